Source: an optimization exercise on an open RTL-to-GDS flow (aim: small area). Production flows keep margins and buffers that such runs may drop.
Where RTL was checked, it was by simulation tests only, not by an equivalence proof against the original.
Runs are listed by start time; runs that overlapped did not see each other's results, and the first one shown may already differ from the original design.
Not every run is shown, and edits may drop behaviour that the tests do not exercise.
Only the layout flow was run in runs 3 to 8, 11 to 13 and 17; the RTL was not checked for function there.

`config.mk`:
```
export PLATFORM = sky130hd
export DESIGN_NAME = pipelined_fir
export DESIGN_NICKNAME = pipelined_fir
export VERILOG_FILES = /design/flow/design.v
export SDC_FILE = /design/flow/constraint.sdc
export NUM_CORES = 4
export LEC_CHECK = 0
export CAP_MARGIN = 20
export CORE_MARGIN = 2
export CORE_UTILIZATION = 40
export SLEW_MARGIN = 20
```
`constraint.sdc`:
```
create_clock -name core_clock -period 8.0 [get_ports {clk}]
set_input_delay 1.6000 -clock core_clock [delete_from_list [all_inputs] [get_ports {clk}]]
set_output_delay 1.6000 -clock core_clock [all_outputs]
set_load 0.01 [all_outputs]
```
`design.v`:
```
module pipelined_fir(clk,reset,xn,yn);
input clk,reset;
input signed [15:0] xn;
output wire signed [15:0] yn;
parameter signed [15:0] h0=16'b1001100110111011;
parameter signed [15:0] h1=16'b1010111010101110;
parameter signed [15:0] h2=16'b0101001111011011;
parameter signed [15:0] h3=16'b0100100100101000;
reg signed [31:0] mul_reg [0:3];
reg signed [31:0] add_reg [0:2];
reg signed [31:0] yn_reg;
always @(posedge clk or posedge reset)
	if(reset)
		begin
		mul_reg[0]<=0;
		mul_reg[1]<=0;
		mul_reg[2]<=0;
		mul_reg[3]<=0;
		add_reg[0]<=0;
		add_reg[1]<=0;
		add_reg[2]<=0;
		yn_reg<=0;	
		end
	else
		begin
		add_reg[0]<=mul_reg[0];
		add_reg[1]<=mul_reg[1]+add_reg[0];
		add_reg[2]<=mul_reg[2]+add_reg[1];
		yn_reg<=mul_reg[3]+add_reg[2];
		mul_reg[0]<=xn*h3;
		mul_reg[1]<=xn*h2;
		mul_reg[2]<=xn*h1;
		mul_reg[3]<=xn*h0;
		end
	assign yn=yn_reg[31:16];
endmodule 
```
`run.sh`:
```
#!/bin/bash
# synth_recipe.tcl (not shown) runs the flow's synth.tcl, then flattens the netlist and writes it again
# the make line also repeats each setting of config.mk as NAME=value (left out here)
make -C /OpenROAD-flow-scripts/flow DESIGN_CONFIG=/design/flow/config.mk WORK_HOME=/design/flow/orfs CLKGATE_MAP_FILE= SYNTH_SCRIPT=/design/flow/synth_recipe.tcl finish
```
==> results.cfg, run 1 <==
[grt]
grt_max_degree = 146
grt_overflow_total = 0
grtUsageTotal_pct = 21.6
grt_pass1_wl_um = 123000
grt_pass1_vias = 21100
antenna_found_initial = 0

[final_layout]
final_core_util_pct = 45.0
layout.nets = 3925
area_growth_pct = 10.8
largest_reg_flops = 116
final_common_cell = inv_1
final_cell_mix = inv_1, ha_1, fa_1, dfrtp_1, a21oi_1
drive_gt1_share_pct = 5.56
diodes = 0

[setup_path]
rr_startpoint = mul_reg[3][3]
worst-setup-path-type = in2reg
cpMaxStageDelayCell = fa_1
crit_chain = clkdlybuf4s50_1, inv_1, ha_1, inv_1, fa_1, inv_1, fa_1, inv_1, ha_1, fa_1, fa_1, ha_1, nand4_1, nor2_1, o31ai_1, o211ai_1, a31oi_1, o21ai_1, mux2i_1, a2111oi_0
ff2ff_path_depth = 11
cp_slowest_stage_delay_ns = 0.56
start_kind = primary input
critPathArrivalTime_ns = 7.76
r2r_slack_ns = 4.17
reg2reg_to = add_reg[1][31]
path_max_fanout = 6
endpoint_kind = flip-flop
worstPathRequired_ns = 8.45

[clock_network]
cts_tree = built
clk_latency_ns = 0.59
htreeDepth = 1
cts_made_buffers = 28
clock_path_buffers = 3
cts_resized = 0
clk_pin_slew_worst_paths_ns = 0.06
cts-root-buf = clkbuf_16
cts.sinks = 224
cts_hold_buf = 0
post_cts_buffers = 0

[yosys]
ys_seq_elements = 224
synthFlopType = dfrtp_1
async_flop_share_pct = 100
synth_cells = 2905
synth_edf_count = 0
synthesis.area_um2 = 29100
yosys.cell_types.count = 75
yosys_warnings = 3
yosysSeqAreaShare_pct = 19.3
avgSynthCellArea_um2 = 10.0

[timing]
setup_viol = 0
period_share_pct = 91.4
slew_violations = 0
rsz0062_at_grt = false
final.setup.tns_ns = 0
finClkSkew_ns = 0.0118
worstMarginPinSlew_ns = 1.05
relSlewSlack_pct = 29.1
holdWs_ns = 0.343
setup_ws_ns = 0.692
finalHoldViolCount = 0
max_freq_ghz = 0.137
fin_crit_ns = 7.31

[route]
route.detailed.drc = 0
vias = 20700
drtIter0Drc = 1459
ant_nets = 0
wl_per_cell_um = 19.4
wirelength_um = 77600
vias_per_cell = 5.16
first_pass_iters = 5

[min_path]
hold_depth = 0
hold_class = reg2reg
hp-start = mul_reg[0][18]
hold_end = add_reg[0][18]

[status]
status = no timing/DRC/antenna violations

[placed_design]
dp_hpwl_um = 67000
port_buffers = 33
gp_congestion = 0.938
pre_cts_ws_ns = 0.217

[floorplan]
dieHeight_um = 274
rows = 98
die_x_um = 274
ioPinCount = 34
core_area_um2 = 71700
die_area_um2 = 74900
start_util_pct = 40.6

[job]
cap_violations = 0
[how the worst max path moves through the flow]
stage               start        endpoint  slack, ns  depth (start not counted)
global placement    xn[4]  mul_reg[1][28]       0.23                         21
global route        xn[8]  mul_reg[3][28]       0.45                         20
detailed placement  xn[6]  mul_reg[3][28]       0.22                         18
floorplan           reset  add_reg[0][10]       0.27                          1
CTS                 xn[6]  mul_reg[3][28]       0.80                         18
finish              xn[8]  mul_reg[3][28]       0.69                         20
[stage by stage]
stage	instances	area, µm²
2_1_floorplan	2905	29100
3_3_place_gp	3955	31300
3_5_place_dp	3955	31300
4_1_cts	4007	32200
5_1_grt	4007	32200
6_report	4007	32200
[kinds of logic after synthesis]
group,after synthesis,synth area share (%)
compound gates,518,11.7
xor+xnor,186,5.60
fa+ha+maj,872,47.4
buf+inv,708,9.17
flops,224,19.3
mux,11,0.383
simple gates,386,6.49
[synthesized netlist by cell type, drive strengths merged, types with 6 or more instances]
library cell | count | area share, %
a311oi | 6 | 0.18
inv | 678 | 8.7
a21o | 91 | 2.4
nor3 | 29 | 0.50
o21a | 21 | 0.54
a41oi | 6 | 0.18
mux2i | 10 | 0.34
a21oi | 157 | 2.7
clkbuf | 27 | 0.35
ha | 487 | 21
and3 | 14 | 0.31
a2111oi | 7 | 0.23
nor2b | 13 | 0.28
xor2 | 52 | 1.6
nand3 | 34 | 0.58
o21ai | 83 | 1.4
nor2 | 114 | 1.5
a211oi | 19 | 0.51
fa | 385 | 26
o31ai | 9 | 0.23
o311ai | 7 | 0.21
xnor2 | 134 | 4.0
a31oi | 26 | 0.56
nand2b | 20 | 0.43
o211ai | 11 | 0.28
nand4 | 24 | 0.52
nor3b | 6 | 0.15
nand2 | 85 | 1.1
nand4b | 6 | 0.18
and2 | 17 | 0.37
dfrtp | 224 | 19
o21bai | 24 | 0.62
[critical path: cells and delay by family]
kind,cells,cell delay (ns)
compound gates,5,1.36
simple gates,2,0.51
mux,1,0.11
fa+ha+maj,7,3.14
buf+inv,5,1.03
[area by class of cell]
class	instances	area (µm²)
clock buffer	35	777
clock inverter	17	209
inverter	678	2550
tap	950	1190
sequential	224	5610
fill	6883	39500
multi-input combinational	1973	20800
timing repair buffer	130	1090
[per-layer routing]
metal  vias up  global-route usage (%)  part of all wire (%)
met4         0                    4.96                   2.7
met3        81                    2.99                   5.9
met1     10400                    31.3                    47
li1       9712                       -                     -
met2       464                    34.0                    45
met5         -                       0                     0
Power of run 1 is not shown: default switching activity piles up to over one toggle a cycle in this logic, so the estimate is an artifact.
==> run 2, diff against run 1 <==
==> design.v (replaced) <==
module pipelined_fir(clk,reset,xn,yn);
input clk,reset;
input signed [15:0] xn;
output wire signed [15:0] yn;
reg [15:0] a, b, c, d;
reg [15:0] yr;
wire [15:0] ysum;
always @(posedge clk or posedge reset)
  if (reset) begin
    a <= 16'd0; b <= 16'd0; c <= 16'd0; d <= 16'd0; yr <= 16'd0;
  end else begin
    a <= xn; b <= a; c <= b; d <= c; yr <= ysum;
  end
assign yn = yr;
wire s1 = a[1] ^ b[0];
wire c2 = ~(a[1] | b[0]);
wire s3, c4;
fir_fa u_s3 (.a(1'b0), .b(a[0]), .c(a[2]), .s(s3), .co(c4));
wire s5, c6;
fir_fa u_s5 (.a(b[1]), .b(c[0]), .c(c[2]), .s(s5), .co(c6));
wire s7 = c2 ^ s3;
wire c8 = c2 & ~s3;
wire s9, c10;
fir_fa u_s9 (.a(1'b0), .b(a[1]), .c(a[3]), .s(s9), .co(c10));
wire s11, c12;
fir_fa u_s11 (.a(b[2]), .b(c[1]), .c(c[3]), .s(s11), .co(c12));
wire s13, c14;
fir_fa u_s13 (.a(c4), .b(c6), .c(s11), .s(s13), .co(c14));
wire i15 = ~s9;
wire s16, c17;
fir_fa u_s16 (.a(d[0]), .b(i15), .c(c8), .s(s16), .co(c17));
wire s18, c19;
fir_fa u_s18 (.a(1'b0), .b(a[2]), .c(a[4]), .s(s18), .co(c19));
wire s20, c21;
fir_fa u_s20 (.a(b[0]), .b(b[3]), .c(c[2]), .s(s20), .co(c21));
wire s22, c23;
fir_fa u_s22 (.a(c[4]), .b(c10), .c(c12), .s(s22), .co(c23));
wire i24 = ~d[1];
wire s25, c26;
fir_fa u_s25 (.a(i24), .b(s18), .c(s20), .s(s25), .co(c26));
wire s27, c28;
fir_fa u_s27 (.a(c14), .b(s22), .c(s25), .s(s27), .co(c28));
wire s29, c30;
fir_fa u_s29 (.a(1'b0), .b(a[3]), .c(a[5]), .s(s29), .co(c30));
wire s31, c32;
fir_fa u_s31 (.a(b[1]), .b(b[4]), .c(c[0]), .s(s31), .co(c32));
wire i33 = ~d[0];
wire s34, c35;
fir_fa u_s34 (.a(c[3]), .b(c[5]), .c(i33), .s(s34), .co(c35));
wire s36, c37;
fir_fa u_s36 (.a(c19), .b(c21), .c(s29), .s(s36), .co(c37));
wire i38 = ~d[2];
wire s39, c40;
fir_fa u_s39 (.a(i38), .b(s31), .c(s34), .s(s39), .co(c40));
wire s41, c42;
fir_fa u_s41 (.a(c23), .b(c26), .c(s36), .s(s41), .co(c42));
wire s43 = s39 ^ c28;
wire c44 = ~(s39 | c28);
wire s45, c46;
fir_fa u_s45 (.a(a[0]), .b(a[4]), .c(a[6]), .s(s45), .co(c46));
wire s47, c48;
fir_fa u_s47 (.a(b[0]), .b(b[2]), .c(b[5]), .s(s47), .co(c48));
wire s49, c50;
fir_fa u_s49 (.a(c[1]), .b(c[4]), .c(c[6]), .s(s49), .co(c50));
wire s51, c52;
fir_fa u_s51 (.a(c30), .b(c32), .c(c35), .s(s51), .co(c52));
wire s53, c54;
fir_fa u_s53 (.a(s45), .b(s47), .c(s49), .s(s53), .co(c54));
wire s55, c56;
fir_fa u_s55 (.a(c37), .b(c40), .c(s51), .s(s55), .co(c56));
wire i57 = ~s53;
wire s58, c59;
fir_fa u_s58 (.a(d[1]), .b(d[3]), .c(i57), .s(s58), .co(c59));
wire i60 = ~s58;
wire s61, c62;
fir_fa u_s61 (.a(c42), .b(s55), .c(i60), .s(s61), .co(c62));
wire s63, c64;
fir_fa u_s63 (.a(1'b0), .b(a[1]), .c(a[5]), .s(s63), .co(c64));
wire s65, c66;
fir_fa u_s65 (.a(a[7]), .b(b[1]), .c(b[3]), .s(s65), .co(c66));
wire s67, c68;
fir_fa u_s67 (.a(b[6]), .b(c[2]), .c(c[5]), .s(s67), .co(c68));
wire i69 = ~c[7];
wire s70, c71;
fir_fa u_s70 (.a(i69), .b(d[2]), .c(d[4]), .s(s70), .co(c71));
wire s72, c73;
fir_fa u_s72 (.a(c46), .b(c48), .c(c50), .s(s72), .co(c73));
wire s74, c75;
fir_fa u_s74 (.a(s63), .b(s65), .c(s67), .s(s74), .co(c75));
wire s76, c77;
fir_fa u_s76 (.a(c52), .b(c54), .c(s72), .s(s76), .co(c77));
wire s78, c79;
fir_fa u_s78 (.a(s74), .b(c56), .c(s76), .s(s78), .co(c79));
wire i80 = ~s78;
wire s81, c82;
fir_fa u_s81 (.a(s70), .b(c59), .c(i80), .s(s81), .co(c82));
wire s83, c84;
fir_fa u_s83 (.a(d[0]), .b(d[3]), .c(d[5]), .s(s83), .co(c84));
wire s85, c86;
fir_fa u_s85 (.a(1'b0), .b(a[2]), .c(a[6]), .s(s85), .co(c86));
wire s87, c88;
fir_fa u_s87 (.a(a[8]), .b(b[0]), .c(b[2]), .s(s87), .co(c88));
wire s89, c90;
fir_fa u_s89 (.a(b[4]), .b(b[7]), .c(c[3]), .s(s89), .co(c90));
wire s91, c92;
fir_fa u_s91 (.a(c[6]), .b(c[8]), .c(c64), .s(s91), .co(c92));
wire s93, c94;
fir_fa u_s93 (.a(c66), .b(c68), .c(s85), .s(s93), .co(c94));
wire i95 = ~s87;
wire s96, c97;
fir_fa u_s96 (.a(c71), .b(s83), .c(i95), .s(s96), .co(c97));
wire s98, c99;
fir_fa u_s98 (.a(s89), .b(c73), .c(c75), .s(s98), .co(c99));
wire i100 = ~s96;
wire s101, c102;
fir_fa u_s101 (.a(s91), .b(s93), .c(i100), .s(s101), .co(c102));
wire s103, c104;
fir_fa u_s103 (.a(c77), .b(s98), .c(s101), .s(s103), .co(c104));
wire s105 = c79 ^ s103;
wire c106 = ~(c79 | s103);
wire s107, c108;
fir_fa u_s107 (.a(a[0]), .b(d[1]), .c(d[4]), .s(s107), .co(c108));
wire s109, c110;
fir_fa u_s109 (.a(a[3]), .b(a[7]), .c(a[9]), .s(s109), .co(c110));
wire s111, c112;
fir_fa u_s111 (.a(b[1]), .b(b[3]), .c(b[5]), .s(s111), .co(c112));
wire s113, c114;
fir_fa u_s113 (.a(b[8]), .b(c[4]), .c(c[7]), .s(s113), .co(c114));
wire s115, c116;
fir_fa u_s115 (.a(d[6]), .b(c84), .c(s107), .s(s115), .co(c116));
wire s117, c118;
fir_fa u_s117 (.a(c[9]), .b(c86), .c(c88), .s(s117), .co(c118));
wire s119, c120;
fir_fa u_s119 (.a(c90), .b(s109), .c(s111), .s(s119), .co(c120));
wire s121, c122;
fir_fa u_s121 (.a(s113), .b(c92), .c(c94), .s(s121), .co(c122));
wire i123 = ~s117;
wire s124, c125;
fir_fa u_s124 (.a(i123), .b(c97), .c(s115), .s(s124), .co(c125));
wire s126, c127;
fir_fa u_s126 (.a(s119), .b(c99), .c(s121), .s(s126), .co(c127));
wire i128 = ~s124;
wire s129, c130;
fir_fa u_s129 (.a(i128), .b(c102), .c(s126), .s(s129), .co(c130));
wire s131 = c104 ^ c106;
wire c132 = ~c104 & c106;
wire s133, c134;
fir_fa u_s133 (.a(a[1]), .b(c[0]), .c(d[2]), .s(s133), .co(c134));
wire s135, c136;
fir_fa u_s135 (.a(a[10]), .b(a[4]), .c(a[8]), .s(s135), .co(c136));
wire s137, c138;
fir_fa u_s137 (.a(b[2]), .b(b[4]), .c(b[6]), .s(s137), .co(c138));
wire s139, c140;
fir_fa u_s139 (.a(b[9]), .b(c[10]), .c(c[5]), .s(s139), .co(c140));
wire i141 = ~c[8];
wire s142, c143;
fir_fa u_s142 (.a(i141), .b(d[5]), .c(d[7]), .s(s142), .co(c143));
wire s144, c145;
fir_fa u_s144 (.a(c110), .b(c112), .c(c114), .s(s144), .co(c145));
wire s146, c147;
fir_fa u_s146 (.a(c108), .b(s133), .c(s142), .s(s146), .co(c147));
wire s148, c149;
fir_fa u_s148 (.a(s135), .b(s137), .c(s139), .s(s148), .co(c149));
wire s150, c151;
fir_fa u_s150 (.a(c118), .b(c120), .c(s144), .s(s150), .co(c151));
wire i152 = ~s148;
wire s153, c154;
fir_fa u_s153 (.a(c116), .b(i152), .c(s146), .s(s153), .co(c154));
wire i155 = ~c125;
wire s156, c157;
fir_fa u_s156 (.a(c122), .b(i155), .c(s150), .s(s156), .co(c157));
wire i158 = ~s153;
wire s159, c160;
fir_fa u_s159 (.a(i158), .b(c127), .c(s156), .s(s159), .co(c160));
wire s161 = c130 ^ s159;
wire c162 = ~(c130 | s159);
wire s163, c164;
fir_fa u_s163 (.a(a[2]), .b(c[1]), .c(d[0]), .s(s163), .co(c164));
wire s165, c166;
fir_fa u_s165 (.a(d[3]), .b(d[6]), .c(d[8]), .s(s165), .co(c166));
wire s167, c168;
fir_fa u_s167 (.a(1'b0), .b(a[0]), .c(a[11]), .s(s167), .co(c168));
wire s169, c170;
fir_fa u_s169 (.a(a[5]), .b(a[9]), .c(b[10]), .s(s169), .co(c170));
wire s171, c172;
fir_fa u_s171 (.a(b[3]), .b(b[5]), .c(b[7]), .s(s171), .co(c172));
wire s173, c174;
fir_fa u_s173 (.a(c[11]), .b(c[6]), .c(c[9]), .s(s173), .co(c174));
wire s175, c176;
fir_fa u_s175 (.a(c134), .b(c143), .c(s163), .s(s175), .co(c176));
wire s177, c178;
fir_fa u_s177 (.a(c136), .b(c138), .c(c140), .s(s177), .co(c178));
wire s179, c180;
fir_fa u_s179 (.a(s167), .b(s169), .c(s171), .s(s179), .co(c180));
wire s181, c182;
fir_fa u_s181 (.a(s173), .b(c145), .c(c149), .s(s181), .co(c182));
wire s183, c184;
fir_fa u_s183 (.a(s165), .b(c147), .c(s175), .s(s183), .co(c184));
wire s185, c186;
fir_fa u_s185 (.a(s177), .b(s179), .c(c151), .s(s185), .co(c186));
wire i187 = ~s181;
wire s188, c189;
fir_fa u_s188 (.a(i187), .b(c154), .c(s183), .s(s188), .co(c189));
wire i190 = ~s188;
wire s191, c192;
fir_fa u_s191 (.a(s185), .b(c157), .c(i190), .s(s191), .co(c192));
wire s193 = c160 ^ s191;
wire c194 = ~(c160 | s191);
wire s195, c196;
fir_fa u_s195 (.a(a[3]), .b(c[0]), .c(c[2]), .s(s195), .co(c196));
wire s197, c198;
fir_fa u_s197 (.a(d[1]), .b(d[4]), .c(d[7]), .s(s197), .co(c198));
wire s199, c200;
fir_fa u_s199 (.a(1'b0), .b(a[10]), .c(a[12]), .s(s199), .co(c200));
wire s201, c202;
fir_fa u_s201 (.a(a[1]), .b(a[6]), .c(b[0]), .s(s201), .co(c202));
wire s203, c204;
fir_fa u_s203 (.a(b[11]), .b(b[4]), .c(b[6]), .s(s203), .co(c204));
wire s205, c206;
fir_fa u_s205 (.a(b[8]), .b(c[10]), .c(c[12]), .s(s205), .co(c206));
wire s207, c208;
fir_fa u_s207 (.a(d[9]), .b(c164), .c(c166), .s(s207), .co(c208));
wire s209, c210;
fir_fa u_s209 (.a(c[7]), .b(c168), .c(c170), .s(s209), .co(c210));
wire s211, c212;
fir_fa u_s211 (.a(c172), .b(c174), .c(s199), .s(s211), .co(c212));
wire s213, c214;
fir_fa u_s213 (.a(s201), .b(s203), .c(s205), .s(s213), .co(c214));
wire s215, c216;
fir_fa u_s215 (.a(s195), .b(s197), .c(c176), .s(s215), .co(c216));
wire s217, c218;
fir_fa u_s217 (.a(c178), .b(c180), .c(s209), .s(s217), .co(c218));
wire i219 = ~s207;
wire s220, c221;
fir_fa u_s220 (.a(i219), .b(s211), .c(s213), .s(s220), .co(c221));
wire s222, c223;
fir_fa u_s222 (.a(c182), .b(s217), .c(s220), .s(s222), .co(c223));
wire i224 = ~c186;
wire s225, c226;
fir_fa u_s225 (.a(c184), .b(s215), .c(i224), .s(s225), .co(c226));
wire i227 = ~s222;
wire s228, c229;
fir_fa u_s228 (.a(c189), .b(i227), .c(s225), .s(s228), .co(c229));
wire s230 = c192 ^ c194;
wire c231 = ~c192 & c194;
wire s232, c233;
fir_fa u_s232 (.a(a[0]), .b(a[4]), .c(c[1]), .s(s232), .co(c233));
wire s234, c235;
fir_fa u_s234 (.a(c[3]), .b(d[10]), .c(d[2]), .s(s234), .co(c235));
wire s236, c237;
fir_fa u_s236 (.a(a[11]), .b(a[13]), .c(a[2]), .s(s236), .co(c237));
wire s238, c239;
fir_fa u_s238 (.a(a[7]), .b(b[12]), .c(b[1]), .s(s238), .co(c239));
wire s240, c241;
fir_fa u_s240 (.a(b[5]), .b(b[7]), .c(b[9]), .s(s240), .co(c241));
wire s242, c243;
fir_fa u_s242 (.a(c[11]), .b(c[13]), .c(c[8]), .s(s242), .co(c243));
wire s244, c245;
fir_fa u_s244 (.a(d[5]), .b(d[8]), .c(c196), .s(s244), .co(c245));
wire s246, c247;
fir_fa u_s246 (.a(c198), .b(s232), .c(s234), .s(s246), .co(c247));
wire s248, c249;
fir_fa u_s248 (.a(c200), .b(c202), .c(c204), .s(s248), .co(c249));
wire s250, c251;
fir_fa u_s250 (.a(c206), .b(s236), .c(s238), .s(s250), .co(c251));
wire s252, c253;
fir_fa u_s252 (.a(s240), .b(s242), .c(c210), .s(s252), .co(c253));
wire s254, c255;
fir_fa u_s254 (.a(c208), .b(s244), .c(s246), .s(s254), .co(c255));
wire s256, c257;
fir_fa u_s256 (.a(c212), .b(c214), .c(s248), .s(s256), .co(c257));
wire s258, c259;
fir_fa u_s258 (.a(s250), .b(c218), .c(s252), .s(s258), .co(c259));
wire i260 = ~c216;
wire s261, c262;
fir_fa u_s261 (.a(i260), .b(c221), .c(s256), .s(s261), .co(c262));
wire s263, c264;
fir_fa u_s263 (.a(s258), .b(c223), .c(s261), .s(s263), .co(c264));
wire i265 = ~s263;
wire s266, c267;
fir_fa u_s266 (.a(s254), .b(c226), .c(i265), .s(s266), .co(c267));
wire s268, c269;
fir_ha u_s268 (.a(c229), .b(s266), .s(s268), .co(c269));
wire s270, c271;
fir_fa u_s270 (.a(a[1]), .b(a[5]), .c(c[0]), .s(s270), .co(c271));
wire s272, c273;
fir_fa u_s272 (.a(c[2]), .b(c[4]), .c(d[0]), .s(s272), .co(c273));
wire s274, c275;
fir_fa u_s274 (.a(d[11]), .b(d[3]), .c(d[6]), .s(s274), .co(c275));
wire s276, c277;
fir_fa u_s276 (.a(1'b0), .b(a[12]), .c(a[14]), .s(s276), .co(c277));
wire s278, c279;
fir_fa u_s278 (.a(a[3]), .b(a[8]), .c(b[0]), .s(s278), .co(c279));
wire s280, c281;
fir_fa u_s280 (.a(b[10]), .b(b[13]), .c(b[2]), .s(s280), .co(c281));
wire s282, c283;
fir_fa u_s282 (.a(b[6]), .b(b[8]), .c(c[12]), .s(s282), .co(c283));
wire i284 = ~d[9];
wire s285, c286;
fir_fa u_s285 (.a(c[14]), .b(c[9]), .c(i284), .s(s285), .co(c286));
wire s287, c288;
fir_fa u_s287 (.a(c233), .b(c235), .c(s270), .s(s287), .co(c288));
wire s289, c290;
fir_fa u_s289 (.a(c237), .b(c239), .c(c241), .s(s289), .co(c290));
wire s291, c292;
fir_fa u_s291 (.a(c243), .b(s276), .c(s278), .s(s291), .co(c292));
wire s293, c294;
fir_fa u_s293 (.a(s280), .b(s282), .c(s285), .s(s293), .co(c294));
wire s295, c296;
fir_fa u_s295 (.a(s272), .b(s274), .c(c245), .s(s295), .co(c296));
wire s297, c298;
fir_fa u_s297 (.a(c249), .b(c251), .c(s289), .s(s297), .co(c298));
wire i299 = ~s291;
wire s300, c301;
fir_fa u_s300 (.a(c247), .b(s287), .c(i299), .s(s300), .co(c301));
wire s302, c303;
fir_fa u_s302 (.a(s293), .b(c253), .c(c257), .s(s302), .co(c303));
wire i304 = ~s297;
wire s305, c306;
fir_fa u_s305 (.a(s295), .b(c255), .c(i304), .s(s305), .co(c306));
wire s307, c308;
fir_fa u_s307 (.a(c259), .b(c262), .c(s302), .s(s307), .co(c308));
wire i309 = ~c264;
wire s310, c311;
fir_fa u_s310 (.a(s300), .b(s305), .c(i309), .s(s310), .co(c311));
wire i312 = ~s307;
wire s313, c314;
fir_fa u_s313 (.a(i312), .b(c267), .c(s310), .s(s313), .co(c314));
wire s315, c316;
fir_fa u_s315 (.a(a[15]), .b(a[2]), .c(a[6]), .s(s315), .co(c316));
wire s317, c318;
fir_fa u_s317 (.a(c[15]), .b(c[1]), .c(c[3]), .s(s317), .co(c318));
wire s319, c320;
fir_fa u_s319 (.a(c[5]), .b(d[10]), .c(d[12]), .s(s319), .co(c320));
wire s321, c322;
fir_fa u_s321 (.a(d[1]), .b(d[4]), .c(d[7]), .s(s321), .co(c322));
wire s323, c324;
fir_fa u_s323 (.a(1'b0), .b(a[0]), .c(a[13]), .s(s323), .co(c324));
wire s325, c326;
fir_fa u_s325 (.a(a[4]), .b(a[9]), .c(b[11]), .s(s325), .co(c326));
wire s327, c328;
fir_fa u_s327 (.a(b[14]), .b(b[1]), .c(b[3]), .s(s327), .co(c328));
wire s329, c330;
fir_fa u_s329 (.a(b[7]), .b(b[9]), .c(c[10]), .s(s329), .co(c330));
wire s331, c332;
fir_fa u_s331 (.a(c271), .b(c273), .c(c275), .s(s331), .co(c332));
wire s333, c334;
fir_fa u_s333 (.a(s315), .b(s317), .c(s319), .s(s333), .co(c334));
wire s335, c336;
fir_fa u_s335 (.a(c[13]), .b(c277), .c(c279), .s(s335), .co(c336));
wire s337, c338;
fir_fa u_s337 (.a(c281), .b(c283), .c(c286), .s(s337), .co(c338));
wire s339, c340;
fir_fa u_s339 (.a(s323), .b(s325), .c(s327), .s(s339), .co(c340));
wire s341, c342;
fir_fa u_s341 (.a(s321), .b(c288), .c(s331), .s(s341), .co(c342));
wire s343, c344;
fir_fa u_s343 (.a(s329), .b(c290), .c(c292), .s(s343), .co(c344));
wire s345, c346;
fir_fa u_s345 (.a(s335), .b(c294), .c(s337), .s(s345), .co(c346));
wire i347 = ~s339;
wire s348, c349;
fir_fa u_s348 (.a(s333), .b(i347), .c(c296), .s(s348), .co(c349));
wire s350, c351;
fir_fa u_s350 (.a(c298), .b(s343), .c(s345), .s(s350), .co(c351));
wire s352, c353;
fir_fa u_s352 (.a(s341), .b(c301), .c(s348), .s(s352), .co(c353));
wire i354 = ~c306;
wire s355, c356;
fir_fa u_s355 (.a(c303), .b(i354), .c(s350), .s(s355), .co(c356));
wire i357 = ~s352;
wire s358, c359;
fir_fa u_s358 (.a(c308), .b(i357), .c(s355), .s(s358), .co(c359));
wire s360 = c311 ^ s358;
wire c361 = c311 & ~s358;
wire s362, c363;
fir_fa u_s362 (.a(a[3]), .b(a[7]), .c(b[15]), .s(s362), .co(c363));
wire s364, c365;
fir_fa u_s364 (.a(c[2]), .b(c[4]), .c(c[6]), .s(s364), .co(c365));
wire s366, c367;
fir_fa u_s366 (.a(d[11]), .b(d[13]), .c(d[2]), .s(s366), .co(c367));
wire s368, c369;
fir_fa u_s368 (.a(a[10]), .b(a[14]), .c(a[1]), .s(s368), .co(c369));
wire s370, c371;
fir_fa u_s370 (.a(a[5]), .b(b[10]), .c(b[12]), .s(s370), .co(c371));
wire s372, c373;
fir_fa u_s372 (.a(b[2]), .b(b[4]), .c(b[8]), .s(s372), .co(c373));
wire i374 = ~d[5];
wire s375, c376;
fir_fa u_s375 (.a(c[11]), .b(c[14]), .c(i374), .s(s375), .co(c376));
wire s377, c378;
fir_fa u_s377 (.a(d[8]), .b(c316), .c(c318), .s(s377), .co(c378));
wire s379, c380;
fir_fa u_s379 (.a(c320), .b(c322), .c(s362), .s(s379), .co(c380));
wire s381, c382;
fir_fa u_s381 (.a(c324), .b(c326), .c(c328), .s(s381), .co(c382));
wire s383, c384;
fir_fa u_s383 (.a(c330), .b(s368), .c(s370), .s(s383), .co(c384));
wire i385 = ~s372;
wire s386, c387;
fir_fa u_s386 (.a(s364), .b(s366), .c(i385), .s(s386), .co(c387));
wire s388, c389;
fir_fa u_s388 (.a(c332), .b(c334), .c(s377), .s(s388), .co(c389));
wire s390, c391;
fir_fa u_s390 (.a(s375), .b(c336), .c(c338), .s(s390), .co(c391));
wire s392, c393;
fir_fa u_s392 (.a(c340), .b(s381), .c(s383), .s(s392), .co(c393));
wire s394, c395;
fir_fa u_s394 (.a(s379), .b(s386), .c(c342), .s(s394), .co(c395));
wire s396, c397;
fir_fa u_s396 (.a(c344), .b(c346), .c(s390), .s(s396), .co(c397));
wire i398 = ~s392;
wire s399, c400;
fir_fa u_s399 (.a(s388), .b(i398), .c(c349), .s(s399), .co(c400));
wire i401 = ~s394;
wire s402, c403;
fir_fa u_s402 (.a(i401), .b(c351), .c(s396), .s(s402), .co(c403));
wire i404 = ~c356;
wire s405, c406;
fir_fa u_s405 (.a(c353), .b(s399), .c(i404), .s(s405), .co(c406));
wire i407 = ~s405;
wire s408, c409;
fir_fa u_s408 (.a(s402), .b(c359), .c(i407), .s(s408), .co(c409));
wire s410, c411;
fir_fa u_s410 (.a(a[15]), .b(a[4]), .c(a[8]), .s(s410), .co(c411));
wire s412, c413;
fir_fa u_s412 (.a(c[15]), .b(c[3]), .c(c[5]), .s(s412), .co(c413));
wire s414, c415;
fir_fa u_s414 (.a(c[7]), .b(d[12]), .c(d[14]), .s(s414), .co(c415));
wire s416, c417;
fir_fa u_s416 (.a(d[3]), .b(d[6]), .c(d[9]), .s(s416), .co(c417));
wire s418, c419;
fir_fa u_s418 (.a(1'b0), .b(a[11]), .c(a[2]), .s(s418), .co(c419));
wire s420, c421;
fir_fa u_s420 (.a(a[6]), .b(b[11]), .c(b[13]), .s(s420), .co(c421));
wire s422, c423;
fir_fa u_s422 (.a(b[3]), .b(b[5]), .c(b[9]), .s(s422), .co(c423));
wire s424, c425;
fir_fa u_s424 (.a(c363), .b(c365), .c(c367), .s(s424), .co(c425));
wire s426, c427;
fir_fa u_s426 (.a(s410), .b(s412), .c(s414), .s(s426), .co(c427));
wire s428, c429;
fir_fa u_s428 (.a(c[12]), .b(c369), .c(c371), .s(s428), .co(c429));
wire s430, c431;
fir_fa u_s430 (.a(c373), .b(c376), .c(s418), .s(s430), .co(c431));
wire i432 = ~s416;
wire s433, c434;
fir_fa u_s433 (.a(i432), .b(s420), .c(s422), .s(s433), .co(c434));
wire s435, c436;
fir_fa u_s435 (.a(c378), .b(c380), .c(s424), .s(s435), .co(c436));
wire s437, c438;
fir_fa u_s437 (.a(c382), .b(c384), .c(s428), .s(s437), .co(c438));
wire i439 = ~s430;
wire s440, c441;
fir_fa u_s440 (.a(c387), .b(s426), .c(i439), .s(s440), .co(c441));
wire s442, c443;
fir_fa u_s442 (.a(s433), .b(c391), .c(c393), .s(s442), .co(c443));
wire i444 = ~s437;
wire s445, c446;
fir_fa u_s445 (.a(c389), .b(s435), .c(i444), .s(s445), .co(c446));
wire i447 = ~c397;
wire s448, c449;
fir_fa u_s448 (.a(s440), .b(c395), .c(i447), .s(s448), .co(c449));
wire i450 = ~s442;
wire s451, c452;
fir_fa u_s451 (.a(i450), .b(s445), .c(c400), .s(s451), .co(c452));
wire i453 = ~c403;
wire s454, c455;
fir_fa u_s454 (.a(i453), .b(s448), .c(s451), .s(s454), .co(c455));
wire s456, c457;
fir_ha u_s456 (.a(c406), .b(s454), .s(s456), .co(c457));
wire s458, c459;
fir_fa u_s458 (.a(a[5]), .b(a[9]), .c(c[4]), .s(s458), .co(c459));
wire s460, c461;
fir_fa u_s460 (.a(c[6]), .b(c[8]), .c(d[10]), .s(s460), .co(c461));
wire s462, c463;
fir_fa u_s462 (.a(d[13]), .b(d[4]), .c(d[7]), .s(s462), .co(c463));
wire s464, c465;
fir_fa u_s464 (.a(1'b0), .b(a[12]), .c(a[3]), .s(s464), .co(c465));
wire s466, c467;
fir_fa u_s466 (.a(a[7]), .b(b[10]), .c(b[12]), .s(s466), .co(c467));
wire s468, c469;
fir_fa u_s468 (.a(b[14]), .b(b[4]), .c(b[6]), .s(s468), .co(c469));
wire s470, c471;
fir_fa u_s470 (.a(c411), .b(c413), .c(c415), .s(s470), .co(c471));
wire s472, c473;
fir_fa u_s472 (.a(c417), .b(s458), .c(s460), .s(s472), .co(c473));
wire s474, c475;
fir_fa u_s474 (.a(c[13]), .b(d[15]), .c(c419), .s(s474), .co(c475));
wire s476, c477;
fir_fa u_s476 (.a(c421), .b(c423), .c(s464), .s(s476), .co(c477));
wire i478 = ~s462;
wire s479, c480;
fir_fa u_s479 (.a(i478), .b(s466), .c(s468), .s(s479), .co(c480));
wire s481, c482;
fir_fa u_s481 (.a(c425), .b(c427), .c(s470), .s(s481), .co(c482));
wire s483, c484;
fir_fa u_s483 (.a(c429), .b(c431), .c(s474), .s(s483), .co(c484));
wire s485, c486;
fir_fa u_s485 (.a(c434), .b(s476), .c(s479), .s(s485), .co(c486));
wire s487, c488;
fir_fa u_s487 (.a(s472), .b(c436), .c(s481), .s(s487), .co(c488));
wire s489, c490;
fir_fa u_s489 (.a(c438), .b(s483), .c(s485), .s(s489), .co(c490));
wire s491, c492;
fir_fa u_s491 (.a(c441), .b(c446), .c(s487), .s(s491), .co(c492));
wire i493 = ~c449;
wire s494, c495;
fir_fa u_s494 (.a(c443), .b(s489), .c(i493), .s(s494), .co(c495));
wire s496, c497;
fir_fa u_s496 (.a(s491), .b(c452), .c(c455), .s(s496), .co(c497));
wire s498 = s494 ^ c457;
wire c499 = ~s494 & c457;
wire s500, c501;
fir_fa u_s500 (.a(a[10]), .b(a[6]), .c(b[15]), .s(s500), .co(c501));
wire s502, c503;
fir_fa u_s502 (.a(c[5]), .b(c[7]), .c(c[9]), .s(s502), .co(c503));
wire s504, c505;
fir_fa u_s504 (.a(d[11]), .b(d[14]), .c(d[5]), .s(s504), .co(c505));
wire s506, c507;
fir_fa u_s506 (.a(1'b0), .b(a[13]), .c(a[4]), .s(s506), .co(c507));
wire s508, c509;
fir_fa u_s508 (.a(a[8]), .b(b[11]), .c(b[13]), .s(s508), .co(c509));
wire s510, c511;
fir_fa u_s510 (.a(b[5]), .b(b[7]), .c(c[14]), .s(s510), .co(c511));
wire s512, c513;
fir_fa u_s512 (.a(d[8]), .b(c459), .c(c461), .s(s512), .co(c513));
wire s514, c515;
fir_fa u_s514 (.a(c463), .b(s500), .c(s502), .s(s514), .co(c515));
wire s516, c517;
fir_fa u_s516 (.a(c465), .b(c467), .c(c469), .s(s516), .co(c517));
wire s518, c519;
fir_fa u_s518 (.a(s506), .b(s508), .c(s510), .s(s518), .co(c519));
wire s520, c521;
fir_fa u_s520 (.a(s504), .b(c471), .c(c473), .s(s520), .co(c521));
wire s522, c523;
fir_fa u_s522 (.a(c475), .b(c477), .c(s516), .s(s522), .co(c523));
wire i524 = ~c480;
wire s525, c526;
fir_fa u_s525 (.a(s512), .b(i524), .c(s514), .s(s525), .co(c526));
wire s527, c528;
fir_fa u_s527 (.a(s518), .b(c484), .c(s522), .s(s527), .co(c528));
wire s529, c530;
fir_fa u_s529 (.a(c482), .b(s520), .c(s525), .s(s529), .co(c530));
wire s531, c532;
fir_fa u_s531 (.a(c486), .b(s527), .c(c490), .s(s531), .co(c532));
wire s533, c534;
fir_fa u_s533 (.a(c488), .b(s529), .c(c492), .s(s533), .co(c534));
wire i535 = ~s533;
wire s536, c537;
fir_fa u_s536 (.a(s531), .b(c495), .c(i535), .s(s536), .co(c537));
wire s538 = s536 ^ c497;
wire c539 = ~s536 & c497;
wire s540, c541;
fir_fa u_s540 (.a(a[11]), .b(a[7]), .c(c[10]), .s(s540), .co(c541));
wire s542, c543;
fir_fa u_s542 (.a(c[15]), .b(c[6]), .c(c[8]), .s(s542), .co(c543));
wire s544, c545;
fir_fa u_s544 (.a(d[12]), .b(d[6]), .c(d[9]), .s(s544), .co(c545));
wire s546, c547;
fir_fa u_s546 (.a(a[14]), .b(a[5]), .c(a[9]), .s(s546), .co(c547));
wire s548, c549;
fir_fa u_s548 (.a(b[12]), .b(b[14]), .c(b[6]), .s(s548), .co(c549));
wire s550, c551;
fir_fa u_s550 (.a(c501), .b(c503), .c(c505), .s(s550), .co(c551));
wire s552, c553;
fir_fa u_s552 (.a(s540), .b(s542), .c(s544), .s(s552), .co(c553));
wire s554, c555;
fir_fa u_s554 (.a(b[8]), .b(d[15]), .c(c507), .s(s554), .co(c555));
wire s556, c557;
fir_fa u_s556 (.a(c509), .b(c511), .c(s546), .s(s556), .co(c557));
wire s558, c559;
fir_fa u_s558 (.a(c513), .b(c515), .c(s550), .s(s558), .co(c559));
wire s560, c561;
fir_fa u_s560 (.a(s548), .b(c517), .c(c519), .s(s560), .co(c561));
wire i562 = ~s552;
wire s563, c564;
fir_fa u_s563 (.a(s554), .b(i562), .c(s556), .s(s563), .co(c564));
wire s565, c566;
fir_fa u_s565 (.a(c521), .b(s558), .c(c526), .s(s565), .co(c566));
wire s567, c568;
fir_fa u_s567 (.a(c523), .b(s560), .c(s563), .s(s567), .co(c568));
wire i569 = ~c528;
wire s570, c571;
fir_fa u_s570 (.a(i569), .b(c530), .c(s565), .s(s570), .co(c571));
wire i572 = ~s570;
wire s573, c574;
fir_fa u_s573 (.a(s567), .b(c532), .c(i572), .s(s573), .co(c574));
wire i575 = ~c534;
wire s576, c577;
fir_fa u_s576 (.a(i575), .b(s573), .c(c537), .s(s576), .co(c577));
wire s578, c579;
fir_fa u_s578 (.a(a[12]), .b(a[15]), .c(a[8]), .s(s578), .co(c579));
wire s580, c581;
fir_fa u_s580 (.a(b[15]), .b(c[11]), .c(c[7]), .s(s580), .co(c581));
wire s582, c583;
fir_fa u_s582 (.a(c[9]), .b(d[10]), .c(d[13]), .s(s582), .co(c583));
wire s584, c585;
fir_fa u_s584 (.a(a[10]), .b(a[6]), .c(b[13]), .s(s584), .co(c585));
wire i586 = ~d[7];
wire s587, c588;
fir_fa u_s587 (.a(b[7]), .b(b[9]), .c(i586), .s(s587), .co(c588));
wire s589, c590;
fir_fa u_s589 (.a(c541), .b(c543), .c(c545), .s(s589), .co(c590));
wire s591, c592;
fir_fa u_s591 (.a(s578), .b(s580), .c(s582), .s(s591), .co(c592));
wire s593, c594;
fir_fa u_s593 (.a(c547), .b(c549), .c(s584), .s(s593), .co(c594));
wire s595, c596;
fir_fa u_s595 (.a(c551), .b(c553), .c(s589), .s(s595), .co(c596));
wire s597, c598;
fir_fa u_s597 (.a(s587), .b(c555), .c(c557), .s(s597), .co(c598));
wire s599, c600;
fir_fa u_s599 (.a(s591), .b(c559), .c(s595), .s(s599), .co(c600));
wire s601, c602;
fir_fa u_s601 (.a(s593), .b(c561), .c(s597), .s(s601), .co(c602));
wire s603, c604;
fir_fa u_s603 (.a(c564), .b(s601), .c(c568), .s(s603), .co(c604));
wire s605, c606;
fir_fa u_s605 (.a(c566), .b(s599), .c(c571), .s(s605), .co(c606));
wire i607 = ~s605;
wire s608, c609;
fir_fa u_s608 (.a(s603), .b(i607), .c(c574), .s(s608), .co(c609));
wire s610, c611;
fir_fa u_s610 (.a(a[13]), .b(a[9]), .c(c[10]), .s(s610), .co(c611));
wire s612, c613;
fir_fa u_s612 (.a(c[12]), .b(c[8]), .c(d[11]), .s(s612), .co(c613));
wire s614, c615;
fir_fa u_s614 (.a(a[11]), .b(a[7]), .c(b[10]), .s(s614), .co(c615));
wire i616 = ~d[14];
wire s617, c618;
fir_fa u_s617 (.a(b[14]), .b(b[8]), .c(i616), .s(s617), .co(c618));
wire s619, c620;
fir_fa u_s619 (.a(d[8]), .b(c579), .c(c581), .s(s619), .co(c620));
wire s621, c622;
fir_fa u_s621 (.a(c583), .b(s610), .c(s612), .s(s621), .co(c622));
wire s623, c624;
fir_fa u_s623 (.a(c585), .b(c588), .c(s614), .s(s623), .co(c624));
wire s625, c626;
fir_fa u_s625 (.a(c590), .b(c592), .c(s619), .s(s625), .co(c626));
wire s627, c628;
fir_fa u_s627 (.a(s617), .b(c594), .c(s623), .s(s627), .co(c628));
wire s629, c630;
fir_fa u_s629 (.a(s621), .b(c596), .c(s625), .s(s629), .co(c630));
wire s631, c632;
fir_fa u_s631 (.a(c598), .b(s627), .c(c602), .s(s631), .co(c632));
wire i633 = ~s631;
wire s634, c635;
fir_fa u_s634 (.a(c600), .b(s629), .c(i633), .s(s634), .co(c635));
wire i636 = ~c604;
wire s637, c638;
fir_fa u_s637 (.a(i636), .b(c606), .c(s634), .s(s637), .co(c638));
wire s639, c640;
fir_fa u_s639 (.a(a[10]), .b(a[14]), .c(b[15]), .s(s639), .co(c640));
wire s641, c642;
fir_fa u_s641 (.a(c[11]), .b(c[13]), .c(c[9]), .s(s641), .co(c642));
wire s643, c644;
fir_fa u_s643 (.a(1'b0), .b(a[12]), .c(a[8]), .s(s643), .co(c644));
wire s645, c646;
fir_fa u_s645 (.a(b[11]), .b(b[9]), .c(d[15]), .s(s645), .co(c646));
wire s647, c648;
fir_fa u_s647 (.a(d[12]), .b(d[9]), .c(c611), .s(s647), .co(c648));
wire s649, c650;
fir_fa u_s649 (.a(c613), .b(s639), .c(s641), .s(s649), .co(c650));
wire s651, c652;
fir_fa u_s651 (.a(c615), .b(c618), .c(s643), .s(s651), .co(c652));
wire s653, c654;
fir_fa u_s653 (.a(c620), .b(c622), .c(s647), .s(s653), .co(c654));
wire s655, c656;
fir_fa u_s655 (.a(s645), .b(c624), .c(s651), .s(s655), .co(c656));
wire s657, c658;
fir_fa u_s657 (.a(s649), .b(c626), .c(s653), .s(s657), .co(c658));
wire i659 = ~c630;
wire s660, c661;
fir_fa u_s660 (.a(c628), .b(s655), .c(i659), .s(s660), .co(c661));
wire i662 = ~s657;
wire s663, c664;
fir_fa u_s663 (.a(i662), .b(c632), .c(s660), .s(s663), .co(c664));
wire s665 = c635 ^ s663;
wire c666 = c635 & ~s663;
wire s667, c668;
fir_fa u_s667 (.a(a[11]), .b(c[10]), .c(c[12]), .s(s667), .co(c668));
wire s669, c670;
fir_fa u_s669 (.a(c[14]), .b(d[10]), .c(d[13]), .s(s669), .co(c670));
wire s671, c672;
fir_fa u_s671 (.a(1'b0), .b(a[13]), .c(a[15]), .s(s671), .co(c672));
wire s673, c674;
fir_fa u_s673 (.a(a[9]), .b(b[10]), .c(b[12]), .s(s673), .co(c674));
wire s675, c676;
fir_fa u_s675 (.a(c640), .b(c642), .c(s667), .s(s675), .co(c676));
wire s677, c678;
fir_fa u_s677 (.a(c644), .b(c646), .c(s671), .s(s677), .co(c678));
wire s679, c680;
fir_fa u_s679 (.a(s669), .b(c648), .c(c650), .s(s679), .co(c680));
wire s681, c682;
fir_fa u_s681 (.a(s673), .b(c652), .c(s677), .s(s681), .co(c682));
wire s683, c684;
fir_fa u_s683 (.a(s675), .b(c654), .c(s679), .s(s683), .co(c684));
wire i685 = ~c658;
wire s686, c687;
fir_fa u_s686 (.a(c656), .b(s681), .c(i685), .s(s686), .co(c687));
wire i688 = ~s683;
wire s689, c690;
fir_fa u_s689 (.a(i688), .b(c661), .c(s686), .s(s689), .co(c690));
wire s691 = c664 ^ s689;
wire c692 = ~(c664 | s689);
wire s693, c694;
fir_fa u_s693 (.a(a[12]), .b(c[11]), .c(c[13]), .s(s693), .co(c694));
wire s695, c696;
fir_fa u_s695 (.a(1'b0), .b(a[10]), .c(a[14]), .s(s695), .co(c696));
wire s697, c698;
fir_fa u_s697 (.a(b[11]), .b(b[13]), .c(c[15]), .s(s697), .co(c698));
wire s699, c700;
fir_fa u_s699 (.a(d[11]), .b(d[14]), .c(c668), .s(s699), .co(c700));
wire s701, c702;
fir_fa u_s701 (.a(c672), .b(c674), .c(s695), .s(s701), .co(c702));
wire i703 = ~s697;
wire s704, c705;
fir_fa u_s704 (.a(c670), .b(s693), .c(i703), .s(s704), .co(c705));
wire i706 = ~c678;
wire s707, c708;
fir_fa u_s707 (.a(c676), .b(i706), .c(s699), .s(s707), .co(c708));
wire i709 = ~s701;
wire s710, c711;
fir_fa u_s710 (.a(i709), .b(s704), .c(c680), .s(s710), .co(c711));
wire s712, c713;
fir_fa u_s712 (.a(s707), .b(c684), .c(s710), .s(s712), .co(c713));
wire i714 = ~s712;
wire s715, c716;
fir_fa u_s715 (.a(c682), .b(c687), .c(i714), .s(s715), .co(c716));
wire s717 = c690 ^ s715;
wire c718 = ~(c690 | s715);
wire s719, c720;
fir_fa u_s719 (.a(a[13]), .b(a[15]), .c(c[12]), .s(s719), .co(c720));
wire s721, c722;
fir_fa u_s721 (.a(a[11]), .b(b[12]), .c(b[14]), .s(s721), .co(c722));
wire i723 = ~d[15];
wire s724, c725;
fir_fa u_s724 (.a(c[14]), .b(d[12]), .c(i723), .s(s724), .co(c725));
wire s726, c727;
fir_fa u_s726 (.a(c696), .b(c698), .c(s721), .s(s726), .co(c727));
wire s728, c729;
fir_fa u_s728 (.a(c694), .b(s719), .c(s724), .s(s728), .co(c729));
wire s730, c731;
fir_fa u_s730 (.a(c700), .b(c705), .c(s728), .s(s730), .co(c731));
wire i732 = ~c708;
wire s733, c734;
fir_fa u_s733 (.a(c702), .b(s726), .c(i732), .s(s733), .co(c734));
wire i735 = ~s733;
wire s736, c737;
fir_fa u_s736 (.a(s730), .b(c711), .c(i735), .s(s736), .co(c737));
wire i738 = ~c716;
wire s739, c740;
fir_fa u_s739 (.a(c713), .b(s736), .c(i738), .s(s739), .co(c740));
wire s741, c742;
fir_fa u_s741 (.a(a[14]), .b(b[15]), .c(c[13]), .s(s741), .co(c742));
wire s743, c744;
fir_fa u_s743 (.a(a[12]), .b(b[13]), .c(c[15]), .s(s743), .co(c744));
wire s745, c746;
fir_fa u_s745 (.a(d[13]), .b(c720), .c(c725), .s(s745), .co(c746));
wire i747 = ~s741;
wire s748, c749;
fir_fa u_s748 (.a(c722), .b(i747), .c(s743), .s(s748), .co(c749));
wire i750 = ~c727;
wire s751, c752;
fir_fa u_s751 (.a(i750), .b(c729), .c(s745), .s(s751), .co(c752));
wire i753 = ~s748;
wire s754, c755;
fir_fa u_s754 (.a(i753), .b(c731), .c(s751), .s(s754), .co(c755));
wire i756 = ~c734;
wire s757, c758;
fir_fa u_s757 (.a(i756), .b(s754), .c(c737), .s(s757), .co(c758));
wire s759, c760;
fir_fa u_s759 (.a(1'b0), .b(a[13]), .c(a[15]), .s(s759), .co(c760));
wire i761 = ~b[14];
wire s762, c763;
fir_fa u_s762 (.a(i761), .b(c[14]), .c(d[14]), .s(s762), .co(c763));
wire i764 = ~c742;
wire s765, c766;
fir_fa u_s765 (.a(i764), .b(c744), .c(s759), .s(s765), .co(c766));
wire i767 = ~c749;
wire s768, c769;
fir_fa u_s768 (.a(s762), .b(c746), .c(i767), .s(s768), .co(c769));
wire i770 = ~s765;
wire s771, c772;
fir_fa u_s771 (.a(i770), .b(c752), .c(s768), .s(s771), .co(c772));
wire s773, c774;
fir_ha u_s773 (.a(c755), .b(s771), .s(s773), .co(c774));
wire s775, c776;
fir_fa u_s775 (.a(1'b0), .b(a[14]), .c(c[15]), .s(s775), .co(c776));
wire s777, c778;
fir_fa u_s777 (.a(d[15]), .b(c760), .c(s775), .s(s777), .co(c778));
wire i779 = ~c766;
wire s780, c781;
fir_fa u_s780 (.a(b[15]), .b(c763), .c(i779), .s(s780), .co(c781));
wire i782 = ~s777;
wire s783, c784;
fir_fa u_s783 (.a(i782), .b(c769), .c(s780), .s(s783), .co(c784));
wire s785, c786;
fir_ha u_s785 (.a(c772), .b(s783), .s(s785), .co(c786));
wire i787 = ~a[15];
wire s788, c789;
fir_fa u_s788 (.a(i787), .b(c776), .c(c778), .s(s788), .co(c789));
wire i790 = ~s788;
wire s791, c792;
fir_fa u_s791 (.a(c781), .b(i790), .c(c784), .s(s791), .co(c792));
wire g793 = ~a[0] & ~c[0];
wire p794 = ~a[0] ^ ~c[0];
wire g795 = ~c[1] & s1;
wire p796 = ~c[1] ^ s1;
wire g797 = ~s5 & ~s7;
wire p798 = ~s5 ^ ~s7;
wire g799 = ~s13 & s16;
wire p800 = ~s13 ^ s16;
wire g801 = c17 & ~s27;
wire p802 = c17 ^ ~s27;
wire g803 = ~s41 & s43;
wire p804 = ~s41 ^ s43;
wire g805 = c44 & ~s61;
wire p806 = c44 ^ ~s61;
wire g807 = ~c62 & s81;
wire p808 = ~c62 ^ s81;
wire g809 = s105 & c82;
wire p810 = s105 ^ c82;
wire g811 = ~s129 & ~s131;
wire p812 = ~s129 ^ ~s131;
wire g813 = c132 & s161;
wire p814 = c132 ^ s161;
wire g815 = c162 & s193;
wire p816 = c162 ^ s193;
wire g817 = s228 & ~s230;
wire p818 = s228 ^ ~s230;
wire g819 = c231 & s268;
wire p820 = c231 ^ s268;
wire g821 = c269 & s313;
wire p822 = c269 ^ s313;
wire g823 = ~s360 & c314;
wire p824 = ~s360 ^ c314;
wire g825 = c361 & ~s408;
wire p826 = c361 ^ ~s408;
wire g827 = s456 & ~c409;
wire p828 = s456 ^ ~c409;
wire g829 = s496 & ~s498;
wire p830 = s496 ^ ~s498;
wire g831 = c499 & ~s538;
wire p832 = c499 ^ ~s538;
wire g833 = c539 & ~s576;
wire p834 = c539 ^ ~s576;
wire g835 = ~s608 & ~c577;
wire p836 = ~s608 ^ ~c577;
wire g837 = ~c609 & s637;
wire p838 = ~c609 ^ s637;
wire g839 = ~s665 & c638;
wire p840 = ~s665 ^ c638;
wire g841 = c666 & s691;
wire p842 = c666 ^ s691;
wire g843 = c692 & s717;
wire p844 = c692 ^ s717;
wire g845 = c718 & s739;
wire p846 = c718 ^ s739;
wire g847 = s757 & c740;
wire p848 = s757 ^ c740;
wire g849 = s773 & c758;
wire p850 = s773 ^ c758;
wire g851 = s785 & c774;
wire p852 = s785 ^ c774;
wire g853 = c786 & s791;
wire p854 = c786 ^ s791;
wire g855 = ~c789 & c792;
wire p856 = ~c789 ^ c792;
wire G857 = g795 | p796 & g793;
wire P858 = p796 & p794;
wire G859 = g799 | p800 & g797;
wire P860 = p800 & p798;
wire G861 = g803 | p804 & g801;
wire P862 = p804 & p802;
wire G863 = g807 | p808 & g805;
wire P864 = p808 & p806;
wire G865 = g811 | p812 & g809;
wire P866 = p812 & p810;
wire G867 = g815 | p816 & g813;
wire P868 = p816 & p814;
wire G869 = g819 | p820 & g817;
wire P870 = p820 & p818;
wire G871 = g823 | p824 & g821;
wire P872 = p824 & p822;
wire G873 = g827 | p828 & g825;
wire P874 = p828 & p826;
wire G875 = g831 | p832 & g829;
wire P876 = p832 & p830;
wire G877 = g835 | p836 & g833;
wire P878 = p836 & p834;
wire G879 = g839 | p840 & g837;
wire P880 = p840 & p838;
wire G881 = g843 | p844 & g841;
wire P882 = p844 & p842;
wire G883 = g847 | p848 & g845;
wire P884 = p848 & p846;
wire G885 = g851 | p852 & g849;
wire P886 = p852 & p850;
wire G887 = g855 | p856 & g853;
wire P888 = p856 & p854;
wire G889 = g797 | p798 & G857;
wire P890 = p798 & P858;
wire G891 = G859 | P860 & G857;
wire P892 = P860 & P858;
wire G893 = g805 | p806 & G861;
wire P894 = p806 & P862;
wire G895 = G863 | P864 & G861;
wire P896 = P864 & P862;
wire G897 = g813 | p814 & G865;
wire P898 = p814 & P866;
wire G899 = G867 | P868 & G865;
wire P900 = P868 & P866;
wire G901 = g821 | p822 & G869;
wire P902 = p822 & P870;
wire G903 = G871 | P872 & G869;
wire P904 = P872 & P870;
wire G905 = g829 | p830 & G873;
wire P906 = p830 & P874;
wire G907 = G875 | P876 & G873;
wire P908 = P876 & P874;
wire G909 = g837 | p838 & G877;
wire P910 = p838 & P878;
wire G911 = G879 | P880 & G877;
wire P912 = P880 & P878;
wire G913 = g845 | p846 & G881;
wire P914 = p846 & P882;
wire G915 = G883 | P884 & G881;
wire P916 = P884 & P882;
wire G917 = g853 | p854 & G885;
wire P918 = p854 & P886;
wire G919 = G887 | P888 & G885;
wire P920 = P888 & P886;
wire G921 = g801 | p802 & G891;
wire P922 = p802 & P892;
wire G923 = G861 | P862 & G891;
wire P924 = P862 & P892;
wire G925 = G893 | P894 & G891;
wire P926 = P894 & P892;
wire G927 = G895 | P896 & G891;
wire P928 = P896 & P892;
wire G929 = g817 | p818 & G899;
wire P930 = p818 & P900;
wire G931 = G869 | P870 & G899;
wire P932 = P870 & P900;
wire G933 = G901 | P902 & G899;
wire P934 = P902 & P900;
wire G935 = G903 | P904 & G899;
wire P936 = P904 & P900;
wire G937 = g833 | p834 & G907;
wire P938 = p834 & P908;
wire G939 = G877 | P878 & G907;
wire P940 = P878 & P908;
wire G941 = G909 | P910 & G907;
wire P942 = P910 & P908;
wire G943 = G911 | P912 & G907;
wire P944 = P912 & P908;
wire G945 = g849 | p850 & G915;
wire P946 = p850 & P916;
wire G947 = G885 | P886 & G915;
wire P948 = P886 & P916;
wire G949 = G917 | P918 & G915;
wire P950 = P918 & P916;
wire G951 = G919 | P920 & G915;
wire P952 = P920 & P916;
wire G953 = g809 | p810 & G927;
wire P954 = p810 & P928;
wire G955 = G865 | P866 & G927;
wire P956 = P866 & P928;
wire G957 = G897 | P898 & G927;
wire P958 = P898 & P928;
wire G959 = G899 | P900 & G927;
wire P960 = P900 & P928;
wire G961 = G929 | P930 & G927;
wire P962 = P930 & P928;
wire G963 = G931 | P932 & G927;
wire P964 = P932 & P928;
wire G965 = G933 | P934 & G927;
wire P966 = P934 & P928;
wire G967 = G935 | P936 & G927;
wire P968 = P936 & P928;
wire G969 = g841 | p842 & G943;
wire P970 = p842 & P944;
wire G971 = G881 | P882 & G943;
wire P972 = P882 & P944;
wire G973 = G913 | P914 & G943;
wire P974 = P914 & P944;
wire G975 = G915 | P916 & G943;
wire P976 = P916 & P944;
wire G977 = G945 | P946 & G943;
wire P978 = P946 & P944;
wire G979 = G947 | P948 & G943;
wire P980 = P948 & P944;
wire G981 = G949 | P950 & G943;
wire P982 = P950 & P944;
wire G983 = G951 | P952 & G943;
wire P984 = P952 & P944;
wire G985 = g825 | p826 & G967;
wire P986 = p826 & P968;
wire G987 = G873 | P874 & G967;
wire P988 = P874 & P968;
wire G989 = G905 | P906 & G967;
wire P990 = P906 & P968;
wire G991 = G907 | P908 & G967;
wire P992 = P908 & P968;
wire G993 = G937 | P938 & G967;
wire P994 = P938 & P968;
wire G995 = G939 | P940 & G967;
wire P996 = P940 & P968;
wire G997 = G941 | P942 & G967;
wire P998 = P942 & P968;
wire G999 = G943 | P944 & G967;
wire P1000 = P944 & P968;
wire G1001 = G969 | P970 & G967;
wire P1002 = P970 & P968;
wire G1003 = G971 | P972 & G967;
wire P1004 = P972 & P968;
wire G1005 = G973 | P974 & G967;
wire P1006 = P974 & P968;
wire G1007 = G975 | P976 & G967;
wire P1008 = P976 & P968;
wire G1009 = G977 | P978 & G967;
wire P1010 = P978 & P968;
wire G1011 = G979 | P980 & G967;
wire P1012 = P980 & P968;
wire G1013 = G981 | P982 & G967;
wire P1014 = P982 & P968;
wire G1015 = G983 | P984 & G967;
wire P1016 = P984 & P968;
wire y1017 = p826 ^ G967;
wire y1018 = p828 ^ G985;
wire y1019 = p830 ^ G987;
wire y1020 = p832 ^ G989;
wire y1021 = p834 ^ G991;
wire y1022 = p836 ^ G993;
wire y1023 = p838 ^ G995;
wire y1024 = p840 ^ G997;
wire y1025 = p842 ^ G999;
wire y1026 = p844 ^ G1001;
wire y1027 = p846 ^ G1003;
wire y1028 = p848 ^ G1005;
wire y1029 = p850 ^ G1007;
wire y1030 = p852 ^ G1009;
wire y1031 = p854 ^ G1011;
wire y1032 = p856 ^ G1013;
assign ysum = {y1032, y1031, y1030, y1029, y1028, y1027, y1026, y1025, y1024, y1023, y1022, y1021, y1020, y1019, y1018, y1017};
endmodule
module fir_fa(a, b, c, s, co);
input a, b, c;
output s, co;
assign s = a ^ b ^ c;
assign co = (a & b) | (a & c) | (b & c);
endmodule
module fir_ha(a, b, s, co);
input a, b;
output s, co;
assign s = a ^ b;
assign co = a & b;
endmodule
--- a/config.mk
+++ b/config.mk
@@ -10,2 +10,3 @@
 export CORE_UTILIZATION = 40
 export SLEW_MARGIN = 20
+export SYNTH_HIERARCHICAL = 1
==> run 2 against run 1 <==
  * Critical path type is now reg2reg
  * Global-route usage shrank 1.9 points
  * Count of clock-buffer cells in the layout shrank 26
  * Design area shrank 64%
  * Worst setup slack gained 1.1 ns
  * Synthesized cell count shrank 77%
  * Still clean on timing, DRC and antenna
==> results.cfg, run 2 <==
[status]
status = no timing/DRC/antenna violations

[placed_design]
port_buffers = 33
gp_congestion = 0.925
dp_hpwl_um = 20400
dp.cells = 1056

[floorplan]
die_x_um = 165
dieHeight_um = 165
rows = 59
ioPinCount = 34
start_util_pct = 40.4
die_area_um2 = 27300
core_area_um2 = 25800

[route]
wl_per_cell_um = 22.4
route.detailed.drc = 0
vias = 5298
dr.max_layer_used = met4
first_pass_iters = 4
met1_length_um = 9520
ant_nets = 0
wirelength_um = 24000
wl_met2_um = 12300
vias_per_cell = 4.94
drtIter0Drc = 260
routed-wl-met3_um = 1520

[yosys]
synth_simple_gate_area_share_pct = 1.41
synth_edf_count = 0
avgSynthCellArea_um2 = 15.5
yosys.cell_types.count = 33
synth_fa_ha_area_share_pct = 71.0
async_flop_share_pct = 100
synth.top_cell.area_share_pct = 65.3
synth_mux_area_share_pct = 0
yosysTopAreaCell = fa_1
synthesis.area_um2 = 10400
synthXorXnorAreaFrac_pct = 1.26
synth_commonest_cells = fa_1, inv_1, dfrtp_1, ha_1, xnor2_1
synth.most_common_cell = fa_1
synth_compound_area_share_pct = 2.68
yosysSeqAreaShare_pct = 19.2
synth_cells = 669
ys_seq_elements = 80
synth_top_family_by_area = adder cells
yosys_warnings = 7
synthFlopType = dfrtp_1
synth.area.top_cells = fa_1, dfrtp_1, ha_1, inv_1, xnor2_1

[clock_network]
htreeDepth = 3
cts_tree = built
post_cts_buffers = 0
clk_pin_slew_worst_paths_ns = 0.08
cts.sinks = 80
clk_latency_ns = 0.37
cts_made_buffers = 9
cts-root-buf = clkbuf_16
clock_path_buffers = 2
cts_resized = 0
cts_hold_buf = 0

[timing]
setup_viol = 0
finClkSkew_ns = 0.0125
relSlewSlack_pct = 47.1
fin_crit_ns = 6.16
slew_violations = 0
period_share_pct = 77.0
max_freq_ghz = 0.162
final.setup.tns_ns = 0
worstMarginPinSlew_ns = 0.793
finalHoldViolCount = 0
rsz0062_at_grt = false

[grt]
grtUsageTotal_pct = 19.7
antenna_found_initial = 0
grt_pass1_vias = 6312
grt_max_degree = 62
grt_overflow_total = 0
grt_pass1_wl_um = 37400

[setup_path]
reg2reg_to = yr[10]
worstPathRequired_ns = 8.26
start_kind = flip-flop
ff2ff_path_depth = 19
rr_startpoint = a[10]
endpoint_kind = flip-flop
r2r_slack_ns = 1.84
worst-setup-path-type = reg2reg
critPathArrivalTime_ns = 6.42
path_max_fanout = 8
crit_end = yr[10]
startpoint = a[10]

[final_layout]
final_core_util_pct = 44.9
final_cell_mix = fa_1, inv_1, dfrtp_1, ha_1, clkdlybuf4s50_1
fin_cells = 1072
area_growth_pct = 11.2
drive_gt1_share_pct = 3.80
diodes = 0
final_common_cell = fa_1
layout.nets = 1137

[min_path]
hold_class = reg2reg

[job]
cap_violations = 0
==> run 2: cell count changes after synthesis, moves of 33 or more <==
cell / change
inv_1: -557
a21oi_1: -145
fa_1: -46
ha_1: -439
a21o_1: -82
xor2_1: -51
dfrtp_1: -144
nand3_1: -33
o21ai_0: -74
nor2_1: -104
nand2_1: -79
xnor2_1: -120
==> run 2: worst max-delay path, stage by stage (launching register included) <==
cell and delay [ns]:
dfrtp_1 0.75, fa_1 0.53, fa_1 0.44, fa_1 0.56, inv_1 0.08, fa_1 0.40, fa_1 0.41, fa_1 0.48
inv_1 0.05, fa_1 0.47, inv_1 0.04, ha_1 0.27, ha_1 0.33, and3_2 0.20, nand3_1 0.12, a21oi_4 0.21
o2111ai_4 0.19, a21boi_1 0.25, o22ai_1 0.13, xnor2_1 0.13
==> run 2: Yosys stat by module (local to each module, per instance) <==
module	copies in the design	flip-flops and latches	cells inside
fir_fa	338	0	1
fir_ha	4	0	1
pipelined_fir	1	80	327
==> run 2: logic make-up (layout without fill, tap and decap cells) <==
logic type,Yosys count,count (layout)
compound gates,36,36
simple gates,30,30
flops,80,80
xor+xnor,15,15
buf+inv,120,171
other cells,1,18
fa+ha+maj,387,387
==> run 2: worst min-delay path by stage <==
| stage | startpoint | to | slack, ns | cells after the start |
|---|---|---|---|---|
| finish | c[0] | d[0] | 0.63 | 0 |
| global placement | c[0] | d[0] | 0.65 | 0 |
| CTS | c[0] | d[0] | 0.64 | 0 |
| floorplan | c[0] | d[0] | 0.56 | 0 |
| detailed placement | c[0] | d[0] | 0.63 | 0 |
| global route | c[0] | d[0] | 0.67 | 0 |
==> run 2: area by class of cell <==
cell class	instances	area, µm²
Clock buffer	9	225
Timing Repair Buffer	35	345
Fill cell	2284	14200
Sequential cell	80	2000
Multi-Input combinational cell	486	8010
Inverter	120	452
Clock inverter	7	108
Tap cell	335	419
==> run 2: per-layer routing <==
| layer | track usage [%] | vias up |
|---|---|---|
| li1 | - | 2127 |
| met1 | 26.9 | 2962 |
| met2 | 32.0 | 168 |
| met3 | 3.37 | 41 |
| met4 | 7.11 | 0 |
| met5 | 0 | - |
==> run 2: stage by stage <==
| step | worst slack [ns] | hold WS [ns] | cell area [µm²] |
|---|---|---|---|
| global placement | 1.82 | 0.652 | 11200 |
| finish | 1.84 | 0.634 | 11600 |
| floorplan | 2.36 | 0.555 | 10500 |
| CTS | 1.78 | 0.645 | 11600 |
| detailed placement | 1.80 | 0.635 | 11200 |
| global route | 1.52 | 0.667 | 11600 |
Power of run 2 is left out for the same reason.
==> run 3, diff against run 2 <==
==> design.v (replaced) <==
module pipelined_fir(clk,reset,xn,yn);
input clk,reset;
input signed [15:0] xn;
output wire signed [15:0] yn;
reg [15:0] a;
reg [15:0] b;
reg [15:0] c;
reg [15:0] d;   
reg [15:0] yr;
wire [15:0] ysum;
wire [15:0] na = ~a;
wire [15:0] nb = ~b;
wire [15:0] nc = ~c;
wire [15:0] nd = ~d;
always @(posedge clk or posedge reset)
  if (reset) begin
    a <= 16'h0000; b <= 16'h0000; c <= 16'h0000; d <= 16'hffff; yr <= 16'h0000;
  end else begin
    a <= xn; b <= a; c <= b; d <= nc; yr <= ysum;
  end
assign yn = yr;
wire s1, c2;
fir_fa u_s1 (.a(a[1]), .b(b[0]), .c(c[1]), .s(s1), .co(c2));
wire s3, c4;
fir_fa u_s3 (.a(a[0]), .b(a[2]), .c(b[1]), .s(s3), .co(c4));
wire s5, c6;
fir_ha u_s5 (.a(c[0]), .b(c[2]), .s(s5), .co(c6));
wire s7, c8;
fir_fa u_s7 (.a(s5), .b(c2), .c(s3), .s(s7), .co(c8));
wire s9, c10;
fir_fa u_s9 (.a(a[1]), .b(a[3]), .c(b[2]), .s(s9), .co(c10));
wire s11, c12;
fir_fa u_s11 (.a(c[1]), .b(c[3]), .c(d[0]), .s(s11), .co(c12));
wire s13, c14;
fir_fa u_s13 (.a(c6), .b(c4), .c(s11), .s(s13), .co(c14));
wire s15, c16;
fir_fa u_s15 (.a(s9), .b(c8), .c(s13), .s(s15), .co(c16));
wire s17, c18;
fir_fa u_s17 (.a(a[2]), .b(a[4]), .c(b[0]), .s(s17), .co(c18));
wire s19, c20;
fir_fa u_s19 (.a(b[3]), .b(c[2]), .c(c[4]), .s(s19), .co(c20));
wire s21, c22;
fir_fa u_s21 (.a(d[1]), .b(c10), .c(c12), .s(s21), .co(c22));
wire s23, c24;
fir_ha u_s23 (.a(s17), .b(s19), .s(s23), .co(c24));
wire s25, c26;
fir_fa u_s25 (.a(s23), .b(c14), .c(s21), .s(s25), .co(c26));
wire s27, c28;
fir_fa u_s27 (.a(a[3]), .b(a[5]), .c(b[1]), .s(s27), .co(c28));
wire s29, c30;
fir_fa u_s29 (.a(b[4]), .b(c[0]), .c(c[3]), .s(s29), .co(c30));
wire s31, c32;
fir_fa u_s31 (.a(c[5]), .b(d[0]), .c(d[2]), .s(s31), .co(c32));
wire s33, c34;
fir_fa u_s33 (.a(c18), .b(c20), .c(s27), .s(s33), .co(c34));
wire s35, c36;
fir_ha u_s35 (.a(s29), .b(s31), .s(s35), .co(c36));
wire s37, c38;
fir_fa u_s37 (.a(c24), .b(s35), .c(c22), .s(s37), .co(c38));
wire s39, c40;
fir_fa u_s39 (.a(s33), .b(c26), .c(s37), .s(s39), .co(c40));
wire s41, c42;
fir_fa u_s41 (.a(a[0]), .b(a[4]), .c(a[6]), .s(s41), .co(c42));
wire s43, c44;
fir_fa u_s43 (.a(b[0]), .b(b[2]), .c(b[5]), .s(s43), .co(c44));
wire s45, c46;
fir_fa u_s45 (.a(c[1]), .b(c[4]), .c(c[6]), .s(s45), .co(c46));
wire s47, c48;
fir_fa u_s47 (.a(d[1]), .b(d[3]), .c(c28), .s(s47), .co(c48));
wire s49, c50;
fir_fa u_s49 (.a(c30), .b(c32), .c(s41), .s(s49), .co(c50));
wire s51, c52;
fir_fa u_s51 (.a(s43), .b(s45), .c(c36), .s(s51), .co(c52));
wire s53, c54;
fir_fa u_s53 (.a(c34), .b(s47), .c(s49), .s(s53), .co(c54));
wire s55, c56;
fir_fa u_s55 (.a(s51), .b(c38), .c(s53), .s(s55), .co(c56));
wire s57, c58;
fir_fa u_s57 (.a(a[1]), .b(a[5]), .c(a[7]), .s(s57), .co(c58));
wire s59, c60;
fir_fa u_s59 (.a(b[1]), .b(b[3]), .c(b[6]), .s(s59), .co(c60));
wire s61, c62;
fir_fa u_s61 (.a(c[2]), .b(c[5]), .c(c[7]), .s(s61), .co(c62));
wire s63, c64;
fir_ha u_s63 (.a(d[2]), .b(d[4]), .s(s63), .co(c64));
wire s65, c66;
fir_fa u_s65 (.a(s63), .b(c42), .c(c44), .s(s65), .co(c66));
wire s67, c68;
fir_fa u_s67 (.a(c46), .b(s57), .c(s59), .s(s67), .co(c68));
wire s69, c70;
fir_fa u_s69 (.a(s61), .b(c48), .c(c50), .s(s69), .co(c70));
wire s71, c72;
fir_fa u_s71 (.a(s65), .b(s67), .c(c52), .s(s71), .co(c72));
wire s73, c74;
fir_fa u_s73 (.a(c54), .b(s69), .c(s71), .s(s73), .co(c74));
wire s75, c76;
fir_fa u_s75 (.a(a[2]), .b(a[6]), .c(a[8]), .s(s75), .co(c76));
wire s77, c78;
fir_fa u_s77 (.a(b[0]), .b(b[2]), .c(b[4]), .s(s77), .co(c78));
wire s79, c80;
fir_fa u_s79 (.a(b[7]), .b(c[3]), .c(c[6]), .s(s79), .co(c80));
wire s81, c82;
fir_fa u_s81 (.a(c[8]), .b(d[0]), .c(d[3]), .s(s81), .co(c82));
wire s83, c84;
fir_ha u_s83 (.a(d[5]), .b(c64), .s(s83), .co(c84));
wire s85, c86;
fir_fa u_s85 (.a(c58), .b(c60), .c(c62), .s(s85), .co(c86));
wire s87, c88;
fir_fa u_s87 (.a(s75), .b(s77), .c(s79), .s(s87), .co(c88));
wire s89, c90;
fir_fa u_s89 (.a(s81), .b(s83), .c(c66), .s(s89), .co(c90));
wire s91, c92;
fir_fa u_s91 (.a(c68), .b(s85), .c(s87), .s(s91), .co(c92));
wire s93, c94;
fir_fa u_s93 (.a(c70), .b(s89), .c(s91), .s(s93), .co(c94));
wire s95, c96;
fir_fa u_s95 (.a(c72), .b(s93), .c(c74), .s(s95), .co(c96));
wire s97, c98;
fir_fa u_s97 (.a(a[0]), .b(a[3]), .c(a[7]), .s(s97), .co(c98));
wire s99, c100;
fir_fa u_s99 (.a(a[9]), .b(b[1]), .c(b[3]), .s(s99), .co(c100));
wire s101, c102;
fir_fa u_s101 (.a(b[5]), .b(b[8]), .c(c[4]), .s(s101), .co(c102));
wire s103, c104;
fir_fa u_s103 (.a(c[7]), .b(c[9]), .c(d[1]), .s(s103), .co(c104));
wire s105, c106;
fir_ha u_s105 (.a(d[4]), .b(d[6]), .s(s105), .co(c106));
wire s107, c108;
fir_fa u_s107 (.a(s105), .b(c76), .c(c78), .s(s107), .co(c108));
wire s109, c110;
fir_fa u_s109 (.a(c80), .b(c82), .c(c84), .s(s109), .co(c110));
wire s111, c112;
fir_fa u_s111 (.a(s101), .b(s103), .c(s97), .s(s111), .co(c112));
wire s113, c114;
fir_fa u_s113 (.a(s99), .b(c86), .c(c88), .s(s113), .co(c114));
wire s115, c116;
fir_fa u_s115 (.a(s107), .b(s109), .c(s111), .s(s115), .co(c116));
wire s117, c118;
fir_fa u_s117 (.a(c90), .b(c92), .c(s113), .s(s117), .co(c118));
wire s119, c120;
fir_fa u_s119 (.a(s115), .b(c94), .c(s117), .s(s119), .co(c120));
wire s121, c122;
fir_fa u_s121 (.a(a[0]), .b(a[10]), .c(a[1]), .s(s121), .co(c122));
wire s123, c124;
fir_fa u_s123 (.a(a[4]), .b(a[8]), .c(b[2]), .s(s123), .co(c124));
wire s125, c126;
fir_fa u_s125 (.a(b[4]), .b(b[6]), .c(b[9]), .s(s125), .co(c126));
wire s127, c128;
fir_fa u_s127 (.a(c[10]), .b(c[5]), .c(c[8]), .s(s127), .co(c128));
wire s129, c130;
fir_fa u_s129 (.a(d[2]), .b(d[5]), .c(d[7]), .s(s129), .co(c130));
wire s131, c132;
fir_ha u_s131 (.a(nc[0]), .b(c106), .s(s131), .co(c132));
wire s133, c134;
fir_fa u_s133 (.a(c100), .b(c102), .c(c104), .s(s133), .co(c134));
wire s135, c136;
fir_fa u_s135 (.a(c98), .b(s121), .c(s123), .s(s135), .co(c136));
wire s137, c138;
fir_fa u_s137 (.a(s125), .b(s127), .c(s129), .s(s137), .co(c138));
wire s139, c140;
fir_fa u_s139 (.a(s131), .b(c108), .c(c110), .s(s139), .co(c140));
wire s141, c142;
fir_fa u_s141 (.a(c112), .b(s133), .c(s135), .s(s141), .co(c142));
wire s143, c144;
fir_fa u_s143 (.a(s137), .b(c114), .c(c116), .s(s143), .co(c144));
wire s145, c146;
fir_fa u_s145 (.a(s139), .b(s141), .c(c118), .s(s145), .co(c146));
wire s147, c148;
fir_fa u_s147 (.a(s143), .b(c120), .c(s145), .s(s147), .co(c148));
wire s149, c150;
fir_fa u_s149 (.a(a[11]), .b(a[1]), .c(a[2]), .s(s149), .co(c150));
wire s151, c152;
fir_fa u_s151 (.a(a[5]), .b(a[9]), .c(b[10]), .s(s151), .co(c152));
wire s153, c154;
fir_fa u_s153 (.a(b[3]), .b(b[5]), .c(b[7]), .s(s153), .co(c154));
wire s155, c156;
fir_fa u_s155 (.a(c[11]), .b(c[6]), .c(c[9]), .s(s155), .co(c156));
wire s157, c158;
fir_fa u_s157 (.a(d[0]), .b(d[3]), .c(d[6]), .s(s157), .co(c158));
wire s159, c160;
fir_fa u_s159 (.a(d[8]), .b(nc[1]), .c(c122), .s(s159), .co(c160));
wire s161, c162;
fir_fa u_s161 (.a(c124), .b(c126), .c(c128), .s(s161), .co(c162));
wire s163, c164;
fir_fa u_s163 (.a(c130), .b(c132), .c(s149), .s(s163), .co(c164));
wire s165, c166;
fir_fa u_s165 (.a(s151), .b(s153), .c(s155), .s(s165), .co(c166));
wire s167, c168;
fir_fa u_s167 (.a(s157), .b(c134), .c(c136), .s(s167), .co(c168));
wire s169, c170;
fir_fa u_s169 (.a(c138), .b(s159), .c(s161), .s(s169), .co(c170));
wire s171, c172;
fir_fa u_s171 (.a(s163), .b(s165), .c(c140), .s(s171), .co(c172));
wire s173, c174;
fir_fa u_s173 (.a(c142), .b(s167), .c(s169), .s(s173), .co(c174));
wire s175, c176;
fir_fa u_s175 (.a(c144), .b(s171), .c(s173), .s(s175), .co(c176));
wire s177, c178;
fir_fa u_s177 (.a(c146), .b(s175), .c(c148), .s(s177), .co(c178));
wire s179, c180;
fir_fa u_s179 (.a(a[10]), .b(a[12]), .c(a[2]), .s(s179), .co(c180));
wire s181, c182;
fir_fa u_s181 (.a(a[3]), .b(a[6]), .c(b[0]), .s(s181), .co(c182));
wire s183, c184;
fir_fa u_s183 (.a(b[11]), .b(b[4]), .c(b[6]), .s(s183), .co(c184));
wire s185, c186;
fir_fa u_s185 (.a(b[8]), .b(c[10]), .c(c[12]), .s(s185), .co(c186));
wire s187, c188;
fir_fa u_s187 (.a(c[7]), .b(d[1]), .c(d[4]), .s(s187), .co(c188));
wire s189, c190;
fir_fa u_s189 (.a(d[7]), .b(d[9]), .c(nc[0]), .s(s189), .co(c190));
wire s191, c192;
fir_fa u_s191 (.a(nc[2]), .b(c150), .c(c152), .s(s191), .co(c192));
wire s193, c194;
fir_fa u_s193 (.a(c154), .b(c156), .c(c158), .s(s193), .co(c194));
wire s195, c196;
fir_fa u_s195 (.a(s179), .b(s181), .c(s183), .s(s195), .co(c196));
wire s197, c198;
fir_fa u_s197 (.a(s185), .b(s187), .c(s189), .s(s197), .co(c198));
wire s199, c200;
fir_fa u_s199 (.a(c160), .b(c162), .c(c164), .s(s199), .co(c200));
wire s201, c202;
fir_fa u_s201 (.a(c166), .b(s191), .c(s193), .s(s201), .co(c202));
wire s203, c204;
fir_ha u_s203 (.a(s195), .b(s197), .s(s203), .co(c204));
wire s205, c206;
fir_fa u_s205 (.a(s203), .b(c168), .c(c170), .s(s205), .co(c206));
wire s207, c208;
fir_fa u_s207 (.a(s199), .b(s201), .c(c172), .s(s207), .co(c208));
wire s209, c210;
fir_fa u_s209 (.a(c174), .b(s205), .c(s207), .s(s209), .co(c210));
wire s211, c212;
fir_fa u_s211 (.a(c176), .b(s209), .c(c178), .s(s211), .co(c212));
wire s213, c214;
fir_fa u_s213 (.a(a[0]), .b(a[11]), .c(a[13]), .s(s213), .co(c214));
wire s215, c216;
fir_fa u_s215 (.a(a[3]), .b(a[4]), .c(a[7]), .s(s215), .co(c216));
wire s217, c218;
fir_fa u_s217 (.a(b[12]), .b(b[1]), .c(b[5]), .s(s217), .co(c218));
wire s219, c220;
fir_fa u_s219 (.a(b[7]), .b(b[9]), .c(c[11]), .s(s219), .co(c220));
wire s221, c222;
fir_fa u_s221 (.a(c[13]), .b(c[8]), .c(d[10]), .s(s221), .co(c222));
wire s223, c224;
fir_fa u_s223 (.a(d[2]), .b(d[5]), .c(d[8]), .s(s223), .co(c224));
wire s225, c226;
fir_ha u_s225 (.a(nc[1]), .b(nc[3]), .s(s225), .co(c226));
wire s227, c228;
fir_fa u_s227 (.a(s225), .b(c180), .c(c182), .s(s227), .co(c228));
wire s229, c230;
fir_fa u_s229 (.a(c184), .b(c186), .c(c188), .s(s229), .co(c230));
wire s231, c232;
fir_fa u_s231 (.a(c190), .b(s213), .c(s215), .s(s231), .co(c232));
wire s233, c234;
fir_fa u_s233 (.a(s217), .b(s219), .c(s221), .s(s233), .co(c234));
wire s235, c236;
fir_fa u_s235 (.a(s223), .b(c192), .c(c194), .s(s235), .co(c236));
wire s237, c238;
fir_fa u_s237 (.a(c196), .b(s227), .c(s229), .s(s237), .co(c238));
wire s239, c240;
fir_fa u_s239 (.a(c198), .b(s231), .c(s233), .s(s239), .co(c240));
wire s241, c242;
fir_fa u_s241 (.a(c204), .b(c200), .c(c202), .s(s241), .co(c242));
wire s243, c244;
fir_fa u_s243 (.a(s235), .b(s237), .c(s239), .s(s243), .co(c244));
wire s245, c246;
fir_fa u_s245 (.a(c206), .b(s241), .c(s243), .s(s245), .co(c246));
wire s247, c248;
fir_fa u_s247 (.a(c208), .b(s245), .c(c210), .s(s247), .co(c248));
wire s249, c250;
fir_fa u_s249 (.a(a[0]), .b(a[12]), .c(a[14]), .s(s249), .co(c250));
wire s251, c252;
fir_fa u_s251 (.a(a[1]), .b(a[4]), .c(a[5]), .s(s251), .co(c252));
wire s253, c254;
fir_fa u_s253 (.a(a[8]), .b(b[0]), .c(b[10]), .s(s253), .co(c254));
wire s255, c256;
fir_fa u_s255 (.a(b[13]), .b(b[2]), .c(b[6]), .s(s255), .co(c256));
wire s257, c258;
fir_fa u_s257 (.a(b[8]), .b(c[12]), .c(c[14]), .s(s257), .co(c258));
wire s259, c260;
fir_fa u_s259 (.a(c[9]), .b(d[0]), .c(d[11]), .s(s259), .co(c260));
wire s261, c262;
fir_fa u_s261 (.a(d[3]), .b(d[6]), .c(d[9]), .s(s261), .co(c262));
wire s263, c264;
fir_fa u_s263 (.a(nc[0]), .b(nc[2]), .c(nc[4]), .s(s263), .co(c264));
wire s265, c266;
fir_fa u_s265 (.a(c226), .b(c214), .c(c216), .s(s265), .co(c266));
wire s267, c268;
fir_fa u_s267 (.a(c218), .b(c220), .c(c222), .s(s267), .co(c268));
wire s269, c270;
fir_fa u_s269 (.a(c224), .b(s249), .c(s251), .s(s269), .co(c270));
wire s271, c272;
fir_fa u_s271 (.a(s253), .b(s255), .c(s257), .s(s271), .co(c272));
wire s273, c274;
fir_fa u_s273 (.a(s259), .b(s261), .c(s263), .s(s273), .co(c274));
wire s275, c276;
fir_fa u_s275 (.a(c228), .b(c230), .c(c232), .s(s275), .co(c276));
wire s277, c278;
fir_fa u_s277 (.a(c234), .b(s265), .c(s267), .s(s277), .co(c278));
wire s279, c280;
fir_fa u_s279 (.a(s269), .b(s271), .c(s273), .s(s279), .co(c280));
wire s281, c282;
fir_fa u_s281 (.a(c236), .b(c238), .c(c240), .s(s281), .co(c282));
wire s283, c284;
fir_fa u_s283 (.a(s275), .b(s277), .c(s279), .s(s283), .co(c284));
wire s285, c286;
fir_fa u_s285 (.a(c242), .b(c244), .c(s281), .s(s285), .co(c286));
wire s287, c288;
fir_fa u_s287 (.a(s283), .b(c246), .c(s285), .s(s287), .co(c288));
wire s289, c290;
fir_fa u_s289 (.a(a[13]), .b(a[1]), .c(a[2]), .s(s289), .co(c290));
wire s291, c292;
fir_fa u_s291 (.a(a[5]), .b(a[6]), .c(a[9]), .s(s291), .co(c292));
wire s293, c294;
fir_fa u_s293 (.a(b[11]), .b(b[14]), .c(b[1]), .s(s293), .co(c294));
wire s295, c296;
fir_fa u_s295 (.a(b[3]), .b(b[7]), .c(b[9]), .s(s295), .co(c296));
wire s297, c298;
fir_fa u_s297 (.a(c[10]), .b(c[13]), .c(d[10]), .s(s297), .co(c298));
wire s299, c300;
fir_fa u_s299 (.a(d[12]), .b(d[1]), .c(d[4]), .s(s299), .co(c300));
wire s301, c302;
fir_fa u_s301 (.a(d[7]), .b(na[15]), .c(nc[15]), .s(s301), .co(c302));
wire s303, c304;
fir_fa u_s303 (.a(nc[1]), .b(nc[3]), .c(nc[5]), .s(s303), .co(c304));
wire s305, c306;
fir_fa u_s305 (.a(c250), .b(c252), .c(c254), .s(s305), .co(c306));
wire s307, c308;
fir_fa u_s307 (.a(c256), .b(c258), .c(c260), .s(s307), .co(c308));
wire s309, c310;
fir_fa u_s309 (.a(c262), .b(c264), .c(s289), .s(s309), .co(c310));
wire s311, c312;
fir_fa u_s311 (.a(s291), .b(s293), .c(s295), .s(s311), .co(c312));
wire s313, c314;
fir_fa u_s313 (.a(s297), .b(s299), .c(s301), .s(s313), .co(c314));
wire s315, c316;
fir_fa u_s315 (.a(s303), .b(c266), .c(c268), .s(s315), .co(c316));
wire s317, c318;
fir_fa u_s317 (.a(c270), .b(c272), .c(s305), .s(s317), .co(c318));
wire s319, c320;
fir_fa u_s319 (.a(s307), .b(c274), .c(s309), .s(s319), .co(c320));
wire s321, c322;
fir_ha u_s321 (.a(s311), .b(s313), .s(s321), .co(c322));
wire s323, c324;
fir_fa u_s323 (.a(s321), .b(c276), .c(c278), .s(s323), .co(c324));
wire s325, c326;
fir_fa u_s325 (.a(s315), .b(s317), .c(c280), .s(s325), .co(c326));
wire s327, c328;
fir_fa u_s327 (.a(s319), .b(c282), .c(s323), .s(s327), .co(c328));
wire s329, c330;
fir_fa u_s329 (.a(c284), .b(s325), .c(c286), .s(s329), .co(c330));
wire s331, c332;
fir_fa u_s331 (.a(s327), .b(c288), .c(s329), .s(s331), .co(c332));
wire s333, c334;
fir_fa u_s333 (.a(a[10]), .b(a[14]), .c(a[2]), .s(s333), .co(c334));
wire s335, c336;
fir_fa u_s335 (.a(a[3]), .b(a[6]), .c(a[7]), .s(s335), .co(c336));
wire s337, c338;
fir_fa u_s337 (.a(b[10]), .b(b[12]), .c(b[2]), .s(s337), .co(c338));
wire s339, c340;
fir_fa u_s339 (.a(b[4]), .b(b[8]), .c(c[11]), .s(s339), .co(c340));
wire s341, c342;
fir_fa u_s341 (.a(c[14]), .b(d[11]), .c(d[13]), .s(s341), .co(c342));
wire s343, c344;
fir_fa u_s343 (.a(d[2]), .b(d[5]), .c(d[8]), .s(s343), .co(c344));
wire s345, c346;
fir_fa u_s345 (.a(nb[15]), .b(nc[2]), .c(nc[4]), .s(s345), .co(c346));
wire s347, c348;
fir_fa u_s347 (.a(nc[6]), .b(c290), .c(c292), .s(s347), .co(c348));
wire s349, c350;
fir_fa u_s349 (.a(c294), .b(c296), .c(c298), .s(s349), .co(c350));
wire s351, c352;
fir_fa u_s351 (.a(c300), .b(c302), .c(c304), .s(s351), .co(c352));
wire s353, c354;
fir_fa u_s353 (.a(s333), .b(s335), .c(s337), .s(s353), .co(c354));
wire s355, c356;
fir_fa u_s355 (.a(s339), .b(s341), .c(s343), .s(s355), .co(c356));
wire s357, c358;
fir_fa u_s357 (.a(s345), .b(c306), .c(c308), .s(s357), .co(c358));
wire s359, c360;
fir_fa u_s359 (.a(c310), .b(c312), .c(s347), .s(s359), .co(c360));
wire s361, c362;
fir_fa u_s361 (.a(s349), .b(c314), .c(s351), .s(s361), .co(c362));
wire s363, c364;
fir_fa u_s363 (.a(s353), .b(s355), .c(c316), .s(s363), .co(c364));
wire s365, c366;
fir_fa u_s365 (.a(c322), .b(c318), .c(s357), .s(s365), .co(c366));
wire s367, c368;
fir_fa u_s367 (.a(c320), .b(s359), .c(s361), .s(s367), .co(c368));
wire s369, c370;
fir_fa u_s369 (.a(c324), .b(s363), .c(s365), .s(s369), .co(c370));
wire s371, c372;
fir_fa u_s371 (.a(c326), .b(s367), .c(c328), .s(s371), .co(c372));
wire s373, c374;
fir_fa u_s373 (.a(s369), .b(c330), .c(s371), .s(s373), .co(c374));
wire s375, c376;
fir_fa u_s375 (.a(a[11]), .b(a[3]), .c(a[4]), .s(s375), .co(c376));
wire s377, c378;
fir_fa u_s377 (.a(a[7]), .b(a[8]), .c(b[11]), .s(s377), .co(c378));
wire s379, c380;
fir_fa u_s379 (.a(b[13]), .b(b[3]), .c(b[5]), .s(s379), .co(c380));
wire s381, c382;
fir_fa u_s381 (.a(b[9]), .b(c[12]), .c(d[12]), .s(s381), .co(c382));
wire s383, c384;
fir_fa u_s383 (.a(d[14]), .b(d[3]), .c(d[6]), .s(s383), .co(c384));
wire s385, c386;
fir_fa u_s385 (.a(d[9]), .b(na[15]), .c(nc[15]), .s(s385), .co(c386));
wire s387, c388;
fir_fa u_s387 (.a(nc[3]), .b(nc[5]), .c(nc[7]), .s(s387), .co(c388));
wire s389, c390;
fir_fa u_s389 (.a(c334), .b(c336), .c(c338), .s(s389), .co(c390));
wire s391, c392;
fir_fa u_s391 (.a(c340), .b(c342), .c(c344), .s(s391), .co(c392));
wire s393, c394;
fir_fa u_s393 (.a(c346), .b(s375), .c(s377), .s(s393), .co(c394));
wire s395, c396;
fir_fa u_s395 (.a(s379), .b(s381), .c(s383), .s(s395), .co(c396));
wire s397, c398;
fir_ha u_s397 (.a(s385), .b(s387), .s(s397), .co(c398));
wire s399, c400;
fir_fa u_s399 (.a(s397), .b(c348), .c(c350), .s(s399), .co(c400));
wire s401, c402;
fir_fa u_s401 (.a(c352), .b(c354), .c(c356), .s(s401), .co(c402));
wire s403, c404;
fir_fa u_s403 (.a(s389), .b(s391), .c(s393), .s(s403), .co(c404));
wire s405, c406;
fir_fa u_s405 (.a(s395), .b(c358), .c(c360), .s(s405), .co(c406));
wire s407, c408;
fir_fa u_s407 (.a(s399), .b(c362), .c(s401), .s(s407), .co(c408));
wire s409, c410;
fir_fa u_s409 (.a(s403), .b(c364), .c(c366), .s(s409), .co(c410));
wire s411, c412;
fir_fa u_s411 (.a(s405), .b(c368), .c(s407), .s(s411), .co(c412));
wire s413, c414;
fir_fa u_s413 (.a(c370), .b(s409), .c(s411), .s(s413), .co(c414));
wire s415, c416;
fir_fa u_s415 (.a(c372), .b(s413), .c(c374), .s(s415), .co(c416));
wire s417, c418;
fir_fa u_s417 (.a(a[12]), .b(a[4]), .c(a[5]), .s(s417), .co(c418));
wire s419, c420;
fir_fa u_s419 (.a(a[8]), .b(a[9]), .c(b[10]), .s(s419), .co(c420));
wire s421, c422;
fir_fa u_s421 (.a(b[12]), .b(b[14]), .c(b[4]), .s(s421), .co(c422));
wire s423, c424;
fir_fa u_s423 (.a(b[6]), .b(c[13]), .c(d[10]), .s(s423), .co(c424));
wire s425, c426;
fir_fa u_s425 (.a(d[13]), .b(d[4]), .c(d[7]), .s(s425), .co(c426));
wire s427, c428;
fir_fa u_s427 (.a(nc[4]), .b(nc[6]), .c(nc[8]), .s(s427), .co(c428));
wire s429, c430;
fir_fa u_s429 (.a(nd[15]), .b(c376), .c(c378), .s(s429), .co(c430));
wire s431, c432;
fir_fa u_s431 (.a(c380), .b(c382), .c(c384), .s(s431), .co(c432));
wire s433, c434;
fir_fa u_s433 (.a(c386), .b(c388), .c(s417), .s(s433), .co(c434));
wire s435, c436;
fir_fa u_s435 (.a(s419), .b(s421), .c(s423), .s(s435), .co(c436));
wire s437, c438;
fir_ha u_s437 (.a(s425), .b(s427), .s(s437), .co(c438));
wire s439, c440;
fir_fa u_s439 (.a(c398), .b(s437), .c(c390), .s(s439), .co(c440));
wire s441, c442;
fir_fa u_s441 (.a(c392), .b(c394), .c(c396), .s(s441), .co(c442));
wire s443, c444;
fir_fa u_s443 (.a(s429), .b(s431), .c(s433), .s(s443), .co(c444));
wire s445, c446;
fir_fa u_s445 (.a(s435), .b(c400), .c(c402), .s(s445), .co(c446));
wire s447, c448;
fir_fa u_s447 (.a(s439), .b(c404), .c(s441), .s(s447), .co(c448));
wire s449, c450;
fir_fa u_s449 (.a(s443), .b(c406), .c(c408), .s(s449), .co(c450));
wire s451, c452;
fir_fa u_s451 (.a(s445), .b(s447), .c(c410), .s(s451), .co(c452));
wire s453, c454;
fir_fa u_s453 (.a(c412), .b(s449), .c(s451), .s(s453), .co(c454));
wire s455, c456;
fir_fa u_s455 (.a(c414), .b(s453), .c(c416), .s(s455), .co(c456));
wire s457, c458;
fir_fa u_s457 (.a(a[10]), .b(a[13]), .c(a[5]), .s(s457), .co(c458));
wire s459, c460;
fir_fa u_s459 (.a(a[6]), .b(a[9]), .c(b[11]), .s(s459), .co(c460));
wire s461, c462;
fir_fa u_s461 (.a(b[13]), .b(b[5]), .c(b[7]), .s(s461), .co(c462));
wire s463, c464;
fir_fa u_s463 (.a(c[14]), .b(d[11]), .c(d[14]), .s(s463), .co(c464));
wire s465, c466;
fir_fa u_s465 (.a(d[5]), .b(d[8]), .c(nb[15]), .s(s465), .co(c466));
wire s467, c468;
fir_fa u_s467 (.a(nc[5]), .b(nc[7]), .c(nc[9]), .s(s467), .co(c468));
wire s469, c470;
fir_fa u_s469 (.a(c418), .b(c420), .c(c422), .s(s469), .co(c470));
wire s471, c472;
fir_fa u_s471 (.a(c424), .b(c426), .c(c428), .s(s471), .co(c472));
wire s473, c474;
fir_fa u_s473 (.a(s457), .b(s459), .c(s461), .s(s473), .co(c474));
wire s475, c476;
fir_fa u_s475 (.a(s463), .b(s465), .c(s467), .s(s475), .co(c476));
wire s477, c478;
fir_fa u_s477 (.a(c438), .b(c430), .c(c432), .s(s477), .co(c478));
wire s479, c480;
fir_fa u_s479 (.a(c434), .b(c436), .c(s469), .s(s479), .co(c480));
wire s481, c482;
fir_fa u_s481 (.a(s471), .b(s473), .c(s475), .s(s481), .co(c482));
wire s483, c484;
fir_fa u_s483 (.a(c440), .b(c442), .c(s477), .s(s483), .co(c484));
wire s485, c486;
fir_ha u_s485 (.a(c444), .b(s479), .s(s485), .co(c486));
wire s487, c488;
fir_fa u_s487 (.a(s481), .b(s485), .c(c446), .s(s487), .co(c488));
wire s489, c490;
fir_fa u_s489 (.a(c448), .b(s483), .c(c450), .s(s489), .co(c490));
wire s491, c492;
fir_fa u_s491 (.a(s487), .b(c452), .c(s489), .s(s491), .co(c492));
wire s493, c494;
fir_fa u_s493 (.a(c454), .b(s491), .c(c456), .s(s493), .co(c494));
wire s495, c496;
fir_fa u_s495 (.a(a[10]), .b(a[11]), .c(a[14]), .s(s495), .co(c496));
wire s497, c498;
fir_fa u_s497 (.a(a[6]), .b(a[7]), .c(b[12]), .s(s497), .co(c498));
wire s499, c500;
fir_fa u_s499 (.a(b[14]), .b(b[6]), .c(b[8]), .s(s499), .co(c500));
wire s501, c502;
fir_fa u_s501 (.a(d[12]), .b(d[6]), .c(d[9]), .s(s501), .co(c502));
wire s503, c504;
fir_fa u_s503 (.a(nc[10]), .b(nc[15]), .c(nc[6]), .s(s503), .co(c504));
wire s505, c506;
fir_fa u_s505 (.a(nc[8]), .b(nd[15]), .c(c458), .s(s505), .co(c506));
wire s507, c508;
fir_fa u_s507 (.a(c460), .b(c462), .c(c464), .s(s507), .co(c508));
wire s509, c510;
fir_fa u_s509 (.a(c466), .b(c468), .c(s495), .s(s509), .co(c510));
wire s511, c512;
fir_fa u_s511 (.a(s497), .b(s499), .c(s501), .s(s511), .co(c512));
wire s513, c514;
fir_fa u_s513 (.a(s503), .b(c470), .c(c472), .s(s513), .co(c514));
wire s515, c516;
fir_fa u_s515 (.a(c474), .b(s505), .c(s507), .s(s515), .co(c516));
wire s517, c518;
fir_fa u_s517 (.a(c476), .b(s509), .c(s511), .s(s517), .co(c518));
wire s519, c520;
fir_fa u_s519 (.a(c478), .b(c480), .c(s513), .s(s519), .co(c520));
wire s521, c522;
fir_fa u_s521 (.a(s515), .b(c482), .c(s517), .s(s521), .co(c522));
wire s523, c524;
fir_fa u_s523 (.a(c486), .b(c484), .c(s519), .s(s523), .co(c524));
wire s525, c526;
fir_fa u_s525 (.a(s521), .b(c488), .c(s523), .s(s525), .co(c526));
wire s527, c528;
fir_fa u_s527 (.a(c490), .b(s525), .c(c492), .s(s527), .co(c528));
wire s529, c530;
fir_fa u_s529 (.a(a[11]), .b(a[12]), .c(a[7]), .s(s529), .co(c530));
wire s531, c532;
fir_fa u_s531 (.a(a[8]), .b(b[13]), .c(b[7]), .s(s531), .co(c532));
wire s533, c534;
fir_fa u_s533 (.a(b[9]), .b(d[10]), .c(d[13]), .s(s533), .co(c534));
wire s535, c536;
fir_fa u_s535 (.a(d[7]), .b(na[15]), .c(nb[15]), .s(s535), .co(c536));
wire s537, c538;
fir_fa u_s537 (.a(nc[11]), .b(nc[7]), .c(nc[9]), .s(s537), .co(c538));
wire s539, c540;
fir_fa u_s539 (.a(c496), .b(c498), .c(c500), .s(s539), .co(c540));
wire s541, c542;
fir_fa u_s541 (.a(c502), .b(c504), .c(s529), .s(s541), .co(c542));
wire s543, c544;
fir_fa u_s543 (.a(s531), .b(s533), .c(s535), .s(s543), .co(c544));
wire s545, c546;
fir_fa u_s545 (.a(s537), .b(c506), .c(c508), .s(s545), .co(c546));
wire s547, c548;
fir_fa u_s547 (.a(c510), .b(c512), .c(s539), .s(s547), .co(c548));
wire s549, c550;
fir_fa u_s549 (.a(s541), .b(s543), .c(c514), .s(s549), .co(c550));
wire s551, c552;
fir_fa u_s551 (.a(c516), .b(s545), .c(c518), .s(s551), .co(c552));
wire s553, c554;
fir_fa u_s553 (.a(s547), .b(c520), .c(s549), .s(s553), .co(c554));
wire s555, c556;
fir_fa u_s555 (.a(c522), .b(s551), .c(c524), .s(s555), .co(c556));
wire s557, c558;
fir_fa u_s557 (.a(s553), .b(c526), .c(s555), .s(s557), .co(c558));
wire s559, c560;
fir_fa u_s559 (.a(a[12]), .b(a[13]), .c(a[8]), .s(s559), .co(c560));
wire s561, c562;
fir_fa u_s561 (.a(a[9]), .b(b[10]), .c(b[14]), .s(s561), .co(c562));
wire s563, c564;
fir_fa u_s563 (.a(b[8]), .b(d[11]), .c(d[14]), .s(s563), .co(c564));
wire s565, c566;
fir_fa u_s565 (.a(d[8]), .b(nc[10]), .c(nc[12]), .s(s565), .co(c566));
wire s567, c568;
fir_fa u_s567 (.a(nc[8]), .b(c530), .c(c532), .s(s567), .co(c568));
wire s569, c570;
fir_fa u_s569 (.a(c534), .b(c536), .c(c538), .s(s569), .co(c570));
wire s571, c572;
fir_fa u_s571 (.a(s559), .b(s561), .c(s563), .s(s571), .co(c572));
wire s573, c574;
fir_fa u_s573 (.a(s565), .b(c540), .c(c542), .s(s573), .co(c574));
wire s575, c576;
fir_fa u_s575 (.a(s567), .b(c544), .c(s569), .s(s575), .co(c576));
wire s577, c578;
fir_fa u_s577 (.a(s571), .b(c546), .c(c548), .s(s577), .co(c578));
wire s579, c580;
fir_fa u_s579 (.a(s573), .b(s575), .c(c550), .s(s579), .co(c580));
wire s581, c582;
fir_fa u_s581 (.a(c552), .b(s577), .c(c554), .s(s581), .co(c582));
wire s583, c584;
fir_fa u_s583 (.a(s579), .b(c556), .c(s581), .s(s583), .co(c584));
wire s585, c586;
fir_fa u_s585 (.a(a[10]), .b(a[13]), .c(a[14]), .s(s585), .co(c586));
wire s587, c588;
fir_fa u_s587 (.a(a[9]), .b(b[11]), .c(b[9]), .s(s587), .co(c588));
wire s589, c590;
fir_fa u_s589 (.a(d[12]), .b(d[9]), .c(nb[15]), .s(s589), .co(c590));
wire s591, c592;
fir_fa u_s591 (.a(nc[11]), .b(nc[13]), .c(nc[9]), .s(s591), .co(c592));
wire s593, c594;
fir_fa u_s593 (.a(nd[15]), .b(c560), .c(c562), .s(s593), .co(c594));
wire s595, c596;
fir_fa u_s595 (.a(c564), .b(c566), .c(s585), .s(s595), .co(c596));
wire s597, c598;
fir_fa u_s597 (.a(s587), .b(s589), .c(s591), .s(s597), .co(c598));
wire s599, c600;
fir_fa u_s599 (.a(c568), .b(c570), .c(c572), .s(s599), .co(c600));
wire s601, c602;
fir_fa u_s601 (.a(s593), .b(s595), .c(s597), .s(s601), .co(c602));
wire s603, c604;
fir_fa u_s603 (.a(c574), .b(c576), .c(s599), .s(s603), .co(c604));
wire s605, c606;
fir_ha u_s605 (.a(s601), .b(c578), .s(s605), .co(c606));
wire s607, c608;
fir_fa u_s607 (.a(s603), .b(s605), .c(c580), .s(s607), .co(c608));
wire s609, c610;
fir_fa u_s609 (.a(c582), .b(s607), .c(c584), .s(s609), .co(c610));
wire s611, c612;
fir_fa u_s611 (.a(a[10]), .b(a[11]), .c(a[14]), .s(s611), .co(c612));
wire s613, c614;
fir_fa u_s613 (.a(b[10]), .b(b[12]), .c(d[10]), .s(s613), .co(c614));
wire s615, c616;
fir_fa u_s615 (.a(d[13]), .b(na[15]), .c(nc[10]), .s(s615), .co(c616));
wire s617, c618;
fir_ha u_s617 (.a(nc[12]), .b(nc[14]), .s(s617), .co(c618));
wire s619, c620;
fir_fa u_s619 (.a(s617), .b(c586), .c(c588), .s(s619), .co(c620));
wire s621, c622;
fir_fa u_s621 (.a(c590), .b(c592), .c(s611), .s(s621), .co(c622));
wire s623, c624;
fir_fa u_s623 (.a(s613), .b(s615), .c(c594), .s(s623), .co(c624));
wire s625, c626;
fir_fa u_s625 (.a(c596), .b(s619), .c(c598), .s(s625), .co(c626));
wire s627, c628;
fir_fa u_s627 (.a(s621), .b(c600), .c(s623), .s(s627), .co(c628));
wire s629, c630;
fir_fa u_s629 (.a(c602), .b(s625), .c(c604), .s(s629), .co(c630));
wire s631, c632;
fir_fa u_s631 (.a(s627), .b(c606), .c(s629), .s(s631), .co(c632));
wire s633, c634;
fir_fa u_s633 (.a(c608), .b(s631), .c(c610), .s(s633), .co(c634));
wire s635, c636;
fir_fa u_s635 (.a(a[11]), .b(a[12]), .c(b[11]), .s(s635), .co(c636));
wire s637, c638;
fir_fa u_s637 (.a(b[13]), .b(c[15]), .c(d[11]), .s(s637), .co(c638));
wire s639, c640;
fir_fa u_s639 (.a(d[14]), .b(na[15]), .c(nc[11]), .s(s639), .co(c640));
wire s641, c642;
fir_fa u_s641 (.a(nc[13]), .b(c618), .c(c612), .s(s641), .co(c642));
wire s643, c644;
fir_fa u_s643 (.a(c614), .b(c616), .c(s635), .s(s643), .co(c644));
wire s645, c646;
fir_fa u_s645 (.a(s637), .b(s639), .c(c620), .s(s645), .co(c646));
wire s647, c648;
fir_fa u_s647 (.a(c622), .b(s641), .c(s643), .s(s647), .co(c648));
wire s649, c650;
fir_fa u_s649 (.a(c624), .b(s645), .c(c626), .s(s649), .co(c650));
wire s651, c652;
fir_fa u_s651 (.a(s647), .b(c628), .c(s649), .s(s651), .co(c652));
wire s653, c654;
fir_fa u_s653 (.a(c630), .b(s651), .c(c632), .s(s653), .co(c654));
wire s655, c656;
fir_fa u_s655 (.a(a[12]), .b(a[13]), .c(b[12]), .s(s655), .co(c656));
wire s657, c658;
fir_fa u_s657 (.a(b[14]), .b(d[12]), .c(nc[12]), .s(s657), .co(c658));
wire s659, c660;
fir_ha u_s659 (.a(nc[14]), .b(nd[15]), .s(s659), .co(c660));
wire s661, c662;
fir_fa u_s661 (.a(s659), .b(c636), .c(c638), .s(s661), .co(c662));
wire s663, c664;
fir_fa u_s663 (.a(c640), .b(s655), .c(s657), .s(s663), .co(c664));
wire s665, c666;
fir_fa u_s665 (.a(c642), .b(c644), .c(s661), .s(s665), .co(c666));
wire s667, c668;
fir_fa u_s667 (.a(s663), .b(c646), .c(c648), .s(s667), .co(c668));
wire s669, c670;
fir_fa u_s669 (.a(s665), .b(c650), .c(s667), .s(s669), .co(c670));
wire s671, c672;
fir_fa u_s671 (.a(c652), .b(s669), .c(c654), .s(s671), .co(c672));
wire s673, c674;
fir_fa u_s673 (.a(a[13]), .b(a[14]), .c(b[13]), .s(s673), .co(c674));
wire s675, c676;
fir_fa u_s675 (.a(c[15]), .b(d[13]), .c(nb[15]), .s(s675), .co(c676));
wire s677, c678;
fir_fa u_s677 (.a(nc[13]), .b(c660), .c(c656), .s(s677), .co(c678));
wire s679, c680;
fir_fa u_s679 (.a(c658), .b(s673), .c(s675), .s(s679), .co(c680));
wire s681, c682;
fir_fa u_s681 (.a(c662), .b(s677), .c(c664), .s(s681), .co(c682));
wire s683, c684;
fir_fa u_s683 (.a(s679), .b(c666), .c(s681), .s(s683), .co(c684));
wire s685, c686;
fir_fa u_s685 (.a(c668), .b(s683), .c(c670), .s(s685), .co(c686));
wire s687, c688;
fir_fa u_s687 (.a(a[14]), .b(b[14]), .c(d[14]), .s(s687), .co(c688));
wire s689, c690;
fir_ha u_s689 (.a(na[15]), .b(nc[14]), .s(s689), .co(c690));
wire s691, c692;
fir_fa u_s691 (.a(s689), .b(c674), .c(c676), .s(s691), .co(c692));
wire s693, c694;
fir_fa u_s693 (.a(s687), .b(c678), .c(c680), .s(s693), .co(c694));
wire s695, c696;
fir_fa u_s695 (.a(s691), .b(c682), .c(s693), .s(s695), .co(c696));
wire s697, c698;
fir_fa u_s697 (.a(c684), .b(s695), .c(c686), .s(s697), .co(c698));
wire s699, c700;
fir_fa u_s699 (.a(c[15]), .b(na[15]), .c(nb[15]), .s(s699), .co(c700));
wire s701, c702;
fir_fa u_s701 (.a(nd[15]), .b(c690), .c(c688), .s(s701), .co(c702));
wire s703, c704;
fir_fa u_s703 (.a(s699), .b(c692), .c(s701), .s(s703), .co(c704));
wire s705, c706;
fir_fa u_s705 (.a(c694), .b(s703), .c(c696), .s(s705), .co(c706));
wire s707, c708;
fir_ha u_s707 (.a(c700), .b(c702), .s(s707), .co(c708));
wire s709, c710;
fir_fa u_s709 (.a(s707), .b(c704), .c(c706), .s(s709), .co(c710));
wire g711 = ~a[0] & ~c[0];
wire p712 = ~a[0] ^ ~c[0];
wire g713 = 1'b1 & ~s15;
wire p714 = 1'b1 ^ ~s15;
wire g715 = ~c16 & ~s25;
wire p716 = ~c16 ^ ~s25;
wire g717 = ~c40 & ~s55;
wire p718 = ~c40 ^ ~s55;
wire g719 = ~c56 & ~s73;
wire p720 = ~c56 ^ ~s73;
wire g721 = ~s119 & ~c96;
wire p722 = ~s119 ^ ~c96;
wire g723 = ~s247 & ~c212;
wire p724 = ~s247 ^ ~c212;
wire g725 = ~s287 & ~c248;
wire p726 = ~s287 ^ ~c248;
wire g727 = ~c332 & ~s373;
wire p728 = ~c332 ^ ~s373;
wire g729 = ~s527 & ~c494;
wire p730 = ~s527 ^ ~c494;
wire g731 = ~s557 & ~c528;
wire p732 = ~s557 ^ ~c528;
wire g733 = ~c558 & ~s583;
wire p734 = ~c558 ^ ~s583;
wire g735 = ~s653 & ~c634;
wire p736 = ~s653 ^ ~c634;
wire g737 = ~s685 & ~c672;
wire p738 = ~s685 ^ ~c672;
wire g739 = ~s705 & ~c698;
wire p740 = ~s705 ^ ~c698;
wire g741 = ~c708 & ~c710;
wire p742 = ~c708 ^ ~c710;
wire G743 = ~s1 & g711;
wire P744 = ~s1 & p712;
wire G745 = ~s7 & G743;
wire P746 = ~s7 & P744;
wire G747 = g713 | p714 & G745;
wire P748 = p714 & P746;
wire G749 = g715 | p716 & G747;
wire P750 = p716 & P748;
wire G751 = ~s39 & G749;
wire P752 = ~s39 & P750;
wire G753 = g717 | p718 & G751;
wire P754 = p718 & P752;
wire G755 = g719 | p720 & G753;
wire P756 = p720 & P754;
wire G757 = ~s95 & G755;
wire P758 = ~s95 & P756;
wire G759 = g721 | p722 & G757;
wire P760 = p722 & P758;
wire G761 = ~s147 & G759;
wire P762 = ~s147 & P760;
wire G763 = ~s177 & G761;
wire P764 = ~s177 & P762;
wire G765 = ~s211 & G763;
wire P766 = ~s211 & P764;
wire G767 = g723 | p724 & G765;
wire P768 = p724 & P766;
wire G769 = g725 | p726 & G767;
wire P770 = p726 & P768;
wire G771 = ~s331 & G769;
wire P772 = ~s331 & P770;
wire G773 = g727 | p728 & G771;
wire P774 = p728 & P772;
wire P775 = ~s455 & ~s415;
wire P776 = p730 & ~s493;
wire G777 = g733 | p734 & g731;
wire P778 = p734 & p732;
wire P779 = ~s633 & ~s609;
wire G780 = ~s671 & g735;
wire P781 = ~s671 & p736;
wire G782 = ~s697 & g737;
wire P783 = ~s697 & p738;
wire G784 = ~s709 & g739;
wire P785 = ~s709 & p740;
wire G786 = ~s415 & G773;
wire P787 = ~s415 & P774;
wire G788 = P775 & G773;
wire P789 = P775 & P774;
wire G790 = g731 | p732 & g729;
wire P791 = p732 & P776;
wire G792 = G777 | P778 & g729;
wire P793 = P778 & P776;
wire P794 = p736 & P779;
wire P795 = P781 & P779;
wire G796 = g739 | p740 & G782;
wire P797 = p740 & P783;
wire G798 = G784 | P785 & G782;
wire P799 = P785 & P783;
wire G800 = ~s493 & G788;
wire P801 = ~s493 & P789;
wire G802 = g729 | P776 & G788;
wire P803 = P776 & P789;
wire G804 = G790 | P791 & G788;
wire P805 = P791 & P789;
wire G806 = G792 | P793 & G788;
wire P807 = P793 & P789;
wire G808 = g737 | p738 & G780;
wire P809 = p738 & P795;
wire G810 = G782 | P783 & G780;
wire P811 = P783 & P795;
wire G812 = G796 | P797 & G780;
wire P813 = P797 & P795;
wire G814 = G798 | P799 & G780;
wire P815 = P799 & P795;
wire G816 = ~s609 & G806;
wire P817 = ~s609 & P807;
wire G818 = P779 & G806;
wire P819 = P779 & P807;
wire G820 = g735 | P794 & G806;
wire P821 = P794 & P807;
wire G822 = G780 | P795 & G806;
wire P823 = P795 & P807;
wire G824 = G808 | P809 & G806;
wire P825 = P809 & P807;
wire G826 = G810 | P811 & G806;
wire P827 = P811 & P807;
wire G828 = G812 | P813 & G806;
wire P829 = P813 & P807;
wire G830 = G814 | P815 & G806;
wire P831 = P815 & P807;
wire G832 = g741 | p742 & G830;
wire P833 = p742 & P831;
wire y834 = p728 ^ G771;
wire y835 = ~s415 ^ G773;
wire y836 = ~s455 ^ G786;
wire y837 = ~s493 ^ G788;
wire y838 = p730 ^ G800;
wire y839 = p732 ^ G802;
wire y840 = p734 ^ G804;
wire y841 = ~s609 ^ G806;
wire y842 = ~s633 ^ G816;
wire y843 = p736 ^ G818;
wire y844 = ~s671 ^ G820;
wire y845 = p738 ^ G822;
wire y846 = ~s697 ^ G824;
wire y847 = p740 ^ G826;
wire y848 = ~s709 ^ G828;
wire y849 = p742 ^ G830;
assign ysum = {y849, y848, y847, y846, y845, y844, y843, y842, y841, y840, y839, y838, y837, y836, y835, y834};
endmodule
module fir_fa(a, b, c, s, co);
input a, b, c;
output s, co;
assign s = a ^ b ^ c;
assign co = (a & b) | (a & c) | (b & c);
endmodule
module fir_ha(a, b, s, co);
input a, b;
output s, co;
assign s = a ^ b;
assign co = a & b;
endmodule
==> run 3 against run 2 <==
  * Worst setup slack got worse by 0.55 ns
  * Count of clock-buffer cells in the layout is the same
  * Still clean
  * Fmax fell by 8.2%
  * Highest routed layer unchanged
  * Worst hold slack got worse by 0.25 ns
==> results.cfg, run 3 <==
[placed_design]
gp_congestion = 0.968
port_buffers = 33
dp_hpwl_um = 20600
pre_cts_ws_ns = 1.25

[grt]
grt_pass1_vias = 5989
antenna_found_initial = 0
grt_max_degree = 60
grt_pass1_wl_um = 37200
grtUsageTotal_pct = 20.4
grt_overflow_total = 0

[route]
drtIter0Drc = 370
first_pass_iters = 4
vias = 4577
wirelength_um = 23300
route.detailed.drc = 0
vias_per_cell = 4.98
wl_per_cell_um = 25.4
ant_nets = 0

[timing]
setup_viol = 0
holdWs_ns = 0.383
setup_ws_ns = 1.29
finClkSkew_ns = 0.0119
max_freq_ghz = 0.149
final.setup.tns_ns = 0
relSlewSlack_pct = 50.0
fin_crit_ns = 6.71
rsz0062_at_grt = false
worstMarginPinSlew_ns = 0.750
finalHoldViolCount = 0
slew_violations = 0
period_share_pct = 83.9

[setup_path]
cp_slowest_stage_delay_ns = 0.70
crit_buf_inv = 1
path_max_fanout = 8
crit_top_cell = fa_1
start_kind = flip-flop
crit_chain = fa_1, fa_1, fa_1, fa_1, fa_1, fa_1, fa_1, fa_1, inv_1, ha_1, nor4b_1, o21a_1, nor2_1, a211oi_2, fa_1, nor3b_4, a22oi_2, o22ai_2, a21oi_1, nor2_1, xor2_1
cpMaxStageDelayCell = dfrtp_1
crit_family = adder cells
worstPathRequired_ns = 8.23
endpoint_kind = flip-flop
worst-setup-path-type = reg2reg
critPathArrivalTime_ns = 6.94

[final_layout]
drive_gt1_share_pct = 7.23
fill_cells = 2136
final_cell_mix = fa_1, dfrtp_1, inv_1, ha_1, clkdlybuf4s50_1
final_common_cell = fa_1
layout.nets = 979
area_growth_pct = 10.8
diodes = 0

[yosys]
synth_top_family_by_area = adder cells
synth_cells = 545
ys_seq_elements = 80
synth.most_common_cell = fa_1
synth_fa_ha_area_share_pct = 73.7
yosys_warnings = 7
yosysTopAreaCell = fa_1
synthFlopType = dfrtp_1
synthXorXnorAreaFrac_pct = 1.17
synth_compound_area_share_pct = 1.31
yosys.cell_types.count = 30
synth_simple_gate_area_share_pct = 1.17
synth_mux_area_share_pct = 0
synth.top_cell.area_share_pct = 69.4
yosysSeqAreaShare_pct = 20.7
synthesis.area_um2 = 9740
synth_commonest_cells = fa_1, dfrtp_1, inv_1, ha_1, dfstp_2
async_flop_share_pct = 100
avgSynthCellArea_um2 = 17.9
synth.area.top_cells = fa_1, dfrtp_1, dfstp_2, ha_1, inv_1
synth_edf_count = 0

[clock_network]
cts_resized = 0
clk_latency_ns = 0.35
cts_tree = built
cts-root-buf = clkbuf_16
cts_hold_buf = 0
cts.sinks = 80
htreeDepth = 3
clock_path_buffers = 2
clk_pin_slew_worst_paths_ns = 0.06
cts_made_buffers = 9
post_cts_buffers = 0

[floorplan]
start_util_pct = 40.4
rows = 57
ioPinCount = 34
dieHeight_um = 160
die_x_um = 160
core_area_um2 = 24100
die_area_um2 = 25600

[status]
status = no timing/DRC/antenna violations

[min_path]
hold_class = reg2reg

[job]
cap_violations = 0
## run 3: modules after synthesis (local to each module, per instance)
| module | times used | area [µm²] |
|---|---|---|
| fir_ha | 18 | 12.5 |
| pipelined_fir | 1 | 2770 |
| fir_fa | 337 | 20.0 |
## run 3: logic make-up (layout without fill, tap and decap cells)
kind of cell | after synthesis | in the layout
xor+xnor | 13 | 13
simple gates | 16 | 16
buf+inv | 50 | 100
compound gates | 15 | 15
flops | 80 | 80
fa+ha+maj | 371 | 371
## run 3: layout make-up
| class | instances | area, µm² | area share [%] |
|---|---|---|---|
| Multi-Input combinational cell | 415 | 7530 | 69.8 |
| Sequential cell | 80 | 2020 | 18.7 |
| Tap cell | 324 | 405 | 3.75 |
| Timing Repair Buffer | 34 | 338 | 3.13 |
| Clock buffer | 9 | 225 | 2.09 |
| Inverter | 50 | 189 | 1.75 |
| Clock inverter | 7 | 86.3 | 0.799 |
## run 3: per-stage QoR
stage | cells | utilization [%] | instance area [µm²]
finish | 919 | 44.8 | 10800
global route | 919 | 44.8 | 10800
CTS | 919 | 44.8 | 10800
detailed placement | 903 | 43.5 | 10500
global placement | 903 | 43.5 | 10500
floorplan | 545 | - | 9740
## run 3: worst paths after layout
kind / endpoint / slack, ns / depth (start not counted) / startpoint
hold / removal: c[15] / 0.38 / 0 / b[15]
setup reg to reg: yr[13] / 1.29 / 21 / a[2]
max in group asynchronous: c[1] / 5.37 / 3 / reset
setup / recovery: yr[13] / 1.29 / 21 / a[2]
hold reg to reg: c[15] / 0.38 / 0 / b[15]
min in group asynchronous: yr[12] / 1.55 / 2 / reset
## run 3: metal layers
layer	vias up	track usage [%]	wire length, µm
li1	1756	-	-
met4	0	6.02	638
met2	135	35.2	12400
met5	-	0	0
met3	32	4.47	1350
met1	2654	26.2	8940
Power of run 3 is left out for the same reason.
==> run 4, diff against run 3 <==
--- a/config.mk
+++ b/config.mk
@@ -9,4 +9,5 @@
 export CORE_MARGIN = 2
 export CORE_UTILIZATION = 40
+export CTS_BUF_LIST = sky130_fd_sc_hd__clkbuf_8
 export SLEW_MARGIN = 20
 export SYNTH_HIERARCHICAL = 1
==> run 4 against run 3 <==
  * Critical path type unchanged
  * Fmax rose by 0.30%
  * Sequential share of layout area rose by 0.18 points
  * Largest cell class unchanged
  * Via count up 0.98%
  * Worst setup slack better by 0.020 ns
  * Worst hold slack better by 0.0062 ns
  * Non-clock buffer count stayed put
  * Count of clock-buffer cells in the layout is the same
  * Critical path depth unchanged
==> results.cfg, run 4 <==
[status]
status = no timing/DRC/antenna violations

[setup_path]
critPathArrivalTime_ns = 6.97
crit_chain = fa_1, fa_1, fa_1, fa_1, fa_1, fa_1, fa_1, fa_1, inv_1, ha_1, nor4b_1, o21a_1, nor2_1, a211oi_2, fa_1, nor3b_4, a22oi_2, o22ai_2, a21oi_1, nor2_1, xor2_1
r2r_slack_ns = 1.31
path_max_fanout = 8
crit_top_cell = fa_1
start_kind = flip-flop
cp_slowest_stage_delay_ns = 0.68
endpoint_kind = flip-flop
cpMaxStageDelayCell = dfrtp_1
worstPathRequired_ns = 8.27
worst-setup-path-type = reg2reg

[route]
wl_per_cell_um = 25.5
wirelength_um = 23400
vias = 4622
ant_nets = 0
route.detailed.drc = 0
vias_per_cell = 5.03
first_pass_iters = 4
drtIter0Drc = 362

[final_layout]
layout.nets = 979
drive_gt1_share_pct = 7.23
final_common_cell = fa_1
fill_cells = 2148
diodes = 0
area_growth_pct = 9.80
final_cell_mix = fa_1, dfrtp_1, inv_1, ha_1, clkdlybuf4s50_1

[clock_network]
cts_resized = 0
post_cts_buffers = 0
cts_made_buffers = 9
cts-root-buf = clkbuf_8
cts_tree = built
cts.sinks = 80
clk_latency_ns = 0.39
clock_path_buffers = 2
clk_pin_slew_worst_paths_ns = 0.10
htreeDepth = 3
cts_hold_buf = 0

[min_path]
hold_class = reg2reg

[yosys]
synth.top_cell.area_share_pct = 69.4
synth.area.top_cells = fa_1, dfrtp_1, dfstp_2, ha_1, inv_1
yosysSeqAreaShare_pct = 20.7
avgSynthCellArea_um2 = 17.9
async_flop_share_pct = 100
synthFlopType = dfrtp_1
ys_seq_elements = 80
synthesis.area_um2 = 9740
yosys_warnings = 7
yosys.cell_types.count = 30
synth_edf_count = 0
synth_cells = 545
yosysTopAreaCell = fa_1
synth_commonest_cells = fa_1, dfrtp_1, inv_1, ha_1, dfstp_2
synth.most_common_cell = fa_1

[floorplan]
rows = 57
ioPinCount = 34
core_area_um2 = 24100
die_x_um = 160
dieHeight_um = 160
start_util_pct = 40.4
die_area_um2 = 25600

[timing]
setup_viol = 0
final.setup.tns_ns = 0
worstMarginPinSlew_ns = 0.762
finClkSkew_ns = 0.0207
relSlewSlack_pct = 49.2
period_share_pct = 83.6
slew_violations = 0
fin_crit_ns = 6.69
finalHoldViolCount = 0
max_freq_ghz = 0.149
rsz0062_at_grt = false

[grt]
grt_pass1_wl_um = 37100
grt_pass1_vias = 5993
grt_overflow_total = 0
antenna_found_initial = 0
grt_max_degree = 60
grtUsageTotal_pct = 20.4

[placed_design]
dp_hpwl_um = 20600
gp_congestion = 0.968
port_buffers = 33

[job]
cap_violations = 0
run 4: changes by cell type in the layout (fill, tap and decap cells not counted):
cell	previous run	this run
clkbuf_8	0	9
clkbuf_16	9	0
run 4: through the flow:
step / utilization [%] / hold WS, ns / cells / cell area (µm²) / setup WS [ns]
after global placement: 43.5 / 0.370 / 903 / 10500 / 1.32
after detailed placement: 43.5 / 0.371 / 903 / 10500 / 1.25
final: 44.4 / 0.389 / 919 / 10700 / 1.31
after floorplan: - / 0.354 / 545 / 9740 / 1.85
after CTS: 44.4 / 0.391 / 919 / 10700 / 1.24
after global routing: 44.4 / 0.396 / 919 / 10700 / 0.908
run 4: cell type report:
type / count / area [µm²] / share of cell area [%]
clock buffer: 9 / 124 / 1.16
tap: 324 / 405 / 3.79
inverter: 50 / 189 / 1.77
timing repair buffer: 34 / 338 / 3.16
multi-input combinational: 415 / 7530 / 70.4
sequential: 80 / 2020 / 18.9
clock inverter: 7 / 86.3 / 0.807
run 4: kinds of logic after synthesis:
| kind of cell | Yosys count | synth area share [%] |
|---|---|---|
| AOI/OAI and AO/OA | 15 | 1.31 |
| xor gates and xnor gates | 13 | 1.17 |
| adders and majority gates | 371 | 73.7 |
| buffers and inverters | 50 | 1.93 |
| DFF | 80 | 20.7 |
| and+or+nand+nor | 16 | 1.17 |
run 4: critical path: cells and delay by family, from the launching register on:
family	cells	cell delay [ns]
AOI/OAI and AO/OA	5	0.90
adders and majority gates	10	4.27
buffers and inverters	1	0.07
and+or+nand+nor	4	0.53
DFF	1	0.68
xor gates and xnor gates	1	0.14
run 4: path summary, 6_finish.rpt:
| path | cells past startpoint | startpoint | end |
|---|---|---|---|
| max | 21 | a[8] | yr[13] |
| min | 0 | b[15] | c[15] |
| max reg2reg | 21 | a[8] | yr[13] |
| min reg2reg | 0 | b[15] | c[15] |
| max in group asynchronous | 3 | reset | b[2] |
| min in group asynchronous | 2 | reset | yr[12] |
run 4: metal layers:
layer | up-vias | routed length, µm | GRT usage (%)
met4 | 0 | 629 | 6.39
met1 | 2700 | 8910 | 25.9
met2 | 134 | 12400 | 34.9
met3 | 38 | 1490 | 4.99
met5 | - | 0 | 0
li1 | 1750 | - | -
run 4: modules after synthesis, one instance, submodules excluded:
module	area, µm²	copies in the design
fir_fa	20.0	337
fir_ha	12.5	18
pipelined_fir	2770	1
Power of run 4 is left out for the same reason.
==> run 5, diff against run 4 <==
==> flow/run.sh (new file) <==
#!/bin/bash
# Layout flow: the standard flow (standard.sh, unchanged synthesis), with
# the port buffers made from the smallest buffer cell and clock tree synthesis
# run without dummy balancing loads. The make output goes to standard.log.
set -e
bash standard.sh \
  'BUFFER_PORTS_ARGS=-buffer_cell sky130_fd_sc_hd__buf_1' \
  'CTS_ARGS=-sink_clustering_enable -repair_clock_nets -dont_use_dummy_load -buf_list sky130_fd_sc_hd__clkbuf_8' \
  finish > standard.log 2>&1
==> standard.sh (new file) <==
#!/bin/bash
# synth_recipe.tcl (not shown) runs the flow's synth.tcl, then flattens the netlist and writes it again
# the make line also repeats each setting of config.mk as NAME=value (left out here)
make -C /OpenROAD-flow-scripts/flow DESIGN_CONFIG=/design/flow/config.mk WORK_HOME=/design/flow/orfs CLKGATE_MAP_FILE= SYNTH_SCRIPT=/design/flow/synth_recipe.tcl "${@:-finish}"
removed: run.sh
==> run 5 against run 4 <==
  * Fmax down 0.15%
  * Synthesized area did not move
  * Critical endpoint unchanged
  * Critical path type unchanged
  * Global-route usage decreased by 0.35 points
  * Still clean
  * Sequential share of layout area up 0.52 points
  * Synthesized cell count did not move
  * Flip-flop and latch count stayed put
  * Non-clock buffer count rose by 1
  * Routed wire length shrank 0.39%
==> results.cfg, run 5 <==
[status]
status = no timing/DRC/antenna violations

[grt]
grt_overflow_total = 0
grt-busiest-layer = met2
grt_pass1_vias = 5937
met3_usage_pct = 5.01
antenna_found_initial = 0
grtUsageTotal_pct = 20.0
met1_usage_pct = 26.4
met2_usage_pct = 32.9
grt_max_degree = 60
grt_pass1_wl_um = 36400

[floorplan]
ioPinCount = 34
dieHeight_um = 160
start_util_pct = 40.4
core_area_um2 = 24100
rows = 57
die_x_um = 160
die_area_um2 = 25600

[setup_path]
worstPathRequired_ns = 8.26
critPathArrivalTime_ns = 6.96
rr_startpoint = a[10]
start_kind = flip-flop
path_max_fanout = 8
crit_top_cell = fa_1
cpMaxStageDelayCell = dfrtp_1
startpoint = a[10]
crit_family = adder cells
crit_chain = fa_1, fa_1, fa_1, fa_1, fa_1, fa_1, fa_1, fa_1, fa_1, fa_1, inv_1, ha_1, and4b_1, a22oi_2, o22ai_2, a21oi_1, nor2_1, xor2_1
endpoint_kind = flip-flop
crit_buf_inv = 1
worst-setup-path-type = reg2reg
cp_slowest_stage_delay_ns = 0.76

[yosys]
synth.most_common_cell = fa_1
yosysTopAreaCell = fa_1
synthFlopType = dfrtp_1
synth_mux_area_share_pct = 0
ys_seq_elements = 80
synthesis.area_um2 = 9740
synth.top_cell.area_share_pct = 69.4
synth_edf_count = 0
synth_commonest_cells = fa_1, dfrtp_1, inv_1, ha_1, dfstp_2
synth_simple_gate_area_share_pct = 1.17
synth.area.top_cells = fa_1, dfrtp_1, dfstp_2, ha_1, inv_1
avgSynthCellArea_um2 = 17.9
synth_fa_ha_area_share_pct = 73.7
async_flop_share_pct = 100
synth_compound_area_share_pct = 1.31
yosys.cell_types.count = 30
synth_cells = 545
yosys_warnings = 7
yosysSeqAreaShare_pct = 20.7
synthXorXnorAreaFrac_pct = 1.17
synth_top_family_by_area = adder cells

[timing]
worstMarginPinSlew_ns = 0.746
setup_viol = 0
final.setup.tns_ns = 0
finClkSkew_ns = 0.0192
finalHoldViolCount = 0
max_freq_ghz = 0.149
rsz0062_at_grt = false
relSlewSlack_pct = 50.3
period_share_pct = 83.8
slew_violations = 0
fin_crit_ns = 6.70

[clock_network]
post_cts_buffers = 0
htreeDepth = 3
cts_made_buffers = 9
clock_path_buffers = 2
cts_hold_buf = 0
cts_tree = built
cts_resized = 0
clk_pin_slew_worst_paths_ns = 0.09
cts-root-buf = clkbuf_8
clk_latency_ns = 0.38
cts.sinks = 80

[min_path]
hp-start = b[15]
hold_class = reg2reg

[final_layout]
final_cell_mix = fa_1, dfrtp_1, inv_1, ha_1, buf_1
diodes = 0
final_core_util_pct = 43.2
layout.nets = 980
final_common_cell = fa_1
drive_gt1_share_pct = 6.28
fin_cells = 913
area_growth_pct = 6.87

[route]
wl_per_cell_um = 25.6
ant_nets = 0
vias = 4670
first_pass_iters = 4
wirelength_um = 23300
drtIter0Drc = 298
vias_per_cell = 5.12
route.detailed.drc = 0

[placed_design]
dp_hpwl_um = 20400
port_buffers = 33
gp_congestion = 0.967
dp.cells = 904

[job]
cap_violations = 0
-- run 5: cell type report --
class	instances	area [µm²]
Multi-Input combinational cell	415	7530
Clock buffer	9	124
Fill cell	2202	13700
Timing Repair Buffer	35	139
Sequential cell	80	2020
Inverter	50	189
Tap cell	324	405
-- run 5: modules after synthesis, one instance, submodules excluded --
module	cell area, µm²	cells	flops+latches	times used
fir_fa	20.0	1	0	337
pipelined_fir	2770	190	80	1
fir_ha	12.5	1	0	18
-- run 5: metal layers --
| metal | vias to the layer above | part of all wire, % | wire [µm] |
|---|---|---|---|
| met3 | 44 | 6.9 | 1610 |
| li1 | 1750 | - | - |
| met4 | 2 | 3.1 | 717 |
| met5 | - | 0.21 | 48 |
| met2 | 149 | 50 | 11800 |
| met1 | 2725 | 39 | 9170 |
-- run 5: worst paths after layout --
path | to | slack, ns | cells past startpoint
min in group asynchronous | yr[14] | 1.18 | 2
max in group asynchronous | c[6] | 5.74 | 3
setup / recovery | yr[13] | 1.30 | 18
hold reg to reg | c[15] | 0.38 | 0
hold / removal | c[15] | 0.38 | 0
setup reg to reg | yr[13] | 1.30 | 18
-- run 5: kinds of logic (layout without fill, tap and decap cells) --
group / count (synthesis) / after routing
AO/OA/AOI/OAI: 15 / 15
XOR/XNOR: 13 / 13
adder cells (fa/ha/maj): 371 / 371
buffers and inverters: 50 / 94
flip-flops: 80 / 80
AND/OR/NAND/NOR: 16 / 16
-- run 5: through the flow --
stage,cell area [µm²],setup slack (ns),hold slack (ns)
2_1_floorplan,9740,1.85,0.354
3_3_place_gp,10300,1.26,0.369
3_5_place_dp,10300,1.23,0.366
4_1_cts,10400,1.21,0.384
5_1_grt,10400,0.955,0.402
6_report,10400,1.30,0.384
Power of run 5 is left out for the same reason.
==> run 6, diff against run 5 <==
--- a/flow/run.sh
+++ b/flow/run.sh
@@ -6,4 +6,4 @@
 bash standard.sh \
   'BUFFER_PORTS_ARGS=-buffer_cell sky130_fd_sc_hd__buf_1' \
-  'CTS_ARGS=-sink_clustering_enable -repair_clock_nets -dont_use_dummy_load -buf_list sky130_fd_sc_hd__clkbuf_8' \
+  'CTS_ARGS=-sink_clustering_enable -sink_clustering_size 40 -sink_clustering_max_diameter 300 -repair_clock_nets -dont_use_dummy_load -buf_list sky130_fd_sc_hd__clkbuf_8' \
   finish > standard.log 2>&1
==> run 6 against run 5 <==
  * Worst hold slack unchanged
  * Design area unchanged
  * Fmax unchanged
  * Routed wire length is the same
  * Flip-flop and latch count unchanged
  * Worst setup slack unchanged
  * Global-route usage is the same
  * Clock skew stayed put
  * Final cell count unchanged
  * Count of clock-buffer cells in the layout did not move
  * Sequential share of layout area unchanged
  * Largest cell class unchanged
  * Highest routed layer unchanged
==> results.cfg, run 6 <==
[clock_network]
clk_latency_ns = 0.38
cts_tree = built
cts_hold_buf = 0
clk_pin_slew_worst_paths_ns = 0.09
cts_resized = 0
cts.sinks = 80
clock_path_buffers = 2
cts_made_buffers = 9
post_cts_buffers = 0
htreeDepth = 3
cts-root-buf = clkbuf_8

[route]
vias_per_cell = 5.12
wirelength_um = 23300
vias = 4670
ant_nets = 0
first_pass_iters = 4
wl_per_cell_um = 25.6
drtIter0Drc = 298
route.detailed.drc = 0

[final_layout]
design_area_um2 = 10400
final_cell_mix = fa_1, dfrtp_1, inv_1, ha_1, buf_1
final_core_util_pct = 43.2
final_common_cell = fa_1
area_growth_pct = 6.87
multi_input_area_um2 = 7530
fill_cells = 2202
diodes = 0
regArea_um2 = 2020
layout.nets = 980
drive_gt1_share_pct = 6.28

[grt]
grt_overflow_total = 0
grt_pass1_vias = 5937
grt_max_degree = 60
grtUsageTotal_pct = 20.0
antenna_found_initial = 0
grt_pass1_wl_um = 36400

[floorplan]
die_x_um = 160
ioPinCount = 34
dieHeight_um = 160
die_area_um2 = 25600
core_area_um2 = 24100
rows = 57
start_util_pct = 40.4

[placed_design]
port_buffers = 33
dpl_cell_area_um2 = 10300
gp_congestion = 0.967
dp_hpwl_um = 20400

[timing]
period_share_pct = 83.8
fin_crit_ns = 6.70
finalHoldViolCount = 0
holdWs_ns = 0.384
rsz0062_at_grt = false
slew_violations = 0
worstMarginPinSlew_ns = 0.746
final.setup.tns_ns = 0
setup_viol = 0
max_freq_ghz = 0.149
relSlewSlack_pct = 50.3
finClkSkew_ns = 0.0192

[yosys]
synth.top_cell.area_share_pct = 69.4
yosysSeqAreaShare_pct = 20.7
synth.area.top_cells = fa_1, dfrtp_1, dfstp_2, ha_1, inv_1
yosysTopAreaCell = fa_1
synth.most_common_cell = fa_1
synthesis.area_um2 = 9740
avgSynthCellArea_um2 = 17.9
synthFlopType = dfrtp_1
async_flop_share_pct = 100
yosys.cell_types.count = 30
ys_seq_elements = 80
synth_cells = 545
synth_commonest_cells = fa_1, dfrtp_1, inv_1, ha_1, dfstp_2
yosys_warnings = 7
synth_edf_count = 0

[setup_path]
start_kind = flip-flop
endpoint_kind = flip-flop
worstPathRequired_ns = 8.26
path_max_fanout = 8
critPathArrivalTime_ns = 6.96
r2r_slack_ns = 1.30
worst-setup-path-type = reg2reg

[job]
cap_violations = 0

[status]
status = no timing/DRC/antenna violations

[min_path]
hold_class = reg2reg
==> run 6: cell counts after synthesis <==
Identical to the previous run, type by type.
==> run 6: path summary, 6_finish.rpt <==
kind	from	to	depth (start not counted)
min in group asynchronous	reset	yr[14]	2
max in group asynchronous	reset	c[6]	3
hold / removal	b[15]	c[15]	0
hold reg to reg	b[15]	c[15]	0
setup reg to reg	a[10]	yr[13]	18
setup / recovery	a[10]	yr[13]	18
==> run 6: final cells by class <==
| class | instances | share of cell area (%) |
|---|---|---|
| Multi-Input combinational cell | 415 | 72.4 |
| Sequential cell | 80 | 19.4 |
| Tap cell | 324 | 3.89 |
| Inverter | 50 | 1.81 |
| Timing Repair Buffer | 35 | 1.33 |
| Clock buffer | 9 | 1.19 |
==> run 6: Yosys stat by module, one instance, submodules excluded <==
| module | cells inside | flops+latches | copies in the design | cell area [µm²] |
|---|---|---|---|---|
| pipelined_fir | 190 | 80 | 1 | 2770 |
| fir_ha | 1 | 0 | 18 | 12.5 |
| fir_fa | 1 | 0 | 337 | 20.0 |
==> run 6: critical path, stage by stage (launching register included) <==
cell and delay, ns:
dfrtp_1 0.76, fa_1 0.56, fa_1 0.50, fa_1 0.52, fa_1 0.43, fa_1 0.44
fa_1 0.41, fa_1 0.42, fa_1 0.39, fa_1 0.39, fa_1 0.36, inv_1 0.06
ha_1 0.26, and4b_1 0.20, a22oi_2 0.29, o22ai_2 0.14, a21oi_1 0.24, nor2_1 0.08
xor2_1 0.14
==> run 6: kinds of logic after synthesis <==
logic type,synth area share [%]
AO/OA/AOI/OAI,1.31
XOR/XNOR,1.17
adder cells (fa/ha/maj),73.7
buffers and inverters,1.93
flip-flops,20.7
AND/OR/NAND/NOR,1.17
==> run 6: per-layer routing <==
| layer | GRT usage (%) | share of wire, % |
|---|---|---|
| met1 | 26.4 | 39 |
| met2 | 32.9 | 50 |
| met3 | 5.01 | 6.9 |
| met4 | 6.43 | 3.1 |
| met5 | 1.52 | 0.21 |
==> run 6: through the flow <==
step,instances,setup WS [ns]
global placement,904,1.26
global route,913,0.955
finish,913,1.30
CTS,913,1.21
detailed placement,904,1.23
floorplan,545,1.85
Power of run 6 is left out for the same reason.
==> run 7, diff against run 6 <==
--- a/flow/run.sh
+++ b/flow/run.sh
@@ -6,4 +6,4 @@
 bash standard.sh \
   'BUFFER_PORTS_ARGS=-buffer_cell sky130_fd_sc_hd__buf_1' \
-  'CTS_ARGS=-sink_clustering_enable -sink_clustering_size 40 -sink_clustering_max_diameter 300 -repair_clock_nets -dont_use_dummy_load -buf_list sky130_fd_sc_hd__clkbuf_8' \
+  'CTS_ARGS=-repair_clock_nets -dont_use_dummy_load -buf_list sky130_fd_sc_hd__clkbuf_8' \
   finish > standard.log 2>&1
--- a/config.mk
+++ b/config.mk
@@ -8,6 +8,6 @@
 export CAP_MARGIN = 20
 export CORE_MARGIN = 2
-export CORE_UTILIZATION = 40
-export CTS_BUF_LIST = sky130_fd_sc_hd__clkbuf_8
+export CORE_UTILIZATION = 70
+export PLACE_DENSITY = 0.8
 export SLEW_MARGIN = 20
 export SYNTH_HIERARCHICAL = 1
==> run 7 against run 6 <==
  * Flip-flop and latch count did not move
  * Sequential share of layout area rose by 0.35 points
  * Global-route usage rose by 16 points
  * Synthesized area did not move
  * Fmax fell by 2.4%
  * Worst setup slack got worse by 0.16 ns
  * Non-clock buffer count fell by 1
  * Largest cell class unchanged
==> results.cfg, run 7 <==
[status]
status = no timing/DRC/antenna violations

[setup_path]
cp_slowest_stage_delay_ns = 0.74
endpoint_kind = flip-flop
rr_startpoint = a[6]
startpoint = a[6]
crit_top_cell = fa_1
worst-setup-path-type = reg2reg
cpMaxStageDelayCell = dfrtp_1
crit_family = adder cells
path_max_fanout = 8
worstPathRequired_ns = 8.24
crit_chain = fa_1, fa_1, fa_1, fa_1, fa_1, fa_1, fa_1, fa_1, inv_1, ha_1, nor4b_1, o21a_1, nor2_1, a211oi_2, fa_1, nor3b_4, a22oi_2, o22ai_2, a21oi_1, nor2_1, xor2_1
critPathArrivalTime_ns = 7.11
crit_buf_inv = 1
start_kind = flip-flop

[final_layout]
final_cell_mix = fa_1, dfrtp_1, inv_1, ha_1, buf_1
diodes = 0
final_common_cell = fa_1
area_growth_pct = 4.98
drive_gt1_share_pct = 6.12
final_core_util_pct = 74.6
layout.nets = 979

[yosys]
yosysTopAreaCell = fa_1
ys_seq_elements = 80
synth_commonest_cells = fa_1, dfrtp_1, inv_1, ha_1, dfstp_2
synth_cells = 545
synth.top_cell.area_share_pct = 69.4
synthesis.area_um2 = 9740
yosysSeqAreaShare_pct = 20.7
async_flop_share_pct = 100
synth.area.top_cells = fa_1, dfrtp_1, dfstp_2, ha_1, inv_1
yosys_warnings = 7
avgSynthCellArea_um2 = 17.9
synth_edf_count = 0
yosys.cell_types.count = 30
synthFlopType = dfrtp_1
synth.most_common_cell = fa_1

[clock_network]
clk_pin_slew_worst_paths_ns = 0.09
cts_hold_buf = 0
cts_tree = built
cts.sinks = 80
clk_latency_ns = 0.37
cts_resized = 0
post_cts_buffers = 0
cts_made_buffers = 9
htreeDepth = 3
clock_path_buffers = 2
cts-root-buf = clkbuf_8

[route]
wirelength_um = 22900
vias_per_cell = 6.26
route.detailed.drc = 0
vias = 4804
drtIter0Drc = 475
wl_per_cell_um = 29.8
first_pass_iters = 5
ant_nets = 0

[placed_design]
port_buffers = 33
gp_congestion = 0.995
dp_hpwl_um = 19800

[grt]
grt_overflow_total = 0
antenna_found_initial = 0
grtUsageTotal_pct = 35.6
grt_max_degree = 81
grt_pass1_vias = 6050
grt_pass1_wl_um = 35700

[timing]
final.setup.tns_ns = 0
finalHoldViolCount = 0
max_freq_ghz = 0.146
rsz0062_at_grt = false
relSlewSlack_pct = 50.6
worstMarginPinSlew_ns = 0.740
finClkSkew_ns = 0.0235
slew_violations = 0
fin_crit_ns = 6.87
period_share_pct = 85.8
setup_viol = 0
holdWs_ns = 0.377

[job]
cap_violations = 0

[floorplan]
rows = 43
die_area_um2 = 14900
start_util_pct = 71.0
core_area_um2 = 13700
dieHeight_um = 122
ioPinCount = 34
die_x_um = 122

[min_path]
hp-start = b[15]
hold_class = reg2reg
-- run 7: changes by cell type in the layout (fill, tap and decap cells not counted), sizes merged --
cell and delta:
buf -1
-- run 7: path summary, 6_finish.rpt --
check                               to  slack (ns)  depth (start not counted)
worst min-delay path             c[15]        0.38                          0
worst max-delay path            yr[13]        1.13                         21
max in group asynchronous        b[14]        6.09                          3
worst max register to register  yr[13]        1.13                         21
min in group asynchronous        yr[0]        1.40                          3
worst min register to register   c[15]        0.38                          0
-- run 7: worst register-to-register path: cells and delay by family (launching register included) --
kind,cells,cell delay (ns)
AO/OA/AOI/OAI,5,0.94
XOR/XNOR,1,0.14
adder cells (fa/ha/maj),10,4.34
buffers and inverters,1,0.07
flip-flops,1,0.74
AND/OR/NAND/NOR,4,0.52
-- run 7: cells by family (layout without fill, tap and decap cells) --
logic type	Yosys count	in the layout	share of synthesized area, %
fa+ha+maj	371	371	73.7
simple gates	16	16	1.17
xor+xnor	13	13	1.17
buf+inv	50	93	1.93
flops	80	80	20.7
compound gates	15	15	1.31
-- run 7: layout make-up --
type                       count  area, µm²
clock buffer                   9        124
fill                         825       3490
inverter                      50        189
tap                          180        225
timing repair buffer          34        135
multi-input combinational    415       7530
sequential                    80       2020
-- run 7: per-layer routing --
layer	GRT usage (%)	vias up	share of wire (%)	wire length, µm
li1	-	1751	-	-
met1	51.1	2747	38	8620
met2	54.7	265	50	11300
met5	0	-	0	0
met4	8.48	0	2.1	490
met3	12.3	41	11	2420
-- run 7: per-stage QoR --
step	setup slack [ns]	cell area (µm²)	instances
3_3_place_gp	1.33	10100	759
2_1_floorplan	1.85	9740	545
6_report	1.13	10200	768
3_5_place_dp	1.13	10100	759
5_1_grt	0.902	10200	768
4_1_cts	1.10	10200	768
-- run 7: per-module statistics from Yosys, one instance, submodules excluded --
| module | flops+latches | cells inside |
|---|---|---|
| fir_ha | 0 | 1 |
| fir_fa | 0 | 1 |
| pipelined_fir | 80 | 190 |
Power of run 7 is left out for the same reason.
==> run 8, diff against run 7 <==
--- a/flow/run.sh
+++ b/flow/run.sh
@@ -6,4 +6,4 @@
 bash standard.sh \
   'BUFFER_PORTS_ARGS=-buffer_cell sky130_fd_sc_hd__buf_1' \
-  'CTS_ARGS=-repair_clock_nets -dont_use_dummy_load -buf_list sky130_fd_sc_hd__clkbuf_8' \
+  'CTS_ARGS=-sink_clustering_enable -repair_clock_nets -dont_use_dummy_load -buf_list sky130_fd_sc_hd__clkbuf_8' \
   finish > standard.log 2>&1
==> run 8 against run 7 <==
  * Flip-flop and latch count unchanged
  * Clock skew unchanged
  * Synthesized cell count unchanged
  * Worst hold slack unchanged
  * Register-to-register slack about the same
  * Utilization unchanged
  * Global-route usage unchanged
  * Fmax unchanged
  * Design area unchanged
  * First-iteration DRC count unchanged
  * Non-clock buffer count unchanged
  * Worst setup slack unchanged
  * Highest routed layer unchanged
==> results.cfg, run 8 <==
[setup_path]
crit_family = adder cells
ff2ff_path_depth = 21
r2r_slack_ns = 1.13
startpoint = a[6]
start_kind = flip-flop
cpMaxStageDelayCell = dfrtp_1
crit_buf_inv = 1
worst-setup-path-type = reg2reg
cp_slowest_stage_delay_ns = 0.74
worstPathRequired_ns = 8.24
rr_startpoint = a[6]
crit_top_cell = fa_1
critPathArrivalTime_ns = 7.11
path_depth = 21
crit_end = yr[13]
path_max_fanout = 8
endpoint_kind = flip-flop
reg2reg_to = yr[13]
crit_chain = fa_1, fa_1, fa_1, fa_1, fa_1, fa_1, fa_1, fa_1, inv_1, ha_1, nor4b_1, o21a_1, nor2_1, a211oi_2, fa_1, nor3b_4, a22oi_2, o22ai_2, a21oi_1, nor2_1, xor2_1

[yosys]
yosys_warnings = 7
synth_edf_count = 0
synth.area.top_cells = fa_1, dfrtp_1, dfstp_2, ha_1, inv_1
async_flop_share_pct = 100
synthesis.area_um2 = 9740
synthFlopType = dfrtp_1
yosysTopAreaCell = fa_1
synth.most_common_cell = fa_1
synth.top_cell.area_share_pct = 69.4
avgSynthCellArea_um2 = 17.9
yosysSeqAreaShare_pct = 20.7
synth_commonest_cells = fa_1, dfrtp_1, inv_1, ha_1, dfstp_2
yosys.cell_types.count = 30
synth_cells = 545
ys_seq_elements = 80

[timing]
relSlewSlack_pct = 50.6
finalHoldViolCount = 0
setup_viol = 0
holdWs_ns = 0.377
final.setup.tns_ns = 0
fin_crit_ns = 6.87
finClkSkew_ns = 0.0235
rsz0062_at_grt = false
worstMarginPinSlew_ns = 0.740
period_share_pct = 85.8
slew_violations = 0
max_freq_ghz = 0.146

[final_layout]
layout.nets = 979
final_core_util_pct = 74.6
final_cell_mix = fa_1, dfrtp_1, inv_1, ha_1, buf_1
diodes = 0
final_common_cell = fa_1
area_growth_pct = 4.98
drive_gt1_share_pct = 6.12

[placed_design]
port_buffers = 33
gp_congestion = 0.995
dp_hpwl_um = 19800

[status]
status = no timing/DRC/antenna violations

[floorplan]
core_area_um2 = 13700
start_util_pct = 71.0
die_area_um2 = 14900
ioPinCount = 34
die_x_um = 122
dieHeight_um = 122
rows = 43

[min_path]
hp-start = b[15]
hold_class = reg2reg

[clock_network]
clk_pin_slew_worst_paths_ns = 0.09
cts_hold_buf = 0
htreeDepth = 3
cts_tree = built
cts_resized = 0
clk_latency_ns = 0.37
cts.sinks = 80
post_cts_buffers = 0
clock_path_buffers = 2
cts-root-buf = clkbuf_8
cts_made_buffers = 9

[grt]
grt_pass1_vias = 6050
grt_overflow_total = 0
antenna_found_initial = 0
grtUsageTotal_pct = 35.6
grt_pass1_wl_um = 35700
grt_max_degree = 81

[job]
cap_violations = 0

[route]
vias = 4804
wirelength_um = 22900
first_pass_iters = 5
drtIter0Drc = 475
vias_per_cell = 6.26
route.detailed.drc = 0
ant_nets = 0
wl_per_cell_um = 29.8
## run 8: cell counts after synthesis
Identical to the previous run, type by type.
## run 8: final cells by class
cell class | instances | area [µm²]
repair buffers | 34 | 135
clock buffers | 9 | 124
well taps | 180 | 225
flip-flops and latches | 80 | 2020
multi-input cells | 415 | 7530
inverters | 50 | 189
fillers | 825 | 3490
## run 8: metrics by stage
stage | instance area (µm²) | setup WS, ns | cells
6_report | 10200 | 1.13 | 768
5_1_grt | 10200 | 0.902 | 768
4_1_cts | 10200 | 1.10 | 768
3_5_place_dp | 10100 | 1.13 | 759
3_3_place_gp | 10100 | 1.33 | 759
2_1_floorplan | 9740 | 1.85 | 545
## run 8: worst min-delay path by stage
stage	slack, ns	cells past startpoint	endpoint
global placement	0.36	0	c[15]
CTS	0.38	0	c[15]
detailed placement	0.36	0	c[15]
global route	0.40	0	c[15]
floorplan	0.35	0	b[15]
finish	0.38	0	c[15]
## run 8: worst reg2reg max path, delay by kind of cell, from the launching register on
kind / cells / cell delay (ns)
adders and majority gates: 10 / 4.34
and+or+nand+nor: 4 / 0.52
AOI/OAI and AO/OA: 5 / 0.94
DFF: 1 / 0.74
buffers and inverters: 1 / 0.07
xor gates and xnor gates: 1 / 0.14
## run 8: cell families after synthesis
logic type / after synthesis / share of synthesized area [%]
xor gates and xnor gates: 13 / 1.17
DFF: 80 / 20.7
and+or+nand+nor: 16 / 1.17
AOI/OAI and AO/OA: 15 / 1.31
buffers and inverters: 50 / 1.93
adders and majority gates: 371 / 73.7
## run 8: metal layers
| layer | GRT usage, % | routed length [µm] | share of wire [%] |
|---|---|---|---|
| met1 | 51.1 | 8620 | 38 |
| met5 | 0 | 0 | 0 |
| met2 | 54.7 | 11300 | 50 |
| met4 | 8.48 | 490 | 2.1 |
| met3 | 12.3 | 2420 | 11 |
## run 8: per-module statistics from Yosys, one instance, submodules excluded
module,flops+latches,cells inside
pipelined_fir,80,190
fir_fa,0,1
fir_ha,0,1
Power of run 8 is left out for the same reason.
==> run 9, diff against run 8 <==
==> design.v (replaced) <==
module pipelined_fir(clk,reset,xn,yn);
input clk,reset;
input signed [15:0] xn;
output wire signed [15:0] yn;
reg [15:0] a, b, c;
reg [17:0] u;   
reg [15:0] yr;
wire [15:0] ysum;
wire n1 = ~c[0];
wire n2 = ~c[1];
wire n3 = ~c[2];
wire n4 = ~c[3];
wire n5 = ~c[4];
wire n6 = ~c[5];
wire n7 = ~c[6];
wire n8 = ~c[7];
wire n9 = ~c[8];
wire n10 = ~c[9];
wire n11 = ~c[10];
wire n12 = ~c[11];
wire n13 = ~c[12];
wire n14 = ~c[13];
wire n15 = ~c[14];
wire n16 = ~a[15];
wire n53 = ~b[15];
wire n54 = ~b[0];
wire n55 = ~b[1];
wire n56 = ~b[2];
wire n57 = ~b[3];
wire n58 = ~b[4];
wire n59 = ~b[5];
wire n60 = ~b[6];
wire n61 = ~b[7];
wire n62 = ~b[8];
wire n63 = ~b[9];
wire n64 = ~b[10];
wire n65 = ~b[11];
wire n66 = ~b[12];
wire n67 = ~b[13];
wire n68 = ~b[14];
wire n69 = ~c[15];
wire n70 = ~u[15];
always @(posedge clk or posedge reset)
  if (reset) begin
    a <= 16'h0000; b <= 16'h0000; c <= 16'h0000; yr <= 16'h0000; u <= 18'b010111111111111111;
  end else begin
    a <= xn; b <= a; c <= b; yr <= ysum; u <= u_next;
  end
assign yn = yr;
wire [17:0] u_next;
wire s17, c18;
fir_ha u_s17 (.a(a[0]), .b(n2), .s(s17), .co(c18));
wire s19, c20;
fir_fa u_s19 (.a(a[1]), .b(n3), .c(c18), .s(s19), .co(c20));
wire s21, c22;
fir_fa u_s21 (.a(a[2]), .b(n4), .c(c20), .s(s21), .co(c22));
wire s23, c24;
fir_fa u_s23 (.a(a[3]), .b(n5), .c(c22), .s(s23), .co(c24));
wire s25, c26;
fir_fa u_s25 (.a(a[4]), .b(n6), .c(c24), .s(s25), .co(c26));
wire s27, c28;
fir_fa u_s27 (.a(a[5]), .b(n7), .c(c26), .s(s27), .co(c28));
wire s29, c30;
fir_fa u_s29 (.a(a[6]), .b(n8), .c(c28), .s(s29), .co(c30));
wire s31, c32;
fir_fa u_s31 (.a(a[7]), .b(n9), .c(c30), .s(s31), .co(c32));
wire s33, c34;
fir_fa u_s33 (.a(a[8]), .b(n10), .c(c32), .s(s33), .co(c34));
wire s35, c36;
fir_fa u_s35 (.a(a[9]), .b(n11), .c(c34), .s(s35), .co(c36));
wire s37, c38;
fir_fa u_s37 (.a(a[10]), .b(n12), .c(c36), .s(s37), .co(c38));
wire s39, c40;
fir_fa u_s39 (.a(a[11]), .b(n13), .c(c38), .s(s39), .co(c40));
wire s41, c42;
fir_fa u_s41 (.a(a[12]), .b(n14), .c(c40), .s(s41), .co(c42));
wire s43, c44;
fir_fa u_s43 (.a(a[13]), .b(n15), .c(c42), .s(s43), .co(c44));
wire s45, c46;
fir_ha u_s45 (.a(a[14]), .b(c[15]), .s(s45), .co(c46));
wire s47, c48;
fir_ha u_s47 (.a(s45), .b(c44), .s(s47), .co(c48));
wire k49 = ~(s47 | c48);
wire i50 = ~k49;
wire s51, c52;
fir_fa u_s51 (.a(n16), .b(c46), .c(i50), .s(s51), .co(c52));
wire s71, c72;
fir_fa u_s71 (.a(a[1]), .b(b[0]), .c(c[1]), .s(s71), .co(c72));
wire s73, c74;
fir_fa u_s73 (.a(a[0]), .b(a[2]), .c(b[1]), .s(s73), .co(c74));
wire s75, c76;
fir_ha u_s75 (.a(c[0]), .b(c[2]), .s(s75), .co(c76));
wire s77, c78;
fir_fa u_s77 (.a(s75), .b(c72), .c(s73), .s(s77), .co(c78));
wire s79, c80;
fir_fa u_s79 (.a(a[1]), .b(a[3]), .c(b[2]), .s(s79), .co(c80));
wire s81, c82;
fir_fa u_s81 (.a(c[1]), .b(c[3]), .c(u[0]), .s(s81), .co(c82));
wire s83, c84;
fir_fa u_s83 (.a(c76), .b(c74), .c(s79), .s(s83), .co(c84));
wire s85, c86;
fir_fa u_s85 (.a(s81), .b(c78), .c(s83), .s(s85), .co(c86));
wire s87, c88;
fir_fa u_s87 (.a(a[2]), .b(a[4]), .c(b[3]), .s(s87), .co(c88));
wire s89, c90;
fir_fa u_s89 (.a(c[2]), .b(c[4]), .c(u[1]), .s(s89), .co(c90));
wire s91, c92;
fir_fa u_s91 (.a(c80), .b(c82), .c(s87), .s(s91), .co(c92));
wire s93, c94;
fir_fa u_s93 (.a(s89), .b(c84), .c(s91), .s(s93), .co(c94));
wire s95, c96;
fir_fa u_s95 (.a(a[3]), .b(a[5]), .c(b[4]), .s(s95), .co(c96));
wire s97, c98;
fir_fa u_s97 (.a(c[0]), .b(c[3]), .c(c[5]), .s(s97), .co(c98));
wire s99, c100;
fir_ha u_s99 (.a(u[0]), .b(u[2]), .s(s99), .co(c100));
wire s101, c102;
fir_fa u_s101 (.a(s99), .b(c88), .c(c90), .s(s101), .co(c102));
wire s103, c104;
fir_fa u_s103 (.a(s95), .b(s97), .c(c92), .s(s103), .co(c104));
wire s105, c106;
fir_fa u_s105 (.a(s101), .b(c94), .c(s103), .s(s105), .co(c106));
wire s107, c108;
fir_fa u_s107 (.a(a[0]), .b(a[4]), .c(a[6]), .s(s107), .co(c108));
wire s109, c110;
fir_fa u_s109 (.a(b[5]), .b(c[1]), .c(c[4]), .s(s109), .co(c110));
wire s111, c112;
fir_fa u_s111 (.a(c[6]), .b(u[1]), .c(u[3]), .s(s111), .co(c112));
wire s113, c114;
fir_fa u_s113 (.a(c100), .b(c96), .c(c98), .s(s113), .co(c114));
wire s115, c116;
fir_fa u_s115 (.a(s107), .b(s109), .c(s111), .s(s115), .co(c116));
wire s117, c118;
fir_fa u_s117 (.a(c102), .b(s113), .c(s115), .s(s117), .co(c118));
wire s119, c120;
fir_ha u_s119 (.a(c104), .b(s117), .s(s119), .co(c120));
wire s121, c122;
fir_fa u_s121 (.a(a[1]), .b(a[5]), .c(a[7]), .s(s121), .co(c122));
wire s123, c124;
fir_fa u_s123 (.a(b[6]), .b(c[2]), .c(c[5]), .s(s123), .co(c124));
wire s125, c126;
fir_fa u_s125 (.a(c[7]), .b(u[2]), .c(u[4]), .s(s125), .co(c126));
wire s127, c128;
fir_fa u_s127 (.a(c108), .b(c110), .c(c112), .s(s127), .co(c128));
wire s129, c130;
fir_fa u_s129 (.a(s121), .b(s123), .c(s125), .s(s129), .co(c130));
wire s131, c132;
fir_fa u_s131 (.a(c114), .b(c116), .c(s127), .s(s131), .co(c132));
wire s133, c134;
fir_fa u_s133 (.a(s129), .b(c118), .c(s131), .s(s133), .co(c134));
wire s135, c136;
fir_fa u_s135 (.a(a[2]), .b(a[6]), .c(a[8]), .s(s135), .co(c136));
wire s137, c138;
fir_fa u_s137 (.a(b[7]), .b(c[3]), .c(c[6]), .s(s137), .co(c138));
wire s139, c140;
fir_fa u_s139 (.a(c[8]), .b(u[0]), .c(u[3]), .s(s139), .co(c140));
wire s141, c142;
fir_fa u_s141 (.a(u[5]), .b(n54), .c(c122), .s(s141), .co(c142));
wire s143, c144;
fir_fa u_s143 (.a(c124), .b(c126), .c(s135), .s(s143), .co(c144));
wire s145, c146;
fir_fa u_s145 (.a(s137), .b(s139), .c(c128), .s(s145), .co(c146));
wire s147, c148;
fir_fa u_s147 (.a(c130), .b(s141), .c(s143), .s(s147), .co(c148));
wire s149, c150;
fir_fa u_s149 (.a(c132), .b(s145), .c(s147), .s(s149), .co(c150));
wire s151, c152;
fir_fa u_s151 (.a(a[0]), .b(a[3]), .c(a[7]), .s(s151), .co(c152));
wire s153, c154;
fir_fa u_s153 (.a(a[9]), .b(b[8]), .c(c[4]), .s(s153), .co(c154));
wire s155, c156;
fir_fa u_s155 (.a(c[7]), .b(c[9]), .c(u[1]), .s(s155), .co(c156));
wire s157, c158;
fir_fa u_s157 (.a(u[4]), .b(u[6]), .c(n55), .s(s157), .co(c158));
wire s159, c160;
fir_fa u_s159 (.a(c136), .b(c138), .c(c140), .s(s159), .co(c160));
wire s161, c162;
fir_fa u_s161 (.a(s151), .b(s153), .c(s155), .s(s161), .co(c162));
wire s163, c164;
fir_fa u_s163 (.a(s157), .b(c142), .c(c144), .s(s163), .co(c164));
wire s165, c166;
fir_ha u_s165 (.a(s159), .b(s161), .s(s165), .co(c166));
wire s167, c168;
fir_fa u_s167 (.a(s165), .b(c146), .c(c148), .s(s167), .co(c168));
wire s169, c170;
fir_fa u_s169 (.a(s163), .b(c150), .c(s167), .s(s169), .co(c170));
wire s171, c172;
fir_fa u_s171 (.a(a[0]), .b(a[10]), .c(a[1]), .s(s171), .co(c172));
wire s173, c174;
fir_fa u_s173 (.a(a[4]), .b(a[8]), .c(b[9]), .s(s173), .co(c174));
wire s175, c176;
fir_fa u_s175 (.a(c[10]), .b(c[5]), .c(c[8]), .s(s175), .co(c176));
wire s177, c178;
fir_fa u_s177 (.a(u[2]), .b(u[5]), .c(u[7]), .s(s177), .co(c178));
wire s179, c180;
fir_ha u_s179 (.a(n1), .b(n56), .s(s179), .co(c180));
wire s181, c182;
fir_fa u_s181 (.a(s179), .b(c152), .c(c154), .s(s181), .co(c182));
wire s183, c184;
fir_fa u_s183 (.a(c156), .b(c158), .c(s171), .s(s183), .co(c184));
wire s185, c186;
fir_fa u_s185 (.a(s173), .b(s175), .c(s177), .s(s185), .co(c186));
wire s187, c188;
fir_fa u_s187 (.a(c160), .b(c162), .c(s181), .s(s187), .co(c188));
wire s189, c190;
fir_fa u_s189 (.a(s183), .b(s185), .c(c166), .s(s189), .co(c190));
wire s191, c192;
fir_fa u_s191 (.a(c164), .b(s187), .c(s189), .s(s191), .co(c192));
wire s193, c194;
fir_fa u_s193 (.a(c168), .b(s191), .c(c170), .s(s193), .co(c194));
wire s195, c196;
fir_fa u_s195 (.a(a[11]), .b(a[1]), .c(a[2]), .s(s195), .co(c196));
wire s197, c198;
fir_fa u_s197 (.a(a[5]), .b(a[9]), .c(b[10]), .s(s197), .co(c198));
wire s199, c200;
fir_fa u_s199 (.a(c[11]), .b(c[6]), .c(c[9]), .s(s199), .co(c200));
wire s201, c202;
fir_fa u_s201 (.a(u[0]), .b(u[3]), .c(u[6]), .s(s201), .co(c202));
wire s203, c204;
fir_fa u_s203 (.a(u[8]), .b(n2), .c(n57), .s(s203), .co(c204));
wire s205, c206;
fir_fa u_s205 (.a(c180), .b(c172), .c(c174), .s(s205), .co(c206));
wire s207, c208;
fir_fa u_s207 (.a(c176), .b(c178), .c(s195), .s(s207), .co(c208));
wire s209, c210;
fir_fa u_s209 (.a(s197), .b(s199), .c(s201), .s(s209), .co(c210));
wire s211, c212;
fir_fa u_s211 (.a(s203), .b(c182), .c(c184), .s(s211), .co(c212));
wire s213, c214;
fir_fa u_s213 (.a(c186), .b(s205), .c(s207), .s(s213), .co(c214));
wire s215, c216;
fir_fa u_s215 (.a(s209), .b(c188), .c(s211), .s(s215), .co(c216));
wire s217, c218;
fir_fa u_s217 (.a(s213), .b(c190), .c(s215), .s(s217), .co(c218));
wire s219, c220;
fir_fa u_s219 (.a(c192), .b(s217), .c(c194), .s(s219), .co(c220));
wire s221, c222;
fir_fa u_s221 (.a(a[10]), .b(a[12]), .c(a[2]), .s(s221), .co(c222));
wire s223, c224;
fir_fa u_s223 (.a(a[3]), .b(a[6]), .c(b[11]), .s(s223), .co(c224));
wire s225, c226;
fir_fa u_s225 (.a(c[10]), .b(c[12]), .c(c[7]), .s(s225), .co(c226));
wire s227, c228;
fir_fa u_s227 (.a(u[1]), .b(u[4]), .c(u[7]), .s(s227), .co(c228));
wire s229, c230;
fir_fa u_s229 (.a(u[9]), .b(n1), .c(n3), .s(s229), .co(c230));
wire s231, c232;
fir_fa u_s231 (.a(n58), .b(c196), .c(c198), .s(s231), .co(c232));
wire s233, c234;
fir_fa u_s233 (.a(c200), .b(c202), .c(c204), .s(s233), .co(c234));
wire s235, c236;
fir_fa u_s235 (.a(s221), .b(s223), .c(s225), .s(s235), .co(c236));
wire s237, c238;
fir_fa u_s237 (.a(s227), .b(s229), .c(c206), .s(s237), .co(c238));
wire s239, c240;
fir_fa u_s239 (.a(c208), .b(c210), .c(s231), .s(s239), .co(c240));
wire s241, c242;
fir_fa u_s241 (.a(s233), .b(s235), .c(c212), .s(s241), .co(c242));
wire s243, c244;
fir_fa u_s243 (.a(s237), .b(c214), .c(s239), .s(s243), .co(c244));
wire s245, c246;
fir_fa u_s245 (.a(c216), .b(s241), .c(s243), .s(s245), .co(c246));
wire s247, c248;
fir_fa u_s247 (.a(c218), .b(s245), .c(c220), .s(s247), .co(c248));
wire s249, c250;
fir_fa u_s249 (.a(a[0]), .b(a[11]), .c(a[13]), .s(s249), .co(c250));
wire s251, c252;
fir_fa u_s251 (.a(a[3]), .b(a[4]), .c(a[7]), .s(s251), .co(c252));
wire s253, c254;
fir_fa u_s253 (.a(b[12]), .b(c[11]), .c(c[13]), .s(s253), .co(c254));
wire s255, c256;
fir_fa u_s255 (.a(c[8]), .b(u[10]), .c(u[2]), .s(s255), .co(c256));
wire s257, c258;
fir_fa u_s257 (.a(u[5]), .b(u[8]), .c(n2), .s(s257), .co(c258));
wire s259, c260;
fir_ha u_s259 (.a(n4), .b(n59), .s(s259), .co(c260));
wire s261, c262;
fir_fa u_s261 (.a(s259), .b(c222), .c(c224), .s(s261), .co(c262));
wire s263, c264;
fir_fa u_s263 (.a(c226), .b(c228), .c(c230), .s(s263), .co(c264));
wire s265, c266;
fir_fa u_s265 (.a(s249), .b(s251), .c(s253), .s(s265), .co(c266));
wire s267, c268;
fir_fa u_s267 (.a(s255), .b(s257), .c(c232), .s(s267), .co(c268));
wire s269, c270;
fir_fa u_s269 (.a(c234), .b(c236), .c(s261), .s(s269), .co(c270));
wire s271, c272;
fir_fa u_s271 (.a(s263), .b(s265), .c(c238), .s(s271), .co(c272));
wire s273, c274;
fir_fa u_s273 (.a(c240), .b(s267), .c(s269), .s(s273), .co(c274));
wire s275, c276;
fir_fa u_s275 (.a(c242), .b(s271), .c(c244), .s(s275), .co(c276));
wire s277, c278;
fir_fa u_s277 (.a(s273), .b(c246), .c(s275), .s(s277), .co(c278));
wire s279, c280;
fir_fa u_s279 (.a(a[0]), .b(a[12]), .c(a[14]), .s(s279), .co(c280));
wire s281, c282;
fir_fa u_s281 (.a(a[1]), .b(a[4]), .c(a[5]), .s(s281), .co(c282));
wire s283, c284;
fir_fa u_s283 (.a(a[8]), .b(b[13]), .c(c[12]), .s(s283), .co(c284));
wire s285, c286;
fir_fa u_s285 (.a(c[14]), .b(c[9]), .c(u[0]), .s(s285), .co(c286));
wire s287, c288;
fir_fa u_s287 (.a(u[11]), .b(u[3]), .c(u[6]), .s(s287), .co(c288));
wire s289, c290;
fir_fa u_s289 (.a(u[9]), .b(n1), .c(n3), .s(s289), .co(c290));
wire s291, c292;
fir_fa u_s291 (.a(n5), .b(n54), .c(n60), .s(s291), .co(c292));
wire s293, c294;
fir_fa u_s293 (.a(c260), .b(c250), .c(c252), .s(s293), .co(c294));
wire s295, c296;
fir_fa u_s295 (.a(c254), .b(c256), .c(c258), .s(s295), .co(c296));
wire s297, c298;
fir_fa u_s297 (.a(s279), .b(s281), .c(s283), .s(s297), .co(c298));
wire s299, c300;
fir_fa u_s299 (.a(s285), .b(s287), .c(s289), .s(s299), .co(c300));
wire s301, c302;
fir_fa u_s301 (.a(s291), .b(c262), .c(c264), .s(s301), .co(c302));
wire s303, c304;
fir_fa u_s303 (.a(c266), .b(s293), .c(s295), .s(s303), .co(c304));
wire s305, c306;
fir_ha u_s305 (.a(s297), .b(s299), .s(s305), .co(c306));
wire s307, c308;
fir_fa u_s307 (.a(c268), .b(s305), .c(c270), .s(s307), .co(c308));
wire s309, c310;
fir_fa u_s309 (.a(s301), .b(s303), .c(c272), .s(s309), .co(c310));
wire s311, c312;
fir_fa u_s311 (.a(c274), .b(s307), .c(s309), .s(s311), .co(c312));
wire s313, c314;
fir_fa u_s313 (.a(c276), .b(s311), .c(c278), .s(s313), .co(c314));
wire s315, c316;
fir_fa u_s315 (.a(a[13]), .b(a[1]), .c(a[2]), .s(s315), .co(c316));
wire s317, c318;
fir_fa u_s317 (.a(a[5]), .b(a[6]), .c(a[9]), .s(s317), .co(c318));
wire s319, c320;
fir_fa u_s319 (.a(b[14]), .b(c[10]), .c(c[13]), .s(s319), .co(c320));
wire s321, c322;
fir_fa u_s321 (.a(u[10]), .b(u[12]), .c(u[1]), .s(s321), .co(c322));
wire s323, c324;
fir_fa u_s323 (.a(u[4]), .b(u[7]), .c(n16), .s(s323), .co(c324));
wire s325, c326;
fir_fa u_s325 (.a(n2), .b(n4), .c(n55), .s(s325), .co(c326));
wire s327, c328;
fir_fa u_s327 (.a(n6), .b(n61), .c(n69), .s(s327), .co(c328));
wire s329, c330;
fir_fa u_s329 (.a(c280), .b(c282), .c(c284), .s(s329), .co(c330));
wire s331, c332;
fir_fa u_s331 (.a(c286), .b(c288), .c(c290), .s(s331), .co(c332));
wire s333, c334;
fir_fa u_s333 (.a(c292), .b(s315), .c(s317), .s(s333), .co(c334));
wire s335, c336;
fir_fa u_s335 (.a(s319), .b(s321), .c(s323), .s(s335), .co(c336));
wire s337, c338;
fir_fa u_s337 (.a(s325), .b(s327), .c(c294), .s(s337), .co(c338));
wire s339, c340;
fir_fa u_s339 (.a(c296), .b(c298), .c(s329), .s(s339), .co(c340));
wire s341, c342;
fir_fa u_s341 (.a(c300), .b(s331), .c(s333), .s(s341), .co(c342));
wire s343, c344;
fir_fa u_s343 (.a(s335), .b(c306), .c(c302), .s(s343), .co(c344));
wire s345, c346;
fir_fa u_s345 (.a(s337), .b(c304), .c(s339), .s(s345), .co(c346));
wire s347, c348;
fir_fa u_s347 (.a(s341), .b(c308), .c(s343), .s(s347), .co(c348));
wire s349, c350;
fir_fa u_s349 (.a(s345), .b(c310), .c(s347), .s(s349), .co(c350));
wire s351, c352;
fir_fa u_s351 (.a(c312), .b(s349), .c(c314), .s(s351), .co(c352));
wire s353, c354;
fir_fa u_s353 (.a(a[10]), .b(a[14]), .c(a[2]), .s(s353), .co(c354));
wire s355, c356;
fir_fa u_s355 (.a(a[3]), .b(a[6]), .c(a[7]), .s(s355), .co(c356));
wire s357, c358;
fir_fa u_s357 (.a(c[11]), .b(c[14]), .c(u[11]), .s(s357), .co(c358));
wire s359, c360;
fir_fa u_s359 (.a(u[13]), .b(u[2]), .c(u[5]), .s(s359), .co(c360));
wire s361, c362;
fir_fa u_s361 (.a(u[8]), .b(n3), .c(n5), .s(s361), .co(c362));
wire s363, c364;
fir_fa u_s363 (.a(n53), .b(n56), .c(n62), .s(s363), .co(c364));
wire s365, c366;
fir_fa u_s365 (.a(n7), .b(c316), .c(c318), .s(s365), .co(c366));
wire s367, c368;
fir_fa u_s367 (.a(c320), .b(c322), .c(c324), .s(s367), .co(c368));
wire s369, c370;
fir_fa u_s369 (.a(c326), .b(c328), .c(s353), .s(s369), .co(c370));
wire s371, c372;
fir_fa u_s371 (.a(s355), .b(s357), .c(s359), .s(s371), .co(c372));
wire s373, c374;
fir_fa u_s373 (.a(s361), .b(s363), .c(c330), .s(s373), .co(c374));
wire s375, c376;
fir_fa u_s375 (.a(c332), .b(c334), .c(s365), .s(s375), .co(c376));
wire s377, c378;
fir_fa u_s377 (.a(c336), .b(s367), .c(s369), .s(s377), .co(c378));
wire s379, c380;
fir_fa u_s379 (.a(s371), .b(c338), .c(c340), .s(s379), .co(c380));
wire s381, c382;
fir_fa u_s381 (.a(s373), .b(c342), .c(s375), .s(s381), .co(c382));
wire s383, c384;
fir_fa u_s383 (.a(s377), .b(c344), .c(c346), .s(s383), .co(c384));
wire s385, c386;
fir_fa u_s385 (.a(s379), .b(s381), .c(c348), .s(s385), .co(c386));
wire s387, c388;
fir_fa u_s387 (.a(s383), .b(c350), .c(s385), .s(s387), .co(c388));
wire s389, c390;
fir_fa u_s389 (.a(a[11]), .b(a[3]), .c(a[4]), .s(s389), .co(c390));
wire s391, c392;
fir_fa u_s391 (.a(a[7]), .b(a[8]), .c(c[12]), .s(s391), .co(c392));
wire s393, c394;
fir_fa u_s393 (.a(u[12]), .b(u[14]), .c(u[3]), .s(s393), .co(c394));
wire s395, c396;
fir_fa u_s395 (.a(u[6]), .b(u[9]), .c(n16), .s(s395), .co(c396));
wire s397, c398;
fir_fa u_s397 (.a(n4), .b(n57), .c(n6), .s(s397), .co(c398));
wire s399, c400;
fir_fa u_s399 (.a(n63), .b(n69), .c(n8), .s(s399), .co(c400));
wire s401, c402;
fir_fa u_s401 (.a(c354), .b(c356), .c(c358), .s(s401), .co(c402));
wire s403, c404;
fir_fa u_s403 (.a(c360), .b(c362), .c(c364), .s(s403), .co(c404));
wire s405, c406;
fir_fa u_s405 (.a(s389), .b(s391), .c(s393), .s(s405), .co(c406));
wire s407, c408;
fir_fa u_s407 (.a(s395), .b(s397), .c(s399), .s(s407), .co(c408));
wire s409, c410;
fir_fa u_s409 (.a(c366), .b(c368), .c(c370), .s(s409), .co(c410));
wire s411, c412;
fir_fa u_s411 (.a(c372), .b(s401), .c(s403), .s(s411), .co(c412));
wire s413, c414;
fir_ha u_s413 (.a(s405), .b(s407), .s(s413), .co(c414));
wire s415, c416;
fir_fa u_s415 (.a(c374), .b(s413), .c(c376), .s(s415), .co(c416));
wire s417, c418;
fir_fa u_s417 (.a(c378), .b(s409), .c(s411), .s(s417), .co(c418));
wire s419, c420;
fir_fa u_s419 (.a(c380), .b(c382), .c(s415), .s(s419), .co(c420));
wire s421, c422;
fir_fa u_s421 (.a(s417), .b(c384), .c(s419), .s(s421), .co(c422));
wire s423, c424;
fir_fa u_s423 (.a(c386), .b(s421), .c(c388), .s(s423), .co(c424));
wire s425, c426;
fir_fa u_s425 (.a(a[12]), .b(a[4]), .c(a[5]), .s(s425), .co(c426));
wire s427, c428;
fir_fa u_s427 (.a(a[8]), .b(a[9]), .c(c[13]), .s(s427), .co(c428));
wire s429, c430;
fir_fa u_s429 (.a(u[10]), .b(u[13]), .c(u[4]), .s(s429), .co(c430));
wire s431, c432;
fir_fa u_s431 (.a(u[7]), .b(n5), .c(n58), .s(s431), .co(c432));
wire s433, c434;
fir_fa u_s433 (.a(n64), .b(n7), .c(n70), .s(s433), .co(c434));
wire s435, c436;
fir_fa u_s435 (.a(n9), .b(c390), .c(c392), .s(s435), .co(c436));
wire s437, c438;
fir_fa u_s437 (.a(c394), .b(c396), .c(c398), .s(s437), .co(c438));
wire s439, c440;
fir_fa u_s439 (.a(c400), .b(s425), .c(s427), .s(s439), .co(c440));
wire s441, c442;
fir_fa u_s441 (.a(s429), .b(s431), .c(s433), .s(s441), .co(c442));
wire s443, c444;
fir_fa u_s443 (.a(c402), .b(c404), .c(c406), .s(s443), .co(c444));
wire s445, c446;
fir_fa u_s445 (.a(s435), .b(c408), .c(s437), .s(s445), .co(c446));
wire s447, c448;
fir_fa u_s447 (.a(s439), .b(s441), .c(c414), .s(s447), .co(c448));
wire s449, c450;
fir_fa u_s449 (.a(c410), .b(c412), .c(s443), .s(s449), .co(c450));
wire s451, c452;
fir_fa u_s451 (.a(s445), .b(c416), .c(s447), .s(s451), .co(c452));
wire s453, c454;
fir_fa u_s453 (.a(c418), .b(s449), .c(c420), .s(s453), .co(c454));
wire s455, c456;
fir_fa u_s455 (.a(s451), .b(c422), .c(s453), .s(s455), .co(c456));
wire s457, c458;
fir_fa u_s457 (.a(a[10]), .b(a[13]), .c(a[5]), .s(s457), .co(c458));
wire s459, c460;
fir_fa u_s459 (.a(a[6]), .b(a[9]), .c(c[14]), .s(s459), .co(c460));
wire s461, c462;
fir_fa u_s461 (.a(u[11]), .b(u[14]), .c(u[16]), .s(s461), .co(c462));
wire s463, c464;
fir_fa u_s463 (.a(u[5]), .b(u[8]), .c(n10), .s(s463), .co(c464));
wire s465, c466;
fir_fa u_s465 (.a(n59), .b(n6), .c(n65), .s(s465), .co(c466));
wire s467, c468;
fir_fa u_s467 (.a(n8), .b(c426), .c(c428), .s(s467), .co(c468));
wire s469, c470;
fir_fa u_s469 (.a(c430), .b(c432), .c(c434), .s(s469), .co(c470));
wire s471, c472;
fir_fa u_s471 (.a(s457), .b(s459), .c(s461), .s(s471), .co(c472));
wire s473, c474;
fir_ha u_s473 (.a(s463), .b(s465), .s(s473), .co(c474));
wire s475, c476;
fir_fa u_s475 (.a(s473), .b(c436), .c(c438), .s(s475), .co(c476));
wire s477, c478;
fir_fa u_s477 (.a(c440), .b(s467), .c(c442), .s(s477), .co(c478));
wire s479, c480;
fir_fa u_s479 (.a(s469), .b(s471), .c(c444), .s(s479), .co(c480));
wire s481, c482;
fir_fa u_s481 (.a(c446), .b(s475), .c(s477), .s(s481), .co(c482));
wire s483, c484;
fir_fa u_s483 (.a(c448), .b(c450), .c(s479), .s(s483), .co(c484));
wire s485, c486;
fir_fa u_s485 (.a(s481), .b(c452), .c(s483), .s(s485), .co(c486));
wire s487, c488;
fir_fa u_s487 (.a(c454), .b(s485), .c(c456), .s(s487), .co(c488));
wire s489, c490;
fir_fa u_s489 (.a(a[10]), .b(a[11]), .c(a[14]), .s(s489), .co(c490));
wire s491, c492;
fir_fa u_s491 (.a(a[6]), .b(a[7]), .c(u[12]), .s(s491), .co(c492));
wire s493, c494;
fir_fa u_s493 (.a(u[17]), .b(u[6]), .c(u[9]), .s(s493), .co(c494));
wire s495, c496;
fir_fa u_s495 (.a(n11), .b(n60), .c(n66), .s(s495), .co(c496));
wire s497, c498;
fir_fa u_s497 (.a(n69), .b(n7), .c(n70), .s(s497), .co(c498));
wire s499, c500;
fir_fa u_s499 (.a(n9), .b(c458), .c(c460), .s(s499), .co(c500));
wire s501, c502;
fir_fa u_s501 (.a(c462), .b(c464), .c(c466), .s(s501), .co(c502));
wire s503, c504;
fir_fa u_s503 (.a(s489), .b(s491), .c(s493), .s(s503), .co(c504));
wire s505, c506;
fir_ha u_s505 (.a(s495), .b(s497), .s(s505), .co(c506));
wire s507, c508;
fir_fa u_s507 (.a(c474), .b(s505), .c(c468), .s(s507), .co(c508));
wire s509, c510;
fir_fa u_s509 (.a(c470), .b(c472), .c(s499), .s(s509), .co(c510));
wire s511, c512;
fir_fa u_s511 (.a(s501), .b(s503), .c(c476), .s(s511), .co(c512));
wire s513, c514;
fir_fa u_s513 (.a(s507), .b(c478), .c(s509), .s(s513), .co(c514));
wire s515, c516;
fir_fa u_s515 (.a(c480), .b(s511), .c(c482), .s(s515), .co(c516));
wire s517, c518;
fir_fa u_s517 (.a(s513), .b(c484), .c(s515), .s(s517), .co(c518));
wire s519, c520;
fir_fa u_s519 (.a(c486), .b(s517), .c(c488), .s(s519), .co(c520));
wire s521, c522;
fir_fa u_s521 (.a(a[11]), .b(a[12]), .c(a[7]), .s(s521), .co(c522));
wire s523, c524;
fir_fa u_s523 (.a(a[8]), .b(u[10]), .c(u[13]), .s(s523), .co(c524));
wire s525, c526;
fir_fa u_s525 (.a(u[16]), .b(u[7]), .c(n10), .s(s525), .co(c526));
wire s527, c528;
fir_fa u_s527 (.a(n12), .b(n16), .c(n61), .s(s527), .co(c528));
wire s529, c530;
fir_ha u_s529 (.a(n67), .b(n8), .s(s529), .co(c530));
wire s531, c532;
fir_fa u_s531 (.a(s529), .b(c490), .c(c492), .s(s531), .co(c532));
wire s533, c534;
fir_fa u_s533 (.a(c494), .b(c496), .c(c498), .s(s533), .co(c534));
wire s535, c536;
fir_fa u_s535 (.a(s521), .b(s523), .c(s525), .s(s535), .co(c536));
wire s537, c538;
fir_fa u_s537 (.a(s527), .b(c506), .c(c500), .s(s537), .co(c538));
wire s539, c540;
fir_fa u_s539 (.a(c502), .b(c504), .c(s531), .s(s539), .co(c540));
wire s541, c542;
fir_fa u_s541 (.a(s533), .b(s535), .c(c508), .s(s541), .co(c542));
wire s543, c544;
fir_fa u_s543 (.a(c510), .b(s537), .c(s539), .s(s543), .co(c544));
wire s545, c546;
fir_fa u_s545 (.a(c512), .b(s541), .c(c514), .s(s545), .co(c546));
wire s547, c548;
fir_fa u_s547 (.a(s543), .b(c516), .c(s545), .s(s547), .co(c548));
wire s549, c550;
fir_fa u_s549 (.a(c518), .b(s547), .c(c520), .s(s549), .co(c550));
wire s551, c552;
fir_fa u_s551 (.a(a[12]), .b(a[13]), .c(a[8]), .s(s551), .co(c552));
wire s553, c554;
fir_fa u_s553 (.a(a[9]), .b(u[11]), .c(u[14]), .s(s553), .co(c554));
wire s555, c556;
fir_fa u_s555 (.a(u[17]), .b(u[8]), .c(n11), .s(s555), .co(c556));
wire s557, c558;
fir_fa u_s557 (.a(n13), .b(n62), .c(n68), .s(s557), .co(c558));
wire s559, c560;
fir_fa u_s559 (.a(n9), .b(c530), .c(c522), .s(s559), .co(c560));
wire s561, c562;
fir_fa u_s561 (.a(c524), .b(c526), .c(c528), .s(s561), .co(c562));
wire s563, c564;
fir_fa u_s563 (.a(s551), .b(s553), .c(s555), .s(s563), .co(c564));
wire s565, c566;
fir_fa u_s565 (.a(s557), .b(c532), .c(c534), .s(s565), .co(c566));
wire s567, c568;
fir_fa u_s567 (.a(s559), .b(c536), .c(s561), .s(s567), .co(c568));
wire s569, c570;
fir_fa u_s569 (.a(s563), .b(c538), .c(c540), .s(s569), .co(c570));
wire s571, c572;
fir_ha u_s571 (.a(s565), .b(s567), .s(s571), .co(c572));
wire s573, c574;
fir_fa u_s573 (.a(c542), .b(s571), .c(c544), .s(s573), .co(c574));
wire s575, c576;
fir_fa u_s575 (.a(s569), .b(c546), .c(s573), .s(s575), .co(c576));
wire s577, c578;
fir_ha u_s577 (.a(c548), .b(s575), .s(s577), .co(c578));
wire k579 = ~(s577 | c578);
wire s580, c581;
fir_fa u_s580 (.a(a[10]), .b(a[13]), .c(a[14]), .s(s580), .co(c581));
wire s582, c583;
fir_fa u_s582 (.a(a[9]), .b(b[15]), .c(u[12]), .s(s582), .co(c583));
wire s584, c585;
fir_fa u_s584 (.a(u[9]), .b(n10), .c(n12), .s(s584), .co(c585));
wire s586, c587;
fir_fa u_s586 (.a(n14), .b(n63), .c(n70), .s(s586), .co(c587));
wire s588, c589;
fir_fa u_s588 (.a(c552), .b(c554), .c(c556), .s(s588), .co(c589));
wire s590, c591;
fir_fa u_s590 (.a(c558), .b(s580), .c(s582), .s(s590), .co(c591));
wire s592, c593;
fir_ha u_s592 (.a(s584), .b(s586), .s(s592), .co(c593));
wire s594, c595;
fir_fa u_s594 (.a(s592), .b(c560), .c(c562), .s(s594), .co(c595));
wire s596, c597;
fir_fa u_s596 (.a(c564), .b(s588), .c(s590), .s(s596), .co(c597));
wire s598, c599;
fir_fa u_s598 (.a(c566), .b(c568), .c(s594), .s(s598), .co(c599));
wire s600, c601;
fir_fa u_s600 (.a(s596), .b(c572), .c(c570), .s(s600), .co(c601));
wire s602, c603;
fir_fa u_s602 (.a(s598), .b(c574), .c(s600), .s(s602), .co(c603));
wire i604 = ~k579;
wire s605, c606;
fir_fa u_s605 (.a(c576), .b(s602), .c(i604), .s(s605), .co(c606));
wire s607, c608;
fir_fa u_s607 (.a(a[10]), .b(a[11]), .c(a[14]), .s(s607), .co(c608));
wire s609, c610;
fir_fa u_s609 (.a(u[10]), .b(u[13]), .c(u[16]), .s(s609), .co(c610));
wire s611, c612;
fir_fa u_s611 (.a(n11), .b(n13), .c(n15), .s(s611), .co(c612));
wire s613, c614;
fir_ha u_s613 (.a(n16), .b(n64), .s(s613), .co(c614));
wire s615, c616;
fir_fa u_s615 (.a(s613), .b(c581), .c(c583), .s(s615), .co(c616));
wire s617, c618;
fir_fa u_s617 (.a(c585), .b(c587), .c(s607), .s(s617), .co(c618));
wire s619, c620;
fir_fa u_s619 (.a(s609), .b(s611), .c(c593), .s(s619), .co(c620));
wire s621, c622;
fir_fa u_s621 (.a(c589), .b(c591), .c(s615), .s(s621), .co(c622));
wire s623, c624;
fir_fa u_s623 (.a(s617), .b(s619), .c(c595), .s(s623), .co(c624));
wire s625, c626;
fir_fa u_s625 (.a(c597), .b(s621), .c(c599), .s(s625), .co(c626));
wire s627, c628;
fir_fa u_s627 (.a(s623), .b(c601), .c(s625), .s(s627), .co(c628));
wire s629, c630;
fir_fa u_s629 (.a(c603), .b(s627), .c(c606), .s(s629), .co(c630));
wire s631, c632;
fir_fa u_s631 (.a(a[11]), .b(a[12]), .c(c[15]), .s(s631), .co(c632));
wire s633, c634;
fir_fa u_s633 (.a(u[11]), .b(u[14]), .c(u[17]), .s(s633), .co(c634));
wire s635, c636;
fir_fa u_s635 (.a(n12), .b(n14), .c(n16), .s(s635), .co(c636));
wire s637, c638;
fir_fa u_s637 (.a(n65), .b(c614), .c(c608), .s(s637), .co(c638));
wire s639, c640;
fir_fa u_s639 (.a(c610), .b(c612), .c(s631), .s(s639), .co(c640));
wire s641, c642;
fir_ha u_s641 (.a(s633), .b(s635), .s(s641), .co(c642));
wire s643, c644;
fir_fa u_s643 (.a(s641), .b(c616), .c(c618), .s(s643), .co(c644));
wire s645, c646;
fir_fa u_s645 (.a(s637), .b(s639), .c(c620), .s(s645), .co(c646));
wire s647, c648;
fir_fa u_s647 (.a(c622), .b(s643), .c(s645), .s(s647), .co(c648));
wire s649, c650;
fir_fa u_s649 (.a(c624), .b(s647), .c(c626), .s(s649), .co(c650));
wire s651, c652;
fir_ha u_s651 (.a(c628), .b(s649), .s(s651), .co(c652));
wire k653 = ~(s651 | c652);
wire s654, c655;
fir_fa u_s654 (.a(a[12]), .b(a[13]), .c(u[12]), .s(s654), .co(c655));
wire s656, c657;
fir_fa u_s656 (.a(n13), .b(n15), .c(n66), .s(s656), .co(c657));
wire s658, c659;
fir_fa u_s658 (.a(n70), .b(c632), .c(c634), .s(s658), .co(c659));
wire s660, c661;
fir_fa u_s660 (.a(c636), .b(s654), .c(s656), .s(s660), .co(c661));
wire s662, c663;
fir_fa u_s662 (.a(c642), .b(c638), .c(c640), .s(s662), .co(c663));
wire s664, c665;
fir_ha u_s664 (.a(s658), .b(s660), .s(s664), .co(c665));
wire s666, c667;
fir_fa u_s666 (.a(s664), .b(c644), .c(s662), .s(s666), .co(c667));
wire s668, c669;
fir_fa u_s668 (.a(c646), .b(s666), .c(c648), .s(s668), .co(c669));
wire i670 = ~k653;
wire s671, c672;
fir_fa u_s671 (.a(s668), .b(c650), .c(i670), .s(s671), .co(c672));
wire s673, c674;
fir_fa u_s673 (.a(a[13]), .b(a[14]), .c(c[15]), .s(s673), .co(c674));
wire s675, c676;
fir_fa u_s675 (.a(u[13]), .b(u[16]), .c(n14), .s(s675), .co(c676));
wire s677, c678;
fir_fa u_s677 (.a(n67), .b(c655), .c(c657), .s(s677), .co(c678));
wire s679, c680;
fir_ha u_s679 (.a(s673), .b(s675), .s(s679), .co(c680));
wire s681, c682;
fir_fa u_s681 (.a(s679), .b(c659), .c(c661), .s(s681), .co(c682));
wire s683, c684;
fir_fa u_s683 (.a(s677), .b(c665), .c(c663), .s(s683), .co(c684));
wire s685, c686;
fir_fa u_s685 (.a(s681), .b(c667), .c(s683), .s(s685), .co(c686));
wire s687, c688;
fir_fa u_s687 (.a(s685), .b(c669), .c(c672), .s(s687), .co(c688));
wire s689, c690;
fir_fa u_s689 (.a(a[14]), .b(u[14]), .c(u[17]), .s(s689), .co(c690));
wire s691, c692;
fir_fa u_s691 (.a(n15), .b(n16), .c(n68), .s(s691), .co(c692));
wire s693, c694;
fir_fa u_s693 (.a(c674), .b(c676), .c(s689), .s(s693), .co(c694));
wire s695, c696;
fir_fa u_s695 (.a(s691), .b(c680), .c(c678), .s(s695), .co(c696));
wire s697, c698;
fir_fa u_s697 (.a(s693), .b(c682), .c(s695), .s(s697), .co(c698));
wire s699, c700;
fir_fa u_s699 (.a(c684), .b(s697), .c(c686), .s(s699), .co(c700));
wire s701, c702;
fir_fa u_s701 (.a(b[15]), .b(c[15]), .c(n16), .s(s701), .co(c702));
wire s703, c704;
fir_fa u_s703 (.a(n70), .b(c690), .c(c692), .s(s703), .co(c704));
wire s705, c706;
fir_fa u_s705 (.a(s701), .b(c694), .c(s703), .s(s705), .co(c706));
wire s707, c708;
fir_ha u_s707 (.a(c696), .b(s705), .s(s707), .co(c708));
wire s709, c710;
fir_fa u_s709 (.a(s707), .b(c698), .c(c700), .s(s709), .co(c710));
wire s711, c712;
fir_ha u_s711 (.a(u[16]), .b(c702), .s(s711), .co(c712));
wire s713, c714;
fir_fa u_s713 (.a(s711), .b(c704), .c(c706), .s(s713), .co(c714));
wire s715, c716;
fir_fa u_s715 (.a(c708), .b(s713), .c(c710), .s(s715), .co(c716));
wire s717 = u[17] ^ c712;
wire s718 = s717 ^ c714 ^ c716;
wire s719, c720;
fir_ha u_s719 (.a(a[0]), .b(c[0]), .s(s719), .co(c720));
wire k721 = ~(s719 | c720);
wire s722, c723;
fir_ha u_s722 (.a(c86), .b(s93), .s(s722), .co(c723));
wire k724 = ~(s722 | c723);
wire s725, c726;
fir_ha u_s725 (.a(s119), .b(c106), .s(s725), .co(c726));
wire k727 = ~(s725 | c726);
wire s728, c729;
fir_ha u_s728 (.a(c120), .b(s133), .s(s728), .co(c729));
wire k730 = ~(s728 | c729);
wire s731, c732;
fir_ha u_s731 (.a(c134), .b(s149), .s(s731), .co(c732));
wire k733 = ~(s731 | c732);
wire s734, c735;
fir_ha u_s734 (.a(s277), .b(c248), .s(s734), .co(c735));
wire k736 = ~(s734 | c735);
wire s737, c738;
fir_ha u_s737 (.a(s387), .b(c352), .s(s737), .co(c738));
wire k739 = ~(s737 | c738);
wire s740, c741;
fir_ha u_s740 (.a(s455), .b(c424), .s(s740), .co(c741));
wire k742 = ~(s740 | c741);
wire s743, c744;
fir_ha u_s743 (.a(s577), .b(c550), .s(s743), .co(c744));
wire k745 = s743 & s577;
wire s746, c747;
fir_ha u_s746 (.a(s651), .b(c630), .s(s746), .co(c747));
wire k748 = s746 & s651;
wire s749, c750;
fir_ha u_s749 (.a(s699), .b(c688), .s(s749), .co(c750));
wire k751 = ~(s749 | c750);
wire G752 = ~s71 & k721;
wire P753 = ~s71 & s719;
wire G754 = ~s77 & G752;
wire P755 = ~s77 & P753;
wire G756 = ~s85 | s85 & G754;
wire P757 = s85 & P755;
wire G758 = k724 | s722 & G756;
wire P759 = s722 & P757;
wire G760 = ~s105 & G758;
wire P761 = ~s105 & P759;
wire G762 = k727 | s725 & G760;
wire P763 = s725 & P761;
wire G764 = k730 | s728 & G762;
wire P765 = s728 & P763;
wire G766 = k733 | s731 & G764;
wire P767 = s731 & P765;
wire G768 = ~s169 & G766;
wire P769 = ~s169 & P767;
wire G770 = ~s193 & G768;
wire P771 = ~s193 & P769;
wire G772 = ~s219 & G770;
wire P773 = ~s219 & P771;
wire G774 = ~s247 & G772;
wire P775 = ~s247 & P773;
wire G776 = k736 | s734 & G774;
wire P777 = s734 & P775;
wire G778 = ~s313 & G776;
wire P779 = ~s313 & P777;
wire G780 = ~s351 & G778;
wire P781 = ~s351 & P779;
wire G782 = k739 | s737 & G780;
wire P783 = s737 & P781;
wire G784 = ~s423 & G782;
wire P785 = ~s423 & P783;
wire G786 = k742 | s740 & G784;
wire P787 = s740 & P785;
wire G788 = ~s487 & G786;
wire P789 = ~s487 & P787;
wire G790 = ~s519 & G788;
wire P791 = ~s519 & P789;
wire P792 = ~s743 & ~s549;
wire P793 = ~s629 & ~s605;
wire G794 = ~s671 & k748;
wire P795 = ~s671 & ~s746;
wire P796 = s749 & ~s687;
wire P797 = ~s715 & ~s709;
wire G798 = ~s549 & G790;
wire P799 = ~s549 & P791;
wire G800 = k745 | P792 & G790;
wire P801 = P792 & P791;
wire P802 = ~s746 & P793;
wire P803 = P795 & P793;
wire G804 = ~s709 & k751;
wire P805 = ~s709 & P796;
wire G806 = P797 & k751;
wire P807 = P797 & P796;
wire G808 = ~s605 & G800;
wire P809 = ~s605 & P801;
wire G810 = P793 & G800;
wire P811 = P793 & P801;
wire G812 = k748 | P802 & G800;
wire P813 = P802 & P801;
wire G814 = G794 | P803 & G800;
wire P815 = P803 & P801;
wire G816 = ~s718 & G806;
wire P817 = ~s718 & P807;
wire G818 = ~s687 & G814;
wire P819 = ~s687 & P815;
wire G820 = k751 | P796 & G814;
wire P821 = P796 & P815;
wire G822 = G804 | P805 & G814;
wire P823 = P805 & P815;
wire G824 = G806 | P807 & G814;
wire P825 = P807 & P815;
wire G826 = G816 | P817 & G814;
wire P827 = P817 & P815;
wire y828 = s737 ^ G780;
wire y829 = ~s423 ^ G782;
wire y830 = s740 ^ G784;
wire y831 = ~s487 ^ G786;
wire y832 = ~s519 ^ G788;
wire y833 = ~s549 ^ G790;
wire y834 = ~s743 ^ G798;
wire y835 = ~s605 ^ G800;
wire y836 = ~s629 ^ G808;
wire y837 = ~s746 ^ G810;
wire y838 = ~s671 ^ G812;
wire y839 = ~s687 ^ G814;
wire y840 = s749 ^ G818;
wire y841 = ~s709 ^ G820;
wire y842 = ~s715 ^ G822;
wire y843 = ~s718 ^ G824;
assign u_next = {c52, s51, s47, s43, s41, s39, s37, s35, s33, s31, s29, s27, s25, s23, s21, s19, s17, n1};
assign ysum = {y843, y842, y841, y840, y839, y838, y837, y836, y835, y834, y833, y832, y831, y830, y829, y828};
endmodule
module fir_fa(a, b, c, s, co);
input a, b, c;
output s, co;
assign s = a ^ b ^ c;
assign co = (a & b) | (a & c) | (b & c);
endmodule
module fir_ha(a, b, s, co);
input a, b;
output s, co;
assign s = a ^ b;
assign co = a & b;
endmodule
==> flow/run.sh (replaced) <==
#!/bin/bash
# Layout flow: the standard flow (standard.sh, with its synthesis
# unchanged), except that the port buffers use the smallest buffer cell and
# clock tree synthesis runs without dummy balancing loads and with one clock
# buffer type. The full make output goes to standard.log in this folder.
set -e
bash standard.sh \
  'BUFFER_PORTS_ARGS=-buffer_cell sky130_fd_sc_hd__buf_1' \
  'CTS_ARGS=-sink_clustering_enable -repair_clock_nets -dont_use_dummy_load -buf_list sky130_fd_sc_hd__clkbuf_8' \
  finish > standard.log 2>&1
--- a/config.mk
+++ b/config.mk
@@ -8,6 +8,5 @@
 export CAP_MARGIN = 20
 export CORE_MARGIN = 2
-export CORE_UTILIZATION = 70
-export PLACE_DENSITY = 0.8
+export CORE_UTILIZATION = 40
 export SLEW_MARGIN = 20
 export SYNTH_HIERARCHICAL = 1
==> run 9 against run 8 <==
  * Worst hold slack improved by 0.037 ns
  * Routed wire length shrank 0.16%
  * Register-to-register slack got worse by 0.63 ns
  * Non-clock buffer count increased by 14
  * Flip-flop and latch count grew 2
  * Utilization decreased by 30 points
  * Synthesized cell count down 3.3%
==> results.cfg, run 9 <==
[status]
status = no timing/DRC/antenna violations

[yosys]
synth.top_cell.area_share_pct = 67.1
synth_edf_count = 0
synth_cells = 527
async_flop_share_pct = 100
yosysSeqAreaShare_pct = 22.1
avgSynthCellArea_um2 = 17.8
synth_commonest_cells = fa_1, dfrtp_1, inv_1, ha_1, dfstp_2
synth.most_common_cell = fa_1
synthesis.area_um2 = 9370
synth.area.top_cells = fa_1, dfrtp_1, ha_1, dfstp_2, inv_1
yosys_warnings = 7
ys_seq_elements = 82
yosys.cell_types.count = 26
yosysTopAreaCell = fa_1
synthFlopType = dfrtp_1

[placed_design]
pre_cts_ws_ns = 0.382
dp.cells = 888
gp_congestion = 0.995
dpl_cell_area_um2 = 10000
dp_hpwl_um = 20200
port_buffers = 33

[grt]
grt_pass1_wl_um = 35800
grt_overflow_total = 0
grt_pass1_vias = 5815
antenna_found_initial = 0
grtUsageTotal_pct = 20.7
grt_max_degree = 70

[clock_network]
cts_hold_buf = 0
cts_tree = built
post_cts_buffers = 0
cts_resized = 0
cts-root-buf = clkbuf_8
htreeDepth = 3
clk_pin_slew_worst_paths_ns = 0.10
cts.sinks = 82
clock_path_buffers = 2
clk_latency_ns = 0.38
cts_made_buffers = 9

[route]
wirelength_um = 22800
vias = 4539
drtIter0Drc = 218
first_pass_iters = 4
ant_nets = 0
vias_per_cell = 5.06
wl_per_cell_um = 25.5
route.detailed.drc = 0

[timing]
max_freq_ghz = 0.133
slew_violations = 0
period_share_pct = 93.8
finClkSkew_ns = 0.0300
rsz0062_at_grt = false
finalHoldViolCount = 0
final.setup.tns_ns = 0
relSlewSlack_pct = 38.3
setup_viol = 0
fin_crit_ns = 7.50
setup_ws_ns = 0.500
worstMarginPinSlew_ns = 0.925

[final_layout]
drive_gt1_share_pct = 8.22
layout.nets = 959
final_common_cell = fa_1
design_area_um2 = 10100
diodes = 0
fin_cells = 897
largest_reg_flops = 18
area_growth_pct = 8.04
final_cell_mix = fa_1, dfrtp_1, inv_1, ha_1, buf_1

[setup_path]
start_kind = flip-flop
worstPathRequired_ns = 8.28
cpMaxStageDelayCell = dfrtp_1
path_max_fanout = 9
crit_top_cell = fa_1
endpoint_kind = flip-flop
cp_slowest_stage_delay_ns = 0.61
critPathArrivalTime_ns = 7.78
worst-setup-path-type = reg2reg

[floorplan]
die_x_um = 157
dieHeight_um = 157
ioPinCount = 34
core_area_um2 = 22800
die_area_um2 = 24700
start_util_pct = 41.0
rows = 55

[min_path]
hold_class = reg2reg

[job]
cap_violations = 0
run 9: area by class of cell:
type / instances / area (µm²)
clock buffer: 9 / 124
fill: 2079 / 12700
inverter: 45 / 170
multi-input combinational: 400 / 7130
sequential: 82 / 2070
tap: 313 / 392
timing repair buffer: 48 / 236
run 9: logic make-up (layout without fill, tap and decap cells):
group,after synthesis,after routing,share of synthesized area [%]
multiplexers,2,2,0.214
flip-flops,82,82,22.1
buffers and inverters,45,102,1.80
XOR/XNOR,13,13,1.22
AO/OA/AOI/OAI,9,9,0.815
AND/OR/NAND/NOR,21,21,1.26
adder cells (fa/ha/maj),355,355,72.6
run 9: metal layers:
layer	share of wire, %	up-vias	track usage, %
met5	0	-	0
met4	2.3	0	5.71
li1	-	1725	-
met1	39	2594	28.3
met2	50	186	33.1
met3	8.9	34	5.78
run 9: path summary, 6_finish.rpt:
check / start / to / slack, ns / cells past startpoint
worst max-delay path: a[3] / yr[12] / 0.50 / 25
worst min-delay path: a[15] / b[15] / 0.41 / 0
worst max register to register: a[3] / yr[12] / 0.50 / 25
worst min register to register: a[15] / b[15] / 0.41 / 0
max in group asynchronous: reset / a[1] / 5.69 / 3
min in group asynchronous: reset / yr[4] / 1.13 / 2
run 9: per-stage QoR:
stage / utilization [%] / hold WS [ns]
3_5_place_dp: 43.8 / 0.376
6_report: 44.3 / 0.415
3_3_place_gp: 43.8 / 0.359
4_1_cts: 44.3 / 0.427
2_1_floorplan: - / 0.354
5_1_grt: 44.3 / 0.443
run 9: per-module statistics from Yosys (local to each module, per instance):
| module | cells | flops+latches |
|---|---|---|
| pipelined_fir | 178 | 82 |
| fir_ha | 1 | 0 |
| fir_fa | 1 | 0 |
run 9: critical path: cells and delay by family (launching register included):
kind | cells | cell delay, ns
fa+ha+maj | 13 | 4.68
buf+inv | 1 | 0.05
xor+xnor | 1 | 0.14
simple gates | 4 | 0.80
compound gates | 5 | 1.02
mux | 1 | 0.16
flops | 1 | 0.61
Power of run 9 is left out for the same reason.
==> run 10, diff against run 9 <==
--- a/config.mk
+++ b/config.mk
@@ -9,4 +9,5 @@
 export CORE_MARGIN = 2
 export CORE_UTILIZATION = 40
+export GPL_TIMING_DRIVEN = 0
 export SLEW_MARGIN = 20
 export SYNTH_HIERARCHICAL = 1
==> run 10 against run 9 <==
  * Critical endpoint unchanged
  * Worst setup slack improved by 0.016 ns
  * Worst hold slack got worse by 0.027 ns
  * Synthesized cell count did not move
  * Via count fell by 1.9%
  * Register-to-register slack improved by 0.02 ns
  * Fmax rose by 0.22%
  * Utilization fell by 0.31 points
  * Die area did not move
==> results.cfg, run 10 <==
[status]
status = no timing/DRC/antenna violations

[setup_path]
start_kind = flip-flop
ff2ff_path_depth = 25
rr_startpoint = a[6]
worstPathRequired_ns = 8.29
critPathArrivalTime_ns = 7.77
endpoint_kind = flip-flop
r2r_slack_ns = 0.52
reg2reg_to = yr[12]
worst-setup-path-type = reg2reg
path_max_fanout = 9

[final_layout]
final_cell_mix = fa_1, dfrtp_1, inv_1, ha_1, buf_1
final_common_cell = fa_1
largest_reg_flops = 18
design_area_um2 = 10000
area_growth_pct = 7.28
layout.nets = 945
drive_gt1_share_pct = 7.72
fin_cells = 883
diodes = 0

[route]
vias = 4451
wl_per_cell_um = 24.7
ant_nets = 0
route.detailed.drc = 0
drtIter0Drc = 246
vias_per_cell = 5.04
wirelength_um = 21800
first_pass_iters = 4

[placed_design]
gp_congestion = 0.928
dpl_cell_area_um2 = 9910
dp_hpwl_um = 18500
dp.cells = 874
port_buffers = 33

[yosys]
ys_seq_elements = 82
synth_cells = 527
async_flop_share_pct = 100
yosysTopAreaCell = fa_1
yosysSeqAreaShare_pct = 22.1
synthesis.area_um2 = 9370
yosys_warnings = 7
synth.most_common_cell = fa_1
synth.top_cell.area_share_pct = 67.1
yosys.cell_types.count = 26
synth.area.top_cells = fa_1, dfrtp_1, ha_1, dfstp_2, inv_1
synthFlopType = dfrtp_1
synth_commonest_cells = fa_1, dfrtp_1, inv_1, ha_1, dfstp_2
synth_edf_count = 0
avgSynthCellArea_um2 = 17.8

[clock_network]
htreeDepth = 3
cts_tree = built
cts.sinks = 82
cts_made_buffers = 9
clock_path_buffers = 2
cts-root-buf = clkbuf_8
post_cts_buffers = 0
clk_latency_ns = 0.38
clk_pin_slew_worst_paths_ns = 0.10

[floorplan]
rows = 55
die_x_um = 157
core_area_um2 = 22800
dieHeight_um = 157
ioPinCount = 34
start_util_pct = 41.0
die_area_um2 = 24700

[timing]
slew_violations = 0
fin_crit_ns = 7.48
rsz0062_at_grt = false
max_freq_ghz = 0.134
finalHoldViolCount = 0
period_share_pct = 93.5
setup_viol = 0
worstMarginPinSlew_ns = 0.759
relSlewSlack_pct = 49.4
final.setup.tns_ns = 0
finClkSkew_ns = 0.0250

[grt]
grt_pass1_vias = 5680
grt_max_degree = 62
grt_pass1_wl_um = 34400
antenna_found_initial = 0
grt_overflow_total = 0
grtUsageTotal_pct = 20.0

[min_path]
hold_class = reg2reg
hp-start = a[15]
hold_depth = 0
hold_end = b[15]

[job]
cap_violations = 0
[run 10: cell types whose count changed in the layout (fill, tap and decap cells not counted)]
cell,before,now
buf_16,0,1
buf_4,15,0
clkinv_2,1,0
dfrtp_1,66,56
dfrtp_2,0,10
inv_4,0,1
[run 10: area by class of cell]
class                           count  area (µm²)
Clock buffer                        9         124
Sequential cell                    82        2080
Multi-Input combinational cell    400        7130
Tap cell                          313         392
Inverter                           45         171
Fill cell                        2065       12800
Timing Repair Buffer               34         151
[run 10: logic make-up (layout without fill, tap and decap cells)]
family | count (synthesis) | count (layout) | synth area share, %
adder cells (fa/ha/maj) | 355 | 355 | 72.6
flip-flops | 82 | 82 | 22.1
buffers and inverters | 45 | 88 | 1.80
AND/OR/NAND/NOR | 21 | 21 | 1.26
XOR/XNOR | 13 | 13 | 1.22
AO/OA/AOI/OAI | 9 | 9 | 0.815
multiplexers | 2 | 2 | 0.214
[run 10: worst max-delay path by stage]
stage | startpoint | endpoint | cells after the start
after floorplan | a[0] | u[16] | 17
after global placement | a[6] | yr[12] | 25
after detailed placement | a[6] | yr[12] | 25
after CTS | a[6] | yr[12] | 25
after global routing | a[6] | yr[12] | 25
final | a[6] | yr[12] | 25
[run 10: critical path, cell delays in order (launching register included)]
cell and delay [ns]:
dfrtp_2 0.66, fa_1 0.52, fa_1 0.47, fa_1 0.46, fa_1 0.45, fa_1 0.42
fa_1 0.39, fa_1 0.41, fa_1 0.39, ha_1 0.31, o21ai_0 0.18, a211oi_1 0.08
a2111oi_2 0.53, nand2_1 0.09, o21ai_0 0.10, ha_1 0.22, inv_1 0.05, mux2i_1 0.15
ha_1 0.19, ha_1 0.17, nor3b_1 0.27, a211oi_1 0.13, or2_2 0.33, nor2_1 0.11
ha_1 0.17, xor2_1 0.12
[run 10: layer usage]
| layer | track usage (%) | up-vias | share of wire, % |
|---|---|---|---|
| met1 | 26.8 | 2597 | 40 |
| li1 | - | 1700 | - |
| met5 | 0 | - | 0 |
| met3 | 4.02 | 17 | 5.9 |
| met2 | 34.2 | 137 | 53 |
| met4 | 4.59 | 0 | 1.2 |
[run 10: timing repair]
action                     4_1_cts  5_1_grt
hold buffers                     0        0
setup endpoints to repair        0        5
gates resized for setup          0       10
[run 10: per-module statistics from Yosys (local to each module, per instance)]
module | cells inside | cell area (µm²) | times used
fir_fa | 1 | 20.0 | 314
fir_ha | 1 | 12.5 | 35
pipelined_fir | 178 | 2640 | 1
[run 10: per-stage QoR]
step | setup slack [ns] | hold slack (ns) | util, %
after detailed placement | 0.156 | 0.360 | 43.4
final | 0.516 | 0.388 | 44.0
after floorplan | 1.19 | 0.354 | -
after global routing | 0.0129 | 0.395 | 44.0
after global placement | 0.181 | 0.359 | 43.3
after CTS | 0.0730 | 0.385 | 43.9
Power of run 10 is left out for the same reason.
==> run 11, diff against run 10 <==
==> design.v (replaced) <==
module pipelined_fir(clk,reset,xn,yn);
input clk,reset;
input signed [15:0] xn;
output wire signed [15:0] yn;
reg [15:0] a, b;
reg [17:0] e, f;   
reg [15:0] yr;
wire [15:0] ysum;
wire n1 = ~b[0];
wire n2 = ~b[1];
wire n3 = ~b[2];
wire n4 = ~b[3];
wire n5 = ~b[4];
wire n6 = ~b[5];
wire n7 = ~b[6];
wire n8 = ~b[7];
wire n9 = ~b[8];
wire n10 = ~b[9];
wire n11 = ~b[10];
wire n12 = ~b[11];
wire n13 = ~b[12];
wire n14 = ~b[13];
wire n15 = ~b[14];
wire n16 = ~xn[15];
wire n53 = ~a[0];
wire n54 = ~a[1];
wire n55 = ~a[2];
wire n56 = ~a[3];
wire n57 = ~a[4];
wire n58 = ~a[5];
wire n59 = ~a[6];
wire n60 = ~a[7];
wire n61 = ~a[8];
wire n62 = ~a[9];
wire n63 = ~a[10];
wire n64 = ~a[11];
wire n65 = ~a[12];
wire n66 = ~a[13];
wire n67 = ~a[14];
wire n68 = ~a[15];
wire n69 = ~b[15];
wire n70 = ~e[0];
wire n71 = ~e[1];
wire n72 = ~e[2];
wire n73 = ~e[3];
wire n74 = ~e[4];
wire n75 = ~e[5];
wire n76 = ~e[6];
wire n77 = ~e[7];
wire n78 = ~e[8];
wire n79 = ~e[9];
wire n80 = ~e[10];
wire n81 = ~e[11];
wire n82 = ~e[12];
wire n83 = ~e[13];
wire n84 = ~e[14];
wire n85 = ~e[16];
wire n86 = ~e[17];
wire n87 = ~e[15];
wire n88 = ~f[15];
always @(posedge clk or posedge reset)
  if (reset) begin
    a <= 16'h0000; b <= 16'h0000; yr <= 16'h0000; e <= 18'b010111111111111111; f <= 18'b010111111111111111;
  end else begin
    a <= xn; b <= a; yr <= ysum; e <= e_next; f <= e;
  end
assign yn = yr;
wire [17:0] e_next;
wire s17, c18;
fir_ha u_s17 (.a(xn[0]), .b(n2), .s(s17), .co(c18));
wire s19, c20;
fir_fa u_s19 (.a(xn[1]), .b(n3), .c(c18), .s(s19), .co(c20));
wire s21, c22;
fir_fa u_s21 (.a(xn[2]), .b(n4), .c(c20), .s(s21), .co(c22));
wire s23, c24;
fir_fa u_s23 (.a(xn[3]), .b(n5), .c(c22), .s(s23), .co(c24));
wire s25, c26;
fir_fa u_s25 (.a(xn[4]), .b(n6), .c(c24), .s(s25), .co(c26));
wire s27, c28;
fir_fa u_s27 (.a(xn[5]), .b(n7), .c(c26), .s(s27), .co(c28));
wire s29, c30;
fir_fa u_s29 (.a(xn[6]), .b(n8), .c(c28), .s(s29), .co(c30));
wire s31, c32;
fir_fa u_s31 (.a(xn[7]), .b(n9), .c(c30), .s(s31), .co(c32));
wire s33, c34;
fir_fa u_s33 (.a(xn[8]), .b(n10), .c(c32), .s(s33), .co(c34));
wire s35, c36;
fir_fa u_s35 (.a(xn[9]), .b(n11), .c(c34), .s(s35), .co(c36));
wire s37, c38;
fir_fa u_s37 (.a(xn[10]), .b(n12), .c(c36), .s(s37), .co(c38));
wire s39, c40;
fir_fa u_s39 (.a(xn[11]), .b(n13), .c(c38), .s(s39), .co(c40));
wire s41, c42;
fir_fa u_s41 (.a(xn[12]), .b(n14), .c(c40), .s(s41), .co(c42));
wire s43, c44;
fir_fa u_s43 (.a(xn[13]), .b(n15), .c(c42), .s(s43), .co(c44));
wire s45, c46;
fir_ha u_s45 (.a(b[15]), .b(xn[14]), .s(s45), .co(c46));
wire s47, c48;
fir_ha u_s47 (.a(s45), .b(c44), .s(s47), .co(c48));
wire k49 = ~(s47 | c48);
wire i50 = ~k49;
wire s51, c52;
fir_fa u_s51 (.a(n16), .b(c46), .c(i50), .s(s51), .co(c52));
wire s89, c90;
fir_ha u_s89 (.a(n53), .b(n70), .s(s89), .co(c90));
wire s91, c92;
fir_fa u_s91 (.a(b[0]), .b(n54), .c(n71), .s(s91), .co(c92));
wire s93, c94;
fir_ha u_s93 (.a(c90), .b(s91), .s(s93), .co(c94));
wire s95, c96;
fir_fa u_s95 (.a(b[1]), .b(n55), .c(n70), .s(s95), .co(c96));
wire s97, c98;
fir_fa u_s97 (.a(n72), .b(c92), .c(s95), .s(s97), .co(c98));
wire s99, c100;
fir_ha u_s99 (.a(c94), .b(s97), .s(s99), .co(c100));
wire s101, c102;
fir_fa u_s101 (.a(b[2]), .b(f[0]), .c(n56), .s(s101), .co(c102));
wire s103, c104;
fir_fa u_s103 (.a(n71), .b(n73), .c(c96), .s(s103), .co(c104));
wire s105, c106;
fir_fa u_s105 (.a(s101), .b(c98), .c(s103), .s(s105), .co(c106));
wire s107, c108;
fir_fa u_s107 (.a(a[0]), .b(b[3]), .c(f[1]), .s(s107), .co(c108));
wire s109, c110;
fir_fa u_s109 (.a(n57), .b(n72), .c(n74), .s(s109), .co(c110));
wire s111, c112;
fir_fa u_s111 (.a(c102), .b(s107), .c(s109), .s(s111), .co(c112));
wire s113, c114;
fir_ha u_s113 (.a(c104), .b(s111), .s(s113), .co(c114));
wire s115, c116;
fir_fa u_s115 (.a(a[1]), .b(b[4]), .c(f[0]), .s(s115), .co(c116));
wire s117, c118;
fir_fa u_s117 (.a(f[2]), .b(n58), .c(n70), .s(s117), .co(c118));
wire s119, c120;
fir_ha u_s119 (.a(n73), .b(n75), .s(s119), .co(c120));
wire s121, c122;
fir_fa u_s121 (.a(s119), .b(c108), .c(c110), .s(s121), .co(c122));
wire s123, c124;
fir_fa u_s123 (.a(s115), .b(s117), .c(c112), .s(s123), .co(c124));
wire s125, c126;
fir_fa u_s125 (.a(s121), .b(c114), .c(s123), .s(s125), .co(c126));
wire s127, c128;
fir_fa u_s127 (.a(a[2]), .b(b[5]), .c(f[1]), .s(s127), .co(c128));
wire s129, c130;
fir_fa u_s129 (.a(f[3]), .b(n59), .c(n71), .s(s129), .co(c130));
wire s131, c132;
fir_fa u_s131 (.a(n74), .b(n76), .c(c120), .s(s131), .co(c132));
wire s133, c134;
fir_fa u_s133 (.a(c116), .b(c118), .c(s127), .s(s133), .co(c134));
wire s135, c136;
fir_fa u_s135 (.a(s129), .b(s131), .c(c122), .s(s135), .co(c136));
wire s137, c138;
fir_fa u_s137 (.a(s133), .b(c124), .c(s135), .s(s137), .co(c138));
wire s139, c140;
fir_fa u_s139 (.a(a[0]), .b(a[3]), .c(b[6]), .s(s139), .co(c140));
wire s141, c142;
fir_fa u_s141 (.a(f[2]), .b(f[4]), .c(n60), .s(s141), .co(c142));
wire s143, c144;
fir_fa u_s143 (.a(n72), .b(n75), .c(n77), .s(s143), .co(c144));
wire s145, c146;
fir_fa u_s145 (.a(c128), .b(c130), .c(s139), .s(s145), .co(c146));
wire s147, c148;
fir_ha u_s147 (.a(s141), .b(s143), .s(s147), .co(c148));
wire s149, c150;
fir_fa u_s149 (.a(c132), .b(s147), .c(c134), .s(s149), .co(c150));
wire s151, c152;
fir_fa u_s151 (.a(s145), .b(c136), .c(s149), .s(s151), .co(c152));
wire s153, c154;
fir_fa u_s153 (.a(a[1]), .b(a[4]), .c(b[7]), .s(s153), .co(c154));
wire s155, c156;
fir_fa u_s155 (.a(f[0]), .b(f[3]), .c(f[5]), .s(s155), .co(c156));
wire s157, c158;
fir_fa u_s157 (.a(n1), .b(n61), .c(n73), .s(s157), .co(c158));
wire s159, c160;
fir_fa u_s159 (.a(n76), .b(n78), .c(c140), .s(s159), .co(c160));
wire s161, c162;
fir_fa u_s161 (.a(c142), .b(c144), .c(s153), .s(s161), .co(c162));
wire s163, c164;
fir_fa u_s163 (.a(s155), .b(s157), .c(c148), .s(s163), .co(c164));
wire s165, c166;
fir_fa u_s165 (.a(c146), .b(s159), .c(s161), .s(s165), .co(c166));
wire s167, c168;
fir_fa u_s167 (.a(s163), .b(c150), .c(s165), .s(s167), .co(c168));
wire s169, c170;
fir_fa u_s169 (.a(a[2]), .b(a[5]), .c(b[8]), .s(s169), .co(c170));
wire s171, c172;
fir_fa u_s171 (.a(f[1]), .b(f[4]), .c(f[6]), .s(s171), .co(c172));
wire s173, c174;
fir_fa u_s173 (.a(n2), .b(n53), .c(n62), .s(s173), .co(c174));
wire s175, c176;
fir_fa u_s175 (.a(n74), .b(n77), .c(n79), .s(s175), .co(c176));
wire s177, c178;
fir_fa u_s177 (.a(c154), .b(c156), .c(c158), .s(s177), .co(c178));
wire s179, c180;
fir_fa u_s179 (.a(s169), .b(s171), .c(s173), .s(s179), .co(c180));
wire s181, c182;
fir_fa u_s181 (.a(s175), .b(c160), .c(c162), .s(s181), .co(c182));
wire s183, c184;
fir_fa u_s183 (.a(s177), .b(s179), .c(c164), .s(s183), .co(c184));
wire s185, c186;
fir_fa u_s185 (.a(c166), .b(s181), .c(s183), .s(s185), .co(c186));
wire s187, c188;
fir_fa u_s187 (.a(a[3]), .b(a[6]), .c(b[9]), .s(s187), .co(c188));
wire s189, c190;
fir_fa u_s189 (.a(e[0]), .b(f[2]), .c(f[5]), .s(s189), .co(c190));
wire s191, c192;
fir_fa u_s191 (.a(f[7]), .b(n3), .c(n54), .s(s191), .co(c192));
wire s193, c194;
fir_fa u_s193 (.a(n63), .b(n75), .c(n78), .s(s193), .co(c194));
wire s195, c196;
fir_fa u_s195 (.a(n80), .b(c170), .c(c172), .s(s195), .co(c196));
wire s197, c198;
fir_fa u_s197 (.a(c174), .b(c176), .c(s187), .s(s197), .co(c198));
wire s199, c200;
fir_fa u_s199 (.a(s189), .b(s191), .c(s193), .s(s199), .co(c200));
wire s201, c202;
fir_fa u_s201 (.a(c178), .b(s195), .c(c180), .s(s201), .co(c202));
wire s203, c204;
fir_fa u_s203 (.a(s197), .b(s199), .c(c182), .s(s203), .co(c204));
wire s205, c206;
fir_fa u_s205 (.a(s201), .b(c184), .c(s203), .s(s205), .co(c206));
wire s207, c208;
fir_fa u_s207 (.a(a[4]), .b(a[7]), .c(b[10]), .s(s207), .co(c208));
wire s209, c210;
fir_fa u_s209 (.a(e[1]), .b(f[0]), .c(f[3]), .s(s209), .co(c210));
wire s211, c212;
fir_fa u_s211 (.a(f[6]), .b(f[8]), .c(n4), .s(s211), .co(c212));
wire s213, c214;
fir_fa u_s213 (.a(n55), .b(n64), .c(n76), .s(s213), .co(c214));
wire s215, c216;
fir_fa u_s215 (.a(n79), .b(n81), .c(c188), .s(s215), .co(c216));
wire s217, c218;
fir_fa u_s217 (.a(c190), .b(c192), .c(c194), .s(s217), .co(c218));
wire s219, c220;
fir_fa u_s219 (.a(s207), .b(s209), .c(s211), .s(s219), .co(c220));
wire s221, c222;
fir_fa u_s221 (.a(s213), .b(c196), .c(c198), .s(s221), .co(c222));
wire s223, c224;
fir_fa u_s223 (.a(s215), .b(c200), .c(s217), .s(s223), .co(c224));
wire s225, c226;
fir_fa u_s225 (.a(s219), .b(c202), .c(s221), .s(s225), .co(c226));
wire s227, c228;
fir_fa u_s227 (.a(s223), .b(c204), .c(s225), .s(s227), .co(c228));
wire s229, c230;
fir_fa u_s229 (.a(a[5]), .b(a[8]), .c(b[11]), .s(s229), .co(c230));
wire s231, c232;
fir_fa u_s231 (.a(e[0]), .b(e[2]), .c(f[1]), .s(s231), .co(c232));
wire s233, c234;
fir_fa u_s233 (.a(f[4]), .b(f[7]), .c(f[9]), .s(s233), .co(c234));
wire s235, c236;
fir_fa u_s235 (.a(n5), .b(n56), .c(n65), .s(s235), .co(c236));
wire s237, c238;
fir_fa u_s237 (.a(n77), .b(n80), .c(n82), .s(s237), .co(c238));
wire s239, c240;
fir_fa u_s239 (.a(c208), .b(c210), .c(c212), .s(s239), .co(c240));
wire s241, c242;
fir_fa u_s241 (.a(c214), .b(s229), .c(s231), .s(s241), .co(c242));
wire s243, c244;
fir_fa u_s243 (.a(s233), .b(s235), .c(s237), .s(s243), .co(c244));
wire s245, c246;
fir_fa u_s245 (.a(c216), .b(c218), .c(c220), .s(s245), .co(c246));
wire s247, c248;
fir_fa u_s247 (.a(s239), .b(s241), .c(s243), .s(s247), .co(c248));
wire s249, c250;
fir_fa u_s249 (.a(c222), .b(c224), .c(s245), .s(s249), .co(c250));
wire s251, c252;
fir_fa u_s251 (.a(s247), .b(c226), .c(s249), .s(s251), .co(c252));
wire s253, c254;
fir_fa u_s253 (.a(a[6]), .b(a[9]), .c(b[12]), .s(s253), .co(c254));
wire s255, c256;
fir_fa u_s255 (.a(e[1]), .b(e[3]), .c(f[10]), .s(s255), .co(c256));
wire s257, c258;
fir_fa u_s257 (.a(f[2]), .b(f[5]), .c(f[8]), .s(s257), .co(c258));
wire s259, c260;
fir_fa u_s259 (.a(n57), .b(n6), .c(n66), .s(s259), .co(c260));
wire s261, c262;
fir_fa u_s261 (.a(n78), .b(n81), .c(n83), .s(s261), .co(c262));
wire s263, c264;
fir_fa u_s263 (.a(c230), .b(c232), .c(c234), .s(s263), .co(c264));
wire s265, c266;
fir_fa u_s265 (.a(c236), .b(c238), .c(s253), .s(s265), .co(c266));
wire s267, c268;
fir_fa u_s267 (.a(s255), .b(s257), .c(s259), .s(s267), .co(c268));
wire s269, c270;
fir_fa u_s269 (.a(s261), .b(c240), .c(c242), .s(s269), .co(c270));
wire s271, c272;
fir_fa u_s271 (.a(s263), .b(c244), .c(s265), .s(s271), .co(c272));
wire s273, c274;
fir_fa u_s273 (.a(s267), .b(c246), .c(s269), .s(s273), .co(c274));
wire s275, c276;
fir_fa u_s275 (.a(c248), .b(s271), .c(c250), .s(s275), .co(c276));
wire s277, c278;
fir_fa u_s277 (.a(s273), .b(c252), .c(s275), .s(s277), .co(c278));
wire s279, c280;
fir_fa u_s279 (.a(a[10]), .b(a[7]), .c(b[13]), .s(s279), .co(c280));
wire s281, c282;
fir_fa u_s281 (.a(e[0]), .b(e[2]), .c(e[4]), .s(s281), .co(c282));
wire s283, c284;
fir_fa u_s283 (.a(f[0]), .b(f[11]), .c(f[3]), .s(s283), .co(c284));
wire s285, c286;
fir_fa u_s285 (.a(f[6]), .b(f[9]), .c(n1), .s(s285), .co(c286));
wire s287, c288;
fir_fa u_s287 (.a(n53), .b(n58), .c(n67), .s(s287), .co(c288));
wire s289, c290;
fir_fa u_s289 (.a(n7), .b(n79), .c(n82), .s(s289), .co(c290));
wire s291, c292;
fir_fa u_s291 (.a(n84), .b(c254), .c(c256), .s(s291), .co(c292));
wire s293, c294;
fir_fa u_s293 (.a(c258), .b(c260), .c(c262), .s(s293), .co(c294));
wire s295, c296;
fir_fa u_s295 (.a(s279), .b(s281), .c(s283), .s(s295), .co(c296));
wire s297, c298;
fir_fa u_s297 (.a(s285), .b(s287), .c(s289), .s(s297), .co(c298));
wire s299, c300;
fir_fa u_s299 (.a(c264), .b(c266), .c(s291), .s(s299), .co(c300));
wire s301, c302;
fir_fa u_s301 (.a(c268), .b(s293), .c(s295), .s(s301), .co(c302));
wire s303, c304;
fir_fa u_s303 (.a(s297), .b(c270), .c(c272), .s(s303), .co(c304));
wire s305, c306;
fir_fa u_s305 (.a(s299), .b(s301), .c(c274), .s(s305), .co(c306));
wire s307, c308;
fir_fa u_s307 (.a(s303), .b(c276), .c(s305), .s(s307), .co(c308));
wire s309, c310;
fir_fa u_s309 (.a(a[11]), .b(a[15]), .c(a[8]), .s(s309), .co(c310));
wire s311, c312;
fir_fa u_s311 (.a(b[14]), .b(e[15]), .c(e[1]), .s(s311), .co(c312));
wire s313, c314;
fir_fa u_s313 (.a(e[3]), .b(e[5]), .c(f[10]), .s(s313), .co(c314));
wire s315, c316;
fir_fa u_s315 (.a(f[12]), .b(f[1]), .c(f[4]), .s(s315), .co(c316));
wire s317, c318;
fir_fa u_s317 (.a(f[7]), .b(n2), .c(n54), .s(s317), .co(c318));
wire s319, c320;
fir_fa u_s319 (.a(n59), .b(n8), .c(n80), .s(s319), .co(c320));
wire s321, c322;
fir_fa u_s321 (.a(n83), .b(c280), .c(c282), .s(s321), .co(c322));
wire s323, c324;
fir_fa u_s323 (.a(c284), .b(c286), .c(c288), .s(s323), .co(c324));
wire s325, c326;
fir_fa u_s325 (.a(c290), .b(s309), .c(s311), .s(s325), .co(c326));
wire s327, c328;
fir_fa u_s327 (.a(s313), .b(s315), .c(s317), .s(s327), .co(c328));
wire s329, c330;
fir_fa u_s329 (.a(s319), .b(c292), .c(c294), .s(s329), .co(c330));
wire s331, c332;
fir_fa u_s331 (.a(c296), .b(s321), .c(c298), .s(s331), .co(c332));
wire s333, c334;
fir_fa u_s333 (.a(s323), .b(s325), .c(s327), .s(s333), .co(c334));
wire s335, c336;
fir_fa u_s335 (.a(c300), .b(c302), .c(s329), .s(s335), .co(c336));
wire s337, c338;
fir_ha u_s337 (.a(s331), .b(s333), .s(s337), .co(c338));
wire s339, c340;
fir_fa u_s339 (.a(s337), .b(c304), .c(s335), .s(s339), .co(c340));
wire s341, c342;
fir_fa u_s341 (.a(c306), .b(s339), .c(c308), .s(s341), .co(c342));
wire s343, c344;
fir_fa u_s343 (.a(a[12]), .b(a[9]), .c(e[2]), .s(s343), .co(c344));
wire s345, c346;
fir_fa u_s345 (.a(e[4]), .b(e[6]), .c(f[11]), .s(s345), .co(c346));
wire s347, c348;
fir_fa u_s347 (.a(f[13]), .b(f[2]), .c(f[5]), .s(s347), .co(c348));
wire s349, c350;
fir_fa u_s349 (.a(f[8]), .b(n3), .c(n55), .s(s349), .co(c350));
wire s351, c352;
fir_fa u_s351 (.a(n60), .b(n69), .c(n81), .s(s351), .co(c352));
wire s353, c354;
fir_fa u_s353 (.a(n84), .b(n85), .c(n9), .s(s353), .co(c354));
wire s355, c356;
fir_fa u_s355 (.a(c310), .b(c312), .c(c314), .s(s355), .co(c356));
wire s357, c358;
fir_fa u_s357 (.a(c316), .b(c318), .c(c320), .s(s357), .co(c358));
wire s359, c360;
fir_fa u_s359 (.a(s343), .b(s345), .c(s347), .s(s359), .co(c360));
wire s361, c362;
fir_fa u_s361 (.a(s349), .b(s351), .c(s353), .s(s361), .co(c362));
wire s363, c364;
fir_fa u_s363 (.a(c322), .b(c324), .c(c326), .s(s363), .co(c364));
wire s365, c366;
fir_fa u_s365 (.a(s355), .b(c328), .c(s357), .s(s365), .co(c366));
wire s367, c368;
fir_fa u_s367 (.a(s359), .b(s361), .c(c330), .s(s367), .co(c368));
wire s369, c370;
fir_fa u_s369 (.a(c332), .b(s363), .c(c334), .s(s369), .co(c370));
wire s371, c372;
fir_fa u_s371 (.a(s365), .b(c338), .c(c336), .s(s371), .co(c372));
wire s373, c374;
fir_fa u_s373 (.a(s367), .b(s369), .c(c340), .s(s373), .co(c374));
wire s375, c376;
fir_fa u_s375 (.a(s371), .b(s373), .c(c342), .s(s375), .co(c376));
wire s377, c378;
fir_fa u_s377 (.a(a[10]), .b(a[13]), .c(e[15]), .s(s377), .co(c378));
wire s379, c380;
fir_fa u_s379 (.a(e[3]), .b(e[5]), .c(e[7]), .s(s379), .co(c380));
wire s381, c382;
fir_fa u_s381 (.a(f[12]), .b(f[14]), .c(f[3]), .s(s381), .co(c382));
wire s383, c384;
fir_fa u_s383 (.a(f[6]), .b(f[9]), .c(n10), .s(s383), .co(c384));
wire s385, c386;
fir_fa u_s385 (.a(n4), .b(n56), .c(n61), .s(s385), .co(c386));
wire s387, c388;
fir_fa u_s387 (.a(n82), .b(n86), .c(c344), .s(s387), .co(c388));
wire s389, c390;
fir_fa u_s389 (.a(c346), .b(c348), .c(c350), .s(s389), .co(c390));
wire s391, c392;
fir_fa u_s391 (.a(c352), .b(c354), .c(s377), .s(s391), .co(c392));
wire s393, c394;
fir_fa u_s393 (.a(s379), .b(s381), .c(s383), .s(s393), .co(c394));
wire s395, c396;
fir_fa u_s395 (.a(s385), .b(c356), .c(c358), .s(s395), .co(c396));
wire s397, c398;
fir_fa u_s397 (.a(c360), .b(s387), .c(c362), .s(s397), .co(c398));
wire s399, c400;
fir_fa u_s399 (.a(s389), .b(s391), .c(s393), .s(s399), .co(c400));
wire s401, c402;
fir_fa u_s401 (.a(c364), .b(c366), .c(s395), .s(s401), .co(c402));
wire s403, c404;
fir_fa u_s403 (.a(s397), .b(s399), .c(c368), .s(s403), .co(c404));
wire s405, c406;
fir_fa u_s405 (.a(c370), .b(s401), .c(c372), .s(s405), .co(c406));
wire s407, c408;
fir_fa u_s407 (.a(s403), .b(c374), .c(s405), .s(s407), .co(c408));
wire s409, c410;
fir_fa u_s409 (.a(a[11]), .b(a[14]), .c(e[4]), .s(s409), .co(c410));
wire s411, c412;
fir_fa u_s411 (.a(e[6]), .b(e[8]), .c(f[10]), .s(s411), .co(c412));
wire s413, c414;
fir_fa u_s413 (.a(f[13]), .b(f[4]), .c(f[7]), .s(s413), .co(c414));
wire s415, c416;
fir_fa u_s415 (.a(n11), .b(n5), .c(n57), .s(s415), .co(c416));
wire s417, c418;
fir_fa u_s417 (.a(n62), .b(n83), .c(n85), .s(s417), .co(c418));
wire s419, c420;
fir_fa u_s419 (.a(n88), .b(c378), .c(c380), .s(s419), .co(c420));
wire s421, c422;
fir_fa u_s421 (.a(c382), .b(c384), .c(c386), .s(s421), .co(c422));
wire s423, c424;
fir_fa u_s423 (.a(s409), .b(s411), .c(s413), .s(s423), .co(c424));
wire s425, c426;
fir_ha u_s425 (.a(s415), .b(s417), .s(s425), .co(c426));
wire s427, c428;
fir_fa u_s427 (.a(s425), .b(c388), .c(c390), .s(s427), .co(c428));
wire s429, c430;
fir_fa u_s429 (.a(c392), .b(s419), .c(c394), .s(s429), .co(c430));
wire s431, c432;
fir_fa u_s431 (.a(s421), .b(s423), .c(c396), .s(s431), .co(c432));
wire s433, c434;
fir_fa u_s433 (.a(c398), .b(s427), .c(c400), .s(s433), .co(c434));
wire s435, c436;
fir_fa u_s435 (.a(s429), .b(c402), .c(s431), .s(s435), .co(c436));
wire s437, c438;
fir_fa u_s437 (.a(s433), .b(c404), .c(s435), .s(s437), .co(c438));
wire s439, c440;
fir_fa u_s439 (.a(c406), .b(s437), .c(c408), .s(s439), .co(c440));
wire s441, c442;
fir_fa u_s441 (.a(a[12]), .b(e[5]), .c(e[7]), .s(s441), .co(c442));
wire s443, c444;
fir_fa u_s443 (.a(e[9]), .b(f[11]), .c(f[14]), .s(s443), .co(c444));
wire s445, c446;
fir_fa u_s445 (.a(f[16]), .b(f[5]), .c(f[8]), .s(s445), .co(c446));
wire s447, c448;
fir_fa u_s447 (.a(n12), .b(n58), .c(n6), .s(s447), .co(c448));
wire s449, c450;
fir_fa u_s449 (.a(n63), .b(n68), .c(n84), .s(s449), .co(c450));
wire s451, c452;
fir_fa u_s451 (.a(n86), .b(c410), .c(c412), .s(s451), .co(c452));
wire s453, c454;
fir_fa u_s453 (.a(c414), .b(c416), .c(c418), .s(s453), .co(c454));
wire s455, c456;
fir_fa u_s455 (.a(s441), .b(s443), .c(s445), .s(s455), .co(c456));
wire s457, c458;
fir_ha u_s457 (.a(s447), .b(s449), .s(s457), .co(c458));
wire s459, c460;
fir_fa u_s459 (.a(c426), .b(s457), .c(c420), .s(s459), .co(c460));
wire s461, c462;
fir_fa u_s461 (.a(c422), .b(c424), .c(s451), .s(s461), .co(c462));
wire s463, c464;
fir_fa u_s463 (.a(s453), .b(s455), .c(c428), .s(s463), .co(c464));
wire s465, c466;
fir_fa u_s465 (.a(s459), .b(c430), .c(s461), .s(s465), .co(c466));
wire s467, c468;
fir_fa u_s467 (.a(c432), .b(s463), .c(c434), .s(s467), .co(c468));
wire s469, c470;
fir_fa u_s469 (.a(s465), .b(c436), .c(s467), .s(s469), .co(c470));
wire s471, c472;
fir_fa u_s471 (.a(c438), .b(s469), .c(c440), .s(s471), .co(c472));
wire s473, c474;
fir_fa u_s473 (.a(a[13]), .b(e[10]), .c(e[15]), .s(s473), .co(c474));
wire s475, c476;
fir_fa u_s475 (.a(e[6]), .b(e[8]), .c(f[12]), .s(s475), .co(c476));
wire s477, c478;
fir_fa u_s477 (.a(f[17]), .b(f[6]), .c(f[9]), .s(s477), .co(c478));
wire s479, c480;
fir_fa u_s479 (.a(n13), .b(n59), .c(n64), .s(s479), .co(c480));
wire s481, c482;
fir_ha u_s481 (.a(n7), .b(n88), .s(s481), .co(c482));
wire s483, c484;
fir_fa u_s483 (.a(s481), .b(c442), .c(c444), .s(s483), .co(c484));
wire s485, c486;
fir_fa u_s485 (.a(c446), .b(c448), .c(c450), .s(s485), .co(c486));
wire s487, c488;
fir_fa u_s487 (.a(s473), .b(s475), .c(s477), .s(s487), .co(c488));
wire s489, c490;
fir_fa u_s489 (.a(s479), .b(c458), .c(c452), .s(s489), .co(c490));
wire s491, c492;
fir_fa u_s491 (.a(c454), .b(c456), .c(s483), .s(s491), .co(c492));
wire s493, c494;
fir_fa u_s493 (.a(s485), .b(s487), .c(c460), .s(s493), .co(c494));
wire s495, c496;
fir_fa u_s495 (.a(c462), .b(s489), .c(s491), .s(s495), .co(c496));
wire s497, c498;
fir_fa u_s497 (.a(c464), .b(s493), .c(c466), .s(s497), .co(c498));
wire s499, c500;
fir_fa u_s499 (.a(s495), .b(c468), .c(s497), .s(s499), .co(c500));
wire s501, c502;
fir_fa u_s501 (.a(c470), .b(s499), .c(c472), .s(s501), .co(c502));
wire s503, c504;
fir_fa u_s503 (.a(a[14]), .b(e[11]), .c(e[7]), .s(s503), .co(c504));
wire s505, c506;
fir_fa u_s505 (.a(e[9]), .b(f[10]), .c(f[13]), .s(s505), .co(c506));
wire s507, c508;
fir_fa u_s507 (.a(f[16]), .b(f[7]), .c(n14), .s(s507), .co(c508));
wire s509, c510;
fir_fa u_s509 (.a(n60), .b(n65), .c(n8), .s(s509), .co(c510));
wire s511, c512;
fir_fa u_s511 (.a(n85), .b(c482), .c(c474), .s(s511), .co(c512));
wire s513, c514;
fir_fa u_s513 (.a(c476), .b(c478), .c(c480), .s(s513), .co(c514));
wire s515, c516;
fir_fa u_s515 (.a(s503), .b(s505), .c(s507), .s(s515), .co(c516));
wire s517, c518;
fir_fa u_s517 (.a(s509), .b(c484), .c(c486), .s(s517), .co(c518));
wire s519, c520;
fir_fa u_s519 (.a(c488), .b(s511), .c(s513), .s(s519), .co(c520));
wire s521, c522;
fir_fa u_s521 (.a(s515), .b(c490), .c(c492), .s(s521), .co(c522));
wire s523, c524;
fir_fa u_s523 (.a(s517), .b(s519), .c(c494), .s(s523), .co(c524));
wire s525, c526;
fir_fa u_s525 (.a(c496), .b(s521), .c(s523), .s(s525), .co(c526));
wire s527, c528;
fir_fa u_s527 (.a(c498), .b(s525), .c(c500), .s(s527), .co(c528));
wire s529, c530;
fir_fa u_s529 (.a(e[10]), .b(e[12]), .c(e[8]), .s(s529), .co(c530));
wire s531, c532;
fir_fa u_s531 (.a(f[11]), .b(f[14]), .c(f[17]), .s(s531), .co(c532));
wire s533, c534;
fir_fa u_s533 (.a(f[8]), .b(n15), .c(n61), .s(s533), .co(c534));
wire s535, c536;
fir_fa u_s535 (.a(n66), .b(n68), .c(n86), .s(s535), .co(c536));
wire s537, c538;
fir_fa u_s537 (.a(n9), .b(c504), .c(c506), .s(s537), .co(c538));
wire s539, c540;
fir_fa u_s539 (.a(c508), .b(c510), .c(s529), .s(s539), .co(c540));
wire s541, c542;
fir_fa u_s541 (.a(s531), .b(s533), .c(s535), .s(s541), .co(c542));
wire s543, c544;
fir_fa u_s543 (.a(c512), .b(c514), .c(s537), .s(s543), .co(c544));
wire s545, c546;
fir_fa u_s545 (.a(c516), .b(s539), .c(s541), .s(s545), .co(c546));
wire s547, c548;
fir_fa u_s547 (.a(c518), .b(c520), .c(s543), .s(s547), .co(c548));
wire s549, c550;
fir_fa u_s549 (.a(s545), .b(c522), .c(s547), .s(s549), .co(c550));
wire s551, c552;
fir_fa u_s551 (.a(c524), .b(s549), .c(c526), .s(s551), .co(c552));
wire s553, c554;
fir_fa u_s553 (.a(b[15]), .b(e[11]), .c(e[13]), .s(s553), .co(c554));
wire s555, c556;
fir_fa u_s555 (.a(e[9]), .b(f[12]), .c(f[9]), .s(s555), .co(c556));
wire s557, c558;
fir_fa u_s557 (.a(n10), .b(n62), .c(n67), .s(s557), .co(c558));
wire s559, c560;
fir_fa u_s559 (.a(n88), .b(c530), .c(c532), .s(s559), .co(c560));
wire s561, c562;
fir_fa u_s561 (.a(c534), .b(c536), .c(s553), .s(s561), .co(c562));
wire s563, c564;
fir_ha u_s563 (.a(s555), .b(s557), .s(s563), .co(c564));
wire s565, c566;
fir_fa u_s565 (.a(s563), .b(c538), .c(c540), .s(s565), .co(c566));
wire s567, c568;
fir_fa u_s567 (.a(s559), .b(c542), .c(s561), .s(s567), .co(c568));
wire s569, c570;
fir_fa u_s569 (.a(c544), .b(s565), .c(c546), .s(s569), .co(c570));
wire s571, c572;
fir_fa u_s571 (.a(s567), .b(c548), .c(s569), .s(s571), .co(c572));
wire s573, c574;
fir_fa u_s573 (.a(c550), .b(s571), .c(c552), .s(s573), .co(c574));
wire s575, c576;
fir_fa u_s575 (.a(a[15]), .b(e[10]), .c(e[12]), .s(s575), .co(c576));
wire s577, c578;
fir_fa u_s577 (.a(e[14]), .b(f[10]), .c(f[13]), .s(s577), .co(c578));
wire s579, c580;
fir_fa u_s579 (.a(f[16]), .b(n11), .c(n63), .s(s579), .co(c580));
wire s581, c582;
fir_fa u_s581 (.a(c554), .b(c556), .c(c558), .s(s581), .co(c582));
wire s583, c584;
fir_fa u_s583 (.a(s575), .b(s577), .c(s579), .s(s583), .co(c584));
wire s585, c586;
fir_fa u_s585 (.a(c564), .b(c560), .c(c562), .s(s585), .co(c586));
wire s587, c588;
fir_ha u_s587 (.a(s581), .b(s583), .s(s587), .co(c588));
wire s589, c590;
fir_fa u_s589 (.a(s587), .b(c566), .c(c568), .s(s589), .co(c590));
wire s591, c592;
fir_fa u_s591 (.a(s585), .b(c570), .c(s589), .s(s591), .co(c592));
wire s593, c594;
fir_fa u_s593 (.a(c572), .b(s591), .c(c574), .s(s593), .co(c594));
wire s595, c596;
fir_fa u_s595 (.a(e[11]), .b(e[13]), .c(f[11]), .s(s595), .co(c596));
wire s597, c598;
fir_fa u_s597 (.a(f[14]), .b(f[17]), .c(n12), .s(s597), .co(c598));
wire s599, c600;
fir_ha u_s599 (.a(n64), .b(n87), .s(s599), .co(c600));
wire s601, c602;
fir_fa u_s601 (.a(s599), .b(c576), .c(c578), .s(s601), .co(c602));
wire s603, c604;
fir_fa u_s603 (.a(c580), .b(s595), .c(s597), .s(s603), .co(c604));
wire s605, c606;
fir_fa u_s605 (.a(c582), .b(s601), .c(c584), .s(s605), .co(c606));
wire s607, c608;
fir_fa u_s607 (.a(s603), .b(c588), .c(c586), .s(s607), .co(c608));
wire s609, c610;
fir_fa u_s609 (.a(s605), .b(c590), .c(s607), .s(s609), .co(c610));
wire s611, c612;
fir_fa u_s611 (.a(c592), .b(s609), .c(c594), .s(s611), .co(c612));
wire s613, c614;
fir_fa u_s613 (.a(e[12]), .b(e[14]), .c(e[16]), .s(s613), .co(c614));
wire s615, c616;
fir_fa u_s615 (.a(f[12]), .b(n13), .c(n65), .s(s615), .co(c616));
wire s617, c618;
fir_fa u_s617 (.a(n88), .b(c600), .c(c596), .s(s617), .co(c618));
wire s619, c620;
fir_fa u_s619 (.a(c598), .b(s613), .c(s615), .s(s619), .co(c620));
wire s621, c622;
fir_fa u_s621 (.a(c602), .b(s617), .c(c604), .s(s621), .co(c622));
wire s623, c624;
fir_fa u_s623 (.a(s619), .b(c606), .c(s621), .s(s623), .co(c624));
wire s625, c626;
fir_fa u_s625 (.a(c608), .b(s623), .c(c610), .s(s625), .co(c626));
wire s627, c628;
fir_fa u_s627 (.a(e[13]), .b(e[17]), .c(f[13]), .s(s627), .co(c628));
wire s629, c630;
fir_fa u_s629 (.a(f[16]), .b(n14), .c(n66), .s(s629), .co(c630));
wire s631, c632;
fir_fa u_s631 (.a(n87), .b(c614), .c(c616), .s(s631), .co(c632));
wire s633, c634;
fir_fa u_s633 (.a(s627), .b(s629), .c(c618), .s(s633), .co(c634));
wire s635, c636;
fir_fa u_s635 (.a(c620), .b(s631), .c(s633), .s(s635), .co(c636));
wire s637, c638;
fir_fa u_s637 (.a(c622), .b(s635), .c(c624), .s(s637), .co(c638));
wire s639, c640;
fir_fa u_s639 (.a(e[14]), .b(e[16]), .c(f[14]), .s(s639), .co(c640));
wire s641, c642;
fir_fa u_s641 (.a(f[17]), .b(n15), .c(n67), .s(s641), .co(c642));
wire s643, c644;
fir_fa u_s643 (.a(c628), .b(c630), .c(s639), .s(s643), .co(c644));
wire s645, c646;
fir_fa u_s645 (.a(s641), .b(c632), .c(s643), .s(s645), .co(c646));
wire s647, c648;
fir_fa u_s647 (.a(c634), .b(s645), .c(c636), .s(s647), .co(c648));
wire s649, c650;
fir_fa u_s649 (.a(a[15]), .b(b[15]), .c(e[17]), .s(s649), .co(c650));
wire s651, c652;
fir_fa u_s651 (.a(n87), .b(n88), .c(c640), .s(s651), .co(c652));
wire s653, c654;
fir_fa u_s653 (.a(c642), .b(s649), .c(c644), .s(s653), .co(c654));
wire s655, c656;
fir_fa u_s655 (.a(s651), .b(c646), .c(s653), .s(s655), .co(c656));
wire s657, c658;
fir_fa u_s657 (.a(e[16]), .b(f[16]), .c(c650), .s(s657), .co(c658));
wire s659, c660;
fir_fa u_s659 (.a(c652), .b(s657), .c(c654), .s(s659), .co(c660));
wire s661 = e[17] ^ f[17];
wire s662 = s661 ^ c658 ^ c660;
wire s663, c664;
fir_ha u_s663 (.a(c100), .b(s105), .s(s663), .co(c664));
wire k665 = ~(s663 | c664);
wire s666, c667;
fir_ha u_s666 (.a(s113), .b(c106), .s(s666), .co(c667));
wire k668 = ~(s666 | c667);
wire s669, c670;
fir_ha u_s669 (.a(c126), .b(s137), .s(s669), .co(c670));
wire k671 = ~(s669 | c670);
wire s672, c673;
fir_ha u_s672 (.a(c138), .b(s151), .s(s672), .co(c673));
wire k674 = ~(s672 | c673);
wire s675, c676;
fir_ha u_s675 (.a(c152), .b(s167), .s(s675), .co(c676));
wire k677 = ~(s675 | c676);
wire s678, c679;
fir_ha u_s678 (.a(c168), .b(s185), .s(s678), .co(c679));
wire k680 = ~(s678 | c679);
wire s681, c682;
fir_ha u_s681 (.a(c186), .b(s205), .s(s681), .co(c682));
wire k683 = ~(s681 | c682);
wire s684, c685;
fir_ha u_s684 (.a(c206), .b(s227), .s(s684), .co(c685));
wire k686 = ~(s684 | c685);
wire s687, c688;
fir_ha u_s687 (.a(c228), .b(s251), .s(s687), .co(c688));
wire k689 = ~(s687 | c688);
wire s690, c691;
fir_ha u_s690 (.a(c278), .b(s307), .s(s690), .co(c691));
wire k692 = ~(s690 | c691);
wire s693, c694;
fir_ha u_s693 (.a(s407), .b(c376), .s(s693), .co(c694));
wire k695 = ~(s693 | c694);
wire s696, c697;
fir_ha u_s696 (.a(s527), .b(c502), .s(s696), .co(c697));
wire k698 = ~(s696 | c697);
wire s699, c700;
fir_ha u_s699 (.a(s551), .b(c528), .s(s699), .co(c700));
wire k701 = ~(s699 | c700);
wire s702, c703;
fir_ha u_s702 (.a(s625), .b(c612), .s(s702), .co(c703));
wire k704 = ~(s702 | c703);
wire s705, c706;
fir_ha u_s705 (.a(s637), .b(c626), .s(s705), .co(c706));
wire k707 = ~(s705 | c706);
wire s708, c709;
fir_ha u_s708 (.a(s647), .b(c638), .s(s708), .co(c709));
wire k710 = ~(s708 | c709);
wire s711, c712;
fir_ha u_s711 (.a(s655), .b(c648), .s(s711), .co(c712));
wire k713 = ~(s711 | c712);
wire s714, c715;
fir_ha u_s714 (.a(c656), .b(s659), .s(s714), .co(c715));
wire k716 = ~(s714 | c715);
wire P717 = ~s93 & ~s89;
wire P718 = ~s99 & P717;
wire P719 = s663 & P718;
wire G720 = k668 | s666 & k665;
wire P721 = s666 & P719;
wire G722 = ~s125 & G720;
wire P723 = ~s125 & P721;
wire G724 = k671 | s669 & G722;
wire P725 = s669 & P723;
wire G726 = k674 | s672 & G724;
wire P727 = s672 & P725;
wire G728 = k677 | s675 & G726;
wire P729 = s675 & P727;
wire G730 = k680 | s678 & G728;
wire P731 = s678 & P729;
wire G732 = k683 | s681 & G730;
wire P733 = s681 & P731;
wire G734 = k686 | s684 & G732;
wire P735 = s684 & P733;
wire G736 = k689 | s687 & G734;
wire P737 = s687 & P735;
wire G738 = ~s277 & G736;
wire P739 = ~s277 & P737;
wire G740 = k692 | s690 & G738;
wire P741 = s690 & P739;
wire G742 = ~s341 & G740;
wire P743 = ~s341 & P741;
wire G744 = ~s375 & G742;
wire P745 = ~s375 & P743;
wire G746 = k695 | s693 & G744;
wire P747 = s693 & P745;
wire G748 = ~s439 & G746;
wire P749 = ~s439 & P747;
wire G750 = ~s471 & G748;
wire P751 = ~s471 & P749;
wire G752 = ~s501 & G750;
wire P753 = ~s501 & P751;
wire G754 = k698 | s696 & G752;
wire P755 = s696 & P753;
wire G756 = k701 | s699 & G754;
wire P757 = s699 & P755;
wire G758 = ~s573 & G756;
wire P759 = ~s573 & P757;
wire G760 = ~s593 & G758;
wire P761 = ~s593 & P759;
wire G762 = ~s611 & G760;
wire P763 = ~s611 & P761;
wire G764 = k704 | s702 & G762;
wire P765 = s702 & P763;
wire G766 = k707 | s705 & G764;
wire P767 = s705 & P765;
wire G768 = k710 | s708 & G766;
wire P769 = s708 & P767;
wire G770 = k716 | s714 & k713;
wire P771 = s714 & s711;
wire G772 = k713 | s711 & G768;
wire P773 = s711 & P769;
wire G774 = G770 | P771 & G768;
wire P775 = P771 & P769;
wire G776 = ~s662 & G774;
wire P777 = ~s662 & P775;
wire y778 = ~s375 ^ G742;
wire y779 = s693 ^ G744;
wire y780 = ~s439 ^ G746;
wire y781 = ~s471 ^ G748;
wire y782 = ~s501 ^ G750;
wire y783 = s696 ^ G752;
wire y784 = s699 ^ G754;
wire y785 = ~s573 ^ G756;
wire y786 = ~s593 ^ G758;
wire y787 = ~s611 ^ G760;
wire y788 = s702 ^ G762;
wire y789 = s705 ^ G764;
wire y790 = s708 ^ G766;
wire y791 = s711 ^ G768;
wire y792 = s714 ^ G772;
wire y793 = ~s662 ^ G774;
assign e_next = {c52, s51, s47, s43, s41, s39, s37, s35, s33, s31, s29, s27, s25, s23, s21, s19, s17, n1};
assign ysum = {y793, y792, y791, y790, y789, y788, y787, y786, y785, y784, y783, y782, y781, y780, y779, y778};
endmodule
module fir_fa(a, b, c, s, co);
input a, b, c;
output s, co;
assign s = a ^ b ^ c;
assign co = (a & b) | (a & c) | (b & c);
endmodule
module fir_ha(a, b, s, co);
input a, b;
output s, co;
assign s = a ^ b;
assign co = a & b;
endmodule
--- a/config.mk
+++ b/config.mk
@@ -8,5 +8,5 @@
 export CAP_MARGIN = 20
 export CORE_MARGIN = 2
-export CORE_UTILIZATION = 40
+export CORE_UTILIZATION = 60
 export GPL_TIMING_DRIVEN = 0
 export SLEW_MARGIN = 20
==> run 11 against run 10 <==
  * Sequential share of layout area up 1.8 points
  * Design area shrank 5.5%
  * Register-to-register slack lost 0.02 ns
  * Non-clock buffer count unchanged
  * Critical path depth down 7
  * First-iteration DRC count shrank 15%
  * Flip-flop and latch count up 2
  * Global-route usage is 10 points higher
  * Worst hold slack improved by 0.058 ns
  * Critical path type is now in2reg
  * Highest routed layer unchanged
==> results.cfg, run 11 <==
[route]
wl_per_cell_um = 28.0
drtIter0Drc = 209
met1_length_um = 8260
routed-wl-met3_um = 1170
vias = 4308
first_pass_iters = 4
wirelength_um = 21100
route.detailed.drc = 0
wl_met2_um = 10900
dr.max_layer_used = met4
vias_per_cell = 5.73
ant_nets = 0

[timing]
max_freq_ghz = 0.128
finalHoldViolCount = 0
worstMarginPinSlew_ns = 0.423
relSlewSlack_pct = 71.4
period_share_pct = 97.7
setup_viol = 0
setup_ws_ns = 0.181
rsz0062_at_grt = false
slew_violations = 0
finClkSkew_ns = 0.0265
fin_crit_ns = 7.82

[final_layout]
final_core_util_pct = 65.1
fill_cells = 1048
area_growth_pct = 5.65
fin_cells = 752
drive_gt1_share_pct = 8.10
design_area_um2 = 9500
final_common_cell = fa_1
final_cell_mix = fa_1, inv_1, dfrtp_1, ha_1, buf_1
layout.nets = 916
diodes = 0

[grt]
grtUsageTotal_pct = 30.4
grt_pass1_vias = 5508
grt_overflow_total = 0
antenna_found_initial = 0
grt_max_degree = 66
grt_pass1_wl_um = 33500

[yosys]
yosys.cell_types.count = 27
avgSynthCellArea_um2 = 17.1
synth_edf_count = 0
ys_seq_elements = 84
synth_commonest_cells = fa_1, inv_1, dfrtp_1, ha_1, dfstp_2
yosysSeqAreaShare_pct = 23.8
synthesis.area_um2 = 8990
yosysTopAreaCell = fa_1
async_flop_share_pct = 100
synth.top_cell.area_share_pct = 63.9
synth.most_common_cell = fa_1
synthFlopType = dfrtp_1
synth.area.top_cells = fa_1, dfrtp_1, dfstp_2, ha_1, inv_1
synth_cells = 525
yosys_warnings = 7

[floorplan]
core_area_um2 = 14600
dieHeight_um = 126
start_util_pct = 61.6
die_x_um = 126
rows = 44
die_area_um2 = 16000
ioPinCount = 34

[clock_network]
cts.sinks = 84
cts_made_buffers = 9
clk_pin_slew_worst_paths_ns = 0.10
cts_hold_buf = 0
cts_tree = built
htreeDepth = 3
cts-root-buf = clkbuf_8
post_cts_buffers = 0
cts_resized = 0
clk_latency_ns = 0.38
clock_path_buffers = 2

[min_path]
hold_class = reg2reg
hp-start = e[13]

[placed_design]
pre_cts_ws_ns = -0.232
dp.cells = 743
gp_congestion = 0.964
dpl_cell_area_um2 = 9380
port_buffers = 33
dp_hpwl_um = 18600

[setup_path]
startpoint = xn[0]
worstPathRequired_ns = 8.33
path_max_fanout = 2
start_kind = primary input
worst-setup-path-type = in2reg
rr_startpoint = e[6]
endpoint_kind = flip-flop
critPathArrivalTime_ns = 8.15

[job]
cap_violations = 0

[status]
status = no timing/DRC/antenna violations
[run 11: cell count changes after synthesis, moves of 3 or more]
cell and delta:
inv_1 +20, nand2b_1 +4, dfrtp_1 -14, or2_2 -3
fa_1 -27, xnor2_1 -3, dfstp_2 +16
[run 11: final timing paths]
path / cells past startpoint / slack, ns / endpoint
max reg2reg: 26 / 0.50 / yr[13]
min reg2reg: 0 / 0.45 / f[13]
max: 18 / 0.18 / e[16]
max in group asynchronous: 3 / 6.13 / f[3]
min in group asynchronous: 2 / 1.20 / yr[1]
min: 0 / 0.45 / f[13]
[run 11: cell families after synthesis]
logic type,count (synthesis),synth area share (%)
DFF,84,23.8
buffers and inverters,65,2.71
adders and majority gates,328,69.6
AOI/OAI and AO/OA,12,0.960
and+or+nand+nor,20,1.28
xor gates and xnor gates,12,1.17
muxes,4,0.445
[run 11: layer usage]
metal / GRT usage (%) / up-vias
li1: - / 1680
met1: 40.9 / 2435
met2: 50.4 / 145
met3: 6.24 / 48
met4: 10.9 / 0
met5: 0 / -
[run 11: modules after synthesis (local to each module, per instance)]
| module | cell area (µm²) | flops+latches | copies in the design |
|---|---|---|---|
| fir_fa | 20.0 | 0 | 287 |
| fir_ha | 12.5 | 0 | 34 |
| pipelined_fir | 2820 | 84 | 1 |
[run 11: metrics by stage]
step                setup TNS [ns]  hold WS, ns
floorplan                        0        0.391
global route                     0        0.457
global placement            -0.114        0.431
CTS                              0        0.451
finish                           0        0.446
detailed placement          -0.405        0.435
[run 11: area by class of cell]
type	count	area [µm²]	share of cell area [%]
clock buffers	9	124	1.30
inverters	65	246	2.59
multi-input cells	376	6610	69.5
flip-flops and latches	84	2140	22.6
well taps	184	230	2.42
repair buffers	34	151	1.59
[run 11: critical path: stages]
cell and delay (ns):
buf_1 0.09, ha_1 0.21, fa_1 0.39, fa_1 0.39, fa_1 0.39, fa_1 0.40, fa_1 0.41, fa_1 0.39
fa_1 0.39, fa_1 0.40, fa_1 0.40, fa_1 0.42, fa_1 0.41, fa_1 0.40, fa_1 0.38, ha_1 0.29
or2_2 0.29, fa_1 0.49
Power of run 11 is left out for the same reason.
==> run 12, diff against run 11 <==
--- a/design.v
+++ b/design.v
@@ -768,46 +768,60 @@
 wire G752 = ~s501 & G750;
 wire P753 = ~s501 & P751;
-wire G754 = k698 | s696 & G752;
-wire P755 = s696 & P753;
-wire G756 = k701 | s699 & G754;
-wire P757 = s699 & P755;
-wire G758 = ~s573 & G756;
-wire P759 = ~s573 & P757;
-wire G760 = ~s593 & G758;
-wire P761 = ~s593 & P759;
-wire G762 = ~s611 & G760;
-wire P763 = ~s611 & P761;
-wire G764 = k704 | s702 & G762;
-wire P765 = s702 & P763;
-wire G766 = k707 | s705 & G764;
-wire P767 = s705 & P765;
-wire G768 = k710 | s708 & G766;
-wire P769 = s708 & P767;
-wire G770 = k716 | s714 & k713;
-wire P771 = s714 & s711;
-wire G772 = k713 | s711 & G768;
-wire P773 = s711 & P769;
-wire G774 = G770 | P771 & G768;
-wire P775 = P771 & P769;
-wire G776 = ~s662 & G774;
-wire P777 = ~s662 & P775;
-wire y778 = ~s375 ^ G742;
-wire y779 = s693 ^ G744;
-wire y780 = ~s439 ^ G746;
-wire y781 = ~s471 ^ G748;
-wire y782 = ~s501 ^ G750;
-wire y783 = s696 ^ G752;
-wire y784 = s699 ^ G754;
-wire y785 = ~s573 ^ G756;
-wire y786 = ~s593 ^ G758;
-wire y787 = ~s611 ^ G760;
-wire y788 = s702 ^ G762;
-wire y789 = s705 ^ G764;
-wire y790 = s708 ^ G766;
-wire y791 = s711 ^ G768;
-wire y792 = s714 ^ G772;
-wire y793 = ~s662 ^ G774;
+wire G754 = k701 | s699 & k698;
+wire P755 = s699 & s696;
+wire P756 = ~s593 & ~s573;
+wire P757 = s702 & ~s611;
+wire G758 = k710 | s708 & k707;
+wire P759 = s708 & s705;
+wire G760 = k716 | s714 & k713;
+wire P761 = s714 & s711;
+wire G762 = k698 | s696 & G752;
+wire P763 = s696 & P753;
+wire G764 = G754 | P755 & G752;
+wire P765 = P755 & P753;
+wire P766 = ~s611 & P756;
+wire P767 = P757 & P756;
+wire G768 = k713 | s711 & G758;
+wire P769 = s711 & P759;
+wire G770 = G760 | P761 & G758;
+wire P771 = P761 & P759;
+wire G772 = ~s573 & G764;
+wire P773 = ~s573 & P765;
+wire G774 = P756 & G764;
+wire P775 = P756 & P765;
+wire G776 = P766 & G764;
+wire P777 = P766 & P765;
+wire G778 = k704 | P767 & G764;
+wire P779 = P767 & P765;
+wire G780 = ~s662 & G770;
+wire P781 = ~s662 & P771;
+wire G782 = k707 | s705 & G778;
+wire P783 = s705 & P779;
+wire G784 = G758 | P759 & G778;
+wire P785 = P759 & P779;
+wire G786 = G768 | P769 & G778;
+wire P787 = P769 & P779;
+wire G788 = G770 | P771 & G778;
+wire P789 = P771 & P779;
+wire G790 = G780 | P781 & G778;
+wire P791 = P781 & P779;
+wire y792 = ~s375 ^ G742;
+wire y793 = s693 ^ G744;
+wire y794 = ~s439 ^ G746;
+wire y795 = ~s471 ^ G748;
+wire y796 = ~s501 ^ G750;
+wire y797 = s696 ^ G752;
+wire y798 = s699 ^ G762;
+wire y799 = ~s573 ^ G764;
+wire y800 = ~s593 ^ G772;
+wire y801 = ~s611 ^ G774;
+wire y802 = s702 ^ G776;
+wire y803 = s705 ^ G778;
+wire y804 = s708 ^ G782;
+wire y805 = s711 ^ G784;
+wire y806 = s714 ^ G786;
+wire y807 = ~s662 ^ G788;
 assign e_next = {c52, s51, s47, s43, s41, s39, s37, s35, s33, s31, s29, s27, s25, s23, s21, s19, s17, n1};
-assign ysum = {y793, y792, y791, y790, y789, y788, y787, y786, y785, y784, y783, y782, y781, y780, y779, y778};
+assign ysum = {y807, y806, y805, y804, y803, y802, y801, y800, y799, y798, y797, y796, y795, y794, y793, y792};
 endmodule
 module fir_fa(a, b, c, s, co);
==> run 12 against run 11 <==
  * Fmax is 1.4% higher
  * First-iteration DRC count is 9.6% higher
  * Worst hold slack worse by 0.022 ns
  * Largest cell class unchanged
  * Non-clock buffer count stayed put
  * Count of clock-buffer cells in the layout stayed put
  * Design area is 0.45% higher
  * Routed wire length is 4.0% lower
  * Critical endpoint unchanged
  * Synthesized area is 0.47% higher
  * Worst setup slack better by 0.11 ns
==> results.cfg, run 12 <==
[yosys]
yosys.cell_types.count = 32
async_flop_share_pct = 100
yosys_warnings = 7
synthFlopType = dfrtp_1
synth.area.top_cells = fa_1, dfrtp_1, dfstp_2, ha_1, inv_1
synthesis.area_um2 = 9030
avgSynthCellArea_um2 = 17.1
synth.most_common_cell = fa_1
synth_edf_count = 0
ys_seq_elements = 84
synth.top_cell.area_share_pct = 63.6
synth_cells = 529
yosysSeqAreaShare_pct = 23.7
synth_commonest_cells = fa_1, inv_1, dfrtp_1, ha_1, dfstp_2
yosysTopAreaCell = fa_1

[route]
ant_nets = 0
drtIter0Drc = 229
wl_per_cell_um = 26.8
first_pass_iters = 4
vias = 4346
route.detailed.drc = 0
vias_per_cell = 5.75
wirelength_um = 20200

[clock_network]
cts_resized = 0
clk_latency_ns = 0.38
post_cts_buffers = 0
clock_path_buffers = 2
cts_made_buffers = 9
cts-root-buf = clkbuf_8
cts.sinks = 84
clk_pin_slew_worst_paths_ns = 0.10
cts_tree = built
htreeDepth = 3
cts_hold_buf = 0

[final_layout]
drive_gt1_share_pct = 8.92
final_cell_mix = fa_1, inv_1, dfrtp_1, ha_1, buf_1
layout.nets = 918
design_area_um2 = 9540
regArea_um2 = 2140
multi_input_area_um2 = 6650
diodes = 0
final_common_cell = fa_1
fin_cells = 756
area_growth_pct = 5.62
fill_cells = 1035

[placed_design]
gp_congestion = 0.996
port_buffers = 33
dpl_cell_area_um2 = 9420
dp.cells = 747
dp_hpwl_um = 17900

[setup_path]
worstPathRequired_ns = 8.33
endpoint_kind = flip-flop
worst-setup-path-type = in2reg
cpMaxStageDelayCell = fa_1
crit_family = adder cells
crit_buf_inv = 1
cp_slowest_stage_delay_ns = 0.48
path_max_fanout = 2
crit_chain = buf_1, ha_1, fa_1, fa_1, fa_1, fa_1, fa_1, fa_1, fa_1, fa_1, fa_1, fa_1, fa_1, fa_1, fa_1, ha_1, or2_2, fa_1
crit_top_cell = fa_1
start_kind = primary input
critPathArrivalTime_ns = 8.04

[job]
cap_violations = 0

[floorplan]
die_x_um = 127
rows = 44
dieHeight_um = 127
ioPinCount = 34
core_area_um2 = 14600
start_util_pct = 61.7
die_area_um2 = 16100

[grt]
grt_pass1_wl_um = 32300
grtUsageTotal_pct = 29.1
antenna_found_initial = 0
grt_overflow_total = 0
grt_max_degree = 65
grt_pass1_vias = 5356

[timing]
rsz0062_at_grt = false
setup_viol = 0
slew_violations = 0
relSlewSlack_pct = 70.3
worstMarginPinSlew_ns = 0.446
fin_crit_ns = 7.71
max_freq_ghz = 0.130
finClkSkew_ns = 0.0363
period_share_pct = 96.4
finalHoldViolCount = 0

[min_path]
hold_class = reg2reg

[status]
status = no timing/DRC/antenna violations
run 12: worst paths after layout:
check	from	endpoint	slack, ns	cells after the start
worst max-delay path	xn[0]	e[16]	0.29	18
worst min-delay path	e[10]	f[10]	0.42	0
worst max register to register	e[6]	yr[15]	0.95	21
worst min register to register	e[10]	f[10]	0.42	0
max in group asynchronous	reset	f[3]	6.12	3
min in group asynchronous	reset	yr[8]	1.19	2
run 12: kinds of logic after synthesis:
family | synth area share [%]
AOI/OAI and AO/OA | 1.63
xor gates and xnor gates | 1.36
adders and majority gates | 69.0
buffers and inverters | 2.66
DFF | 23.7
muxes | 0.111
and+or+nand+nor | 1.52
run 12: metal layers:
layer | track usage, % | share of wire [%] | vias to the layer above | routed length, µm
met3 | 7.72 | 7.1 | 42 | 1450
met5 | 0 | 0 | - | 0
li1 | - | - | 1704 | -
met1 | 38.8 | 37 | 2442 | 7550
met4 | 9.70 | 3.2 | 0 | 656
met2 | 48.0 | 52 | 158 | 10600
run 12: per-stage QoR:
step	setup slack [ns]	utilization, %	setup TNS (ns)	hold WS, ns
4_1_cts	0.261	65.2	0	0.421
5_1_grt	0.113	65.2	0	0.430
2_1_floorplan	0.212	-	0	0.391
3_5_place_dp	-0.129	64.3	-0.218	0.431
3_3_place_gp	-0.0872	64.1	-0.124	0.430
6_report	0.289	65.2	0	0.424
run 12: modules after synthesis (local to each module, per instance):
module | copies in the design | cells inside | flops+latches | area (µm²)
pipelined_fir | 1 | 208 | 84 | 2860
fir_fa | 287 | 1 | 0 | 20.0
fir_ha | 34 | 1 | 0 | 12.5
run 12: final cells by class:
class / count / area share (%)
well taps: 184 / 2.41
multi-input cells: 381 / 69.7
flip-flops and latches: 84 / 22.4
repair buffers: 34 / 1.59
inverters: 64 / 2.54
clock buffers: 9 / 1.30
run 12: worst reg2reg max path, stage by stage, from the launching register on:
cell and delay [ns]:
dfstp_2 0.68, inv_1 0.18, fa_1 0.45, fa_1 0.48, fa_1 0.47, fa_1 0.40
fa_1 0.45, fa_1 0.39, fa_1 0.47, or4b_2 0.65, o32ai_1 0.22, ha_1 0.27
inv_1 0.05, mux2i_1 0.15, ha_1 0.18, ha_1 0.15, ha_1 0.19, nand2b_1 0.23
a41oi_2 0.27, o211ai_2 0.35, a31oi_2 0.14, xnor2_1 0.13
Power of run 12 is left out for the same reason.
==> run 13, diff against run 12 <==
==> design.v (replaced) <==
module pipelined_fir(clk,reset,xn,yn);
input clk,reset;
input signed [15:0] xn;
output wire signed [15:0] yn;
reg [15:0] a, b;
reg [17:0] e, f;   
reg [15:0] yr;
wire [15:0] ysum;
wire n1 = ~b[1];
wire n2 = ~b[2];
wire n3 = ~b[3];
wire n4 = ~b[4];
wire n5 = ~b[5];
wire n6 = ~b[6];
wire n7 = ~b[7];
wire n8 = ~b[8];
wire n9 = ~b[9];
wire n10 = ~b[10];
wire n11 = ~b[11];
wire n12 = ~b[12];
wire n13 = ~b[13];
wire n14 = ~b[14];
wire n15 = ~b[15];
wire n46 = ~a[0];
wire n47 = ~a[1];
wire n48 = ~a[2];
wire n49 = ~a[3];
wire n50 = ~a[4];
wire n51 = ~a[5];
wire n52 = ~a[6];
wire n53 = ~a[7];
wire n54 = ~a[8];
wire n55 = ~a[9];
wire n56 = ~a[10];
wire n57 = ~a[11];
wire n58 = ~a[12];
wire n59 = ~a[13];
wire n60 = ~a[14];
wire n61 = ~a[15];
wire n62 = ~b[0];
wire n63 = ~e[1];
wire n64 = ~e[2];
wire n65 = ~e[3];
wire n66 = ~e[4];
wire n67 = ~e[5];
wire n68 = ~e[6];
wire n69 = ~e[7];
wire n70 = ~e[8];
wire n71 = ~e[9];
wire n72 = ~e[10];
wire n73 = ~e[11];
wire n74 = ~e[12];
wire n75 = ~e[13];
wire n76 = ~e[14];
wire n77 = ~e[15];
wire n78 = ~ev[1];
wire n79 = ~e[0];
wire n80 = ~ev[0];
wire n81 = ~f[0];
wire n82 = ~f[16];
always @(posedge clk or posedge reset)
  if (reset) begin
    a <= 16'h0000; b <= 16'h0000; yr <= 16'h0000; e <= 18'b001111111111111110; f <= 18'b001111111111111110;
  end else begin
    a <= xn; b <= a; yr <= ysum; e <= e_next; f <= {ev, e[15:0]};
  end
assign yn = yr;
wire [17:0] e_next;
wire ep = e[17] ^ ~a[15];
wire [1:0] ev;
assign ev[0] = ep ^ ~e[16];
assign ev[1] = ep ? e[16] : e[17];
wire s16, c17;
fir_ha u_s16 (.a(n1), .b(xn[0]), .s(s16), .co(c17));
wire s18, c19;
fir_fa u_s18 (.a(n2), .b(xn[1]), .c(c17), .s(s18), .co(c19));
wire s20, c21;
fir_fa u_s20 (.a(n3), .b(xn[2]), .c(c19), .s(s20), .co(c21));
wire s22, c23;
fir_fa u_s22 (.a(n4), .b(xn[3]), .c(c21), .s(s22), .co(c23));
wire s24, c25;
fir_fa u_s24 (.a(n5), .b(xn[4]), .c(c23), .s(s24), .co(c25));
wire s26, c27;
fir_fa u_s26 (.a(n6), .b(xn[5]), .c(c25), .s(s26), .co(c27));
wire s28, c29;
fir_fa u_s28 (.a(n7), .b(xn[6]), .c(c27), .s(s28), .co(c29));
wire s30, c31;
fir_fa u_s30 (.a(n8), .b(xn[7]), .c(c29), .s(s30), .co(c31));
wire s32, c33;
fir_fa u_s32 (.a(n9), .b(xn[8]), .c(c31), .s(s32), .co(c33));
wire s34, c35;
fir_fa u_s34 (.a(n10), .b(xn[9]), .c(c33), .s(s34), .co(c35));
wire s36, c37;
fir_fa u_s36 (.a(n11), .b(xn[10]), .c(c35), .s(s36), .co(c37));
wire s38, c39;
fir_fa u_s38 (.a(n12), .b(xn[11]), .c(c37), .s(s38), .co(c39));
wire s40, c41;
fir_fa u_s40 (.a(n13), .b(xn[12]), .c(c39), .s(s40), .co(c41));
wire s42, c43;
fir_fa u_s42 (.a(n14), .b(xn[13]), .c(c41), .s(s42), .co(c43));
wire s44, c45;
fir_fa u_s44 (.a(n15), .b(xn[14]), .c(c43), .s(s44), .co(c45));
wire s83, c84;
fir_ha u_s83 (.a(e[0]), .b(n46), .s(s83), .co(c84));
wire s85, c86;
fir_fa u_s85 (.a(b[0]), .b(n47), .c(n63), .s(s85), .co(c86));
wire s87, c88;
fir_ha u_s87 (.a(c84), .b(s85), .s(s87), .co(c88));
wire s89, c90;
fir_fa u_s89 (.a(b[1]), .b(e[0]), .c(n48), .s(s89), .co(c90));
wire s91, c92;
fir_fa u_s91 (.a(n64), .b(c86), .c(s89), .s(s91), .co(c92));
wire s93, c94;
fir_ha u_s93 (.a(c88), .b(s91), .s(s93), .co(c94));
wire s95, c96;
fir_fa u_s95 (.a(b[2]), .b(n49), .c(n63), .s(s95), .co(c96));
wire s97, c98;
fir_fa u_s97 (.a(n65), .b(n81), .c(c90), .s(s97), .co(c98));
wire s99, c100;
fir_fa u_s99 (.a(s95), .b(c92), .c(s97), .s(s99), .co(c100));
wire s101, c102;
fir_fa u_s101 (.a(a[0]), .b(b[3]), .c(f[1]), .s(s101), .co(c102));
wire s103, c104;
fir_fa u_s103 (.a(n50), .b(n64), .c(n66), .s(s103), .co(c104));
wire s105, c106;
fir_fa u_s105 (.a(c96), .b(s101), .c(s103), .s(s105), .co(c106));
wire s107, c108;
fir_ha u_s107 (.a(c98), .b(s105), .s(s107), .co(c108));
wire s109, c110;
fir_fa u_s109 (.a(a[1]), .b(b[4]), .c(e[0]), .s(s109), .co(c110));
wire s111, c112;
fir_fa u_s111 (.a(f[2]), .b(n51), .c(n65), .s(s111), .co(c112));
wire s113, c114;
fir_ha u_s113 (.a(n67), .b(n81), .s(s113), .co(c114));
wire s115, c116;
fir_fa u_s115 (.a(s113), .b(c102), .c(c104), .s(s115), .co(c116));
wire s117, c118;
fir_fa u_s117 (.a(s109), .b(s111), .c(c106), .s(s117), .co(c118));
wire s119, c120;
fir_fa u_s119 (.a(s115), .b(c108), .c(s117), .s(s119), .co(c120));
wire s121, c122;
fir_fa u_s121 (.a(a[2]), .b(b[5]), .c(f[1]), .s(s121), .co(c122));
wire s123, c124;
fir_fa u_s123 (.a(f[3]), .b(n52), .c(n63), .s(s123), .co(c124));
wire s125, c126;
fir_fa u_s125 (.a(n66), .b(n68), .c(c114), .s(s125), .co(c126));
wire s127, c128;
fir_fa u_s127 (.a(c110), .b(c112), .c(s121), .s(s127), .co(c128));
wire s129, c130;
fir_fa u_s129 (.a(s123), .b(s125), .c(c116), .s(s129), .co(c130));
wire s131, c132;
fir_fa u_s131 (.a(s127), .b(c118), .c(s129), .s(s131), .co(c132));
wire s133, c134;
fir_fa u_s133 (.a(a[0]), .b(a[3]), .c(b[6]), .s(s133), .co(c134));
wire s135, c136;
fir_fa u_s135 (.a(f[2]), .b(f[4]), .c(n53), .s(s135), .co(c136));
wire s137, c138;
fir_fa u_s137 (.a(n64), .b(n67), .c(n69), .s(s137), .co(c138));
wire s139, c140;
fir_fa u_s139 (.a(c122), .b(c124), .c(s133), .s(s139), .co(c140));
wire s141, c142;
fir_ha u_s141 (.a(s135), .b(s137), .s(s141), .co(c142));
wire s143, c144;
fir_fa u_s143 (.a(c126), .b(s141), .c(c128), .s(s143), .co(c144));
wire s145, c146;
fir_fa u_s145 (.a(s139), .b(c130), .c(s143), .s(s145), .co(c146));
wire s147, c148;
fir_fa u_s147 (.a(a[1]), .b(a[4]), .c(b[7]), .s(s147), .co(c148));
wire s149, c150;
fir_fa u_s149 (.a(f[3]), .b(f[5]), .c(n54), .s(s149), .co(c150));
wire s151, c152;
fir_fa u_s151 (.a(n62), .b(n65), .c(n68), .s(s151), .co(c152));
wire s153, c154;
fir_fa u_s153 (.a(n70), .b(n81), .c(c134), .s(s153), .co(c154));
wire s155, c156;
fir_fa u_s155 (.a(c136), .b(c138), .c(s147), .s(s155), .co(c156));
wire s157, c158;
fir_fa u_s157 (.a(s149), .b(s151), .c(c142), .s(s157), .co(c158));
wire s159, c160;
fir_fa u_s159 (.a(c140), .b(s153), .c(s155), .s(s159), .co(c160));
wire s161, c162;
fir_fa u_s161 (.a(s157), .b(c144), .c(s159), .s(s161), .co(c162));
wire s163, c164;
fir_fa u_s163 (.a(a[2]), .b(a[5]), .c(b[8]), .s(s163), .co(c164));
wire s165, c166;
fir_fa u_s165 (.a(f[1]), .b(f[4]), .c(f[6]), .s(s165), .co(c166));
wire s167, c168;
fir_fa u_s167 (.a(n1), .b(n46), .c(n55), .s(s167), .co(c168));
wire s169, c170;
fir_fa u_s169 (.a(n66), .b(n69), .c(n71), .s(s169), .co(c170));
wire s171, c172;
fir_fa u_s171 (.a(c148), .b(c150), .c(c152), .s(s171), .co(c172));
wire s173, c174;
fir_fa u_s173 (.a(s163), .b(s165), .c(s167), .s(s173), .co(c174));
wire s175, c176;
fir_fa u_s175 (.a(s169), .b(c154), .c(c156), .s(s175), .co(c176));
wire s177, c178;
fir_fa u_s177 (.a(s171), .b(s173), .c(c158), .s(s177), .co(c178));
wire s179, c180;
fir_fa u_s179 (.a(c160), .b(s175), .c(s177), .s(s179), .co(c180));
wire s181, c182;
fir_fa u_s181 (.a(a[3]), .b(a[6]), .c(b[9]), .s(s181), .co(c182));
wire s183, c184;
fir_fa u_s183 (.a(f[2]), .b(f[5]), .c(f[7]), .s(s183), .co(c184));
wire s185, c186;
fir_fa u_s185 (.a(n2), .b(n47), .c(n56), .s(s185), .co(c186));
wire s187, c188;
fir_fa u_s187 (.a(n67), .b(n70), .c(n72), .s(s187), .co(c188));
wire s189, c190;
fir_fa u_s189 (.a(n79), .b(c164), .c(c166), .s(s189), .co(c190));
wire s191, c192;
fir_fa u_s191 (.a(c168), .b(c170), .c(s181), .s(s191), .co(c192));
wire s193, c194;
fir_fa u_s193 (.a(s183), .b(s185), .c(s187), .s(s193), .co(c194));
wire s195, c196;
fir_fa u_s195 (.a(c172), .b(s189), .c(c174), .s(s195), .co(c196));
wire s197, c198;
fir_fa u_s197 (.a(s191), .b(s193), .c(c176), .s(s197), .co(c198));
wire s199, c200;
fir_fa u_s199 (.a(s195), .b(c178), .c(s197), .s(s199), .co(c200));
wire s201, c202;
fir_fa u_s201 (.a(a[4]), .b(a[7]), .c(b[10]), .s(s201), .co(c202));
wire s203, c204;
fir_fa u_s203 (.a(e[1]), .b(f[3]), .c(f[6]), .s(s203), .co(c204));
wire s205, c206;
fir_fa u_s205 (.a(f[8]), .b(n3), .c(n48), .s(s205), .co(c206));
wire s207, c208;
fir_fa u_s207 (.a(n57), .b(n68), .c(n71), .s(s207), .co(c208));
wire s209, c210;
fir_fa u_s209 (.a(n73), .b(n81), .c(c182), .s(s209), .co(c210));
wire s211, c212;
fir_fa u_s211 (.a(c184), .b(c186), .c(c188), .s(s211), .co(c212));
wire s213, c214;
fir_fa u_s213 (.a(s201), .b(s203), .c(s205), .s(s213), .co(c214));
wire s215, c216;
fir_fa u_s215 (.a(s207), .b(c190), .c(c192), .s(s215), .co(c216));
wire s217, c218;
fir_fa u_s217 (.a(s209), .b(c194), .c(s211), .s(s217), .co(c218));
wire s219, c220;
fir_fa u_s219 (.a(s213), .b(c196), .c(s215), .s(s219), .co(c220));
wire s221, c222;
fir_fa u_s221 (.a(s217), .b(c198), .c(s219), .s(s221), .co(c222));
wire s223, c224;
fir_fa u_s223 (.a(a[5]), .b(a[8]), .c(b[11]), .s(s223), .co(c224));
wire s225, c226;
fir_fa u_s225 (.a(e[2]), .b(f[1]), .c(f[4]), .s(s225), .co(c226));
wire s227, c228;
fir_fa u_s227 (.a(f[7]), .b(f[9]), .c(n4), .s(s227), .co(c228));
wire s229, c230;
fir_fa u_s229 (.a(n49), .b(n58), .c(n69), .s(s229), .co(c230));
wire s231, c232;
fir_fa u_s231 (.a(n72), .b(n74), .c(n79), .s(s231), .co(c232));
wire s233, c234;
fir_fa u_s233 (.a(c202), .b(c204), .c(c206), .s(s233), .co(c234));
wire s235, c236;
fir_fa u_s235 (.a(c208), .b(s223), .c(s225), .s(s235), .co(c236));
wire s237, c238;
fir_fa u_s237 (.a(s227), .b(s229), .c(s231), .s(s237), .co(c238));
wire s239, c240;
fir_fa u_s239 (.a(c210), .b(c212), .c(c214), .s(s239), .co(c240));
wire s241, c242;
fir_fa u_s241 (.a(s233), .b(s235), .c(s237), .s(s241), .co(c242));
wire s243, c244;
fir_fa u_s243 (.a(c216), .b(c218), .c(s239), .s(s243), .co(c244));
wire s245, c246;
fir_fa u_s245 (.a(s241), .b(c220), .c(s243), .s(s245), .co(c246));
wire s247, c248;
fir_fa u_s247 (.a(a[6]), .b(a[9]), .c(b[12]), .s(s247), .co(c248));
wire s249, c250;
fir_fa u_s249 (.a(e[1]), .b(e[3]), .c(f[10]), .s(s249), .co(c250));
wire s251, c252;
fir_fa u_s251 (.a(f[2]), .b(f[5]), .c(f[8]), .s(s251), .co(c252));
wire s253, c254;
fir_fa u_s253 (.a(n5), .b(n50), .c(n59), .s(s253), .co(c254));
wire s255, c256;
fir_fa u_s255 (.a(n70), .b(n73), .c(n75), .s(s255), .co(c256));
wire s257, c258;
fir_fa u_s257 (.a(c224), .b(c226), .c(c228), .s(s257), .co(c258));
wire s259, c260;
fir_fa u_s259 (.a(c230), .b(c232), .c(s247), .s(s259), .co(c260));
wire s261, c262;
fir_fa u_s261 (.a(s249), .b(s251), .c(s253), .s(s261), .co(c262));
wire s263, c264;
fir_fa u_s263 (.a(s255), .b(c234), .c(c236), .s(s263), .co(c264));
wire s265, c266;
fir_fa u_s265 (.a(c238), .b(s257), .c(s259), .s(s265), .co(c266));
wire s267, c268;
fir_fa u_s267 (.a(s261), .b(c240), .c(s263), .s(s267), .co(c268));
wire s269, c270;
fir_fa u_s269 (.a(c242), .b(s265), .c(c244), .s(s269), .co(c270));
wire s271, c272;
fir_fa u_s271 (.a(s267), .b(c246), .c(s269), .s(s271), .co(c272));
wire s273, c274;
fir_fa u_s273 (.a(a[10]), .b(a[7]), .c(b[13]), .s(s273), .co(c274));
wire s275, c276;
fir_fa u_s275 (.a(e[2]), .b(e[4]), .c(f[11]), .s(s275), .co(c276));
wire s277, c278;
fir_fa u_s277 (.a(f[3]), .b(f[6]), .c(f[9]), .s(s277), .co(c278));
wire s279, c280;
fir_fa u_s279 (.a(n46), .b(n51), .c(n6), .s(s279), .co(c280));
wire s281, c282;
fir_fa u_s281 (.a(n60), .b(n62), .c(n71), .s(s281), .co(c282));
wire s283, c284;
fir_fa u_s283 (.a(n74), .b(n76), .c(n79), .s(s283), .co(c284));
wire s285, c286;
fir_fa u_s285 (.a(n81), .b(c248), .c(c250), .s(s285), .co(c286));
wire s287, c288;
fir_fa u_s287 (.a(c252), .b(c254), .c(c256), .s(s287), .co(c288));
wire s289, c290;
fir_fa u_s289 (.a(s273), .b(s275), .c(s277), .s(s289), .co(c290));
wire s291, c292;
fir_fa u_s291 (.a(s279), .b(s281), .c(s283), .s(s291), .co(c292));
wire s293, c294;
fir_fa u_s293 (.a(c258), .b(c260), .c(s285), .s(s293), .co(c294));
wire s295, c296;
fir_fa u_s295 (.a(c262), .b(s287), .c(s289), .s(s295), .co(c296));
wire s297, c298;
fir_fa u_s297 (.a(s291), .b(c264), .c(c266), .s(s297), .co(c298));
wire s299, c300;
fir_fa u_s299 (.a(s293), .b(s295), .c(c268), .s(s299), .co(c300));
wire s301, c302;
fir_fa u_s301 (.a(s297), .b(c270), .c(s299), .s(s301), .co(c302));
wire s303, c304;
fir_fa u_s303 (.a(a[11]), .b(a[15]), .c(a[8]), .s(s303), .co(c304));
wire s305, c306;
fir_fa u_s305 (.a(b[14]), .b(e[1]), .c(e[3]), .s(s305), .co(c306));
wire s307, c308;
fir_fa u_s307 (.a(e[5]), .b(f[10]), .c(f[12]), .s(s307), .co(c308));
wire s309, c310;
fir_fa u_s309 (.a(f[1]), .b(f[4]), .c(f[7]), .s(s309), .co(c310));
wire s311, c312;
fir_fa u_s311 (.a(n1), .b(n47), .c(n52), .s(s311), .co(c312));
wire s313, c314;
fir_fa u_s313 (.a(n7), .b(n72), .c(n75), .s(s313), .co(c314));
wire s315, c316;
fir_fa u_s315 (.a(n77), .b(c274), .c(c276), .s(s315), .co(c316));
wire s317, c318;
fir_fa u_s317 (.a(c278), .b(c280), .c(c282), .s(s317), .co(c318));
wire s319, c320;
fir_fa u_s319 (.a(c284), .b(s303), .c(s305), .s(s319), .co(c320));
wire s321, c322;
fir_fa u_s321 (.a(s307), .b(s309), .c(s311), .s(s321), .co(c322));
wire s323, c324;
fir_fa u_s323 (.a(s313), .b(c286), .c(c288), .s(s323), .co(c324));
wire s325, c326;
fir_fa u_s325 (.a(c290), .b(s315), .c(c292), .s(s325), .co(c326));
wire s327, c328;
fir_fa u_s327 (.a(s317), .b(s319), .c(s321), .s(s327), .co(c328));
wire s329, c330;
fir_fa u_s329 (.a(c294), .b(c296), .c(s323), .s(s329), .co(c330));
wire s331, c332;
fir_ha u_s331 (.a(s325), .b(s327), .s(s331), .co(c332));
wire s333, c334;
fir_fa u_s333 (.a(s331), .b(c298), .c(s329), .s(s333), .co(c334));
wire s335, c336;
fir_fa u_s335 (.a(c300), .b(s333), .c(c302), .s(s335), .co(c336));
wire s337, c338;
fir_fa u_s337 (.a(a[12]), .b(a[9]), .c(e[2]), .s(s337), .co(c338));
wire s339, c340;
fir_fa u_s339 (.a(e[4]), .b(e[6]), .c(ev[0]), .s(s339), .co(c340));
wire s341, c342;
fir_fa u_s341 (.a(f[11]), .b(f[13]), .c(f[2]), .s(s341), .co(c342));
wire s343, c344;
fir_fa u_s343 (.a(f[5]), .b(f[8]), .c(n15), .s(s343), .co(c344));
wire s345, c346;
fir_fa u_s345 (.a(n2), .b(n48), .c(n53), .s(s345), .co(c346));
wire s347, c348;
fir_fa u_s347 (.a(n73), .b(n76), .c(n8), .s(s347), .co(c348));
wire s349, c350;
fir_fa u_s349 (.a(c304), .b(c306), .c(c308), .s(s349), .co(c350));
wire s351, c352;
fir_fa u_s351 (.a(c310), .b(c312), .c(c314), .s(s351), .co(c352));
wire s353, c354;
fir_fa u_s353 (.a(s337), .b(s339), .c(s341), .s(s353), .co(c354));
wire s355, c356;
fir_fa u_s355 (.a(s343), .b(s345), .c(s347), .s(s355), .co(c356));
wire s357, c358;
fir_fa u_s357 (.a(c316), .b(c318), .c(c320), .s(s357), .co(c358));
wire s359, c360;
fir_fa u_s359 (.a(s349), .b(c322), .c(s351), .s(s359), .co(c360));
wire s361, c362;
fir_fa u_s361 (.a(s353), .b(s355), .c(c324), .s(s361), .co(c362));
wire s363, c364;
fir_fa u_s363 (.a(c326), .b(s357), .c(c328), .s(s363), .co(c364));
wire s365, c366;
fir_fa u_s365 (.a(s359), .b(c332), .c(c330), .s(s365), .co(c366));
wire s367, c368;
fir_fa u_s367 (.a(s361), .b(s363), .c(c334), .s(s367), .co(c368));
wire s369, c370;
fir_fa u_s369 (.a(s365), .b(s367), .c(c336), .s(s369), .co(c370));
wire s371, c372;
fir_fa u_s371 (.a(a[10]), .b(a[13]), .c(e[3]), .s(s371), .co(c372));
wire s373, c374;
fir_fa u_s373 (.a(e[5]), .b(e[7]), .c(f[12]), .s(s373), .co(c374));
wire s375, c376;
fir_fa u_s375 (.a(f[14]), .b(f[3]), .c(f[6]), .s(s375), .co(c376));
wire s377, c378;
fir_fa u_s377 (.a(f[9]), .b(n3), .c(n49), .s(s377), .co(c378));
wire s379, c380;
fir_fa u_s379 (.a(n54), .b(n74), .c(n77), .s(s379), .co(c380));
wire s381, c382;
fir_fa u_s381 (.a(n78), .b(n9), .c(c338), .s(s381), .co(c382));
wire s383, c384;
fir_fa u_s383 (.a(c340), .b(c342), .c(c344), .s(s383), .co(c384));
wire s385, c386;
fir_fa u_s385 (.a(c346), .b(c348), .c(s371), .s(s385), .co(c386));
wire s387, c388;
fir_fa u_s387 (.a(s373), .b(s375), .c(s377), .s(s387), .co(c388));
wire s389, c390;
fir_fa u_s389 (.a(s379), .b(c350), .c(c352), .s(s389), .co(c390));
wire s391, c392;
fir_fa u_s391 (.a(c354), .b(s381), .c(c356), .s(s391), .co(c392));
wire s393, c394;
fir_fa u_s393 (.a(s383), .b(s385), .c(s387), .s(s393), .co(c394));
wire s395, c396;
fir_fa u_s395 (.a(c358), .b(c360), .c(s389), .s(s395), .co(c396));
wire s397, c398;
fir_fa u_s397 (.a(s391), .b(s393), .c(c362), .s(s397), .co(c398));
wire s399, c400;
fir_fa u_s399 (.a(c364), .b(s395), .c(c366), .s(s399), .co(c400));
wire s401, c402;
fir_fa u_s401 (.a(s397), .b(c368), .c(s399), .s(s401), .co(c402));
wire s403, c404;
fir_fa u_s403 (.a(a[11]), .b(a[14]), .c(e[4]), .s(s403), .co(c404));
wire s405, c406;
fir_fa u_s405 (.a(e[6]), .b(e[8]), .c(ev[0]), .s(s405), .co(c406));
wire s407, c408;
fir_fa u_s407 (.a(f[10]), .b(f[13]), .c(f[15]), .s(s407), .co(c408));
wire s409, c410;
fir_fa u_s409 (.a(f[4]), .b(f[7]), .c(n10), .s(s409), .co(c410));
wire s411, c412;
fir_fa u_s411 (.a(n4), .b(n50), .c(n55), .s(s411), .co(c412));
wire s413, c414;
fir_fa u_s413 (.a(n75), .b(c372), .c(c374), .s(s413), .co(c414));
wire s415, c416;
fir_fa u_s415 (.a(c376), .b(c378), .c(c380), .s(s415), .co(c416));
wire s417, c418;
fir_fa u_s417 (.a(s403), .b(s405), .c(s407), .s(s417), .co(c418));
wire s419, c420;
fir_ha u_s419 (.a(s409), .b(s411), .s(s419), .co(c420));
wire s421, c422;
fir_fa u_s421 (.a(s419), .b(c382), .c(c384), .s(s421), .co(c422));
wire s423, c424;
fir_fa u_s423 (.a(c386), .b(s413), .c(c388), .s(s423), .co(c424));
wire s425, c426;
fir_fa u_s425 (.a(s415), .b(s417), .c(c390), .s(s425), .co(c426));
wire s427, c428;
fir_fa u_s427 (.a(c392), .b(s421), .c(c394), .s(s427), .co(c428));
wire s429, c430;
fir_fa u_s429 (.a(s423), .b(c396), .c(s425), .s(s429), .co(c430));
wire s431, c432;
fir_fa u_s431 (.a(s427), .b(c398), .c(s429), .s(s431), .co(c432));
wire s433, c434;
fir_fa u_s433 (.a(c400), .b(s431), .c(c402), .s(s433), .co(c434));
wire s435, c436;
fir_fa u_s435 (.a(a[12]), .b(e[5]), .c(e[7]), .s(s435), .co(c436));
wire s437, c438;
fir_fa u_s437 (.a(e[9]), .b(f[11]), .c(f[14]), .s(s437), .co(c438));
wire s439, c440;
fir_fa u_s439 (.a(f[5]), .b(f[8]), .c(n11), .s(s439), .co(c440));
wire s441, c442;
fir_fa u_s441 (.a(n5), .b(n51), .c(n56), .s(s441), .co(c442));
wire s443, c444;
fir_fa u_s443 (.a(n61), .b(n76), .c(n78), .s(s443), .co(c444));
wire s445, c446;
fir_fa u_s445 (.a(n82), .b(c404), .c(c406), .s(s445), .co(c446));
wire s447, c448;
fir_fa u_s447 (.a(c408), .b(c410), .c(c412), .s(s447), .co(c448));
wire s449, c450;
fir_fa u_s449 (.a(s435), .b(s437), .c(s439), .s(s449), .co(c450));
wire s451, c452;
fir_ha u_s451 (.a(s441), .b(s443), .s(s451), .co(c452));
wire s453, c454;
fir_fa u_s453 (.a(c420), .b(s451), .c(c414), .s(s453), .co(c454));
wire s455, c456;
fir_fa u_s455 (.a(c416), .b(c418), .c(s445), .s(s455), .co(c456));
wire s457, c458;
fir_fa u_s457 (.a(s447), .b(s449), .c(c422), .s(s457), .co(c458));
wire s459, c460;
fir_fa u_s459 (.a(s453), .b(c424), .c(s455), .s(s459), .co(c460));
wire s461, c462;
fir_fa u_s461 (.a(c426), .b(s457), .c(c428), .s(s461), .co(c462));
wire s463, c464;
fir_fa u_s463 (.a(s459), .b(c430), .c(s461), .s(s463), .co(c464));
wire s465, c466;
fir_fa u_s465 (.a(c432), .b(s463), .c(c434), .s(s465), .co(c466));
wire s467, c468;
fir_fa u_s467 (.a(a[13]), .b(e[10]), .c(e[6]), .s(s467), .co(c468));
wire s469, c470;
fir_fa u_s469 (.a(e[8]), .b(f[12]), .c(f[15]), .s(s469), .co(c470));
wire s471, c472;
fir_fa u_s471 (.a(f[17]), .b(f[6]), .c(f[9]), .s(s471), .co(c472));
wire s473, c474;
fir_fa u_s473 (.a(n12), .b(n52), .c(n57), .s(s473), .co(c474));
wire s475, c476;
fir_ha u_s475 (.a(n6), .b(n77), .s(s475), .co(c476));
wire s477, c478;
fir_fa u_s477 (.a(s475), .b(c436), .c(c438), .s(s477), .co(c478));
wire s479, c480;
fir_fa u_s479 (.a(c440), .b(c442), .c(c444), .s(s479), .co(c480));
wire s481, c482;
fir_fa u_s481 (.a(s467), .b(s469), .c(s471), .s(s481), .co(c482));
wire s483, c484;
fir_fa u_s483 (.a(s473), .b(c452), .c(c446), .s(s483), .co(c484));
wire s485, c486;
fir_fa u_s485 (.a(c448), .b(s477), .c(c450), .s(s485), .co(c486));
wire s487, c488;
fir_fa u_s487 (.a(s479), .b(s481), .c(c454), .s(s487), .co(c488));
wire s489, c490;
fir_fa u_s489 (.a(c456), .b(s483), .c(s485), .s(s489), .co(c490));
wire s491, c492;
fir_fa u_s491 (.a(c458), .b(s487), .c(c460), .s(s491), .co(c492));
wire s493, c494;
fir_fa u_s493 (.a(s489), .b(c462), .c(s491), .s(s493), .co(c494));
wire s495, c496;
fir_fa u_s495 (.a(c464), .b(s493), .c(c466), .s(s495), .co(c496));
wire s497, c498;
fir_fa u_s497 (.a(a[14]), .b(e[11]), .c(e[7]), .s(s497), .co(c498));
wire s499, c500;
fir_fa u_s499 (.a(e[9]), .b(ev[0]), .c(f[10]), .s(s499), .co(c500));
wire s501, c502;
fir_fa u_s501 (.a(f[13]), .b(f[7]), .c(n13), .s(s501), .co(c502));
wire s503, c504;
fir_fa u_s503 (.a(n53), .b(n58), .c(n7), .s(s503), .co(c504));
wire s505, c506;
fir_fa u_s505 (.a(n82), .b(c476), .c(c468), .s(s505), .co(c506));
wire s507, c508;
fir_fa u_s507 (.a(c470), .b(c472), .c(c474), .s(s507), .co(c508));
wire s509, c510;
fir_fa u_s509 (.a(s497), .b(s499), .c(s501), .s(s509), .co(c510));
wire s511, c512;
fir_fa u_s511 (.a(s503), .b(c478), .c(c480), .s(s511), .co(c512));
wire s513, c514;
fir_fa u_s513 (.a(c482), .b(s505), .c(s507), .s(s513), .co(c514));
wire s515, c516;
fir_fa u_s515 (.a(s509), .b(c484), .c(c486), .s(s515), .co(c516));
wire s517, c518;
fir_fa u_s517 (.a(s511), .b(s513), .c(c488), .s(s517), .co(c518));
wire s519, c520;
fir_fa u_s519 (.a(c490), .b(s515), .c(s517), .s(s519), .co(c520));
wire s521, c522;
fir_fa u_s521 (.a(c492), .b(s519), .c(c494), .s(s521), .co(c522));
wire s523, c524;
fir_fa u_s523 (.a(e[10]), .b(e[12]), .c(e[8]), .s(s523), .co(c524));
wire s525, c526;
fir_fa u_s525 (.a(f[11]), .b(f[14]), .c(f[17]), .s(s525), .co(c526));
wire s527, c528;
fir_fa u_s527 (.a(f[8]), .b(n14), .c(n54), .s(s527), .co(c528));
wire s529, c530;
fir_fa u_s529 (.a(n59), .b(n61), .c(n78), .s(s529), .co(c530));
wire s531, c532;
fir_fa u_s531 (.a(n8), .b(c498), .c(c500), .s(s531), .co(c532));
wire s533, c534;
fir_fa u_s533 (.a(c502), .b(c504), .c(s523), .s(s533), .co(c534));
wire s535, c536;
fir_fa u_s535 (.a(s525), .b(s527), .c(s529), .s(s535), .co(c536));
wire s537, c538;
fir_fa u_s537 (.a(c506), .b(c508), .c(s531), .s(s537), .co(c538));
wire s539, c540;
fir_fa u_s539 (.a(c510), .b(s533), .c(s535), .s(s539), .co(c540));
wire s541, c542;
fir_fa u_s541 (.a(c512), .b(c514), .c(s537), .s(s541), .co(c542));
wire s543, c544;
fir_fa u_s543 (.a(s539), .b(c516), .c(s541), .s(s543), .co(c544));
wire s545, c546;
fir_fa u_s545 (.a(c518), .b(s543), .c(c520), .s(s545), .co(c546));
wire s547, c548;
fir_fa u_s547 (.a(b[15]), .b(e[11]), .c(e[13]), .s(s547), .co(c548));
wire s549, c550;
fir_fa u_s549 (.a(e[9]), .b(f[12]), .c(f[15]), .s(s549), .co(c550));
wire s551, c552;
fir_fa u_s551 (.a(f[9]), .b(n55), .c(n60), .s(s551), .co(c552));
wire s553, c554;
fir_fa u_s553 (.a(n9), .b(c524), .c(c526), .s(s553), .co(c554));
wire s555, c556;
fir_fa u_s555 (.a(c528), .b(c530), .c(s547), .s(s555), .co(c556));
wire s557, c558;
fir_ha u_s557 (.a(s549), .b(s551), .s(s557), .co(c558));
wire s559, c560;
fir_fa u_s559 (.a(s557), .b(c532), .c(c534), .s(s559), .co(c560));
wire s561, c562;
fir_fa u_s561 (.a(s553), .b(c536), .c(s555), .s(s561), .co(c562));
wire s563, c564;
fir_fa u_s563 (.a(c538), .b(s559), .c(c540), .s(s563), .co(c564));
wire s565, c566;
fir_fa u_s565 (.a(s561), .b(c542), .c(s563), .s(s565), .co(c566));
wire s567, c568;
fir_fa u_s567 (.a(c544), .b(s565), .c(c546), .s(s567), .co(c568));
wire s569, c570;
fir_fa u_s569 (.a(a[15]), .b(e[10]), .c(e[12]), .s(s569), .co(c570));
wire s571, c572;
fir_fa u_s571 (.a(e[14]), .b(f[10]), .c(f[13]), .s(s571), .co(c572));
wire s573, c574;
fir_fa u_s573 (.a(n10), .b(n56), .c(n82), .s(s573), .co(c574));
wire s575, c576;
fir_fa u_s575 (.a(c548), .b(c550), .c(c552), .s(s575), .co(c576));
wire s577, c578;
fir_fa u_s577 (.a(s569), .b(s571), .c(s573), .s(s577), .co(c578));
wire s579, c580;
fir_fa u_s579 (.a(c558), .b(c554), .c(c556), .s(s579), .co(c580));
wire s581, c582;
fir_ha u_s581 (.a(s575), .b(s577), .s(s581), .co(c582));
wire s583, c584;
fir_fa u_s583 (.a(s581), .b(c560), .c(c562), .s(s583), .co(c584));
wire s585, c586;
fir_fa u_s585 (.a(s579), .b(c564), .c(s583), .s(s585), .co(c586));
wire s587, c588;
fir_fa u_s587 (.a(c566), .b(s585), .c(c568), .s(s587), .co(c588));
wire s589, c590;
fir_fa u_s589 (.a(e[11]), .b(e[13]), .c(e[15]), .s(s589), .co(c590));
wire s591, c592;
fir_fa u_s591 (.a(f[11]), .b(f[14]), .c(f[17]), .s(s591), .co(c592));
wire s593, c594;
fir_ha u_s593 (.a(n11), .b(n57), .s(s593), .co(c594));
wire s595, c596;
fir_fa u_s595 (.a(s593), .b(c570), .c(c572), .s(s595), .co(c596));
wire s597, c598;
fir_fa u_s597 (.a(c574), .b(s589), .c(s591), .s(s597), .co(c598));
wire s599, c600;
fir_fa u_s599 (.a(c576), .b(s595), .c(c578), .s(s599), .co(c600));
wire s601, c602;
fir_fa u_s601 (.a(s597), .b(c582), .c(c580), .s(s601), .co(c602));
wire s603, c604;
fir_fa u_s603 (.a(s599), .b(c584), .c(s601), .s(s603), .co(c604));
wire s605, c606;
fir_fa u_s605 (.a(c586), .b(s603), .c(c588), .s(s605), .co(c606));
wire s607, c608;
fir_fa u_s607 (.a(e[12]), .b(e[14]), .c(f[12]), .s(s607), .co(c608));
wire s609, c610;
fir_fa u_s609 (.a(f[15]), .b(n12), .c(n58), .s(s609), .co(c610));
wire s611, c612;
fir_fa u_s611 (.a(n80), .b(c594), .c(c590), .s(s611), .co(c612));
wire s613, c614;
fir_fa u_s613 (.a(c592), .b(s607), .c(s609), .s(s613), .co(c614));
wire s615, c616;
fir_fa u_s615 (.a(c596), .b(c598), .c(s611), .s(s615), .co(c616));
wire s617, c618;
fir_fa u_s617 (.a(s613), .b(c600), .c(s615), .s(s617), .co(c618));
wire s619, c620;
fir_fa u_s619 (.a(c602), .b(s617), .c(c604), .s(s619), .co(c620));
wire s621, c622;
fir_fa u_s621 (.a(e[13]), .b(e[15]), .c(ev[1]), .s(s621), .co(c622));
wire s623, c624;
fir_fa u_s623 (.a(f[13]), .b(n13), .c(n59), .s(s623), .co(c624));
wire s625, c626;
fir_fa u_s625 (.a(n82), .b(c608), .c(c610), .s(s625), .co(c626));
wire s627, c628;
fir_fa u_s627 (.a(s621), .b(s623), .c(c612), .s(s627), .co(c628));
wire s629, c630;
fir_fa u_s629 (.a(c614), .b(s625), .c(c616), .s(s629), .co(c630));
wire s631, c632;
fir_fa u_s631 (.a(s627), .b(c618), .c(s629), .s(s631), .co(c632));
wire s633, c634;
fir_fa u_s633 (.a(e[14]), .b(f[14]), .c(f[17]), .s(s633), .co(c634));
wire s635, c636;
fir_fa u_s635 (.a(n14), .b(n60), .c(n80), .s(s635), .co(c636));
wire s637, c638;
fir_fa u_s637 (.a(c622), .b(c624), .c(s633), .s(s637), .co(c638));
wire s639, c640;
fir_fa u_s639 (.a(s635), .b(c626), .c(s637), .s(s639), .co(c640));
wire s641, c642;
fir_fa u_s641 (.a(c628), .b(s639), .c(c630), .s(s641), .co(c642));
wire s643, c644;
fir_fa u_s643 (.a(a[15]), .b(b[15]), .c(e[15]), .s(s643), .co(c644));
wire s645, c646;
fir_fa u_s645 (.a(ev[1]), .b(f[15]), .c(c634), .s(s645), .co(c646));
wire s647, c648;
fir_fa u_s647 (.a(c636), .b(s643), .c(c638), .s(s647), .co(c648));
wire s649, c650;
fir_fa u_s649 (.a(s645), .b(c640), .c(s647), .s(s649), .co(c650));
wire s651, c652;
fir_fa u_s651 (.a(n80), .b(n82), .c(c644), .s(s651), .co(c652));
wire s653, c654;
fir_fa u_s653 (.a(c646), .b(s651), .c(c648), .s(s653), .co(c654));
wire s655 = ev[1] ^ f[17];
wire s656 = s655 ^ c652 ^ c654;
wire s657, c658;
fir_ha u_s657 (.a(c94), .b(s99), .s(s657), .co(c658));
wire k659 = ~(s657 | c658);
wire s660, c661;
fir_ha u_s660 (.a(s107), .b(c100), .s(s660), .co(c661));
wire k662 = ~(s660 | c661);
wire s663, c664;
fir_ha u_s663 (.a(c120), .b(s131), .s(s663), .co(c664));
wire k665 = ~(s663 | c664);
wire s666, c667;
fir_ha u_s666 (.a(c132), .b(s145), .s(s666), .co(c667));
wire k668 = ~(s666 | c667);
wire s669, c670;
fir_ha u_s669 (.a(c146), .b(s161), .s(s669), .co(c670));
wire k671 = ~(s669 | c670);
wire s672, c673;
fir_ha u_s672 (.a(c162), .b(s179), .s(s672), .co(c673));
wire k674 = ~(s672 | c673);
wire s675, c676;
fir_ha u_s675 (.a(c180), .b(s199), .s(s675), .co(c676));
wire k677 = ~(s675 | c676);
wire s678, c679;
fir_ha u_s678 (.a(c200), .b(s221), .s(s678), .co(c679));
wire k680 = ~(s678 | c679);
wire s681, c682;
fir_ha u_s681 (.a(c222), .b(s245), .s(s681), .co(c682));
wire k683 = ~(s681 | c682);
wire s684, c685;
fir_ha u_s684 (.a(c272), .b(s301), .s(s684), .co(c685));
wire k686 = ~(s684 | c685);
wire s687, c688;
fir_ha u_s687 (.a(s401), .b(c370), .s(s687), .co(c688));
wire k689 = ~(s687 | c688);
wire s690, c691;
fir_ha u_s690 (.a(s521), .b(c496), .s(s690), .co(c691));
wire k692 = ~(s690 | c691);
wire s693, c694;
fir_ha u_s693 (.a(s545), .b(c522), .s(s693), .co(c694));
wire k695 = ~(s693 | c694);
wire s696, c697;
fir_ha u_s696 (.a(s619), .b(c606), .s(s696), .co(c697));
wire k698 = ~(s696 | c697);
wire s699, c700;
fir_ha u_s699 (.a(s631), .b(c620), .s(s699), .co(c700));
wire k701 = ~(s699 | c700);
wire s702, c703;
fir_ha u_s702 (.a(c632), .b(s641), .s(s702), .co(c703));
wire k704 = ~(s702 | c703);
wire s705, c706;
fir_ha u_s705 (.a(s649), .b(c642), .s(s705), .co(c706));
wire k707 = ~(s705 | c706);
wire s708, c709;
fir_ha u_s708 (.a(c650), .b(s653), .s(s708), .co(c709));
wire k710 = ~(s708 | c709);
wire P711 = ~s87 & ~s83;
wire P712 = ~s93 & P711;
wire P713 = s657 & P712;
wire G714 = k662 | s660 & k659;
wire P715 = s660 & P713;
wire G716 = ~s119 & G714;
wire P717 = ~s119 & P715;
wire G718 = k665 | s663 & G716;
wire P719 = s663 & P717;
wire G720 = k668 | s666 & G718;
wire P721 = s666 & P719;
wire G722 = k671 | s669 & G720;
wire P723 = s669 & P721;
wire G724 = k674 | s672 & G722;
wire P725 = s672 & P723;
wire G726 = k677 | s675 & G724;
wire P727 = s675 & P725;
wire G728 = k680 | s678 & G726;
wire P729 = s678 & P727;
wire G730 = k683 | s681 & G728;
wire P731 = s681 & P729;
wire G732 = ~s271 & G730;
wire P733 = ~s271 & P731;
wire G734 = k686 | s684 & G732;
wire P735 = s684 & P733;
wire G736 = ~s335 & G734;
wire P737 = ~s335 & P735;
wire G738 = ~s369 & G736;
wire P739 = ~s369 & P737;
wire G740 = k689 | s687 & G738;
wire P741 = s687 & P739;
wire G742 = ~s433 & G740;
wire P743 = ~s433 & P741;
wire G744 = ~s465 & G742;
wire P745 = ~s465 & P743;
wire G746 = ~s495 & G744;
wire P747 = ~s495 & P745;
wire G748 = k695 | s693 & k692;
wire P749 = s693 & s690;
wire P750 = ~s587 & ~s567;
wire P751 = s696 & ~s605;
wire G752 = k704 | s702 & k701;
wire P753 = s702 & s699;
wire G754 = k710 | s708 & k707;
wire P755 = s708 & s705;
wire G756 = k692 | s690 & G746;
wire P757 = s690 & P747;
wire G758 = G748 | P749 & G746;
wire P759 = P749 & P747;
wire P760 = ~s605 & P750;
wire P761 = P751 & P750;
wire G762 = k707 | s705 & G752;
wire P763 = s705 & P753;
wire G764 = G754 | P755 & G752;
wire P765 = P755 & P753;
wire G766 = ~s567 & G758;
wire P767 = ~s567 & P759;
wire G768 = P750 & G758;
wire P769 = P750 & P759;
wire G770 = P760 & G758;
wire P771 = P760 & P759;
wire G772 = k698 | P761 & G758;
wire P773 = P761 & P759;
wire G774 = ~s656 & G764;
wire P775 = ~s656 & P765;
wire G776 = k701 | s699 & G772;
wire P777 = s699 & P773;
wire G778 = G752 | P753 & G772;
wire P779 = P753 & P773;
wire G780 = G762 | P763 & G772;
wire P781 = P763 & P773;
wire G782 = G764 | P765 & G772;
wire P783 = P765 & P773;
wire G784 = G774 | P775 & G772;
wire P785 = P775 & P773;
wire y786 = ~s369 ^ G736;
wire y787 = s687 ^ G738;
wire y788 = ~s433 ^ G740;
wire y789 = ~s465 ^ G742;
wire y790 = ~s495 ^ G744;
wire y791 = s690 ^ G746;
wire y792 = s693 ^ G756;
wire y793 = ~s567 ^ G758;
wire y794 = ~s587 ^ G766;
wire y795 = ~s605 ^ G768;
wire y796 = s696 ^ G770;
wire y797 = s699 ^ G772;
wire y798 = s702 ^ G776;
wire y799 = s705 ^ G778;
wire y800 = s708 ^ G780;
wire y801 = ~s656 ^ G782;
assign e_next = {b[15], c45, s44, s42, s40, s38, s36, s34, s32, s30, s28, s26, s24, s22, s20, s18, s16, b[0]};
assign ysum = {y801, y800, y799, y798, y797, y796, y795, y794, y793, y792, y791, y790, y789, y788, y787, y786};
endmodule
module fir_fa(a, b, c, s, co);
input a, b, c;
output s, co;
assign s = a ^ b ^ c;
assign co = (a & b) | (a & c) | (b & c);
endmodule
module fir_ha(a, b, s, co);
input a, b;
output s, co;
assign s = a ^ b;
assign co = a & b;
endmodule
==> run 13 against run 12 <==
  * Critical path depth grew 1
  * Still clean
  * First-iteration DRC count grew 8.7%
  * Synthesized area is essentially flat
  * Design area is essentially flat
  * Highest routed layer unchanged
  * Sequential share of layout area is essentially flat
  * Clock skew shrank 0.019 ns
  * Register-to-register slack lost 0.12 ns
  * Flip-flop and latch count is the same
  * Synthesized cell count grew 0.19%
  * Via count grew 0.92%
  * Non-clock buffer count is the same
  * Critical path type is now reg2reg
  * Fmax grew 7.5%
==> results.cfg, run 13 <==
[clock_network]
cts_made_buffers = 9
cts_hold_buf = 0
cts_resized = 0
clk_pin_slew_worst_paths_ns = 0.09
cts-root-buf = clkbuf_8
cts_tree = built
cts.sinks = 84
clock_path_buffers = 2
clk_latency_ns = 0.36
post_cts_buffers = 0
htreeDepth = 3

[floorplan]
die_x_um = 127
dieHeight_um = 127
die_area_um2 = 16000
ioPinCount = 34
rows = 44
core_area_um2 = 14600
start_util_pct = 61.7

[setup_path]
start_kind = flip-flop
rr_startpoint = a[15]
reg2reg_to = yr[15]
ff2ff_path_depth = 19
path_max_fanout = 6
r2r_slack_ns = 0.83
endpoint_kind = flip-flop
worst-setup-path-type = reg2reg
critPathArrivalTime_ns = 7.45
worstPathRequired_ns = 8.28

[final_layout]
drive_gt1_share_pct = 8.38
final_common_cell = fa_1
fill_cells = 1087
area_growth_pct = 5.63
fin_cells = 757
layout.nets = 917
final_cell_mix = fa_1, inv_1, dfrtp_1, ha_1, buf_1
diodes = 0

[yosys]
yosys_warnings = 7
synth.most_common_cell = fa_1
synthesis.area_um2 = 9030
synth_edf_count = 0
synth.top_cell.area_share_pct = 63.6
synth_cells = 530
synth.area.top_cells = fa_1, dfrtp_1, dfstp_2, ha_1, inv_1
avgSynthCellArea_um2 = 17.0
ys_seq_elements = 84
yosys.cell_types.count = 32
yosysTopAreaCell = fa_1
async_flop_share_pct = 100
synthFlopType = dfrtp_1
yosysSeqAreaShare_pct = 23.7
synth_commonest_cells = fa_1, inv_1, dfrtp_1, ha_1, dfstp_2

[timing]
period_share_pct = 89.7
rsz0062_at_grt = false
final.setup.tns_ns = 0
setup_viol = 0
slew_violations = 0
worstMarginPinSlew_ns = 0.951
fin_crit_ns = 7.17
finalHoldViolCount = 0
max_freq_ghz = 0.139
finClkSkew_ns = 0.0172
relSlewSlack_pct = 36.1

[placed_design]
dp.cells = 748
gp_congestion = 0.977
dp_hpwl_um = 19000
port_buffers = 33

[status]
status = no timing/DRC/antenna violations

[job]
cap_violations = 0

[min_path]
hp-start = e[12]
hold_class = reg2reg
hold_depth = 0
hold_end = f[12]

[route]
vias = 4386
drtIter0Drc = 249
wirelength_um = 21400
first_pass_iters = 4
vias_per_cell = 5.79
ant_nets = 0
wl_per_cell_um = 28.3
route.detailed.drc = 0

[grt]
grt_max_degree = 66
grt_overflow_total = 0
grt_pass1_vias = 5465
antenna_found_initial = 0
grtUsageTotal_pct = 30.6
grt_pass1_wl_um = 33700
[run 13: area by class of cell]
type | instances | area [µm²] | share of cell area, %
well taps | 184 | 230 | 2.41
flip-flops and latches | 84 | 2140 | 22.4
repair buffers | 34 | 151 | 1.59
multi-input cells | 382 | 6650 | 69.7
inverters | 64 | 243 | 2.54
clock buffers | 9 | 124 | 1.30
[run 13: cell families after synthesis]
| family | after synthesis | share of synthesized area [%] |
|---|---|---|
| flops | 84 | 23.7 |
| compound gates | 22 | 1.77 |
| xor+xnor | 16 | 1.55 |
| fa+ha+maj | 324 | 68.8 |
| mux | 1 | 0.111 |
| buf+inv | 64 | 2.66 |
| simple gates | 19 | 1.45 |
[run 13: per-layer routing]
layer	track usage, %	vias to the layer above	part of all wire [%]
li1	-	1703	-
met1	42.2	2491	39
met2	50.3	154	51
met3	7.04	38	6.9
met4	9.11	0	3.2
met5	0	-	0
[run 13: worst max path at each step]
stage,to,from
after floorplan,e[15],xn[0]
after global placement,e[15],xn[0]
after detailed placement,e[15],xn[0]
after CTS,yr[15],a[15]
after global routing,yr[15],a[15]
final,yr[15],a[15]
[run 13: Yosys stat by module (local to each module, per instance)]
| module | times used | flip-flops and latches | cells |
|---|---|---|---|
| pipelined_fir | 1 | 84 | 211 |
| fir_fa | 287 | 0 | 1 |
| fir_ha | 32 | 0 | 1 |
[run 13: through the flow]
stage / hold slack, ns / cell area (µm²) / util [%] / setup WS (ns)
finish: 0.429 / 9540 / 65.1 / 0.827
global route: 0.452 / 9540 / 65.1 / 0.437
CTS: 0.430 / 9540 / 65.1 / 0.766
detailed placement: 0.423 / 9410 / 64.3 / 0.515
global placement: 0.422 / 9380 / 64.1 / 0.532
floorplan: 0.394 / 9030 / - / 0.764
[run 13: critical path, stage by stage, from the launching register on]
cell	delay (ns)
dfrtp_1	0.62
inv_1	0.27
o21ai_0	0.22
a21boi_1	0.75
fa_1	0.55
ha_1	0.33
fa_1	0.42
fa_1	0.39
fa_1	0.45
fa_1	0.38
fa_1	0.38
fa_1	0.39
fa_1	0.39
fa_1	0.37
ha_1	0.39
nor3b_1	0.08
o22ai_1	0.21
o211ai_2	0.15
a31oi_2	0.20
xnor2_1	0.13
Power of run 13 is left out for the same reason.
==> run 14, diff against run 13 <==
--- a/design.v
+++ b/design.v
@@ -766,60 +766,46 @@
 wire G746 = ~s495 & G744;
 wire P747 = ~s495 & P745;
-wire G748 = k695 | s693 & k692;
-wire P749 = s693 & s690;
-wire P750 = ~s587 & ~s567;
-wire P751 = s696 & ~s605;
-wire G752 = k704 | s702 & k701;
-wire P753 = s702 & s699;
-wire G754 = k710 | s708 & k707;
-wire P755 = s708 & s705;
-wire G756 = k692 | s690 & G746;
-wire P757 = s690 & P747;
-wire G758 = G748 | P749 & G746;
-wire P759 = P749 & P747;
-wire P760 = ~s605 & P750;
-wire P761 = P751 & P750;
-wire G762 = k707 | s705 & G752;
-wire P763 = s705 & P753;
-wire G764 = G754 | P755 & G752;
-wire P765 = P755 & P753;
-wire G766 = ~s567 & G758;
-wire P767 = ~s567 & P759;
-wire G768 = P750 & G758;
-wire P769 = P750 & P759;
-wire G770 = P760 & G758;
-wire P771 = P760 & P759;
-wire G772 = k698 | P761 & G758;
-wire P773 = P761 & P759;
-wire G774 = ~s656 & G764;
-wire P775 = ~s656 & P765;
-wire G776 = k701 | s699 & G772;
-wire P777 = s699 & P773;
-wire G778 = G752 | P753 & G772;
-wire P779 = P753 & P773;
-wire G780 = G762 | P763 & G772;
-wire P781 = P763 & P773;
-wire G782 = G764 | P765 & G772;
-wire P783 = P765 & P773;
-wire G784 = G774 | P775 & G772;
-wire P785 = P775 & P773;
-wire y786 = ~s369 ^ G736;
-wire y787 = s687 ^ G738;
-wire y788 = ~s433 ^ G740;
-wire y789 = ~s465 ^ G742;
-wire y790 = ~s495 ^ G744;
-wire y791 = s690 ^ G746;
-wire y792 = s693 ^ G756;
-wire y793 = ~s567 ^ G758;
-wire y794 = ~s587 ^ G766;
-wire y795 = ~s605 ^ G768;
-wire y796 = s696 ^ G770;
-wire y797 = s699 ^ G772;
-wire y798 = s702 ^ G776;
-wire y799 = s705 ^ G778;
-wire y800 = s708 ^ G780;
-wire y801 = ~s656 ^ G782;
+wire G748 = k692 | s690 & G746;
+wire P749 = s690 & P747;
+wire G750 = k695 | s693 & G748;
+wire P751 = s693 & P749;
+wire G752 = ~s567 & G750;
+wire P753 = ~s567 & P751;
+wire G754 = ~s587 & G752;
+wire P755 = ~s587 & P753;
+wire G756 = ~s605 & G754;
+wire P757 = ~s605 & P755;
+wire G758 = k698 | s696 & G756;
+wire P759 = s696 & P757;
+wire G760 = k701 | s699 & G758;
+wire P761 = s699 & P759;
+wire G762 = k704 | s702 & G760;
+wire P763 = s702 & P761;
+wire G764 = k710 | s708 & k707;
+wire P765 = s708 & s705;
+wire G766 = k707 | s705 & G762;
+wire P767 = s705 & P763;
+wire G768 = G764 | P765 & G762;
+wire P769 = P765 & P763;
+wire G770 = ~s656 & G768;
+wire P771 = ~s656 & P769;
+wire y772 = ~s369 ^ G736;
+wire y773 = s687 ^ G738;
+wire y774 = ~s433 ^ G740;
+wire y775 = ~s465 ^ G742;
+wire y776 = ~s495 ^ G744;
+wire y777 = s690 ^ G746;
+wire y778 = s693 ^ G748;
+wire y779 = ~s567 ^ G750;
+wire y780 = ~s587 ^ G752;
+wire y781 = ~s605 ^ G754;
+wire y782 = s696 ^ G756;
+wire y783 = s699 ^ G758;
+wire y784 = s702 ^ G760;
+wire y785 = s705 ^ G762;
+wire y786 = s708 ^ G766;
+wire y787 = ~s656 ^ G768;
 assign e_next = {b[15], c45, s44, s42, s40, s38, s36, s34, s32, s30, s28, s26, s24, s22, s20, s18, s16, b[0]};
-assign ysum = {y801, y800, y799, y798, y797, y796, y795, y794, y793, y792, y791, y790, y789, y788, y787, y786};
+assign ysum = {y787, y786, y785, y784, y783, y782, y781, y780, y779, y778, y777, y776, y775, y774, y773, y772};
 endmodule
 module fir_fa(a, b, c, s, co);
--- a/flow/run.sh
+++ b/flow/run.sh
@@ -7,4 +7,4 @@
 bash standard.sh \
   'BUFFER_PORTS_ARGS=-buffer_cell sky130_fd_sc_hd__buf_1' \
-  'CTS_ARGS=-sink_clustering_enable -repair_clock_nets -dont_use_dummy_load -buf_list sky130_fd_sc_hd__clkbuf_8' \
+  'CTS_ARGS=-sink_clustering_enable -repair_clock_nets -dont_use_dummy_load -buf_list {sky130_fd_sc_hd__clkbuf_2 sky130_fd_sc_hd__clkbuf_4 sky130_fd_sc_hd__clkbuf_8}' \
   finish > standard.log 2>&1
==> run 14 against run 13 <==
  * Design area shrank 0.16%
  * Highest routed layer unchanged
  * Still clean
  * Via count shrank 1.3%
  * Worst setup slack lost 0.23 ns
  * Synthesized area shrank 0.25%
  * Flip-flop and latch count is the same
==> results.cfg, run 14 <==
[floorplan]
rows = 44
ioPinCount = 34
dieHeight_um = 127
start_util_pct = 61.7
die_area_um2 = 16000
die_x_um = 127
core_area_um2 = 14600

[setup_path]
crit_top_cell = fa_1
worstPathRequired_ns = 8.28
crit_family = adder cells
worst-setup-path-type = reg2reg
endpoint_kind = flip-flop
cpMaxStageDelayCell = dfstp_2
crit_chain = inv_1, fa_1, fa_1, fa_1, fa_1, fa_1, fa_1, fa_1, fa_1, fa_1, fa_1, ha_1, mux2i_1, mux2i_1, ha_1, ha_1, ha_1, nand2b_1, a31oi_4, mux2i_4, a21oi_2, xnor2_1
critPathArrivalTime_ns = 7.68
path_max_fanout = 5
rr_startpoint = e[7]
crit_buf_inv = 1
startpoint = e[7]
cp_slowest_stage_delay_ns = 0.67
start_kind = flip-flop

[min_path]
hold_class = reg2reg
hp-start = e[3]

[final_layout]
drive_gt1_share_pct = 8.82
layout.nets = 913
diodes = 0
fill_cells = 1056
final_cell_mix = fa_1, inv_1, dfrtp_1, ha_1, buf_1
area_growth_pct = 5.72
final_common_cell = fa_1

[grt]
grt_pass1_vias = 5507
grtUsageTotal_pct = 29.2
antenna_found_initial = 0
grt_max_degree = 66
grt_overflow_total = 0
grt_pass1_wl_um = 32800

[placed_design]
port_buffers = 33
gp_congestion = 0.988
dp_hpwl_um = 18400

[yosys]
synth_commonest_cells = fa_1, inv_1, dfrtp_1, ha_1, dfstp_2
yosys_warnings = 7
synth.top_cell.area_share_pct = 63.8
synth.area.top_cells = fa_1, dfrtp_1, dfstp_2, ha_1, inv_1
synth_cells = 524
yosysTopAreaCell = fa_1
avgSynthCellArea_um2 = 17.2
synth_edf_count = 0
yosys.cell_types.count = 27
yosysSeqAreaShare_pct = 23.8
synthesis.area_um2 = 9010
synthFlopType = dfrtp_1
async_flop_share_pct = 100
ys_seq_elements = 84
synth.most_common_cell = fa_1

[timing]
max_freq_ghz = 0.135
slew_violations = 0
worstMarginPinSlew_ns = 0.593
finClkSkew_ns = 0.0325
finalHoldViolCount = 0
period_share_pct = 92.5
rsz0062_at_grt = false
relSlewSlack_pct = 60.3
final.setup.tns_ns = 0
setup_viol = 0
fin_crit_ns = 7.40

[route]
vias_per_cell = 5.76
wl_per_cell_um = 27.2
wirelength_um = 20500
vias = 4328
ant_nets = 0
first_pass_iters = 4
route.detailed.drc = 0
drtIter0Drc = 320

[clock_network]
cts.sinks = 84
clock_path_buffers = 2
cts_hold_buf = 0
cts_resized = 0
cts-root-buf = clkbuf_8
post_cts_buffers = 0
cts_made_buffers = 9
cts_tree = built
clk_latency_ns = 0.38
htreeDepth = 3
clk_pin_slew_worst_paths_ns = 0.10

[status]
status = no timing/DRC/antenna violations

[job]
cap_violations = 0
[run 14: cell types whose count changed after synthesis, moves of 2 or more]
cell and delta:
nand2_1 +2, xor2_1 -3, o32ai_1 -2, o22ai_1 -2
nor2_1 -2, mux2i_1 +2, ha_1 +2, nand4b_1 -2
o21ai_0 -4, a21oi_1 +3
[run 14: stage by stage]
stage / util, % / instance area (µm²) / setup WS, ns / std cells / hold slack (ns)
after floorplan: - / 9010 / 0.764 / 524 / 0.394
after global placement: 64.2 / 9360 / 0.428 / 741 / 0.429
after detailed placement: 64.4 / 9390 / 0.356 / 742 / 0.426
after CTS: 65.2 / 9520 / 0.306 / 751 / 0.432
after global routing: 65.3 / 9520 / 0.223 / 751 / 0.438
final: 65.3 / 9520 / 0.602 / 751 / 0.437
[run 14: final timing paths]
kind / to / slack, ns / cells after the start
min: f[3] / 0.44 / 0
min reg2reg: f[3] / 0.44 / 0
max: yr[14] / 0.60 / 22
max reg2reg: yr[14] / 0.60 / 22
min in group asynchronous: yr[1] / 1.19 / 2
max in group asynchronous: f[4] / 6.15 / 3
[run 14: final cells by class]
cell class | count | area [µm²] | area share [%]
Clock buffer | 9 | 124 | 1.30
Inverter | 65 | 246 | 2.59
Multi-Input combinational cell | 375 | 6630 | 69.6
Sequential cell | 84 | 2140 | 22.5
Tap cell | 184 | 230 | 2.42
Timing Repair Buffer | 34 | 151 | 1.59
[run 14: logic make-up after synthesis]
| kind of cell | count (synthesis) | share of synthesized area, % |
|---|---|---|
| XOR/XNOR | 14 | 1.36 |
| AO/OA/AOI/OAI | 17 | 1.44 |
| multiplexers | 4 | 0.583 |
| adder cells (fa/ha/maj) | 326 | 69.2 |
| flip-flops | 84 | 23.8 |
| buffers and inverters | 65 | 2.71 |
| AND/OR/NAND/NOR | 14 | 0.944 |
[run 14: Yosys stat by module, one instance, submodules excluded]
| module | cells inside | flops+latches | area, µm² |
|---|---|---|---|
| pipelined_fir | 205 | 84 | 2860 |
| fir_ha | 1 | 0 | 12.5 |
| fir_fa | 1 | 0 | 20.0 |
[run 14: metal layers]
layer  up-vias  global-route usage, %  wire, µm
met2       165                   48.4     10700
li1       1663                      -         -
met4         0                   8.73       490
met5         -                      0         0
met3        33                   5.44      1590
met1      2467                   40.6      7650
Power of run 14 is left out for the same reason.
==> run 15, diff against run 14 <==
--- a/flow/run.sh
+++ b/flow/run.sh
@@ -7,4 +7,4 @@
 bash standard.sh \
   'BUFFER_PORTS_ARGS=-buffer_cell sky130_fd_sc_hd__buf_1' \
-  'CTS_ARGS=-sink_clustering_enable -repair_clock_nets -dont_use_dummy_load -buf_list {sky130_fd_sc_hd__clkbuf_2 sky130_fd_sc_hd__clkbuf_4 sky130_fd_sc_hd__clkbuf_8}' \
+  'CTS_ARGS=-sink_clustering_enable -repair_clock_nets -dont_use_dummy_load -root_buf sky130_fd_sc_hd__clkbuf_8 -buf_list {sky130_fd_sc_hd__clkbuf_4 sky130_fd_sc_hd__clkbuf_8}' \
   finish > standard.log 2>&1
==> run 15 against run 14 <==
  * Still clean
  * Routed wire length unchanged
  * Final cell count is the same
  * Worst hold slack unchanged
  * Global-route usage is the same
  * Sequential share of layout area unchanged
  * Flip-flop and latch count unchanged
==> results.cfg, run 15 <==
[setup_path]
crit_top_cell = fa_1
worst-setup-path-type = reg2reg
cp_slowest_stage_delay_ns = 0.67
start_kind = flip-flop
crit_chain = inv_1, fa_1, fa_1, fa_1, fa_1, fa_1, fa_1, fa_1, fa_1, fa_1, fa_1, ha_1, mux2i_1, mux2i_1, ha_1, ha_1, ha_1, nand2b_1, a31oi_4, mux2i_4, a21oi_2, xnor2_1
crit_family = adder cells
cpMaxStageDelayCell = dfstp_2
endpoint_kind = flip-flop
worstPathRequired_ns = 8.28
path_max_fanout = 5
critPathArrivalTime_ns = 7.68
crit_buf_inv = 1

[route]
ant_nets = 0
wirelength_um = 20500
first_pass_iters = 4
vias_per_cell = 5.76
wl_per_cell_um = 27.2
drtIter0Drc = 320
route.detailed.drc = 0
vias = 4328

[yosys]
synth.top_cell.area_share_pct = 63.8
synth_cells = 524
synthesis.area_um2 = 9010
synth_edf_count = 0
yosysTopAreaCell = fa_1
synth.area.top_cells = fa_1, dfrtp_1, dfstp_2, ha_1, inv_1
avgSynthCellArea_um2 = 17.2
yosysSeqAreaShare_pct = 23.8
synth_commonest_cells = fa_1, inv_1, dfrtp_1, ha_1, dfstp_2
yosys.cell_types.count = 27
yosys_warnings = 7
synth.most_common_cell = fa_1
synthFlopType = dfrtp_1
async_flop_share_pct = 100
ys_seq_elements = 84

[grt]
antenna_found_initial = 0
grt_pass1_vias = 5507
grtUsageTotal_pct = 29.2
grt_max_degree = 66
grt_overflow_total = 0
grt_pass1_wl_um = 32800

[timing]
slew_violations = 0
worstMarginPinSlew_ns = 0.593
max_freq_ghz = 0.135
fin_crit_ns = 7.40
rsz0062_at_grt = false
setup_ws_ns = 0.602
final.setup.tns_ns = 0
finClkSkew_ns = 0.0325
period_share_pct = 92.5
relSlewSlack_pct = 60.3
setup_viol = 0
finalHoldViolCount = 0

[floorplan]
die_area_um2 = 16000
die_x_um = 127
dieHeight_um = 127
start_util_pct = 61.7
ioPinCount = 34
rows = 44
core_area_um2 = 14600

[clock_network]
cts.sinks = 84
cts-root-buf = clkbuf_8
post_cts_buffers = 0
htreeDepth = 3
cts_tree = built
clk_latency_ns = 0.38
clk_pin_slew_worst_paths_ns = 0.10
clock_path_buffers = 2
cts_hold_buf = 0
cts_made_buffers = 9

[final_layout]
fill_cells = 1056
final_core_util_pct = 65.3
diodes = 0
layout.nets = 913
final_cell_mix = fa_1, inv_1, dfrtp_1, ha_1, buf_1
final_common_cell = fa_1
drive_gt1_share_pct = 8.82
fin_cells = 751
area_growth_pct = 5.72

[placed_design]
port_buffers = 33
pre_cts_ws_ns = 0.356
dp.cells = 742
gp_congestion = 0.988
dp_hpwl_um = 18400

[job]
cap_violations = 0

[status]
status = no timing/DRC/antenna violations

[min_path]
hold_class = reg2reg
## run 15: final timing paths
path / from / endpoint / slack [ns] / cells past startpoint
worst max-delay path: e[7] / yr[14] / 0.60 / 22
worst min-delay path: e[3] / f[3] / 0.44 / 0
worst min register to register: e[3] / f[3] / 0.44 / 0
min in group asynchronous: reset / yr[1] / 1.19 / 2
worst max register to register: e[7] / yr[14] / 0.60 / 22
max in group asynchronous: reset / f[4] / 6.15 / 3
## run 15: stage by stage
| step | hold WS (ns) | instance area, µm² |
|---|---|---|
| floorplan | 0.394 | 9010 |
| global placement | 0.429 | 9360 |
| detailed placement | 0.426 | 9390 |
| CTS | 0.432 | 9520 |
| global route | 0.438 | 9520 |
| finish | 0.437 | 9520 |
## run 15: cell families (layout without fill, tap and decap cells)
kind of cell,Yosys count,count (layout),synth area share [%]
adder cells (fa/ha/maj),326,326,69.2
multiplexers,4,4,0.583
flip-flops,84,84,23.8
AND/OR/NAND/NOR,14,14,0.944
XOR/XNOR,14,14,1.36
AO/OA/AOI/OAI,17,17,1.44
buffers and inverters,65,108,2.71
## run 15: timing repair
item | 4_1_cts | 5_1_grt
hold endpoints to repair | 0 | 0
gates resized for setup | 0 | 1
setup endpoints to repair | 0 | 2
## run 15: area by class of cell
| type | instances | area [µm²] | share of cell area (%) |
|---|---|---|---|
| Inverter | 65 | 246 | 2.59 |
| Clock buffer | 9 | 124 | 1.30 |
| Multi-Input combinational cell | 375 | 6630 | 69.6 |
| Timing Repair Buffer | 34 | 151 | 1.59 |
| Sequential cell | 84 | 2140 | 22.5 |
| Tap cell | 184 | 230 | 2.42 |
## run 15: metal layers
metal / vias up / track usage, % / share of wire [%]
met5: - / 0 / 0
met1: 2467 / 40.6 / 37
met2: 165 / 48.4 / 52
li1: 1663 / - / -
met4: 0 / 8.73 / 2.4
met3: 33 / 5.44 / 7.8
## run 15: per-module statistics from Yosys (local to each module, per instance)
module         cells  copies in the design  area [µm²]
pipelined_fir    205                     1        2860
fir_fa             1                   287        20.0
fir_ha             1                    32        12.5
Power of run 15 is left out for the same reason.
==> run 16, diff against run 15 <==
--- a/flow/run.sh
+++ b/flow/run.sh
@@ -7,4 +7,4 @@
 bash standard.sh \
   'BUFFER_PORTS_ARGS=-buffer_cell sky130_fd_sc_hd__buf_1' \
-  'CTS_ARGS=-sink_clustering_enable -repair_clock_nets -dont_use_dummy_load -root_buf sky130_fd_sc_hd__clkbuf_8 -buf_list {sky130_fd_sc_hd__clkbuf_4 sky130_fd_sc_hd__clkbuf_8}' \
+  'CTS_ARGS=-sink_clustering_enable -repair_clock_nets -dont_use_dummy_load -buf_list sky130_fd_sc_hd__clkbuf_8' \
   finish > standard.log 2>&1
==> run 16 against run 15 <==
  * Global-route usage stayed put
  * Worst setup slack stayed put
  * Synthesized area stayed put
  * Non-clock buffer count stayed put
  * Critical path depth stayed put
  * Flip-flop and latch count stayed put
  * Still clean on timing, DRC and antenna
  * Critical endpoint unchanged
  * First-iteration DRC count stayed put
  * Worst hold slack stayed put
  * Fmax stayed put
  * Via count stayed put
  * Utilization stayed put
  * Register-to-register slack hardly changed
==> results.cfg, run 16 <==
[clock_network]
cts.sinks = 84
cts_made_buffers = 9
cts-root-buf = clkbuf_8
htreeDepth = 3
cts_resized = 0
cts_hold_buf = 0
clock_path_buffers = 2
cts_tree = built
clk_latency_ns = 0.38
clk_pin_slew_worst_paths_ns = 0.10
post_cts_buffers = 0

[final_layout]
final_cell_mix = fa_1, inv_1, dfrtp_1, ha_1, buf_1
multi_input_area_um2 = 6630
regArea_um2 = 2140
area_growth_pct = 5.72
layout.nets = 913
diodes = 0
final_common_cell = fa_1
fin_cells = 751
drive_gt1_share_pct = 8.82
fill_cells = 1056

[setup_path]
crit_chain = inv_1, fa_1, fa_1, fa_1, fa_1, fa_1, fa_1, fa_1, fa_1, fa_1, fa_1, ha_1, mux2i_1, mux2i_1, ha_1, ha_1, ha_1, nand2b_1, a31oi_4, mux2i_4, a21oi_2, xnor2_1
ff2ff_path_depth = 22
cp_slowest_stage_delay_ns = 0.67
worstPathRequired_ns = 8.28
endpoint_kind = flip-flop
rr_startpoint = e[7]
worst-setup-path-type = reg2reg
crit_top_cell = fa_1
critPathArrivalTime_ns = 7.68
reg2reg_to = yr[14]
r2r_slack_ns = 0.60
start_kind = flip-flop
cpMaxStageDelayCell = dfstp_2
crit_end = yr[14]
startpoint = e[7]
path_max_fanout = 5

[yosys]
synthesis.area_um2 = 9010
synthFlopType = dfrtp_1
synth.top_cell.area_share_pct = 63.8
yosys.cell_types.count = 27
yosys_warnings = 7
yosysTopAreaCell = fa_1
synth.most_common_cell = fa_1
ys_seq_elements = 84
avgSynthCellArea_um2 = 17.2
synth.area.top_cells = fa_1, dfrtp_1, dfstp_2, ha_1, inv_1
synth_commonest_cells = fa_1, inv_1, dfrtp_1, ha_1, dfstp_2
synth_cells = 524
synth_edf_count = 0
async_flop_share_pct = 100
yosysSeqAreaShare_pct = 23.8

[route]
ant_nets = 0
wirelength_um = 20500
vias_per_cell = 5.76
drtIter0Drc = 320
first_pass_iters = 4
route.detailed.drc = 0
wl_per_cell_um = 27.2
vias = 4328

[timing]
fin_crit_ns = 7.40
final.setup.tns_ns = 0
finClkSkew_ns = 0.0325
relSlewSlack_pct = 60.3
finalHoldViolCount = 0
holdWs_ns = 0.437
rsz0062_at_grt = false
slew_violations = 0
worstMarginPinSlew_ns = 0.593
max_freq_ghz = 0.135
period_share_pct = 92.5
setup_viol = 0

[floorplan]
die_area_um2 = 16000
rows = 44
dieHeight_um = 127
start_util_pct = 61.7
ioPinCount = 34
core_area_um2 = 14600
die_x_um = 127

[min_path]
hold_class = reg2reg
hold_depth = 0

[grt]
grt_pass1_vias = 5507
grtUsageTotal_pct = 29.2
antenna_found_initial = 0
grt_overflow_total = 0
grt_pass1_wl_um = 32800
grt_max_degree = 66

[status]
status = no timing/DRC/antenna violations

[placed_design]
dp.cells = 742
dp_hpwl_um = 18400
gp_congestion = 0.988
port_buffers = 33

[job]
cap_violations = 0
## run 16: modules after synthesis, one instance, submodules excluded
module | cells | copies in the design | cell area (µm²)
fir_fa | 1 | 287 | 20.0
pipelined_fir | 205 | 1 | 2860
fir_ha | 1 | 32 | 12.5
## run 16: worst min path at each step
stage,from,to,slack [ns]
4_1_cts,e[3],f[3],0.43
5_1_grt,e[3],f[3],0.44
3_5_place_dp,e[13],f[13],0.43
2_1_floorplan,e[15],f[15],0.39
6_report,e[3],f[3],0.44
3_3_place_gp,e[10],f[10],0.43
## run 16: stage by stage
| step | cell area [µm²] | utilization, % | setup slack [ns] |
|---|---|---|---|
| CTS | 9520 | 65.2 | 0.306 |
| global placement | 9360 | 64.2 | 0.428 |
| floorplan | 9010 | - | 0.764 |
| global route | 9520 | 65.3 | 0.223 |
| finish | 9520 | 65.3 | 0.602 |
| detailed placement | 9390 | 64.4 | 0.356 |
## run 16: kinds of logic (layout without fill, tap and decap cells)
| logic type | count (synthesis) | in the layout | share of synthesized area [%] |
|---|---|---|---|
| XOR/XNOR | 14 | 14 | 1.36 |
| adder cells (fa/ha/maj) | 326 | 326 | 69.2 |
| flip-flops | 84 | 84 | 23.8 |
| buffers and inverters | 65 | 108 | 2.71 |
| AND/OR/NAND/NOR | 14 | 14 | 0.944 |
| multiplexers | 4 | 4 | 0.583 |
| AO/OA/AOI/OAI | 17 | 17 | 1.44 |
## run 16: layer usage
layer	global-route usage, %	vias up	wire length [µm]
met5	0	-	0
met4	8.73	0	490
met3	5.44	33	1590
met2	48.4	165	10700
met1	40.6	2467	7650
li1	-	1663	-
## run 16: critical path, delay by kind of cell, from the launching register on
| kind | cells | cell delay (ns) |
|---|---|---|
| mux | 3 | 0.55 |
| xor+xnor | 1 | 0.12 |
| simple gates | 1 | 0.20 |
| flops | 1 | 0.67 |
| compound gates | 2 | 0.39 |
| fa+ha+maj | 14 | 5.18 |
| buf+inv | 1 | 0.17 |
## run 16: cell type report
cell class	instances	area share [%]
Multi-Input combinational cell	375	69.6
Sequential cell	84	22.5
Inverter	65	2.59
Tap cell	184	2.42
Timing Repair Buffer	34	1.59
Clock buffer	9	1.30
Power of run 16 is left out for the same reason.
==> run 17, diff against run 16 <==
--- a/design.v
+++ b/design.v
@@ -160,9 +160,9 @@
 fir_fa u_s139 (.a(c122), .b(c124), .c(s133), .s(s139), .co(c140));
 wire s141, c142;
-fir_ha u_s141 (.a(s135), .b(s137), .s(s141), .co(c142));
+fir_fa u_s141 (.a(s135), .b(s137), .c(c126), .s(s141), .co(c142));
 wire s143, c144;
-fir_fa u_s143 (.a(c126), .b(s141), .c(c128), .s(s143), .co(c144));
+fir_fa u_s143 (.a(c128), .b(s139), .c(s141), .s(s143), .co(c144));
 wire s145, c146;
-fir_fa u_s145 (.a(s139), .b(c130), .c(s143), .s(s145), .co(c146));
+fir_fa u_s145 (.a(c130), .b(s143), .c(c132), .s(s145), .co(c146));
 wire s147, c148;
 fir_fa u_s147 (.a(a[1]), .b(a[4]), .c(b[7]), .s(s147), .co(c148));
@@ -176,7 +176,7 @@
 fir_fa u_s155 (.a(c136), .b(c138), .c(s147), .s(s155), .co(c156));
 wire s157, c158;
-fir_fa u_s157 (.a(s149), .b(s151), .c(c142), .s(s157), .co(c158));
+fir_fa u_s157 (.a(s149), .b(s151), .c(c140), .s(s157), .co(c158));
 wire s159, c160;
-fir_fa u_s159 (.a(c140), .b(s153), .c(s155), .s(s159), .co(c160));
+fir_fa u_s159 (.a(s153), .b(s155), .c(c142), .s(s159), .co(c160));
 wire s161, c162;
 fir_fa u_s161 (.a(s157), .b(c144), .c(s159), .s(s161), .co(c162));
@@ -198,5 +198,5 @@
 fir_fa u_s177 (.a(s171), .b(s173), .c(c158), .s(s177), .co(c178));
 wire s179, c180;
-fir_fa u_s179 (.a(c160), .b(s175), .c(s177), .s(s179), .co(c180));
+fir_fa u_s179 (.a(s175), .b(c160), .c(s177), .s(s179), .co(c180));
 wire s181, c182;
 fir_fa u_s181 (.a(a[3]), .b(a[6]), .c(b[9]), .s(s181), .co(c182));
@@ -350,9 +350,9 @@
 fir_fa u_s329 (.a(c294), .b(c296), .c(s323), .s(s329), .co(c330));
 wire s331, c332;
-fir_ha u_s331 (.a(s325), .b(s327), .s(s331), .co(c332));
+fir_fa u_s331 (.a(s325), .b(s327), .c(c298), .s(s331), .co(c332));
 wire s333, c334;
-fir_fa u_s333 (.a(s331), .b(c298), .c(s329), .s(s333), .co(c334));
+fir_fa u_s333 (.a(s329), .b(c300), .c(s331), .s(s333), .co(c334));
 wire s335, c336;
-fir_fa u_s335 (.a(c300), .b(s333), .c(c302), .s(s335), .co(c336));
+fir_ha u_s335 (.a(c302), .b(s333), .s(s335), .co(c336));
 wire s337, c338;
 fir_fa u_s337 (.a(a[12]), .b(a[9]), .c(e[2]), .s(s337), .co(c338));
@@ -384,9 +384,9 @@
 fir_fa u_s363 (.a(c326), .b(s357), .c(c328), .s(s363), .co(c364));
 wire s365, c366;
-fir_fa u_s365 (.a(s359), .b(c332), .c(c330), .s(s365), .co(c366));
+fir_fa u_s365 (.a(s359), .b(c330), .c(s361), .s(s365), .co(c366));
 wire s367, c368;
-fir_fa u_s367 (.a(s361), .b(s363), .c(c334), .s(s367), .co(c368));
+fir_fa u_s367 (.a(s363), .b(c332), .c(s365), .s(s367), .co(c368));
 wire s369, c370;
-fir_fa u_s369 (.a(s365), .b(s367), .c(c336), .s(s369), .co(c370));
+fir_fa u_s369 (.a(c334), .b(s367), .c(c336), .s(s369), .co(c370));
 wire s371, c372;
 fir_fa u_s371 (.a(a[10]), .b(a[13]), .c(e[3]), .s(s371), .co(c372));
@@ -438,19 +438,19 @@
 fir_fa u_s417 (.a(s403), .b(s405), .c(s407), .s(s417), .co(c418));
 wire s419, c420;
-fir_ha u_s419 (.a(s409), .b(s411), .s(s419), .co(c420));
+fir_fa u_s419 (.a(s409), .b(s411), .c(c382), .s(s419), .co(c420));
 wire s421, c422;
-fir_fa u_s421 (.a(s419), .b(c382), .c(c384), .s(s421), .co(c422));
+fir_fa u_s421 (.a(c384), .b(c386), .c(s413), .s(s421), .co(c422));
 wire s423, c424;
-fir_fa u_s423 (.a(c386), .b(s413), .c(c388), .s(s423), .co(c424));
+fir_fa u_s423 (.a(c388), .b(s415), .c(s417), .s(s423), .co(c424));
 wire s425, c426;
-fir_fa u_s425 (.a(s415), .b(s417), .c(c390), .s(s425), .co(c426));
+fir_fa u_s425 (.a(c390), .b(s419), .c(c392), .s(s425), .co(c426));
 wire s427, c428;
-fir_fa u_s427 (.a(c392), .b(s421), .c(c394), .s(s427), .co(c428));
+fir_fa u_s427 (.a(s421), .b(c394), .c(s423), .s(s427), .co(c428));
 wire s429, c430;
-fir_fa u_s429 (.a(s423), .b(c396), .c(s425), .s(s429), .co(c430));
+fir_fa u_s429 (.a(c396), .b(s425), .c(s427), .s(s429), .co(c430));
 wire s431, c432;
-fir_fa u_s431 (.a(s427), .b(c398), .c(s429), .s(s431), .co(c432));
+fir_fa u_s431 (.a(c398), .b(s429), .c(c400), .s(s431), .co(c432));
 wire s433, c434;
-fir_fa u_s433 (.a(c400), .b(s431), .c(c402), .s(s433), .co(c434));
+fir_ha u_s433 (.a(c402), .b(s431), .s(s433), .co(c434));
 wire s435, c436;
 fir_fa u_s435 (.a(a[12]), .b(e[5]), .c(e[7]), .s(s435), .co(c436));
@@ -470,19 +470,19 @@
 fir_fa u_s449 (.a(s435), .b(s437), .c(s439), .s(s449), .co(c450));
 wire s451, c452;
-fir_ha u_s451 (.a(s441), .b(s443), .s(s451), .co(c452));
+fir_fa u_s451 (.a(s441), .b(s443), .c(c414), .s(s451), .co(c452));
 wire s453, c454;
-fir_fa u_s453 (.a(c420), .b(s451), .c(c414), .s(s453), .co(c454));
+fir_fa u_s453 (.a(c416), .b(c418), .c(s445), .s(s453), .co(c454));
 wire s455, c456;
-fir_fa u_s455 (.a(c416), .b(c418), .c(s445), .s(s455), .co(c456));
+fir_fa u_s455 (.a(s447), .b(s449), .c(c420), .s(s455), .co(c456));
 wire s457, c458;
-fir_fa u_s457 (.a(s447), .b(s449), .c(c422), .s(s457), .co(c458));
+fir_fa u_s457 (.a(c422), .b(s451), .c(c424), .s(s457), .co(c458));
 wire s459, c460;
-fir_fa u_s459 (.a(s453), .b(c424), .c(s455), .s(s459), .co(c460));
+fir_fa u_s459 (.a(s453), .b(s455), .c(c426), .s(s459), .co(c460));
 wire s461, c462;
-fir_fa u_s461 (.a(c426), .b(s457), .c(c428), .s(s461), .co(c462));
+fir_ha u_s461 (.a(c428), .b(s457), .s(s461), .co(c462));
 wire s463, c464;
-fir_fa u_s463 (.a(s459), .b(c430), .c(s461), .s(s463), .co(c464));
+fir_fa u_s463 (.a(s461), .b(s459), .c(c430), .s(s463), .co(c464));
 wire s465, c466;
-fir_fa u_s465 (.a(c432), .b(s463), .c(c434), .s(s465), .co(c466));
+fir_fa u_s465 (.a(s463), .b(c432), .c(c434), .s(s465), .co(c466));
 wire s467, c468;
 fir_fa u_s467 (.a(a[13]), .b(e[10]), .c(e[6]), .s(s467), .co(c468));
@@ -502,15 +502,15 @@
 fir_fa u_s481 (.a(s467), .b(s469), .c(s471), .s(s481), .co(c482));
 wire s483, c484;
-fir_fa u_s483 (.a(s473), .b(c452), .c(c446), .s(s483), .co(c484));
+fir_fa u_s483 (.a(s473), .b(c446), .c(c448), .s(s483), .co(c484));
 wire s485, c486;
-fir_fa u_s485 (.a(c448), .b(s477), .c(c450), .s(s485), .co(c486));
+fir_fa u_s485 (.a(s477), .b(c450), .c(s479), .s(s485), .co(c486));
 wire s487, c488;
-fir_fa u_s487 (.a(s479), .b(s481), .c(c454), .s(s487), .co(c488));
+fir_fa u_s487 (.a(s481), .b(c452), .c(c454), .s(s487), .co(c488));
 wire s489, c490;
-fir_fa u_s489 (.a(c456), .b(s483), .c(s485), .s(s489), .co(c490));
+fir_fa u_s489 (.a(s483), .b(s485), .c(c456), .s(s489), .co(c490));
 wire s491, c492;
-fir_fa u_s491 (.a(c458), .b(s487), .c(c460), .s(s491), .co(c492));
+fir_fa u_s491 (.a(c458), .b(s487), .c(c462), .s(s491), .co(c492));
 wire s493, c494;
-fir_fa u_s493 (.a(s489), .b(c462), .c(s491), .s(s493), .co(c494));
+fir_fa u_s493 (.a(s489), .b(c460), .c(s491), .s(s493), .co(c494));
 wire s495, c496;
 fir_fa u_s495 (.a(c464), .b(s493), .c(c466), .s(s495), .co(c496));
@@ -538,5 +538,5 @@
 fir_fa u_s517 (.a(s511), .b(s513), .c(c488), .s(s517), .co(c518));
 wire s519, c520;
-fir_fa u_s519 (.a(c490), .b(s515), .c(s517), .s(s519), .co(c520));
+fir_fa u_s519 (.a(s515), .b(c490), .c(s517), .s(s519), .co(c520));
 wire s521, c522;
 fir_fa u_s521 (.a(c492), .b(s519), .c(c494), .s(s521), .co(c522));
@@ -576,13 +576,13 @@
 fir_fa u_s555 (.a(c528), .b(c530), .c(s547), .s(s555), .co(c556));
 wire s557, c558;
-fir_ha u_s557 (.a(s549), .b(s551), .s(s557), .co(c558));
+fir_fa u_s557 (.a(s549), .b(s551), .c(c532), .s(s557), .co(c558));
 wire s559, c560;
-fir_fa u_s559 (.a(s557), .b(c532), .c(c534), .s(s559), .co(c560));
+fir_fa u_s559 (.a(c534), .b(s553), .c(c536), .s(s559), .co(c560));
 wire s561, c562;
-fir_fa u_s561 (.a(s553), .b(c536), .c(s555), .s(s561), .co(c562));
+fir_fa u_s561 (.a(s555), .b(c538), .c(s557), .s(s561), .co(c562));
 wire s563, c564;
-fir_fa u_s563 (.a(c538), .b(s559), .c(c540), .s(s563), .co(c564));
+fir_ha u_s563 (.a(c540), .b(s559), .s(s563), .co(c564));
 wire s565, c566;
-fir_fa u_s565 (.a(s561), .b(c542), .c(s563), .s(s565), .co(c566));
+fir_fa u_s565 (.a(s563), .b(c542), .c(s561), .s(s565), .co(c566));
 wire s567, c568;
 fir_fa u_s567 (.a(c544), .b(s565), .c(c546), .s(s567), .co(c568));
@@ -598,13 +598,13 @@
 fir_fa u_s577 (.a(s569), .b(s571), .c(s573), .s(s577), .co(c578));
 wire s579, c580;
-fir_fa u_s579 (.a(c558), .b(c554), .c(c556), .s(s579), .co(c580));
+fir_fa u_s579 (.a(c554), .b(c556), .c(s575), .s(s579), .co(c580));
 wire s581, c582;
-fir_ha u_s581 (.a(s575), .b(s577), .s(s581), .co(c582));
+fir_fa u_s581 (.a(s577), .b(c558), .c(c560), .s(s581), .co(c582));
 wire s583, c584;
-fir_fa u_s583 (.a(s581), .b(c560), .c(c562), .s(s583), .co(c584));
+fir_fa u_s583 (.a(s579), .b(c564), .c(c562), .s(s583), .co(c584));
 wire s585, c586;
-fir_fa u_s585 (.a(s579), .b(c564), .c(s583), .s(s585), .co(c586));
+fir_fa u_s585 (.a(s581), .b(c566), .c(s583), .s(s585), .co(c586));
 wire s587, c588;
-fir_fa u_s587 (.a(c566), .b(s585), .c(c568), .s(s587), .co(c588));
+fir_ha u_s587 (.a(s585), .b(c568), .s(s587), .co(c588));
 wire s589, c590;
 fir_fa u_s589 (.a(e[11]), .b(e[13]), .c(e[15]), .s(s589), .co(c590));
@@ -620,7 +620,7 @@
 fir_fa u_s599 (.a(c576), .b(s595), .c(c578), .s(s599), .co(c600));
 wire s601, c602;
-fir_fa u_s601 (.a(s597), .b(c582), .c(c580), .s(s601), .co(c602));
+fir_fa u_s601 (.a(s597), .b(c580), .c(s599), .s(s601), .co(c602));
 wire s603, c604;
-fir_fa u_s603 (.a(s599), .b(c584), .c(s601), .s(s603), .co(c604));
+fir_fa u_s603 (.a(c582), .b(s601), .c(c584), .s(s603), .co(c604));
 wire s605, c606;
 fir_fa u_s605 (.a(c586), .b(s603), .c(c588), .s(s605), .co(c606));
@@ -675,137 +675,81 @@
 wire s655 = ev[1] ^ f[17];
 wire s656 = s655 ^ c652 ^ c654;
-wire s657, c658;
-fir_ha u_s657 (.a(c94), .b(s99), .s(s657), .co(c658));
-wire k659 = ~(s657 | c658);
-wire s660, c661;
-fir_ha u_s660 (.a(s107), .b(c100), .s(s660), .co(c661));
-wire k662 = ~(s660 | c661);
-wire s663, c664;
-fir_ha u_s663 (.a(c120), .b(s131), .s(s663), .co(c664));
-wire k665 = ~(s663 | c664);
-wire s666, c667;
-fir_ha u_s666 (.a(c132), .b(s145), .s(s666), .co(c667));
-wire k668 = ~(s666 | c667);
-wire s669, c670;
-fir_ha u_s669 (.a(c146), .b(s161), .s(s669), .co(c670));
-wire k671 = ~(s669 | c670);
-wire s672, c673;
-fir_ha u_s672 (.a(c162), .b(s179), .s(s672), .co(c673));
-wire k674 = ~(s672 | c673);
-wire s675, c676;
-fir_ha u_s675 (.a(c180), .b(s199), .s(s675), .co(c676));
-wire k677 = ~(s675 | c676);
-wire s678, c679;
-fir_ha u_s678 (.a(c200), .b(s221), .s(s678), .co(c679));
-wire k680 = ~(s678 | c679);
-wire s681, c682;
-fir_ha u_s681 (.a(c222), .b(s245), .s(s681), .co(c682));
-wire k683 = ~(s681 | c682);
-wire s684, c685;
-fir_ha u_s684 (.a(c272), .b(s301), .s(s684), .co(c685));
-wire k686 = ~(s684 | c685);
-wire s687, c688;
-fir_ha u_s687 (.a(s401), .b(c370), .s(s687), .co(c688));
-wire k689 = ~(s687 | c688);
-wire s690, c691;
-fir_ha u_s690 (.a(s521), .b(c496), .s(s690), .co(c691));
-wire k692 = ~(s690 | c691);
-wire s693, c694;
-fir_ha u_s693 (.a(s545), .b(c522), .s(s693), .co(c694));
-wire k695 = ~(s693 | c694);
-wire s696, c697;
-fir_ha u_s696 (.a(s619), .b(c606), .s(s696), .co(c697));
-wire k698 = ~(s696 | c697);
-wire s699, c700;
-fir_ha u_s699 (.a(s631), .b(c620), .s(s699), .co(c700));
-wire k701 = ~(s699 | c700);
-wire s702, c703;
-fir_ha u_s702 (.a(c632), .b(s641), .s(s702), .co(c703));
-wire k704 = ~(s702 | c703);
-wire s705, c706;
-fir_ha u_s705 (.a(s649), .b(c642), .s(s705), .co(c706));
-wire k707 = ~(s705 | c706);
-wire s708, c709;
-fir_ha u_s708 (.a(c650), .b(s653), .s(s708), .co(c709));
-wire k710 = ~(s708 | c709);
-wire P711 = ~s87 & ~s83;
-wire P712 = ~s93 & P711;
-wire P713 = s657 & P712;
-wire G714 = k662 | s660 & k659;
-wire P715 = s660 & P713;
-wire G716 = ~s119 & G714;
-wire P717 = ~s119 & P715;
-wire G718 = k665 | s663 & G716;
-wire P719 = s663 & P717;
-wire G720 = k668 | s666 & G718;
-wire P721 = s666 & P719;
-wire G722 = k671 | s669 & G720;
-wire P723 = s669 & P721;
-wire G724 = k674 | s672 & G722;
-wire P725 = s672 & P723;
-wire G726 = k677 | s675 & G724;
-wire P727 = s675 & P725;
-wire G728 = k680 | s678 & G726;
-wire P729 = s678 & P727;
-wire G730 = k683 | s681 & G728;
-wire P731 = s681 & P729;
-wire G732 = ~s271 & G730;
-wire P733 = ~s271 & P731;
-wire G734 = k686 | s684 & G732;
-wire P735 = s684 & P733;
-wire G736 = ~s335 & G734;
-wire P737 = ~s335 & P735;
-wire G738 = ~s369 & G736;
-wire P739 = ~s369 & P737;
-wire G740 = k689 | s687 & G738;
-wire P741 = s687 & P739;
-wire G742 = ~s433 & G740;
-wire P743 = ~s433 & P741;
-wire G744 = ~s465 & G742;
-wire P745 = ~s465 & P743;
-wire G746 = ~s495 & G744;
-wire P747 = ~s495 & P745;
-wire G748 = k692 | s690 & G746;
-wire P749 = s690 & P747;
-wire G750 = k695 | s693 & G748;
-wire P751 = s693 & P749;
-wire G752 = ~s567 & G750;
-wire P753 = ~s567 & P751;
-wire G754 = ~s587 & G752;
-wire P755 = ~s587 & P753;
-wire G756 = ~s605 & G754;
-wire P757 = ~s605 & P755;
-wire G758 = k698 | s696 & G756;
-wire P759 = s696 & P757;
-wire G760 = k701 | s699 & G758;
-wire P761 = s699 & P759;
-wire G762 = k704 | s702 & G760;
-wire P763 = s702 & P761;
-wire G764 = k710 | s708 & k707;
-wire P765 = s708 & s705;
-wire G766 = k707 | s705 & G762;
-wire P767 = s705 & P763;
-wire G768 = G764 | P765 & G762;
-wire P769 = P765 & P763;
-wire G770 = ~s656 & G768;
-wire P771 = ~s656 & P769;
-wire y772 = ~s369 ^ G736;
-wire y773 = s687 ^ G738;
-wire y774 = ~s433 ^ G740;
-wire y775 = ~s465 ^ G742;
-wire y776 = ~s495 ^ G744;
-wire y777 = s690 ^ G746;
-wire y778 = s693 ^ G748;
-wire y779 = ~s567 ^ G750;
-wire y780 = ~s587 ^ G752;
-wire y781 = ~s605 ^ G754;
-wire y782 = s696 ^ G756;
-wire y783 = s699 ^ G758;
-wire y784 = s702 ^ G760;
-wire y785 = s705 ^ G762;
-wire y786 = s708 ^ G766;
-wire y787 = ~s656 ^ G768;
+wire c657 = ~c94 & ~s99;
+wire i658 = ~c657;
+wire c659 = (s107 & c100) | (s107 & i658) | (c100 & i658);
+wire c660 = ~s119 & ~c659;
+wire i661 = ~c660;
+wire c662 = (c120 & s131) | (c120 & i661) | (s131 & i661);
+wire c663 = s145 & c662;
+wire c664 = (s161 & c146) | (s161 & c663) | (c146 & c663);
+wire c665 = (c162 & s179) | (c162 & c664) | (s179 & c664);
+wire c666 = (c180 & s199) | (c180 & c665) | (s199 & c665);
+wire c667 = (c200 & s221) | (c200 & c666) | (s221 & c666);
+wire c668 = (c222 & s245) | (c222 & c667) | (s245 & c667);
+wire c669 = ~s271 & ~c668;
+wire i670 = ~c669;
+wire c671 = (c272 & s301) | (c272 & i670) | (s301 & i670);
+wire c672 = ~s335 & ~c671;
+wire s673, c674;
+fir_ha u_s673 (.a(c672), .b(s369), .s(s673), .co(c674));
+wire k675 = s673 & c672;
+wire i676 = ~k675;
+wire s677, c678;
+fir_fa u_s677 (.a(s401), .b(c370), .c(i676), .s(s677), .co(c678));
+wire s679, c680;
+fir_ha u_s679 (.a(s433), .b(c678), .s(s679), .co(c680));
+wire k681 = ~(s679 | c680);
+wire s682, c683;
+fir_ha u_s682 (.a(k681), .b(s465), .s(s682), .co(c683));
+wire k684 = s682 & k681;
+wire s685, c686;
+fir_ha u_s685 (.a(s521), .b(c496), .s(s685), .co(c686));
+wire k687 = ~(s685 | c686);
+wire s688, c689;
+fir_ha u_s688 (.a(s545), .b(c522), .s(s688), .co(c689));
+wire k690 = ~(s688 | c689);
+wire s691, c692;
+fir_ha u_s691 (.a(s619), .b(c606), .s(s691), .co(c692));
+wire k693 = ~(s691 | c692);
+wire s694, c695;
+fir_ha u_s694 (.a(s631), .b(c620), .s(s694), .co(c695));
+wire k696 = ~(s694 | c695);
+wire s697, c698;
+fir_ha u_s697 (.a(c632), .b(s641), .s(s697), .co(c698));
+wire k699 = ~(s697 | c698);
+wire s700, c701;
+fir_ha u_s700 (.a(s649), .b(c642), .s(s700), .co(c701));
+wire k702 = ~(s700 | c701);
+wire s703, c704;
+fir_ha u_s703 (.a(c650), .b(s653), .s(s703), .co(c704));
+wire k705 = ~(s703 | c704);
+wire G706 = ~s495 & k684;
+wire G707 = k687 | s685 & G706;
+wire G708 = k690 | s688 & G707;
+wire G709 = ~s567 & G708;
+wire G710 = ~s587 & G709;
+wire G711 = ~s605 & G710;
+wire G712 = k693 | s691 & G711;
+wire G713 = k696 | s694 & G712;
+wire G714 = k699 | s697 & G713;
+wire G715 = k705 | s703 & k702;
+wire P716 = s703 & s700;
+wire G717 = k702 | s700 & G714;
+wire G718 = G715 | P716 & G714;
+wire G719 = ~s656 & G718;
+wire y720 = ~s495 ^ k684;
+wire y721 = s685 ^ G706;
+wire y722 = s688 ^ G707;
+wire y723 = ~s567 ^ G708;
+wire y724 = ~s587 ^ G709;
+wire y725 = ~s605 ^ G710;
+wire y726 = s691 ^ G711;
+wire y727 = s694 ^ G712;
+wire y728 = s697 ^ G713;
+wire y729 = s700 ^ G714;
+wire y730 = s703 ^ G717;
+wire y731 = ~s656 ^ G718;
 assign e_next = {b[15], c45, s44, s42, s40, s38, s36, s34, s32, s30, s28, s26, s24, s22, s20, s18, s16, b[0]};
-assign ysum = {y787, y786, y785, y784, y783, y782, y781, y780, y779, y778, y777, y776, y775, y774, y773, y772};
+assign ysum = {y731, y730, y729, y728, y727, y726, y725, y724, y723, y722, y721, y720, ~s682, s679, ~s677, ~s673};
 endmodule
 module fir_fa(a, b, c, s, co);
==> run 17 against run 16 <==
  * Register-to-register slack got worse by 0.33 ns
  * Critical path depth grew 7
  * Critical endpoint is now yr[13]
  * Still clean
  * Highest routed layer unchanged
  * Via count up 6.6%
  * Fmax decreased by 4.3%
  * Worst hold slack worse by 0.015 ns
  * Final cell count up 7.2%
  * Count of clock-buffer cells in the layout stayed put
  * Synthesized cell count decreased by 1.9%
  * Largest cell class unchanged
  * Synthesized area is 1.7% lower
==> results.cfg, run 17 <==
[route]
vias = 4612
vias_per_cell = 5.73
wl_per_cell_um = 27.6
ant_nets = 0
drtIter0Drc = 269
first_pass_iters = 5
wirelength_um = 22200
route.detailed.drc = 0

[final_layout]
drive_gt1_share_pct = 29.5
fin_cells = 805
diodes = 0
layout.nets = 957
final_cell_mix = fa_1, buf_4, inv_1, dfrtp_1, buf_1
area_growth_pct = 14.2
final_common_cell = fa_1
final_core_util_pct = 69.8

[timing]
fin_crit_ns = 7.73
setup_ws_ns = 0.271
finClkSkew_ns = 0.0198
worstMarginPinSlew_ns = 0.968
setup_viol = 0
finalHoldViolCount = 0
relSlewSlack_pct = 35.3
period_share_pct = 96.6
holdWs_ns = 0.422
max_freq_ghz = 0.129
slew_violations = 0

[yosys]
synth_simple_gate_area_share_pct = 0.975
synthXorXnorAreaFrac_pct = 1.29
synth_fa_ha_area_share_pct = 69.3
yosysTopAreaCell = fa_1
synth_edf_count = 0
synth_compound_area_share_pct = 1.34
synth_top_family_by_area = adder cells
synth_cells = 514
synthesis.area_um2 = 8850
synthFlopType = dfrtp_1
yosysSeqAreaShare_pct = 24.2
synth.most_common_cell = fa_1
yosys_warnings = 7
synth_commonest_cells = fa_1, inv_1, dfrtp_1, dfstp_2, ha_1
synth.area.top_cells = fa_1, dfrtp_1, dfstp_2, ha_1, inv_1
avgSynthCellArea_um2 = 17.2
synth_mux_area_share_pct = 0.339
yosys.cell_types.count = 28
ys_seq_elements = 84
async_flop_share_pct = 100
synth.top_cell.area_share_pct = 65.3

[clock_network]
cts.sinks = 84
htreeDepth = 3
cts-root-buf = clkbuf_8
cts_made_buffers = 9
cts_hold_buf = 0
clk_pin_slew_worst_paths_ns = 0.09
clock_path_buffers = 2
cts_tree = built
clk_latency_ns = 0.37

[floorplan]
rows = 44
start_util_pct = 61.2
dieHeight_um = 125
die_x_um = 125
ioPinCount = 34
core_area_um2 = 14500
die_area_um2 = 15700

[placed_design]
gp_congestion = 0.986
dp_hpwl_um = 18600
dp.cells = 732
pre_cts_ws_ns = -0.957
port_buffers = 33

[setup_path]
cpMaxStageDelayCell = dfstp_2
endpoint_kind = flip-flop
ff2ff_path_depth = 29
start_kind = flip-flop
critPathArrivalTime_ns = 7.97
cp_slowest_stage_delay_ns = 0.56
worstPathRequired_ns = 8.24
startpoint = e[7]
path_max_fanout = 3
rr_startpoint = e[7]
worst-setup-path-type = reg2reg

[grt]
grt_overflow_total = 0
antenna_found_initial = 0
grtUsageTotal_pct = 31.4
grt_pass1_vias = 5599
grt_pass1_wl_um = 34300
grt_max_degree = 66

[job]
cap_violations = 0

[min_path]
hold_class = reg2reg
hold_depth = 0
hp-start = e[13]

[status]
status = no timing/DRC/antenna violations
[run 17: cell count changes after synthesis, moves of 3 or more]
cell,change
ha_1,-12
o21ai_0,-4
nor2_1,+4
a21oi_1,-3
inv_1,-3
[run 17: cell families after synthesis]
family	Yosys count
buf+inv	62
simple gates	18
flops	84
fa+ha+maj	317
compound gates	17
mux	3
xor+xnor	13
[run 17: repair_timing]
item / in CTS / in global routing
resized for setup: 50 / 38
pin swaps: 20 / 24
setup endpoints to repair: 7 / 4
setup buffers: 35 / 29
[run 17: Yosys stat by module, one instance, submodules excluded]
module | flops+latches | cell area [µm²] | cells inside | times used
fir_ha | 0 | 12.5 | 1 | 23
fir_fa | 0 | 20.0 | 1 | 289
pipelined_fir | 84 | 2780 | 202 | 1
[run 17: worst paths after layout]
path | to | slack [ns]
setup / recovery | yr[13] | 0.27
hold / removal | f[13] | 0.42
setup reg to reg | yr[13] | 0.27
hold reg to reg | f[13] | 0.42
max in group asynchronous | e[1] | 6.14
min in group asynchronous | yr[2] | 1.20
[run 17: final cells by class]
| cell class | count | area [µm²] |
|---|---|---|
| clock buffer | 9 | 124 |
| fill | 1005 | 4370 |
| inverter | 62 | 259 |
| multi-input combinational | 368 | 6690 |
| sequential | 84 | 2160 |
| tap | 184 | 230 |
| timing repair buffer | 98 | 647 |
[run 17: stage by stage]
| stage | TNS, ns | instance area (µm²) |
|---|---|---|
| detailed placement | -4.01 | 9240 |
| global route | -0.0773 | 10100 |
| global placement | -3.11 | 9210 |
| CTS | 0 | 9760 |
| finish | 0 | 10100 |
| floorplan | 0 | 8850 |
[run 17: metal layers]
layer / wire length (µm) / up-vias / share of wire, % / track usage (%)
met1: 8390 / 2566 / 38 / 44.7
met5: 0 / - / 0 / 0
li1: - / 1769 / - / -
met2: 11400 / 231 / 52 / 50.6
met4: 679 / 0 / 3.1 / 9.48
met3: 1690 / 46 / 7.6 / 6.25
[run 17: worst max-delay path, delay by kind of cell (launching register included)]
family                   cells  cell delay, ns
AO/OA/AOI/OAI                1            0.20
XOR/XNOR                     1            0.11
adder cells (fa/ha/maj)     16            5.13
buffers and inverters        4            0.38
flip-flops                   1            0.56
multiplexers                 3            0.46
AND/OR/NAND/NOR              4            0.75
Power of run 17 is left out for the same reason.
==> run 18, diff against run 17 <==
--- a/design.v
+++ b/design.v
@@ -692,64 +692,63 @@
 wire c672 = ~s335 & ~c671;
 wire s673, c674;
-fir_ha u_s673 (.a(c672), .b(s369), .s(s673), .co(c674));
-wire k675 = s673 & c672;
-wire i676 = ~k675;
-wire s677, c678;
-fir_fa u_s677 (.a(s401), .b(c370), .c(i676), .s(s677), .co(c678));
+fir_ha u_s673 (.a(s401), .b(c370), .s(s673), .co(c674));
+wire k675 = ~(s673 | c674);
+wire s676, c677;
+fir_ha u_s676 (.a(s521), .b(c496), .s(s676), .co(c677));
+wire k678 = ~(s676 | c677);
 wire s679, c680;
-fir_ha u_s679 (.a(s433), .b(c678), .s(s679), .co(c680));
+fir_ha u_s679 (.a(s545), .b(c522), .s(s679), .co(c680));
 wire k681 = ~(s679 | c680);
 wire s682, c683;
-fir_ha u_s682 (.a(k681), .b(s465), .s(s682), .co(c683));
-wire k684 = s682 & k681;
+fir_ha u_s682 (.a(s619), .b(c606), .s(s682), .co(c683));
+wire k684 = ~(s682 | c683);
 wire s685, c686;
-fir_ha u_s685 (.a(s521), .b(c496), .s(s685), .co(c686));
+fir_ha u_s685 (.a(s631), .b(c620), .s(s685), .co(c686));
 wire k687 = ~(s685 | c686);
 wire s688, c689;
-fir_ha u_s688 (.a(s545), .b(c522), .s(s688), .co(c689));
+fir_ha u_s688 (.a(c632), .b(s641), .s(s688), .co(c689));
 wire k690 = ~(s688 | c689);
 wire s691, c692;
-fir_ha u_s691 (.a(s619), .b(c606), .s(s691), .co(c692));
+fir_ha u_s691 (.a(s649), .b(c642), .s(s691), .co(c692));
 wire k693 = ~(s691 | c692);
 wire s694, c695;
-fir_ha u_s694 (.a(s631), .b(c620), .s(s694), .co(c695));
+fir_ha u_s694 (.a(c650), .b(s653), .s(s694), .co(c695));
 wire k696 = ~(s694 | c695);
-wire s697, c698;
-fir_ha u_s697 (.a(c632), .b(s641), .s(s697), .co(c698));
-wire k699 = ~(s697 | c698);
-wire s700, c701;
-fir_ha u_s700 (.a(s649), .b(c642), .s(s700), .co(c701));
-wire k702 = ~(s700 | c701);
-wire s703, c704;
-fir_ha u_s703 (.a(c650), .b(s653), .s(s703), .co(c704));
-wire k705 = ~(s703 | c704);
-wire G706 = ~s495 & k684;
-wire G707 = k687 | s685 & G706;
-wire G708 = k690 | s688 & G707;
-wire G709 = ~s567 & G708;
-wire G710 = ~s587 & G709;
-wire G711 = ~s605 & G710;
-wire G712 = k693 | s691 & G711;
-wire G713 = k696 | s694 & G712;
-wire G714 = k699 | s697 & G713;
-wire G715 = k705 | s703 & k702;
-wire P716 = s703 & s700;
-wire G717 = k702 | s700 & G714;
-wire G718 = G715 | P716 & G714;
-wire G719 = ~s656 & G718;
-wire y720 = ~s495 ^ k684;
-wire y721 = s685 ^ G706;
-wire y722 = s688 ^ G707;
-wire y723 = ~s567 ^ G708;
-wire y724 = ~s587 ^ G709;
-wire y725 = ~s605 ^ G710;
-wire y726 = s691 ^ G711;
-wire y727 = s694 ^ G712;
-wire y728 = s697 ^ G713;
-wire y729 = s700 ^ G714;
-wire y730 = s703 ^ G717;
-wire y731 = ~s656 ^ G718;
+wire G697 = ~s369 & c672;
+wire G698 = k675 | s673 & G697;
+wire G699 = ~s433 & G698;
+wire G700 = ~s465 & G699;
+wire G701 = ~s495 & G700;
+wire G702 = k678 | s676 & G701;
+wire G703 = k681 | s679 & G702;
+wire G704 = ~s567 & G703;
+wire G705 = ~s587 & G704;
+wire G706 = ~s605 & G705;
+wire G707 = k684 | s682 & G706;
+wire G708 = k687 | s685 & G707;
+wire G709 = k690 | s688 & G708;
+wire G710 = k696 | s694 & k693;
+wire P711 = s694 & s691;
+wire G712 = k693 | s691 & G709;
+wire G713 = G710 | P711 & G709;
+wire G714 = ~s656 & G713;
+wire y715 = ~s369 ^ c672;
+wire y716 = s673 ^ G697;
+wire y717 = ~s433 ^ G698;
+wire y718 = ~s465 ^ G699;
+wire y719 = ~s495 ^ G700;
+wire y720 = s676 ^ G701;
+wire y721 = s679 ^ G702;
+wire y722 = ~s567 ^ G703;
+wire y723 = ~s587 ^ G704;
+wire y724 = ~s605 ^ G705;
+wire y725 = s682 ^ G706;
+wire y726 = s685 ^ G707;
+wire y727 = s688 ^ G708;
+wire y728 = s691 ^ G709;
+wire y729 = s694 ^ G712;
+wire y730 = ~s656 ^ G713;
 assign e_next = {b[15], c45, s44, s42, s40, s38, s36, s34, s32, s30, s28, s26, s24, s22, s20, s18, s16, b[0]};
-assign ysum = {y731, y730, y729, y728, y727, y726, y725, y724, y723, y722, y721, y720, ~s682, s679, ~s677, ~s673};
+assign ysum = {y730, y729, y728, y727, y726, y725, y724, y723, y722, y721, y720, y719, y718, y717, y716, y715};
 endmodule
 module fir_fa(a, b, c, s, co);
==> run 18 against run 17 <==
  * Routed wire length shrank 5.7%
  * Worst hold slack better by 0.010 ns
  * Largest cell class unchanged
  * Fmax is 1.9% higher
  * Utilization shrank 4.9 points
==> results.cfg, run 18 <==
[status]
status = no timing/DRC/antenna violations

[yosys]
synth.area.top_cells = fa_1, dfrtp_1, dfstp_2, ha_1, inv_1
avgSynthCellArea_um2 = 17.5
synth.top_cell.area_share_pct = 64.9
yosysTopAreaCell = fa_1
async_flop_share_pct = 100
yosysSeqAreaShare_pct = 24.1
synthFlopType = dfrtp_1
synthesis.area_um2 = 8880
synth_commonest_cells = fa_1, inv_1, dfrtp_1, dfstp_2, ha_1
yosys.cell_types.count = 31
synth_edf_count = 0
yosys_warnings = 7
synth.most_common_cell = fa_1
synth_cells = 509
ys_seq_elements = 84

[floorplan]
die_area_um2 = 15800
rows = 44
ioPinCount = 34
dieHeight_um = 126
start_util_pct = 61.4
core_area_um2 = 14500
die_x_um = 126

[timing]
rsz0062_at_grt = false
fin_crit_ns = 7.58
setup_viol = 0
max_freq_ghz = 0.132
finClkSkew_ns = 0.0270
finalHoldViolCount = 0
final.setup.tns_ns = 0
period_share_pct = 94.8
holdWs_ns = 0.432
slew_violations = 0
worstMarginPinSlew_ns = 0.630
relSlewSlack_pct = 57.8

[min_path]
hp-start = e[3]
hold_depth = 0
hold_end = f[3]
hold_class = reg2reg

[clock_network]
clk_pin_slew_worst_paths_ns = 0.09
cts_tree = built
cts-root-buf = clkbuf_8
clock_path_buffers = 2
cts_hold_buf = 0
cts_made_buffers = 9
cts.sinks = 84
post_cts_buffers = 0
clk_latency_ns = 0.37
htreeDepth = 3

[final_layout]
layout.nets = 888
final_cell_mix = fa_1, inv_1, dfrtp_1, buf_1, dfstp_2
diodes = 0
design_area_um2 = 9400
area_growth_pct = 5.80
drive_gt1_share_pct = 9.06
fin_cells = 736
final_common_cell = fa_1
fill_cells = 1022

[placed_design]
port_buffers = 33
gp_congestion = 0.951
dp.cells = 727
dp_hpwl_um = 18600
dpl_cell_area_um2 = 9270

[grt]
grtUsageTotal_pct = 30.1
grt_overflow_total = 0
grt_pass1_vias = 5321
antenna_found_initial = 0
grt_pass1_wl_um = 33100
grt_max_degree = 66

[route]
wirelength_um = 20900
vias_per_cell = 5.94
drtIter0Drc = 263
wl_per_cell_um = 28.5
first_pass_iters = 5
ant_nets = 0
vias = 4374
route.detailed.drc = 0

[setup_path]
path_max_fanout = 6
r2r_slack_ns = 0.42
start_kind = flip-flop
critPathArrivalTime_ns = 7.86
worst-setup-path-type = reg2reg
ff2ff_path_depth = 22
rr_startpoint = a[15]
reg2reg_to = yr[14]
worstPathRequired_ns = 8.28
endpoint_kind = flip-flop
startpoint = a[15]

[job]
cap_violations = 0
run 18: changes by cell type after synthesis, moves of 2 or more:
cell | before | now
nor2_1 | 7 | 4
nor3_1 | 2 | 0
nor4_1 | 2 | 0
o21ai_1 | 3 | 1
o21ai_2 | 0 | 2
run 18: worst max path at each step:
| stage | slack (ns) | endpoint |
|---|---|---|
| 4_1_cts | 0.11 | yr[15] |
| 3_3_place_gp | 0.22 | yr[14] |
| 5_1_grt | 0.02 | yr[14] |
| 2_1_floorplan | 0.76 | e[15] |
| 6_report | 0.42 | yr[14] |
| 3_5_place_dp | 0.17 | yr[14] |
run 18: area by class of cell:
class / instances / area, µm² / area share (%)
multi-input combinational: 362 / 6520 / 69.3
clock buffer: 9 / 124 / 1.32
tap: 184 / 230 / 2.45
inverter: 63 / 239 / 2.54
sequential: 84 / 2140 / 22.8
timing repair buffer: 34 / 151 / 1.61
run 18: what timing repair did:
item	4_1_cts	5_1_grt
resized for setup	0	1
endpoints found under the setup margin	0	3
hold endpoints to repair	0	0
run 18: Yosys stat by module, one instance, submodules excluded:
module	times used	cells	flops+latches	cell area (µm²)
fir_fa	288	1	0	20.0
fir_ha	21	1	0	12.5
pipelined_fir	1	200	84	2860
run 18: metrics by stage:
stage	utilization [%]	setup WS, ns
2_1_floorplan	-	0.764
3_3_place_gp	63.8	0.216
3_5_place_dp	64.0	0.174
4_1_cts	64.9	0.112
5_1_grt	64.9	0.0197
6_report	64.9	0.417
run 18: worst max-delay path: stages, from the launching register on:
cell and delay [ns]:
dfrtp_1 0.63, xnor2_1 0.18, xnor2_2 0.52, fa_1 0.55, fa_1 0.55, fa_1 0.44, fa_1 0.52, fa_1 0.44
fa_1 0.47, ha_1 0.20, fa_1 0.38, fa_1 0.37, ha_1 0.34, mux2i_1 0.33, mux2i_1 0.14, ha_1 0.21
ha_1 0.19, ha_1 0.20, nand2b_1 0.20, a31oi_4 0.23, mux2i_4 0.12, a21oi_2 0.16, xnor2_1 0.12
run 18: cell families (layout without fill, tap and decap cells):
logic type	Yosys count	count (layout)	synth area share (%)
muxes	4	4	0.592
DFF	84	84	24.1
xor gates and xnor gates	14	14	1.38
adders and majority gates	316	316	68.8
and+or+nand+nor	9	9	0.549
buffers and inverters	63	106	2.66
AOI/OAI and AO/OA	19	19	1.89
run 18: layer usage:
layer	vias up	routed length (µm)	share of wire, %	GRT usage (%)
met5	-	0	0	0
met4	0	662	3.2	9.41
met3	38	1400	6.7	5.56
met2	209	10800	51	48.3
met1	2503	8110	39	43.3
li1	1624	-	-	-
Power of run 18 is left out for the same reason.
==> run 19, diff against run 18 <==
--- a/design.v
+++ b/design.v
@@ -718,37 +718,60 @@
 wire G698 = k675 | s673 & G697;
 wire G699 = ~s433 & G698;
-wire G700 = ~s465 & G699;
-wire G701 = ~s495 & G700;
-wire G702 = k678 | s676 & G701;
-wire G703 = k681 | s679 & G702;
-wire G704 = ~s567 & G703;
-wire G705 = ~s587 & G704;
-wire G706 = ~s605 & G705;
-wire G707 = k684 | s682 & G706;
-wire G708 = k687 | s685 & G707;
-wire G709 = k690 | s688 & G708;
-wire G710 = k696 | s694 & k693;
-wire P711 = s694 & s691;
-wire G712 = k693 | s691 & G709;
-wire G713 = G710 | P711 & G709;
-wire G714 = ~s656 & G713;
-wire y715 = ~s369 ^ c672;
-wire y716 = s673 ^ G697;
-wire y717 = ~s433 ^ G698;
-wire y718 = ~s465 ^ G699;
-wire y719 = ~s495 ^ G700;
-wire y720 = s676 ^ G701;
-wire y721 = s679 ^ G702;
-wire y722 = ~s567 ^ G703;
-wire y723 = ~s587 ^ G704;
-wire y724 = ~s605 ^ G705;
-wire y725 = s682 ^ G706;
-wire y726 = s685 ^ G707;
-wire y727 = s688 ^ G708;
-wire y728 = s691 ^ G709;
-wire y729 = s694 ^ G712;
-wire y730 = ~s656 ^ G713;
+wire P700 = ~s495 & ~s465;
+wire G701 = k681 | s679 & k678;
+wire P702 = s679 & s676;
+wire P703 = ~s587 & ~s567;
+wire P704 = s682 & ~s605;
+wire G705 = k690 | s688 & k687;
+wire P706 = s688 & s685;
+wire G707 = k696 | s694 & k693;
+wire P708 = s694 & s691;
+wire G709 = ~s465 & G699;
+wire G710 = P700 & G699;
+wire G711 = ~s567 & G701;
+wire P712 = ~s567 & P702;
+wire G713 = P703 & G701;
+wire P714 = P703 & P702;
+wire G715 = k687 | s685 & k684;
+wire P716 = s685 & P704;
+wire G717 = G705 | P706 & k684;
+wire P718 = P706 & P704;
+wire G719 = ~s656 & G707;
+wire P720 = ~s656 & P708;
+wire G721 = k678 | s676 & G710;
+wire G722 = G701 | P702 & G710;
+wire G723 = G711 | P712 & G710;
+wire G724 = G713 | P714 & G710;
+wire G725 = k693 | s691 & G717;
+wire P726 = s691 & P718;
+wire G727 = G707 | P708 & G717;
+wire P728 = P708 & P718;
+wire G729 = G719 | P720 & G717;
+wire P730 = P720 & P718;
+wire G731 = ~s605 & G724;
+wire G732 = k684 | P704 & G724;
+wire G733 = G715 | P716 & G724;
+wire G734 = G717 | P718 & G724;
+wire G735 = G725 | P726 & G724;
+wire G736 = G727 | P728 & G724;
+wire G737 = G729 | P730 & G724;
+wire y738 = ~s369 ^ c672;
+wire y739 = s673 ^ G697;
+wire y740 = ~s433 ^ G698;
+wire y741 = ~s465 ^ G699;
+wire y742 = ~s495 ^ G709;
+wire y743 = s676 ^ G710;
+wire y744 = s679 ^ G721;
+wire y745 = ~s567 ^ G722;
+wire y746 = ~s587 ^ G723;
+wire y747 = ~s605 ^ G724;
+wire y748 = s682 ^ G731;
+wire y749 = s685 ^ G732;
+wire y750 = s688 ^ G733;
+wire y751 = s691 ^ G734;
+wire y752 = s694 ^ G735;
+wire y753 = ~s656 ^ G736;
 assign e_next = {b[15], c45, s44, s42, s40, s38, s36, s34, s32, s30, s28, s26, s24, s22, s20, s18, s16, b[0]};
-assign ysum = {y730, y729, y728, y727, y726, y725, y724, y723, y722, y721, y720, y719, y718, y717, y716, y715};
+assign ysum = {y753, y752, y751, y750, y749, y748, y747, y746, y745, y744, y743, y742, y741, y740, y739, y738};
 endmodule
 module fir_fa(a, b, c, s, co);
--- a/config.mk
+++ b/config.mk
@@ -6,8 +6,8 @@
 export NUM_CORES = 4
 export LEC_CHECK = 0
-export CAP_MARGIN = 20
+export CAP_MARGIN = 0
 export CORE_MARGIN = 2
 export CORE_UTILIZATION = 60
 export GPL_TIMING_DRIVEN = 0
-export SLEW_MARGIN = 20
+export SLEW_MARGIN = 0
 export SYNTH_HIERARCHICAL = 1
==> run 19 against run 18 <==
  * The layout now fails its checks (max-capacitance violations, max-slew violations)
  * Routed wire length fell by 0.37%
  * Highest routed layer unchanged
  * Register-to-register slack improved by 0.29 ns
  * Via count is 0.16% lower
  * Critical path depth decreased by 4
  * Critical path type unchanged
  * Sequential share of layout area about the same
  * Fmax increased by 4.0%
  * Design area fell by 0.11%
  * Global-route usage shrank 0.27 points
==> results.cfg, run 19 <==
[final_layout]
final_common_cell = fa_1
drive_gt1_share_pct = 8.41
area_growth_pct = 5.72
fill_cells = 1087
layout.nets = 892
final_cell_mix = fa_1, inv_1, dfrtp_1, buf_1, dfstp_2
diodes = 0

[grt]
grt_pass1_wl_um = 33000
antenna_found_initial = 0
grtUsageTotal_pct = 29.8
grt_pass1_vias = 5472
grt_max_degree = 69
grt_overflow_total = 0

[route]
wirelength_um = 20900
ant_nets = 0
vias_per_cell = 5.88
first_pass_iters = 5
vias = 4367
drtIter0Drc = 242
wl_per_cell_um = 28.1
route.detailed.drc = 0

[yosys]
synth.most_common_cell = fa_1
yosys.cell_types.count = 29
synthFlopType = dfrtp_1
yosysTopAreaCell = fa_1
ys_seq_elements = 84
synth_commonest_cells = fa_1, inv_1, dfrtp_1, dfstp_2, ha_1
yosys_warnings = 7
synth_cells = 516
avgSynthCellArea_um2 = 17.2
yosysSeqAreaShare_pct = 24.1
synthesis.area_um2 = 8880
synth.top_cell.area_share_pct = 64.9
async_flop_share_pct = 100
synth_edf_count = 0
synth.area.top_cells = fa_1, dfrtp_1, dfstp_2, ha_1, inv_1

[floorplan]
die_area_um2 = 15800
dieHeight_um = 126
core_area_um2 = 14500
rows = 44
ioPinCount = 34
start_util_pct = 61.3
die_x_um = 126

[timing]
slew_violations = 1
finalHoldViolCount = 0
period_share_pct = 91.1
relSlewSlack_pct = -0.119
finClkSkew_ns = 0.0328
rsz0062_at_grt = false
worstMarginPinSlew_ns = 1.49
fin_crit_ns = 7.29
max_freq_ghz = 0.137
final.setup.tns_ns = 0
setup_viol = 0

[placed_design]
port_buffers = 33
dp_hpwl_um = 18500
gp_congestion = 0.972

[clock_network]
cts_resized = 0
cts_hold_buf = 0
cts_made_buffers = 9
clk_pin_slew_worst_paths_ns = 0.10
cts-root-buf = clkbuf_8
htreeDepth = 3
cts_tree = built
post_cts_buffers = 0
clock_path_buffers = 2
clk_latency_ns = 0.38
cts.sinks = 84

[setup_path]
crit_top_cell = fa_1
path_max_fanout = 6
cp_slowest_stage_delay_ns = 1.15
worstPathRequired_ns = 8.26
crit_chain = inv_2, o21ai_1, a21boi_0, fa_1, fa_1, fa_1, fa_1, fa_1, ha_1, fa_1, fa_1, ha_1, and4bb_4, o22ai_4, nor4_4, o31ai_2, a21oi_1, xor2_1
critPathArrivalTime_ns = 7.55
worst-setup-path-type = reg2reg
cpMaxStageDelayCell = a21boi_0
endpoint_kind = flip-flop
start_kind = flip-flop

[job]
cap_violations = 1

[status]
status = finished with violations
so_faults = max-capacitance violations, max-slew violations

[min_path]
hold_class = reg2reg
run 19: cell count changes in the layout (fill, tap and decap cells not counted), moves of 2 or more:
cell | previous run | this run
inv_1 | 61 | 59
o31ai_1 | 0 | 3
a31oi_1 | 1 | 3
nor2_1 | 4 | 7
o21ai_2 | 2 | 0
mux2i_1 | 3 | 1
ha_1 | 28 | 25
a21oi_1 | 2 | 4
o21ai_0 | 0 | 5
xnor2_1 | 9 | 12
run 19: kinds of logic (layout without fill, tap and decap cells):
logic type | after synthesis | in the layout | synth area share, %
adders and majority gates | 313 | 313 | 68.4
DFF | 84 | 84 | 24.1
buffers and inverters | 61 | 104 | 2.58
AOI/OAI and AO/OA | 25 | 25 | 2.00
xor gates and xnor gates | 16 | 16 | 1.58
and+or+nand+nor | 15 | 15 | 1.07
muxes | 2 | 2 | 0.239
run 19: final cells by class:
class	instances	area, µm²	area share, %
flip-flops and latches	84	2140	22.8
clock buffers	9	124	1.32
repair buffers	34	151	1.61
well taps	184	230	2.45
multi-input cells	371	6510	69.4
inverters	61	231	2.47
run 19: path summary, 6_finish.rpt:
check,depth (start not counted),from,end,slack [ns]
worst max-delay path,18,a[15],yr[14],0.71
worst min-delay path,0,b[0],e[0],0.44
worst max register to register,18,a[15],yr[14],0.71
worst min register to register,0,b[0],e[0],0.44
max in group asynchronous,3,reset,f[1],6.17
min in group asynchronous,2,reset,yr[7],1.16
run 19: worst max-delay path: cells and delay by family (launching register included):
family	cells	cell delay, ns
AOI/OAI and AO/OA	5	2.01
xor gates and xnor gates	1	0.15
buffers and inverters	1	0.17
adders and majority gates	9	3.83
and+or+nand+nor	2	0.34
DFF	1	0.66
run 19: per-stage QoR:
stage	hold slack (ns)	cells	worst slack, ns	util (%)	instance area (µm²)
6_report	0.445	743	0.710	64.8	9390
3_5_place_dp	0.430	734	0.419	64.0	9270
4_1_cts	0.453	743	0.694	64.8	9390
5_1_grt	0.457	743	0.402	64.8	9390
2_1_floorplan	0.394	516	0.764	-	8880
3_3_place_gp	0.420	733	0.528	63.8	9240
run 19: per-layer routing:
metal  vias up  wire length, µm  GRT usage [%]
met3        59             1440           7.01
li1       1655                -              -
met2       188            10600           48.4
met4         0              895           11.4
met5         -                0              0
met1      2465             7900           40.2
run 19: modules after synthesis (local to each module, per instance):
| module | flip-flops and latches | cells inside | copies in the design |
|---|---|---|---|
| fir_ha | 0 | 1 | 21 |
| pipelined_fir | 84 | 207 | 1 |
| fir_fa | 0 | 1 | 288 |
Power of run 19 is left out for the same reason.
==> run 20, diff against run 19 <==
--- a/config.mk
+++ b/config.mk
@@ -6,8 +6,9 @@
 export NUM_CORES = 4
 export LEC_CHECK = 0
-export CAP_MARGIN = 0
+export CAP_MARGIN = 20
 export CORE_MARGIN = 2
-export CORE_UTILIZATION = 60
+export CORE_UTILIZATION = 75
 export GPL_TIMING_DRIVEN = 0
-export SLEW_MARGIN = 0
+export PLACE_DENSITY = 0.85
+export SLEW_MARGIN = 20
 export SYNTH_HIERARCHICAL = 1
==> run 20 against run 19 <==
  * Via count rose by 6.1%
  * Clock skew grew 0.0017 ns
  * First-iteration DRC count grew 97%
  * Sequential share of layout area increased by 0.13 points
  * Critical path depth stayed put
  * Critical path type unchanged
  * The run now finishes clean
==> results.cfg, run 20 <==
[yosys]
synth_cells = 516
yosysSeqAreaShare_pct = 24.1
yosys.cell_types.count = 29
avgSynthCellArea_um2 = 17.2
synth.most_common_cell = fa_1
synth_top_family_by_area = adder cells
synthFlopType = dfrtp_1
async_flop_share_pct = 100
synth_mux_area_share_pct = 0.240
synthesis.area_um2 = 8880
synth.area.top_cells = fa_1, dfrtp_1, dfstp_2, ha_1, inv_1
synthXorXnorAreaFrac_pct = 1.58
yosys_warnings = 7
synth_fa_ha_area_share_pct = 68.4
synth.top_cell.area_share_pct = 64.9
yosysTopAreaCell = fa_1
synth_edf_count = 0
synth_commonest_cells = fa_1, inv_1, dfrtp_1, dfstp_2, ha_1
synth_simple_gate_area_share_pct = 1.07
synth_compound_area_share_pct = 2.00
ys_seq_elements = 84

[final_layout]
final_cell_mix = fa_1, inv_1, dfrtp_1, buf_1, dfstp_2
multi_input_area_um2 = 6510
layout.nets = 892
diodes = 0
drive_gt1_share_pct = 8.41
final_common_cell = fa_1
regArea_um2 = 2140
fill_cells = 594
area_growth_pct = 5.14

[timing]
fin_crit_ns = 7.42
period_share_pct = 92.8
worstMarginPinSlew_ns = 1.01
finalHoldViolCount = 0
max_freq_ghz = 0.135
relSlewSlack_pct = 32.2
slew_violations = 0
setup_viol = 0
final.setup.tns_ns = 0
finClkSkew_ns = 0.0346
rsz0062_at_grt = false

[clock_network]
post_cts_buffers = 0
cts_tree = built
clk_pin_slew_worst_paths_ns = 0.10
cts_hold_buf = 0
clock_path_buffers = 2
cts_resized = 0
cts_made_buffers = 9
cts.sinks = 84
clk_latency_ns = 0.39
cts-root-buf = clkbuf_8
htreeDepth = 3

[route]
wirelength_um = 22000
vias = 4634
route.detailed.drc = 0
vias_per_cell = 6.60
first_pass_iters = 5
wl_per_cell_um = 31.4
ant_nets = 0
drtIter0Drc = 476

[placed_design]
dp_hpwl_um = 19300
port_buffers = 33
gp_congestion = 1.07

[grt]
grt_pass1_vias = 5663
met1_usage_pct = 52.7
grt_pass1_wl_um = 34200
grt_overflow_total = 0
grtUsageTotal_pct = 39.6
antenna_found_initial = 0
grt_max_degree = 66
met3_usage_pct = 10.6
grt-busiest-layer = met2
met2_usage_pct = 63.2

[floorplan]
die_area_um2 = 12700
dieHeight_um = 113
start_util_pct = 77.4
core_area_um2 = 11500
rows = 39
die_x_um = 113
ioPinCount = 34

[setup_path]
endpoint_kind = flip-flop
start_kind = flip-flop
path_max_fanout = 6
worstPathRequired_ns = 8.28
worst-setup-path-type = reg2reg
critPathArrivalTime_ns = 7.70

[status]
status = no timing/DRC/antenna violations

[min_path]
hold_class = reg2reg

[job]
cap_violations = 0
-- run 20: cell count changes in the layout (fill, tap and decap cells not counted) --
cell      previous run  this run
a21boi_0             1         0
a21boi_1             0         1
-- run 20: path summary, 6_finish.rpt --
| kind | from | end | slack [ns] | depth (start not counted) |
|---|---|---|---|---|
| max | a[15] | yr[15] | 0.58 | 18 |
| min | e[3] | f[3] | 0.44 | 0 |
| max reg2reg | a[15] | yr[15] | 0.58 | 18 |
| min reg2reg | e[3] | f[3] | 0.44 | 0 |
| max in group asynchronous | reset | f[4] | 6.14 | 3 |
| min in group asynchronous | reset | yr[5] | 1.19 | 2 |
-- run 20: Yosys stat by module, one instance, submodules excluded --
| module | cell area [µm²] | copies in the design | flops+latches |
|---|---|---|---|
| fir_ha | 12.5 | 21 | 0 |
| pipelined_fir | 2850 | 1 | 84 |
| fir_fa | 20.0 | 288 | 0 |
-- run 20: per-stage QoR --
| step | setup WS (ns) | utilization [%] | cells | hold slack, ns | area, µm² |
|---|---|---|---|---|---|
| after detailed placement | 0.258 | 80.3 | 693 | 0.428 | 9210 |
| after CTS | 0.603 | 81.4 | 702 | 0.439 | 9340 |
| final | 0.578 | 81.4 | 702 | 0.441 | 9340 |
| after global placement | 0.555 | 80.1 | 692 | 0.423 | 9180 |
| after global routing | 0.294 | 81.4 | 702 | 0.446 | 9340 |
| after floorplan | 0.764 | - | 516 | 0.394 | 8880 |
-- run 20: layout make-up --
cell class                 count  share of cell area (%)
multi-input combinational    371                    69.7
sequential                    84                    22.9
inverter                      61                    2.48
tap                          143                    1.92
timing repair buffer          34                    1.62
clock buffer                   9                    1.33
-- run 20: cells by family after synthesis --
family | count (synthesis)
DFF | 84
buffers and inverters | 61
AOI/OAI and AO/OA | 25
and+or+nand+nor | 15
muxes | 2
adders and majority gates | 313
xor gates and xnor gates | 16
-- run 20: critical path, cell delays in order (launching register included) --
cell      delay [ns]
dfrtp_1         0.65
xnor2_1         0.18
xnor2_1         0.81
fa_1            0.59
fa_1            0.55
fa_1            0.44
fa_1            0.52
fa_1            0.44
fa_1            0.46
ha_1            0.21
fa_1            0.38
fa_1            0.37
ha_1            0.36
and4bb_4        0.25
o22ai_4         0.23
nor4_4          0.10
o31ai_2         0.39
a31oi_1         0.16
xnor2_1         0.21
-- run 20: per-layer routing --
| metal | routed length, µm | vias to the layer above |
|---|---|---|
| met2 | 11000 | 291 |
| met5 | 0 | - |
| li1 | - | 1657 |
| met1 | 7680 | 2597 |
| met4 | 1350 | 0 |
| met3 | 2030 | 89 |
Power of run 20 is left out for the same reason.
==> run 21, diff against run 20 <==
--- a/flow/run.sh
+++ b/flow/run.sh
@@ -7,4 +7,4 @@
 bash standard.sh \
   'BUFFER_PORTS_ARGS=-buffer_cell sky130_fd_sc_hd__buf_1' \
-  'CTS_ARGS=-sink_clustering_enable -repair_clock_nets -dont_use_dummy_load -buf_list sky130_fd_sc_hd__clkbuf_8' \
+  'CTS_ARGS=-sink_clustering_enable -sink_clustering_levels 1 -sink_clustering_size 30 -sink_clustering_max_diameter 200 -repair_clock_nets -dont_use_dummy_load -buf_list sky130_fd_sc_hd__clkbuf_8' \
   finish > standard.log 2>&1
==> run 21 against run 20 <==
  * Worst setup slack is the same
  * First-iteration DRC count unchanged
  * Utilization unchanged
  * Fmax stayed put
  * Design area did not move
  * Synthesized cell count unchanged
  * Largest cell class unchanged
  * Still clean on timing, DRC and antenna
  * Clock skew unchanged
  * Synthesized area did not move
==> results.cfg, run 21 <==
[yosys]
yosys_warnings = 7
synth_commonest_cells = fa_1, inv_1, dfrtp_1, dfstp_2, ha_1
yosys.cell_types.count = 29
synthFlopType = dfrtp_1
synth.most_common_cell = fa_1
synth.top_cell.area_share_pct = 64.9
synth.area.top_cells = fa_1, dfrtp_1, dfstp_2, ha_1, inv_1
yosysSeqAreaShare_pct = 24.1
synth_edf_count = 0
yosysTopAreaCell = fa_1
avgSynthCellArea_um2 = 17.2
synthesis.area_um2 = 8880
async_flop_share_pct = 100
synth_cells = 516
ys_seq_elements = 84

[timing]
setup_viol = 0
rsz0062_at_grt = false
finalHoldViolCount = 0
period_share_pct = 92.8
max_freq_ghz = 0.135
final.setup.tns_ns = 0
relSlewSlack_pct = 32.2
slew_violations = 0
finClkSkew_ns = 0.0346
worstMarginPinSlew_ns = 1.01
setup_ws_ns = 0.578
fin_crit_ns = 7.42

[grt]
grt_pass1_wl_um = 34200
grt_overflow_total = 0
grt_max_degree = 66
grt_pass1_vias = 5663
antenna_found_initial = 0
grtUsageTotal_pct = 39.6

[setup_path]
path_max_fanout = 6
rr_startpoint = a[15]
r2r_slack_ns = 0.58
endpoint_kind = flip-flop
worstPathRequired_ns = 8.28
critPathArrivalTime_ns = 7.70
ff2ff_path_depth = 18
worst-setup-path-type = reg2reg
reg2reg_to = yr[15]
start_kind = flip-flop

[route]
vias = 4634
wl_per_cell_um = 31.4
drtIter0Drc = 476
first_pass_iters = 5
vias_per_cell = 6.60
route.detailed.drc = 0
wirelength_um = 22000
ant_nets = 0

[clock_network]
post_cts_buffers = 0
cts.sinks = 84
cts_made_buffers = 9
clk_latency_ns = 0.39
cts_resized = 0
clk_pin_slew_worst_paths_ns = 0.10
htreeDepth = 3
clock_path_buffers = 2
cts-root-buf = clkbuf_8
cts_hold_buf = 0
cts_tree = built

[final_layout]
final_common_cell = fa_1
layout.nets = 892
diodes = 0
final_cell_mix = fa_1, inv_1, dfrtp_1, buf_1, dfstp_2
area_growth_pct = 5.14
fill_cells = 594
regArea_um2 = 2140
multi_input_area_um2 = 6510
drive_gt1_share_pct = 8.41

[placed_design]
dp_hpwl_um = 19300
gp_congestion = 1.07
port_buffers = 33
pre_cts_ws_ns = 0.258

[floorplan]
ioPinCount = 34
die_x_um = 113
die_area_um2 = 12700
dieHeight_um = 113
rows = 39
start_util_pct = 77.4
core_area_um2 = 11500

[min_path]
hold_end = f[3]
hp-start = e[3]
hold_depth = 0
hold_class = reg2reg

[job]
cap_violations = 0

[status]
status = no timing/DRC/antenna violations
-- run 21: through the flow --
stage | util, % | area [µm²] | hold slack (ns) | std cells
2_1_floorplan | - | 8880 | 0.394 | 516
3_3_place_gp | 80.1 | 9180 | 0.423 | 692
3_5_place_dp | 80.3 | 9210 | 0.428 | 693
4_1_cts | 81.4 | 9340 | 0.439 | 702
5_1_grt | 81.4 | 9340 | 0.446 | 702
6_report | 81.4 | 9340 | 0.441 | 702
-- run 21: final cells by class --
class | instances | share of cell area, %
clock buffers | 9 | 1.33
inverters | 61 | 2.48
multi-input cells | 371 | 69.7
flip-flops and latches | 84 | 22.9
well taps | 143 | 1.92
repair buffers | 34 | 1.62
-- run 21: Yosys stat by module, one instance, submodules excluded --
module,cells inside,flops+latches,cell area (µm²)
fir_ha,1,0,12.5
pipelined_fir,207,84,2850
fir_fa,1,0,20.0
-- run 21: how the worst max path moves through the flow --
stage          startpoint  endpoint  slack (ns)
5_1_grt             a[15]    yr[15]        0.29
4_1_cts             a[15]    yr[14]        0.60
3_3_place_gp        xn[0]     e[15]        0.55
3_5_place_dp        xn[0]     e[15]        0.26
2_1_floorplan       xn[0]     e[15]        0.76
6_report            a[15]    yr[15]        0.58
-- run 21: critical path: stages (launching register included) --
cell	delay [ns]
dfrtp_1	0.65
xnor2_1	0.18
xnor2_1	0.81
fa_1	0.59
fa_1	0.55
fa_1	0.44
fa_1	0.52
fa_1	0.44
fa_1	0.46
ha_1	0.21
fa_1	0.38
fa_1	0.37
ha_1	0.36
and4bb_4	0.25
o22ai_4	0.23
nor4_4	0.10
o31ai_2	0.39
a31oi_1	0.16
xnor2_1	0.21
-- run 21: cell families after synthesis --
kind of cell	after synthesis	share of synthesized area, %
AOI/OAI and AO/OA	25	2.00
xor gates and xnor gates	16	1.58
adders and majority gates	313	68.4
buffers and inverters	61	2.58
DFF	84	24.1
muxes	2	0.239
and+or+nand+nor	15	1.07
-- run 21: routing by layer --
layer	GRT usage, %	routed length, µm
met2	63.2	11000
met1	52.7	7680
met5	0	0
met3	10.6	2030
met4	18.7	1350
Power of run 21 is left out for the same reason.

[what the ideal ports hide]
Ports are ideal in the flow. The routed layouts listed here were re-timed in OpenROAD.
Step 1 assumes that a clkbuf_16 drives the clock port and a buf_2 every other input.
Step 2 also shifts input and output timing later by t, the mid clock arrival at the registers, as if the neighbouring blocks saw the same clock.
Slacks: no drivers / after step 1 / after step 2; pairs: no drivers / after step 1.
run	shift t [ns]	setup slack, ns	worst hold slack (ns)	slew at the worst register clock pin (ns)
run 1	0.646	0.692 / 0.709 / 0.063	0.343 / 0.343 / 0.343	0.06 / 0.06
run 2	0.409	1.837 / 1.837 / 1.837	0.634 / 0.634 / 0.634	0.08 / 0.08
run 3	0.392	1.289 / 1.289 / 1.289	0.383 / 0.383 / 0.383	0.08 / 0.08
run 4	0.418	1.308 / 1.308 / 1.308	0.389 / 0.389 / 0.389	0.11 / 0.11
run 5	0.414	1.299 / 1.299 / 1.299	0.384 / 0.384 / 0.384	0.09 / 0.09
run 6	0.414	1.299 / 1.299 / 1.299	0.384 / 0.384 / 0.384	0.09 / 0.09
run 7	0.400	1.134 / 1.134 / 1.134	0.377 / 0.377 / 0.377	0.09 / 0.09
run 8	0.400	1.134 / 1.134 / 1.134	0.377 / 0.377 / 0.377	0.09 / 0.09
run 9	0.405	0.500 / 0.500 / 0.500	0.415 / 0.415 / 0.415	0.10 / 0.10
run 10	0.405	0.516 / 0.516 / 0.516	0.388 / 0.388 / 0.388	0.10 / 0.10
run 11	0.405	0.181 / 0.195 / -0.210	0.446 / 0.446 / 0.446	0.10 / 0.10
run 12	0.399	0.289 / 0.307 / -0.092	0.424 / 0.424 / 0.424	0.10 / 0.10
run 13	0.394	0.827 / 0.827 / 0.522	0.429 / 0.429 / 0.429	0.09 / 0.09
run 14	0.396	0.602 / 0.602 / 0.509	0.437 / 0.437 / 0.437	0.10 / 0.10
run 15	0.396	0.602 / 0.602 / 0.509	0.437 / 0.437 / 0.437	0.10 / 0.10
run 16	0.396	0.602 / 0.602 / 0.509	0.437 / 0.437 / 0.437	0.10 / 0.10
run 17	0.396	0.271 / 0.271 / 0.271	0.422 / 0.422 / 0.422	0.09 / 0.09
run 18	0.398	0.417 / 0.417 / 0.417	0.432 / 0.432 / 0.432	0.09 / 0.09
run 19	0.401	0.710 / 0.710 / 0.462	0.445 / 0.445 / 0.445	0.10 / 0.10
run 20	0.408	0.578 / 0.578 / 0.285	0.441 / 0.441 / 0.441	0.10 / 0.10
run 21	0.408	0.578 / 0.578 / 0.285	0.441 / 0.441 / 0.441	0.10 / 0.10
Met with ideal ports but missed after step 2: setup timing in run 11 and run 12. The setup slack of run 1, which loses most, moves by +0.017 ns with the drivers and by -0.629 ns with both steps.
